From an optimization exercise on the open Yosys and OpenROAD flow, aimed at small area and a short achievable clock period; shortcuts taken in it are not production practice. RTL that was checked went through simulation tests only; none was proved equivalent to the original. The runs stand in the order in which they began. Some may have run side by side, so a run need not build on the results above it, and the first need not be the original design. Some runs may be left out. An edit can pass the tests and still lose a function that they never use. Function not checked in runs 5 to 10, 16 to 28, 40 and 41: the RTL went through the layout flow alone. Power is estimated from default activity; no workload was simulated.

--- flow/design.v ---
module cla(
		input  [3:0] A, B,
		input  CIN,
		output COUT,
		output [3:0] S
	);
	wire [3:0] P, G; 
	assign P = A ^ B;
	assign G = A & B;
	wire [3:0] CARRY;
	assign CARRY[0] = G[0] | (P[0] & CIN);																															 
	assign CARRY[1] = G[1] | (P[1] & G[0]) | (P[1] & P[0] & CIN);																							 
	assign CARRY[2] = G[2] | (P[2] & G[1]) | (P[2] & P[1] & G[0]) | (P[2] & P[1] & P[0] & CIN);													 
	assign CARRY[3] = G[3] | (P[3] & G[2]) | (P[3] & P[2] & G[1]) | (P[3] & P[2] & P[1] & G[0]) | (P[3] & P[2] & P[1] & P[0] & CIN);  
	assign COUT  = CARRY[3];
	assign S = P ^ {CARRY[2:0], CIN};
endmodule 
module cla_add(
		input  [23:0] A,B,
		input   CIN,
		output [23:0] OUT,
		output  OF
	);
	wire COUT0, COUT1, COUT2, COUT3, COUT4,COUT5;
	cla claalu_0(.A(A[ 3: 0]), .B(B[ 3: 0]^{4{CIN}}), .CIN(CIN),   .COUT(COUT0), .S(OUT[3:0]));
	cla claalu_1(.A(A[ 7: 4]), .B(B[ 7: 4]^{4{CIN}}), .CIN(COUT0), .COUT(COUT1), .S(OUT[7:4]));
	cla claalu_2(.A(A[11: 8]), .B(B[11: 8]^{4{CIN}}), .CIN(COUT1), .COUT(COUT2), .S(OUT[11:8]));
	cla claalu_3(.A(A[15:12]), .B(B[15:12]^{4{CIN}}), .CIN(COUT2), .COUT(COUT3), .S(OUT[15:12]));
	cla claalu_4(.A(A[19:16]),	.B(B[19:16]^{4{CIN}}), .CIN(COUT3), .COUT(COUT4), .S(OUT[19:16]));
	cla claalu_5(.A(A[23:20]),	.B(B[23:20]^{4{CIN}}), .CIN(COUT4), .COUT(COUT5), .S(OUT[23:20]));
	assign OF = COUT5;
endmodule 
module twos_cla(
		input  [3:0] B,
		input  CIN, 
		output COUT,
		output [3:0] S
	);
	wire [3:0] CARRY;
	assign CARRY[0] = (B[0] & CIN);								 
	assign CARRY[1] = (B[1] & B[0] & CIN);						 
	assign CARRY[2] = (B[2] & B[1] & B[0] & CIN);			 
	assign CARRY[3] = (B[3] & B[2] & B[1] & B[0] & CIN);	 
	assign COUT  = CARRY[3];
	assign S = (B ^ {CARRY[2:0], CIN});
endmodule 
module twoscomp(
		input  [23:0] B,
		output [23:0] OUT
	);
	wire COUT0, COUT1, COUT2, COUT3, COUT4;
	twos_cla t0(.B(~B[ 3: 0]), .CIN(1'b1),   .COUT(COUT0), .S(OUT[3:0]));
	twos_cla t1(.B(~B[ 7: 4]), .CIN(COUT0),  .COUT(COUT1), .S(OUT[7:4]));
	twos_cla t2(.B(~B[11: 8]), .CIN(COUT1),  .COUT(COUT2), .S(OUT[11:8]));
	twos_cla t3(.B(~B[15:12]), .CIN(COUT2),  .COUT(COUT3), .S(OUT[15:12]));
	twos_cla t4(.B(~B[19:16]), .CIN(COUT3),  .COUT(COUT4), .S(OUT[19:16]));
	twos_cla t5(.B(~B[23:20]), .CIN(COUT4),  .COUT(),      .S(OUT[23:20]));
endmodule 
module shifter(
		input  [23:0] IN,
		input  [7:0]  BY,
		input  NEG,				 
		output reg [23:0] OUT
	);
	wire COUT_INT;
	wire [7:0] BY_COMPL;
	twos_cla t_shft0(
		.B(~BY[3:0]), 
		.CIN(1'b1),   
		.COUT(COUT_INT), 
		.S(BY_COMPL[3:0])
	);
	twos_cla t_shft1(
		.B(~BY[7:4]), 
		.CIN(COUT_INT),   
		.COUT(), 
		.S(BY_COMPL[7:4])
	);
	always@(*) begin
		if (NEG == 1'b0) begin	 
			OUT = IN >> BY;
		end else begin					 
			OUT = IN >> BY_COMPL;
		end
	end
endmodule 
module normal(
			input  [23:0] IN,
			input  INOF,
			output reg [22:0] OUT,
			output reg [7:0] COUNT,
			output reg ZEROFLAG
	);
	always@(*) begin
		if (INOF == 1'b1) begin
			OUT   <= IN[23:1];	COUNT <= 8'b1;	  ZEROFLAG <= 1'b0;
		end else begin
			casez (IN)			
				24'b1???????????????????????:
					begin
						OUT <= IN[22:0];	COUNT <= 8'd0;  ZEROFLAG <= 1'b0;
					end 
				24'b01??????????????????????:
					begin
						OUT <= {IN[21:0], 1'b0};  COUNT <= -8'd1;  ZEROFLAG <= 1'b0;
					end
				24'b001?????????????????????:
					begin
						OUT <= {IN[20:0], 2'b0};  COUNT <= -8'd2;  ZEROFLAG <= 1'b0;
					end 
				24'b0001????????????????????:
					begin
						OUT <= {IN[19:0], 3'b0};  COUNT <= -8'd3;  ZEROFLAG <= 1'b0;
					end 
				24'b00001???????????????????:
					begin
						OUT <= {IN[18:0], 4'b0};  COUNT <= -8'd4;  ZEROFLAG <= 1'b0;
					end 
				24'b000001??????????????????:
					begin
						OUT <= {IN[17:0], 5'b0};  COUNT <= -8'd5;  ZEROFLAG <= 1'b0;
					end 
				24'b0000001?????????????????:
					begin
						OUT <= {IN[16:0], 6'b0};  COUNT <= -8'd6;  ZEROFLAG <= 1'b0;
					end 
				24'b00000001????????????????:
					begin
						OUT <= {IN[15:0], 7'b0};  COUNT <= -8'd7;  ZEROFLAG <= 1'b0;
					end 
				24'b000000001???????????????:
					begin
						OUT <= {IN[14:0], 8'b0};  COUNT <= -8'd8;  ZEROFLAG <= 1'b0;
					end 
				24'b0000000001??????????????:
					begin
						OUT <= {IN[13:0], 9'b0};  COUNT <= -8'd9;  ZEROFLAG <= 1'b0;
					end 
				24'b00000000001?????????????:
					begin
						OUT <= {IN[12:0], 10'b0};  COUNT <= -8'd10;  ZEROFLAG <= 1'b0;
					end 
				24'b000000000001????????????:
					begin
						OUT <= {IN[11:0], 11'b0};  COUNT <= -8'd11;  ZEROFLAG <= 1'b0;
					end 
				24'b0000000000001???????????:
					begin
						OUT <= {IN[10:0], 12'b0};  COUNT <= -8'd12;  ZEROFLAG <= 1'b0;
					end 
				24'b00000000000001??????????:
					begin
						OUT <= {IN[9:0], 13'b0};  COUNT <= -8'd13;  ZEROFLAG <= 1'b0;
					end 
				24'b000000000000001?????????:
					begin
						OUT <= {IN[8:0], 14'b0};  COUNT <= -8'd14;  ZEROFLAG <= 1'b0;
					end 
				24'b0000000000000001????????:
					begin
						OUT <= {IN[7:0], 15'b0};  COUNT <= -8'd15;  ZEROFLAG <= 1'b0;
					end 
				24'b00000000000000001???????:
					begin
						OUT <= {IN[6:0], 16'b0};  COUNT <= -8'd16;  ZEROFLAG <= 1'b0;
					end 
				24'b000000000000000001??????:
					begin
						OUT <= {IN[5:0], 17'b0};  COUNT <= -8'd17;  ZEROFLAG <= 1'b0;
					end 
				24'b0000000000000000001?????:
					begin
						OUT <= {IN[4:0], 18'b0};  COUNT <= -8'd18;  ZEROFLAG <= 1'b0;
					end 
				24'b00000000000000000001????:
					begin
						OUT <= {IN[3:0], 19'b0};  COUNT <= -8'd19;  ZEROFLAG <= 1'b0;
					end 
				24'b000000000000000000001???:
					begin
						OUT <= {IN[2:0], 20'b0};  COUNT <= -8'd20;  ZEROFLAG <= 1'b0;
					end 
				24'b0000000000000000000001??:
					begin
						OUT <= {IN[1:0], 21'b0};  COUNT <= -8'd21;  ZEROFLAG <= 1'b0;
					end 
				24'b00000000000000000000001?:
					begin
						OUT <= {IN[0], 22'b0};  COUNT <= -8'd22;  ZEROFLAG <= 1'b0;
					end
				24'b000000000000000000000001:
					begin
						OUT <= {23'b0};  COUNT <= -8'd23;  ZEROFLAG <= 1'b0;
					end
				default:
					begin
						OUT <= {23'b0};  COUNT <= -8'd24;  ZEROFLAG <= 1'b1;
					end 
			endcase
		end
	end
endmodule 
module alu(
		input  FPUCLK,
		input  [31:0] A, B,
		input  [2:0]  CTRL,
		output reg [31:0] OUT
	);
	reg [23:0] APP0, APP1, BPP0, BPP1, RESM;	 
	reg [31:0] OUT0;
	reg ASIGN0, ASIGN1, BSIGN0, BSIGN1, SIGN, OF0;
	reg [2:0]  CTRL1, CTRL2, CTRL3;
	reg [7:0] EXPONENT;
	reg  EXPCIN;				 
	wire [7:0] EXPDIF_w;		 
	wire COUT_EX, COUT_EX1;
	reg [7:0]  EXPCARRY0, EXPCARRY1;						 
	reg  EXPZFLAG0, EXPZFLAG1, EXPZFLAG2;
	cla claexp_0(.A(A[26:23]), .B(B[26:23]^{4{EXPCIN}}), .CIN(EXPCIN),  .COUT(COUT_EX), .S(EXPDIF_w[3:0]));	
	cla claexp_1(.A(A[30:27]),	.B(B[30:27]^{4{EXPCIN}}), .CIN(COUT_EX), .COUT(COUT_EX1), .S(EXPDIF_w[7:4]));
	reg [7:0] EXPDIF0;
	reg EXPLT0;					 
	reg [7:0] AEXP0, BEXP0;		 
	reg [23:0] TBSHIFTED;
	wire [23:0] SHIFTOUT_w;
	shifter shift_0(.IN(TBSHIFTED), .BY(EXPDIF0), .NEG(EXPLT0), .OUT(SHIFTOUT_w));
	reg  [23:0] A_ALUIN, B_ALUIN;
	wire [23:0] ALUOUT;
	reg ALUCIN;
	wire OVERFLOW;
	cla_add cla_add0(
		.A(A_ALUIN),
		.B(B_ALUIN),
		.CIN(ALUCIN),
		.OUT(ALUOUT),
		.OF(OVERFLOW)
	);
	wire [23:0] TWOSOUT;
	twoscomp twosconv0(
		.B(ALUOUT),
		.OUT(TWOSOUT)
	);
	wire [22:0] NORMOUT;
	wire NORMFLAG, NORMZERO;
	wire [7:0] NORM_SHIFT;
	normal normalize0(
		.IN(RESM),
		.INOF(OF0),
		.OUT(NORMOUT),
		.COUNT(NORM_SHIFT),
		.ZEROFLAG(NORMZERO)
	);
	wire COUT_SRES;
	wire [7:0] EXPSRES;
	cla clasresexp_0(.A(EXPCARRY1[3:0]),	.B(NORM_SHIFT[3:0]), .CIN(1'b0),      .COUT(COUT_SRES), .S(EXPSRES[3:0]));
	cla clasresexp_1(.A(EXPCARRY1[7:4]),	.B(NORM_SHIFT[7:4]), .CIN(COUT_SRES), .COUT(),          .S(EXPSRES[7:4]));
	parameter ADD = 3'b000, SUB = 3'b001;
	always@(*) begin
		if (CTRL == ADD | CTRL == SUB) begin
			EXPCIN <= 1'b1;
		end else begin
			EXPCIN <= 1'b0;
		end
		if (CTRL1 == ADD | CTRL1 == SUB) begin			
			if (EXPLT0 == 1'b0) begin			 
				TBSHIFTED <= BPP0;
			end else begin								 
				TBSHIFTED <= APP0;		
			end
		end else begin
			TBSHIFTED <= 24'bX;
		end
		if (CTRL2 == ADD) begin		
			if (((ASIGN1 == 1'b0) & (BSIGN1 == 1'b0)) | ((ASIGN1 == 1'b1) & (BSIGN1 == 1'b1))) begin 	 
				A_ALUIN <= APP1;
				B_ALUIN <= BPP1;
				ALUCIN  <= 1'b0;
			end else if ((ASIGN1 == 1'b0) & (BSIGN1 == 1'b1)) begin
				A_ALUIN <= APP1;	 
				B_ALUIN <= BPP1;
				ALUCIN  <= 1'b1;
			end else if ((ASIGN1 == 1'b1) & (BSIGN1 == 1'b0)) begin
				A_ALUIN <= BPP1;	 
				B_ALUIN <= APP1;
				ALUCIN  <= 1'b1;				
			end else begin
				A_ALUIN <= 24'bX;
				B_ALUIN <= 24'bX;
				ALUCIN  <= 1'bX;
			end			
		end else if (CTRL2 == SUB) begin
			if (((ASIGN1 == 1'b0) & (BSIGN1 == 1'b1)) | ((ASIGN1 == 1'b1) & (BSIGN1 == 1'b0))) begin 	 
				A_ALUIN <= APP1;
				B_ALUIN <= BPP1;
				ALUCIN  <= 1'b0;				
			end else if ((ASIGN1 == 1'b0) & (BSIGN1 == 1'b0)) begin
				A_ALUIN <= APP1;	 
				B_ALUIN <= BPP1;
				ALUCIN  <= 1'b1;				
			end else if ((ASIGN1 == 1'b1) & (BSIGN1 == 1'b1)) begin
				A_ALUIN <= BPP1;	 
				B_ALUIN <= APP1;
				ALUCIN  <= 1'b1;
			end else begin
				A_ALUIN <= 24'bX;
				B_ALUIN <= 24'bX;
				ALUCIN  <= 1'bX;
			end	
		end else begin
			A_ALUIN <= 24'bX;
			B_ALUIN <= 24'bX;
			ALUCIN  <= 1'bX;
		end
		if ((CTRL3 == ADD)|(CTRL3 == SUB)) begin
			if ((EXPZFLAG2 == 1'b1) & (NORMZERO == 1'b1)) begin
				EXPONENT <= 8'b0;
			end else begin
				EXPONENT <= EXPSRES;
			end
		end else begin
			EXPONENT <= EXPSRES;			 
		end
	end
	always@(posedge FPUCLK) begin		
		if (CTRL == ADD | CTRL == SUB) begin
			APP0    <= {1'b1,A[22:0]};
			BPP0    <= {1'b1,B[22:0]};
			ASIGN0  <= A[31];
			BSIGN0  <= B[31];
			EXPDIF0 <= EXPDIF_w;
			EXPLT0  <= ~COUT_EX1;
			AEXP0   <= A[30:23];
			BEXP0   <= B[30:23];
			CTRL1	  <= CTRL;
			if (EXPDIF_w == 8'b0) begin
				EXPZFLAG0 <= 1'b1;
			end else begin
				EXPZFLAG0 <= 1'b0;
			end
		end
		if (CTRL1 == ADD | CTRL1 == SUB) begin
			EXPZFLAG1 <= EXPZFLAG0;
			CTRL2  <= CTRL1;					
			ASIGN1 <= ASIGN0;
			BSIGN1 <= BSIGN0;
			if (EXPLT0 == 1'b0) begin			 
				APP1      <= APP0;
				BPP1      <= SHIFTOUT_w;
				EXPCARRY0  <= AEXP0; 
			end else begin									 
				APP1  	 <= SHIFTOUT_w;
				BPP1      <= BPP0;
				EXPCARRY0  <= BEXP0;					
			end
		end
		if (CTRL2 == ADD) begin
			EXPZFLAG2 <= EXPZFLAG1;
			CTRL3 <= CTRL2;
			if (((ASIGN1 == 1'b0) & (BSIGN1 == 1'b0)) | ((ASIGN1 == 1'b1) & (BSIGN1 == 1'b1))) begin 	 
				RESM <= ALUOUT;
				OF0  <= OVERFLOW;
				EXPCARRY1 <= EXPCARRY0;
				SIGN <= ASIGN1;
			end else if ((ASIGN1 == 1'b0) & (BSIGN1 == 1'b1)) begin
				if (OVERFLOW == 1'b0) begin
					RESM <= TWOSOUT;
				end else begin
					RESM <= ALUOUT;
				end
				OF0 <= 1'b0;
				EXPCARRY1 <= EXPCARRY0;
				SIGN <= ~OVERFLOW;
			end else if ((ASIGN1 == 1'b1) & (BSIGN1 == 1'b0)) begin
				if (OVERFLOW == 1'b0) begin
					RESM <= TWOSOUT;
				end else begin
					RESM <= ALUOUT;
				end
				OF0 <= 1'b0;
				EXPCARRY1 <= EXPCARRY0;
				SIGN <= ~OVERFLOW;
			end
		end else if (CTRL2 == SUB) begin
			CTRL3 <= CTRL2;
			EXPZFLAG2 <= EXPZFLAG1;
			if (((ASIGN1 == 1'b0) & (BSIGN1 == 1'b1)) | ((ASIGN1 == 1'b1) & (BSIGN1 == 1'b0))) begin 	 
				RESM <= ALUOUT;
				OF0 <= OVERFLOW;
				EXPCARRY1 <= EXPCARRY0;
				SIGN <= ASIGN1;
			end else if ((ASIGN1 == 1'b0) & (BSIGN1 == 1'b0)) begin
				if (OVERFLOW == 1'b0) begin
					RESM <= TWOSOUT;
				end else begin
					RESM <= ALUOUT;
				end
				OF0 <= 1'b0;
				EXPCARRY1 <= EXPCARRY0;
				SIGN <= ~OVERFLOW;
			end else if ((ASIGN1 == 1'b1) & (BSIGN1 == 1'b1)) begin
				if (OVERFLOW == 1'b0) begin
					RESM <= TWOSOUT;
				end else begin
					RESM <= ALUOUT;
				end
				OF0 <= 1'b0;
				EXPCARRY1 <= EXPCARRY0;
				SIGN <= ~OVERFLOW;
			end
		end
		if ((CTRL3 == ADD)|(CTRL3 == SUB)) begin
			OUT <= {SIGN, EXPONENT, NORMOUT};
		end
	end
endmodule 
--- flow/constraint.sdc ---
create_clock -name core_clock -period 5.5 [get_ports {FPUCLK}]
set_input_delay 1.1000 -clock core_clock [delete_from_list [all_inputs] [get_ports {FPUCLK}]]
set_output_delay 1.1000 -clock core_clock [all_outputs]
set_load 0.01 [all_outputs]
--- flow/config.mk ---
export PLATFORM = sky130hd
export DESIGN_NAME = alu
export DESIGN_NICKNAME = alu
export VERILOG_FILES = /design/flow/design.v
export SDC_FILE = /design/flow/constraint.sdc
export NUM_CORES = 4
export LEC_CHECK = 0
export CAP_MARGIN = 20
export CORE_MARGIN = 2
export CORE_UTILIZATION = 40
export SLEW_MARGIN = 20
--- flow/run.sh ---
#!/bin/bash
# synth_recipe.tcl (not shown) runs the flow's synth.tcl, then flattens the netlist and writes it again
# the make line also repeats each setting of config.mk as NAME=value (left out here)
make -C /OpenROAD-flow-scripts/flow DESIGN_CONFIG=/design/flow/config.mk WORK_HOME=/design/flow/orfs CLKGATE_MAP_FILE= SYNTH_SCRIPT=/design/flow/synth_recipe.tcl finish
==> run summary, run 1 <==
Hold WC Path Type: register to register
Final instance area: 17100 um2
Synth Cell Area: 14500 um2
Max Cap Viol: 0
Register area: 6250 um2
Worst-skew pair later-pin latency: 0.55 ns
Synth async-reset ratio: 0%
H-tree depth: 1
Mapped Avg Cell Area: 9.69 um2
Area of the multi-input gates: 7780 um2
Initial core utilization: 40.7%
GP Congestion: 0.935
Die span in x: 195 um
R2r setup slk: 0.22 ns
Core ar.: 35700 um2
M2 GR Usage: 34.2%
Rel. slew slack: 28.0%
Initial DRC count: 1161
WL/cell: 19.0 um
Syn nets: 1626
Via count: 12200
Layout cells sized above 1: 13.8%
Post-synthesis cell count: 1499
Clock buffer depth: 3
Clk root buf: clkbuf_16
Data arrival, critical path: 5.60 ns
Fin Clk Skew: 0.0203 ns
Met3 Use GR: 3.24%
VDD IR-drop max: 0.252 mV
Rows: 69
Register area share after synthesis: 43.0%
Post-synth EDFFs: 208
Met1 Use GR: 27.2%
CTS Buf Count: 25
Flop and latch count out of synthesis: 208
Placed Instance Area: 16300 um2
Leakage power total: 6.15 nW
Worst Setup Start Kind: register
Detailed Place HPWL: 28.2 mm
Total track usage: 20.6%
Ys flop type: edfxtp_1
Die Y-Extent: 195 um
Detail Route Antenna Nets: 0
Final worst path period need: 5.28 ns
Clk pin slew, worst setup/hold paths: 0.06 ns
CTS tree: yes
GR Overflow Total: 0
Min Hold Slack: 0.416 ns
Remaining DRCs: 0
Final setup viols: 0
Number of antenna violations at the first check in global routing: 0
Total Wirelength: 39.2 mm
PD cells: 413 nW/um2
Area grow syn2layout: 17.9%
Nets: 1710
Vias per inst: 5.91
CTS Hold Bufs: 0
Tightest Pin Transition: 1.08 ns
Critical path class: register to register
Unique masters post-synth: 81
Synth warn: 3
Fmax: 189 MHz
# fillers: 3357
CP Data Required Time: 5.81 ns
Synth area leader: edfxtp_1
IO Pins: 100
Max Slew Vio Count: 0
Synth top area share: 43.0%
Largest net degree at the start of global routing: 79
Gr busiest metal: met2
# diodes: 0
Final period utilization: 96.1%
Clock Sinks: 208
Port-buffer cells: 99
Setup crit end kind: register
Synth top area cells: edfxtp_1, nand2_1, ha_1, nor2_1, a21oi_1
Hold Vio Cnt, Final: 0
Number of global-route vias before repair: 11700
Die area: 37800 um2
Global-route wire length before repair: 63.9 mm
Outcome: no timing/DRC/antenna violations
First-pass DRT Iterations: 6
Worst Path Max Fanout: 7
[through the flow]
step	TNS, ns	power [mW]	worst slack, ns	util (%)	instances
3_3_place_gp	0	5.46	0.277	45.6	2015
4_1_cts	0	7.02	0.100	47.7	2061
5_1_grt	-0.0544	7.55	-0.0451	48.0	2063
2_1_floorplan	0	4.51	0.0495	-	1499
6_report	0	7.08	0.216	48.0	2063
3_5_place_dp	0	5.49	0.109	45.6	2015
[layout by cell type, fill, tap and decap left out, types with 11 or more instances in the layout]
cell type	Yosys	final
a21oi_1	106	103
a221oi_1	51	49
a222oi_1	23	23
a22o_1	23	23
a22oi_1	23	23
and3_1	18	18
buf_4	0	81
clkbuf_16	0	25
clkdlybuf4s50_1	0	99
edfxtp_1	208	208
ha_1	51	48
inv_1	38	38
mux2_2	44	44
mux2i_1	20	19
mux4_2	17	17
nand2_1	177	177
nand2b_1	11	11
nand3_1	33	33
nor2_1	152	148
nor2b_1	14	13
nor3_1	34	34
o21a_1	11	11
o21ai_0	80	79
o31ai_1	16	15
or3_1	12	12
xnor2_1	31	30
xor2_1	23	21
[worst paths after layout]
kind | startpoint | endpoint | cells past startpoint
setup reg to reg | ASIGN1$_DFFE_PP_ | RESM[15]$_DFFE_PP_ | 21
hold reg to reg | EXPCARRY0[0]$_DFFE_PP_ | EXPCARRY1[0]$_DFFE_PP_ | 0
setup / recovery | ASIGN1$_DFFE_PP_ | RESM[15]$_DFFE_PP_ | 21
hold / removal | EXPCARRY0[0]$_DFFE_PP_ | EXPCARRY1[0]$_DFFE_PP_ | 0
[cell type report]
cell class / count / area share, %
clock buffers: 29 / 3.74
flip-flops and latches: 208 / 36.5
clock inverters: 17 / 0.628
well taps: 461 / 3.37
repair buffers: 182 / 9.47
multi-input cells: 1126 / 45.4
inverters: 40 / 0.877
[layer usage]
metal / up-vias / wire length (um)
met2: 515 / 18500
met5: - / 0
met1: 5675 / 16900
met3: 119 / 2390
li1: 5876 / -
met4: 0 / 1420
[synthesized netlist by cell type, drive strengths merged, types with 12 or more instances]
master and number:
nor2 152, a22o 23, xnor2 31, mux4 17, a21oi 106, a221oi 51
buf 14, nand2 177, nand3 33, mux2i 20, ha 51, or3 12
edfxtp 208, a22oi 23, inv 40, o31ai 16, o21ai 81, nor2b 14
and3 18, xor2 23, clkbuf 111, nor3 35, a222oi 23, mux2 44
[cell families (layout without fill, tap and decap cells)]
family | Yosys count | after routing | synth area share (%)
buf+inv | 165 | 268 | 4.32
flops | 208 | 208 | 43.0
xor+xnor | 54 | 54 | 3.26
compound gates | 424 | 424 | 20.2
mux | 81 | 81 | 7.43
simple gates | 508 | 508 | 16.3
fa+ha+maj | 59 | 59 | 5.50
[state kept, by name, summed over array words and instances, names as in the netlist, 2 cells and up]
name,cells
OUT,32
APP1,24
BPP1,24
RESM,24
APP0,23
BPP0,23
AEXP0,8
BEXP0,8
EXPCARRY0,8
EXPCARRY1,8
EXPDIF0,8
CTRL1,3
CTRL2,3
CTRL3,2
[worst max-delay path, cell delays in order (launching register included)]
cell and delay (ns):
edfxtp_1 0.37, inv_1 0.16, ha_2 0.35, or4_1 0.47
nand2_1 0.13, nor2_1 0.05, nor3_1 0.13, a31oi_1 0.07
ha_1 0.34, nand4_1 0.11, nor3_2 0.26, buf_4 0.17
o21ai_0 0.11, a21bo_2 0.27, o21a_1 0.19, fa_1 0.47
xor2_2 0.18, and2_4 0.18, and3_1 0.21, and3_1 0.21
or4b_1 0.46, o2111a_1 0.14
[what timing repair did]
item | CTS | global route
resized for setup | 0 | 22
setup buffers | 0 | 2
endpoints found under the setup margin | 0 | 7
[power by group]
| group | internal (mW) | switching [mW] |
|---|---|---|
| clock network | 0.842 | 0.656 |
| registers | 2.11 | 0.349 |
| logic | 1.39 | 1.73 |
| total | 4.34 | 2.74 |
==> inputs of run 2 (changes only) <==
==> flow/design.v (replaced) <==
module alu(
		input  FPUCLK,
		input  [31:0] A, B,
		input  [2:0]  CTRL,
		output reg [31:0] OUT
	);
	wire        v_in  = (CTRL[2:1] == 2'b00);
	wire        agb_w = (A[30:0] >= B[30:0]);	 
	reg  [30:0] a0, b0;
	reg         sa0, sb0, agb0, v0;
	always @(posedge FPUCLK) begin
		a0   <= A[30:0];
		b0   <= B[30:0];
		sa0  <= A[31];
		sb0  <= B[31] ^ CTRL[0];		 
		agb0 <= agb_w;
		v0   <= v_in;
	end
	wire [30:0] x1 = agb0 ? a0 : b0;	 
	wire [30:0] y1 = agb0 ? b0 : a0;	 
	wire [7:0]  d1 = x1[30:23] - y1[30:23];
	wire [23:0] ys1 = {1'b1, y1[22:0]} >> d1;
	reg  [22:0] xm1;
	reg  [23:0] ym1;
	reg  [7:0]  e1;
	reg         s1, sub1, v1;
	always @(posedge FPUCLK) begin
		xm1  <= x1[22:0];
		ym1  <= ys1;
		e1   <= x1[30:23];
		s1   <= agb0 ? sa0 : sb0;
		sub1 <= sa0 ^ sb0;
		v1   <= v0;
	end
	wire [24:0] sum2 = {1'b0, 1'b1, xm1} + {1'b0, ym1 ^ {24{sub1}}} + {24'b0, sub1};
	wire [24:0] r2   = {sum2[24] & ~sub1, sum2[23:0]};
	wire        z16 = (r2[24:9] == 16'b0);
	wire [24:0] t16 = z16 ? {r2[8:0], 16'b0} : r2;
	wire        z8  = (t16[24:17] == 8'b0);
	wire [24:0] t8  = z8 ? {t16[16:0], 8'b0} : t16;
	reg  [24:0] m2;
	reg  [1:0]  n2;
	reg  [7:0]  e2;
	reg         s2, v2;
	always @(posedge FPUCLK) begin
		m2 <= t8;
		n2 <= {z16, z8};
		e2 <= e1;
		s2 <= s1;
		v2 <= v1;
	end
	wire        z4  = (m2[24:21] == 4'b0);
	wire [24:0] t4  = z4 ? {m2[20:0], 4'b0} : m2;
	wire        z2  = (t4[24:23] == 2'b0);
	wire [24:0] t2  = z2 ? {t4[22:0], 2'b0} : t4;
	wire        z1  = ~t2[24];
	wire [24:0] t1  = z1 ? {t2[23:0], 1'b0} : t2;
	wire [4:0]  n3  = {n2, z4, z2, z1};
	wire [7:0]  e3  = e2 + 8'd1 - {3'b0, n3};
	wire        zero = ~t1[24];				 
	always @(posedge FPUCLK) begin
		if (v2)
			OUT <= zero ? 32'h00000000 : {s2, e3, t1[23:1]};
	end
endmodule
==> run 2 against run 1 <==
Net effect:
- die area down 29%
- critical path type unchanged
- register-to-register slack better by 0.56 ns
- still clean on timing, DRC and antenna
- total power down 11%
- sequential power down about 20%
- utilization up 0.35 points
==> run summary, run 2 <==
Outcome: no timing/DRC/antenna violations (unchanged)
PD cells: 514 nW/um2 (was 413 nW/um2)
Most numerous cell in the Yosys netlist: dfxtp_1 (was edfxtp_1)
Global-route wire length before repair: 38.5 mm (was 63.9 mm)
Final instance area: 12200 um2 (was 17100 um2)
Data arrival, critical path: 5.02 ns (was 5.60 ns)
Worst Path Max Fanout: 14 (was 7)
Synth async-reset ratio: 0% (unchanged)
Pint: 3.74 mW (was 4.34 mW)
Clk network pwr share: 19.7% (was 21.1%)
Sequential Power Share: 31.3% (was 34.7%)
CP Data Required Time: 5.79 ns (was 5.81 ns)
Postcts setup bufs: 0 (unchanged)
Final period utilization: 85.9% (was 96.1%)
H-tree depth: 4 (was 1)
Worst setup path end: m2[9]$_DFF_P_ (was RESM[15]$_DFFE_PP_)
Switching pwr: 2.54 mW (was 2.74 mW)
Number of flip-flops under the largest register name: 32 (unchanged)
Rows: 58 (was 69)
Worst Setup Start Kind: register (unchanged)
Critical-path top delay cell: o31ai_1 (was or4_1)
R2r setup slk: 0.78 ns (was 0.22 ns)
Cts repair resizes: 0 (unchanged)
Vias per inst: 5.23 (was 5.91)
Number of antenna violations at the first check in global routing: 0 (unchanged)
Register area share after synthesis: 40.6% (was 43.0%)
Initial core utilization: 40.8% (was 40.7%)
Clock buffer depth: 2 (was 3)
Number of global-route vias before repair: 7611 (was 11700)
Core ar.: 25300 um2 (was 35700 um2)
Critical path class: register to register (unchanged)
Final worst path period need: 4.72 ns (was 5.28 ns)
Reg2Reg Depth: 12 (was 21)
# diodes: 0 (unchanged)
Most frequent cells in the layout: dfxtp_1, clkdlybuf4s50_1, nor2_1, ha_1, a21oi_1 (was edfxtp_1, nand2_1, nor2_1, a21oi_1, clkdlybuf4s50_1)
GR Overflow Total: 0 (unchanged)
Remaining DRCs: 0 (unchanged)
Clock Sinks: 193 (was 208)
Cell breakdown of the critical path: xor2_1 -> fa_1 -> a211oi_1 -> o31ai_1 -> nand2_1 -> a31oi_1 -> mux2_2 -> a2111oi_2 -> buf_4 -> inv_1 -> a2111oi_0 -> o22ai_1 (was inv_1 -> ha_2 -> or4_1 -> nand2_1 -> nor2_1 -> nor3_1 -> a31oi_1 -> ha_1 -> nand4_1 -> nor3_2 -> buf_4 -> o21ai_0 -> a21bo_2 -> o21a_1 -> fa_1 -> xor2_2 -> and2_4 -> and3_1 -> and3_1 -> or4b_1 -> o2111a_1)
Leakage power total: 5.06 nW (was 6.15 nW)
Max Cap Viol: 0 (unchanged)
Synth Cell Area: 10300 um2 (was 14500 um2)
Setup crit end kind: register (unchanged)
Synth area leader: dfxtp_1 (was edfxtp_1)
Total Wirelength: 23.4 mm (was 39.2 mm)
Hold Vio Cnt, Final: 0 (unchanged)
Hold WC Path Type: register to register (unchanged)
Top reg by flops: OUT (unchanged)
Clk root buf: clkbuf_16 (unchanged)
Synth warn: 1 (was 3)
CTS Hold Bufs: 0 (unchanged)
Via count: 7619 (was 12200)
Worst reg2reg path endpoint: m2[9]$_DFF_P_ (was RESM[15]$_DFFE_PP_)
Detailed Place HPWL: 18.7 mm (was 28.2 mm)
Mapped Avg Cell Area: 9.99 um2 (was 9.69 um2)
Commonest non-fill, non-tap cell in the layout: dfxtp_1 (was edfxtp_1)
Largest net degree at the start of global routing: 47 (was 79)
Detail Route Antenna Nets: 0 (unchanged)
Rel. slew slack: 31.4% (was 28.0%)
Clk pin slew, worst setup/hold paths: 0.08 ns (was 0.06 ns)
Unrepaired setup endpoints after global routing: no
First-pass DRT Iterations: 7 (was 6)
Layout cells sized above 1: 11.2% (was 13.8%)
Placed Instance Area: 11600 um2 (was 16300 um2)
Post-synthesis cell count: 1031 (was 1499)
Die area: 27100 um2 (was 37800 um2)
Final setup viols: 0 (unchanged)
Port-buffer cells: 99 (unchanged)
Initial DRC count: 477 (was 1161)
Largest regs: OUT (32), a0 (31), b0 (31)
Synth top area cells: dfxtp_1, edfxtp_1, ha_1, mux2_2, mux2i_1 (was edfxtp_1, nand2_1, ha_1, nor2_1, a21oi_1)
IO Pins: 100 (unchanged)
Max Slew Vio Count: 0 (unchanged)
Post-synth EDFFs: 32 (was 208)
Unique masters post-synth: 73 (was 81)
VDD IR-drop max: 0.218 mV (was 0.252 mV)
Setup_tns: 0 ns (unchanged)
Ys flop type: dfxtp_1 (was edfxtp_1)
Total power draw: 6.28 mW (was 7.08 mW)
Top cells by count, synth: dfxtp_1, nor2_1, ha_1 (was edfxtp_1, nand2_1, nor2_1)
WL/cell: 16.1 um (was 19.0 um)
Die Y-Extent: 164 um (was 195 um)
Sw Share: 40.5% (was 38.7%)
CTS Buf Count: 17 (was 25)
Kind of cell adding the most delay to the critical path: compound AO/OA/AOI/OAI gates (was simple AND/OR/NAND/NOR gates)
Fin Clk Skew: 0.0120 ns (was 0.0203 ns)
Slowest stage delay, CP: 0.80 ns (was 0.47 ns)
Fmax: 212 MHz (was 189 MHz)
Critical R2R Launch: sub1$_DFF_P_ (was ASIGN1$_DFFE_PP_)
CTS tree: yes (unchanged)
Total track usage: 18.0% (was 20.6%)
Synth top area share: 31.3% (was 43.0%)
CP Launch Point: sub1$_DFF_P_ (was ASIGN1$_DFFE_PP_)
Crit path buf inv count: 2 (unchanged)
Gate power share: 49.1% (was 44.1%)
Tightest Pin Transition: 1.03 ns (was 1.08 ns)
Die span in x: 164 um (was 195 um)
Min Hold Slack: 0.325 ns (was 0.416 ns)
Area grow syn2layout: 18.6% (was 17.9%)
Nets: 1256 (was 1710)
GP Congestion: 0.891 (was 0.935)
Flop and latch count out of synthesis: 193 (was 208)
Worst-skew pair later-pin latency: 0.44 ns (was 0.55 ns)
Syn nets: 1172 (was 1626)
Crit path depth: 12 (was 21)
==> run 2: worst register-to-register path: cells and delay by family, from the launching register on <==
family                   cells  cell delay (ns)
adder cells (fa/ha/maj)      1             0.31
flip-flops                   1             0.63
AO/OA/AOI/OAI                6             2.33
AND/OR/NAND/NOR              1             0.26
multiplexers                 1             0.38
buffers and inverters        2             0.38
XOR/XNOR                     1             0.30
==> run 2: area by class of cell <==
class,instances,area (um2)
inverters,56,210
clock inverters,15,183
flip-flops and latches,193,4190
multi-input cells,738,5730
clock buffers,17,425
repair buffers,109,1070
fillers,2395,13000
well taps,330,413
==> run 2: power by group through the flow <==
stage | registers, mW | clock network (mW) | logic (mW)
floorplan | 1.98 | 0 | 2.21
global placement | 1.99 | 0 | 3.06
detailed placement | 2.00 | 0 | 3.07
CTS | 1.97 | 1.26 | 3.08
global route | 1.99 | 1.33 | 3.44
finish | 1.96 | 1.23 | 3.08
==> run 2: stage by stage <==
| stage | util [%] | setup slack (ns) | std cells |
|---|---|---|---|
| floorplan | - | 0.808 | 1031 |
| global placement | 46.0 | 1.07 | 1426 |
| detailed placement | 46.0 | 0.881 | 1426 |
| CTS | 48.4 | 0.855 | 1458 |
| global route | 48.4 | 0.442 | 1458 |
| finish | 48.4 | 0.778 | 1458 |
==> run 2: metal layers <==
| metal | track usage (%) | vias up | part of all wire, % |
|---|---|---|---|
| met5 | 0 | - | 0 |
| met4 | 5.97 | 0 | 2.1 |
| met3 | 2.84 | 31 | 2.8 |
| met2 | 31.7 | 162 | 49 |
| met1 | 22.6 | 3494 | 46 |
| li1 | - | 3932 | - |
==> run 2: cells by family after synthesis <==
group | count (synthesis) | share of synthesized area [%]
buffers and inverters | 100 | 3.81
AOI/OAI and AO/OA | 247 | 16.1
muxes | 114 | 14.0
and+or+nand+nor | 247 | 11.5
adders and majority gates | 73 | 9.08
xor gates and xnor gates | 57 | 4.85
DFF | 193 | 40.6
==> run 2: how the worst min path moves through the flow <==
stage / startpoint / endpoint / slack (ns) / cells after the start
after floorplan: e1[0]$_DFF_P_ / e2[0]$_DFF_P_ / 0.31 / 0
after global placement: v1$_DFF_P_ / v2$_DFF_P_ / 0.31 / 0
after detailed placement: e1[1]$_DFF_P_ / e2[1]$_DFF_P_ / 0.31 / 0
after CTS: e1[1]$_DFF_P_ / e2[1]$_DFF_P_ / 0.33 / 0
after global routing: e1[1]$_DFF_P_ / e2[1]$_DFF_P_ / 0.33 / 0
final: e1[1]$_DFF_P_ / e2[1]$_DFF_P_ / 0.33 / 0
==> inputs of run 3 (changes only) <==
--- a/flow/config.mk
+++ b/flow/config.mk
@@ -5,7 +5,9 @@
 export SDC_FILE = /design/flow/constraint.sdc
 export NUM_CORES = 4
 export LEC_CHECK = 0
+export ABC_CLOCK_PERIOD_IN_PS = 2500
 export CAP_MARGIN = 20
 export CORE_MARGIN = 2
 export CORE_UTILIZATION = 40
+export SETUP_SLACK_MARGIN = 2.5
 export SLEW_MARGIN = 20
==> run 3 against run 2 <==
Net effect:
- combinational power grew 34%
- sequential cell count unchanged
- global-route usage rose by 1.4 points
- sequential share of layout area decreased by 4.5 points
- total power up 17%
- first-iteration DRC count up 1.3%
- die area is the same
- sequential power about the same
- final cell count is 6.3% higher
- design area increased by 16%
- critical path type unchanged
==> run summary, run 3 <==
Outcome: no timing/DRC/antenna violations (unchanged)
Total Wirelength: 26.3 mm (was 23.4 mm)
Top reg by flops: OUT (unchanged)
Largest net degree at the start of global routing: 47 (unchanged)
Die Y-Extent: 164 um (unchanged)
Worst Path Max Fanout: 5 (was 14)
Synth area leader: dfxtp_1 (unchanged)
Commonest non-fill, non-tap cell in the layout: dfxtp_1 (unchanged)
Top cells by count, synth: dfxtp_1, nor2_1, ha_1 (unchanged)
CTS Buf Count: 17 (unchanged)
Flop and latch count out of synthesis: 193 (unchanged)
Unique masters post-synth: 73 (unchanged)
Final period utilization: 65.7% (was 85.9%)
GR Overflow Total: 0 (unchanged)
Post-synth EDFFs: 32 (unchanged)
Synth top area cells: dfxtp_1, edfxtp_1, ha_1, mux2_2, mux2i_1 (unchanged)
Clock Sinks: 193 (unchanged)
Detail Route Antenna Nets: 0 (unchanged)
Final worst path period need: 3.61 ns (was 4.72 ns)
Rel. slew slack: 39.2% (was 31.4%)
CP Data Required Time: 5.85 ns (was 5.79 ns)
Gate power share: 56.0% (was 49.1%)
Layout cells sized above 1: 30.0% (was 11.2%)
Clk root buf: clkbuf_16 (unchanged)
Setup crit end kind: register (unchanged)
VDD IR-drop max: 0.252 mV (was 0.218 mV)
Unrepaired setup endpoints after global routing: yes (was no)
CTS tree: yes (unchanged)
Fmax: 277 MHz (was 212 MHz)
Number of global-route vias before repair: 8201 (was 7611)
Synth top area share: 31.3% (unchanged)
Sequential Power Share: 26.8% (was 31.3%)
Initial DRC count: 483 (was 477)
Synth warn: 1 (unchanged)
Rows: 58 (unchanged)
Dpl ws: 1.05 ns (was 0.881 ns)
Port-buffer cells: 99 (unchanged)
WL/cell: 17.0 um (was 16.1 um)
CTS Hold Bufs: 0 (unchanged)
Synth async-reset ratio: 0% (unchanged)
Number of flip-flops under the largest register name: 32 (unchanged)
Core ar.: 25300 um2 (unchanged)
H-tree depth: 4 (unchanged)
Leakage power total: 5.80 nW (was 5.06 nW)
Data arrival, critical path: 3.97 ns (was 5.02 ns)
Clk network pwr share: 17.2% (was 19.7%)
Syn nets: 1172 (unchanged)
Pint: 4.34 mW (was 3.74 mW)
Most numerous cell in the Yosys netlist: dfxtp_1 (unchanged)
Nets: 1348 (was 1256)
# diodes: 0 (unchanged)
Via count: 8197 (was 7619)
First-pass DRT Iterations: 5 (was 7)
Most frequent cells in the layout: dfxtp_1, clkdlybuf4s50_1, buf_4, nor2_1, nand2_1 (was dfxtp_1, clkdlybuf4s50_1, nor2_1, ha_1, a21oi_1)
Area grow syn2layout: 37.2% (was 18.6%)
Switching pwr: 3.02 mW (was 2.54 mW)
Initial core utilization: 40.8% (unchanged)
Fin Clk Skew: 0.0126 ns (was 0.0120 ns)
Ys flop type: dfxtp_1 (unchanged)
Worst-skew pair later-pin latency: 0.44 ns (about the same)
Die area: 27100 um2 (unchanged)
Clock buffer depth: 2 (unchanged)
Sw Share: 41.1% (was 40.5%)
Post-synthesis cell count: 1031 (unchanged)
Number of antenna violations at the first check in global routing: 0 (unchanged)
Tightest Pin Transition: 0.909 ns (was 1.03 ns)
Register area share after synthesis: 40.6% (unchanged)
Critical path class: register to register (unchanged)
Remaining DRCs: 0 (unchanged)
IO Pins: 100 (unchanged)
Hold WC Path Type: register to register (unchanged)
Worst setup margin: 1.89 ns (was 0.778 ns)
Final setup viols: 0 (unchanged)
Worst Setup Start Kind: register (unchanged)
Max Cap Viol: 0 (unchanged)
Largest regs: OUT (32), a0 (31), b0 (31) (unchanged)
GP Congestion: 0.908 (was 0.891)
Vias per inst: 5.29 (was 5.23)
Setup_tns: 0 ns (unchanged)
Detailed Place HPWL: 18.7 mm (about the same)
Hold Vio Cnt, Final: 0 (unchanged)
Total track usage: 19.4% (was 18.0%)
Synth Cell Area: 10300 um2 (unchanged)
PD cells: 521 nW/um2 (was 514 nW/um2)
Max Slew Vio Count: 0 (unchanged)
Clk pin slew, worst setup/hold paths: 0.07 ns (was 0.08 ns)
Die span in x: 164 um (unchanged)
Global-route wire length before repair: 41.2 mm (was 38.5 mm)
Mapped Avg Cell Area: 9.99 um2 (unchanged)
-- run 3: cell type report --
cell class	instances	area [um2]
Fill cell	2234	11100
Multi-Input combinational cell	741	6800
Sequential cell	193	4200
Timing Repair Buffer	198	1890
Clock buffer	18	439
Tap cell	330	413
Inverter	56	230
Clock inverter	14	170
-- run 3: final timing paths --
kind            startpoint        endpoint  slack (ns)  cells after the start
max           sub1$_DFF_P_  m2[17]$_DFF_P_        1.89                     12
max reg2reg   sub1$_DFF_P_  m2[17]$_DFF_P_        1.89                     12
min reg2reg  e1[6]$_DFF_P_   e2[6]$_DFF_P_        0.33                      0
min          e1[6]$_DFF_P_   e2[6]$_DFF_P_        0.33                      0
-- run 3: worst max-delay path, cell delays in order, from the launching register on --
cell and delay, ns:
dfxtp_4 0.39, buf_12 0.14, mux2_4 0.28, fa_2 0.39, a211oi_4 0.30, o31ai_4 0.13, a21o_1 0.20, o22a_2 0.27
a31oi_4 0.21, nand4_1 0.14, or3b_4 0.48, or4_4 0.50, o211ai_2 0.09
-- run 3: cells by family after synthesis --
family	count (synthesis)	synth area share (%)
xor gates and xnor gates	57	4.85
buffers and inverters	100	3.81
AOI/OAI and AO/OA	247	16.1
muxes	114	14.0
adders and majority gates	73	9.08
DFF	193	40.6
and+or+nand+nor	247	11.5
-- run 3: timing repair --
| action | in CTS | in global routing |
|---|---|---|
| setup buffers | 72 | 20 |
| pin swaps | 44 | 50 |
| setup endpoints to repair | 76 | 50 |
| gates resized for setup | 112 | 90 |
| cloned | 3 | 2 |
-- run 3: per-stage QoR --
| step | total power [mW] | std cells | hold slack [ns] | util [%] | area, um2 |
|---|---|---|---|---|---|
| finish | 7.36 | 1550 | 0.328 | 56.0 | 14100 |
| global route | 7.82 | 1550 | 0.333 | 56.0 | 14100 |
| CTS | 7.01 | 1528 | 0.330 | 53.6 | 13500 |
| detailed placement | 5.20 | 1421 | 0.313 | 46.9 | 11800 |
| global placement | 5.19 | 1421 | 0.311 | 46.9 | 11800 |
| floorplan | 4.42 | 1031 | 0.310 | - | 10800 |
-- run 3: power by group through the flow --
| stage | Clock, mW | Sequential (mW) | Combinational, mW |
|---|---|---|---|
| 2_1_floorplan | 0 | 1.99 | 2.43 |
| 3_3_place_gp | 0 | 2.01 | 3.18 |
| 3_5_place_dp | 0 | 2.01 | 3.19 |
| 4_1_cts | 1.29 | 1.98 | 3.75 |
| 5_1_grt | 1.35 | 2.01 | 4.47 |
| 6_report | 1.27 | 1.97 | 4.13 |
-- run 3: routing by layer --
metal / global-route usage, % / routed length (um) / vias up
met5: 0 / 0 / -
met4: 9.29 / 1180 / 0
met3: 2.79 / 777 / 68
met2: 34.6 / 13100 / 189
met1: 22.9 / 11300 / 3824
li1: - / - / 4116
==> inputs of run 4 (changes only) <==
--- a/flow/config.mk
+++ b/flow/config.mk
@@ -5,7 +5,6 @@
 export SDC_FILE = /design/flow/constraint.sdc
 export NUM_CORES = 4
 export LEC_CHECK = 0
-export ABC_CLOCK_PERIOD_IN_PS = 2500
 export CAP_MARGIN = 20
 export CORE_MARGIN = 2
 export CORE_UTILIZATION = 40
==> run 4 against run 3 <==
Net effect:
- still clean
- setup slack stayed put
- clock power about the same
- area after synthesis unchanged
- critical endpoint unchanged
- largest power group unchanged
==> run summary, run 4 <==
Outcome: no timing/DRC/antenna violations (unchanged)
Largest net degree at the start of global routing: 47 (unchanged)
Hold path startpoint: e1[6]$_DFF_P_ (unchanged)
Unrepaired setup endpoints after global routing: yes (unchanged)
PD cells: 521 nW/um2 (unchanged)
Synth top area share: 31.3% (unchanged)
Unique masters post-synth: 73 (unchanged)
Total power draw: 7.36 mW (unchanged)
Syn nets: 1172 (unchanged)
Number of flip-flops under the largest register name: 32 (unchanged)
Top cells by count, synth: dfxtp_1, nor2_1, ha_1 (unchanged)
Placed cells: 1421 (unchanged)
Post-Layout Cell Count: 1550 (unchanged)
Post-synthesis cell count: 1031 (unchanged)
Dpl ws: 1.05 ns (unchanged)
Final period utilization: 65.7% (unchanged)
Worst-skew pair later-pin latency: 0.44 ns (about the same)
Critical path class: register to register (unchanged)
CP Data Required Time: 5.85 ns (about the same)
Hold WC Path Type: register to register (unchanged)
Critical R2R Launch: sub1$_DFF_P_ (unchanged)
Number of global-route vias before repair: 8201 (unchanged)
H-tree depth: 4 (unchanged)
Setup crit end kind: register (unchanged)
VDD IR-drop max: 0.252 mV (unchanged)
First-pass DRT Iterations: 5 (unchanged)
Total track usage: 19.4% (unchanged)
Top reg by flops: OUT (unchanged)
Clock Sinks: 193 (unchanged)
Total Wirelength: 26.3 mm (unchanged)
Initial core utilization: 40.8% (unchanged)
GR Overflow Total: 0 (unchanged)
Hold Vio Cnt, Final: 0 (unchanged)
Via count: 8197 (unchanged)
Register area share after synthesis: 40.6% (unchanged)
IO Pins: 100 (unchanged)
Rows: 58 (unchanged)
Die span in x: 164 um (unchanged)
# diodes: 0 (unchanged)
Rel. slew slack: 39.2% (unchanged)
Core ar.: 25300 um2 (unchanged)
Worst setup margin: 1.89 ns (unchanged)
Nets: 1348 (unchanged)
Worst reg2reg path endpoint: m2[17]$_DFF_P_ (unchanged)
Largest regs: OUT (32), a0 (31), b0 (31) (unchanged)
Synth top area cells: dfxtp_1, edfxtp_1, ha_1, mux2_2, mux2i_1 (unchanged)
CTS Buf Count: 17 (unchanged)
Max Cap Viol: 0 (unchanged)
Vias per inst: 5.29 (unchanged)
Area of the multi-input gates: 6800 um2 (unchanged)
Post-synth EDFFs: 32 (unchanged)
R2r setup slk: 1.89 ns (about the same)
Remaining DRCs: 0 (unchanged)
Min-Delay Path Depth: 0 (unchanged)
CTS tree: yes (unchanged)
Detailed Place HPWL: 18.7 mm (unchanged)
Final setup viols: 0 (unchanged)
Tightest Pin Transition: 0.909 ns (unchanged)
GP Congestion: 0.908 (unchanged)
Layout cells sized above 1: 30.0% (unchanged)
# fillers: 2234 (unchanged)
Data arrival, critical path: 3.97 ns (about the same)
WL/cell: 17.0 um (unchanged)
Synth async-reset ratio: 0% (unchanged)
Register area: 4200 um2 (unchanged)
Reg2Reg Depth: 12 (unchanged)
Synth Cell Area: 10300 um2 (unchanged)
Die area: 27100 um2 (unchanged)
Initial DRC count: 483 (unchanged)
Flop and latch count out of synthesis: 193 (unchanged)
Clk root buf: clkbuf_16 (unchanged)
Mapped Avg Cell Area: 9.99 um2 (unchanged)
Synth area leader: dfxtp_1 (unchanged)
Clock buffer depth: 2 (unchanged)
Area grow syn2layout: 37.2% (unchanged)
Worst Path Max Fanout: 5 (unchanged)
Clk pin slew, worst setup/hold paths: 0.07 ns (about the same)
Number of antenna violations at the first check in global routing: 0 (unchanged)
Worst Setup Start Kind: register (unchanged)
Fin Clk Skew: 0.0126 ns (unchanged)
Most frequent cells in the layout: dfxtp_1, clkdlybuf4s50_1, buf_4, nor2_1, nand2_1 (unchanged)
Die Y-Extent: 164 um (unchanged)
Leakage power total: 5.80 nW (unchanged)
Setup_tns: 0 ns (unchanged)
Commonest non-fill, non-tap cell in the layout: dfxtp_1 (unchanged)
Final worst path period need: 3.61 ns (unchanged)
Ys flop type: dfxtp_1 (unchanged)
Detail Route Antenna Nets: 0 (unchanged)
Port-buffer cells: 99 (unchanged)
Most numerous cell in the Yosys netlist: dfxtp_1 (unchanged)
Hold Path End: e2[6]$_DFF_P_ (unchanged)
Max Slew Vio Count: 0 (unchanged)
Synth warn: 1 (unchanged)
Global-route wire length before repair: 41.2 mm (unchanged)
Fmax: 277 MHz (unchanged)
[run 4: cell counts after synthesis]
No cell type changed its count.
[run 4: final cells by class]
type,instances,share of cell area (%)
Multi-Input combinational cell,741,48.1
Sequential cell,193,29.7
Timing Repair Buffer,198,13.4
Clock buffer,18,3.11
Tap cell,330,2.92
Inverter,56,1.63
Clock inverter,14,1.20
[run 4: logic make-up (layout without fill, tap and decap cells)]
family / Yosys count / after routing / share of synthesized area (%)
compound gates: 247 / 247 / 16.1
xor+xnor: 57 / 57 / 4.85
fa+ha+maj: 73 / 73 / 9.08
buf+inv: 100 / 286 / 3.81
flops: 193 / 193 / 40.6
mux: 114 / 114 / 14.0
simple gates: 247 / 250 / 11.5
[run 4: how the worst max path moves through the flow]
stage | start | end | slack, ns
2_1_floorplan | sub1$_DFF_P_ | m2[17]$_DFF_P_ | 1.99
3_3_place_gp | sub1$_DFF_P_ | m2[8]$_DFF_P_ | 1.17
3_5_place_dp | sub1$_DFF_P_ | m2[23]$_DFF_P_ | 1.05
4_1_cts | sub1$_DFF_P_ | m2[17]$_DFF_P_ | 1.85
5_1_grt | sub1$_DFF_P_ | m2[17]$_DFF_P_ | 1.81
6_report | sub1$_DFF_P_ | m2[17]$_DFF_P_ | 1.89
[run 4: power by group]
part | total (mW) | switching [mW] | internal, mW | leakage (nW)
sequential | 1.97 | 0.164 | 1.81 | 1.64
combinational | 4.13 | 2.26 | 1.87 | 3.86
clock | 1.27 | 0.601 | 0.664 | 0.300
total | 7.36 | 3.02 | 4.34 | 5.80
[run 4: per-layer routing]
layer	vias to the layer above	wire length, um	track usage, %
met1	3824	11300	22.9
met4	0	1180	9.29
met2	189	13100	34.6
li1	4116	-	-
met3	68	777	2.79
met5	-	0	0
[run 4: critical path: stages, from the launching register on]
cell and delay [ns]:
dfxtp_4 0.39, buf_12 0.14, mux2_4 0.28, fa_2 0.39, a211oi_4 0.30, o31ai_4 0.13
a21o_1 0.20, o22a_2 0.27, a31oi_4 0.21, nand4_1 0.14, or3b_4 0.48, or4_4 0.50
o211ai_2 0.09
[run 4: what timing repair did]
| action | in CTS | in global routing |
|---|---|---|
| hold buffers | 0 | 0 |
| gates cloned | 3 | 2 |
| setup endpoints to repair | 76 | 50 |
| resized for setup | 112 | 90 |
| buffers inserted | 72 | 20 |
| pin swaps | 44 | 50 |
[run 4: through the flow]
stage                     instance area, um2  hold slack, ns  util, %
final                                  14100           0.328     56.0
after global routing                   14100           0.333     56.0
after CTS                              13500           0.330     53.6
after detailed placement               11800           0.313     46.9
after global placement                 11800           0.311     46.9
after floorplan                        10800           0.310        -
==> inputs of run 5 (changes only) <==
==> flow/design.v (replaced) <==
module alu(
		input  FPUCLK,
		input  [31:0] A, B,
		input  [2:0]  CTRL,
		output reg [31:0] OUT
	);
	wire        v_in = (CTRL[2:1] == 2'b00);
	wire        agb  = (A[30:0] >= B[30:0]);		 
	wire [8:0]  dab  = {1'b0, A[30:23]} - {1'b0, B[30:23]};
	wire [7:0]  dba  = B[30:23] - A[30:23];
	wire        ageb = ~dab[8];						 
	wire [7:0]  d    = ageb ? dab[7:0] : dba;
	wire [4:0]  d5   = (d[7:5] != 3'b000) ? 5'd31 : d[4:0];
	reg  [22:0] ma0, mb0;
	reg  [7:0]  e0;
	reg  [4:0]  d0;
	reg         sa0, sb0, agb0, v0;
	always @(posedge FPUCLK) begin
		ma0  <= A[22:0];
		mb0  <= B[22:0];
		e0   <= ageb ? A[30:23] : B[30:23];
		d0   <= d5;
		sa0  <= A[31];
		sb0  <= B[31] ^ CTRL[0];		 
		agb0 <= agb;
		v0   <= v_in;
	end
	wire [22:0] x1  = agb0 ? ma0 : mb0;	 
	wire [22:0] y1  = agb0 ? mb0 : ma0;	 
	wire        sub = sa0 ^ sb0;
	wire [23:0] ys1 = {1'b1, y1} >> d0;
	reg  [22:0] xm1;
	reg  [23:0] ym1;
	reg  [7:0]  e1;
	reg         s1, sub1, v1;
	always @(posedge FPUCLK) begin
		xm1  <= x1;
		ym1  <= ys1 ^ {24{sub}};
		e1   <= e0;
		s1   <= agb0 ? sa0 : sb0;
		sub1 <= sub;
		v1   <= v0;
	end
	wire [25:0] sum2 = {2'b01, xm1, 1'b1} + {1'b0, ym1, sub1};
	wire [24:0] r2   = {sum2[25] & ~sub1, sum2[24:1]};
	reg  [24:0] r2q;
	reg  [7:0]  e2;
	reg         s2, v2;
	always @(posedge FPUCLK) begin
		r2q <= r2;
		e2  <= e1 + 8'd1;
		s2  <= s1;
		v2  <= v1;
	end
	wire [31:0] lz_in = {r2q, 7'b0};
	wire [15:0] v_1;  wire [15:0] p_1;
	wire [7:0]  v_2;  wire [15:0] p_2;
	wire [3:0]  v_4;  wire [11:0] p_4;
	wire [1:0]  v_8;  wire [7:0]  p_8;
	wire [4:0]  n3;
	genvar gi;
	generate
		for (gi = 0; gi < 16; gi = gi + 1) begin : l1
			assign v_1[gi] = lz_in[2*gi+1] | lz_in[2*gi];
			assign p_1[gi] = ~lz_in[2*gi+1];
		end
		for (gi = 0; gi < 8; gi = gi + 1) begin : l2
			assign v_2[gi] = v_1[2*gi+1] | v_1[2*gi];
			assign p_2[2*gi+1:2*gi] = v_1[2*gi+1] ? {1'b0, p_1[2*gi+1]} : {1'b1, p_1[2*gi]};
		end
		for (gi = 0; gi < 4; gi = gi + 1) begin : l4
			assign v_4[gi] = v_2[2*gi+1] | v_2[2*gi];
			assign p_4[3*gi+2:3*gi] = v_2[2*gi+1] ? {1'b0, p_2[4*gi+3:4*gi+2]} : {1'b1, p_2[4*gi+1:4*gi]};
		end
		for (gi = 0; gi < 2; gi = gi + 1) begin : l8
			assign v_8[gi] = v_4[2*gi+1] | v_4[2*gi];
			assign p_8[4*gi+3:4*gi] = v_4[2*gi+1] ? {1'b0, p_4[6*gi+5:6*gi+3]} : {1'b1, p_4[6*gi+2:6*gi]};
		end
	endgenerate
	assign n3 = v_8[1] ? {1'b0, p_8[7:4]} : {1'b1, p_8[3:0]};
	wire [24:0] t16 = n3[4] ? {r2q[8:0], 16'b0} : r2q;
	wire [24:0] t8  = n3[3] ? {t16[16:0], 8'b0} : t16;
	wire [24:0] t4  = n3[2] ? {t8[20:0], 4'b0}  : t8;
	wire [24:0] t2  = n3[1] ? {t4[22:0], 2'b0}  : t4;
	wire [24:0] t1  = n3[0] ? {t2[23:0], 1'b0}  : t2;
	wire [7:0]  e3  = e2 - {3'b0, n3};
	wire        zero = (r2q == 25'b0);
	always @(posedge FPUCLK) begin
		if (v2)
			OUT <= zero ? 32'h00000000 : {s2, e3, t1[23:1]};
	end
endmodule
--- a/flow/config.mk
+++ b/flow/config.mk
@@ -8,5 +8,5 @@
 export CAP_MARGIN = 20
 export CORE_MARGIN = 2
 export CORE_UTILIZATION = 40
-export SETUP_SLACK_MARGIN = 2.5
+export SETUP_SLACK_MARGIN = 3.0
 export SLEW_MARGIN = 20
==> run 5 against run 4 <==
Net effect:
- setup slack gained 0.45 ns
- final cell count down 3.9%
- non-clock buffer count fell by 23
- clock skew increased by 0.0012 ns
- utilization is 0.21 points lower
- total power shrank 17%
==> run summary, run 5 <==
Min-Delay Path Depth: 0 (unchanged)
Total Wirelength: 23.6 mm (was 26.3 mm)
Flop and latch count out of synthesis: 188 (was 193)
Max Slew Vio Count: 0 (unchanged)
Unique masters post-synth: 72 (was 73)
Commonest non-fill, non-tap cell in the layout: dfxtp_1 (unchanged)
Clk pin slew, worst setup/hold paths: 0.07 ns (about the same)
Leakage power total: 5.42 nW (was 5.80 nW)
GP Congestion: 0.908 (about the same)
Ys flop type: dfxtp_1 (unchanged)
Via count: 7835 (was 8197)
Remaining DRCs: 0 (unchanged)
Number of antenna violations at the first check in global routing: 0 (unchanged)
Most numerous cell in the Yosys netlist: dfxtp_1 (unchanged)
Fin Clk Skew: 0.0137 ns (was 0.0126 ns)
Setup_tns: 0 ns (unchanged)
Clk root buf: clkbuf_16 (unchanged)
Final worst path period need: 3.16 ns (was 3.61 ns)
Top cells by count, synth: dfxtp_1, a21oi_1, ha_1, nor2_1, nand2_1 (was dfxtp_1, nor2_1, ha_1)
Detail Route Antenna Nets: 0 (unchanged)
Top reg by flops: OUT (unchanged)
Layout cells sized above 1: 30.9% (was 30.0%)
Largest net degree at the start of global routing: 33 (was 47)
CP Data Required Time: 5.65 ns (was 5.85 ns)
Rel. slew slack: 34.8% (was 39.2%)
Synth Cell Area: 10000 um2 (was 10300 um2)
Global-route wire length before repair: 37.7 mm (was 41.2 mm)
Die Y-Extent: 162 um (was 164 um)
Mapped Avg Cell Area: 10.1 um2 (was 9.99 um2)
R2r setup slk: 2.34 ns (was 1.89 ns)
Die area: 26400 um2 (was 27100 um2)
Worst reg2reg path endpoint: OUT[1]$_SDFFCE_PN0P_ (was m2[17]$_DFF_P_)
Synth async-reset ratio: 0% (unchanged)
Hold WC Path Type: register to register (unchanged)
Unrepaired setup endpoints after global routing: yes (unchanged)
Most frequent cells in the layout: dfxtp_1, clkdlybuf4s50_1, nor2_1, nand2_1, buf_4 (was dfxtp_1, clkdlybuf4s50_1, buf_4, nor2_1, nand2_1)
Hold Path End: e1[3]$_DFF_P_ (was e2[6]$_DFF_P_)
Die span in x: 162 um (was 164 um)
Max Cap Viol: 0 (unchanged)
First-pass DRT Iterations: 5 (unchanged)
Hold path startpoint: e0[3]$_DFF_P_ (was e1[6]$_DFF_P_)
Largest regs: OUT (32), r2q (25), ym1 (24) (was OUT (32), a0 (31), b0 (31))
Worst-skew pair later-pin latency: 0.43 ns (was 0.44 ns)
# diodes: 0 (unchanged)
CTS tree: yes (unchanged)
Final instance area: 13600 um2 (was 14100 um2)
Number of flip-flops under the largest register name: 32 (unchanged)
Fmax: 316 MHz (was 277 MHz)
WL/cell: 15.8 um (was 17.0 um)
H-tree depth: 4 (unchanged)
Initial DRC count: 380 (was 483)
CTS Buf Count: 17 (unchanged)
GR Overflow Total: 0 (unchanged)
Post-synth EDFFs: 32 (unchanged)
Clock Sinks: 188 (was 193)
Final setup viols: 0 (unchanged)
Syn nets: 1136 (was 1172)
Initial core utilization: 41.1% (was 40.8%)
PD cells: 446 nW/um2 (was 521 nW/um2)
Worst Setup Start Kind: register (unchanged)
Hold Vio Cnt, Final: 0 (unchanged)
Worst Path Max Fanout: 5 (unchanged)
Vias per inst: 5.26 (was 5.29)
Nets: 1291 (was 1348)
# fillers: 2114 (was 2234)
Synth top area cells: dfxtp_1, edfxtp_1, ha_1, mux2i_1, mux2_2 (was dfxtp_1, edfxtp_1, ha_1, mux2_2, mux2i_1)
Tightest Pin Transition: 0.976 ns (was 0.909 ns)
Final period utilization: 57.5% (was 65.7%)
Outcome: no timing/DRC/antenna violations (unchanged)
Data arrival, critical path: 3.31 ns (was 3.97 ns)
VDD IR-drop max: 0.231 mV (was 0.252 mV)
Placed Instance Area: 11500 um2 (was 11800 um2)
Synth area leader: dfxtp_1 (unchanged)
Register area share after synthesis: 40.7% (was 40.6%)
Critical R2R Launch: r2q[16]$_DFF_P_ (was sub1$_DFF_P_)
Rows: 57 (was 58)
Port-buffer cells: 99 (unchanged)
Detailed Place HPWL: 16.4 mm (was 18.7 mm)
Critical path class: register to register (unchanged)
Setup crit end kind: register (unchanged)
Number of global-route vias before repair: 7615 (was 8201)
Reg2Reg Depth: 16 (was 12)
Synth top area share: 31.1% (was 31.3%)
Area grow syn2layout: 35.8% (was 37.2%)
Synth warn: 1 (unchanged)
Post-synthesis cell count: 998 (was 1031)
Core ar.: 24500 um2 (was 25300 um2)
Clock buffer depth: 2 (unchanged)
Total track usage: 17.8% (was 19.4%)
IO Pins: 100 (unchanged)
## run 5: routing by layer
metal  global-route usage, %  share of wire [%]
met2                    29.6                 47
met3                    2.70                3.4
met1                    22.8                 45
met5                       0                  0
met4                    8.69                3.9
## run 5: layout make-up
type                            count  area, um2  share of cell area, %
Inverter                           64        283                   2.07
Clock buffer                       20        478                   3.50
Multi-Input combinational cell    706       6510                   47.7
Clock inverter                     12        116                  0.853
Timing Repair inverter              1       8.76                 0.0642
Timing Repair Buffer              175       1740                   12.7
Tap cell                          324        405                   2.97
Sequential cell                   188       4110                   30.1
## run 5: worst max path at each step
stage	startpoint	to	slack [ns]	cells past startpoint
after detailed placement	A[23]	d0[1]$_SDFF_PP1_	1.21	12
after global routing	r2q[5]$_DFF_P_	OUT[30]$_SDFFCE_PN0P_	2.16	15
after global placement	A[23]	d0[1]$_SDFF_PP1_	1.30	12
final	r2q[16]$_DFF_P_	OUT[1]$_SDFFCE_PN0P_	2.34	16
after CTS	r2q[5]$_DFF_P_	OUT[30]$_SDFFCE_PN0P_	2.34	15
after floorplan	r2q[7]$_DFF_P_	OUT[30]$_SDFFCE_PN0P_	2.14	17
## run 5: cell families (layout without fill, tap and decap cells)
kind of cell	count (synthesis)	after routing	synth area share (%)
adder cells (fa/ha/maj)	70	70	9.02
XOR/XNOR	65	65	5.67
AND/OR/NAND/NOR	217	218	10.4
AO/OA/AOI/OAI	234	236	15.2
flip-flops	188	188	40.7
multiplexers	117	117	14.4
buffers and inverters	107	272	4.61
## run 5: worst max-delay path, stage by stage, from the launching register on
cell and delay (ns):
dfxtp_1 0.40, nor4_4 0.40, nand2_2 0.12, a311oi_2 0.34
o41ai_2 0.11, o311a_4 0.16, buf_4 0.15, buf_6 0.10
buf_6 0.10, buf_6 0.10, buf_6 0.10, buf_6 0.10
buf_6 0.12, bufbuf_16 0.26, and3_4 0.17, a21oi_2 0.10
nor2_1 0.05
## run 5: what timing repair did
| item | in CTS | in global routing |
|---|---|---|
| gates cloned | 7 | 0 |
| hold buffers | 0 | 0 |
| resized for setup | 179 | 99 |
| setup endpoints to repair | 73 | 51 |
| buffers inserted | 50 | 18 |
| pin swaps | 59 | 56 |
## run 5: report_power, final
part,total (mW),switching [mW],internal [mW]
combinational,2.81,1.35,1.45
sequential,2.07,0.289,1.78
clock,1.22,0.565,0.652
total,6.09,2.20,3.88
## run 5: per-stage QoR
stage / worst slack, ns / power, mW / hold WS (ns) / util, % / std cells
finish: 2.34 / 6.09 / 0.329 / 55.8 / 1490
CTS: 2.34 / 5.83 / 0.329 / 53.4 / 1472
global placement: 1.30 / 4.07 / 0.312 / 46.8 / 1383
detailed placement: 1.21 / 4.10 / 0.312 / 46.9 / 1383
floorplan: 2.14 / 3.57 / 0.310 / - / 998
global route: 2.16 / 6.45 / 0.335 / 55.8 / 1490
==> inputs of run 6 (changes only) <==
--- a/flow/config.mk
+++ b/flow/config.mk
@@ -8,5 +8,5 @@
 export CAP_MARGIN = 20
 export CORE_MARGIN = 2
 export CORE_UTILIZATION = 40
-export SETUP_SLACK_MARGIN = 3.0
+export SETUP_SLACK_MARGIN = 2.5
 export SLEW_MARGIN = 20
==> run 6 against run 5 <==
Net effect:
- largest cell class unchanged
- combinational power down 17%
- sequential power about the same
- setup slack better by 0.0090 ns
==> run summary, run 6 <==
Hold Vio Cnt, Final: 0 (unchanged)
Unique masters post-synth: 72 (unchanged)
Dpl ws: 1.28 ns (was 1.21 ns)
GR Overflow Total: 0 (unchanged)
First-pass DRT Iterations: 5 (unchanged)
Critical-path top delay cell: or4_4 (was dfxtp_1)
Worst setup margin: 2.35 ns (was 2.34 ns)
Die area: 26400 um2 (unchanged)
Core ar.: 24500 um2 (unchanged)
# fillers: 2224 (was 2114)
Worst-skew pair later-pin latency: 0.44 ns (was 0.43 ns)
Detail Route Antenna Nets: 0 (unchanged)
Die Y-Extent: 162 um (unchanged)
Largest net degree at the start of global routing: 33 (unchanged)
Synth area leader: dfxtp_1 (unchanged)
Rel. slew slack: 33.9% (was 34.8%)
Via count: 7616 (was 7835)
Syn nets: 1136 (unchanged)
Number of antenna violations at the first check in global routing: 0 (unchanged)
Most numerous cell in the Yosys netlist: dfxtp_1 (unchanged)
Synth Cell Area: 10000 um2 (unchanged)
Data arrival, critical path: 3.33 ns (was 3.31 ns)
Worst Setup Start Kind: register (unchanged)
Synth warn: 1 (unchanged)
Port-buffer cells: 99 (unchanged)
Area grow syn2layout: 26.8% (was 35.8%)
Commonest non-fill, non-tap cell in the layout: dfxtp_1 (unchanged)
Total power draw: 5.58 mW (was 6.09 mW)
Initial DRC count: 397 (was 380)
Crit path buf inv count: 2 (was 8)
Max Slew Vio Count: 0 (unchanged)
Register area: 4100 um2 (was 4110 um2)
Max Cap Viol: 0 (unchanged)
Flop and latch count out of synthesis: 188 (unchanged)
Crit-path most repeated cell: nor2_2 (was buf_6)
Vias per inst: 5.21 (was 5.26)
Register area share after synthesis: 40.7% (unchanged)
# diodes: 0 (unchanged)
Post-synth EDFFs: 32 (unchanged)
Clock Sinks: 188 (unchanged)
Remaining DRCs: 0 (unchanged)
Fmax: 317 MHz (was 316 MHz)
Final period utilization: 57.3% (was 57.5%)
Unrepaired setup endpoints after global routing: yes (unchanged)
Outcome: no timing/DRC/antenna violations (unchanged)
Number of flip-flops under the largest register name: 32 (unchanged)
Ys flop type: dfxtp_1 (unchanged)
Initial core utilization: 41.1% (unchanged)
Largest regs: OUT (32), r2q (25), ym1 (24) (unchanged)
GP Congestion: 0.903 (was 0.908)
Slowest stage delay, CP: 0.55 ns (was 0.40 ns)
CP Data Required Time: 5.68 ns (was 5.65 ns)
Clk pin slew, worst setup/hold paths: 0.07 ns (about the same)
Hold WC Path Type: register to register (unchanged)
Critical path class: register to register (unchanged)
Fin Clk Skew: 0.0128 ns (was 0.0137 ns)
Synth top area share: 31.1% (unchanged)
Area of the multi-input gates: 5960 um2 (was 6510 um2)
Setup crit end kind: register (unchanged)
Detailed Place HPWL: 16.3 mm (was 16.4 mm)
Die span in x: 162 um (unchanged)
Clk root buf: clkbuf_16 (unchanged)
Worst Path Max Fanout: 3 (was 5)
PD cells: 438 nW/um2 (was 446 nW/um2)
Mapped Avg Cell Area: 10.1 um2 (unchanged)
IO Pins: 100 (unchanged)
Total track usage: 17.3% (was 17.8%)
Post-synthesis cell count: 998 (unchanged)
Kind of cell adding the most delay to the critical path: compound AO/OA/AOI/OAI gates (was buffers and inverters)
WL/cell: 15.2 um (was 15.8 um)
Leakage power total: 5.06 nW (was 5.42 nW)
Nets: 1263 (was 1291)
Most frequent cells in the layout: dfxtp_1, clkdlybuf4s50_1, a21oi_1, nor2_1, nand2_1 (was dfxtp_1, clkdlybuf4s50_1, nor2_1, nand2_1, buf_4)
Top reg by flops: OUT (unchanged)
Final setup viols: 0 (unchanged)
Final worst path period need: 3.15 ns (was 3.16 ns)
Layout Utilization: 52.1% (was 55.8%)
CTS tree: yes (unchanged)
Top cells by count, synth: dfxtp_1, a21oi_1, ha_1, nor2_1, nand2_1 (unchanged)
Layout cells sized above 1: 21.4% (was 30.9%)
CTS Buf Count: 17 (unchanged)
Tightest Pin Transition: 0.990 ns (was 0.976 ns)
Total Wirelength: 22.2 mm (was 23.6 mm)
Number of global-route vias before repair: 7493 (was 7615)
Cell breakdown of the critical path: or4_4 -> nor3b_4 -> a311oi_2 -> o41ai_2 -> o311a_4 -> buf_12 -> fa_2 -> inv_2 -> a221oi_4 -> nor2_2 -> a211oi_2 -> xnor2_1 -> nor2_2 (was nor4_4 -> nand2_2 -> a311oi_2 -> o41ai_2 -> o311a_4 -> buf_4 -> buf_6 -> buf_6 -> buf_6 -> buf_6 -> buf_6 -> buf_6 -> bufbuf_16 -> and3_4 -> a21oi_2 -> nor2_1)
Global-route wire length before repair: 36.9 mm (was 37.7 mm)
Rows: 57 (unchanged)
Setup_tns: 0 ns (unchanged)
H-tree depth: 4 (unchanged)
Clock buffer depth: 2 (unchanged)
Synth async-reset ratio: 0% (unchanged)
VDD IR-drop max: 0.194 mV (was 0.231 mV)
Synth top area cells: dfxtp_1, edfxtp_1, ha_1, mux2i_1, mux2_2 (unchanged)
[run 6: cell counts after synthesis]
Identical to the previous run, type by type.
[run 6: final cells by class]
cell class                 count  share of cell area [%]
timing repair buffer         147                    10.9
clock buffer                  17                    3.34
multi-input combinational    706                    46.8
clock inverter                15                    1.32
tap                          324                    3.18
sequential                   188                    32.2
inverter                      64                    2.22
timing repair inverter         1                  0.0688
[run 6: metal layers]
layer | track usage, % | part of all wire [%]
met5 | 0 | 0
met3 | 3.13 | 3.8
met2 | 29.0 | 47
met4 | 7.08 | 2.9
met1 | 22.0 | 46
[run 6: cell families (layout without fill, tap and decap cells)]
group	after synthesis	count (layout)	synth area share (%)
buffers and inverters	107	244	4.61
AOI/OAI and AO/OA	234	236	15.2
DFF	188	188	40.7
muxes	117	117	14.4
adders and majority gates	70	70	9.02
xor gates and xnor gates	65	65	5.67
and+or+nand+nor	217	218	10.4
[run 6: path summary, 6_finish.rpt]
path / start / to / slack [ns] / cells after the start
max: r2q[5]$_DFF_P_ / OUT[29]$_SDFFCE_PN0P_ / 2.35 / 13
min: e0[7]$_DFF_P_ / e1[7]$_DFF_P_ / 0.33 / 0
max reg2reg: r2q[5]$_DFF_P_ / OUT[29]$_SDFFCE_PN0P_ / 2.35 / 13
min reg2reg: e0[7]$_DFF_P_ / e1[7]$_DFF_P_ / 0.33 / 0
[run 6: through the flow]
stage / cells / hold WS [ns] / instance area, um2
detailed placement: 1384 / 0.313 / 11400
global route: 1462 / 0.340 / 12700
finish: 1462 / 0.329 / 12700
global placement: 1384 / 0.311 / 11400
CTS: 1456 / 0.330 / 12600
floorplan: 998 / 0.310 / 10300
[run 6: power by group]
group / internal [mW] / leakage [nW] / switching, mW / total (mW)
Sequential: 1.77 / 1.61 / 0.269 / 2.04
Clock: 0.615 / 0.294 / 0.591 / 1.21
Combinational: 1.17 / 3.15 / 1.16 / 2.33
[run 6: timing repair]
action                                  4_1_cts  5_1_grt
endpoints found under the setup margin       21       15
buffers inserted                             35        6
pin swaps                                    32       16
gates resized for setup                      90       25
cloned                                        5        0
hold buffers                                  0        0
==> inputs of run 7 (changes only) <==
--- a/flow/config.mk
+++ b/flow/config.mk
@@ -8,5 +8,5 @@
 export CAP_MARGIN = 20
 export CORE_MARGIN = 2
 export CORE_UTILIZATION = 40
-export SETUP_SLACK_MARGIN = 2.5
+export SETUP_SLACK_MARGIN = 2.0
 export SLEW_MARGIN = 20
==> run 7 against run 6 <==
Net effect:
- sequential cell count stayed put
- register-to-register slack lost 0.20 ns
- worst hold slack is essentially flat
- non-clock buffer count down 7
- clock power hardly changed
- critical endpoint is now d0[1]$_SDFF_PP1_
- largest cell class unchanged
- highest routed layer unchanged
==> run summary, run 7 <==
Register area share after synthesis: 40.7% (unchanged)
Data arrival, critical path: 3.74 ns (was 3.33 ns)
Reg2Reg Depth: 16 (was 13)
Die span in x: 162 um (unchanged)
CP Data Required Time: 5.79 ns (was 5.68 ns)
Detail Route Antenna Nets: 0 (unchanged)
Rel. slew slack: 34.0% (was 33.9%)
IO Pins: 100 (unchanged)
Min-Delay Path Depth: 0 (unchanged)
Detailed Place HPWL: 16.4 mm (was 16.3 mm)
Mapped Avg Cell Area: 10.1 um2 (unchanged)
Worst reg2reg path endpoint: OUT[30]$_SDFFCE_PN0P_ (was OUT[29]$_SDFFCE_PN0P_)
Register area: 4090 um2 (was 4100 um2)
# fillers: 2210 (was 2224)
R2r setup slk: 2.15 ns (was 2.35 ns)
Clock buffer depth: 2 (unchanged)
# diodes: 0 (unchanged)
Top cells by count, synth: dfxtp_1, a21oi_1, ha_1, nor2_1, nand2_1 (unchanged)
Post-synth EDFFs: 32 (unchanged)
Rows: 57 (unchanged)
Total track usage: 16.8% (was 17.3%)
Core ar.: 24500 um2 (unchanged)
Placed Instance Area: 11300 um2 (was 11400 um2)
Number of flip-flops under the largest register name: 32 (unchanged)
Unique masters post-synth: 72 (unchanged)
CTS Hold Bufs: 0 (unchanged)
Total Wirelength: 21.8 mm (was 22.2 mm)
Number of antenna violations at the first check in global routing: 0 (unchanged)
Largest regs: OUT (32), r2q (25), ym1 (24) (unchanged)
Vias per inst: 5.20 (was 5.21)
Via count: 7563 (was 7616)
Fmax: 289 MHz (was 317 MHz)
Post-synthesis cell count: 998 (unchanged)
Clk pin slew, worst setup/hold paths: 0.07 ns (about the same)
Die Y-Extent: 162 um (unchanged)
Setup_tns: 0 ns (unchanged)
Ys flop type: dfxtp_1 (unchanged)
CTS tree: yes (unchanged)
WL/cell: 15.0 um (was 15.2 um)
Unrepaired setup endpoints after global routing: yes (unchanged)
Tightest Pin Transition: 0.989 ns (was 0.990 ns)
Top reg by flops: OUT (unchanged)
Hold path startpoint: e0[0]$_DFF_P_ (was e0[7]$_DFF_P_)
Clock Sinks: 188 (unchanged)
Synth async-reset ratio: 0% (unchanged)
Worst-skew pair later-pin latency: 0.43 ns (was 0.44 ns)
Max Cap Viol: 0 (unchanged)
Critical path class: input port to register (was register to register)
H-tree depth: 4 (unchanged)
Port-buffer cells: 99 (unchanged)
PD cells: 437 nW/um2 (was 438 nW/um2)
Max Slew Vio Count: 0 (unchanged)
Setup crit end kind: register (unchanged)
Hold WC Path Type: register to register (unchanged)
Most frequent cells in the layout: dfxtp_1, clkdlybuf4s50_1, a21oi_1, nor2_1, nand2_1 (unchanged)
Fin Clk Skew: 0.0146 ns (was 0.0128 ns)
Final worst path period need: 3.46 ns (was 3.15 ns)
Hold Path End: e1[0]$_DFF_P_ (was e1[7]$_DFF_P_)
Syn nets: 1136 (unchanged)
Global-route wire length before repair: 35.9 mm (was 36.9 mm)
Commonest non-fill, non-tap cell in the layout: dfxtp_1 (unchanged)
Clk root buf: clkbuf_16 (unchanged)
GR Overflow Total: 0 (unchanged)
Synth warn: 1 (unchanged)
Number of global-route vias before repair: 7231 (was 7493)
VDD IR-drop max: 0.192 mV (was 0.194 mV)
Outcome: no timing/DRC/antenna violations (unchanged)
Final setup viols: 0 (unchanged)
Worst Setup Start Kind: input port (was register)
Initial DRC count: 318 (was 397)
Synth top area share: 31.1% (unchanged)
Remaining DRCs: 0 (unchanged)
Hold Vio Cnt, Final: 0 (unchanged)
Worst Path Max Fanout: 7 (was 3)
Leakage power total: 5.02 nW (was 5.06 nW)
CTS Buf Count: 17 (unchanged)
Critical R2R Launch: r2q[8]$_DFF_P_ (was r2q[5]$_DFF_P_)
Layout Utilization: 50.9% (was 52.1%)
Synth Cell Area: 10000 um2 (unchanged)
Most numerous cell in the Yosys netlist: dfxtp_1 (unchanged)
GP Congestion: 0.899 (was 0.903)
Synth area leader: dfxtp_1 (unchanged)
Layout cells sized above 1: 17.3% (was 21.4%)
Die area: 26400 um2 (unchanged)
Flop and latch count out of synthesis: 188 (unchanged)
First-pass DRT Iterations: 5 (unchanged)
Initial core utilization: 41.1% (unchanged)
Largest net degree at the start of global routing: 33 (unchanged)
Area grow syn2layout: 24.0% (was 26.8%)
Area of the multi-input gates: 5750 um2 (was 5960 um2)
Synth top area cells: dfxtp_1, edfxtp_1, ha_1, mux2i_1, mux2_2 (unchanged)
Final instance area: 12500 um2 (was 12700 um2)
Final period utilization: 62.8% (was 57.3%)
Nets: 1255 (was 1263)
[run 7: repair_timing]
item / 4_1_cts / 5_1_grt
setup endpoints to repair: 11 / 8
gates cloned: 4 / 0
pin swaps: 16 / 17
resized for setup: 38 / 27
setup buffers: 22 / 10
[run 7: worst max-delay path by stage]
stage | start | endpoint | slack, ns | cells past startpoint
final | A[26] | d0[1]$_SDFF_PP1_ | 2.04 | 12
after global routing | A[26] | d0[1]$_SDFF_PP1_ | 1.94 | 12
after CTS | B[30] | d0[1]$_SDFF_PP1_ | 2.00 | 12
after detailed placement | A[28] | d0[1]$_SDFF_PP1_ | 0.93 | 11
after global placement | A[28] | d0[1]$_SDFF_PP1_ | 1.03 | 11
after floorplan | r2q[21]$_DFF_P_ | OUT[29]$_SDFFCE_PN0P_ | 2.00 | 16
[run 7: power by group]
group / internal, mW / leakage [nW] / switching [mW]
Clock: 0.651 / 0.290 / 0.569
Combinational: 1.09 / 3.12 / 1.09
Sequential: 1.77 / 1.61 / 0.275
[run 7: through the flow]
step | setup WS, ns | power, mW | hold slack (ns) | instances
2_1_floorplan | 2.00 | 3.51 | 0.310 | 998
5_1_grt | 1.94 | 5.81 | 0.335 | 1454
3_5_place_dp | 0.928 | 4.04 | 0.312 | 1386
3_3_place_gp | 1.03 | 4.02 | 0.311 | 1385
4_1_cts | 2.00 | 5.43 | 0.329 | 1444
6_report | 2.04 | 5.44 | 0.328 | 1454
[run 7: area by class of cell]
class / instances / share of cell area, %
Clock inverter: 15 / 1.44
Sequential cell: 188 / 32.9
Timing Repair Buffer: 140 / 10.8
Clock buffer: 17 / 3.42
Multi-Input combinational cell: 706 / 46.2
Tap cell: 324 / 3.25
Inverter: 64 / 2.03
[run 7: cell families after synthesis]
kind of cell	after synthesis	synth area share [%]
fa+ha+maj	70	9.02
buf+inv	107	4.61
mux	117	14.4
compound gates	234	15.2
flops	188	40.7
xor+xnor	65	5.67
simple gates	217	10.4
[run 7: worst max-delay path, stage by stage]
cell and delay (ns):
clkdlybuf4s50_1 0.50, inv_1 0.10, ha_4 0.28, a21oi_4 0.14, nand2_4 0.10, a31oi_4 0.32
mux2i_2 0.29, a21oi_2 0.11, or2_2 0.32, o211ai_1 0.20, buf_4 0.16, o2111ai_1 0.12
[run 7: per-layer routing]
metal	vias up	part of all wire, %	track usage, %	wire, um
met1	3504	47	22.2	10300
li1	3833	-	-	-
met3	37	3.4	2.44	750
met4	0	2.6	5.95	564
met2	189	47	28.3	10200
met5	-	0	0	0
==> inputs of run 8 (changes only) <==
--- a/flow/config.mk
+++ b/flow/config.mk
@@ -5,8 +5,9 @@
 export SDC_FILE = /design/flow/constraint.sdc
 export NUM_CORES = 4
 export LEC_CHECK = 0
+export ABC_AREA = 1
 export CAP_MARGIN = 20
 export CORE_MARGIN = 2
 export CORE_UTILIZATION = 40
-export SETUP_SLACK_MARGIN = 2.0
+export SETUP_SLACK_MARGIN = 2.5
 export SLEW_MARGIN = 20
==> run 8 against run 7 <==
Net effect:
- setup slack improved by 0.59 ns
- critical path depth unchanged
- global-route usage up 2.5 points
- clock skew increased by 0.0012 ns
- first-iteration DRC count increased by 81%
- non-clock buffer count shrank 24
- largest cell class unchanged
- clock-buffer cell count rose by 4
- sequential cell count is the same
- wire length up 24%
- critical path type unchanged
- fmax increased by 21%
- register-to-register slack better by 0.49 ns
- total power grew 4.7%
==> run summary, run 8 <==
Nets: 1655 (was 1255)
Mapped Avg Cell Area: 7.34 um2 (was 10.1 um2)
Hold Vio Cnt, Final: 0 (unchanged)
Synth warn: 1 (unchanged)
Top cells by count, synth: nand2_1, nand3_1, dfxtp_1 (was dfxtp_1, a21oi_1, ha_1, nor2_1, nand2_1)
Unrepaired setup endpoints after global routing: yes (unchanged)
GR Overflow Total: 0 (unchanged)
PD cells: 452 nW/um2 (was 437 nW/um2)
CP Data Required Time: 5.81 ns (was 5.79 ns)
Layout cells sized above 1: 7.19% (was 17.3%)
Die area: 27600 um2 (was 26400 um2)
Syn nets: 1570 (was 1136)
Clock buffer depth: 2 (unchanged)
Placed cells: 1822 (was 1386)
Clk pin slew, worst setup/hold paths: 0.07 ns (about the same)
Global-route wire length before repair: 43.5 mm (was 35.9 mm)
Tightest Pin Transition: 0.766 ns (was 0.989 ns)
Largest regs: OUT (32), r2q (25), ym1 (24) (unchanged)
Max Slew Vio Count: 0 (unchanged)
Rows: 59 (was 57)
Area grow syn2layout: 19.8% (was 24.0%)
Synth top area share: 29.7% (was 31.1%)
Final setup viols: 0 (unchanged)
Dpl ws: 1.67 ns (was 0.928 ns)
Data arrival, critical path: 3.18 ns (was 3.74 ns)
CTS Buf Count: 17 (unchanged)
Die span in x: 166 um (was 162 um)
Setup crit end kind: register (unchanged)
Total Wirelength: 27.0 mm (was 21.8 mm)
CTS tree: yes (unchanged)
R2r setup slk: 2.64 ns (was 2.15 ns)
Leakage power total: 5.87 nW (was 5.02 nW)
Commonest non-fill, non-tap cell in the layout: nand2_1 (was dfxtp_1)
Initial core utilization: 40.6% (was 41.1%)
H-tree depth: 4 (unchanged)
Most frequent cells in the layout: nand2_1, nand3_1, dfxtp_1, inv_1, clkdlybuf4s50_1 (was dfxtp_1, clkdlybuf4s50_1, a21oi_1, nor2_1, nand2_1)
Outcome: no timing/DRC/antenna violations (unchanged)
Register area share after synthesis: 38.9% (was 40.7%)
Total power draw: 5.70 mW (was 5.44 mW)
Rel. slew slack: 48.9% (was 34.0%)
Clk root buf: clkbuf_16 (unchanged)
Synth async-reset ratio: 0% (unchanged)
Flop and latch count out of synthesis: 188 (unchanged)
Setup_tns: 0 ns (unchanged)
VDD IR-drop max: 0.251 mV (was 0.192 mV)
Vias per inst: 4.99 (was 5.20)
Worst-skew pair later-pin latency: 0.43 ns (about the same)
Core ar.: 25900 um2 (was 24500 um2)
Remaining DRCs: 0 (unchanged)
Synth Cell Area: 10500 um2 (was 10000 um2)
Worst Setup Start Kind: input port (unchanged)
Synth top area cells: dfxtp_1, nand2_1, edfxtp_1, nand3_1, ha_1 (was dfxtp_1, edfxtp_1, ha_1, mux2i_1, mux2_2)
Port-buffer cells: 99 (unchanged)
Post-synthesis cell count: 1432 (was 998)
# diodes: 0 (unchanged)
GP Congestion: 0.892 (was 0.899)
Initial DRC count: 576 (was 318)
Worst setup margin: 2.63 ns (was 2.04 ns)
Total track usage: 19.3% (was 16.8%)
Ys flop type: dfxtp_1 (unchanged)
Post-Layout Cell Count: 1865 (was 1454)
Detailed Place HPWL: 21.2 mm (was 16.4 mm)
# fillers: 2613 (was 2210)
WL/cell: 14.5 um (was 15.0 um)
Top reg by flops: OUT (unchanged)
Number of antenna violations at the first check in global routing: 0 (unchanged)
Most numerous cell in the Yosys netlist: nand2_1 (was dfxtp_1)
Largest net degree at the start of global routing: 75 (was 33)
Max Cap Viol: 0 (unchanged)
Detail Route Antenna Nets: 0 (unchanged)
Hold WC Path Type: register to register (unchanged)
Number of flip-flops under the largest register name: 32 (unchanged)
First-pass DRT Iterations: 7 (was 5)
Synth area leader: dfxtp_1 (unchanged)
Clock Sinks: 188 (unchanged)
Number of global-route vias before repair: 8747 (was 7231)
Fin Clk Skew: 0.0157 ns (was 0.0146 ns)
Final instance area: 12600 um2 (was 12500 um2)
Unique masters post-synth: 50 (was 72)
Post-synth EDFFs: 32 (unchanged)
Worst Path Max Fanout: 5 (was 7)
Placed Instance Area: 11800 um2 (was 11300 um2)
Critical path class: input port to register (unchanged)
IO Pins: 100 (unchanged)
Final period utilization: 52.1% (was 62.8%)
Final worst path period need: 2.87 ns (was 3.46 ns)
Fmax: 349 MHz (was 289 MHz)
Via count: 9306 (was 7563)
Die Y-Extent: 166 um (was 162 um)
run 8: path summary, 6_finish.rpt:
| check | to | startpoint | cells after the start |
|---|---|---|---|
| setup / recovery | d0[0]$_SDFF_PP1_ | A[23] | 12 |
| hold / removal | v1$_DFF_P_ | v0$_DFF_P_ | 0 |
| setup reg to reg | OUT[29]$_SDFFCE_PN0P_ | r2q[20]$_DFF_P_ | 17 |
| hold reg to reg | v1$_DFF_P_ | v0$_DFF_P_ | 0 |
run 8: metrics by stage:
step / util, % / hold WS, ns
floorplan: - / 0.310
global placement: 45.3 / 0.311
global route: 48.6 / 0.337
CTS: 48.0 / 0.331
detailed placement: 45.4 / 0.315
finish: 48.6 / 0.327
run 8: routing by layer:
metal | up-vias | part of all wire, % | track usage (%)
met5 | - | 0 | 0
met4 | 0 | 2.1 | 5.67
met3 | 37 | 3.5 | 3.07
met2 | 198 | 48 | 33.1
met1 | 4197 | 46 | 25.1
li1 | 4874 | - | -
run 8: repair_timing:
action	CTS	global route
buffers inserted	4	4
hold buffers	0	0
hold endpoints to repair	0	0
pin swaps	3	8
cloned	1	2
gates resized for setup	11	27
endpoints found under the setup margin	9	18
run 8: cell type report:
| class | instances | area, um2 | area share, % |
|---|---|---|---|
| multi-input combinational | 1058 | 5810 | 46.1 |
| sequential | 188 | 4090 | 32.4 |
| timing repair buffer | 116 | 1150 | 9.12 |
| inverter | 135 | 520 | 4.13 |
| clock buffer | 21 | 482 | 3.82 |
| tap | 335 | 419 | 3.33 |
| clock inverter | 11 | 128 | 1.01 |
| timing repair inverter | 1 | 5.00 | 0.0397 |
run 8: cells by family after synthesis:
family	after synthesis	synth area share (%)
XOR/XNOR	59	4.92
flip-flops	188	38.9
AO/OA/AOI/OAI	187	9.94
AND/OR/NAND/NOR	741	30.6
adder cells (fa/ha/maj)	70	8.62
buffers and inverters	187	7.11
run 8: where the power goes:
| part | total [mW] | switching (mW) | internal [mW] |
|---|---|---|---|
| Sequential | 1.97 | 0.188 | 1.78 |
| Combinational | 2.48 | 1.53 | 0.952 |
| Clock | 1.25 | 0.526 | 0.727 |
| Total | 5.70 | 2.24 | 3.46 |
run 8: worst max-delay path, cell delays in order:
cell	delay, ns
clkdlybuf4s50_1	0.51
inv_1	0.06
ha_2	0.21
fa_2	0.44
o21ai_4	0.17
nand2_2	0.12
nand3_4	0.13
inv_2	0.07
nand2_1	0.06
nand2_1	0.08
nor2_4	0.15
nand3_1	0.09
==> inputs of run 9 (changes only) <==
--- a/flow/config.mk
+++ b/flow/config.mk
@@ -9,5 +9,5 @@
 export CAP_MARGIN = 20
 export CORE_MARGIN = 2
 export CORE_UTILIZATION = 40
-export SETUP_SLACK_MARGIN = 2.5
+export SETUP_SLACK_MARGIN = 3.3
 export SLEW_MARGIN = 20
==> run 9 against run 8 <==
Net effect:
- still clean on timing, DRC and antenna
- non-clock buffer count up 64
- design area up 9.8%
- worst hold slack worse by 0.0027 ns
- register-to-register slack better by 0.39 ns
- sequential share of layout area down 2.7 points
- clock power up 3%
- sequential power up 3%
- fmax up 16%
- wire length up 7.4%
- critical path depth up 4
- clock-buffer cell count down 3
- final cell count up 3.8%
- largest cell class unchanged
==> run summary, run 9 <==
CTS Hold Bufs: 0 (unchanged)
CTS Buf Count: 17 (unchanged)
Die span in x: 166 um (unchanged)
Data arrival, critical path: 2.66 ns (was 3.18 ns)
Via count: 9837 (was 9306)
CTS tree: yes (unchanged)
Area of the multi-input gates: 6520 um2 (was 5810 um2)
Hold Vio Cnt, Final: 0 (unchanged)
Most frequent cells in the layout: nand2_1, nand3_1, dfxtp_1, inv_1, buf_4 (was nand2_1, nand3_1, dfxtp_1, inv_1, clkdlybuf4s50_1)
Reg2Reg Depth: 16 (was 17)
Rows: 59 (unchanged)
Post-Synth Simple-Gate Area: 30.6% (unchanged)
GP Congestion: 0.886 (was 0.892)
Synth top area cells: dfxtp_1, nand2_1, edfxtp_1, nand3_1, ha_1 (unchanged)
Compound-Gate Fraction of Synth Area: 9.94% (unchanged)
Worst reg2reg path endpoint: OUT[29]$_SDFFCE_PN0P_ (unchanged)
WL/cell: 15.0 um (was 14.5 um)
Clock Sinks: 188 (unchanged)
GR Overflow Total: 0 (unchanged)
Fmax: 405 MHz (was 349 MHz)
Commonest non-fill, non-tap cell in the layout: nand2_1 (unchanged)
Setup crit end kind: register (unchanged)
Switching pwr: 2.47 mW (was 2.24 mW)
Ys flop type: dfxtp_1 (unchanged)
Clk network pwr share: 21.2% (was 22.0%)
Critical R2R Launch: r2q[7]$_DFF_P_ (was r2q[20]$_DFF_P_)
Crit path depth: 16 (was 12)
Synth area leader: dfxtp_1 (unchanged)
Detail Route Antenna Nets: 0 (unchanged)
Number of antenna violations at the first check in global routing: 0 (unchanged)
Hold WC Path Type: register to register (unchanged)
Final worst path period need: 2.47 ns (was 2.87 ns)
H-tree depth: 4 (unchanged)
Die area: 27600 um2 (unchanged)
Top cells by count, synth: nand2_1, nand3_1, dfxtp_1 (unchanged)
Initial core utilization: 40.6% (unchanged)
Synth async-reset ratio: 0% (unchanged)
Register area: 4120 um2 (was 4090 um2)
Area grow syn2layout: 31.6% (was 19.8%)
Top reg by flops: OUT (unchanged)
Die Y-Extent: 166 um (unchanged)
Clk root buf: clkbuf_16 (unchanged)
Post-synthesis mux area share: 0% (unchanged)
Synth warn: 1 (unchanged)
Rel. slew slack: 52.0% (was 48.9%)
Synth Cell Area: 10500 um2 (unchanged)
Layout cells sized above 1: 20.0% (was 7.19%)
Fin Clk Skew: 0.0246 ns (was 0.0157 ns)
Vias per inst: 5.08 (was 4.99)
Final setup viols: 0 (unchanged)
Clk pin slew, worst setup/hold paths: 0.07 ns (about the same)
Mapped Avg Cell Area: 7.34 um2 (unchanged)
Setup_tns: 0 ns (unchanged)
CP Launch Point: r2q[7]$_DFF_P_ (was A[23])
Remaining DRCs: 0 (unchanged)
Largest family of logic cells by synthesized area: simple AND/OR/NAND/NOR gates (unchanged)
Sequential Power Share: 33.0% (was 34.5%)
Max Cap Viol: 0 (unchanged)
Unique masters post-synth: 50 (unchanged)
Max Slew Vio Count: 0 (unchanged)
Detailed Place HPWL: 20.4 mm (was 21.2 mm)
VDD IR-drop max: 0.231 mV (was 0.251 mV)
Worst Setup Start Kind: register (was input port)
Most numerous cell in the Yosys netlist: nand2_1 (unchanged)
Post-synth EDFFs: 32 (unchanged)
Crit path buf inv count: 2 (was 3)
Gate power share: 45.8% (was 43.5%)
Core ar.: 25900 um2 (unchanged)
Critical-path top delay cell: fa_2 (was clkdlybuf4s50_1)
Total track usage: 20.0% (was 19.3%)
Tightest Pin Transition: 0.719 ns (was 0.766 ns)
Kind of cell adding the most delay to the critical path: simple AND/OR/NAND/NOR gates (was adder cells)
Cell breakdown of the critical path: nor2_4 -> nand2_4 -> nor2_4 -> nand2_2 -> o211ai_1 -> nand2_4 -> nand2_8 -> inv_6 -> ha_4 -> fa_2 -> inv_2 -> a21oi_2 -> a21oi_2 -> nand2_1 -> a21oi_1 -> nor2_1 (was clkdlybuf4s50_1 -> inv_1 -> ha_2 -> fa_2 -> o21ai_4 -> nand2_2 -> nand3_4 -> inv_2 -> nand2_1 -> nand2_1 -> nor2_4 -> nand3_1)
CP Data Required Time: 5.69 ns (was 5.81 ns)
IO Pins: 100 (unchanged)
Initial DRC count: 646 (was 576)
# fillers: 2429 (was 2613)
Total Wirelength: 28.9 mm (was 27.0 mm)
Dpl ws: 2.04 ns (was 1.67 ns)
Register area share after synthesis: 38.9% (unchanged)
Synth top area share: 29.7% (unchanged)
Total power draw: 6.11 mW (was 5.70 mW)
First-pass DRT Iterations: 6 (was 7)
Nets: 1725 (was 1655)
R2r setup slk: 3.03 ns (was 2.64 ns)
Final period utilization: 44.9% (was 52.1%)
Port-buffer cells: 99 (unchanged)
Post-synthesis cell count: 1432 (unchanged)
Largest regs: OUT (32), r2q (25), ym1 (24) (unchanged)
Flop and latch count out of synthesis: 188 (unchanged)
Critical path class: register to register (was input port to register)
Post-synthesis xor/xnor area fraction: 4.92% (unchanged)
Number of flip-flops under the largest register name: 32 (unchanged)
Pint: 3.64 mW (was 3.46 mW)
Clock buffer depth: 2 (unchanged)
Sw Share: 40.4% (was 39.3%)
Outcome: no timing/DRC/antenna violations (unchanged)
Largest net degree at the start of global routing: 76 (was 75)
Global-route wire length before repair: 44.9 mm (was 43.5 mm)
Placed cells: 1819 (was 1822)
PD cells: 442 nW/um2 (was 452 nW/um2)
Syn nets: 1570 (unchanged)
Synth Area in Adders: 8.62% (unchanged)
Worst setup margin: 3.03 ns (was 2.63 ns)
Post-Layout Cell Count: 1935 (was 1865)
Leakage power total: 6.43 nW (was 5.87 nW)
Unrepaired setup endpoints after global routing: yes (unchanged)
Number of global-route vias before repair: 9197 (was 8747)
Worst setup path end: OUT[29]$_SDFFCE_PN0P_ (was d0[0]$_SDFF_PP1_)
# diodes: 0 (unchanged)
Worst Path Max Fanout: 4 (was 5)
Slowest stage delay, CP: 0.37 ns (was 0.51 ns)
Worst-skew pair later-pin latency: 0.44 ns (was 0.43 ns)
[run 9: cell counts after synthesis]
Identical to the previous run, type by type.
[run 9: final cells by class]
type                            count  share of cell area, %
Inverter                          135                   4.03
Timing Repair Buffer              180                   11.5
Multi-Input combinational cell   1062                   47.1
Sequential cell                   188                   29.8
Clock inverter                     14                   1.31
Clock buffer                       18                   3.10
Timing Repair inverter              3                  0.145
Tap cell                          335                   3.03
[run 9: cell families (layout without fill, tap and decap cells)]
kind of cell | after synthesis | after routing
AOI/OAI and AO/OA | 187 | 187
xor gates and xnor gates | 59 | 59
adders and majority gates | 70 | 70
buffers and inverters | 187 | 350
DFF | 188 | 188
and+or+nand+nor | 741 | 746
[run 9: power by group through the flow]
stage,combinational [mW],clock (mW),sequential [mW]
final,2.80,1.29,2.02
after global routing,3.13,1.37,2.05
after CTS,2.57,1.32,1.99
after detailed placement,2.38,0,2.01
after global placement,2.37,0,2.00
after floorplan,1.76,0,1.97
[run 9: worst min-delay path by stage]
stage	start	end	slack (ns)	cells after the start
6_report	e0[0]$_DFF_P_	e1[0]$_DFF_P_	0.32	0
3_5_place_dp	e0[4]$_DFF_P_	e1[4]$_DFF_P_	0.31	0
3_3_place_gp	e0[3]$_DFF_P_	e1[3]$_DFF_P_	0.31	0
5_1_grt	v1$_DFF_P_	v2$_DFF_P_	0.33	0
4_1_cts	e0[0]$_DFF_P_	e1[0]$_DFF_P_	0.33	0
2_1_floorplan	e0[0]$_DFF_P_	e1[0]$_DFF_P_	0.31	0
[run 9: per-layer routing]
metal,track usage (%),wire length [um]
met1,26.1,13300
met2,34.0,13700
met3,3.24,1240
met4,5.97,724
met5,0,0
[run 9: per-stage QoR]
step / cell area [um2] / utilization, % / hold WS [ns]
finish: 13800 / 53.4 / 0.325
global route: 13800 / 53.4 / 0.330
CTS: 13300 / 51.3 / 0.326
detailed placement: 11900 / 45.9 / 0.312
global placement: 11900 / 45.9 / 0.310
floorplan: 10700 / - / 0.310
[run 9: repair_timing]
item	4_1_cts	5_1_grt
pin swaps	62	53
cloned	5	5
endpoints found under the setup margin	99	83
setup buffers	44	30
resized for setup	253	133
==> inputs of run 10 (changes only) <==
--- a/flow/config.mk
+++ b/flow/config.mk
@@ -9,5 +9,5 @@
 export CAP_MARGIN = 20
 export CORE_MARGIN = 2
 export CORE_UTILIZATION = 40
-export SETUP_SLACK_MARGIN = 3.3
+export SETUP_SLACK_MARGIN = 3.0
 export SLEW_MARGIN = 20
==> run 10 against run 9 <==
Net effect:
- die area is the same
- total power is 1.9% lower
- sequential cell count unchanged
==> run summary, run 10 <==
Placed Instance Area: 11800 um2 (was 11900 um2)
Layout cells sized above 1: 13.4% (was 20.0%)
WL/cell: 14.8 um (was 15.0 um)
Largest net degree at the start of global routing: 76 (unchanged)
Port-buffer cells: 99 (unchanged)
Hold path startpoint: e0[5]$_DFF_P_ (was e0[0]$_DFF_P_)
PD cells: 452 nW/um2 (was 442 nW/um2)
Initial DRC count: 618 (was 646)
Final worst path period need: 2.45 ns (was 2.47 ns)
CP Data Required Time: 5.68 ns (was 5.69 ns)
Mapped Avg Cell Area: 7.34 um2 (unchanged)
Unique masters post-synth: 50 (unchanged)
Via count: 9668 (was 9837)
Outcome: no timing/DRC/antenna violations (unchanged)
GR Overflow Total: 0 (unchanged)
Worst Path Max Fanout: 4 (unchanged)
Synth Cell Area: 10500 um2 (unchanged)
Synth top area share: 29.7% (unchanged)
Rows: 59 (unchanged)
CTS tree: yes (unchanged)
Detailed Place HPWL: 21.1 mm (was 20.4 mm)
Unrepaired setup endpoints after global routing: yes (unchanged)
CP Launch Point: r2q[22]$_DFF_P_ (was r2q[7]$_DFF_P_)
Critical-path top delay cell: dfxtp_1 (was fa_2)
Slowest stage delay, CP: 0.34 ns (was 0.37 ns)
Number of flip-flops under the largest register name: 32 (unchanged)
Synth area leader: dfxtp_1 (unchanged)
VDD IR-drop max: 0.210 mV (was 0.231 mV)
Remaining DRCs: 0 (unchanged)
Post-synth EDFFs: 32 (unchanged)
Worst Setup Start Kind: register (unchanged)
First-pass DRT Iterations: 5 (was 6)
Ys flop type: dfxtp_1 (unchanged)
Initial core utilization: 40.6% (unchanged)
Clk root buf: clkbuf_16 (unchanged)
Largest regs: OUT (32), r2q (25), ym1 (24) (unchanged)
Register area share after synthesis: 38.9% (unchanged)
Synth top area cells: dfxtp_1, nand2_1, edfxtp_1, nand3_1, ha_1 (unchanged)
Syn nets: 1570 (unchanged)
GP Congestion: 0.894 (was 0.886)
Core ar.: 25900 um2 (unchanged)
Rel. slew slack: 47.6% (was 52.0%)
Top cells by count, synth: nand2_1, nand3_1, dfxtp_1 (unchanged)
Hold Vio Cnt, Final: 0 (unchanged)
Commonest non-fill, non-tap cell in the layout: nand2_1 (unchanged)
Most numerous cell in the Yosys netlist: nand2_1 (unchanged)
IO Pins: 100 (unchanged)
Synth warn: 1 (unchanged)
Synth async-reset ratio: 0% (unchanged)
Area grow syn2layout: 26.2% (was 31.6%)
Global-route wire length before repair: 44.8 mm (was 44.9 mm)
Die Y-Extent: 166 um (unchanged)
Post-synthesis cell count: 1432 (unchanged)
Most frequent cells in the layout: nand2_1, nand3_1, dfxtp_1, inv_1, clkdlybuf4s50_1 (was nand2_1, nand3_1, dfxtp_1, inv_1, buf_4)
# diodes: 0 (unchanged)
Fin Clk Skew: 0.0135 ns (was 0.0246 ns)
Setup crit end kind: register (unchanged)
Setup_tns: 0 ns (unchanged)
Die area: 27600 um2 (unchanged)
Tightest Pin Transition: 0.785 ns (was 0.719 ns)
Top reg by flops: OUT (unchanged)
CTS Buf Count: 17 (unchanged)
Hold WC Path Type: register to register (unchanged)
Total Wirelength: 28.3 mm (was 28.9 mm)
Final instance area: 13300 um2 (was 13800 um2)
Final period utilization: 44.6% (was 44.9%)
H-tree depth: 4 (unchanged)
CTS Hold Bufs: 0 (unchanged)
Crit-path most repeated cell: a21oi_2
Nets: 1696 (was 1725)
Clk pin slew, worst setup/hold paths: 0.07 ns (about the same)
Fmax: 408 MHz (was 405 MHz)
Flop and latch count out of synthesis: 188 (unchanged)
Cell breakdown of the critical path: nor2_2 -> nand2_4 -> o21ai_0 -> a21oi_2 -> nand2_4 -> inv_2 -> ha_4 -> fa_2 -> inv_1 -> a21oi_1 -> a21oi_2 -> nand2_1 -> a21oi_2 -> nor2_1 (was nor2_4 -> nand2_4 -> nor2_4 -> nand2_2 -> o211ai_1 -> nand2_4 -> nand2_8 -> inv_6 -> ha_4 -> fa_2 -> inv_2 -> a21oi_2 -> a21oi_2 -> nand2_1 -> a21oi_1 -> nor2_1)
Leakage power total: 6.17 nW (was 6.43 nW)
Detail Route Antenna Nets: 0 (unchanged)
Max Cap Viol: 0 (unchanged)
Max Slew Vio Count: 0 (unchanged)
Clock Sinks: 188 (unchanged)
Total track usage: 20.0% (about the same)
Critical path class: register to register (unchanged)
Critical R2R Launch: r2q[22]$_DFF_P_ (was r2q[7]$_DFF_P_)
Final setup viols: 0 (unchanged)
Die span in x: 166 um (unchanged)
Number of antenna violations at the first check in global routing: 0 (unchanged)
Data arrival, critical path: 2.63 ns (was 2.66 ns)
Vias per inst: 5.07 (was 5.08)
Clock buffer depth: 2 (unchanged)
Worst-skew pair later-pin latency: 0.43 ns (was 0.44 ns)
Number of global-route vias before repair: 8928 (was 9197)
==> run 10: worst max-delay path: cells and delay by family, from the launching register on <==
| kind | cells | cell delay (ns) |
|---|---|---|
| adder cells (fa/ha/maj) | 2 | 0.50 |
| buffers and inverters | 2 | 0.12 |
| flip-flops | 1 | 0.34 |
| AO/OA/AOI/OAI | 5 | 0.78 |
| AND/OR/NAND/NOR | 5 | 0.49 |
==> run 10: routing by layer <==
metal  track usage (%)  routed length [um]
met5                 0                   0
met2              33.0               13400
met3              3.03                1210
met1              26.7               12900
met4              7.41                 782
==> run 10: worst paths after layout <==
check | end | slack, ns | cells past startpoint
hold / removal | e1[5]$_DFF_P_ | 0.33 | 0
setup reg to reg | OUT[29]$_SDFFCE_PN0P_ | 3.05 | 14
hold reg to reg | e1[5]$_DFF_P_ | 0.33 | 0
setup / recovery | OUT[29]$_SDFFCE_PN0P_ | 3.05 | 14
==> run 10: kinds of logic (layout without fill, tap and decap cells) <==
| family | count (synthesis) | in the layout | synth area share, % |
|---|---|---|---|
| AOI/OAI and AO/OA | 187 | 187 | 9.94 |
| and+or+nand+nor | 741 | 746 | 30.6 |
| xor gates and xnor gates | 59 | 59 | 4.92 |
| adders and majority gates | 70 | 70 | 8.62 |
| buffers and inverters | 187 | 321 | 7.11 |
| DFF | 188 | 188 | 38.9 |
==> run 10: report_power, final <==
group | switching (mW) | internal [mW]
Combinational | 1.63 | 1.05
Clock | 0.538 | 0.764
Sequential | 0.223 | 1.80
==> run 10: cell type report <==
cell class | instances | area (um2)
multi-input cells | 1062 | 6150
clock inverters | 11 | 155
clock buffers | 21 | 472
fillers | 2511 | 12600
repair inverters | 1 | 5.00
well taps | 335 | 419
repair buffers | 153 | 1410
inverters | 135 | 533
flip-flops and latches | 188 | 4120
==> run 10: timing repair <==
action / in CTS / in global routing
pin swaps: 28 / 33
setup endpoints to repair: 43 / 59
resized for setup: 78 / 65
cloned: 6 / 0
setup buffers: 30 / 18
==> run 10: stage by stage <==
| step | cells | hold WS [ns] | worst slack, ns | util (%) | total power [mW] |
|---|---|---|---|---|---|
| finish | 1906 | 0.328 | 3.05 | 51.2 | 6.00 |
| global route | 1906 | 0.337 | 2.91 | 51.2 | 6.42 |
| CTS | 1888 | 0.328 | 2.92 | 49.9 | 5.84 |
| detailed placement | 1820 | 0.312 | 2.03 | 45.6 | 4.38 |
| global placement | 1820 | 0.311 | 2.07 | 45.6 | 4.38 |
| floorplan | 1432 | 0.310 | 2.98 | - | 3.68 |
==> inputs of run 11 (changes only) <==
--- a/flow/design.v
+++ b/flow/design.v
@@ -5,10 +5,11 @@
 		output reg [31:0] OUT
 	);
 	wire        v_in = (CTRL[2:1] == 2'b00);
-	wire        agb  = (A[30:0] >= B[30:0]);		 
 	wire [8:0]  dab  = {1'b0, A[30:23]} - {1'b0, B[30:23]};
 	wire [7:0]  dba  = B[30:23] - A[30:23];
 	wire        ageb = ~dab[8];						 
+	wire        mge  = (A[22:0] >= B[22:0]);
+	wire        agb  = ageb & ((dab[7:0] != 8'b0) | mge);	 
 	wire [7:0]  d    = ageb ? dab[7:0] : dba;
 	wire [4:0]  d5   = (d[7:5] != 3'b000) ? 5'd31 : d[4:0];
 	reg  [22:0] ma0, mb0;
@@ -84,9 +85,9 @@
 	wire [24:0] t2  = n3[1] ? {t4[22:0], 2'b0}  : t4;
 	wire [24:0] t1  = n3[0] ? {t2[23:0], 1'b0}  : t2;
 	wire [7:0]  e3  = e2 - {3'b0, n3};
-	wire        zero = (r2q == 25'b0);
+	wire        zero = ~(v_8[1] | v_8[0]);		 
 	always @(posedge FPUCLK) begin
 		if (v2)
-			OUT <= zero ? 32'h00000000 : {s2, e3, t1[23:1]};
+			OUT <= {s2 & ~zero, e3 & {8{~zero}}, t1[23:1]};
 	end
 endmodule
==> run 11 against run 10 <==
Net effect:
- non-clock buffer count is 9 higher
- sequential power barely moved
- setup slack got worse by 0.13 ns
- area after synthesis increased by 1.5%
- die area increased by 1.5%
- largest cell class unchanged
- critical path depth is 1 higher
- sequential cell count is the same
- register-to-register slack worse by 0.13 ns
- via count rose by 3.8%
- total power up 0.69%
- combinational power up 3%
- utilization is 1.0 points higher
==> run summary, run 11 <==
Worst Setup Start Kind: register (unchanged)
Min-Delay Path Depth: 0 (unchanged)
Max Cap Viol: 0 (unchanged)
Worst-skew pair later-pin latency: 0.44 ns (was 0.43 ns)
Worst Path Max Fanout: 5 (was 4)
Detailed Place HPWL: 21.3 mm (was 21.1 mm)
PD cells: 443 nW/um2 (was 452 nW/um2)
Sequential Power Share: 33.9% (was 33.7%)
Layout cells sized above 1: 15.4% (was 13.4%)
H-tree depth: 4 (unchanged)
Critical-path top delay cell: fa_2 (was dfxtp_1)
Most numerous cell in the Yosys netlist: nand2_1 (unchanged)
Hold WC Path Type: register to register (unchanged)
Mapped Avg Cell Area: 7.30 um2 (was 7.34 um2)
Fmax: 388 MHz (was 408 MHz)
Post-synthesis cell count: 1463 (was 1432)
Largest net degree at the start of global routing: 53 (was 76)
Die Y-Extent: 167 um (was 166 um)
Synth async-reset ratio: 0% (unchanged)
Synth top area share: 29.3% (was 29.7%)
Total power draw: 6.04 mW (was 6.00 mW)
Global-route wire length before repair: 46.1 mm (was 44.8 mm)
Flop and latch count out of synthesis: 188 (unchanged)
Largest regs: OUT (32), r2q (25), ym1 (24) (unchanged)
Die area: 28000 um2 (was 27600 um2)
Final period utilization: 46.9% (was 44.6%)
Gate power share: 45.7% (was 44.6%)
Setup crit end kind: register (unchanged)
Number of antenna violations at the first check in global routing: 0 (unchanged)
First-pass DRT Iterations: 19 (was 5)
Die span in x: 167 um (was 166 um)
Final worst path period need: 2.58 ns (was 2.45 ns)
Switching pwr: 2.46 mW (was 2.39 mW)
Min Hold Slack: 0.326 ns (was 0.328 ns)
Register area share after synthesis: 38.3% (was 38.9%)
Reg2Reg Depth: 15 (was 14)
Rows: 59 (unchanged)
Clock buffer depth: 2 (unchanged)
Synth top area cells: dfxtp_1, nand2_1, nand3_1, edfxtp_1, ha_1 (was dfxtp_1, nand2_1, edfxtp_1, nand3_1, ha_1)
Remaining DRCs: 0 (unchanged)
GR Overflow Total: 0 (unchanged)
Pint: 3.58 mW (was 3.61 mW)
CTS Hold Bufs: 0 (unchanged)
VDD IR-drop max: 0.210 mV (about the same)
Core ar.: 26100 um2 (was 25900 um2)
Clk network pwr share: 20.5% (was 21.7%)
Sw Share: 40.8% (was 39.9%)
Unrepaired setup endpoints after global routing: yes (unchanged)
GP Congestion: 0.934 (was 0.894)
Leakage power total: 6.21 nW (was 6.17 nW)
Most frequent cells in the layout: nand2_1, nand3_1, dfxtp_1, inv_1, clkdlybuf4s50_1 (unchanged)
Vias per inst: 5.15 (was 5.07)
Number of global-route vias before repair: 9625 (was 8928)
Initial DRC count: 785 (was 618)
Detail Route Antenna Nets: 0 (unchanged)
Number of flip-flops under the largest register name: 32 (unchanged)
Final instance area: 13600 um2 (was 13300 um2)
CTS Buf Count: 17 (unchanged)
Clk pin slew, worst setup/hold paths: 0.07 ns (about the same)
Total track usage: 20.3% (was 20.0%)
Synth warn: 1 (unchanged)
CP Data Required Time: 5.69 ns (was 5.68 ns)
Rel. slew slack: 50.8% (was 47.6%)
Tightest Pin Transition: 0.737 ns (was 0.785 ns)
Post-synth EDFFs: 32 (unchanged)
Setup_tns: 0 ns (unchanged)
Nets: 1740 (was 1696)
# diodes: 0 (unchanged)
Port-buffer cells: 99 (unchanged)
WL/cell: 14.9 um (was 14.8 um)
Cell breakdown of the critical path: nor2_4 -> nand2_4 -> nor2_8 -> nand2_4 -> inv_4 -> nand2_2 -> nand3_4 -> inv_8 -> ha_4 -> fa_2 -> nor2_4 -> o21ai_2 -> a21oi_2 -> nor2_2 -> o21a_1 (was nor2_2 -> nand2_4 -> o21ai_0 -> a21oi_2 -> nand2_4 -> inv_2 -> ha_4 -> fa_2 -> inv_1 -> a21oi_1 -> a21oi_2 -> nand2_1 -> a21oi_2 -> nor2_1)
CTS tree: yes (unchanged)
Layout Utilization: 52.2% (was 51.2%)
Slowest stage delay, CP: 0.38 ns (was 0.34 ns)
Area grow syn2layout: 27.8% (was 26.2%)
Area of the multi-input gates: 6520 um2 (was 6150 um2)
Total Wirelength: 28.9 mm (was 28.3 mm)
Synth Cell Area: 10700 um2 (was 10500 um2)
Final setup viols: 0 (unchanged)
Ys flop type: dfxtp_1 (unchanged)
Top cells by count, synth: nand2_1, nand3_1, dfxtp_1 (unchanged)
Syn nets: 1603 (was 1570)
Fin Clk Skew: 0.0104 ns (was 0.0135 ns)
IO Pins: 100 (unchanged)
Clk root buf: clkbuf_16 (unchanged)
Outcome: no timing/DRC/antenna violations (unchanged)
Max Slew Vio Count: 0 (unchanged)
# fillers: 2556 (was 2511)
Register area: 4130 um2 (was 4120 um2)
Hold Vio Cnt, Final: 0 (unchanged)
Data arrival, critical path: 2.77 ns (was 2.63 ns)
Placed Instance Area: 12000 um2 (was 11800 um2)
Commonest non-fill, non-tap cell in the layout: nand2_1 (unchanged)
Clock Sinks: 188 (unchanged)
Initial core utilization: 40.8% (was 40.6%)
Critical path class: register to register (unchanged)
Top reg by flops: OUT (unchanged)
Synth area leader: dfxtp_1 (unchanged)
Via count: 10000 (was 9668)
Unique masters post-synth: 46 (was 50)
run 11: repair_timing:
item | 4_1_cts | 5_1_grt
buffers inserted | 36 | 22
gates resized for setup | 127 | 75
pin swaps | 40 | 44
endpoints found under the setup margin | 35 | 25
gates cloned | 5 | 2
run 11: final timing paths:
path | from | endpoint | slack (ns)
max | r2q[24]$_DFF_P_ | OUT[29]$_DFFE_PP_ | 2.92
max reg2reg | r2q[24]$_DFF_P_ | OUT[29]$_DFFE_PP_ | 2.92
min | s1$_DFF_P_ | s2$_DFF_P_ | 0.33
min reg2reg | s1$_DFF_P_ | s2$_DFF_P_ | 0.33
run 11: worst max-delay path: cells and delay by family, from the launching register on:
| kind | cells | cell delay [ns] |
|---|---|---|
| AOI/OAI and AO/OA | 3 | 0.44 |
| adders and majority gates | 2 | 0.54 |
| and+or+nand+nor | 8 | 0.86 |
| DFF | 1 | 0.35 |
| buffers and inverters | 2 | 0.14 |
run 11: layer usage:
layer	global-route usage, %	vias to the layer above	share of wire (%)
met4	8.09	0	3.4
met2	36.7	249	50
met1	24.3	4575	43
li1	-	5144	-
met3	3.10	68	3.3
met5	0	-	0
run 11: power groups by stage:
stage / clock network (mW) / logic (mW) / registers (mW)
after floorplan: 0 / 1.72 / 1.97
after global placement: 0 / 2.31 / 2.03
after detailed placement: 0 / 2.33 / 2.03
after CTS: 1.26 / 2.59 / 2.03
after global routing: 1.32 / 3.07 / 2.07
final: 1.24 / 2.76 / 2.05
run 11: cells by family after synthesis:
logic type	synth area share, %
AOI/OAI and AO/OA	8.37
xor gates and xnor gates	4.51
adders and majority gates	8.72
buffers and inverters	6.62
DFF	38.3
and+or+nand+nor	33.5
run 11: layout make-up:
cell class,count,share of cell area (%)
Multi-Input combinational cell,1108,47.8
Inverter,120,3.55
Timing Repair inverter,3,0.156
Timing Repair Buffer,162,10.8
Clock buffer,21,3.45
Clock inverter,11,0.908
Tap cell,335,3.07
Sequential cell,188,30.3
run 11: per-stage QoR:
stage          cells  setup WS [ns]
2_1_floorplan   1463           2.89
3_3_place_gp    1851           1.85
3_5_place_dp    1851           1.80
4_1_cts         1924           2.95
5_1_grt         1948           2.82
6_report        1948           2.92
==> inputs of run 12 (changes only) <==
==> flow/flow/run.sh (new file) <==
#!/bin/bash
set -euo pipefail
bash standard.sh \
  "BUFFER_PORTS_ARGS=-buffer_cell sky130_fd_sc_hd__buf_2" \
  finish > make_finish.log 2>&1
==> flow/standard.sh (new file) <==
#!/bin/bash
# synth_recipe.tcl (not shown) runs the flow's synth.tcl, then flattens the netlist and writes it again
# the make line also repeats each setting of config.mk as NAME=value (left out here)
make -C /OpenROAD-flow-scripts/flow DESIGN_CONFIG=/design/flow/config.mk WORK_HOME=/design/flow/orfs CLKGATE_MAP_FILE= SYNTH_SCRIPT=/design/flow/synth_recipe.tcl "${@:-finish}"
--- a/flow/config.mk
+++ b/flow/config.mk
@@ -8,6 +8,6 @@
 export ABC_AREA = 1
 export CAP_MARGIN = 20
 export CORE_MARGIN = 2
-export CORE_UTILIZATION = 40
+export CORE_UTILIZATION = 55
 export SETUP_SLACK_MARGIN = 3.0
 export SLEW_MARGIN = 20
removed: flow/run.sh
==> run 12 against run 11 <==
Net effect:
- design area fell by 6.2%
- wire length decreased by 2.1%
- clock skew grew 0.0036 ns
- utilization increased by 16 points
- still clean
- clock-buffer cell count fell by 3
- critical path type unchanged
==> run summary, run 12 <==
Post-synth EDFFs: 32 (unchanged)
Register area share after synthesis: 38.3% (unchanged)
Die area: 20500 um2 (was 28000 um2)
Dpl ws: 2.30 ns (was 1.80 ns)
Sequential Power Share: 33.8% (was 33.9%)
Final period utilization: 47.0% (was 46.9%)
Worst setup margin: 2.92 ns (about the same)
Final setup viols: 0 (unchanged)
Initial DRC count: 725 (was 785)
Synth top area cells: dfxtp_1, nand2_1, nand3_1, edfxtp_1, ha_1 (unchanged)
Port-buffer cells: 99 (unchanged)
Most numerous cell in the Yosys netlist: nand2_1 (unchanged)
Worst Setup Start Kind: register (unchanged)
Largest regs: OUT (32), r2q (25), ym1 (24) (unchanged)
Core ar.: 18900 um2 (was 26100 um2)
Unique masters post-synth: 46 (unchanged)
Commonest non-fill, non-tap cell in the layout: nand2_1 (unchanged)
CP Data Required Time: 5.69 ns (about the same)
Critical path class: register to register (unchanged)
Clock Sinks: 188 (unchanged)
Via count: 10100 (was 10000)
Switching pwr: 2.50 mW (was 2.46 mW)
WL/cell: 15.3 um (was 14.9 um)
# diodes: 0 (unchanged)
Initial core utilization: 56.5% (was 40.8%)
Layout cells sized above 1: 18.6% (was 15.4%)
Largest family of logic cells by synthesized area: simple AND/OR/NAND/NOR gates (unchanged)
Post-Layout Cell Count: 1858 (was 1948)
Outcome: no timing/DRC/antenna violations (unchanged)
Top reg by flops: OUT (unchanged)
Clk pin slew, worst setup/hold paths: 0.07 ns (about the same)
Area grow syn2layout: 19.9% (was 27.8%)
Max Slew Vio Count: 0 (unchanged)
Post-synthesis mux area share: 0% (unchanged)
Layout Utilization: 67.7% (was 52.2%)
Synth warn: 1 (unchanged)
Vias per inst: 5.41 (was 5.15)
Setup crit end kind: register (unchanged)
Fmax: 387 MHz (was 388 MHz)
Post-synthesis xor/xnor area fraction: 4.51% (unchanged)
Worst-skew pair later-pin latency: 0.44 ns (about the same)
Placed cells: 1775 (was 1851)
H-tree depth: 4 (unchanged)
Hold WC Path Type: register to register (unchanged)
Remaining DRCs: 0 (unchanged)
Most frequent cells in the layout: nand2_1, nand3_1, dfxtp_1, inv_1, buf_2 (was nand2_1, nand3_1, dfxtp_1, inv_1, clkdlybuf4s50_1)
Placed Instance Area: 11400 um2 (was 12000 um2)
Clk network pwr share: 21.8% (was 20.5%)
Post-Synth Simple-Gate Area: 33.5% (unchanged)
Synth async-reset ratio: 0% (unchanged)
Global-route wire length before repair: 44.6 mm (was 46.1 mm)
Synth Area in Adders: 8.72% (unchanged)
CTS tree: yes (unchanged)
Rel. slew slack: 53.1% (was 50.8%)
Clk root buf: clkbuf_16 (unchanged)
First-pass DRT Iterations: 5 (was 19)
Number of flip-flops under the largest register name: 32 (unchanged)
Gate power share: 44.4% (was 45.7%)
Register area: 4130 um2 (about the same)
Final instance area: 12800 um2 (was 13600 um2)
Largest net degree at the start of global routing: 53 (unchanged)
Worst Path Max Fanout: 5 (unchanged)
Die Y-Extent: 143 um (was 167 um)
Mapped Avg Cell Area: 7.30 um2 (unchanged)
Detailed Place HPWL: 21.0 mm (was 21.3 mm)
Nets: 1725 (was 1740)
GP Congestion: 0.942 (was 0.934)
Data arrival, critical path: 2.77 ns (about the same)
Ys flop type: dfxtp_1 (unchanged)
Number of global-route vias before repair: 9014 (was 9625)
Tightest Pin Transition: 0.703 ns (was 0.737 ns)
Sw Share: 41.5% (was 40.8%)
Rows: 50 (was 59)
Detail Route Antenna Nets: 0 (unchanged)
Pint: 3.52 mW (was 3.58 mW)
Number of antenna violations at the first check in global routing: 0 (unchanged)
CTS Hold Bufs: 0 (unchanged)
CTS Buf Count: 17 (unchanged)
Post-synthesis cell count: 1463 (unchanged)
IO Pins: 100 (unchanged)
Die span in x: 143 um (was 167 um)
GR Overflow Total: 0 (unchanged)
Flop and latch count out of synthesis: 188 (unchanged)
Clock buffer depth: 2 (unchanged)
Total track usage: 27.5% (was 20.3%)
Synth area leader: dfxtp_1 (unchanged)
Setup_tns: 0 ns (unchanged)
Final worst path period need: 2.58 ns (about the same)
Leakage power total: 6.12 nW (was 6.21 nW)
# fillers: 1666 (was 2556)
Unrepaired setup endpoints after global routing: yes (unchanged)
Synth Cell Area: 10700 um2 (unchanged)
Fin Clk Skew: 0.0140 ns (was 0.0104 ns)
Compound-Gate Fraction of Synth Area: 8.37% (unchanged)
Synth top area share: 29.3% (unchanged)
VDD IR-drop max: 0.214 mV (was 0.210 mV)
PD cells: 471 nW/um2 (was 443 nW/um2)
Hold Vio Cnt, Final: 0 (unchanged)
Syn nets: 1603 (unchanged)
Top cells by count, synth: nand2_1, nand3_1, dfxtp_1 (unchanged)
Total Wirelength: 28.3 mm (was 28.9 mm)
Area of the multi-input gates: 6310 um2 (was 6520 um2)
Max Cap Viol: 0 (unchanged)
[run 12: cell counts after synthesis]
Identical to the previous run, type by type.
[run 12: stage by stage]
stage	hold slack (ns)	power, mW
2_1_floorplan	0.310	3.69
3_3_place_gp	0.310	4.25
3_5_place_dp	0.315	4.27
4_1_cts	0.327	5.79
5_1_grt	0.333	6.40
6_report	0.326	6.02
[run 12: final cells by class]
type                            count  area share (%)
Timing Repair inverter              1          0.0489
Clock inverter                     14            1.46
Timing Repair Buffer              149            7.06
Sequential cell                   188            32.3
Multi-Input combinational cell   1108            49.3
Clock buffer                       18            3.52
Inverter                          120            3.81
Tap cell                          260            2.54
[run 12: repair_timing]
item,4_1_cts,5_1_grt
cloned,5,0
resized for setup,49,68
setup buffers,21,25
endpoints found under the setup margin,20,28
pin swaps,22,38
[run 12: final timing paths]
kind	startpoint	endpoint	slack, ns	cells past startpoint
worst max-delay path	r2q[16]$_DFF_P_	OUT[29]$_DFFE_PP_	2.92	15
worst min-delay path	e0[0]$_DFF_P_	e1[0]$_DFF_P_	0.33	0
worst max register to register	r2q[16]$_DFF_P_	OUT[29]$_DFFE_PP_	2.92	15
worst min register to register	e0[0]$_DFF_P_	e1[0]$_DFF_P_	0.33	0
[run 12: worst max-delay path, stage by stage, from the launching register on]
cell     delay [ns]
dfxtp_4        0.36
nor2_4         0.11
nand2_2        0.09
nor2_4         0.19
nand2_8        0.08
inv_8          0.07
nand2_2        0.07
nand3_4        0.15
inv_8          0.04
ha_4           0.16
fa_2           0.41
nor2_4         0.11
o21ai_2        0.08
a21oi_2        0.18
nor2_2         0.06
o21a_1         0.17
[run 12: layer usage]
layer / global-route usage, % / part of all wire [%] / wire (um) / vias to the layer above
li1: - / - / - / 5109
met1: 37.9 / 46 / 13000 / 4561
met2: 43.9 / 46 / 13100 / 325
met3: 4.17 / 5.3 / 1510 / 55
met4: 9.86 / 2.6 / 731 / 0
met5: 0 / 0 / 0 / -
[run 12: power by group through the flow]
stage / registers (mW) / logic (mW) / clock network (mW)
after floorplan: 1.97 / 1.72 / 0
after global placement: 2.02 / 2.23 / 0
after detailed placement: 2.03 / 2.24 / 0
after CTS: 2.02 / 2.44 / 1.33
after global routing: 2.06 / 2.95 / 1.38
final: 2.04 / 2.67 / 1.32
[run 12: kinds of logic (layout without fill, tap and decap cells)]
kind of cell / count (synthesis) / in the layout
simple gates: 817 / 821
compound gates: 160 / 160
fa+ha+maj: 72 / 72
flops: 188 / 188
buf+inv: 171 / 302
xor+xnor: 55 / 55
==> inputs of run 13 (changes only) <==
--- a/flow/config.mk
+++ b/flow/config.mk
@@ -8,6 +8,7 @@
 export ABC_AREA = 1
 export CAP_MARGIN = 20
 export CORE_MARGIN = 2
-export CORE_UTILIZATION = 55
+export CORE_UTILIZATION = 40
+export CTS_BUF_LIST = sky130_fd_sc_hd__clkbuf_8
 export SETUP_SLACK_MARGIN = 3.0
 export SLEW_MARGIN = 20
==> run 13 against run 12 <==
Net effect:
- sequential cell count stayed put
- critical path depth stayed put
- sequential power is 2% lower
- sequential share of layout area is 0.79 points higher
- worst hold slack worse by 0.0059 ns
- fmax is 1.9% lower
- critical path type unchanged
- design area is 2.7% lower
- total power is 8.0% lower
- largest power group unchanged
- first-iteration DRC count stayed put
==> run summary, run 13 <==
GR Overflow Total: 0 (unchanged)
Min Hold Slack: 0.320 ns (was 0.326 ns)
Largest net degree at the start of global routing: 53 (unchanged)
Post-synth EDFFs: 32 (unchanged)
Worst setup margin: 2.87 ns (was 2.92 ns)
Total track usage: 19.1% (was 27.5%)
Die span in x: 167 um (was 143 um)
Compound-Gate Fraction of Synth Area: 8.37% (unchanged)
Outcome: no timing/DRC/antenna violations (unchanged)
Register area share after synthesis: 38.3% (unchanged)
CTS Buf Count: 17 (unchanged)
Total power draw: 5.54 mW (was 6.02 mW)
Max Slew Vio Count: 0 (unchanged)
Final instance area: 12400 um2 (was 12800 um2)
Area grow syn2layout: 16.6% (was 19.9%)
Ys flop type: dfxtp_1 (unchanged)
Clk root buf: clkbuf_8 (was clkbuf_16)
Worst-skew pair later-pin latency: 0.48 ns (was 0.44 ns)
Largest regs: OUT (32), r2q (25), ym1 (24) (unchanged)
Final period utilization: 47.9% (was 47.0%)
Synth top area share: 29.3% (unchanged)
Clk pin slew, worst setup/hold paths: 0.10 ns (was 0.07 ns)
Die area: 28000 um2 (was 20500 um2)
Largest family of logic cells by synthesized area: simple AND/OR/NAND/NOR gates (unchanged)
Number of flip-flops under the largest register name: 32 (unchanged)
Top reg by flops: OUT (unchanged)
Synth top area cells: dfxtp_1, nand2_1, nand3_1, edfxtp_1, ha_1 (unchanged)
# fillers: 2675 (was 1666)
Initial DRC count: 725 (unchanged)
Data arrival, critical path: 2.86 ns (was 2.77 ns)
Synth warn: 1 (unchanged)
GP Congestion: 0.937 (was 0.942)
Dpl ws: 2.28 ns (was 2.30 ns)
Detail Route Antenna Nets: 0 (unchanged)
Clock Sinks: 188 (unchanged)
Leakage power total: 5.97 nW (was 6.12 nW)
Final worst path period need: 2.63 ns (was 2.58 ns)
Synth area leader: dfxtp_1 (unchanged)
PD cells: 445 nW/um2 (was 471 nW/um2)
Number of antenna violations at the first check in global routing: 0 (unchanged)
Detailed Place HPWL: 20.8 mm (was 21.0 mm)
Post-Layout Cell Count: 1917 (was 1858)
Most frequent cells in the layout: nand2_1, nand3_1, dfxtp_1, inv_1, buf_2 (unchanged)
Fmax: 380 MHz (was 387 MHz)
Setup crit end kind: register (unchanged)
Hold Vio Cnt, Final: 0 (unchanged)
Vias per inst: 5.05 (was 5.41)
Port-buffer cells: 99 (unchanged)
Nets: 1710 (was 1725)
Rows: 59 (was 50)
Worst Setup Start Kind: register (unchanged)
Top cells by count, synth: nand2_1, nand3_1, dfxtp_1 (unchanged)
H-tree depth: 4 (unchanged)
Synth Cell Area: 10700 um2 (unchanged)
Layout cells sized above 1: 16.3% (was 18.6%)
IO Pins: 100 (unchanged)
Post-synthesis mux area share: 0% (unchanged)
Final setup viols: 0 (unchanged)
Rel. slew slack: 52.6% (was 53.1%)
Flop and latch count out of synthesis: 188 (unchanged)
Synth Area in Adders: 8.72% (unchanged)
VDD IR-drop max: 0.171 mV (was 0.214 mV)
Synth async-reset ratio: 0% (unchanged)
Hold WC Path Type: register to register (unchanged)
Clock buffer depth: 2 (unchanged)
Unrepaired setup endpoints after global routing: yes (unchanged)
Remaining DRCs: 0 (unchanged)
Post-synthesis xor/xnor area fraction: 4.51% (unchanged)
Commonest non-fill, non-tap cell in the layout: nand2_1 (unchanged)
Initial core utilization: 40.8% (was 56.5%)
Mapped Avg Cell Area: 7.30 um2 (unchanged)
Worst Path Max Fanout: 5 (unchanged)
Post-Synth Simple-Gate Area: 33.5% (unchanged)
Core ar.: 26100 um2 (was 18900 um2)
Layout Utilization: 47.6% (was 67.7%)
Most numerous cell in the Yosys netlist: nand2_1 (unchanged)
Critical path class: register to register (unchanged)
Placed Instance Area: 11500 um2 (was 11400 um2)
Fin Clk Skew: 0.0183 ns (was 0.0140 ns)
Syn nets: 1603 (unchanged)
Unique masters post-synth: 46 (unchanged)
Post-synthesis cell count: 1463 (unchanged)
Tightest Pin Transition: 0.710 ns (was 0.703 ns)
# diodes: 0 (unchanged)
Placed cells: 1852 (was 1775)
Die Y-Extent: 167 um (was 143 um)
WL/cell: 14.0 um (was 15.3 um)
Total Wirelength: 26.8 mm (was 28.3 mm)
Via count: 9675 (was 10100)
Max Cap Viol: 0 (unchanged)
Global-route wire length before repair: 43.7 mm (was 44.6 mm)
Setup_tns: 0 ns (unchanged)
First-pass DRT Iterations: 16 (was 5)
CP Data Required Time: 5.73 ns (was 5.69 ns)
Number of global-route vias before repair: 9045 (was 9014)
CTS tree: yes (unchanged)
-- run 13: cell counts after synthesis --
Identical to the previous run, type by type.
-- run 13: area by class of cell --
type / instances / area (um2) / area share, %
Multi-Input combinational cell: 1107 / 6190 / 49.7
Sequential cell: 188 / 4120 / 33.1
Timing Repair Buffer: 135 / 779 / 6.26
Inverter: 120 / 485 / 3.90
Tap cell: 335 / 419 / 3.37
Clock buffer: 18 / 248 / 1.99
Clock inverter: 13 / 204 / 1.64
Timing Repair inverter: 1 / 8.76 / 0.0704
-- run 13: final timing paths --
check / start / to / slack [ns] / cells after the start
min: e0[4]$_DFF_P_ / e1[4]$_DFF_P_ / 0.32 / 0
max: r2q[24]$_DFF_P_ / OUT[29]$_DFFE_PP_ / 2.87 / 15
min reg2reg: e0[4]$_DFF_P_ / e1[4]$_DFF_P_ / 0.32 / 0
max reg2reg: r2q[24]$_DFF_P_ / OUT[29]$_DFFE_PP_ / 2.87 / 15
-- run 13: timing repair --
action / 4_1_cts / 5_1_grt
hold buffers: 0 / 0
setup endpoints to repair: 29 / 31
buffers inserted: 13 / 17
cloned: 3 / 1
hold endpoints to repair: 0 / 0
gates resized for setup: 27 / 52
pin swaps: 12 / 21
-- run 13: cells by family (layout without fill, tap and decap cells) --
family	Yosys count	after routing
compound gates	160	160
xor+xnor	55	55
fa+ha+maj	72	72
buf+inv	171	287
flops	188	188
simple gates	817	820
-- run 13: layer usage --
layer	up-vias	GRT usage [%]	share of wire, %
met5	-	0	0
met4	0	8.05	3.0
met1	4342	23.6	45
li1	5069	-	-
met2	205	33.1	49
met3	59	3.14	3.3
-- run 13: power breakdown --
group / internal, mW / switching [mW] / leakage (nW)
clock: 0.518 / 0.502 / 0.231
combinational: 0.925 / 1.61 / 4.13
sequential: 1.78 / 0.204 / 1.61
total: 3.23 / 2.32 / 5.97
-- run 13: critical path: stages, from the launching register on --
cell,delay (ns)
dfxtp_2,0.36
nor2_4,0.15
nand2_4,0.11
nor2_8,0.13
nand2_4,0.08
inv_4,0.08
nand2_2,0.08
nand3_4,0.13
clkinv_8,0.08
ha_4,0.16
fa_2,0.41
nor2_4,0.14
o21ai_2,0.09
a21oi_2,0.17
nor2_1,0.07
o21a_1,0.16
==> inputs of run 14 (changes only) <==
--- a/flow/config.mk
+++ b/flow/config.mk
@@ -9,6 +9,5 @@
 export CAP_MARGIN = 20
 export CORE_MARGIN = 2
 export CORE_UTILIZATION = 40
-export CTS_BUF_LIST = sky130_fd_sc_hd__clkbuf_8
 export SETUP_SLACK_MARGIN = 3.0
 export SLEW_MARGIN = 20
==> run 14 against run 13 <==
Net effect:
- final cell count up 0.21%
- synthesized cell count unchanged
- via count up 1.2%
- wire length up 0.69%
- area after synthesis unchanged
- sequential cell count unchanged
- setup slack better by 0.077 ns
==> run summary, run 14 <==
Port-buffer cells: 99 (unchanged)
Fin Clk Skew: 0.0150 ns (was 0.0183 ns)
Nets: 1714 (was 1710)
Clock Sinks: 188 (unchanged)
Core ar.: 26100 um2 (unchanged)
Rel. slew slack: 53.6% (was 52.6%)
Synth top area share: 29.3% (unchanged)
Initial DRC count: 785 (was 725)
H-tree depth: 4 (unchanged)
Mapped Avg Cell Area: 7.30 um2 (unchanged)
Commonest non-fill, non-tap cell in the layout: nand2_1 (unchanged)
Worst setup margin: 2.94 ns (was 2.87 ns)
Layout cells sized above 1: 16.7% (was 16.3%)
Gr busiest metal: met2 (unchanged)
Pint: 3.46 mW (was 3.23 mW)
Global-route wire length before repair: 44.0 mm (was 43.7 mm)
Post-synthesis cell count: 1463 (unchanged)
Largest regs: OUT (32), r2q (25), ym1 (24) (unchanged)
CTS Buf Count: 17 (unchanged)
Unique masters post-synth: 46 (unchanged)
Met3 Use GR: 3.07% (was 3.14%)
# diodes: 0 (unchanged)
Total power draw: 5.82 mW (was 5.54 mW)
Final period utilization: 46.5% (was 47.9%)
Max Slew Vio Count: 0 (unchanged)
Final worst path period need: 2.56 ns (was 2.63 ns)
Fmax: 391 MHz (was 380 MHz)
Syn nets: 1603 (unchanged)
Rows: 59 (unchanged)
IO Pins: 100 (unchanged)
GR Overflow Total: 0 (unchanged)
Max Cap Viol: 0 (unchanged)
Largest net degree at the start of global routing: 53 (unchanged)
Sequential Power Share: 34.3% (was 35.9%)
Detailed Place HPWL: 20.8 mm (unchanged)
Number of flip-flops under the largest register name: 32 (unchanged)
Worst Setup Start Kind: register (unchanged)
Met1 Use GR: 23.7% (was 23.6%)
Clock buffer depth: 2 (unchanged)
Sw Share: 40.5% (was 41.8%)
Top reg by flops: OUT (unchanged)
Synth async-reset ratio: 0% (unchanged)
Leakage power total: 6.07 nW (was 5.97 nW)
Dpl ws: 2.28 ns (unchanged)
CTS tree: yes (unchanged)
Outcome: no timing/DRC/antenna violations (unchanged)
Register area share after synthesis: 38.3% (unchanged)
Hold Vio Cnt, Final: 0 (unchanged)
Critical-path top delay cell: fa_2 (unchanged)
Post-synth EDFFs: 32 (unchanged)
Final setup viols: 0 (unchanged)
Die span in x: 167 um (unchanged)
Layout Utilization: 48.5% (was 47.6%)
PD cells: 459 nW/um2 (was 445 nW/um2)
Worst-skew pair later-pin latency: 0.44 ns (was 0.48 ns)
Clk root buf: clkbuf_16 (was clkbuf_8)
Hold WC Path Type: register to register (unchanged)
Switching pwr: 2.36 mW (was 2.32 mW)
Cell breakdown of the critical path: nor2_4 -> nand2_4 -> nor2_8 -> nand2_4 -> inv_4 -> nand2_2 -> nand3_4 -> clkinv_8 -> ha_4 -> fa_2 -> nor2_4 -> o21ai_2 -> a21oi_2 -> nor2_1 -> o21a_1 (unchanged)
Vias per inst: 5.10 (was 5.05)
Initial core utilization: 40.8% (unchanged)
Remaining DRCs: 0 (unchanged)
First-pass DRT Iterations: 16 (unchanged)
Setup_tns: 0 ns (unchanged)
Total track usage: 19.3% (was 19.1%)
Number of antenna violations at the first check in global routing: 0 (unchanged)
Synth top area cells: dfxtp_1, nand2_1, nand3_1, edfxtp_1, ha_1 (unchanged)
Data arrival, critical path: 2.74 ns (was 2.86 ns)
CTS Hold Bufs: 0 (unchanged)
Detail Route Antenna Nets: 0 (unchanged)
Clk pin slew, worst setup/hold paths: 0.07 ns (was 0.10 ns)
WL/cell: 14.1 um (was 14.0 um)
Number of global-route vias before repair: 9097 (was 9045)
Kind of cell adding the most delay to the critical path: simple AND/OR/NAND/NOR gates (unchanged)
CP Data Required Time: 5.69 ns (was 5.73 ns)
Via count: 9790 (was 9675)
Ys flop type: dfxtp_1 (unchanged)
Area grow syn2layout: 18.8% (was 16.6%)
M2 GR Usage: 34.0% (was 33.1%)
Critical path class: register to register (unchanged)
Synth warn: 1 (unchanged)
Synth Cell Area: 10700 um2 (unchanged)
Setup crit end kind: register (unchanged)
Slowest stage delay, CP: 0.41 ns (about the same)
Unrepaired setup endpoints after global routing: yes (unchanged)
Total Wirelength: 27.0 mm (was 26.8 mm)
Synth area leader: dfxtp_1 (unchanged)
Gate power share: 43.6% (was 45.7%)
Die Y-Extent: 167 um (unchanged)
Most numerous cell in the Yosys netlist: nand2_1 (unchanged)
Most frequent cells in the layout: nand2_1, nand3_1, dfxtp_1, inv_1, buf_2 (unchanged)
Flop and latch count out of synthesis: 188 (unchanged)
Die area: 28000 um2 (unchanged)
Top cells by count, synth: nand2_1, nand3_1, dfxtp_1 (unchanged)
Worst Path Max Fanout: 5 (unchanged)
GP Congestion: 0.937 (unchanged)
Crit path buf inv count: 2 (unchanged)
Clk network pwr share: 22.1% (was 18.4%)
VDD IR-drop max: 0.170 mV (was 0.171 mV)
Tightest Pin Transition: 0.696 ns (was 0.710 ns)
==> run 14: cell counts after synthesis <==
No cell type changed its count.
==> run 14: cell families after synthesis <==
kind of cell / synth area share [%]
AO/OA/AOI/OAI: 8.37
flip-flops: 38.3
XOR/XNOR: 4.51
AND/OR/NAND/NOR: 33.5
adder cells (fa/ha/maj): 8.72
buffers and inverters: 6.62
==> run 14: cell type report <==
cell class                 count  area (um2)
clock buffer                  21         493
timing repair inverter         1        6.26
timing repair buffer         138         802
sequential                   188        4120
multi-input combinational   1108        6220
inverter                     120         485
fill                        2635       13500
clock inverter                10         140
tap                          335         419
==> run 14: per-stage QoR <==
stage                     area [um2]  instances  hold slack [ns]
after global placement         11500       1852            0.310
final                          12700       1921            0.319
after global routing           12700       1921            0.325
after floorplan                10800       1463            0.310
after CTS                      12400       1903            0.320
after detailed placement       11500       1852            0.313
==> run 14: layer usage <==
layer,vias to the layer above,part of all wire (%)
li1,5085,-
met4,0,2.6
met5,-,0
met3,52,3.6
met2,249,49
met1,4404,44
==> run 14: final timing paths <==
path / from / to / slack, ns / cells after the start
worst max register to register: r2q[23]$_DFF_P_ / OUT[29]$_DFFE_PP_ / 2.94 / 15
worst max-delay path: r2q[23]$_DFF_P_ / OUT[29]$_DFFE_PP_ / 2.94 / 15
worst min-delay path: e0[4]$_DFF_P_ / e1[4]$_DFF_P_ / 0.32 / 0
worst min register to register: e0[4]$_DFF_P_ / e1[4]$_DFF_P_ / 0.32 / 0
==> run 14: power groups by stage <==
| stage | clock network (mW) | logic, mW | registers [mW] |
|---|---|---|---|
| floorplan | 0 | 1.72 | 1.97 |
| global placement | 0 | 2.26 | 1.98 |
| detailed placement | 0 | 2.27 | 1.99 |
| CTS | 1.31 | 2.41 | 1.97 |
| global route | 1.37 | 2.85 | 2.03 |
| finish | 1.29 | 2.54 | 1.99 |
==> run 14: timing repair <==
item / in CTS / in global routing
pin swaps: 17 / 26
resized for setup: 34 / 52
endpoints found under the setup margin: 31 / 28
cloned: 5 / 0
setup buffers: 15 / 18
==> inputs of run 15 (changes only) <==
--- a/flow/config.mk
+++ b/flow/config.mk
@@ -9,5 +9,5 @@
 export CAP_MARGIN = 20
 export CORE_MARGIN = 2
 export CORE_UTILIZATION = 40
-export SETUP_SLACK_MARGIN = 3.0
+export SETUP_SLACK_MARGIN = 3.4
 export SLEW_MARGIN = 20
==> run 15 against run 14 <==
Net effect:
- still clean on timing, DRC and antenna
- utilization is 3.3 points higher
- clock-buffer cell count down 2
- non-clock buffer count up 43
- sequential share of layout area is 1.9 points lower
==> run summary, run 15 <==
Register area share after synthesis: 38.3% (unchanged)
Cell breakdown of the critical path: nor2_2 -> nand2_2 -> nor2_2 -> nand2_1 -> o211ai_1 -> nand2_4 -> nand3_4 -> inv_8 -> ha_4 -> fa_2 -> nor2_4 -> o21ai_2 -> a21oi_2 -> nor2_1 -> o21a_1 (was nor2_4 -> nand2_4 -> nor2_8 -> nand2_4 -> inv_4 -> nand2_2 -> nand3_4 -> clkinv_8 -> ha_4 -> fa_2 -> nor2_4 -> o21ai_2 -> a21oi_2 -> nor2_1 -> o21a_1)
Most numerous cell in the Yosys netlist: nand2_1 (unchanged)
Hold WC Path Type: register to register (unchanged)
Area grow syn2layout: 26.7% (was 18.8%)
Rel. slew slack: 50.1% (was 53.6%)
Data arrival, critical path: 2.66 ns (was 2.74 ns)
Area of the multi-input gates: 6590 um2 (was 6220 um2)
Layout cells sized above 1: 23.4% (was 16.7%)
Initial core utilization: 40.8% (unchanged)
Kind of cell adding the most delay to the critical path: simple AND/OR/NAND/NOR gates (unchanged)
Fin Clk Skew: 0.0168 ns (was 0.0150 ns)
PD cells: 453 nW/um2 (was 459 nW/um2)
Die span in x: 167 um (unchanged)
Post-synth EDFFs: 32 (unchanged)
Port-buffer cells: 99 (unchanged)
Critical path class: register to register (unchanged)
# diodes: 0 (unchanged)
Final setup viols: 0 (unchanged)
Die Y-Extent: 167 um (unchanged)
IO Pins: 100 (unchanged)
Initial DRC count: 697 (was 785)
Vias per inst: 5.10 (about the same)
Remaining DRCs: 0 (unchanged)
Number of flip-flops under the largest register name: 32 (unchanged)
Largest net degree at the start of global routing: 53 (unchanged)
Register area: 4140 um2 (was 4120 um2)
CTS tree: yes (unchanged)
Met3 Use GR: 2.84% (was 3.07%)
Hold path startpoint: s1$_DFF_P_ (was e0[4]$_DFF_P_)
Placed cells: 1850 (was 1852)
Commonest non-fill, non-tap cell in the layout: nand2_1 (unchanged)
Flop and latch count out of synthesis: 188 (unchanged)
Clock buffer depth: 2 (unchanged)
Gr busiest metal: met2 (unchanged)
Synth warn: 1 (unchanged)
Most frequent cells in the layout: nand2_1, nand3_1, dfxtp_1, inv_1, buf_2 (unchanged)
VDD IR-drop max: 0.190 mV (was 0.170 mV)
Outcome: no timing/DRC/antenna violations (unchanged)
GR Overflow Total: 0 (unchanged)
Number of global-route vias before repair: 9495 (was 9097)
Tightest Pin Transition: 0.743 ns (was 0.696 ns)
Post-synthesis cell count: 1463 (unchanged)
Unrepaired setup endpoints after global routing: yes (unchanged)
Detail Route Antenna Nets: 0 (unchanged)
Fmax: 407 MHz (was 391 MHz)
Leakage power total: 6.31 nW (was 6.07 nW)
CTS Buf Count: 17 (unchanged)
Clk root buf: clkbuf_16 (unchanged)
Max Cap Viol: 0 (unchanged)
Synth Cell Area: 10700 um2 (unchanged)
Synth top area cells: dfxtp_1, nand2_1, nand3_1, edfxtp_1, ha_1 (unchanged)
Layout Utilization: 51.8% (was 48.5%)
Ys flop type: dfxtp_1 (unchanged)
Top cells by count, synth: nand2_1, nand3_1, dfxtp_1 (unchanged)
Detailed Place HPWL: 21.4 mm (was 20.8 mm)
Clock Sinks: 188 (unchanged)
Crit path buf inv count: 1 (was 2)
Synth top area share: 29.3% (unchanged)
Worst Path Max Fanout: 5 (unchanged)
M2 GR Usage: 36.5% (was 34.0%)
Slowest stage delay, CP: 0.38 ns (was 0.41 ns)
Total track usage: 20.6% (was 19.3%)
First-pass DRT Iterations: 16 (unchanged)
Setup crit end kind: register (unchanged)
Unique masters post-synth: 46 (unchanged)
Synth area leader: dfxtp_1 (unchanged)
Top reg by flops: OUT (unchanged)
H-tree depth: 4 (unchanged)
Total Wirelength: 29.2 mm (was 27.0 mm)
Nets: 1761 (was 1714)
Met1 Use GR: 24.5% (was 23.7%)
Final worst path period need: 2.46 ns (was 2.56 ns)
Post-Layout Cell Count: 1969 (was 1921)
Worst-skew pair later-pin latency: 0.45 ns (was 0.44 ns)
Syn nets: 1603 (unchanged)
Global-route wire length before repair: 46.5 mm (was 44.0 mm)
Via count: 10000 (was 9790)
Rows: 59 (unchanged)
Number of antenna violations at the first check in global routing: 0 (unchanged)
# fillers: 2518 (was 2635)
Critical R2R Launch: r2q[6]$_DFF_P_ (was r2q[23]$_DFF_P_)
Critical-path top delay cell: fa_2 (unchanged)
Die area: 28000 um2 (unchanged)
Mapped Avg Cell Area: 7.30 um2 (unchanged)
Largest regs: OUT (32), r2q (25), ym1 (24) (unchanged)
Crit-path most repeated cell: nor2_2
GP Congestion: 0.910 (was 0.937)
WL/cell: 14.8 um (was 14.1 um)
Max Slew Vio Count: 0 (unchanged)
CP Launch Point: r2q[6]$_DFF_P_ (was r2q[23]$_DFF_P_)
CP Data Required Time: 5.70 ns (was 5.69 ns)
Worst Setup Start Kind: register (unchanged)
Setup_tns: 0 ns (unchanged)
Clk pin slew, worst setup/hold paths: 0.08 ns (was 0.07 ns)
Hold Vio Cnt, Final: 0 (unchanged)
Core ar.: 26100 um2 (unchanged)
Synth async-reset ratio: 0% (unchanged)
Final period utilization: 44.7% (was 46.5%)
[run 15: through the flow]
step	power, mW	area [um2]	setup WS (ns)	hold slack [ns]
after floorplan	3.71	10900	2.89	0.310
after global placement	4.28	11500	2.38	0.310
after detailed placement	4.29	11500	2.32	0.312
after CTS	5.95	13100	3.03	0.324
after global routing	6.55	13500	2.90	0.336
final	6.12	13500	3.04	0.324
[run 15: layout make-up]
type                    instances  share of cell area [%]
clock buffers                  19                    3.36
clock inverters                13                    1.25
inverters                     120                    3.76
multi-input cells            1108                    48.7
flip-flops and latches        188                    30.6
well taps                     335                    3.10
repair buffers                181                    9.00
repair inverters                5                   0.250
[run 15: layer usage]
layer	routed length (um)	vias to the layer above
li1	-	5191
met3	833	70
met2	14500	239
met5	0	-
met1	12600	4546
met4	1230	0
[run 15: what timing repair did]
action | in CTS | in global routing
hold buffers | 0 | 0
hold endpoints to repair | 0 | 0
pin swaps | 51 | 26
setup endpoints to repair | 75 | 59
resized for setup | 132 | 75
gates cloned | 6 | 5
buffers inserted | 55 | 21
[run 15: worst reg2reg max path, stage by stage, from the launching register on]
cell      delay (ns)
dfxtp_2         0.33
nor2_2          0.11
nand2_2         0.10
nor2_2          0.12
nand2_1         0.08
o211ai_1        0.14
nand2_4         0.10
nand3_4         0.11
inv_8           0.04
ha_4            0.15
fa_2            0.38
nor2_4          0.11
o21ai_2         0.07
a21oi_2         0.15
nor2_1          0.06
o21a_1          0.16
[run 15: cells by family (layout without fill, tap and decap cells)]
logic type                 Yosys count  in the layout  synth area share, %
and+or+nand+nor                    817            821                 33.5
DFF                                188            188                 38.3
buffers and inverters              171            338                 6.62
AOI/OAI and AO/OA                  160            160                 8.37
adders and majority gates           72             72                 8.72
xor gates and xnor gates            55             55                 4.51
[run 15: worst paths after layout]
| check | end | slack [ns] | cells after the start |
|---|---|---|---|
| setup / recovery | OUT[29]$_DFFE_PP_ | 3.04 | 15 |
| hold reg to reg | s2$_DFF_P_ | 0.32 | 0 |
| hold / removal | s2$_DFF_P_ | 0.32 | 0 |
| setup reg to reg | OUT[29]$_DFFE_PP_ | 3.04 | 15 |
[run 15: power breakdown]
group          switching [mW]  internal [mW]  total [mW]
registers               0.215           1.79        2.01
logic                    1.73           1.12        2.85
clock network           0.588          0.682        1.27
==> inputs of run 16 (changes only) <==
--- a/flow/design.v
+++ b/flow/design.v
@@ -15,7 +15,7 @@
 	reg  [22:0] ma0, mb0;
 	reg  [7:0]  e0;
 	reg  [4:0]  d0;
-	reg         sa0, sb0, agb0, v0;
+	reg         sa0, sb0, agb0, nagb0, v0;
 	always @(posedge FPUCLK) begin
 		ma0  <= A[22:0];
 		mb0  <= B[22:0];
@@ -24,10 +24,11 @@
 		sa0  <= A[31];
 		sb0  <= B[31] ^ CTRL[0];		 
 		agb0 <= agb;
+		nagb0 <= ~agb;			 
 		v0   <= v_in;
 	end
 	wire [22:0] x1  = agb0 ? ma0 : mb0;	 
-	wire [22:0] y1  = agb0 ? mb0 : ma0;	 
+	wire [22:0] y1  = nagb0 ? ma0 : mb0;	 
 	wire        sub = sa0 ^ sb0;
 	wire [23:0] ys1 = {1'b1, y1} >> d0;
 	reg  [22:0] xm1;
--- a/flow/config.mk
+++ b/flow/config.mk
@@ -6,8 +6,8 @@
 export NUM_CORES = 4
 export LEC_CHECK = 0
 export ABC_AREA = 1
-export CAP_MARGIN = 20
+export CAP_MARGIN = 0
 export CORE_MARGIN = 2
 export CORE_UTILIZATION = 40
-export SETUP_SLACK_MARGIN = 3.4
-export SLEW_MARGIN = 20
+export SETUP_SLACK_MARGIN = 3.0
+export SLEW_MARGIN = 0
==> run 16 against run 15 <==
Net effect:
- setup slack worse by 0.055 ns
- total power is 4.3% lower
- global-route usage is 1.1 points lower
- sequential cell count is 1 higher
- synthesized cell count is 4.1% lower
- largest power group unchanged
- critical endpoint unchanged
- still clean
==> run summary, run 16 <==
Total Wirelength: 27.9 mm (was 29.2 mm)
Rows: 59 (unchanged)
Dpl ws: 2.05 ns (was 2.32 ns)
Synth area leader: dfxtp_1 (unchanged)
# diodes: 0 (unchanged)
Post-synthesis cell count: 1403 (was 1463)
Final period utilization: 45.7% (was 44.7%)
Flop and latch count out of synthesis: 189 (was 188)
Core ar.: 26100 um2 (unchanged)
Clk root buf: clkbuf_16 (unchanged)
Max Slew Vio Count: 0 (unchanged)
Min Hold Slack: 0.316 ns (was 0.324 ns)
GR Overflow Total: 0 (unchanged)
Nets: 1680 (was 1761)
First-pass DRT Iterations: 17 (was 16)
Final setup viols: 0 (unchanged)
Detail Route Antenna Nets: 0 (unchanged)
Number of global-route vias before repair: 9092 (was 9495)
Clock buffer depth: 2 (unchanged)
Placed Instance Area: 11400 um2 (was 11500 um2)
Port-buffer cells: 99 (unchanged)
Met3 Use GR: 2.95% (was 2.84%)
Hold WC Path Type: register to register (unchanged)
H-tree depth: 4 (unchanged)
Synth Cell Area: 10700 um2 (about the same)
Syn nets: 1543 (was 1603)
Leakage power total: 6.05 nW (was 6.31 nW)
Synth async-reset ratio: 0% (unchanged)
Die Y-Extent: 167 um (about the same)
Setup_tns: 0 ns (unchanged)
Total power draw: 5.86 mW (was 6.12 mW)
Commonest non-fill, non-tap cell in the layout: nand2_1 (unchanged)
Detailed Place HPWL: 20.9 mm (was 21.4 mm)
WL/cell: 14.8 um (about the same)
Remaining DRCs: 0 (unchanged)
Rel. slew slack: 23.0% (was 50.1%)
Synth top area cells: dfxtp_1, nand3_1, nand2_1, edfxtp_1, ha_1 (was dfxtp_1, nand2_1, nand3_1, edfxtp_1, ha_1)
Worst setup margin: 2.99 ns (was 3.04 ns)
Clock Sinks: 189 (was 188)
Layout cells sized above 1: 21.6% (was 23.4%)
Hold Vio Cnt, Final: 0 (unchanged)
Synth warn: 1 (unchanged)
Top cells by count, synth: nand2_1, nand3_1, dfxtp_1 (unchanged)
CTS Buf Count: 17 (unchanged)
Die area: 27900 um2 (was 28000 um2)
Post-Layout Cell Count: 1888 (was 1969)
Max Cap Viol: 0 (unchanged)
Synth top area share: 29.5% (was 29.3%)
Met1 Use GR: 24.3% (was 24.5%)
Vias per inst: 5.13 (was 5.10)
Data arrival, critical path: 2.71 ns (was 2.66 ns)
GP Congestion: 0.916 (was 0.910)
Number of flip-flops under the largest register name: 32 (unchanged)
Worst Setup Start Kind: register (unchanged)
Initial core utilization: 40.8% (about the same)
Ys flop type: dfxtp_1 (unchanged)
Fmax: 398 MHz (was 407 MHz)
Via count: 9692 (was 10000)
Most numerous cell in the Yosys netlist: nand2_1 (unchanged)
Post-synth EDFFs: 32 (unchanged)
VDD IR-drop max: 0.185 mV (was 0.190 mV)
Outcome: no timing/DRC/antenna violations (unchanged)
Setup crit end kind: register (unchanged)
M2 GR Usage: 34.8% (was 36.5%)
Largest net degree at the start of global routing: 33 (was 53)
Fin Clk Skew: 0.0159 ns (was 0.0168 ns)
Area grow syn2layout: 21.7% (was 26.7%)
Final worst path period need: 2.51 ns (was 2.46 ns)
Unrepaired setup endpoints after global routing: yes (unchanged)
Placed cells: 1794 (was 1850)
Critical path class: register to register (unchanged)
CTS tree: yes (unchanged)
Die span in x: 167 um (about the same)
Initial DRC count: 665 (was 697)
CP Data Required Time: 5.70 ns (about the same)
Register area share after synthesis: 38.5% (was 38.3%)
Mapped Avg Cell Area: 7.59 um2 (was 7.30 um2)
Number of antenna violations at the first check in global routing: 0 (unchanged)
Layout Utilization: 49.6% (was 51.8%)
PD cells: 452 nW/um2 (was 453 nW/um2)
Most frequent cells in the layout: nand2_1, nand3_1, dfxtp_1, inv_1, buf_2 (unchanged)
Worst-skew pair later-pin latency: 0.44 ns (was 0.45 ns)
IO Pins: 100 (unchanged)
Worst Path Max Fanout: 5 (unchanged)
Gr busiest metal: met2 (unchanged)
Clk pin slew, worst setup/hold paths: 0.07 ns (was 0.08 ns)
Largest regs: OUT (32), r2q (25), ym1 (24) (unchanged)
Total track usage: 19.5% (was 20.6%)
Global-route wire length before repair: 44.7 mm (was 46.5 mm)
Top reg by flops: OUT (unchanged)
Unique masters post-synth: 48 (was 46)
Tightest Pin Transition: 1.15 ns (was 0.743 ns)
Final instance area: 13000 um2 (was 13500 um2)
[run 16: critical path: stages, from the launching register on]
cell and delay, ns:
dfxtp_2 0.34, nor2_4 0.14, nand2_4 0.09, nor2_8 0.16, nand2_4 0.08, clkinv_4 0.08
nand2_2 0.08, nand3_4 0.12, inv_8 0.05, ha_4 0.15, fa_2 0.41, nor2_4 0.11
o21ai_2 0.07, a21oi_2 0.18, nor2_2 0.06, o21a_1 0.16
[run 16: cell type report]
class / instances / area, um2
fillers: 2660 / 13200
multi-input cells: 1050 / 6320
flip-flops and latches: 189 / 4150
repair buffers: 160 / 982
inverters: 119 / 488
clock buffers: 18 / 439
well taps: 335 / 419
clock inverters: 14 / 150
repair inverters: 3 / 18.8
[run 16: metal layers]
layer	vias to the layer above	wire [um]
li1	4991	-
met1	4419	12300
met2	241	14000
met3	41	1000
met4	0	645
met5	-	0
[run 16: what timing repair did]
item / CTS / global route
buffers inserted: 29 / 26
gates cloned: 4 / 3
pin swaps: 32 / 39
hold buffers: 0 / 0
gates resized for setup: 67 / 64
endpoints found under the setup margin: 38 / 15
[run 16: final timing paths]
check	start	end	slack [ns]	cells past startpoint
worst min register to register	e0[6]$_DFF_P_	e1[6]$_DFF_P_	0.32	0
worst max register to register	r2q[17]$_DFF_P_	OUT[29]$_DFFE_PP_	2.99	15
worst min-delay path	e0[6]$_DFF_P_	e1[6]$_DFF_P_	0.32	0
worst max-delay path	r2q[17]$_DFF_P_	OUT[29]$_DFFE_PP_	2.99	15
[run 16: cells by family (layout without fill, tap and decap cells)]
kind of cell / count (synthesis) / after routing / share of synthesized area, %
mux: 22 / 22 / 2.33
flops: 189 / 189 / 38.5
fa+ha+maj: 72 / 72 / 8.74
xor+xnor: 54 / 54 / 4.51
buf+inv: 168 / 314 / 6.59
compound gates: 161 / 161 / 8.49
simple gates: 737 / 741 / 30.8
[run 16: power breakdown]
part	total, mW	internal [mW]	switching (mW)
clock	1.22	0.657	0.562
sequential	2.02	1.79	0.231
combinational	2.62	1.01	1.61
==> inputs of run 17 (changes only) <==
--- a/flow/config.mk
+++ b/flow/config.mk
@@ -6,8 +6,8 @@
 export NUM_CORES = 4
 export LEC_CHECK = 0
 export ABC_AREA = 1
-export CAP_MARGIN = 0
+export CAP_MARGIN = 20
 export CORE_MARGIN = 2
 export CORE_UTILIZATION = 40
 export SETUP_SLACK_MARGIN = 3.0
-export SLEW_MARGIN = 0
+export SLEW_MARGIN = 20
==> run 17 against run 16 <==
Net effect:
- still clean on timing, DRC and antenna
- sequential cell count unchanged
- sequential power about the same
- worst hold slack hardly changed
- first-iteration DRC count unchanged
- register-to-register slack about the same
- critical path type unchanged
==> run summary, run 17 <==
Outcome: no timing/DRC/antenna violations (unchanged)
Most frequent cells in the layout: nand2_1, nand3_1, dfxtp_1, inv_1, buf_2 (unchanged)
Clk pin slew, worst setup/hold paths: 0.07 ns (about the same)
Crit path buf inv count: 2 (unchanged)
# diodes: 0 (unchanged)
Global-route wire length before repair: 44.7 mm (unchanged)
Switching pwr: 2.40 mW (about the same)
Synth area leader: dfxtp_1 (unchanged)
Hold path startpoint: e0[6]$_DFF_P_ (unchanged)
Top cells by count, synth: nand2_1, nand3_1, dfxtp_1 (unchanged)
Hold WC Path Type: register to register (unchanged)
Via count: 9692 (unchanged)
Post-synth EDFFs: 32 (unchanged)
IO Pins: 100 (unchanged)
Number of global-route vias before repair: 9092 (unchanged)
Data arrival, critical path: 2.71 ns (about the same)
Area grow syn2layout: 21.7% (about the same)
Vias per inst: 5.13 (unchanged)
Die Y-Extent: 167 um (unchanged)
Clk network pwr share: 20.8% (about the same)
Largest family of logic cells by synthesized area: simple AND/OR/NAND/NOR gates (unchanged)
Syn nets: 1543 (unchanged)
M2 GR Usage: 34.8% (unchanged)
Critical R2R Launch: r2q[17]$_DFF_P_ (unchanged)
GR Overflow Total: 0 (unchanged)
Leakage power total: 6.05 nW (about the same)
Post-synthesis cell count: 1403 (unchanged)
Final setup viols: 0 (unchanged)
WL/cell: 14.8 um (about the same)
Synth top area cells: dfxtp_1, nand3_1, nand2_1, edfxtp_1, ha_1 (unchanged)
Total track usage: 19.5% (unchanged)
Number of antenna violations at the first check in global routing: 0 (unchanged)
PD cells: 452 nW/um2 (about the same)
Clock Sinks: 189 (unchanged)
Detailed Place HPWL: 20.9 mm (unchanged)
Most numerous cell in the Yosys netlist: nand2_1 (unchanged)
Clock buffer depth: 2 (unchanged)
Met3 Use GR: 2.95% (unchanged)
CTS Buf Count: 17 (unchanged)
Worst Setup Start Kind: register (unchanged)
Synth async-reset ratio: 0% (unchanged)
Tightest Pin Transition: 0.699 ns (was 1.15 ns)
First-pass DRT Iterations: 16 (was 17)
Final worst path period need: 2.51 ns (about the same)
Post-synthesis mux area share: 2.33% (unchanged)
Nets: 1680 (unchanged)
Rows: 59 (unchanged)
Largest regs: OUT (32), r2q (25), ym1 (24) (unchanged)
Gr busiest metal: met2 (unchanged)
Synth top area share: 29.5% (unchanged)
Met1 Use GR: 24.3% (unchanged)
Detail Route Antenna Nets: 0 (unchanged)
GP Congestion: 0.916 (unchanged)
H-tree depth: 4 (unchanged)
Unrepaired setup endpoints after global routing: yes (unchanged)
Unique masters post-synth: 48 (unchanged)
Sw Share: 41.0% (about the same)
Synth warn: 1 (unchanged)
Synth Cell Area: 10700 um2 (unchanged)
Largest net degree at the start of global routing: 33 (unchanged)
Layout cells sized above 1: 21.6% (about the same)
Ys flop type: dfxtp_1 (unchanged)
Slowest stage delay, CP: 0.41 ns (about the same)
Synth Area in Adders: 8.74% (unchanged)
Worst-skew pair later-pin latency: 0.44 ns (about the same)
Max Slew Vio Count: 0 (unchanged)
Mapped Avg Cell Area: 7.59 um2 (unchanged)
CTS Hold Bufs: 0 (unchanged)
Final period utilization: 45.7% (about the same)
Die area: 27900 um2 (unchanged)
Sequential Power Share: 34.5% (about the same)
Cell breakdown of the critical path: nor2_4 -> nand2_4 -> nor2_8 -> nand2_4 -> clkinv_4 -> nand2_2 -> nand3_4 -> inv_8 -> ha_4 -> fa_2 -> nor2_4 -> o21ai_2 -> a21oi_2 -> nor2_2 -> o21a_1 (unchanged)
Fin Clk Skew: 0.0159 ns (about the same)
VDD IR-drop max: 0.185 mV (about the same)
Setup_tns: 0 ns (unchanged)
Gate power share: 44.7% (about the same)
CP Data Required Time: 5.70 ns (about the same)
Post-Synth Simple-Gate Area: 30.8% (unchanged)
CTS tree: yes (unchanged)
Worst Path Max Fanout: 5 (unchanged)
Initial core utilization: 40.8% (unchanged)
Critical path class: register to register (unchanged)
Kind of cell adding the most delay to the critical path: simple AND/OR/NAND/NOR gates (unchanged)
Rel. slew slack: 53.4% (was 23.0%)
Setup crit end kind: register (unchanged)
Core ar.: 26100 um2 (unchanged)
Compound-Gate Fraction of Synth Area: 8.49% (unchanged)
Clk root buf: clkbuf_16 (unchanged)
Max Cap Viol: 0 (unchanged)
Port-buffer cells: 99 (unchanged)
Total power draw: 5.86 mW (about the same)
CP Launch Point: r2q[17]$_DFF_P_ (unchanged)
Pint: 3.46 mW (about the same)
Top reg by flops: OUT (unchanged)
Critical-path top delay cell: fa_2 (unchanged)
Die span in x: 167 um (unchanged)
Number of flip-flops under the largest register name: 32 (unchanged)
Flop and latch count out of synthesis: 189 (unchanged)
Post-synthesis xor/xnor area fraction: 4.51% (unchanged)
Hold Vio Cnt, Final: 0 (unchanged)
Remaining DRCs: 0 (unchanged)
Fmax: 398 MHz (about the same)
Layout Utilization: 49.6% (about the same)
# fillers: 2659 (was 2660)
Commonest non-fill, non-tap cell in the layout: nand2_1 (unchanged)
Total Wirelength: 27.9 mm (about the same)
Register area share after synthesis: 38.5% (unchanged)
Initial DRC count: 665 (unchanged)
[run 17: layer usage]
layer / part of all wire, % / routed length (um)
met2: 50 / 14000
met5: 0 / 0
met3: 3.6 / 1010
met4: 2.3 / 641
met1: 44 / 12300
[run 17: power by group through the flow]
| stage | clock, mW | combinational, mW | sequential (mW) |
|---|---|---|---|
| floorplan | 0 | 1.70 | 1.95 |
| global placement | 0 | 2.21 | 1.99 |
| detailed placement | 0 | 2.22 | 2.00 |
| CTS | 1.25 | 2.46 | 1.99 |
| global route | 1.31 | 2.92 | 2.05 |
| finish | 1.22 | 2.62 | 2.02 |
[run 17: timing repair]
action,in CTS,in global routing
cloned,4,3
pin swaps,32,39
endpoints found under the setup margin,38,15
hold endpoints to repair,0,0
setup buffers,29,26
gates resized for setup,67,64
[run 17: worst paths after layout]
path                                           to  slack, ns  cells past startpoint
worst max-delay path            OUT[29]$_DFFE_PP_       2.99                     15
worst min-delay path                e1[6]$_DFF_P_       0.32                      0
worst max register to register  OUT[29]$_DFFE_PP_       2.99                     15
worst min register to register      e1[6]$_DFF_P_       0.32                      0
[run 17: through the flow]
step	hold WS (ns)	worst slack, ns	instances	instance area [um2]
after floorplan	0.310	2.86	1403	10700
after global placement	0.311	2.14	1794	11400
after detailed placement	0.313	2.05	1794	11400
after CTS	0.318	2.96	1859	12500
after global routing	0.327	2.88	1888	13000
final	0.316	2.99	1888	13000
[run 17: cell type report]
cell class | count | area [um2] | area share (%)
multi-input cells | 1050 | 6320 | 48.7
flip-flops and latches | 189 | 4150 | 32.0
repair buffers | 160 | 982 | 7.58
inverters | 119 | 488 | 3.76
clock buffers | 18 | 439 | 3.39
well taps | 335 | 419 | 3.23
clock inverters | 14 | 150 | 1.16
repair inverters | 3 | 18.8 | 0.145
[run 17: cells by family after synthesis]
group,after synthesis
AOI/OAI and AO/OA,161
buffers and inverters,168
DFF,189
xor gates and xnor gates,54
muxes,22
and+or+nand+nor,737
adders and majority gates,72
==> inputs of run 18 (changes only) <==
--- a/flow/config.mk
+++ b/flow/config.mk
@@ -5,7 +5,7 @@
 export SDC_FILE = /design/flow/constraint.sdc
 export NUM_CORES = 4
 export LEC_CHECK = 0
-export ABC_AREA = 1
+export ABC_AREA = 0
 export CAP_MARGIN = 20
 export CORE_MARGIN = 2
 export CORE_UTILIZATION = 40
==> run 18 against run 17 <==
Net effect:
- wire length shrank 12%
- clock skew shrank 0.0010 ns
- sequential power grew 4%
- still clean
- sequential cell count is the same
- global-route usage shrank 1.1 points
- worst hold slack gained 0.013 ns
- total power grew 1.8%
- die area shrank 2.6%
- largest cell class unchanged
- register-to-register slack lost 0.47 ns
==> run summary, run 18 <==
# diodes: 0 (unchanged)
Cell breakdown of the critical path: or4_4 -> nor2_8 -> buf_12 -> nor2_4 -> a221oi_4 -> o21a_4 -> ha_4 -> fa_2 -> nor2b_2 -> o21ai_1 -> nand2b_1 -> a211oi_2 -> xnor2_1 -> nor2_1 (was nor2_4 -> nand2_4 -> nor2_8 -> nand2_4 -> clkinv_4 -> nand2_2 -> nand3_4 -> inv_8 -> ha_4 -> fa_2 -> nor2_4 -> o21ai_2 -> a21oi_2 -> nor2_2 -> o21a_1)
Critical path class: register to register (unchanged)
Sw Share: 36.5% (was 41.0%)
Reg2Reg Depth: 14 (was 15)
Final period utilization: 54.2% (was 45.7%)
First-pass DRT Iterations: 5 (was 16)
Worst setup path end: OUT[29]$_DFFE_PP_ (unchanged)
Remaining DRCs: 0 (unchanged)
R2r setup slk: 2.52 ns (was 2.99 ns)
Final setup viols: 0 (unchanged)
Most frequent cells in the layout: dfxtp_1, buf_2, nand2_1, inv_1, a21oi_1 (was nand2_1, nand3_1, dfxtp_1, inv_1, buf_2)
Die span in x: 165 um (was 167 um)
GP Congestion: 0.895 (was 0.916)
Unrepaired setup endpoints after global routing: yes (unchanged)
Critical-path top delay cell: or4_4 (was fa_2)
Largest net degree at the start of global routing: 33 (unchanged)
CP Launch Point: r2q[12]$_DFF_P_ (was r2q[17]$_DFF_P_)
CP Data Required Time: 5.69 ns (was 5.70 ns)
Dpl ws: 1.77 ns (was 2.05 ns)
Layout cells sized above 1: 33.8% (was 21.6%)
Worst Setup Start Kind: register (unchanged)
Number of flip-flops under the largest register name: 32 (unchanged)
Synth async-reset ratio: 0% (unchanged)
Worst-skew pair later-pin latency: 0.44 ns (about the same)
H-tree depth: 4 (unchanged)
Worst setup margin: 2.52 ns (was 2.99 ns)
Switching pwr: 2.18 mW (was 2.40 mW)
Via count: 7926 (was 9692)
Global-route wire length before repair: 39.5 mm (was 44.7 mm)
VDD IR-drop max: 0.343 mV (was 0.185 mV)
Unique masters post-synth: 76 (was 48)
Initial DRC count: 447 (was 665)
Post-synth EDFFs: 32 (unchanged)
Tightest Pin Transition: 0.912 ns (was 0.699 ns)
Vias per inst: 5.15 (was 5.13)
Core ar.: 25300 um2 (was 26100 um2)
Gate power share: 44.7% (about the same)
Area grow syn2layout: 26.5% (was 21.7%)
CTS Buf Count: 17 (unchanged)
Max Cap Viol: 0 (unchanged)
Top cells by count, synth: dfxtp_1, nand2_1, a21oi_1 (was nand2_1, nand3_1, dfxtp_1)
Synth top area share: 30.3% (was 29.5%)
Final worst path period need: 2.98 ns (was 2.51 ns)
CTS Hold Bufs: 0 (unchanged)
Register area share after synthesis: 39.6% (was 38.5%)
Number of global-route vias before repair: 7870 (was 9092)
Max Slew Vio Count: 0 (unchanged)
Slowest stage delay, CP: 0.58 ns (was 0.41 ns)
Die Y-Extent: 165 um (was 167 um)
Clk root buf: clkbuf_16 (unchanged)
Pint: 3.79 mW (was 3.46 mW)
Synth top area cells: dfxtp_1, edfxtp_1, ha_1, mux2_2, mux4_2 (was dfxtp_1, nand3_1, nand2_1, edfxtp_1, ha_1)
Synth Cell Area: 10400 um2 (was 10700 um2)
Setup_tns: 0 ns (unchanged)
Most numerous cell in the Yosys netlist: dfxtp_1 (was nand2_1)
Top reg by flops: OUT (unchanged)
Ys flop type: dfxtp_1 (unchanged)
Critical R2R Launch: r2q[12]$_DFF_P_ (was r2q[17]$_DFF_P_)
Worst Path Max Fanout: 4 (was 5)
Leakage power total: 5.52 nW (was 6.05 nW)
Largest regs: OUT (32), r2q (25), ym1 (24) (unchanged)
Setup crit end kind: register (unchanged)
Clk network pwr share: 19.9% (was 20.8%)
Synth warn: 1 (unchanged)
IO Pins: 100 (unchanged)
Die area: 27200 um2 (was 27900 um2)
Mapped Avg Cell Area: 9.96 um2 (was 7.59 um2)
PD cells: 455 nW/um2 (was 452 nW/um2)
Nets: 1335 (was 1680)
Worst reg2reg path endpoint: OUT[29]$_DFFE_PP_ (unchanged)
Rel. slew slack: 39.1% (was 53.4%)
Clk pin slew, worst setup/hold paths: 0.07 ns (about the same)
Total track usage: 18.4% (was 19.5%)
Number of antenna violations at the first check in global routing: 0 (unchanged)
Post-synthesis cell count: 1041 (was 1403)
Detailed Place HPWL: 17.6 mm (was 20.9 mm)
Outcome: no timing/DRC/antenna violations (unchanged)
Port-buffer cells: 99 (unchanged)
CTS tree: yes (unchanged)
Fin Clk Skew: 0.0148 ns (was 0.0159 ns)
Clock buffer depth: 2 (unchanged)
Flop and latch count out of synthesis: 189 (unchanged)
WL/cell: 15.9 um (was 14.8 um)
GR Overflow Total: 0 (unchanged)
Rows: 58 (was 59)
Hold Vio Cnt, Final: 0 (unchanged)
Initial core utilization: 40.9% (was 40.8%)
Total Wirelength: 24.5 mm (was 27.9 mm)
Min Hold Slack: 0.329 ns (was 0.316 ns)
Detail Route Antenna Nets: 0 (unchanged)
Sequential Power Share: 35.4% (was 34.5%)
Commonest non-fill, non-tap cell in the layout: dfxtp_1 (was nand2_1)
Clock Sinks: 189 (unchanged)
Layout Utilization: 51.8% (was 49.6%)
Hold WC Path Type: register to register (unchanged)
Synth area leader: dfxtp_1 (unchanged)
Data arrival, critical path: 3.17 ns (was 2.71 ns)
Syn nets: 1181 (was 1543)
Fmax: 336 MHz (was 398 MHz)
-- run 18: critical path, delay by kind of cell, from the launching register on --
family	cells	cell delay (ns)
DFF	1	0.35
buffers and inverters	1	0.12
xor gates and xnor gates	1	0.14
and+or+nand+nor	6	0.98
AOI/OAI and AO/OA	4	0.81
adders and majority gates	2	0.33
-- run 18: per-stage QoR --
stage | instances | area (um2) | power (mW)
6_report | 1538 | 13100 | 5.96
5_1_grt | 1538 | 13100 | 6.34
4_1_cts | 1500 | 12500 | 5.66
3_5_place_dp | 1430 | 11300 | 4.11
3_3_place_gp | 1430 | 11300 | 4.11
2_1_floorplan | 1041 | 10600 | 3.65
-- run 18: cell type report --
class,count,area [um2]
sequential,189,4140
multi-input combinational,737,6420
clock inverter,14,146
timing repair buffer,178,1280
clock buffer,18,429
fill,2301,12200
timing repair inverter,1,7.51
inverter,71,292
tap,330,413
-- run 18: kinds of logic after synthesis --
group / share of synthesized area (%)
multiplexers: 15.3
XOR/XNOR: 5.15
AO/OA/AOI/OAI: 15.4
flip-flops: 39.6
AND/OR/NAND/NOR: 10.9
buffers and inverters: 4.74
adder cells (fa/ha/maj): 8.98
-- run 18: timing repair --
| item | in CTS | in global routing |
|---|---|---|
| endpoints found under the setup margin | 70 | 56 |
| setup buffers | 32 | 37 |
| gates cloned | 6 | 1 |
| hold endpoints to repair | 0 | 0 |
| pin swaps | 32 | 49 |
| resized for setup | 75 | 84 |
-- run 18: routing by layer --
metal | up-vias | global-route usage [%] | share of wire [%]
li1 | 4048 | - | -
met1 | 3643 | 23.9 | 46
met2 | 190 | 31.2 | 48
met3 | 45 | 2.54 | 3.6
met4 | 0 | 6.64 | 2.3
met5 | - | 0 | 0
-- run 18: worst min path at each step --
stage	startpoint	slack, ns	to	cells past startpoint
floorplan	e0[0]$_DFF_P_	0.31	e1[0]$_DFF_P_	0
global placement	v0$_DFF_P_	0.31	v1$_DFF_P_	0
detailed placement	s1$_DFF_P_	0.31	s2$_DFF_P_	0
CTS	e0[0]$_DFF_P_	0.33	e1[0]$_DFF_P_	0
global route	s1$_DFF_P_	0.33	s2$_DFF_P_	0
finish	s1$_DFF_P_	0.33	s2$_DFF_P_	0
-- run 18: power groups by stage --
stage / clock network, mW / logic, mW / registers (mW)
finish: 1.19 / 2.67 / 2.11
global route: 1.27 / 2.91 / 2.16
CTS: 1.21 / 2.35 / 2.10
detailed placement: 0 / 2.02 / 2.09
global placement: 0 / 2.03 / 2.08
floorplan: 0 / 1.66 / 1.99
==> inputs of run 19 (changes only) <==
--- a/flow/config.mk
+++ b/flow/config.mk
@@ -9,5 +9,5 @@
 export CAP_MARGIN = 20
 export CORE_MARGIN = 2
 export CORE_UTILIZATION = 40
-export SETUP_SLACK_MARGIN = 3.0
+export SETUP_SLACK_MARGIN = 3.3
 export SLEW_MARGIN = 20
==> run 19 against run 18 <==
Net effect:
- still clean on timing, DRC and antenna
- first-iteration DRC count is 20% higher
- non-clock buffer count is 20 higher
- die area stayed put
- final cell count is 1.3% higher
- area after synthesis stayed put
- total power is 4.8% higher
- design area is 3.7% higher
- critical path type unchanged
- critical endpoint is now OUT[30]$_DFFE_PP_
- largest cell class unchanged
==> run summary, run 19 <==
Outcome: no timing/DRC/antenna violations (unchanged)
Final instance area: 13600 um2 (was 13100 um2)
Number of flip-flops under the largest register name: 32 (unchanged)
Hold Vio Cnt, Final: 0 (unchanged)
CTS Hold Bufs: 0 (unchanged)
Clock Sinks: 189 (unchanged)
IO Pins: 100 (unchanged)
Detail Route Antenna Nets: 0 (unchanged)
Most frequent cells in the layout: dfxtp_1, buf_2, nand2_1, buf_4, inv_1 (was dfxtp_1, buf_2, nand2_1, inv_1, a21oi_1)
WL/cell: 16.5 um (was 15.9 um)
Synth warn: 1 (unchanged)
Die area: 27200 um2 (unchanged)
Fin Clk Skew: 0.0194 ns (was 0.0148 ns)
Register area share after synthesis: 39.6% (unchanged)
Synth async-reset ratio: 0% (unchanged)
Worst Path Max Fanout: 7 (was 4)
Initial core utilization: 40.9% (unchanged)
Port-buffer cells: 99 (unchanged)
# fillers: 2294 (was 2301)
Largest net degree at the start of global routing: 33 (unchanged)
Global-route wire length before repair: 39.5 mm (about the same)
Synth top area share: 30.3% (unchanged)
Initial DRC count: 535 (was 447)
Critical path class: register to register (unchanged)
Detailed Place HPWL: 17.6 mm (about the same)
Placed Instance Area: 11300 um2 (about the same)
CTS tree: yes (unchanged)
Final worst path period need: 3.05 ns (was 2.98 ns)
Setup_tns: 0 ns (unchanged)
Number of antenna violations at the first check in global routing: 0 (unchanged)
PD cells: 459 nW/um2 (was 455 nW/um2)
Final period utilization: 55.5% (was 54.2%)
Nets: 1355 (was 1335)
Clock buffer depth: 2 (unchanged)
Clk pin slew, worst setup/hold paths: 0.07 ns (about the same)
Unrepaired setup endpoints after global routing: yes (unchanged)
Remaining DRCs: 0 (unchanged)
Flop and latch count out of synthesis: 189 (unchanged)
Clk root buf: clkbuf_16 (unchanged)
GR Overflow Total: 0 (unchanged)
Max Cap Viol: 0 (unchanged)
Rel. slew slack: 29.3% (was 39.1%)
GP Congestion: 0.874 (was 0.895)
Fmax: 328 MHz (was 336 MHz)
Met1 Use GR: 23.0% (was 23.9%)
Rows: 58 (unchanged)
Largest regs: OUT (32), r2q (25), ym1 (24) (unchanged)
Total Wirelength: 25.6 mm (was 24.5 mm)
Setup crit end kind: register (unchanged)
Total track usage: 18.4% (about the same)
Top reg by flops: OUT (unchanged)
Most numerous cell in the Yosys netlist: dfxtp_1 (unchanged)
First-pass DRT Iterations: 4 (was 5)
Max Slew Vio Count: 0 (unchanged)
Gr busiest metal: met2 (unchanged)
Die Y-Extent: 165 um (unchanged)
Tightest Pin Transition: 1.06 ns (was 0.912 ns)
Mapped Avg Cell Area: 9.96 um2 (unchanged)
M2 GR Usage: 31.9% (was 31.2%)
Synth top area cells: dfxtp_1, edfxtp_1, ha_1, mux2_2, mux4_2 (unchanged)
VDD IR-drop max: 0.367 mV (was 0.343 mV)
Via count: 8186 (was 7926)
Register area: 4150 um2 (was 4140 um2)
Number of global-route vias before repair: 7884 (was 7870)
Data arrival, critical path: 3.21 ns (was 3.17 ns)
Layout cells sized above 1: 38.0% (was 33.8%)
Top cells by count, synth: dfxtp_1, nand2_1, a21oi_1 (unchanged)
Synth area leader: dfxtp_1 (unchanged)
CTS Buf Count: 17 (unchanged)
Final setup viols: 0 (unchanged)
Met3 Use GR: 3.04% (was 2.54%)
Post-synth EDFFs: 32 (unchanged)
Leakage power total: 5.66 nW (was 5.52 nW)
Worst-skew pair later-pin latency: 0.44 ns (about the same)
H-tree depth: 4 (unchanged)
Area of the multi-input gates: 6660 um2 (was 6420 um2)
Ys flop type: dfxtp_1 (unchanged)
# diodes: 0 (unchanged)
Unique masters post-synth: 76 (unchanged)
CP Data Required Time: 5.66 ns (was 5.69 ns)
Die span in x: 165 um (unchanged)
Core ar.: 25300 um2 (unchanged)
Area grow syn2layout: 31.2% (was 26.5%)
Synth Cell Area: 10400 um2 (unchanged)
Syn nets: 1181 (unchanged)
Post-synthesis cell count: 1041 (unchanged)
Hold WC Path Type: register to register (unchanged)
Worst Setup Start Kind: register (unchanged)
Vias per inst: 5.25 (was 5.15)
Commonest non-fill, non-tap cell in the layout: dfxtp_1 (unchanged)
run 19: repair_timing:
| item | 4_1_cts | 5_1_grt |
|---|---|---|
| buffers inserted | 48 | 39 |
| gates resized for setup | 129 | 107 |
| gates cloned | 8 | 2 |
| pin swaps | 39 | 59 |
| endpoints found under the setup margin | 78 | 67 |
| endpoints found under the hold margin | 0 | 0 |
run 19: worst paths after layout:
path | cells past startpoint | slack, ns | start | to
hold / removal | 0 | 0.33 | e0[1]$_DFF_P_ | e1[1]$_DFF_P_
setup reg to reg | 15 | 2.45 | r2q[11]$_DFF_P_ | OUT[30]$_DFFE_PP_
hold reg to reg | 0 | 0.33 | e0[1]$_DFF_P_ | e1[1]$_DFF_P_
setup / recovery | 15 | 2.45 | r2q[11]$_DFF_P_ | OUT[30]$_DFFE_PP_
run 19: cell families (layout without fill, tap and decap cells):
| kind of cell | Yosys count | after routing | synth area share [%] |
|---|---|---|---|
| buffers and inverters | 119 | 302 | 4.74 |
| multiplexers | 123 | 123 | 15.3 |
| flip-flops | 189 | 189 | 39.6 |
| AO/OA/AOI/OAI | 245 | 246 | 15.4 |
| adder cells (fa/ha/maj) | 72 | 72 | 8.98 |
| XOR/XNOR | 61 | 61 | 5.15 |
| AND/OR/NAND/NOR | 232 | 235 | 10.9 |
run 19: cell type report:
cell class	count	area share [%]
Clock inverter	13	0.975
Inverter	71	2.17
Multi-Input combinational cell	737	49.0
Sequential cell	189	30.5
Clock buffer	19	3.18
Timing Repair inverter	1	0.0552
Timing Repair Buffer	198	11.1
Tap cell	330	3.04
run 19: metrics by stage:
step	total power, mW	utilization (%)	hold WS, ns	std cells	setup WS (ns)
floorplan	3.66	-	0.310	1041	2.41
global placement	4.13	44.5	0.312	1429	1.77
finish	6.25	53.7	0.327	1558	2.45
global route	6.60	53.7	0.332	1558	2.39
CTS	5.83	50.8	0.328	1517	2.50
detailed placement	4.12	44.5	0.312	1429	1.72
run 19: critical path: stages (launching register included):
cell      delay [ns]
dfxtp_2         0.37
or4_4           0.54
nor2_8          0.16
buf_6           0.12
nor2_4          0.04
a221oi_4        0.24
o21a_4          0.22
buf_4           0.13
ha_4            0.12
nor2b_2         0.04
o21ai_2         0.15
a21oi_2         0.09
o21ai_2         0.14
nor4b_4         0.22
xnor2_1         0.14
nor2_1          0.05
run 19: where the power goes:
group | switching (mW) | total (mW) | internal [mW] | leakage (nW)
combinational | 1.40 | 2.96 | 1.56 | 3.77
sequential | 0.323 | 2.12 | 1.80 | 1.62
clock | 0.539 | 1.18 | 0.636 | 0.270
total | 2.26 | 6.25 | 3.99 | 5.66
run 19: per-layer routing:
metal	share of wire, %	vias up
met3	4.2	53
met2	49	230
met4	2.8	0
li1	-	4091
met5	0	-
met1	44	3812
==> inputs of run 20 (changes only) <==
--- a/flow/design.v
+++ b/flow/design.v
@@ -7,30 +7,34 @@
 	wire        v_in = (CTRL[2:1] == 2'b00);
 	wire [8:0]  dab  = {1'b0, A[30:23]} - {1'b0, B[30:23]};
 	wire [7:0]  dba  = B[30:23] - A[30:23];
-	wire        ageb = ~dab[8];						 
-	wire        mge  = (A[22:0] >= B[22:0]);
-	wire        agb  = ageb & ((dab[7:0] != 8'b0) | mge);	 
-	wire [7:0]  d    = ageb ? dab[7:0] : dba;
-	wire [4:0]  d5   = (d[7:5] != 3'b000) ? 5'd31 : d[4:0];
+	wire        agb  = (A[30:0] >= B[30:0]);		 
 	reg  [22:0] ma0, mb0;
-	reg  [7:0]  e0;
-	reg  [4:0]  d0;
+	reg  [7:0]  ea0, eb0;
+	reg  [4:0]  dab0, dba0;		 
+	reg         hab0, hba0;		 
+	reg         ageb0;			 
 	reg         sa0, sb0, agb0, nagb0, v0;
 	always @(posedge FPUCLK) begin
-		ma0  <= A[22:0];
-		mb0  <= B[22:0];
-		e0   <= ageb ? A[30:23] : B[30:23];
-		d0   <= d5;
-		sa0  <= A[31];
-		sb0  <= B[31] ^ CTRL[0];		 
-		agb0 <= agb;
-		nagb0 <= ~agb;			 
-		v0   <= v_in;
+		ma0   <= A[22:0];
+		mb0   <= B[22:0];
+		ea0   <= A[30:23];
+		eb0   <= B[30:23];
+		dab0  <= dab[4:0];
+		dba0  <= dba[4:0];
+		hab0  <= (dab[7:5] != 3'b000);
+		hba0  <= (dba[7:5] != 3'b000);
+		ageb0 <= ~dab[8];
+		sa0   <= A[31];
+		sb0   <= B[31] ^ CTRL[0];		 
+		agb0  <= agb;
+		nagb0 <= ~agb;				 
+		v0    <= v_in;
 	end
 	wire [22:0] x1  = agb0 ? ma0 : mb0;	 
 	wire [22:0] y1  = nagb0 ? ma0 : mb0;	 
 	wire        sub = sa0 ^ sb0;
-	wire [23:0] ys1 = {1'b1, y1} >> d0;
+	wire [4:0]  d1  = (ageb0 ? dab0 : dba0) | {5{ageb0 ? hab0 : hba0}};	 
+	wire [23:0] ys1 = {1'b1, y1} >> d1;
 	reg  [22:0] xm1;
 	reg  [23:0] ym1;
 	reg  [7:0]  e1;
@@ -38,7 +42,7 @@
 	always @(posedge FPUCLK) begin
 		xm1  <= x1;
 		ym1  <= ys1 ^ {24{sub}};
-		e1   <= e0;
+		e1   <= ageb0 ? ea0 : eb0;
 		s1   <= agb0 ? sa0 : sb0;
 		sub1 <= sub;
 		v1   <= v0;
--- a/flow/config.mk
+++ b/flow/config.mk
@@ -5,9 +5,9 @@
 export SDC_FILE = /design/flow/constraint.sdc
 export NUM_CORES = 4
 export LEC_CHECK = 0
-export ABC_AREA = 0
+export ABC_AREA = 1
 export CAP_MARGIN = 20
 export CORE_MARGIN = 2
 export CORE_UTILIZATION = 40
-export SETUP_SLACK_MARGIN = 3.3
+export SETUP_SLACK_MARGIN = 3.2
 export SLEW_MARGIN = 20
==> run 20 against run 19 <==
Net effect:
- critical path type unchanged
- global-route usage increased by 2.1 points
- still clean on timing, DRC and antenna
- clock skew increased by 0.00093 ns
- design area increased by 2.6%
- sequential power about the same
- wire length increased by 23%
- combinational power about the same
- register-to-register slack improved by 0.52 ns
==> run summary, run 20 <==
Final setup viols: 0 (unchanged)
Rel. slew slack: 39.3% (was 29.3%)
WL/cell: 15.3 um (was 16.5 um)
Most frequent cells in the layout: nand2_1, nand3_1, dfxtp_1, inv_1, buf_2 (was dfxtp_1, buf_2, nand2_1, buf_4, inv_1)
Area grow syn2layout: 22.3% (was 31.2%)
Clk pin slew, worst setup/hold paths: 0.06 ns (was 0.07 ns)
Vias per inst: 5.12 (was 5.25)
Number of global-route vias before repair: 10100 (was 7884)
Gate power share: 45.1% (was 47.3%)
Detail Route Antenna Nets: 0 (unchanged)
Critical R2R Launch: r2q[7]$_DFF_P_ (was r2q[11]$_DFF_P_)
Hold Vio Cnt, Final: 0 (unchanged)
Worst Setup Start Kind: register (unchanged)
Clock buffer depth: 3 (was 2)
Synth top area share: 30.2% (was 30.3%)
Die Y-Extent: 173 um (was 165 um)
Top reg by flops: OUT (unchanged)
First-pass DRT Iterations: 5 (was 4)
Fin Clk Skew: 0.0204 ns (was 0.0194 ns)
Setup_tns: 0 ns (unchanged)
Rows: 61 (was 58)
Clock Sinks: 204 (was 189)
Switching pwr: 2.64 mW (was 2.26 mW)
CP Data Required Time: 5.74 ns (was 5.66 ns)
Die area: 29900 um2 (was 27200 um2)
Nets: 1808 (was 1355)
Post-Synth Simple-Gate Area: 32.3% (was 10.9%)
Port-buffer cells: 99 (unchanged)
Clk network pwr share: 22.9% (was 18.8%)
Unique masters post-synth: 46 (was 76)
Max Cap Viol: 0 (unchanged)
# diodes: 0 (unchanged)
Post-synthesis mux area share: 1.68% (was 15.3%)
Total track usage: 20.6% (was 18.4%)
Unrepaired setup endpoints after global routing: yes (unchanged)
Reg2Reg Depth: 16 (was 15)
GP Congestion: 0.903 (was 0.874)
Worst reg2reg path endpoint: OUT[29]$_DFFE_PP_ (was OUT[30]$_DFFE_PP_)
H-tree depth: 1 (was 4)
Register area share after synthesis: 38.6% (was 39.6%)
VDD IR-drop max: 0.180 mV (was 0.367 mV)
Min-Delay Path Depth: 0 (unchanged)
Compound-Gate Fraction of Synth Area: 7.87% (was 15.4%)
Largest family of logic cells by synthesized area: simple AND/OR/NAND/NOR gates (was compound AO/OA/AOI/OAI gates)
Total Wirelength: 31.5 mm (was 25.6 mm)
Sequential Power Share: 32.0% (was 33.9%)
Layout cells sized above 1: 21.3% (was 38.0%)
Initial core utilization: 40.8% (was 40.9%)
Final instance area: 14000 um2 (was 13600 um2)
Synth area leader: dfxtp_1 (unchanged)
Synth warn: 1 (unchanged)
Largest regs: OUT (32), r2q (25), ym1 (24) (unchanged)
PD cells: 471 nW/um2 (was 459 nW/um2)
# fillers: 2782 (was 2294)
Critical path class: register to register (unchanged)
Die span in x: 173 um (was 165 um)
Synth Cell Area: 11400 um2 (was 10400 um2)
Data arrival, critical path: 2.77 ns (was 3.21 ns)
Setup crit end kind: register (unchanged)
Placed Instance Area: 12300 um2 (was 11300 um2)
Clk root buf: clkbuf_16 (unchanged)
Pint: 3.94 mW (was 3.99 mW)
Number of antenna violations at the first check in global routing: 1 (was 0)
Leakage power total: 6.51 nW (was 5.66 nW)
Remaining DRCs: 0 (unchanged)
Ys flop type: dfxtp_1 (unchanged)
Post-synthesis xor/xnor area fraction: 3.92% (was 5.15%)
Final worst path period need: 2.53 ns (was 3.05 ns)
Initial DRC count: 774 (was 535)
Flop and latch count out of synthesis: 204 (was 189)
Top cells by count, synth: nand2_1, nand3_1, dfxtp_1 (was dfxtp_1, nand2_1, a21oi_1)
Synth async-reset ratio: 0% (unchanged)
Core ar.: 27900 um2 (was 25300 um2)
Global-route wire length before repair: 51.0 mm (was 39.5 mm)
Post-synth EDFFs: 32 (unchanged)
Max Slew Vio Count: 0 (unchanged)
CTS Buf Count: 22 (was 17)
Hold path startpoint: v1$_DFF_P_ (was e0[1]$_DFF_P_)
Via count: 10500 (was 8186)
CTS tree: yes (unchanged)
Post-synthesis cell count: 1525 (was 1041)
Sw Share: 40.1% (was 36.1%)
R2r setup slk: 2.97 ns (was 2.45 ns)
Fmax: 395 MHz (was 328 MHz)
Synth Area in Adders: 8.27% (was 8.98%)
Hold Path End: v2$_DFF_P_ (was e1[1]$_DFF_P_)
IO Pins: 100 (unchanged)
Outcome: no timing/DRC/antenna violations (unchanged)
GR Overflow Total: 0 (unchanged)
Syn nets: 1666 (was 1181)
Tightest Pin Transition: 0.903 ns (was 1.06 ns)
Number of flip-flops under the largest register name: 32 (unchanged)
Final period utilization: 46.0% (was 55.5%)
Worst Path Max Fanout: 4 (was 7)
Largest net degree at the start of global routing: 34 (was 33)
Mapped Avg Cell Area: 7.48 um2 (was 9.96 um2)
Detailed Place HPWL: 23.2 mm (was 17.6 mm)
Most numerous cell in the Yosys netlist: nand2_1 (was dfxtp_1)
Commonest non-fill, non-tap cell in the layout: nand2_1 (was dfxtp_1)
Synth top area cells: dfxtp_1, nand2_1, nand3_1, edfxtp_1, ha_1 (was dfxtp_1, edfxtp_1, ha_1, mux2_2, mux4_2)
Worst-skew pair later-pin latency: 0.52 ns (was 0.44 ns)
Hold WC Path Type: register to register (unchanged)
[run 20: cell types whose count changed after synthesis, moves of 13 or more]
cell | previous run | this run
dfxtp_1 | 157 | 172
xor2_1 | 9 | 38
clkbuf_1 | 31 | 13
mux4_2 | 23 | 0
nor2_1 | 59 | 87
xnor2_1 | 52 | 13
nand3_1 | 14 | 266
nor2b_1 | 13 | 0
nand2_1 | 80 | 403
mux2_2 | 52 | 17
inv_1 | 69 | 128
mux2i_1 | 48 | 0
[run 20: cells by family after synthesis]
logic type	after synthesis
xor gates and xnor gates	51
adders and majority gates	73
DFF	204
muxes	17
and+or+nand+nor	827
buffers and inverters	192
AOI/OAI and AO/OA	161
[run 20: area by class of cell]
type	count	area [um2]	area share, %
Sequential cell	204	4440	31.8
Multi-Input combinational cell	1135	6700	48.0
Tap cell	378	473	3.39
Clock inverter	8	133	0.951
Clock buffer	29	609	4.37
Timing Repair inverter	3	18.8	0.135
Inverter	139	581	4.16
Timing Repair Buffer	162	1000	7.18
[run 20: power groups by stage]
stage          clock (mW)  sequential (mW)  combinational, mW
6_report             1.51             2.10               2.96
5_1_grt              1.60             2.14               3.30
4_1_cts              1.54             2.08               2.79
3_5_place_dp            0             2.09               2.51
3_3_place_gp            0             2.08               2.51
2_1_floorplan           0             2.09               1.89
[run 20: worst max path at each step]
stage | start | endpoint | slack, ns | depth (start not counted)
finish | r2q[7]$_DFF_P_ | OUT[29]$_DFFE_PP_ | 2.97 | 16
global route | r2q[7]$_DFF_P_ | OUT[29]$_DFFE_PP_ | 2.81 | 16
CTS | r2q[3]$_DFF_P_ | OUT[29]$_DFFE_PP_ | 3.04 | 16
detailed placement | r2q[20]$_DFF_P_ | OUT[29]$_DFFE_PP_ | 1.97 | 16
global placement | r2q[20]$_DFF_P_ | OUT[29]$_DFFE_PP_ | 2.03 | 16
floorplan | r2q[20]$_DFF_P_ | OUT[29]$_DFFE_PP_ | 2.98 | 17
[run 20: timing repair]
item / in CTS / in global routing
cloned: 8 / 1
pin swaps: 34 / 29
buffers inserted: 39 / 18
endpoints found under the hold margin: 0 / 0
hold buffers: 0 / 0
setup endpoints to repair: 66 / 57
gates resized for setup: 73 / 61
[run 20: layer usage]
| metal | wire (um) | track usage (%) | vias up |
|---|---|---|---|
| li1 | - | - | 5358 |
| met1 | 14200 | 27.7 | 4788 |
| met2 | 14800 | 34.7 | 322 |
| met3 | 1550 | 2.33 | 71 |
| met4 | 965 | 6.32 | 0 |
| met5 | 0 | 0 | - |
[run 20: worst max-delay path, stage by stage (launching register included)]
cell and delay (ns):
dfxtp_2 0.33, nor2_4 0.13, nand2_4 0.08, nor2_4 0.12, nand2_2 0.06, o211ai_1 0.13, nand2_2 0.12, nand3_4 0.12
inv_8 0.05, ha_4 0.15, fa_2 0.40, nor2_2 0.11, o21ai_1 0.09, nand2_1 0.10, nand2_2 0.06, a21oi_2 0.14
nor3_2 0.05
[run 20: metrics by stage]
step	setup slack (ns)	total power, mW	cells	util (%)	hold WS (ns)
2_1_floorplan	2.98	3.97	1525	-	0.310
3_3_place_gp	2.03	4.59	1955	44.0	0.312
3_5_place_dp	1.97	4.60	1955	44.0	0.313
4_1_cts	3.04	6.41	2039	48.7	0.327
5_1_grt	2.81	7.05	2058	49.9	0.332
6_report	2.97	6.58	2058	49.9	0.326
==> inputs of run 21 (changes only) <==
--- a/flow/config.mk
+++ b/flow/config.mk
@@ -9,5 +9,5 @@
 export CAP_MARGIN = 20
 export CORE_MARGIN = 2
 export CORE_UTILIZATION = 40
-export SETUP_SLACK_MARGIN = 3.2
+export SETUP_SLACK_MARGIN = 3.0
 export SLEW_MARGIN = 20
==> run 21 against run 20 <==
Net effect:
- setup slack got worse by 0.020 ns
- fmax down 0.78%
- critical endpoint unchanged
- still clean
- wire length down 2.3%
- synthesized cell count unchanged
- global-route usage down 0.72 points
- via count shrank 1.5%
- worst hold slack improved by 0.00061 ns
==> run summary, run 21 <==
First-pass DRT Iterations: 5 (unchanged)
Clk pin slew, worst setup/hold paths: 0.06 ns (about the same)
Dpl ws: 1.90 ns (was 1.97 ns)
Clk root buf: clkbuf_16 (unchanged)
Die area: 29900 um2 (unchanged)
# diodes: 0 (unchanged)
Tightest Pin Transition: 0.945 ns (was 0.903 ns)
Largest net degree at the start of global routing: 33 (was 34)
Setup_tns: 0 ns (unchanged)
Ys flop type: dfxtp_1 (unchanged)
Clock Sinks: 204 (unchanged)
Register area: 4420 um2 (was 4440 um2)
PD cells: 470 nW/um2 (was 471 nW/um2)
Initial DRC count: 768 (was 774)
Hold Vio Cnt, Final: 0 (unchanged)
Final instance area: 13400 um2 (was 14000 um2)
Post-Layout Cell Count: 2034 (was 2058)
Initial core utilization: 40.8% (unchanged)
Commonest non-fill, non-tap cell in the layout: nand2_1 (unchanged)
Remaining DRCs: 0 (unchanged)
Die span in x: 173 um (unchanged)
Max Cap Viol: 0 (unchanged)
Number of global-route vias before repair: 9682 (was 10100)
Fin Clk Skew: 0.0284 ns (was 0.0204 ns)
Data arrival, critical path: 2.80 ns (was 2.77 ns)
Top reg by flops: OUT (unchanged)
GP Congestion: 0.902 (was 0.903)
Worst Path Max Fanout: 5 (was 4)
Final worst path period need: 2.55 ns (was 2.53 ns)
Worst Setup Start Kind: register (unchanged)
Most frequent cells in the layout: nand2_1, nand3_1, dfxtp_1, inv_1, buf_2 (unchanged)
WL/cell: 15.1 um (was 15.3 um)
Cell breakdown of the critical path: nor2_4 -> nand2_4 -> nor2_4 -> nand2_1 -> o211ai_1 -> nand2_4 -> nand3_4 -> inv_8 -> ha_4 -> fa_2 -> nor2_2 -> o21ai_1 -> nand2_1 -> nand2_2 -> a21oi_2 -> nor3_2 (was nor2_4 -> nand2_4 -> nor2_4 -> nand2_2 -> o211ai_1 -> nand2_2 -> nand3_4 -> inv_8 -> ha_4 -> fa_2 -> nor2_2 -> o21ai_1 -> nand2_1 -> nand2_2 -> a21oi_2 -> nor3_2)
Detailed Place HPWL: 23.1 mm (was 23.2 mm)
Number of antenna violations at the first check in global routing: 3 (was 1)
Rel. slew slack: 36.5% (was 39.3%)
Final period utilization: 46.4% (was 46.0%)
CTS tree: yes (unchanged)
Number of flip-flops under the largest register name: 32 (unchanged)
CP Data Required Time: 5.75 ns (was 5.74 ns)
Area grow syn2layout: 17.8% (was 22.3%)
Fmax: 392 MHz (was 395 MHz)
Layout cells sized above 1: 17.1% (was 21.3%)
Total power draw: 6.31 mW (was 6.58 mW)
Top cells by count, synth: nand2_1, nand3_1, dfxtp_1 (unchanged)
Critical-path top delay cell: fa_2 (unchanged)
Critical path class: register to register (unchanged)
Synth area leader: dfxtp_1 (unchanged)
Synth async-reset ratio: 0% (unchanged)
Core ar.: 27900 um2 (unchanged)
Post-synth EDFFs: 32 (unchanged)
Outcome: no timing/DRC/antenna violations (unchanged)
Rows: 61 (unchanged)
Unrepaired setup endpoints after global routing: yes (unchanged)
VDD IR-drop max: 0.243 mV (was 0.180 mV)
Post-synthesis cell count: 1525 (unchanged)
Synth top area cells: dfxtp_1, nand2_1, nand3_1, edfxtp_1, ha_1 (unchanged)
Port-buffer cells: 99 (unchanged)
Syn nets: 1666 (unchanged)
Largest regs: OUT (32), r2q (25), ym1 (24) (unchanged)
IO Pins: 100 (unchanged)
Max Slew Vio Count: 0 (unchanged)
Global-route wire length before repair: 49.1 mm (was 51.0 mm)
Die Y-Extent: 173 um (unchanged)
Synth warn: 1 (unchanged)
Detail Route Antenna Nets: 0 (unchanged)
Final setup viols: 0 (unchanged)
Most numerous cell in the Yosys netlist: nand2_1 (unchanged)
Flop and latch count out of synthesis: 204 (unchanged)
Placed Instance Area: 12100 um2 (was 12300 um2)
GR Overflow Total: 0 (unchanged)
Leakage power total: 6.35 nW (was 6.51 nW)
Nets: 1782 (was 1808)
Total track usage: 19.9% (was 20.6%)
Register area share after synthesis: 38.6% (unchanged)
Via count: 10400 (was 10500)
H-tree depth: 1 (unchanged)
Setup crit end kind: register (unchanged)
Unique masters post-synth: 46 (unchanged)
CTS Buf Count: 23 (was 22)
Total Wirelength: 30.8 mm (was 31.5 mm)
Synth Cell Area: 11400 um2 (unchanged)
Slowest stage delay, CP: 0.39 ns (was 0.40 ns)
# fillers: 2857 (was 2782)
Vias per inst: 5.10 (was 5.12)
Clock buffer depth: 3 (unchanged)
Worst setup margin: 2.95 ns (was 2.97 ns)
Hold WC Path Type: register to register (unchanged)
Worst-skew pair later-pin latency: 0.53 ns (was 0.52 ns)
Mapped Avg Cell Area: 7.48 um2 (unchanged)
Area of the multi-input gates: 6440 um2 (was 6700 um2)
Placed cells: 1956 (was 1955)
Synth top area share: 30.2% (unchanged)
[run 21: cell type report]
class	count	area share, %
Clock buffer	33	5.01
Clock inverter	7	0.578
Inverter	139	4.05
Multi-Input combinational cell	1134	47.9
Sequential cell	204	32.9
Tap cell	378	3.52
Timing Repair Buffer	136	5.85
Timing Repair inverter	3	0.140
[run 21: timing repair]
item	CTS	global route
gates cloned	6	2
setup endpoints to repair	58	20
hold buffers	0	0
buffers inserted	19	11
pin swaps	14	23
resized for setup	34	40
[run 21: final timing paths]
path                                     endpoint            from  slack, ns  cells past startpoint
worst max-delay path            OUT[29]$_DFFE_PP_  r2q[8]$_DFF_P_       2.95                     16
worst min-delay path                   v1$_DFF_P_      v0$_DFF_P_       0.33                      0
worst max register to register  OUT[29]$_DFFE_PP_  r2q[8]$_DFF_P_       2.95                     16
worst min register to register         v1$_DFF_P_      v0$_DFF_P_       0.33                      0
[run 21: logic make-up after synthesis]
| group | count (synthesis) | share of synthesized area (%) |
|---|---|---|
| simple gates | 827 | 32.3 |
| flops | 204 | 38.6 |
| buf+inv | 192 | 7.37 |
| compound gates | 161 | 7.87 |
| fa+ha+maj | 73 | 8.27 |
| xor+xnor | 51 | 3.92 |
| mux | 17 | 1.68 |
[run 21: report_power, final]
group / internal (mW) / switching [mW] / leakage, nW
combinational: 0.964 / 1.77 / 4.23
sequential: 1.91 / 0.174 / 1.75
clock: 0.898 / 0.600 / 0.371
[run 21: critical path, delay by kind of cell (launching register included)]
family,cells,cell delay (ns)
AO/OA/AOI/OAI,3,0.37
AND/OR/NAND/NOR,10,0.94
adder cells (fa/ha/maj),2,0.54
flip-flops,1,0.36
buffers and inverters,1,0.06
[run 21: metal layers]
layer | global-route usage [%] | routed length (um) | up-vias | share of wire (%)
met5 | 0 | 12 | - | 0.039
met4 | 6.46 | 915 | 2 | 3.0
met3 | 2.84 | 1790 | 63 | 5.8
met2 | 32.8 | 14200 | 341 | 46
met1 | 26.8 | 13800 | 4678 | 45
li1 | - | - | 5299 | -
[run 21: per-stage QoR]
stage	hold slack, ns	utilization [%]
2_1_floorplan	0.310	-
3_3_place_gp	0.311	43.4
3_5_place_dp	0.314	43.4
4_1_cts	0.328	47.2
5_1_grt	0.343	48.1
6_report	0.326	48.1
==> inputs of run 22 (changes only) <==
--- a/flow/design.v
+++ b/flow/design.v
@@ -5,36 +5,56 @@
 		output reg [31:0] OUT
 	);
 	wire        v_in = (CTRL[2:1] == 2'b00);
-	wire [8:0]  dab  = {1'b0, A[30:23]} - {1'b0, B[30:23]};
+	wire [31:0] ca = {A[30:0], 1'b0}, cb = {B[30:0], 1'b0};
+	wire [31:0] cg0 = ca & ~cb, cl0 = ~ca & cb;
+	wire [15:0] cg1, cl1;
+	wire [7:0]  cg2, cl2;
+	wire [3:0]  cg3, cl3;
+	wire [1:0]  cg4, cl4;
+	genvar ci;
+	generate
+		for (ci = 0; ci < 16; ci = ci + 1) begin : c1
+			assign cg1[ci] = cg0[2*ci+1] | (~cl0[2*ci+1] & cg0[2*ci]);
+			assign cl1[ci] = cl0[2*ci+1] | (~cg0[2*ci+1] & cl0[2*ci]);
+		end
+		for (ci = 0; ci < 8; ci = ci + 1) begin : c2
+			assign cg2[ci] = cg1[2*ci+1] | (~cl1[2*ci+1] & cg1[2*ci]);
+			assign cl2[ci] = cl1[2*ci+1] | (~cg1[2*ci+1] & cl1[2*ci]);
+		end
+		for (ci = 0; ci < 4; ci = ci + 1) begin : c3
+			assign cg3[ci] = cg2[2*ci+1] | (~cl2[2*ci+1] & cg2[2*ci]);
+			assign cl3[ci] = cl2[2*ci+1] | (~cg2[2*ci+1] & cl2[2*ci]);
+		end
+		for (ci = 0; ci < 2; ci = ci + 1) begin : c4
+			assign cg4[ci] = cg3[2*ci+1] | (~cl3[2*ci+1] & cg3[2*ci]);
+			assign cl4[ci] = cl3[2*ci+1] | (~cg3[2*ci+1] & cl3[2*ci]);
+		end
+	endgenerate
+	wire        agb  = ~(cl4[1] | (~cg4[1] & cl4[0]));	 
+	wire        ageb = ~cl3[3];					 
+	wire [7:0]  dab  = A[30:23] - B[30:23];
 	wire [7:0]  dba  = B[30:23] - A[30:23];
-	wire        agb  = (A[30:0] >= B[30:0]);		 
+	wire [7:0]  d    = ageb ? dab : dba;
+	wire [4:0]  d5   = (d[7:5] != 3'b000) ? 5'd31 : d[4:0];
 	reg  [22:0] ma0, mb0;
-	reg  [7:0]  ea0, eb0;
-	reg  [4:0]  dab0, dba0;		 
-	reg         hab0, hba0;		 
-	reg         ageb0;			 
+	reg  [7:0]  e0;
+	reg  [4:0]  d0;
 	reg         sa0, sb0, agb0, nagb0, v0;
 	always @(posedge FPUCLK) begin
-		ma0   <= A[22:0];
-		mb0   <= B[22:0];
-		ea0   <= A[30:23];
-		eb0   <= B[30:23];
-		dab0  <= dab[4:0];
-		dba0  <= dba[4:0];
-		hab0  <= (dab[7:5] != 3'b000);
-		hba0  <= (dba[7:5] != 3'b000);
-		ageb0 <= ~dab[8];
-		sa0   <= A[31];
-		sb0   <= B[31] ^ CTRL[0];		 
-		agb0  <= agb;
-		nagb0 <= ~agb;				 
-		v0    <= v_in;
+		ma0  <= A[22:0];
+		mb0  <= B[22:0];
+		e0   <= ageb ? A[30:23] : B[30:23];
+		d0   <= d5;
+		sa0  <= A[31];
+		sb0  <= B[31] ^ CTRL[0];		 
+		agb0 <= agb;
+		nagb0 <= ~agb;			 
+		v0   <= v_in;
 	end
 	wire [22:0] x1  = agb0 ? ma0 : mb0;	 
 	wire [22:0] y1  = nagb0 ? ma0 : mb0;	 
 	wire        sub = sa0 ^ sb0;
-	wire [4:0]  d1  = (ageb0 ? dab0 : dba0) | {5{ageb0 ? hab0 : hba0}};	 
-	wire [23:0] ys1 = {1'b1, y1} >> d1;
+	wire [23:0] ys1 = {1'b1, y1} >> d0;
 	reg  [22:0] xm1;
 	reg  [23:0] ym1;
 	reg  [7:0]  e1;
@@ -42,7 +62,7 @@
 	always @(posedge FPUCLK) begin
 		xm1  <= x1;
 		ym1  <= ys1 ^ {24{sub}};
-		e1   <= ageb0 ? ea0 : eb0;
+		e1   <= e0;
 		s1   <= agb0 ? sa0 : sb0;
 		sub1 <= sub;
 		v1   <= v0;
@@ -54,7 +74,7 @@
 	reg         s2, v2;
 	always @(posedge FPUCLK) begin
 		r2q <= r2;
-		e2  <= e1 + 8'd1;
+		e2  <= e1 + 8'd2;			 
 		s2  <= s1;
 		v2  <= v1;
 	end
@@ -89,7 +109,7 @@
 	wire [24:0] t4  = n3[2] ? {t8[20:0], 4'b0}  : t8;
 	wire [24:0] t2  = n3[1] ? {t4[22:0], 2'b0}  : t4;
 	wire [24:0] t1  = n3[0] ? {t2[23:0], 1'b0}  : t2;
-	wire [7:0]  e3  = e2 - {3'b0, n3};
+	wire [7:0]  e3  = e2 + {3'b111, ~n3};
 	wire        zero = ~(v_8[1] | v_8[0]);		 
 	always @(posedge FPUCLK) begin
 		if (v2)
==> run 22 against run 21 <==
Net effect:
- still clean on timing, DRC and antenna
- design area is 6.6% lower
- fmax hardly changed
- combinational power hardly changed
- sequential cell count is 15 lower
- first-iteration DRC count is 6.0% lower
- non-clock buffer count is 11 lower
- critical path depth is 1 higher
- sequential power is 2% lower
- global-route usage is 0.38 points higher
- largest power group unchanged
==> run summary, run 22 <==
Total track usage: 20.3% (was 19.9%)
Synth warn: 1 (unchanged)
Dpl ws: 2.21 ns (was 1.90 ns)
Tightest Pin Transition: 0.784 ns (was 0.945 ns)
Ys flop type: dfxtp_1 (unchanged)
Fin Clk Skew: 0.0202 ns (was 0.0284 ns)
Unique masters post-synth: 49 (was 46)
Top reg by flops: OUT (unchanged)
Most numerous cell in the Yosys netlist: nand2_1 (unchanged)
Core ar.: 26700 um2 (was 27900 um2)
Setup crit end kind: register (unchanged)
Remaining DRCs: 0 (unchanged)
Layout cells sized above 1: 17.2% (was 17.1%)
Post-synth EDFFs: 32 (unchanged)
Clock buffer depth: 2 (was 3)
IO Pins: 100 (unchanged)
WL/cell: 14.7 um (was 15.1 um)
Vias per inst: 5.10 (about the same)
CP Data Required Time: 5.70 ns (was 5.75 ns)
Synth Cell Area: 10800 um2 (was 11400 um2)
Initial DRC count: 722 (was 768)
Largest regs: OUT (32), r2q (25), ym1 (24) (unchanged)
VDD IR-drop max: 0.194 mV (was 0.243 mV)
Detailed Place HPWL: 21.6 mm (was 23.1 mm)
Die Y-Extent: 168 um (was 173 um)
Synth area leader: dfxtp_1 (unchanged)
Rel. slew slack: 47.7% (was 36.5%)
Post-synthesis cell count: 1475 (was 1525)
R2r setup slk: 2.95 ns (about the same)
Crit path buf inv count: 2 (was 1)
Area grow syn2layout: 16.6% (was 17.8%)
Clk pin slew, worst setup/hold paths: 0.07 ns (was 0.06 ns)
Clock Sinks: 189 (was 204)
Critical R2R Launch: r2q[8]$_DFF_P_ (unchanged)
Hold Vio Cnt, Final: 0 (unchanged)
Worst setup margin: 2.95 ns (about the same)
Register area share after synthesis: 38.2% (was 38.6%)
Via count: 9836 (was 10400)
Data arrival, critical path: 2.75 ns (was 2.80 ns)
Number of global-route vias before repair: 9447 (was 9682)
First-pass DRT Iterations: 6 (was 5)
Outcome: no timing/DRC/antenna violations (unchanged)
Nets: 1692 (was 1782)
Max Slew Vio Count: 0 (unchanged)
Total power draw: 5.95 mW (was 6.31 mW)
Max Cap Viol: 0 (unchanged)
Global-route wire length before repair: 46.2 mm (was 49.1 mm)
Port-buffer cells: 99 (unchanged)
Hold WC Path Type: register to register (unchanged)
Most frequent cells in the layout: nand2_1, nand3_1, dfxtp_1, inv_1, buf_2 (unchanged)
Fmax: 392 MHz (about the same)
Unrepaired setup endpoints after global routing: yes (unchanged)
Worst Setup Start Kind: register (unchanged)
CTS Hold Bufs: 0 (unchanged)
Rows: 60 (was 61)
CTS tree: yes (unchanged)
Top cells by count, synth: nand2_1, nand3_1, dfxtp_1 (unchanged)
Critical path class: register to register (unchanged)
Worst-skew pair later-pin latency: 0.44 ns (was 0.53 ns)
Detail Route Antenna Nets: 0 (unchanged)
Cell breakdown of the critical path: nor2_4 -> nand2_2 -> inv_2 -> nand2_1 -> nand2_1 -> o21ai_0 -> nand2_2 -> a21oi_4 -> ha_4 -> fa_2 -> nand2_2 -> inv_2 -> o21ai_2 -> a21oi_2 -> nor2_2 -> a21oi_1 -> o21a_1 (was nor2_4 -> nand2_4 -> nor2_4 -> nand2_1 -> o211ai_1 -> nand2_4 -> nand3_4 -> inv_8 -> ha_4 -> fa_2 -> nor2_2 -> o21ai_1 -> nand2_1 -> nand2_2 -> a21oi_2 -> nor3_2)
Hold path startpoint: s1$_DFF_P_ (was v0$_DFF_P_)
Slowest stage delay, CP: 0.36 ns (was 0.39 ns)
Die span in x: 168 um (was 173 um)
Initial core utilization: 40.4% (was 40.8%)
H-tree depth: 4 (was 1)
Synth top area share: 29.2% (was 30.2%)
Worst Path Max Fanout: 3 (was 5)
Flop and latch count out of synthesis: 189 (was 204)
Final setup viols: 0 (unchanged)
Critical-path top delay cell: dfxtp_2 (was fa_2)
Synth top area cells: dfxtp_1, nand2_1, nand3_1, edfxtp_1, ha_1 (unchanged)
Number of flip-flops under the largest register name: 32 (unchanged)
Kind of cell adding the most delay to the critical path: simple AND/OR/NAND/NOR gates (unchanged)
Final period utilization: 46.4% (about the same)
Largest net degree at the start of global routing: 33 (unchanged)
Placed Instance Area: 11600 um2 (was 12100 um2)
Crit-path most repeated cell: nand2_2
CTS Buf Count: 17 (was 23)
Clk root buf: clkbuf_16 (unchanged)
GR Overflow Total: 0 (unchanged)
Die area: 28200 um2 (was 29900 um2)
CP Launch Point: r2q[8]$_DFF_P_ (unchanged)
Commonest non-fill, non-tap cell in the layout: nand2_1 (unchanged)
Synth async-reset ratio: 0% (unchanged)
Final worst path period need: 2.55 ns (about the same)
Syn nets: 1594 (was 1666)
Total Wirelength: 28.4 mm (was 30.8 mm)
Mapped Avg Cell Area: 7.29 um2 (was 7.48 um2)
Leakage power total: 5.87 nW (was 6.35 nW)
Setup_tns: 0 ns (unchanged)
Final instance area: 12500 um2 (was 13400 um2)
Number of antenna violations at the first check in global routing: 1 (was 3)
GP Congestion: 0.930 (was 0.902)
PD cells: 474 nW/um2 (was 470 nW/um2)
# diodes: 0 (unchanged)
run 22: cell types whose count changed in the layout (fill, tap and decap cells not counted), sizes merged, moves of 5 or more:
cell,previous run,this run
o21ai,62,51
buf,136,124
xor2,38,49
xnor2,13,8
o21a,2,8
clkbuf,33,19
nand2,417,402
ha,69,47
nand4,16,8
nor2,97,109
mux2,17,22
dfxtp,172,157
o22ai,2,8
run 22: logic make-up (layout without fill, tap and decap cells):
| logic type | after synthesis | after routing | synth area share [%] |
|---|---|---|---|
| compound gates | 164 | 165 | 9.06 |
| xor+xnor | 57 | 57 | 4.64 |
| fa+ha+maj | 51 | 51 | 6.21 |
| buf+inv | 180 | 287 | 6.85 |
| flops | 189 | 189 | 38.2 |
| mux | 22 | 22 | 2.30 |
| simple gates | 812 | 815 | 32.8 |
run 22: final timing paths:
path	cells after the start	to
worst max-delay path	17	OUT[29]$_DFFE_PP_
worst min-delay path	0	s2$_DFF_P_
worst max register to register	17	OUT[29]$_DFFE_PP_
worst min register to register	0	s2$_DFF_P_
run 22: area by class of cell:
type                       instances  area [um2]
inverter                         129         524
clock buffer                      18         429
multi-input combinational       1110        6210
clock inverter                    14         124
timing repair inverter             1        5.00
timing repair buffer             125         697
sequential                       189        4130
fill                            2671       14100
tap                              341         427
run 22: repair_timing:
| action | in CTS | in global routing |
|---|---|---|
| endpoints found under the setup margin | 15 | 54 |
| pin swaps | 13 | 18 |
| resized for setup | 28 | 41 |
| buffers inserted | 13 | 8 |
| cloned | 3 | 2 |
run 22: where the power goes:
group / switching, mW / leakage (nW) / internal [mW] / total, mW
Sequential: 0.238 / 1.62 / 1.80 / 2.04
Clock: 0.580 / 0.277 / 0.597 / 1.18
Combinational: 1.74 / 3.97 / 0.982 / 2.73
run 22: through the flow:
stage               hold slack [ns]  instances  util [%]
finish                        0.320       1927      47.1
global route                  0.338       1927      47.1
CTS                           0.329       1917      46.3
global placement              0.310       1869      43.4
detailed placement            0.312       1869      43.4
floorplan                     0.310       1475         -
run 22: routing by layer:
| metal | vias up | GRT usage, % | wire (um) |
|---|---|---|---|
| li1 | 5094 | - | - |
| met1 | 4429 | 26.8 | 13500 |
| met2 | 252 | 33.5 | 12800 |
| met3 | 61 | 3.13 | 1210 |
| met4 | 0 | 7.45 | 933 |
| met5 | - | 0 | 0 |
==> inputs of run 23 (changes only) <==
--- a/flow/design.v
+++ b/flow/design.v
@@ -5,36 +5,12 @@
 		output reg [31:0] OUT
 	);
 	wire        v_in = (CTRL[2:1] == 2'b00);
-	wire [31:0] ca = {A[30:0], 1'b0}, cb = {B[30:0], 1'b0};
-	wire [31:0] cg0 = ca & ~cb, cl0 = ~ca & cb;
-	wire [15:0] cg1, cl1;
-	wire [7:0]  cg2, cl2;
-	wire [3:0]  cg3, cl3;
-	wire [1:0]  cg4, cl4;
-	genvar ci;
-	generate
-		for (ci = 0; ci < 16; ci = ci + 1) begin : c1
-			assign cg1[ci] = cg0[2*ci+1] | (~cl0[2*ci+1] & cg0[2*ci]);
-			assign cl1[ci] = cl0[2*ci+1] | (~cg0[2*ci+1] & cl0[2*ci]);
-		end
-		for (ci = 0; ci < 8; ci = ci + 1) begin : c2
-			assign cg2[ci] = cg1[2*ci+1] | (~cl1[2*ci+1] & cg1[2*ci]);
-			assign cl2[ci] = cl1[2*ci+1] | (~cg1[2*ci+1] & cl1[2*ci]);
-		end
-		for (ci = 0; ci < 4; ci = ci + 1) begin : c3
-			assign cg3[ci] = cg2[2*ci+1] | (~cl2[2*ci+1] & cg2[2*ci]);
-			assign cl3[ci] = cl2[2*ci+1] | (~cg2[2*ci+1] & cl2[2*ci]);
-		end
-		for (ci = 0; ci < 2; ci = ci + 1) begin : c4
-			assign cg4[ci] = cg3[2*ci+1] | (~cl3[2*ci+1] & cg3[2*ci]);
-			assign cl4[ci] = cl3[2*ci+1] | (~cg3[2*ci+1] & cl3[2*ci]);
-		end
-	endgenerate
-	wire        agb  = ~(cl4[1] | (~cg4[1] & cl4[0]));	 
-	wire        ageb = ~cl3[3];					 
-	wire [7:0]  dab  = A[30:23] - B[30:23];
+	wire [8:0]  dab  = {1'b0, A[30:23]} - {1'b0, B[30:23]};
 	wire [7:0]  dba  = B[30:23] - A[30:23];
-	wire [7:0]  d    = ageb ? dab : dba;
+	wire        ageb = ~dab[8];						 
+	wire        mge  = (A[22:0] >= B[22:0]);
+	wire        agb  = ageb & ((dab[7:0] != 8'b0) | mge);	 
+	wire [7:0]  d    = ageb ? dab[7:0] : dba;
 	wire [4:0]  d5   = (d[7:5] != 3'b000) ? 5'd31 : d[4:0];
 	reg  [22:0] ma0, mb0;
 	reg  [7:0]  e0;
@@ -74,7 +50,7 @@
 	reg         s2, v2;
 	always @(posedge FPUCLK) begin
 		r2q <= r2;
-		e2  <= e1 + 8'd2;			 
+		e2  <= e1 + 8'd1;
 		s2  <= s1;
 		v2  <= v1;
 	end
@@ -109,7 +85,7 @@
 	wire [24:0] t4  = n3[2] ? {t8[20:0], 4'b0}  : t8;
 	wire [24:0] t2  = n3[1] ? {t4[22:0], 2'b0}  : t4;
 	wire [24:0] t1  = n3[0] ? {t2[23:0], 1'b0}  : t2;
-	wire [7:0]  e3  = e2 + {3'b111, ~n3};
+	wire [7:0]  e3  = e2 - {3'b0, n3};
 	wire        zero = ~(v_8[1] | v_8[0]);		 
 	always @(posedge FPUCLK) begin
 		if (v2)
--- a/flow/config.mk
+++ b/flow/config.mk
@@ -9,5 +9,7 @@
 export CAP_MARGIN = 20
 export CORE_MARGIN = 2
 export CORE_UTILIZATION = 40
+export CTS_CLUSTER_DIAMETER = 100
+export CTS_CLUSTER_SIZE = 30
 export SETUP_SLACK_MARGIN = 3.0
 export SLEW_MARGIN = 20
==> run 23 against run 22 <==
Net effect:
- final cell count decreased by 2.0%
- non-clock buffer count increased by 35
- sequential cell count unchanged
- utilization increased by 2.5 points
- design area increased by 3.3%
- critical path depth decreased by 2
- critical endpoint unchanged
- synthesized cell count decreased by 4.9%
- clock skew decreased by 0.0043 ns
==> run summary, run 23 <==
Compound-Gate Fraction of Synth Area: 8.49% (was 9.06%)
Ys flop type: dfxtp_1 (unchanged)
Post-synthesis cell count: 1403 (was 1475)
Detail Route Antenna Nets: 0 (unchanged)
Synth top area cells: dfxtp_1, nand3_1, nand2_1, edfxtp_1, ha_1 (was dfxtp_1, nand2_1, nand3_1, edfxtp_1, ha_1)
Setup crit end kind: register (unchanged)
Layout cells sized above 1: 21.6% (was 17.2%)
Post-synthesis xor/xnor area fraction: 4.51% (was 4.64%)
CP Data Required Time: 5.70 ns (about the same)
Unique masters post-synth: 48 (was 49)
Max Cap Viol: 0 (unchanged)
Total power draw: 5.86 mW (was 5.95 mW)
Post-synthesis mux area share: 2.33% (was 2.30%)
Rows: 59 (was 60)
Largest regs: OUT (32), r2q (25), ym1 (24) (unchanged)
GP Congestion: 0.916 (was 0.930)
Synth area leader: dfxtp_1 (unchanged)
Syn nets: 1543 (was 1594)
Critical-path top delay cell: fa_2 (was dfxtp_2)
Placed cells: 1794 (was 1869)
Die span in x: 167 um (was 168 um)
Worst Path Max Fanout: 5 (was 3)
Clock buffer depth: 2 (unchanged)
# diodes: 0 (unchanged)
Vias per inst: 5.13 (was 5.10)
Slowest stage delay, CP: 0.41 ns (was 0.36 ns)
CTS Buf Count: 17 (unchanged)
Worst-skew pair later-pin latency: 0.44 ns (about the same)
Flop and latch count out of synthesis: 189 (unchanged)
Area grow syn2layout: 21.7% (was 16.6%)
Fmax: 398 MHz (was 392 MHz)
Hold WC Path Type: register to register (unchanged)
Worst Setup Start Kind: register (unchanged)
Post-synth EDFFs: 32 (unchanged)
Register area share after synthesis: 38.5% (was 38.2%)
# fillers: 2659 (was 2671)
Largest net degree at the start of global routing: 33 (unchanged)
PD cells: 452 nW/um2 (was 474 nW/um2)
Port-buffer cells: 99 (unchanged)
Clk pin slew, worst setup/hold paths: 0.07 ns (about the same)
Hold Vio Cnt, Final: 0 (unchanged)
Top cells by count, synth: nand2_1, nand3_1, dfxtp_1 (unchanged)
Crit path buf inv count: 2 (unchanged)
Unrepaired setup endpoints after global routing: yes (unchanged)
Outcome: no timing/DRC/antenna violations (unchanged)
GR Overflow Total: 0 (unchanged)
Number of antenna violations at the first check in global routing: 0 (was 1)
Final period utilization: 45.7% (was 46.4%)
Crit path depth: 15 (was 17)
Total track usage: 19.5% (was 20.3%)
Final setup viols: 0 (unchanged)
Die Y-Extent: 167 um (was 168 um)
VDD IR-drop max: 0.185 mV (was 0.194 mV)
Number of flip-flops under the largest register name: 32 (unchanged)
Most numerous cell in the Yosys netlist: nand2_1 (unchanged)
Largest family of logic cells by synthesized area: simple AND/OR/NAND/NOR gates (unchanged)
First-pass DRT Iterations: 16 (was 6)
Core ar.: 26100 um2 (was 26700 um2)
Clock Sinks: 189 (unchanged)
Setup_tns: 0 ns (unchanged)
Leakage power total: 6.05 nW (was 5.87 nW)
CTS tree: yes (unchanged)
Min-Delay Path Depth: 0 (unchanged)
Global-route wire length before repair: 44.7 mm (was 46.2 mm)
Synth Area in Adders: 8.74% (was 6.21%)
Area of the multi-input gates: 6320 um2 (was 6210 um2)
IO Pins: 100 (unchanged)
Post-Layout Cell Count: 1888 (was 1927)
H-tree depth: 4 (unchanged)
Fin Clk Skew: 0.0159 ns (was 0.0202 ns)
Synth warn: 1 (unchanged)
Placed Instance Area: 11400 um2 (was 11600 um2)
Rel. slew slack: 53.4% (was 47.7%)
Die area: 27900 um2 (was 28200 um2)
Mapped Avg Cell Area: 7.59 um2 (was 7.29 um2)
Data arrival, critical path: 2.71 ns (was 2.75 ns)
Cell breakdown of the critical path: nor2_4 -> nand2_4 -> nor2_8 -> nand2_4 -> clkinv_4 -> nand2_2 -> nand3_4 -> inv_8 -> ha_4 -> fa_2 -> nor2_4 -> o21ai_2 -> a21oi_2 -> nor2_2 -> o21a_1 (was nor2_4 -> nand2_2 -> inv_2 -> nand2_1 -> nand2_1 -> o21ai_0 -> nand2_2 -> a21oi_4 -> ha_4 -> fa_2 -> nand2_2 -> inv_2 -> o21ai_2 -> a21oi_2 -> nor2_2 -> a21oi_1 -> o21a_1)
Tightest Pin Transition: 0.699 ns (was 0.784 ns)
Final worst path period need: 2.51 ns (was 2.55 ns)
Min Hold Slack: 0.316 ns (was 0.320 ns)
Final instance area: 13000 um2 (was 12500 um2)
Initial DRC count: 665 (was 722)
Synth Cell Area: 10700 um2 (was 10800 um2)
Nets: 1680 (was 1692)
Initial core utilization: 40.8% (was 40.4%)
Commonest non-fill, non-tap cell in the layout: nand2_1 (unchanged)
Clk root buf: clkbuf_16 (unchanged)
Max Slew Vio Count: 0 (unchanged)
Top reg by flops: OUT (unchanged)
Remaining DRCs: 0 (unchanged)
Synth top area share: 29.5% (was 29.2%)
Critical path class: register to register (unchanged)
Post-Synth Simple-Gate Area: 30.8% (was 32.8%)
Detailed Place HPWL: 20.9 mm (was 21.6 mm)
Synth async-reset ratio: 0% (unchanged)
Most frequent cells in the layout: nand2_1, nand3_1, dfxtp_1, inv_1, buf_2 (unchanged)
Kind of cell adding the most delay to the critical path: simple AND/OR/NAND/NOR gates (unchanged)
Total Wirelength: 27.9 mm (was 28.4 mm)
Via count: 9692 (was 9836)
WL/cell: 14.8 um (was 14.7 um)
Number of global-route vias before repair: 9092 (was 9447)
Register area: 4150 um2 (was 4130 um2)
Reg2Reg Depth: 15 (was 17)
==> run 23: changes by cell type in the layout (fill, tap and decap cells not counted), moves of 6 or more <==
cell	before	now
nand2_1	385	319
buf_4	25	59
dfxtp_1	142	135
nand4_1	8	14
xor2_1	49	40
ha_1	43	60
nand3_1	263	257
nor2_1	93	75
==> run 23: area by class of cell <==
cell class                      count  area share [%]
Multi-Input combinational cell   1050            48.7
Sequential cell                   189            32.0
Timing Repair Buffer              160            7.58
Inverter                          119            3.76
Clock buffer                       18            3.39
Tap cell                          335            3.23
Clock inverter                     14            1.16
Timing Repair inverter              3           0.145
==> run 23: cells by family (layout without fill, tap and decap cells) <==
kind of cell             after synthesis  count (layout)
AO/OA/AOI/OAI                        161             161
buffers and inverters                168             314
XOR/XNOR                              54              54
flip-flops                           189             189
AND/OR/NAND/NOR                      737             741
multiplexers                          22              22
adder cells (fa/ha/maj)               72              72
==> run 23: power breakdown <==
| group | switching, mW | internal (mW) |
|---|---|---|
| sequential | 0.231 | 1.79 |
| clock | 0.561 | 0.657 |
| combinational | 1.61 | 1.01 |
| total | 2.40 | 3.46 |
==> run 23: final timing paths <==
kind              startpoint                 to  slack (ns)
max reg2reg  r2q[17]$_DFF_P_  OUT[29]$_DFFE_PP_        2.99
max          r2q[17]$_DFF_P_  OUT[29]$_DFFE_PP_        2.99
min            e0[6]$_DFF_P_      e1[6]$_DFF_P_        0.32
min reg2reg    e0[6]$_DFF_P_      e1[6]$_DFF_P_        0.32
==> run 23: per-stage QoR <==
| stage | util [%] | setup slack [ns] |
|---|---|---|
| floorplan | - | 2.86 |
| global placement | 43.7 | 2.14 |
| detailed placement | 43.7 | 2.05 |
| CTS | 47.9 | 2.96 |
| global route | 49.6 | 2.88 |
| finish | 49.6 | 2.99 |
==> run 23: layer usage <==
metal | track usage (%) | wire length, um
met2 | 34.8 | 14000
met5 | 0 | 0
met4 | 6.12 | 641
met1 | 24.3 | 12300
met3 | 2.95 | 1010
==> run 23: what timing repair did <==
item,4_1_cts,5_1_grt
endpoints found under the hold margin,0,0
pin swaps,32,39
resized for setup,67,64
setup buffers,29,26
setup endpoints to repair,38,15
cloned,4,3
hold buffers,0,0
==> inputs of run 24 (changes only) <==
--- a/flow/design.v
+++ b/flow/design.v
@@ -5,12 +5,36 @@
 		output reg [31:0] OUT
 	);
 	wire        v_in = (CTRL[2:1] == 2'b00);
-	wire [8:0]  dab  = {1'b0, A[30:23]} - {1'b0, B[30:23]};
+	wire [31:0] ca = {A[30:0], 1'b0}, cb = {B[30:0], 1'b0};
+	wire [31:0] cg0 = ca & ~cb, cl0 = ~ca & cb;
+	wire [15:0] cg1, cl1;
+	wire [7:0]  cg2, cl2;
+	wire [3:0]  cg3, cl3;
+	wire [1:0]  cg4, cl4;
+	genvar ci;
+	generate
+		for (ci = 0; ci < 16; ci = ci + 1) begin : c1
+			assign cg1[ci] = cg0[2*ci+1] | (~cl0[2*ci+1] & cg0[2*ci]);
+			assign cl1[ci] = cl0[2*ci+1] | (~cg0[2*ci+1] & cl0[2*ci]);
+		end
+		for (ci = 0; ci < 8; ci = ci + 1) begin : c2
+			assign cg2[ci] = cg1[2*ci+1] | (~cl1[2*ci+1] & cg1[2*ci]);
+			assign cl2[ci] = cl1[2*ci+1] | (~cg1[2*ci+1] & cl1[2*ci]);
+		end
+		for (ci = 0; ci < 4; ci = ci + 1) begin : c3
+			assign cg3[ci] = cg2[2*ci+1] | (~cl2[2*ci+1] & cg2[2*ci]);
+			assign cl3[ci] = cl2[2*ci+1] | (~cg2[2*ci+1] & cl2[2*ci]);
+		end
+		for (ci = 0; ci < 2; ci = ci + 1) begin : c4
+			assign cg4[ci] = cg3[2*ci+1] | (~cl3[2*ci+1] & cg3[2*ci]);
+			assign cl4[ci] = cl3[2*ci+1] | (~cg3[2*ci+1] & cl3[2*ci]);
+		end
+	endgenerate
+	wire        agb  = ~(cl4[1] | (~cg4[1] & cl4[0]));	 
+	wire        ageb = ~cl3[3];					 
+	wire [7:0]  dab  = A[30:23] - B[30:23];
 	wire [7:0]  dba  = B[30:23] - A[30:23];
-	wire        ageb = ~dab[8];						 
-	wire        mge  = (A[22:0] >= B[22:0]);
-	wire        agb  = ageb & ((dab[7:0] != 8'b0) | mge);	 
-	wire [7:0]  d    = ageb ? dab[7:0] : dba;
+	wire [7:0]  d    = ageb ? dab : dba;
 	wire [4:0]  d5   = (d[7:5] != 3'b000) ? 5'd31 : d[4:0];
 	reg  [22:0] ma0, mb0;
 	reg  [7:0]  e0;
@@ -50,7 +74,7 @@
 	reg         s2, v2;
 	always @(posedge FPUCLK) begin
 		r2q <= r2;
-		e2  <= e1 + 8'd1;
+		e2  <= e1 + 8'd2;			 
 		s2  <= s1;
 		v2  <= v1;
 	end
@@ -85,7 +109,22 @@
 	wire [24:0] t4  = n3[2] ? {t8[20:0], 4'b0}  : t8;
 	wire [24:0] t2  = n3[1] ? {t4[22:0], 2'b0}  : t4;
 	wire [24:0] t1  = n3[0] ? {t2[23:0], 1'b0}  : t2;
-	wire [7:0]  e3  = e2 - {3'b0, n3};
+	wire [3:0]  elo = {1'b0, e2[2:0]} + {1'b0, ~n3[2:0]};
+	wire [4:0]  u0  = e2[7:3] - 5'd4;
+	wire [4:0]  u1  = e2[7:3] - 5'd3;
+	wire [4:0]  u2  = e2[7:3] - 5'd2;
+	wire [4:0]  u3  = e2[7:3] - 5'd1;
+	wire [4:0]  u4  = e2[7:3];
+	reg  [4:0]  ehi0, ehi1;		 
+	always @(*) begin
+		case (~n3[4:3])
+			2'd0: begin ehi0 = u0; ehi1 = u1; end
+			2'd1: begin ehi0 = u1; ehi1 = u2; end
+			2'd2: begin ehi0 = u2; ehi1 = u3; end
+			default: begin ehi0 = u3; ehi1 = u4; end
+		endcase
+	end
+	wire [7:0]  e3  = {elo[3] ? ehi1 : ehi0, elo[2:0]};
 	wire        zero = ~(v_8[1] | v_8[0]);		 
 	always @(posedge FPUCLK) begin
 		if (v2)
--- a/flow/config.mk
+++ b/flow/config.mk
@@ -9,7 +9,5 @@
 export CAP_MARGIN = 20
 export CORE_MARGIN = 2
 export CORE_UTILIZATION = 40
-export CTS_CLUSTER_DIAMETER = 100
-export CTS_CLUSTER_SIZE = 30
 export SETUP_SLACK_MARGIN = 3.0
 export SLEW_MARGIN = 20
==> run 24 against run 23 <==
Net effect:
- still clean
- clock-buffer cell count is 2 higher
- fmax is 0.59% lower
- highest routed layer unchanged
- first-iteration DRC count is 15% higher
- total power is 1.3% higher
- area after synthesis is 4.3% higher
- synthesized cell count is 10% higher
- register-to-register slack hardly changed
==> run summary, run 24 <==
Synth area leader: dfxtp_1 (unchanged)
Clock Sinks: 189 (unchanged)
Synth Cell Area: 11100 um2 (was 10700 um2)
Ys flop type: dfxtp_1 (unchanged)
CTS Hold Bufs: 0 (unchanged)
Final worst path period need: 2.53 ns (was 2.51 ns)
Flop and latch count out of synthesis: 189 (unchanged)
Port-buffer cells: 99 (unchanged)
Worst Path Max Fanout: 5 (unchanged)
Synth top area share: 28.3% (was 29.5%)
Top reg by flops: OUT (unchanged)
Global-route wire length before repair: 46.1 mm (was 44.7 mm)
Top cells by count, synth: nand2_1, nand3_1, dfxtp_1 (unchanged)
Cell breakdown of the critical path: nor2_2 -> nand2_2 -> buf_4 -> o21ai_1 -> inv_1 -> nand2_4 -> ha_1 -> inv_1 -> o21ai_4 -> xor2_1 -> or2_2 -> a21oi_2 (was nor2_4 -> nand2_4 -> nor2_8 -> nand2_4 -> clkinv_4 -> nand2_2 -> nand3_4 -> inv_8 -> ha_4 -> fa_2 -> nor2_4 -> o21ai_2 -> a21oi_2 -> nor2_2 -> o21a_1)
Data arrival, critical path: 2.82 ns (was 2.71 ns)
Clk network pwr share: 20.0% (was 20.8%)
Die Y-Extent: 171 um (was 167 um)
Leakage power total: 6.05 nW (about the same)
Vias per inst: 5.06 (was 5.13)
Outcome: no timing/DRC/antenna violations (unchanged)
Synth top area cells: dfxtp_1, nand2_1, nand3_1, edfxtp_1, ha_1 (was dfxtp_1, nand3_1, nand2_1, edfxtp_1, ha_1)
Fin Clk Skew: 0.0124 ns (was 0.0159 ns)
Syn nets: 1667 (was 1543)
Sw Share: 42.2% (was 41.0%)
Top Metal Used: met4 (unchanged)
Final period utilization: 46.0% (was 45.7%)
Pint: 3.43 mW (was 3.46 mW)
Placed Instance Area: 11800 um2 (was 11400 um2)
First-pass DRT Iterations: 6 (was 16)
Number of global-route vias before repair: 9575 (was 9092)
Slowest stage delay, CP: 0.37 ns (was 0.41 ns)
Number of flip-flops under the largest register name: 32 (unchanged)
Register area share after synthesis: 36.9% (was 38.5%)
Layout cells sized above 1: 15.7% (was 21.6%)
Post-synthesis cell count: 1544 (was 1403)
Initial DRC count: 766 (was 665)
Gate power share: 45.7% (was 44.7%)
Post-synth EDFFs: 32 (unchanged)
Die span in x: 171 um (was 167 um)
Max Slew Vio Count: 0 (unchanged)
WL met3: 1.05 mm (was 1.01 mm)
Placed cells: 1970 (was 1794)
Unique masters post-synth: 45 (was 48)
Clk root buf: clkbuf_16 (unchanged)
Synth async-reset ratio: 0% (unchanged)
Max Cap Viol: 0 (unchanged)
Detailed Place HPWL: 21.5 mm (was 20.9 mm)
Total track usage: 19.6% (was 19.5%)
Post-Layout Cell Count: 2040 (was 1888)
GR Overflow Total: 0 (unchanged)
Detail Route Antenna Nets: 0 (unchanged)
VDD IR-drop max: 0.235 mV (was 0.185 mV)
Most frequent cells in the layout: nand2_1, nand3_1, dfxtp_1, inv_1, buf_2 (unchanged)
Tightest Pin Transition: 1.08 ns (was 0.699 ns)
Critical path class: register to register (unchanged)
CTS Buf Count: 17 (unchanged)
Largest regs: OUT (32), r2q (25), ym1 (24) (unchanged)
Rel. slew slack: 27.8% (was 53.4%)
M1 WL: 12.8 mm (was 12.3 mm)
PD cells: 463 nW/um2 (was 452 nW/um2)
Critical-path top delay cell: o21ai_1 (was fa_2)
Met2 wire len: 13.6 mm (was 14.0 mm)
GP Congestion: 0.894 (was 0.916)
Core ar.: 27600 um2 (was 26100 um2)
Clk pin slew, worst setup/hold paths: 0.07 ns (about the same)
Die area: 29100 um2 (was 27900 um2)
Synth warn: 1 (unchanged)
Via count: 10300 (was 9692)
Worst Setup Start Kind: register (unchanged)
Fmax: 396 MHz (was 398 MHz)
Worst setup margin: 2.97 ns (was 2.99 ns)
Setup_tns: 0 ns (unchanged)
Clock buffer depth: 2 (unchanged)
Number of antenna violations at the first check in global routing: 0 (unchanged)
Switching pwr: 2.50 mW (was 2.40 mW)
Final instance area: 12800 um2 (was 13000 um2)
Hold Vio Cnt, Final: 0 (unchanged)
Crit-path most repeated cell: inv_1
Largest net degree at the start of global routing: 33 (unchanged)
Remaining DRCs: 0 (unchanged)
Dpl ws: 1.94 ns (was 2.05 ns)
Setup crit end kind: register (unchanged)
Sequential Power Share: 34.2% (was 34.5%)
Mapped Avg Cell Area: 7.19 um2 (was 7.59 um2)
Rows: 61 (was 59)
Final setup viols: 0 (unchanged)
# diodes: 0 (unchanged)
Total Wirelength: 28.5 mm (was 27.9 mm)
IO Pins: 100 (unchanged)
Worst-skew pair later-pin latency: 0.43 ns (was 0.44 ns)
H-tree depth: 4 (unchanged)
Area grow syn2layout: 15.4% (was 21.7%)
Hold WC Path Type: register to register (unchanged)
CTS tree: yes (unchanged)
WL/cell: 14.0 um (was 14.8 um)
Nets: 1772 (was 1680)
Unrepaired setup endpoints after global routing: yes (unchanged)
Commonest non-fill, non-tap cell in the layout: nand2_1 (unchanged)
Initial core utilization: 40.3% (was 40.8%)
CP Data Required Time: 5.79 ns (was 5.70 ns)
Most numerous cell in the Yosys netlist: nand2_1 (unchanged)
==> run 24: changes by cell type after synthesis, moves of 6 or more <==
cell      delta
a21boi_0     +6
a31oi_1     +11
buf_6        +7
ha_1        -17
inv_1       +19
nand2_1     +98
nor2_1       +9
o21ai_0      +7
==> run 24: repair_timing <==
action                     in CTS  in global routing
gates resized for setup        30                 25
hold endpoints to repair        0                  0
setup endpoints to repair      59                 55
gates cloned                    6                  3
pin swaps                      10                 13
buffers inserted               20                  9
==> run 24: layer usage <==
metal / vias to the layer above / global-route usage, %
met2: 288 / 33.9
met1: 4664 / 24.5
met5: - / 0
met4: 0 / 8.10
li1: 5309 / -
met3: 58 / 2.64
==> run 24: critical path, delay by kind of cell, from the launching register on <==
kind / cells / cell delay, ns
AO/OA/AOI/OAI: 3 / 0.58
flip-flops: 1 / 0.33
buffers and inverters: 3 / 0.46
AND/OR/NAND/NOR: 4 / 0.61
XOR/XNOR: 1 / 0.17
adder cells (fa/ha/maj): 1 / 0.24
==> run 24: power by group through the flow <==
stage / clock network (mW) / logic (mW) / registers, mW
finish: 1.19 / 2.71 / 2.03
global route: 1.27 / 3.07 / 2.07
CTS: 1.21 / 2.62 / 2.03
detailed placement: 0 / 2.49 / 2.05
global placement: 0 / 2.48 / 2.05
floorplan: 0 / 1.97 / 2.00
==> run 24: cells by family (layout without fill, tap and decap cells) <==
family,count (synthesis),in the layout,synth area share [%]
xor gates and xnor gates,63,63,4.97
muxes,22,22,2.23
buffers and inverters,193,305,7.59
DFF,189,189,36.9
adders and majority gates,55,55,6.47
AOI/OAI and AO/OA,181,181,9.03
and+or+nand+nor,841,847,32.8
==> run 24: worst paths after layout <==
| kind | start | endpoint | slack (ns) | depth (start not counted) |
|---|---|---|---|---|
| setup reg to reg | r2q[20]$_DFF_P_ | OUT[26]$_DFFE_PP_ | 2.97 | 12 |
| hold reg to reg | v0$_DFF_P_ | v1$_DFF_P_ | 0.33 | 0 |
| setup / recovery | r2q[20]$_DFF_P_ | OUT[26]$_DFFE_PP_ | 2.97 | 12 |
| hold / removal | v0$_DFF_P_ | v1$_DFF_P_ | 0.33 | 0 |
==> run 24: stage by stage <==
step | total power [mW] | utilization [%] | hold slack [ns]
2_1_floorplan | 3.97 | - | 0.310
3_3_place_gp | 4.54 | 42.8 | 0.310
3_5_place_dp | 4.55 | 42.8 | 0.312
4_1_cts | 5.86 | 45.9 | 0.329
5_1_grt | 6.41 | 46.5 | 0.335
6_report | 5.94 | 46.5 | 0.329
==> run 24: layout make-up <==
class / instances / area [um2]
fill: 2761 / 14700
multi-input combinational: 1168 / 6350
sequential: 189 / 4110
timing repair buffer: 131 / 739
inverter: 139 / 548
tap: 378 / 473
clock buffer: 20 / 457
clock inverter: 12 / 121
timing repair inverter: 3 / 18.8
==> inputs of run 25 (changes only) <==
--- a/flow/design.v
+++ b/flow/design.v
@@ -109,22 +109,7 @@
 	wire [24:0] t4  = n3[2] ? {t8[20:0], 4'b0}  : t8;
 	wire [24:0] t2  = n3[1] ? {t4[22:0], 2'b0}  : t4;
 	wire [24:0] t1  = n3[0] ? {t2[23:0], 1'b0}  : t2;
-	wire [3:0]  elo = {1'b0, e2[2:0]} + {1'b0, ~n3[2:0]};
-	wire [4:0]  u0  = e2[7:3] - 5'd4;
-	wire [4:0]  u1  = e2[7:3] - 5'd3;
-	wire [4:0]  u2  = e2[7:3] - 5'd2;
-	wire [4:0]  u3  = e2[7:3] - 5'd1;
-	wire [4:0]  u4  = e2[7:3];
-	reg  [4:0]  ehi0, ehi1;		 
-	always @(*) begin
-		case (~n3[4:3])
-			2'd0: begin ehi0 = u0; ehi1 = u1; end
-			2'd1: begin ehi0 = u1; ehi1 = u2; end
-			2'd2: begin ehi0 = u2; ehi1 = u3; end
-			default: begin ehi0 = u3; ehi1 = u4; end
-		endcase
-	end
-	wire [7:0]  e3  = {elo[3] ? ehi1 : ehi0, elo[2:0]};
+	wire [7:0]  e3  = e2 + {3'b111, ~n3};
 	wire        zero = ~(v_8[1] | v_8[0]);		 
 	always @(posedge FPUCLK) begin
 		if (v2)
--- a/flow/config.mk
+++ b/flow/config.mk
@@ -9,5 +9,5 @@
 export CAP_MARGIN = 20
 export CORE_MARGIN = 2
 export CORE_UTILIZATION = 40
-export SETUP_SLACK_MARGIN = 3.0
+export SETUP_SLACK_MARGIN = 2.9
 export SLEW_MARGIN = 20
==> run 25 against run 24 <==
Net effect:
- highest routed layer is now met5
- sequential share of layout area rose by 0.90 points
- setup slack got worse by 0.13 ns
- total power rose by 0.11%
- die area fell by 3.1%
- non-clock buffer count fell by 5
- clock power rose by 4%
- critical endpoint is now OUT[29]$_DFFE_PP_
- clock-buffer cell count fell by 2
- largest cell class unchanged
- worst hold slack got worse by 0.0062 ns
==> run summary, run 25 <==
Outcome: no timing/DRC/antenna violations (unchanged)
Initial DRC count: 732 (was 766)
Unrepaired setup endpoints after global routing: yes (unchanged)
GR Overflow Total: 0 (unchanged)
Total Wirelength: 27.8 mm (was 28.5 mm)
Nets: 1692 (was 1772)
H-tree depth: 4 (unchanged)
Tightest Pin Transition: 0.953 ns (was 1.08 ns)
R2r setup slk: 2.84 ns (was 2.97 ns)
First-pass DRT Iterations: 9 (was 6)
Mapped Avg Cell Area: 7.29 um2 (was 7.19 um2)
GP Congestion: 0.924 (was 0.894)
Reg2Reg Depth: 15 (was 12)
Worst reg2reg path endpoint: OUT[29]$_DFFE_PP_ (was OUT[26]$_DFFE_PP_)
Synth warn: 1 (unchanged)
Die Y-Extent: 168 um (was 171 um)
# fillers: 2669 (was 2761)
Kind of cell adding the most delay to the critical path: simple AND/OR/NAND/NOR gates (unchanged)
Max Cap Viol: 0 (unchanged)
Top cells by count, synth: nand2_1, nand3_1, dfxtp_1 (unchanged)
Commonest non-fill, non-tap cell in the layout: nand2_1 (unchanged)
CTS Hold Bufs: 0 (unchanged)
Crit path buf inv count: 1 (was 3)
Dpl ws: 2.20 ns (was 1.94 ns)
Synth top area cells: dfxtp_1, nand2_1, nand3_1, edfxtp_1, ha_1 (unchanged)
Post-synth EDFFs: 32 (unchanged)
PD cells: 476 nW/um2 (was 463 nW/um2)
Synth area leader: dfxtp_1 (unchanged)
Worst Setup Start Kind: register (unchanged)
Fin Clk Skew: 0.0158 ns (was 0.0124 ns)
Setup crit end kind: register (unchanged)
Worst Path Max Fanout: 11 (was 5)
Clock buffer depth: 2 (unchanged)
Clk root buf: clkbuf_16 (unchanged)
Number of antenna violations at the first check in global routing: 1 (was 0)
Hold WC Path Type: register to register (unchanged)
CP Data Required Time: 5.69 ns (was 5.79 ns)
Vias per inst: 5.14 (was 5.06)
Critical path class: register to register (unchanged)
CTS tree: yes (unchanged)
WL/cell: 14.4 um (was 14.0 um)
Worst setup margin: 2.84 ns (was 2.97 ns)
Crit path depth: 15 (was 12)
Setup_tns: 0 ns (unchanged)
Final setup viols: 0 (unchanged)
Hold Vio Cnt, Final: 0 (unchanged)
Top reg by flops: OUT (unchanged)
Rows: 60 (was 61)
Hold Path End: v2$_DFF_P_ (was v1$_DFF_P_)
Synth top area share: 29.2% (was 28.3%)
Post-synthesis cell count: 1475 (was 1544)
Register area share after synthesis: 38.2% (was 36.9%)
Port-buffer cells: 99 (unchanged)
Area grow syn2layout: 16.1% (was 15.4%)
Detailed Place HPWL: 21.5 mm (about the same)
Data arrival, critical path: 2.85 ns (was 2.82 ns)
Die span in x: 168 um (was 171 um)
Most numerous cell in the Yosys netlist: nand2_1 (unchanged)
Min-Delay Path Depth: 0 (unchanged)
Total track usage: 20.1% (was 19.6%)
Clk pin slew, worst setup/hold paths: 0.08 ns (was 0.07 ns)
Final period utilization: 48.3% (was 46.0%)
Detail Route Antenna Nets: 0 (unchanged)
Critical R2R Launch: r2q[24]$_DFF_P_ (was r2q[20]$_DFF_P_)
Global-route wire length before repair: 45.7 mm (was 46.1 mm)
Number of flip-flops under the largest register name: 32 (unchanged)
Synth Cell Area: 10800 um2 (was 11100 um2)
Final worst path period need: 2.66 ns (was 2.53 ns)
Worst-skew pair later-pin latency: 0.44 ns (was 0.43 ns)
Flop and latch count out of synthesis: 189 (unchanged)
Fmax: 376 MHz (was 396 MHz)
Die area: 28200 um2 (was 29100 um2)
Syn nets: 1594 (was 1667)
Critical-path top delay cell: dfxtp_2 (was o21ai_1)
Leakage power total: 5.92 nW (was 6.05 nW)
Number of global-route vias before repair: 9390 (was 9575)
Cell breakdown of the critical path: nor2_4 -> nand2_4 -> nor2_8 -> nand2_8 -> o21ai_4 -> a21oi_4 -> ha_2 -> fa_2 -> nand2_1 -> inv_1 -> o21ai_2 -> a21oi_2 -> nor2_1 -> a21oi_1 -> o21a_1 (was nor2_2 -> nand2_2 -> buf_4 -> o21ai_1 -> inv_1 -> nand2_4 -> ha_1 -> inv_1 -> o21ai_4 -> xor2_1 -> or2_2 -> a21oi_2)
Min Hold Slack: 0.322 ns (was 0.329 ns)
Synth async-reset ratio: 0% (unchanged)
Slowest stage delay, CP: 0.34 ns (was 0.37 ns)
# diodes: 0 (unchanged)
Rel. slew slack: 36.5% (was 27.8%)
Clock Sinks: 189 (unchanged)
Ys flop type: dfxtp_1 (unchanged)
Largest net degree at the start of global routing: 33 (unchanged)
Final instance area: 12500 um2 (was 12800 um2)
Remaining DRCs: 0 (unchanged)
Via count: 9904 (was 10300)
Placed Instance Area: 11500 um2 (was 11800 um2)
Initial core utilization: 40.4% (was 40.3%)
Unique masters post-synth: 49 (was 45)
Largest regs: OUT (32), r2q (25), ym1 (24) (unchanged)
Layout cells sized above 1: 15.4% (was 15.7%)
Hold path startpoint: v1$_DFF_P_ (was v0$_DFF_P_)
Core ar.: 26700 um2 (was 27600 um2)
Max Slew Vio Count: 0 (unchanged)
CTS Buf Count: 17 (unchanged)
Most frequent cells in the layout: nand2_1, nand3_1, dfxtp_1, inv_1, buf_2 (unchanged)
IO Pins: 100 (unchanged)
VDD IR-drop max: 0.190 mV (was 0.235 mV)
run 25: stage by stage:
step	utilization, %	cells	total power, mW
2_1_floorplan	-	1475	3.86
3_3_place_gp	43.0	1869	4.51
3_5_place_dp	43.0	1869	4.50
4_1_cts	45.8	1910	5.81
5_1_grt	46.9	1927	6.42
6_report	46.9	1927	5.94
run 25: how the worst max path moves through the flow:
| stage | endpoint | from | slack [ns] |
|---|---|---|---|
| floorplan | OUT[29]$_DFFE_PP_ | r2q[23]$_DFF_P_ | 2.86 |
| global placement | OUT[29]$_DFFE_PP_ | r2q[19]$_DFF_P_ | 2.30 |
| detailed placement | OUT[29]$_DFFE_PP_ | r2q[19]$_DFF_P_ | 2.20 |
| CTS | OUT[29]$_DFFE_PP_ | r2q[4]$_DFF_P_ | 2.77 |
| global route | OUT[29]$_DFFE_PP_ | r2q[7]$_DFF_P_ | 2.69 |
| finish | OUT[29]$_DFFE_PP_ | r2q[24]$_DFF_P_ | 2.84 |
run 25: report_power, final:
group / total [mW] / internal [mW] / switching (mW)
sequential: 2.02 / 1.80 / 0.226
clock: 1.24 / 0.628 / 0.611
combinational: 2.68 / 0.983 / 1.70
total: 5.94 / 3.41 / 2.54
run 25: cell type report:
class                   count  area [um2]  area share, %
clock buffers              18         439           3.52
clock inverters            14         169           1.35
inverters                 129         492           3.94
multi-input cells        1110        6110           48.9
flip-flops and latches    189        4120           32.9
well taps                 341         427           3.42
repair buffers            126         736           5.89
run 25: logic make-up (layout without fill, tap and decap cells):
group	after synthesis	after routing	synth area share, %
simple gates	812	815	32.8
flops	189	189	38.2
buf+inv	180	287	6.85
compound gates	164	165	9.06
xor+xnor	57	57	4.64
fa+ha+maj	51	51	6.21
mux	22	22	2.30
run 25: routing by layer:
metal | GRT usage, % | up-vias | routed length, um
li1 | - | 5092 | -
met1 | 25.6 | 4513 | 12700
met2 | 34.8 | 243 | 13200
met3 | 2.84 | 54 | 1050
met4 | 6.88 | 2 | 780
met5 | 0 | - | 13
run 25: timing repair:
| action | in CTS | in global routing |
|---|---|---|
| endpoints found under the hold margin | 0 | 0 |
| gates resized for setup | 14 | 40 |
| pin swaps | 5 | 16 |
| setup endpoints to repair | 13 | 44 |
| cloned | 3 | 2 |
| buffers inserted | 6 | 15 |
==> inputs of run 26 (changes only) <==
--- a/flow/config.mk
+++ b/flow/config.mk
@@ -9,5 +9,5 @@
 export CAP_MARGIN = 20
 export CORE_MARGIN = 2
 export CORE_UTILIZATION = 40
-export SETUP_SLACK_MARGIN = 2.9
+export SETUP_SLACK_MARGIN = 3.1
 export SLEW_MARGIN = 20
==> run 26 against run 25 <==
Net effect:
- largest power group unchanged
- still clean on timing, DRC and antenna
- critical path depth is the same
- design area grew 0.94%
- combinational power grew 2%
- worst hold slack gained 0.0017 ns
- non-clock buffer count grew 4
- register-to-register slack gained 0.13 ns
- via count shrank 0.10%
- global-route usage grew 0.25 points
- total power grew 0.28%
- sequential cell count is the same
- final cell count grew 0.31%
- first-iteration DRC count shrank 7.4%
==> run summary, run 26 <==
Outcome: no timing/DRC/antenna violations (unchanged)
CP Data Required Time: 5.69 ns (about the same)
Worst-skew pair later-pin latency: 0.44 ns (about the same)
First-pass DRT Iterations: 5 (was 9)
Data arrival, critical path: 2.71 ns (was 2.85 ns)
Initial core utilization: 40.4% (unchanged)
Leakage power total: 5.89 nW (was 5.92 nW)
Clock Sinks: 189 (unchanged)
VDD IR-drop max: 0.193 mV (was 0.190 mV)
Setup_tns: 0 ns (unchanged)
Placed Instance Area: 11600 um2 (was 11500 um2)
CTS tree: yes (unchanged)
Gate power share: 45.9% (was 45.1%)
Top reg by flops: OUT (unchanged)
Clock buffer depth: 2 (unchanged)
Area grow syn2layout: 17.2% (was 16.1%)
Ys flop type: dfxtp_1 (unchanged)
Unrepaired setup endpoints after global routing: yes (unchanged)
Rel. slew slack: 47.8% (was 36.5%)
Synth warn: 1 (unchanged)
Fin Clk Skew: 0.0184 ns (was 0.0158 ns)
Detail Route Antenna Nets: 0 (unchanged)
Flop and latch count out of synthesis: 189 (unchanged)
Total Wirelength: 28.5 mm (was 27.8 mm)
GP Congestion: 0.930 (was 0.924)
Die span in x: 168 um (unchanged)
Tightest Pin Transition: 0.783 ns (was 0.953 ns)
Clk pin slew, worst setup/hold paths: 0.07 ns (was 0.08 ns)
Rows: 60 (unchanged)
Mapped Avg Cell Area: 7.29 um2 (unchanged)
Post-synthesis cell count: 1475 (unchanged)
Pint: 3.40 mW (was 3.41 mW)
Top cells by count, synth: nand2_1, nand3_1, dfxtp_1 (unchanged)
Max Slew Vio Count: 0 (unchanged)
IO Pins: 100 (unchanged)
Clk root buf: clkbuf_16 (unchanged)
Core ar.: 26700 um2 (unchanged)
Total power draw: 5.96 mW (was 5.94 mW)
Synth Area in Adders: 6.21% (unchanged)
Final worst path period need: 2.52 ns (was 2.66 ns)
Initial DRC count: 678 (was 732)
Sw Share: 43.0% (was 42.7%)
CTS Buf Count: 17 (unchanged)
# fillers: 2655 (was 2669)
Via count: 9894 (was 9904)
Nets: 1698 (was 1692)
Worst Path Max Fanout: 5 (was 11)
Die area: 28200 um2 (unchanged)
Syn nets: 1594 (unchanged)
Compound-Gate Fraction of Synth Area: 9.06% (unchanged)
Unique masters post-synth: 49 (unchanged)
Synth Cell Area: 10800 um2 (unchanged)
Fmax: 396 MHz (was 376 MHz)
H-tree depth: 4 (unchanged)
Most frequent cells in the layout: nand2_1, nand3_1, dfxtp_1, inv_1, buf_2 (unchanged)
# diodes: 0 (unchanged)
Number of antenna violations at the first check in global routing: 1 (unchanged)
Synth top area cells: dfxtp_1, nand2_1, nand3_1, edfxtp_1, ha_1 (unchanged)
Hold Vio Cnt, Final: 0 (unchanged)
Global-route wire length before repair: 46.4 mm (was 45.7 mm)
Sequential Power Share: 34.3% (was 34.0%)
Hold WC Path Type: register to register (unchanged)
PD cells: 473 nW/um2 (was 476 nW/um2)
Critical path class: register to register (unchanged)
Post-synthesis xor/xnor area fraction: 4.64% (unchanged)
Largest regs: OUT (32), r2q (25), ym1 (24) (unchanged)
Layout cells sized above 1: 18.2% (was 15.4%)
Clk network pwr share: 19.7% (was 20.8%)
Final setup viols: 0 (unchanged)
Setup crit end kind: register (unchanged)
Remaining DRCs: 0 (unchanged)
Post-synth EDFFs: 32 (unchanged)
Vias per inst: 5.12 (was 5.14)
Worst Setup Start Kind: register (unchanged)
WL/cell: 14.8 um (was 14.4 um)
Port-buffer cells: 99 (unchanged)
Largest net degree at the start of global routing: 33 (unchanged)
Synth async-reset ratio: 0% (unchanged)
Die Y-Extent: 168 um (unchanged)
Commonest non-fill, non-tap cell in the layout: nand2_1 (unchanged)
Synth top area share: 29.2% (unchanged)
GR Overflow Total: 0 (unchanged)
Register area share after synthesis: 38.2% (unchanged)
Final period utilization: 45.9% (was 48.3%)
Largest family of logic cells by synthesized area: simple AND/OR/NAND/NOR gates (unchanged)
Max Cap Viol: 0 (unchanged)
Synth area leader: dfxtp_1 (unchanged)
Number of global-route vias before repair: 9487 (was 9390)
Final instance area: 12600 um2 (was 12500 um2)
Layout Utilization: 47.3% (was 46.9%)
Min Hold Slack: 0.324 ns (was 0.322 ns)
Switching pwr: 2.56 mW (was 2.54 mW)
CTS Hold Bufs: 0 (unchanged)
Detailed Place HPWL: 21.6 mm (was 21.5 mm)
Most numerous cell in the Yosys netlist: nand2_1 (unchanged)
Post-Synth Simple-Gate Area: 32.8% (unchanged)
Number of flip-flops under the largest register name: 32 (unchanged)
Total track usage: 20.3% (was 20.1%)
Post-synthesis mux area share: 2.30% (unchanged)
## run 26: worst paths after layout
check	depth (start not counted)	from	end	slack, ns
worst min-delay path	0	s1$_DFF_P_	s2$_DFF_P_	0.32
worst max register to register	15	r2q[19]$_DFF_P_	OUT[29]$_DFFE_PP_	2.98
worst min register to register	0	s1$_DFF_P_	s2$_DFF_P_	0.32
worst max-delay path	15	r2q[19]$_DFF_P_	OUT[29]$_DFFE_PP_	2.98
## run 26: through the flow
stage / std cells / setup slack [ns]
2_1_floorplan: 1475 / 2.98
3_3_place_gp: 1869 / 2.29
3_5_place_dp: 1869 / 2.21
4_1_cts: 1919 / 3.02
5_1_grt: 1933 / 2.87
6_report: 1933 / 2.98
## run 26: worst max-delay path, cell delays in order, from the launching register on
cell     delay, ns
dfxtp_2       0.34
nor2_4        0.13
nand2_4       0.08
nor2_8        0.23
nand2_8       0.08
o21ai_4       0.16
a21oi_4       0.06
ha_4          0.16
fa_2          0.34
nand2_2       0.07
inv_2         0.04
o21ai_2       0.17
a21oi_2       0.10
nor2_2        0.11
a21oi_1       0.07
o21a_1        0.12
## run 26: per-layer routing
layer / vias up / routed length, um / GRT usage, %
met1: 4468 / 13300 / 26.8
met5: - / 0 / 0
met4: 0 / 933 / 7.52
met2: 268 / 12900 / 33.7
li1: 5101 / - / -
met3: 57 / 1400 / 3.17
## run 26: power by group through the flow
stage,Clock [mW],Combinational [mW],Sequential [mW]
floorplan,0,1.89,1.98
global placement,0,2.51,2.03
detailed placement,0,2.50,2.03
CTS,1.20,2.65,2.03
global route,1.26,3.08,2.08
finish,1.18,2.74,2.04
## run 26: final cells by class
| type | instances | area [um2] | area share (%) |
|---|---|---|---|
| multi-input combinational | 1110 | 6240 | 49.4 |
| sequential | 189 | 4130 | 32.7 |
| timing repair buffer | 130 | 734 | 5.82 |
| inverter | 129 | 519 | 4.12 |
| clock buffer | 18 | 429 | 3.40 |
| tap | 341 | 427 | 3.38 |
| clock inverter | 14 | 124 | 0.982 |
| timing repair inverter | 2 | 15.0 | 0.119 |
## run 26: cell families after synthesis
logic type,count (synthesis)
AO/OA/AOI/OAI,164
XOR/XNOR,57
adder cells (fa/ha/maj),51
buffers and inverters,180
flip-flops,189
multiplexers,22
AND/OR/NAND/NOR,812
## run 26: repair_timing
| item | in CTS | in global routing |
|---|---|---|
| endpoints found under the setup margin | 26 | 33 |
| buffers inserted | 15 | 11 |
| pin swaps | 16 | 20 |
| cloned | 3 | 3 |
| gates resized for setup | 45 | 39 |
==> inputs of run 27 (changes only) <==
--- a/flow/config.mk
+++ b/flow/config.mk
@@ -9,5 +9,5 @@
 export CAP_MARGIN = 20
 export CORE_MARGIN = 2
 export CORE_UTILIZATION = 40
-export SETUP_SLACK_MARGIN = 3.1
+export SETUP_SLACK_MARGIN = 3.2
 export SLEW_MARGIN = 20
==> run 27 against run 26 <==
Net effect:
- setup slack better by 0.020 ns
- final cell count up 0.67%
- sequential cell count stayed put
- critical path depth up 1
- die area unchanged
- wire length rose by 1.7%
- largest power group unchanged
- highest routed layer unchanged
- largest cell class unchanged
- synthesized cell count unchanged
==> run summary, run 27 <==
Global-route wire length before repair: 46.9 mm (was 46.4 mm)
Layout Utilization: 48.5% (was 47.3%)
Detail Route Antenna Nets: 0 (unchanged)
Initial DRC count: 644 (was 678)
Nets: 1711 (was 1698)
Worst setup margin: 3.00 ns (was 2.98 ns)
H-tree depth: 4 (unchanged)
First-pass DRT Iterations: 5 (unchanged)
Number of antenna violations at the first check in global routing: 0 (was 1)
Min-Delay Path Depth: 0 (unchanged)
CP Data Required Time: 5.69 ns (about the same)
Largest net degree at the start of global routing: 33 (unchanged)
Worst-skew pair later-pin latency: 0.43 ns (was 0.44 ns)
Fmax: 399 MHz (was 396 MHz)
Synth async-reset ratio: 0% (unchanged)
Sequential Power Share: 32.9% (was 34.3%)
Top reg by flops: OUT (unchanged)
Synth area leader: dfxtp_1 (unchanged)
Hold Vio Cnt, Final: 0 (unchanged)
Synth top area cells: dfxtp_1, nand2_1, nand3_1, edfxtp_1, ha_1 (unchanged)
Detailed Place HPWL: 21.7 mm (was 21.6 mm)
Top cells by count, synth: nand2_1, nand3_1, dfxtp_1 (unchanged)
Remaining DRCs: 0 (unchanged)
Rows: 60 (unchanged)
CTS Buf Count: 17 (unchanged)
Commonest non-fill, non-tap cell in the layout: nand2_1 (unchanged)
Worst Path Max Fanout: 4 (was 5)
Post-synth EDFFs: 32 (unchanged)
Pint: 3.64 mW (was 3.40 mW)
Synth top area share: 29.2% (unchanged)
Syn nets: 1594 (unchanged)
Crit path buf inv count: 3 (was 1)
Clk network pwr share: 21.8% (was 19.7%)
Mapped Avg Cell Area: 7.29 um2 (unchanged)
Data arrival, critical path: 2.70 ns (was 2.71 ns)
Slowest stage delay, CP: 0.35 ns (was 0.34 ns)
WL/cell: 14.9 um (was 14.8 um)
IO Pins: 100 (unchanged)
Leakage power total: 6.02 nW (was 5.89 nW)
Layout cells sized above 1: 18.8% (was 18.2%)
CTS Hold Bufs: 0 (unchanged)
Fin Clk Skew: 0.00880 ns (was 0.0184 ns)
Critical-path top delay cell: dfxtp_1 (was dfxtp_2)
Initial core utilization: 40.4% (unchanged)
Unrepaired setup endpoints after global routing: yes (unchanged)
GP Congestion: 0.945 (was 0.930)
Final setup viols: 0 (unchanged)
Die span in x: 168 um (unchanged)
Final period utilization: 45.5% (was 45.9%)
Clk pin slew, worst setup/hold paths: 0.07 ns (about the same)
Number of flip-flops under the largest register name: 32 (unchanged)
Post-synthesis cell count: 1475 (unchanged)
Die area: 28200 um2 (unchanged)
Via count: 9999 (was 9894)
Clock Sinks: 189 (unchanged)
Sw Share: 41.3% (was 43.0%)
CTS tree: yes (unchanged)
Rel. slew slack: 47.5% (was 47.8%)
Most numerous cell in the Yosys netlist: nand2_1 (unchanged)
Worst reg2reg path endpoint: OUT[29]$_DFFE_PP_ (unchanged)
Clock buffer depth: 2 (unchanged)
GR Overflow Total: 0 (unchanged)
Clk root buf: clkbuf_16 (unchanged)
Setup crit end kind: register (unchanged)
Kind of cell adding the most delay to the critical path: simple AND/OR/NAND/NOR gates (unchanged)
Switching pwr: 2.56 mW (about the same)
Critical path class: register to register (unchanged)
Ys flop type: dfxtp_1 (unchanged)
Area grow syn2layout: 20.1% (was 17.2%)
Synth warn: 1 (unchanged)
Unique masters post-synth: 49 (unchanged)
Final worst path period need: 2.50 ns (was 2.52 ns)
# diodes: 0 (unchanged)
Max Cap Viol: 0 (unchanged)
Core ar.: 26700 um2 (unchanged)
Register area share after synthesis: 38.2% (unchanged)
Flop and latch count out of synthesis: 189 (unchanged)
Hold path startpoint: e0[3]$_DFF_P_ (was s1$_DFF_P_)
Vias per inst: 5.14 (was 5.12)
R2r setup slk: 3.00 ns (was 2.98 ns)
# fillers: 2631 (was 2655)
Cell breakdown of the critical path: nor2_4 -> nand2_4 -> nor2_8 -> buf_12 -> nand2_8 -> inv_8 -> a21oi_4 -> ha_4 -> fa_2 -> nand2_2 -> inv_2 -> o21ai_2 -> a21oi_2 -> nor2_2 -> a21oi_1 -> o21a_1 (was nor2_4 -> nand2_4 -> nor2_8 -> nand2_8 -> o21ai_4 -> a21oi_4 -> ha_4 -> fa_2 -> nand2_2 -> inv_2 -> o21ai_2 -> a21oi_2 -> nor2_2 -> a21oi_1 -> o21a_1)
Gate power share: 45.3% (was 45.9%)
Port-buffer cells: 99 (unchanged)
Critical R2R Launch: r2q[19]$_DFF_P_ (unchanged)
Setup_tns: 0 ns (unchanged)
Total track usage: 20.5% (was 20.3%)
Hold Path End: e1[3]$_DFF_P_ (was s2$_DFF_P_)
Worst Setup Start Kind: register (unchanged)
Largest regs: OUT (32), r2q (25), ym1 (24) (unchanged)
Tightest Pin Transition: 0.786 ns (was 0.783 ns)
Hold WC Path Type: register to register (unchanged)
Reg2Reg Depth: 16 (was 15)
Max Slew Vio Count: 0 (unchanged)
Dpl ws: 2.21 ns (about the same)
VDD IR-drop max: 0.204 mV (was 0.193 mV)
Total Wirelength: 29.0 mm (was 28.5 mm)
Outcome: no timing/DRC/antenna violations (unchanged)
Die Y-Extent: 168 um (unchanged)
Synth Cell Area: 10800 um2 (unchanged)
Most frequent cells in the layout: nand2_1, nand3_1, dfxtp_1, inv_1, buf_2 (unchanged)
Number of global-route vias before repair: 9581 (was 9487)
PD cells: 480 nW/um2 (was 473 nW/um2)
==> run 27: cell counts after synthesis <==
No cell type changed its count.
==> run 27: cell families (layout without fill, tap and decap cells) <==
kind of cell,after synthesis,after routing,synth area share [%]
AOI/OAI and AO/OA,164,166,9.06
xor gates and xnor gates,57,57,4.64
adders and majority gates,51,51,6.21
buffers and inverters,180,305,6.85
DFF,189,189,38.2
muxes,22,22,2.30
and+or+nand+nor,812,815,32.8
==> run 27: how the worst max path moves through the flow <==
| stage | start | endpoint | cells past startpoint |
|---|---|---|---|
| floorplan | B[23] | d0[2]$_SDFF_PP1_ | 13 |
| finish | r2q[19]$_DFF_P_ | OUT[29]$_DFFE_PP_ | 16 |
| detailed placement | A[26] | d0[4]$_SDFF_PP1_ | 14 |
| global route | r2q[19]$_DFF_P_ | OUT[29]$_DFFE_PP_ | 16 |
| CTS | r2q[24]$_DFF_P_ | OUT[29]$_DFFE_PP_ | 16 |
| global placement | r2q[20]$_DFF_P_ | OUT[29]$_DFFE_PP_ | 15 |
==> run 27: per-stage QoR <==
| stage | instance area [um2] | cells | total power, mW | hold slack (ns) |
|---|---|---|---|---|
| after global routing | 12900 | 1946 | 6.63 | 0.332 |
| after global placement | 11600 | 1870 | 4.53 | 0.310 |
| after floorplan | 10900 | 1475 | 3.88 | 0.310 |
| final | 12900 | 1946 | 6.19 | 0.327 |
| after detailed placement | 11600 | 1870 | 4.53 | 0.312 |
| after CTS | 12600 | 1927 | 6.05 | 0.327 |
==> run 27: per-layer routing <==
metal | vias to the layer above | part of all wire, % | GRT usage (%)
met2 | 267 | 46 | 34.1
li1 | 5141 | - | -
met5 | - | 0 | 0
met4 | 0 | 2.8 | 7.60
met1 | 4537 | 47 | 27.2
met3 | 54 | 4.3 | 2.89
==> run 27: power groups by stage <==
stage / Sequential (mW) / Clock [mW] / Combinational, mW
after floorplan: 1.98 / 0 / 1.89
after global placement: 2.02 / 0 / 2.51
after detailed placement: 2.03 / 0 / 2.50
after CTS: 2.01 / 1.37 / 2.67
after global routing: 2.07 / 1.43 / 3.13
final: 2.04 / 1.35 / 2.81
==> run 27: worst reg2reg max path: cells and delay by family, from the launching register on <==
kind                     cells  cell delay, ns
buffers and inverters        3            0.27
adder cells (fa/ha/maj)      2            0.51
flip-flops                   1            0.35
AO/OA/AOI/OAI                5            0.47
AND/OR/NAND/NOR              6            0.66
==> run 27: what timing repair did <==
| item | 4_1_cts | 5_1_grt |
|---|---|---|
| setup buffers | 21 | 16 |
| pin swaps | 22 | 27 |
| gates cloned | 4 | 3 |
| gates resized for setup | 47 | 52 |
| endpoints found under the setup margin | 42 | 57 |
==> run 27: area by class of cell <==
cell class | count | area [um2] | area share, %
clock buffers | 22 | 475 | 3.68
clock inverters | 10 | 173 | 1.34
inverters | 129 | 519 | 4.02
multi-input cells | 1111 | 6320 | 48.9
flip-flops and latches | 189 | 4130 | 31.9
well taps | 341 | 427 | 3.30
repair buffers | 142 | 867 | 6.71
repair inverters | 2 | 15.0 | 0.116
==> inputs of run 28 (changes only) <==
--- a/flow/config.mk
+++ b/flow/config.mk
@@ -9,5 +9,5 @@
 export CAP_MARGIN = 20
 export CORE_MARGIN = 2
 export CORE_UTILIZATION = 40
-export SETUP_SLACK_MARGIN = 3.2
+export SETUP_SLACK_MARGIN = 3.3
 export SLEW_MARGIN = 20
==> run 28 against run 27 <==
Net effect:
- sequential share of layout area down 0.050 points
- synthesized cell count is the same
- clock skew rose by 0.0064 ns
- still clean
- wire length is 0.92% higher
- worst hold slack lost 0.0028 ns
- area after synthesis stayed put
- die area did not move
==> run summary, run 28 <==
Outcome: no timing/DRC/antenna violations (unchanged)
# diodes: 0 (unchanged)
Die Y-Extent: 168 um (unchanged)
Worst setup path end: OUT[29]$_DFFE_PP_ (unchanged)
Synth Cell Area: 10800 um2 (unchanged)
Die area: 28200 um2 (unchanged)
Most frequent cells in the layout: nand2_1, nand3_1, dfxtp_1, inv_1, buf_2 (unchanged)
Synth top area cells: dfxtp_1, nand2_1, nand3_1, edfxtp_1, ha_1 (unchanged)
Unique masters post-synth: 49 (unchanged)
Synth area leader: dfxtp_1 (unchanged)
Flop and latch count out of synthesis: 189 (unchanged)
Fin Clk Skew: 0.0152 ns (was 0.00880 ns)
Final setup viols: 0 (unchanged)
Hold WC Path Type: register to register (unchanged)
Detailed Place HPWL: 21.6 mm (was 21.7 mm)
Number of global-route vias before repair: 9677 (was 9581)
Post-Synth Simple-Gate Area: 32.8% (unchanged)
Most numerous cell in the Yosys netlist: nand2_1 (unchanged)
Rel. slew slack: 54.5% (was 47.5%)
Top cells by count, synth: nand2_1, nand3_1, dfxtp_1 (unchanged)
Post-synthesis mux area share: 2.30% (unchanged)
Remaining DRCs: 0 (unchanged)
Die span in x: 168 um (unchanged)
Port-buffer cells: 99 (unchanged)
Crit path depth: 16 (unchanged)
Clk pin slew, worst setup/hold paths: 0.07 ns (about the same)
Layout cells sized above 1: 20.3% (was 18.8%)
Clock buffer depth: 2 (unchanged)
Clock Sinks: 189 (unchanged)
CP Data Required Time: 5.69 ns (about the same)
Hold Vio Cnt, Final: 0 (unchanged)
Slowest stage delay, CP: 0.35 ns (about the same)
Clk root buf: clkbuf_16 (unchanged)
Syn nets: 1594 (unchanged)
Placed Instance Area: 11600 um2 (about the same)
CTS Buf Count: 17 (unchanged)
VDD IR-drop max: 0.171 mV (was 0.204 mV)
Cell breakdown of the critical path: nor2_4 -> nand2_4 -> nor2_8 -> buf_12 -> nand2_8 -> inv_8 -> a21oi_4 -> ha_4 -> fa_2 -> nand2_2 -> inv_2 -> o21ai_2 -> a21oi_2 -> nor2_2 -> a21oi_1 -> o21a_1 (unchanged)
Nets: 1721 (was 1711)
Critical R2R Launch: r2q[23]$_DFF_P_ (was r2q[19]$_DFF_P_)
R2r setup slk: 3.00 ns (about the same)
GP Congestion: 0.934 (was 0.945)
CP Launch Point: r2q[23]$_DFF_P_ (was r2q[19]$_DFF_P_)
Initial core utilization: 40.4% (unchanged)
Kind of cell adding the most delay to the critical path: simple AND/OR/NAND/NOR gates (unchanged)
Worst Path Max Fanout: 4 (unchanged)
Largest family of logic cells by synthesized area: simple AND/OR/NAND/NOR gates (unchanged)
Worst reg2reg path endpoint: OUT[29]$_DFFE_PP_ (unchanged)
Layout Utilization: 48.6% (was 48.5%)
First-pass DRT Iterations: 5 (unchanged)
Setup crit end kind: register (unchanged)
Final instance area: 13000 um2 (was 12900 um2)
Initial DRC count: 814 (was 644)
Setup_tns: 0 ns (unchanged)
Core ar.: 26700 um2 (unchanged)
WL/cell: 15.0 um (was 14.9 um)
Worst-skew pair later-pin latency: 0.44 ns (was 0.43 ns)
PD cells: 471 nW/um2 (was 480 nW/um2)
Largest net degree at the start of global routing: 33 (unchanged)
Number of flip-flops under the largest register name: 32 (unchanged)
Post-synth EDFFs: 32 (unchanged)
Data arrival, critical path: 2.69 ns (was 2.70 ns)
Max Slew Vio Count: 0 (unchanged)
Rows: 60 (unchanged)
Post-synthesis cell count: 1475 (unchanged)
Max Cap Viol: 0 (unchanged)
Total track usage: 20.9% (was 20.5%)
Via count: 10100 (was 9999)
Final period utilization: 45.4% (was 45.5%)
Number of antenna violations at the first check in global routing: 1 (was 0)
GR Overflow Total: 0 (unchanged)
Post-synthesis xor/xnor area fraction: 4.64% (unchanged)
Tightest Pin Transition: 0.682 ns (was 0.786 ns)
Commonest non-fill, non-tap cell in the layout: nand2_1 (unchanged)
Vias per inst: 5.18 (was 5.14)
Synth Area in Adders: 6.21% (unchanged)
Synth top area share: 29.2% (unchanged)
Total Wirelength: 29.3 mm (was 29.0 mm)
Ys flop type: dfxtp_1 (unchanged)
Largest regs: OUT (32), r2q (25), ym1 (24) (unchanged)
Compound-Gate Fraction of Synth Area: 9.06% (unchanged)
Leakage power total: 6.02 nW (about the same)
Synth warn: 1 (unchanged)
Worst Setup Start Kind: register (unchanged)
Area grow syn2layout: 20.5% (was 20.1%)
Register area share after synthesis: 38.2% (unchanged)
Detail Route Antenna Nets: 0 (unchanged)
IO Pins: 100 (unchanged)
Critical-path top delay cell: dfxtp_2 (was dfxtp_1)
# fillers: 2680 (was 2631)
CTS tree: yes (unchanged)
Mapped Avg Cell Area: 7.29 um2 (unchanged)
Critical path class: register to register (unchanged)
Synth async-reset ratio: 0% (unchanged)
Reg2Reg Depth: 16 (unchanged)
H-tree depth: 4 (unchanged)
Top reg by flops: OUT (unchanged)
Unrepaired setup endpoints after global routing: yes (unchanged)
Fmax: 400 MHz (was 399 MHz)
Global-route wire length before repair: 47.6 mm (was 46.9 mm)
Crit path buf inv count: 3 (unchanged)
Final worst path period need: 2.50 ns (about the same)
## run 28: cell count changes in the layout (fill, tap and decap cells not counted), moves of 4 or more
cell       change
inv_2          +5
buf_4          +7
o21ai_0        -4
bufinv_16      -4
inv_1          -5
dfxtp_1        -4
inv_8          +4
## run 28: cell families after synthesis
logic type / after synthesis
simple gates: 812
flops: 189
buf+inv: 180
compound gates: 164
xor+xnor: 57
fa+ha+maj: 51
mux: 22
## run 28: final cells by class
type | instances | area [um2] | area share, %
clock buffer | 18 | 439 | 3.39
clock inverter | 14 | 120 | 0.927
inverter | 129 | 526 | 4.05
multi-input combinational | 1112 | 6350 | 49.0
sequential | 189 | 4130 | 31.9
tap | 341 | 427 | 3.29
timing repair buffer | 151 | 956 | 7.37
timing repair inverter | 2 | 15.0 | 0.116
## run 28: worst min-delay path by stage
| stage | start | endpoint | slack, ns | cells past startpoint |
|---|---|---|---|---|
| 3_5_place_dp | e0[7]$_DFF_P_ | e1[7]$_DFF_P_ | 0.31 | 0 |
| 2_1_floorplan | e0[0]$_DFF_P_ | e1[0]$_DFF_P_ | 0.31 | 0 |
| 4_1_cts | e0[7]$_DFF_P_ | e1[7]$_DFF_P_ | 0.33 | 0 |
| 6_report | e0[1]$_DFF_P_ | e1[1]$_DFF_P_ | 0.32 | 0 |
| 5_1_grt | e0[1]$_DFF_P_ | e1[1]$_DFF_P_ | 0.33 | 0 |
| 3_3_place_gp | v0$_DFF_P_ | v1$_DFF_P_ | 0.31 | 0 |
## run 28: what timing repair did
item / CTS / global route
hold buffers: 0 / 0
cloned: 7 / 1
pin swaps: 38 / 15
setup endpoints to repair: 57 / 67
buffers inserted: 35 / 12
gates resized for setup: 75 / 42
## run 28: per-stage QoR
| step | cells | setup WS (ns) | power, mW | hold WS, ns |
|---|---|---|---|---|
| after global placement | 1869 | 2.29 | 4.53 | 0.311 |
| final | 1956 | 3.00 | 6.11 | 0.324 |
| after global routing | 1956 | 2.88 | 6.57 | 0.331 |
| after detailed placement | 1869 | 2.20 | 4.52 | 0.312 |
| after CTS | 1943 | 3.02 | 5.97 | 0.329 |
| after floorplan | 1475 | 2.98 | 3.88 | 0.310 |
## run 28: where the power goes
part | total (mW) | internal, mW | switching (mW) | leakage, nW
clock network | 1.19 | 0.609 | 0.579 | 0.276
logic | 2.88 | 1.06 | 1.82 | 4.12
registers | 2.04 | 1.81 | 0.232 | 1.62
## run 28: metal layers
layer  vias up  part of all wire, %  GRT usage, %
li1       5150                    -             -
met1      4599                   45          27.2
met2       332                   47          35.3
met3        60                  5.3          3.17
met4         0                  2.7          7.75
met5         -                    0             0
==> inputs of run 29 (changes only) <==
--- a/flow/design.v
+++ b/flow/design.v
@@ -2,7 +2,7 @@
 		input  FPUCLK,
 		input  [31:0] A, B,
 		input  [2:0]  CTRL,
-		output reg [31:0] OUT
+		output [31:0] OUT
 	);
 	wire        v_in = (CTRL[2:1] == 2'b00);
 	wire [31:0] ca = {A[30:0], 1'b0}, cb = {B[30:0], 1'b0};
@@ -111,8 +111,13 @@
 	wire [24:0] t1  = n3[0] ? {t2[23:0], 1'b0}  : t2;
 	wire [7:0]  e3  = e2 + {3'b111, ~n3};
 	wire        zero = ~(v_8[1] | v_8[0]);		 
+	reg  [31:0] res3;
+	reg         z3;
 	always @(posedge FPUCLK) begin
-		if (v2)
-			OUT <= {s2 & ~zero, e3 & {8{~zero}}, t1[23:1]};
+		if (v2) begin
+			res3 <= {s2, e3, t1[23:1]};
+			z3   <= zero;
+		end
 	end
+	assign OUT = {res3[31:23] & {9{~z3}}, res3[22:0]};
 endmodule
--- a/flow/config.mk
+++ b/flow/config.mk
@@ -9,5 +9,5 @@
 export CAP_MARGIN = 20
 export CORE_MARGIN = 2
 export CORE_UTILIZATION = 40
-export SETUP_SLACK_MARGIN = 3.3
+export SETUP_SLACK_MARGIN = 3.0
 export SLEW_MARGIN = 20
==> run 29 against run 28 <==
Net effect:
- still clean on timing, DRC and antenna
- die area up 0.61%
- wire length down 9.6%
- synthesized cell count up 2.6%
- register-to-register slack improved by 0.09 ns
- clock skew increased by 0.0019 ns
- global-route usage shrank 2.0 points
- sequential power about the same
- largest cell class unchanged
- highest routed layer unchanged
==> run summary, run 29 <==
Top cells by count, synth: nand2_1, nand3_1, inv_1 (was nand2_1, nand3_1, dfxtp_1)
Most frequent cells in the layout: nand2_1, nand3_1, inv_1, dfxtp_1, o21ai_0 (was nand2_1, nand3_1, dfxtp_1, inv_1, buf_2)
Register area share after synthesis: 38.2% (about the same)
Global-route wire length before repair: 43.8 mm (was 47.6 mm)
Synth area leader: dfxtp_1 (unchanged)
Synth top area cells: dfxtp_1, nand2_1, edfxtp_1, nand3_1, inv_1 (was dfxtp_1, nand2_1, nand3_1, edfxtp_1, ha_1)
Flop and latch count out of synthesis: 190 (was 189)
Layout cells sized above 1: 13.8% (was 20.3%)
Register area: 4140 um2 (was 4130 um2)
Worst Setup Start Kind: register (unchanged)
# fillers: 2711 (was 2680)
Worst Path Max Fanout: 24 (was 4)
First-pass DRT Iterations: 5 (unchanged)
Reg2Reg Depth: 9 (was 16)
Clk pin slew, worst setup/hold paths: 0.07 ns (about the same)
Leakage power total: 5.92 nW (was 6.02 nW)
Detailed Place HPWL: 20.4 mm (was 21.6 mm)
# diodes: 0 (unchanged)
Total track usage: 18.9% (was 20.9%)
Outcome: no timing/DRC/antenna violations (unchanged)
Rel. slew slack: 50.3% (was 54.5%)
Ys flop type: dfxtp_1 (unchanged)
Port-buffer cells: 99 (unchanged)
Setup_tns: 0 ns (unchanged)
Die span in x: 169 um (was 168 um)
Largest net degree at the start of global routing: 47 (was 33)
Setup crit end kind: register (unchanged)
Detail Route Antenna Nets: 0 (unchanged)
Syn nets: 1630 (was 1594)
WL/cell: 13.7 um (was 15.0 um)
Placed Instance Area: 11300 um2 (was 11600 um2)
Worst-skew pair later-pin latency: 0.44 ns (about the same)
Top reg by flops: res3 (was OUT)
Largest regs: res3 (32), r2q (25), ym1 (24) (was OUT (32), r2q (25), ym1 (24))
Clock buffer depth: 2 (unchanged)
Layout Utilization: 45.8% (was 48.6%)
Initial DRC count: 680 (was 814)
Number of global-route vias before repair: 9092 (was 9677)
Hold Vio Cnt, Final: 0 (unchanged)
Total Wirelength: 26.5 mm (was 29.3 mm)
Initial core utilization: 40.5% (was 40.4%)
Commonest non-fill, non-tap cell in the layout: nand2_1 (unchanged)
GR Overflow Total: 0 (unchanged)
Post-Layout Cell Count: 1931 (was 1956)
Hold WC Path Type: register to register (unchanged)
Synth top area share: 29.0% (was 29.2%)
Remaining DRCs: 0 (unchanged)
Number of antenna violations at the first check in global routing: 0 (was 1)
Vias per inst: 5.01 (was 5.18)
Worst reg2reg path endpoint: ym1[3]$_DFF_P_ (was OUT[29]$_DFFE_PP_)
PD cells: 471 nW/um2 (about the same)
Fin Clk Skew: 0.0171 ns (was 0.0152 ns)
Nets: 1694 (was 1721)
GP Congestion: 0.924 (was 0.934)
Synth warn: 1 (unchanged)
IO Pins: 100 (unchanged)
Die Y-Extent: 169 um (was 168 um)
VDD IR-drop max: 0.230 mV (was 0.171 mV)
Worst setup margin: 3.09 ns (was 3.00 ns)
Hold Path End: e1[3]$_DFF_P_ (was e1[1]$_DFF_P_)
Critical R2R Launch: d0[1]$_SDFF_PP1_ (was r2q[23]$_DFF_P_)
Final instance area: 12300 um2 (was 13000 um2)
Synth async-reset ratio: 0% (unchanged)
Clock Sinks: 190 (was 189)
Unrepaired setup endpoints after global routing: yes (unchanged)
Top Metal Used: met4 (unchanged)
Final period utilization: 43.8% (was 45.4%)
Core ar.: 26700 um2 (about the same)
Max Slew Vio Count: 0 (unchanged)
WL met3: 879 um (was 1.56 mm)
Post-synth EDFFs: 33 (was 32)
Tightest Pin Transition: 0.745 ns (was 0.682 ns)
Synth Cell Area: 10800 um2 (about the same)
CP Data Required Time: 5.81 ns (was 5.69 ns)
Clk root buf: clkbuf_16 (unchanged)
Final worst path period need: 2.41 ns (was 2.50 ns)
Unique masters post-synth: 51 (was 49)
Via count: 9680 (was 10100)
Max Cap Viol: 0 (unchanged)
Most numerous cell in the Yosys netlist: nand2_1 (unchanged)
Met2 wire len: 12.6 mm (was 13.7 mm)
Mapped Avg Cell Area: 7.15 um2 (was 7.29 um2)
Area of the multi-input gates: 5770 um2 (was 6350 um2)
Min-Delay Path Depth: 0 (unchanged)
Min Hold Slack: 0.327 ns (was 0.324 ns)
Placed cells: 1880 (was 1869)
Final setup viols: 0 (unchanged)
Rows: 60 (unchanged)
CTS Buf Count: 17 (unchanged)
Dpl ws: 2.13 ns (was 2.20 ns)
Hold path startpoint: e0[3]$_DFF_P_ (was e0[1]$_DFF_P_)
Die area: 28400 um2 (was 28200 um2)
Total power draw: 5.77 mW (was 6.11 mW)
R2r setup slk: 3.09 ns (was 3.00 ns)
Data arrival, critical path: 2.72 ns (was 2.69 ns)
CTS tree: yes (unchanged)
M1 WL: 12.2 mm (was 13.3 mm)
Post-synthesis cell count: 1514 (was 1475)
Area grow syn2layout: 13.2% (was 20.5%)
Fmax: 415 MHz (was 400 MHz)
H-tree depth: 4 (unchanged)
Number of flip-flops under the largest register name: 32 (unchanged)
Critical path class: register to register (unchanged)
[run 29: area by class of cell]
class	instances	share of cell area, %
repair inverters	2	0.102
inverters	172	5.44
multi-input cells	1078	47.1
well taps	341	3.48
flip-flops and latches	190	33.8
clock inverters	11	1.30
clock buffers	20	3.56
repair buffers	117	5.18
[run 29: per-layer routing]
metal / up-vias / GRT usage, %
met4: 0 / 7.61
met1: 4357 / 23.9
met3: 58 / 2.67
met5: - / 0
met2: 235 / 32.5
li1: 5030 / -
[run 29: worst max-delay path, cell delays in order (launching register included)]
cell        delay, ns
dfxtp_2          0.65
clkinvlp_2       0.65
nand3_1          0.29
nand3_1          0.11
nand3_1          0.13
o21ai_0          0.11
nand2_1          0.13
nand2_1          0.07
nand2_1          0.06
nand2_1          0.09
[run 29: worst max-delay path by stage]
stage	start	to	cells after the start
3_5_place_dp	B[28]	d0[1]$_SDFF_PP1_	14
5_1_grt	B[28]	d0[1]$_SDFF_PP1_	14
4_1_cts	r2q[13]$_DFF_P_	res3[29]$_DFFE_PP_	18
3_3_place_gp	A[26]	d0[4]$_SDFF_PP1_	15
6_report	d0[1]$_SDFF_PP1_	ym1[3]$_DFF_P_	9
2_1_floorplan	A[23]	d0[0]$_SDFF_PP1_	11
[run 29: kinds of logic (layout without fill, tap and decap cells)]
group	count (synthesis)	in the layout	synth area share, %
AO/OA/AOI/OAI	234	234	12.3
XOR/XNOR	57	57	4.61
adder cells (fa/ha/maj)	48	48	5.76
buffers and inverters	249	322	9.92
flip-flops	190	190	38.2
multiplexers	3	3	0.301
AND/OR/NAND/NOR	733	736	28.9
[run 29: what timing repair did]
action | 4_1_cts | 5_1_grt
buffers inserted | 2 | 13
pin swaps | 2 | 11
setup endpoints to repair | 52 | 38
resized for setup | 12 | 46
hold buffers | 0 | 0
gates cloned | 1 | 4
[run 29: power breakdown]
group	leakage (nW)	internal (mW)	total (mW)	switching [mW]
clock network	0.281	0.721	1.25	0.527
logic	4.01	0.876	2.50	1.62
registers	1.63	1.82	2.02	0.209
total	5.92	3.41	5.77	2.36
==> inputs of run 30 (changes only) <==
--- a/flow/config.mk
+++ b/flow/config.mk
@@ -9,5 +9,5 @@
 export CAP_MARGIN = 20
 export CORE_MARGIN = 2
 export CORE_UTILIZATION = 40
-export SETUP_SLACK_MARGIN = 3.0
+export SETUP_SLACK_MARGIN = 3.1
 export SLEW_MARGIN = 20
==> run 30 against run 29 <==
Net effect:
- still clean
- sequential power about the same
- register-to-register slack improved by 0.08 ns
- total power grew 0.97%
- die area unchanged
- critical endpoint is now OUT[28]
- largest cell class unchanged
- highest routed layer unchanged
==> run summary, run 30 <==
Dpl ws: 2.44 ns (was 2.13 ns)
Fmax: 427 MHz (was 415 MHz)
Vias per inst: 4.98 (was 5.01)
Synth async-reset ratio: 0% (unchanged)
Detailed Place HPWL: 20.6 mm (was 20.4 mm)
Largest net degree at the start of global routing: 47 (unchanged)
Area grow syn2layout: 14.3% (was 13.2%)
Largest regs: res3 (32), r2q (25), ym1 (24) (unchanged)
Total Wirelength: 26.3 mm (was 26.5 mm)
Number of flip-flops under the largest register name: 32 (unchanged)
Worst-skew pair later-pin latency: 0.44 ns (about the same)
Initial DRC count: 592 (was 680)
CTS Hold Bufs: 0 (unchanged)
Reg2Reg Depth: 15 (was 9)
Rows: 60 (unchanged)
Layout cells sized above 1: 15.3% (was 13.8%)
Final setup viols: 0 (unchanged)
Tightest Pin Transition: 0.743 ns (was 0.745 ns)
Worst Setup Start Kind: register (unchanged)
Rel. slew slack: 50.4% (was 50.3%)
Port-buffer cells: 99 (unchanged)
R2r setup slk: 3.17 ns (was 3.09 ns)
Hold Vio Cnt, Final: 0 (unchanged)
Final period utilization: 42.6% (was 43.8%)
Global-route wire length before repair: 43.0 mm (was 43.8 mm)
Data arrival, critical path: 1.24 ns (was 2.72 ns)
Worst setup margin: 3.16 ns (was 3.09 ns)
Gr busiest metal: met2 (unchanged)
Met3 Use GR: 2.83% (was 2.67%)
Max Slew Vio Count: 0 (unchanged)
Synth Cell Area: 10800 um2 (unchanged)
Synth top area cells: dfxtp_1, nand2_1, edfxtp_1, nand3_1, inv_1 (unchanged)
Post-synthesis cell count: 1514 (unchanged)
Clock buffer depth: 2 (unchanged)
Cell breakdown of the critical path: buf_4 -> nor2_1 -> buf_2 (was clkinvlp_2 -> nand3_1 -> nand3_1 -> nand3_1 -> o21ai_0 -> nand2_1 -> nand2_1 -> nand2_1 -> nand2_1)
Placed cells: 1880 (unchanged)
Top reg by flops: res3 (unchanged)
Synth area leader: dfxtp_1 (unchanged)
Remaining DRCs: 0 (unchanged)
Clk root buf: clkbuf_16 (unchanged)
Core ar.: 26700 um2 (unchanged)
Post-synth EDFFs: 33 (unchanged)
Ys flop type: dfxtp_1 (unchanged)
Worst Path Max Fanout: 2 (was 24)
H-tree depth: 4 (unchanged)
PD cells: 471 nW/um2 (about the same)
WL/cell: 13.6 um (was 13.7 um)
Final instance area: 12400 um2 (was 12300 um2)
Mapped Avg Cell Area: 7.15 um2 (unchanged)
CTS tree: yes (unchanged)
Number of antenna violations at the first check in global routing: 0 (unchanged)
Register area share after synthesis: 38.2% (unchanged)
M2 GR Usage: 32.6% (was 32.5%)
Critical-path top delay cell: edfxtp_1 (was dfxtp_2)
Synth top area share: 29.0% (unchanged)
Die area: 28400 um2 (unchanged)
Clk pin slew, worst setup/hold paths: 0.07 ns (about the same)
Leakage power total: 5.92 nW (about the same)
Clock Sinks: 190 (unchanged)
Met1 Use GR: 23.3% (was 23.9%)
CTS Buf Count: 17 (unchanged)
Top cells by count, synth: nand2_1, nand3_1, inv_1 (unchanged)
Nets: 1697 (was 1694)
Via count: 9637 (was 9680)
Hold Path End: v1$_DFF_P_ (was e1[3]$_DFF_P_)
IO Pins: 100 (unchanged)
Hold WC Path Type: register to register (unchanged)
First-pass DRT Iterations: 5 (unchanged)
Outcome: no timing/DRC/antenna violations (unchanged)
Total track usage: 18.6% (was 18.9%)
Total power draw: 5.83 mW (was 5.77 mW)
Hold path startpoint: v0$_DFF_P_ (was e0[3]$_DFF_P_)
Placed Instance Area: 11400 um2 (was 11300 um2)
Initial core utilization: 40.5% (unchanged)
Fin Clk Skew: 0.0140 ns (was 0.0171 ns)
Unique masters post-synth: 51 (unchanged)
# diodes: 0 (unchanged)
Die span in x: 169 um (unchanged)
CP Data Required Time: 4.40 ns (was 5.81 ns)
Critical R2R Launch: r2q[6]$_DFF_P_ (was d0[1]$_SDFF_PP1_)
Worst reg2reg path endpoint: res3[29]$_DFFE_PP_ (was ym1[3]$_DFF_P_)
Final worst path period need: 2.34 ns (was 2.41 ns)
Setup_tns: 0 ns (unchanged)
GP Congestion: 0.896 (was 0.924)
Number of global-route vias before repair: 8842 (was 9092)
Critical path class: register to primary output (was register to register)
Slowest stage delay, CP: 0.40 ns (was 0.65 ns)
Detail Route Antenna Nets: 0 (unchanged)
Commonest non-fill, non-tap cell in the layout: nand2_1 (unchanged)
VDD IR-drop max: 0.200 mV (was 0.230 mV)
GR Overflow Total: 0 (unchanged)
Synth warn: 1 (unchanged)
Max Cap Viol: 0 (unchanged)
Post-Layout Cell Count: 1934 (was 1931)
Flop and latch count out of synthesis: 190 (unchanged)
Unrepaired setup endpoints after global routing: yes (unchanged)
Setup crit end kind: primary output (was register)
Most frequent cells in the layout: nand2_1, nand3_1, inv_1, dfxtp_1, buf_2 (was nand2_1, nand3_1, inv_1, dfxtp_1, o21ai_0)
Min-Delay Path Depth: 0 (unchanged)
Syn nets: 1630 (unchanged)
Die Y-Extent: 169 um (unchanged)
Most numerous cell in the Yosys netlist: nand2_1 (unchanged)
==> run 30: cell counts after synthesis <==
Identical to the previous run, type by type.
==> run 30: critical path, delay by kind of cell, from the launching register on <==
family / cells / cell delay, ns
buf+inv: 2 / 0.30
simple gates: 1 / 0.11
flops: 1 / 0.40
==> run 30: cells by family after synthesis <==
logic type      count (synthesis)  synth area share (%)
simple gates                  733                  28.9
buf+inv                       249                  9.92
compound gates                234                  12.3
flops                         190                  38.2
xor+xnor                       57                  4.61
fa+ha+maj                      48                  5.76
mux                             3                 0.301
==> run 30: report_power, final <==
group,switching (mW),internal [mW]
clock network,0.531,0.730
registers,0.217,1.82
logic,1.62,0.907
total,2.37,3.45
==> run 30: metal layers <==
layer / vias up / wire length [um]
met1: 4300 / 12000
met4: 0 / 826
met3: 55 / 1010
li1: 5046 / -
met2: 236 / 12500
met5: - / 0
==> run 30: worst max path at each step <==
stage                     cells after the start            start  slack [ns]                 end
after floorplan                              11            B[23]        3.10    d0[0]$_SDFF_PP1_
after global placement                       18  r2q[21]$_DFF_P_        2.47  res3[29]$_DFFE_PP_
after detailed placement                     18  r2q[21]$_DFF_P_        2.44  res3[29]$_DFFE_PP_
after CTS                                    16  r2q[17]$_DFF_P_        3.08  res3[29]$_DFFE_PP_
after global routing                         13  r2q[13]$_DFF_P_        3.02  res3[29]$_DFFE_PP_
final                                         3     z3$_DFFE_PP_        3.16             OUT[28]
==> run 30: area by class of cell <==
class,instances,area [um2]
fillers,2725,14400
multi-input cells,1079,5860
flip-flops and latches,190,4150
inverters,172,673
repair buffers,119,649
clock buffers,19,443
well taps,341,427
clock inverters,12,161
repair inverters,2,15.0
==> run 30: repair_timing <==
item / 4_1_cts / 5_1_grt
gates cloned: 3 / 3
buffers inserted: 7 / 10
pin swaps: 8 / 10
setup endpoints to repair: 56 / 44
gates resized for setup: 14 / 48
==> run 30: metrics by stage <==
stage / util [%] / hold WS (ns)
2_1_floorplan: - / 0.310
3_3_place_gp: 42.8 / 0.313
3_5_place_dp: 42.8 / 0.312
4_1_cts: 45.5 / 0.326
5_1_grt: 46.3 / 0.341
6_report: 46.3 / 0.327
==> inputs of run 31 (changes only) <==
--- a/flow/config.mk
+++ b/flow/config.mk
@@ -9,5 +9,5 @@
 export CAP_MARGIN = 20
 export CORE_MARGIN = 2
 export CORE_UTILIZATION = 40
-export SETUP_SLACK_MARGIN = 3.1
+export SETUP_SLACK_MARGIN = 3.3
 export SLEW_MARGIN = 20
==> run 31 against run 30 <==
Net effect:
- non-clock buffer count grew 15
- sequential power is essentially flat
- clock skew shrank 0.0022 ns
- combinational power grew 5%
- total power grew 1.7%
- clock-buffer cell count grew 2
- fmax grew 0.39%
==> run summary, run 31 <==
Initial DRC count: 610 (was 592)
Critical R2R Launch: r2q[16]$_DFF_P_ (was r2q[6]$_DFF_P_)
Worst setup margin: 3.17 ns (was 3.16 ns)
Total track usage: 18.9% (was 18.6%)
Unrepaired setup endpoints after global routing: yes (unchanged)
# fillers: 2745 (was 2725)
Final worst path period need: 2.33 ns (was 2.34 ns)
Worst reg2reg path endpoint: res3[29]$_DFFE_PP_ (unchanged)
Synth Cell Area: 10800 um2 (unchanged)
H-tree depth: 4 (unchanged)
Synth top area share: 29.0% (unchanged)
Worst Setup Start Kind: register (unchanged)
Die Y-Extent: 169 um (unchanged)
Data arrival, critical path: 1.23 ns (was 1.24 ns)
Top cells by count, synth: nand2_1, nand3_1, inv_1 (unchanged)
Worst Path Max Fanout: 7 (was 2)
Total power draw: 5.93 mW (was 5.83 mW)
Commonest non-fill, non-tap cell in the layout: nand2_1 (unchanged)
Rows: 60 (unchanged)
Leakage power total: 6.10 nW (was 5.92 nW)
Remaining DRCs: 0 (unchanged)
Largest net degree at the start of global routing: 47 (unchanged)
Setup crit end kind: primary output (unchanged)
Nets: 1712 (was 1697)
CTS tree: yes (unchanged)
Clock Sinks: 190 (unchanged)
Clk pin slew, worst setup/hold paths: 0.07 ns (about the same)
Dpl ws: 2.52 ns (was 2.44 ns)
Rel. slew slack: 49.8% (was 50.4%)
Hold WC Path Type: register to register (unchanged)
Post-synth EDFFs: 33 (unchanged)
Core ar.: 26700 um2 (unchanged)
Reg2Reg Depth: 18 (was 15)
Post-synthesis cell count: 1514 (unchanged)
Layout cells sized above 1: 20.1% (was 15.3%)
Port-buffer cells: 99 (unchanged)
Setup_tns: 0 ns (unchanged)
Syn nets: 1630 (unchanged)
Hold path startpoint: e0[3]$_DFF_P_ (was v0$_DFF_P_)
GP Congestion: 0.951 (was 0.896)
Fin Clk Skew: 0.0118 ns (was 0.0140 ns)
Ys flop type: dfxtp_1 (unchanged)
Unique masters post-synth: 51 (unchanged)
Vias per inst: 4.99 (was 4.98)
GR Overflow Total: 0 (unchanged)
Final instance area: 12900 um2 (was 12400 um2)
R2r setup slk: 3.34 ns (was 3.17 ns)
Synth warn: 1 (unchanged)
Outcome: no timing/DRC/antenna violations (unchanged)
Placed Instance Area: 11500 um2 (was 11400 um2)
Mapped Avg Cell Area: 7.15 um2 (unchanged)
Number of global-route vias before repair: 9232 (was 8842)
Max Slew Vio Count: 0 (unchanged)
CTS Hold Bufs: 0 (unchanged)
Clk root buf: clkbuf_16 (unchanged)
Initial core utilization: 40.5% (unchanged)
Synth top area cells: dfxtp_1, nand2_1, edfxtp_1, nand3_1, inv_1 (unchanged)
Final period utilization: 42.4% (was 42.6%)
Die area: 28400 um2 (unchanged)
# diodes: 0 (unchanged)
Min-Delay Path Depth: 0 (unchanged)
Synth area leader: dfxtp_1 (unchanged)
Tightest Pin Transition: 0.752 ns (was 0.743 ns)
Layout Utilization: 48.4% (was 46.3%)
Clock buffer depth: 2 (unchanged)
Hold Path End: e1[3]$_DFF_P_ (was v1$_DFF_P_)
Synth async-reset ratio: 0% (unchanged)
Fmax: 429 MHz (was 427 MHz)
WL/cell: 13.7 um (was 13.6 um)
Hold Vio Cnt, Final: 0 (unchanged)
Detail Route Antenna Nets: 0 (unchanged)
CTS Buf Count: 17 (unchanged)
Worst-skew pair later-pin latency: 0.44 ns (about the same)
First-pass DRT Iterations: 6 (was 5)
Final setup viols: 0 (unchanged)
Area grow syn2layout: 19.5% (was 14.3%)
Critical path class: register to primary output (unchanged)
Via count: 9730 (was 9637)
Number of flip-flops under the largest register name: 32 (unchanged)
Global-route wire length before repair: 43.7 mm (was 43.0 mm)
CP Data Required Time: 4.40 ns (about the same)
Number of antenna violations at the first check in global routing: 1 (was 0)
Register area share after synthesis: 38.2% (unchanged)
Most numerous cell in the Yosys netlist: nand2_1 (unchanged)
Most frequent cells in the layout: nand2_1, nand3_1, inv_1, dfxtp_1, o21ai_0 (was nand2_1, nand3_1, inv_1, dfxtp_1, buf_2)
Die span in x: 169 um (unchanged)
Top reg by flops: res3 (unchanged)
IO Pins: 100 (unchanged)
PD cells: 458 nW/um2 (was 471 nW/um2)
Max Cap Viol: 0 (unchanged)
Total Wirelength: 26.8 mm (was 26.3 mm)
Flop and latch count out of synthesis: 190 (unchanged)
VDD IR-drop max: 0.196 mV (was 0.200 mV)
Detailed Place HPWL: 20.5 mm (was 20.6 mm)
Largest regs: res3 (32), r2q (25), ym1 (24) (unchanged)
run 31: cell counts after synthesis:
No cell type changed its count.
run 31: area by class of cell:
cell class / count / area, um2 / area share, %
flip-flops and latches: 190 / 4160 / 32.1
clock buffers: 21 / 480 / 3.71
multi-input cells: 1078 / 6190 / 47.9
well taps: 341 / 427 / 3.30
repair inverters: 3 / 23.8 / 0.184
repair buffers: 134 / 830 / 6.41
inverters: 172 / 706 / 5.45
clock inverters: 11 / 121 / 0.938
run 31: how the worst max path moves through the flow:
stage	start	endpoint	slack, ns	cells past startpoint
6_report	z3$_DFFE_PP_	OUT[29]	3.17	3
3_5_place_dp	B[27]	d0[3]$_SDFF_PP1_	2.52	14
4_1_cts	z3$_DFFE_PP_	OUT[30]	3.15	3
3_3_place_gp	B[27]	d0[4]$_SDFF_PP1_	2.59	14
2_1_floorplan	A[23]	d0[0]$_SDFF_PP1_	3.11	11
5_1_grt	z3$_DFFE_PP_	OUT[24]	3.13	3
run 31: worst max-delay path, cell delays in order (launching register included):
cell      delay (ns)
edfxtp_1        0.42
buf_6           0.17
nor2_1          0.09
buf_2           0.13
run 31: where the power goes:
part           switching [mW]  internal [mW]  total [mW]
clock                   0.542          0.687        1.23
combinational            1.68          0.968        2.65
sequential              0.227           1.82        2.05
total                    2.45           3.48        5.93
run 31: kinds of logic after synthesis:
group,Yosys count,synth area share (%)
AND/OR/NAND/NOR,733,28.9
buffers and inverters,249,9.92
AO/OA/AOI/OAI,234,12.3
flip-flops,190,38.2
XOR/XNOR,57,4.61
adder cells (fa/ha/maj),48,5.76
multiplexers,3,0.301
run 31: what timing repair did:
action | CTS | global route
resized for setup | 52 | 111
endpoints found under the hold margin | 0 | 0
pin swaps | 22 | 42
setup endpoints to repair | 71 | 75
setup buffers | 17 | 15
gates cloned | 5 | 1
run 31: per-layer routing:
layer / vias up / share of wire [%] / wire length, um / global-route usage [%]
met5: - / 0.037 / 10 / 0
met2: 215 / 48 / 12900 / 32.8
met4: 2 / 3.2 / 870 / 8.13
li1: 5086 / - / - / -
met3: 58 / 3.7 / 984 / 3.04
met1: 4369 / 45 / 12100 / 23.2
run 31: per-stage QoR:
step / instances / hold WS (ns)
after floorplan: 1514 / 0.310
after global placement: 1880 / 0.313
after detailed placement: 1880 / 0.312
after CTS: 1934 / 0.330
after global routing: 1950 / 0.336
final: 1950 / 0.330
==> inputs of run 32 (changes only) <==
--- a/flow/config.mk
+++ b/flow/config.mk
@@ -9,5 +9,5 @@
 export CAP_MARGIN = 20
 export CORE_MARGIN = 2
 export CORE_UTILIZATION = 40
-export SETUP_SLACK_MARGIN = 3.3
+export SETUP_SLACK_MARGIN = 3.2
 export SLEW_MARGIN = 20
==> run 32 against run 31 <==
Net effect:
- still clean on timing, DRC and antenna
- clock-buffer cell count fell by 2
- global-route usage barely moved
- wire length fell by 0.28%
- total power shrank 1.3%
- clock skew grew 0.00096 ns
- clock power about the same
- via count shrank 0.68%
- non-clock buffer count shrank 9
- critical path depth is the same
- design area decreased by 2.6%
- area after synthesis unchanged
- sequential cell count did not move
- largest power group unchanged
==> run summary, run 32 <==
Synth area leader: dfxtp_1 (unchanged)
Flop and latch count out of synthesis: 190 (unchanged)
Setup crit end kind: primary output (unchanged)
Nets: 1703 (was 1712)
Max Cap Viol: 0 (unchanged)
Worst Path Max Fanout: 7 (unchanged)
Critical-path top delay cell: edfxtp_1 (unchanged)
Synth top area share: 29.0% (unchanged)
Unique masters post-synth: 51 (unchanged)
Pint: 3.43 mW (was 3.48 mW)
Via count: 9664 (was 9730)
Post-synthesis mux area share: 0.301% (unchanged)
Area grow syn2layout: 16.4% (was 19.5%)
Synth async-reset ratio: 0% (unchanged)
Port-buffer cells: 99 (unchanged)
Synth top area cells: dfxtp_1, nand2_1, edfxtp_1, nand3_1, inv_1 (unchanged)
Sequential Power Share: 34.9% (was 34.6%)
Layout cells sized above 1: 17.4% (was 20.1%)
Hold Vio Cnt, Final: 0 (unchanged)
First-pass DRT Iterations: 5 (was 6)
Detailed Place HPWL: 20.6 mm (was 20.5 mm)
Most numerous cell in the Yosys netlist: nand2_1 (unchanged)
Die area: 28400 um2 (unchanged)
Compound-Gate Fraction of Synth Area: 12.3% (unchanged)
VDD IR-drop max: 0.252 mV (was 0.196 mV)
Post-synthesis xor/xnor area fraction: 4.61% (unchanged)
Data arrival, critical path: 1.23 ns (about the same)
Most frequent cells in the layout: nand2_1, nand3_1, inv_1, dfxtp_1, buf_2 (was nand2_1, nand3_1, inv_1, dfxtp_1, o21ai_0)
Total track usage: 18.8% (was 18.9%)
Commonest non-fill, non-tap cell in the layout: nand2_1 (unchanged)
Largest net degree at the start of global routing: 47 (unchanged)
Largest regs: res3 (32), r2q (25), ym1 (24) (unchanged)
Final period utilization: 42.3% (was 42.4%)
Reg2Reg Depth: 18 (unchanged)
Ys flop type: dfxtp_1 (unchanged)
Outcome: no timing/DRC/antenna violations (unchanged)
Global-route wire length before repair: 43.7 mm (unchanged)
Hold path startpoint: e0[6]$_DFF_P_ (was e0[3]$_DFF_P_)
Post-synthesis cell count: 1514 (unchanged)
Mapped Avg Cell Area: 7.15 um2 (unchanged)
Worst reg2reg path endpoint: res3[29]$_DFFE_PP_ (unchanged)
Total Wirelength: 26.7 mm (was 26.8 mm)
Total power draw: 5.85 mW (was 5.93 mW)
Syn nets: 1630 (unchanged)
Max Slew Vio Count: 0 (unchanged)
CTS Hold Bufs: 0 (unchanged)
Clk network pwr share: 20.5% (was 20.7%)
CP Launch Point: z3$_DFFE_PP_ (unchanged)
Cell breakdown of the critical path: buf_6 -> nor2_1 -> buf_2 (unchanged)
Post-Synth Simple-Gate Area: 28.9% (unchanged)
Top reg by flops: res3 (unchanged)
H-tree depth: 4 (unchanged)
Remaining DRCs: 0 (unchanged)
Switching pwr: 2.42 mW (was 2.45 mW)
R2r setup slk: 3.29 ns (was 3.34 ns)
Worst-skew pair later-pin latency: 0.43 ns (was 0.44 ns)
Slowest stage delay, CP: 0.41 ns (was 0.42 ns)
Vias per inst: 4.98 (was 4.99)
Number of flip-flops under the largest register name: 32 (unchanged)
Initial core utilization: 40.5% (unchanged)
Die span in x: 169 um (unchanged)
Synth Cell Area: 10800 um2 (unchanged)
Largest family of logic cells by synthesized area: simple AND/OR/NAND/NOR gates (unchanged)
Final worst path period need: 2.33 ns (about the same)
GR Overflow Total: 0 (unchanged)
Rows: 60 (unchanged)
CTS Buf Count: 17 (unchanged)
Gate power share: 44.6% (was 44.7%)
Worst Setup Start Kind: register (unchanged)
Critical path class: register to primary output (unchanged)
Leakage power total: 5.94 nW (was 6.10 nW)
GP Congestion: 0.938 (was 0.951)
Fmax: 429 MHz (about the same)
CTS tree: yes (unchanged)
Tightest Pin Transition: 0.744 ns (was 0.752 ns)
Register area share after synthesis: 38.2% (unchanged)
CP Data Required Time: 4.40 ns (about the same)
Core ar.: 26700 um2 (unchanged)
Min-Delay Path Depth: 0 (unchanged)
Clock buffer depth: 2 (unchanged)
Post-synth EDFFs: 33 (unchanged)
Synth Area in Adders: 5.76% (unchanged)
Die Y-Extent: 169 um (unchanged)
Final setup viols: 0 (unchanged)
Rel. slew slack: 50.3% (was 49.8%)
Fin Clk Skew: 0.0128 ns (was 0.0118 ns)
Critical R2R Launch: r2q[14]$_DFF_P_ (was r2q[16]$_DFF_P_)
Top cells by count, synth: nand2_1, nand3_1, inv_1 (unchanged)
PD cells: 464 nW/um2 (was 458 nW/um2)
IO Pins: 100 (unchanged)
Clk pin slew, worst setup/hold paths: 0.06 ns (was 0.07 ns)
# fillers: 2727 (was 2745)
Sw Share: 41.3% (about the same)
Synth warn: 1 (unchanged)
# diodes: 0 (unchanged)
Clock Sinks: 190 (unchanged)
Unrepaired setup endpoints after global routing: yes (unchanged)
Setup_tns: 0 ns (unchanged)
WL/cell: 13.8 um (was 13.7 um)
Hold WC Path Type: register to register (unchanged)
Worst setup path end: OUT[29] (unchanged)
Number of antenna violations at the first check in global routing: 0 (was 1)
Detail Route Antenna Nets: 0 (unchanged)
Clk root buf: clkbuf_16 (unchanged)
Initial DRC count: 665 (was 610)
Number of global-route vias before repair: 9164 (was 9232)
run 32: cell counts after synthesis:
Identical to the previous run, type by type.
run 32: layout make-up:
type / instances / area (um2) / area share, %
timing repair inverter: 3 / 23.8 / 0.189
tap: 341 / 427 / 3.39
clock inverter: 11 / 135 / 1.07
clock buffer: 19 / 433 / 3.44
timing repair buffer: 125 / 716 / 5.68
sequential: 190 / 4150 / 33.0
inverter: 172 / 696 / 5.52
multi-input combinational: 1078 / 6020 / 47.8
run 32: kinds of logic (layout without fill, tap and decap cells):
logic type | after synthesis | in the layout
AO/OA/AOI/OAI | 234 | 234
flip-flops | 190 | 190
AND/OR/NAND/NOR | 733 | 736
XOR/XNOR | 57 | 57
multiplexers | 3 | 3
buffers and inverters | 249 | 330
adder cells (fa/ha/maj) | 48 | 48
run 32: metrics by stage:
step | hold slack [ns] | util, % | std cells | cell area (um2) | setup WS, ns
after detailed placement | 0.312 | 43.0 | 1880 | 11500 | 2.48
after global placement | 0.312 | 43.0 | 1880 | 11500 | 2.54
final | 0.325 | 47.2 | 1939 | 12600 | 3.17
after global routing | 0.327 | 47.2 | 1939 | 12600 | 3.09
after CTS | 0.324 | 45.7 | 1924 | 12200 | 3.16
after floorplan | 0.310 | - | 1514 | 11000 | 3.11
run 32: timing repair:
action / in CTS / in global routing
setup endpoints to repair: 70 / 62
pin swaps: 11 / 27
gates cloned: 3 / 3
buffers inserted: 11 / 12
endpoints found under the hold margin: 0 / 0
resized for setup: 28 / 83
run 32: how the worst min path moves through the flow:
| stage | to | slack [ns] |
|---|---|---|
| after global placement | e1[6]$_DFF_P_ | 0.31 |
| after floorplan | e1[0]$_DFF_P_ | 0.31 |
| after detailed placement | e1[6]$_DFF_P_ | 0.31 |
| after CTS | e1[6]$_DFF_P_ | 0.32 |
| after global routing | e1[6]$_DFF_P_ | 0.33 |
| final | e1[6]$_DFF_P_ | 0.33 |
run 32: routing by layer:
layer | part of all wire, % | routed length (um) | GRT usage, %
met5 | 0 | 0 | 0
met4 | 1.7 | 459 | 5.40
met3 | 3.4 | 912 | 2.97
met2 | 49 | 13200 | 34.1
met1 | 46 | 12200 | 23.1
run 32: power by group through the flow:
| stage | registers (mW) | clock network, mW | logic (mW) |
|---|---|---|---|
| floorplan | 1.95 | 0 | 1.96 |
| global placement | 2.03 | 0 | 2.40 |
| detailed placement | 2.04 | 0 | 2.39 |
| CTS | 2.02 | 1.23 | 2.48 |
| global route | 2.08 | 1.28 | 2.95 |
| finish | 2.04 | 1.20 | 2.61 |
run 32: worst max-delay path: cells and delay by family, from the launching register on:
kind	cells	cell delay, ns
and+or+nand+nor	1	0.10
buffers and inverters	2	0.29
DFF	1	0.41
==> inputs of run 33 (changes only) <==
==> flow/flow/run.sh (replaced) <==
#!/bin/bash
set -euo pipefail
bash standard.sh \
  "BUFFER_PORTS_ARGS=-buffer_cell sky130_fd_sc_hd__buf_1" \
  finish > make_finish.log 2>&1
--- a/flow/config.mk
+++ b/flow/config.mk
@@ -9,5 +9,5 @@
 export CAP_MARGIN = 20
 export CORE_MARGIN = 2
 export CORE_UTILIZATION = 40
-export SETUP_SLACK_MARGIN = 3.2
+export SETUP_SLACK_MARGIN = 3.1
 export SLEW_MARGIN = 20
==> run 33 against run 32 <==
Net effect:
- still clean
- clock power hardly changed
- first-iteration DRC count fell by 16%
- design area is 2.1% lower
- sequential power is essentially flat
- global-route usage shrank 0.33 points
- non-clock buffer count did not move
==> run summary, run 33 <==
Mapped Avg Cell Area: 7.15 um2 (unchanged)
Dpl ws: 2.42 ns (was 2.48 ns)
Flop and latch count out of synthesis: 190 (unchanged)
Port-buffer cells: 99 (unchanged)
Number of global-route vias before repair: 8833 (was 9164)
CP Data Required Time: 4.40 ns (about the same)
WL/cell: 13.7 um (was 13.8 um)
CP Launch Point: z3$_DFFE_PP_ (unchanged)
Max Slew Vio Count: 0 (unchanged)
Switching pwr: 2.45 mW (was 2.42 mW)
Data arrival, critical path: 1.23 ns (about the same)
Setup_tns: 0 ns (unchanged)
Vias per inst: 4.98 (about the same)
Ys flop type: dfxtp_1 (unchanged)
Nets: 1704 (was 1703)
GR Overflow Total: 0 (unchanged)
Fmax: 430 MHz (was 429 MHz)
Remaining DRCs: 0 (unchanged)
Placed Instance Area: 11300 um2 (was 11500 um2)
Synth top area share: 29.0% (unchanged)
Die span in x: 169 um (unchanged)
Sequential Power Share: 35.2% (was 34.9%)
Post-synth EDFFs: 33 (unchanged)
H-tree depth: 4 (unchanged)
IO Pins: 100 (unchanged)
CTS Buf Count: 17 (unchanged)
Most numerous cell in the Yosys netlist: nand2_1 (unchanged)
GP Congestion: 0.929 (was 0.938)
Most frequent cells in the layout: nand2_1, nand3_1, inv_1, dfxtp_1, o21ai_0 (was nand2_1, nand3_1, inv_1, dfxtp_1, buf_2)
Synth top area cells: dfxtp_1, nand2_1, edfxtp_1, nand3_1, inv_1 (unchanged)
Syn nets: 1630 (unchanged)
Outcome: no timing/DRC/antenna violations (unchanged)
Die Y-Extent: 169 um (unchanged)
Leakage power total: 5.73 nW (was 5.94 nW)
Met1 Use GR: 23.6% (was 23.1%)
R2r setup slk: 3.21 ns (was 3.29 ns)
Min-Delay Path Depth: 0 (unchanged)
Register area share after synthesis: 38.2% (unchanged)
Critical path class: register to primary output (unchanged)
Unique masters post-synth: 51 (unchanged)
Worst Setup Start Kind: register (unchanged)
Total track usage: 18.5% (was 18.8%)
Initial core utilization: 40.5% (unchanged)
Detailed Place HPWL: 20.4 mm (was 20.6 mm)
Layout cells sized above 1: 10.4% (was 17.4%)
Rel. slew slack: 50.7% (was 50.3%)
Synth area leader: dfxtp_1 (unchanged)
Commonest non-fill, non-tap cell in the layout: nand2_1 (unchanged)
Total Wirelength: 26.7 mm (about the same)
First-pass DRT Iterations: 5 (unchanged)
Detail Route Antenna Nets: 0 (unchanged)
Pint: 3.36 mW (was 3.43 mW)
Area of the multi-input gates: 5910 um2 (was 6020 um2)
Worst Path Max Fanout: 9 (was 7)
Clk pin slew, worst setup/hold paths: 0.07 ns (was 0.06 ns)
Setup crit end kind: primary output (unchanged)
Critical R2R Launch: r2q[14]$_DFF_P_ (unchanged)
# fillers: 2797 (was 2727)
Max Cap Viol: 0 (unchanged)
Gate power share: 44.2% (was 44.6%)
Via count: 9663 (was 9664)
Rows: 60 (unchanged)
Largest net degree at the start of global routing: 47 (unchanged)
Hold path startpoint: v0$_DFF_P_ (was e0[6]$_DFF_P_)
Register area: 4150 um2 (unchanged)
Worst setup margin: 3.17 ns (about the same)
Area grow syn2layout: 14.0% (was 16.4%)
Number of flip-flops under the largest register name: 32 (unchanged)
Sw Share: 42.2% (was 41.3%)
Clock buffer depth: 2 (unchanged)
Final worst path period need: 2.33 ns (about the same)
# diodes: 0 (unchanged)
Final period utilization: 42.3% (about the same)
VDD IR-drop max: 0.191 mV (was 0.252 mV)
Top cells by count, synth: nand2_1, nand3_1, inv_1 (unchanged)
Unrepaired setup endpoints after global routing: yes (unchanged)
Tightest Pin Transition: 0.739 ns (was 0.744 ns)
Layout Utilization: 46.2% (was 47.2%)
Final instance area: 12300 um2 (was 12600 um2)
Clk network pwr share: 20.7% (was 20.5%)
Worst-skew pair later-pin latency: 0.44 ns (was 0.43 ns)
Number of antenna violations at the first check in global routing: 0 (unchanged)
Global-route wire length before repair: 42.6 mm (was 43.7 mm)
Hold Path End: v1$_DFF_P_ (was e1[6]$_DFF_P_)
Clock Sinks: 190 (unchanged)
CTS Hold Bufs: 0 (unchanged)
Reg2Reg Depth: 15 (was 18)
Hold Vio Cnt, Final: 0 (unchanged)
Total power draw: 5.81 mW (was 5.85 mW)
Top reg by flops: res3 (unchanged)
Post-synthesis cell count: 1514 (unchanged)
CTS tree: yes (unchanged)
Initial DRC count: 559 (was 665)
Hold WC Path Type: register to register (unchanged)
M2 GR Usage: 32.2% (was 34.1%)
Synth async-reset ratio: 0% (unchanged)
Clk root buf: clkbuf_16 (unchanged)
PD cells: 471 nW/um2 (was 464 nW/um2)
Worst reg2reg path endpoint: res3[25]$_DFFE_PP_ (was res3[29]$_DFFE_PP_)
Gr busiest metal: met2 (unchanged)
Fin Clk Skew: 0.0176 ns (was 0.0128 ns)
Met3 Use GR: 3.06% (was 2.97%)
Core ar.: 26700 um2 (unchanged)
Final setup viols: 0 (unchanged)
Synth warn: 1 (unchanged)
Largest regs: res3 (32), r2q (25), ym1 (24) (unchanged)
Synth Cell Area: 10800 um2 (unchanged)
Die area: 28400 um2 (unchanged)
==> run 33: cell counts after synthesis <==
No cell type changed its count.
==> run 33: how the worst max path moves through the flow <==
stage,end,slack [ns],cells past startpoint
2_1_floorplan,d0[0]$_SDFF_PP1_,3.10,11
6_report,OUT[23],3.17,3
3_5_place_dp,res3[29]$_DFFE_PP_,2.42,18
3_3_place_gp,res3[29]$_DFFE_PP_,2.49,18
4_1_cts,res3[29]$_DFFE_PP_,3.06,17
5_1_grt,res3[29]$_DFFE_PP_,3.04,17
==> run 33: power by group through the flow <==
stage / Sequential [mW] / Clock, mW / Combinational (mW)
final: 2.04 / 1.20 / 2.57
after floorplan: 1.95 / 0 / 1.95
after global placement: 2.03 / 0 / 2.36
after detailed placement: 2.04 / 0 / 2.36
after global routing: 2.08 / 1.29 / 2.88
after CTS: 2.01 / 1.23 / 2.42
==> run 33: critical path, cell delays in order, from the launching register on <==
cell,delay (ns)
edfxtp_1,0.36
buf_4,0.17
nor2_1,0.11
buf_1,0.15
==> run 33: logic make-up (layout without fill, tap and decap cells) <==
| logic type | after synthesis | in the layout | synth area share [%] |
|---|---|---|---|
| compound gates | 234 | 234 | 12.3 |
| buf+inv | 249 | 331 | 9.92 |
| mux | 3 | 3 | 0.301 |
| fa+ha+maj | 48 | 48 | 5.76 |
| flops | 190 | 190 | 38.2 |
| xor+xnor | 57 | 57 | 4.61 |
| simple gates | 733 | 737 | 28.9 |
==> run 33: routing by layer <==
metal  vias up  part of all wire, %
li1       5062                    -
met2       218                   49
met5         -                    0
met1      4348                   46
met3        35                  3.2
met4         0                  2.0
==> run 33: repair_timing <==
| action | in CTS | in global routing |
|---|---|---|
| setup buffers | 7 | 16 |
| cloned | 2 | 5 |
| resized for setup | 14 | 65 |
| pin swaps | 7 | 22 |
| setup endpoints to repair | 64 | 47 |
==> run 33: cell type report <==
cell class	instances	area share (%)
repair inverters	3	0.193
multi-input cells	1079	47.9
flip-flops and latches	190	33.7
inverters	172	5.46
clock buffers	19	3.76
clock inverters	12	0.903
well taps	341	3.46
repair buffers	125	4.68
==> run 33: through the flow <==
stage,std cells,hold WS (ns)
6_report,1941,0.329
3_5_place_dp,1880,0.312
2_1_floorplan,1514,0.310
5_1_grt,1941,0.340
3_3_place_gp,1880,0.314
4_1_cts,1920,0.328
==> inputs of run 34 (changes only) <==
==> flow/flow/run.sh (replaced) <==
#!/bin/bash
set -euo pipefail
bash standard.sh \
  "BUFFER_PORTS_ARGS=-buffer_cell sky130_fd_sc_hd__buf_2" \
  finish > make_finish.log 2>&1
--- a/flow/config.mk
+++ b/flow/config.mk
@@ -8,6 +8,6 @@
 export ABC_AREA = 1
 export CAP_MARGIN = 20
 export CORE_MARGIN = 2
-export CORE_UTILIZATION = 40
+export CORE_UTILIZATION = 50
 export SETUP_SLACK_MARGIN = 3.1
 export SLEW_MARGIN = 20
==> run 34 against run 33 <==
Net effect:
- area after synthesis unchanged
- critical path depth stayed put
- fmax fell by 0.36%
- clock power hardly changed
- sequential cell count unchanged
- global-route usage up 5.7 points
- combinational power rose by 4%
- final cell count shrank 2.7%
- critical endpoint is now OUT[27]
==> run summary, run 34 <==
Detail Route Antenna Nets: 0 (unchanged)
Flop and latch count out of synthesis: 190 (unchanged)
Hold Vio Cnt, Final: 0 (unchanged)
Min Hold Slack: 0.328 ns (was 0.329 ns)
Synth top area cells: dfxtp_1, nand2_1, edfxtp_1, nand3_1, inv_1 (unchanged)
Synth area leader: dfxtp_1 (unchanged)
PD cells: 475 nW/um2 (was 471 nW/um2)
Min-Delay Path Depth: 0 (unchanged)
Compound-Gate Fraction of Synth Area: 12.3% (unchanged)
Setup_tns: 0 ns (unchanged)
Top reg by flops: res3 (unchanged)
Final setup viols: 0 (unchanged)
Fin Clk Skew: 0.0125 ns (was 0.0176 ns)
Gr busiest metal: met2 (unchanged)
Die Y-Extent: 151 um (was 169 um)
Hold Path End: v1$_DFF_P_ (unchanged)
Switching pwr: 2.50 mW (was 2.45 mW)
Register area share after synthesis: 38.2% (unchanged)
Nets: 1716 (was 1704)
Sw Share: 42.2% (about the same)
Leakage power total: 6.03 nW (was 5.73 nW)
GP Congestion: 0.902 (was 0.929)
Post-synthesis xor/xnor area fraction: 4.61% (unchanged)
Cell breakdown of the critical path: buf_6 -> nor2_1 -> buf_2 (was buf_4 -> nor2_1 -> buf_1)
CP Data Required Time: 4.40 ns (about the same)
Number of flip-flops under the largest register name: 32 (unchanged)
Met3 Use GR: 4.67% (was 3.06%)
Mapped Avg Cell Area: 7.15 um2 (unchanged)
Gate power share: 45.4% (was 44.2%)
Rows: 53 (was 60)
Most numerous cell in the Yosys netlist: nand2_1 (unchanged)
Worst reg2reg path endpoint: res3[29]$_DFFE_PP_ (was res3[25]$_DFFE_PP_)
Largest family of logic cells by synthesized area: simple AND/OR/NAND/NOR gates (unchanged)
Clock Sinks: 190 (unchanged)
Vias per inst: 5.21 (was 4.98)
Unrepaired setup endpoints after global routing: yes (unchanged)
Syn nets: 1630 (unchanged)
Largest net degree at the start of global routing: 47 (unchanged)
Clk network pwr share: 20.4% (was 20.7%)
Detailed Place HPWL: 21.0 mm (was 20.4 mm)
CTS Buf Count: 17 (unchanged)
Sequential Power Share: 34.3% (was 35.2%)
Number of antenna violations at the first check in global routing: 2 (was 0)
Pint: 3.42 mW (was 3.36 mW)
Synth Cell Area: 10800 um2 (unchanged)
Tightest Pin Transition: 0.750 ns (was 0.739 ns)
Remaining DRCs: 0 (unchanged)
Unique masters post-synth: 51 (unchanged)
Final worst path period need: 2.33 ns (about the same)
Initial core utilization: 51.2% (was 40.5%)
Die area: 22800 um2 (was 28400 um2)
Die span in x: 151 um (was 169 um)
Met1 Use GR: 33.6% (was 23.6%)
Data arrival, critical path: 1.23 ns (about the same)
Number of global-route vias before repair: 8779 (was 8833)
Total track usage: 24.2% (was 18.5%)
Total power draw: 5.91 mW (was 5.81 mW)
Rel. slew slack: 49.9% (was 50.7%)
WL/cell: 14.6 um (was 13.7 um)
Hold WC Path Type: register to register (unchanged)
Worst-skew pair later-pin latency: 0.44 ns (about the same)
Commonest non-fill, non-tap cell in the layout: nand2_1 (unchanged)
Synth warn: 1 (unchanged)
Core ar.: 21200 um2 (was 26700 um2)
Post-synthesis mux area share: 0.301% (unchanged)
Synth Area in Adders: 5.76% (unchanged)
Initial DRC count: 648 (was 559)
Crit path buf inv count: 2 (unchanged)
CTS tree: yes (unchanged)
Area grow syn2layout: 14.9% (was 14.0%)
Top cells by count, synth: nand2_1, nand3_1, inv_1 (unchanged)
Reg2Reg Depth: 17 (was 15)
Ys flop type: dfxtp_1 (unchanged)
H-tree depth: 4 (unchanged)
Most frequent cells in the layout: nand2_1, nand3_1, inv_1, dfxtp_1, buf_2 (was nand2_1, nand3_1, inv_1, dfxtp_1, o21ai_0)
M2 GR Usage: 38.5% (was 32.2%)
# fillers: 2028 (was 2797)
First-pass DRT Iterations: 6 (was 5)
Clk pin slew, worst setup/hold paths: 0.07 ns (about the same)
Clock buffer depth: 2 (unchanged)
Post-synth EDFFs: 33 (unchanged)
Critical path class: register to primary output (unchanged)
Critical-path top delay cell: edfxtp_1 (unchanged)
Area of the multi-input gates: 5880 um2 (was 5910 um2)
Final period utilization: 42.4% (was 42.3%)
Layout cells sized above 1: 16.7% (was 10.4%)
Outcome: no timing/DRC/antenna violations (unchanged)
VDD IR-drop max: 0.223 mV (was 0.191 mV)
Global-route wire length before repair: 43.1 mm (was 42.6 mm)
Fmax: 428 MHz (was 430 MHz)
Largest regs: res3 (32), r2q (25), ym1 (24) (unchanged)
Critical R2R Launch: r2q[19]$_DFF_P_ (was r2q[14]$_DFF_P_)
Hold path startpoint: v0$_DFF_P_ (unchanged)
Synth top area share: 29.0% (unchanged)
Slowest stage delay, CP: 0.38 ns (was 0.36 ns)
Post-synthesis cell count: 1514 (unchanged)
Worst Path Max Fanout: 9 (unchanged)
Setup crit end kind: primary output (unchanged)
Via count: 9839 (was 9663)
R2r setup slk: 3.18 ns (was 3.21 ns)
Max Slew Vio Count: 0 (unchanged)
GR Overflow Total: 0 (unchanged)
IO Pins: 100 (unchanged)
Port-buffer cells: 99 (unchanged)
Synth async-reset ratio: 0% (unchanged)
Clk root buf: clkbuf_16 (unchanged)
Post-Synth Simple-Gate Area: 28.9% (unchanged)
Worst Setup Start Kind: register (unchanged)
Max Cap Viol: 0 (unchanged)
Register area: 4150 um2 (about the same)
Kind of cell adding the most delay to the critical path: flip-flops (unchanged)
Total Wirelength: 27.6 mm (was 26.7 mm)
## run 34: worst reg2reg max path: cells and delay by family, from the launching register on
| kind | cells | cell delay (ns) |
|---|---|---|
| adder cells (fa/ha/maj) | 1 | 0.14 |
| buffers and inverters | 4 | 0.37 |
| flip-flops | 1 | 0.32 |
| AND/OR/NAND/NOR | 12 | 1.24 |
## run 34: timing repair
item | CTS | global route
buffers inserted | 10 | 24
cloned | 3 | 3
hold buffers | 0 | 0
setup endpoints to repair | 55 | 52
pin swaps | 11 | 19
resized for setup | 17 | 50
## run 34: cell families after synthesis
kind of cell               Yosys count
and+or+nand+nor                    733
buffers and inverters              249
AOI/OAI and AO/OA                  234
DFF                                190
xor gates and xnor gates            57
adders and majority gates           48
muxes                                3
## run 34: layer usage
metal	up-vias	part of all wire, %
li1	5086	-
met1	4404	47
met2	302	45
met3	45	5.6
met4	2	1.9
met5	-	0.065
## run 34: per-stage QoR
| step | utilization (%) | setup slack (ns) | cell area [um2] | cells |
|---|---|---|---|---|
| final | 58.8 | 3.17 | 12400 | 1889 |
| after global routing | 58.8 | 3.06 | 12400 | 1888 |
| after CTS | 57.1 | 3.03 | 12100 | 1861 |
| after detailed placement | 53.8 | 2.39 | 11400 | 1816 |
| after global placement | 53.8 | 2.46 | 11400 | 1816 |
| after floorplan | - | 3.10 | 11000 | 1514 |
## run 34: worst max path at each step
stage                               start  slack, ns            endpoint  cells past startpoint
after detailed placement  r2q[21]$_DFF_P_       2.39  res3[29]$_DFFE_PP_                     18
after global placement    r2q[21]$_DFF_P_       2.46  res3[29]$_DFFE_PP_                     18
after floorplan                     B[23]       3.10    d0[0]$_SDFF_PP1_                     11
after CTS                 r2q[23]$_DFF_P_       3.03  res3[29]$_DFFE_PP_                     17
after global routing      r2q[14]$_DFF_P_       3.06  res3[29]$_DFFE_PP_                     15
final                        z3$_DFFE_PP_       3.17             OUT[27]                      3
## run 34: final cells by class
| class | count | area share [%] |
|---|---|---|
| Timing Repair inverter | 2 | 0.131 |
| Multi-Input combinational cell | 1079 | 47.3 |
| Clock buffer | 19 | 3.65 |
| Clock inverter | 13 | 0.976 |
| Antenna cell | 1 | 0.0201 |
| Inverter | 172 | 5.43 |
| Timing Repair Buffer | 138 | 6.40 |
| Sequential cell | 190 | 33.4 |
| Tap cell | 275 | 2.77 |
## run 34: power by group through the flow
stage | Combinational (mW) | Sequential (mW) | Clock [mW]
2_1_floorplan | 1.95 | 1.95 | 0
3_3_place_gp | 2.43 | 2.02 | 0
3_5_place_dp | 2.43 | 2.03 | 0
4_1_cts | 2.51 | 2.01 | 1.23
5_1_grt | 3.00 | 2.06 | 1.28
6_report | 2.68 | 2.03 | 1.20
==> inputs of run 35 (changes only) <==
==> flow/flow/run.sh (replaced) <==
#!/bin/bash
set -euo pipefail
bash standard.sh \
  "BUFFER_PORTS_ARGS=-buffer_cell sky130_fd_sc_hd__buf_1" \
  finish > make_finish.log 2>&1
--- a/flow/config.mk
+++ b/flow/config.mk
@@ -6,8 +6,9 @@
 export NUM_CORES = 4
 export LEC_CHECK = 0
 export ABC_AREA = 1
+export ABC_CLOCK_PERIOD_IN_PS = 2000
 export CAP_MARGIN = 20
 export CORE_MARGIN = 2
-export CORE_UTILIZATION = 50
+export CORE_UTILIZATION = 40
 export SETUP_SLACK_MARGIN = 3.1
 export SLEW_MARGIN = 20
==> run 35 against run 34 <==
Net effect:
- fmax up 0.36%
- largest cell class unchanged
- register-to-register slack better by 0.03 ns
- sequential power about the same
- combinational power down 4%
- clock power about the same
- setup slack better by 0.0084 ns
- sequential share of layout area up 0.31 points
==> run summary, run 35 <==
VDD IR-drop max: 0.191 mV (was 0.223 mV)
Synth top area cells: dfxtp_1, nand2_1, edfxtp_1, nand3_1, inv_1 (unchanged)
Outcome: no timing/DRC/antenna violations (unchanged)
Largest regs: res3 (32), r2q (25), ym1 (24) (unchanged)
Dpl ws: 2.42 ns (was 2.39 ns)
IO Pins: 100 (unchanged)
WL/cell: 13.7 um (was 14.6 um)
Rel. slew slack: 50.7% (was 49.9%)
Flop and latch count out of synthesis: 190 (unchanged)
Die area: 28400 um2 (was 22800 um2)
Setup crit end kind: primary output (unchanged)
CTS tree: yes (unchanged)
Detail Route Antenna Nets: 0 (unchanged)
GR Overflow Total: 0 (unchanged)
Ys flop type: dfxtp_1 (unchanged)
Layout cells sized above 1: 10.4% (was 16.7%)
CTS Buf Count: 17 (unchanged)
Max Slew Vio Count: 0 (unchanged)
Synth top area share: 29.0% (unchanged)
Commonest non-fill, non-tap cell in the layout: nand2_1 (unchanged)
Syn nets: 1630 (unchanged)
Clk root buf: clkbuf_16 (unchanged)
Number of antenna violations at the first check in global routing: 0 (was 2)
Post-synthesis cell count: 1514 (unchanged)
Via count: 9663 (was 9839)
Initial DRC count: 559 (was 648)
Synth Cell Area: 10800 um2 (unchanged)
Min Hold Slack: 0.329 ns (was 0.328 ns)
Top reg by flops: res3 (unchanged)
Worst Setup Start Kind: register (unchanged)
GP Congestion: 0.929 (was 0.902)
# diodes: 0 (was 1)
Synth area leader: dfxtp_1 (unchanged)
Register area: 4150 um2 (about the same)
Area of the multi-input gates: 5910 um2 (was 5880 um2)
Register area share after synthesis: 38.2% (unchanged)
Max Cap Viol: 0 (unchanged)
Top cells by count, synth: nand2_1, nand3_1, inv_1 (unchanged)
Remaining DRCs: 0 (unchanged)
Worst setup margin: 3.17 ns (about the same)
Vias per inst: 4.98 (was 5.21)
Data arrival, critical path: 1.23 ns (about the same)
Final period utilization: 42.3% (was 42.4%)
Synth async-reset ratio: 0% (unchanged)
Die Y-Extent: 169 um (was 151 um)
Leakage power total: 5.73 nW (was 6.03 nW)
Post-synth EDFFs: 33 (unchanged)
Unrepaired setup endpoints after global routing: yes (unchanged)
CTS Hold Bufs: 0 (unchanged)
Worst Path Max Fanout: 9 (unchanged)
Most frequent cells in the layout: nand2_1, nand3_1, inv_1, dfxtp_1, o21ai_0 (was nand2_1, nand3_1, inv_1, dfxtp_1, buf_2)
Largest net degree at the start of global routing: 47 (unchanged)
Number of flip-flops under the largest register name: 32 (unchanged)
Number of global-route vias before repair: 8833 (was 8779)
Hold Vio Cnt, Final: 0 (unchanged)
PD cells: 471 nW/um2 (was 475 nW/um2)
Mapped Avg Cell Area: 7.15 um2 (unchanged)
Total track usage: 18.5% (was 24.2%)
Final worst path period need: 2.33 ns (about the same)
Unique masters post-synth: 51 (unchanged)
Area grow syn2layout: 14.0% (was 14.9%)
Die span in x: 169 um (was 151 um)
First-pass DRT Iterations: 5 (was 6)
H-tree depth: 4 (unchanged)
Fmax: 430 MHz (was 428 MHz)
Clock Sinks: 190 (unchanged)
Core ar.: 26700 um2 (was 21200 um2)
Clock buffer depth: 2 (unchanged)
Port-buffer cells: 99 (unchanged)
Tightest Pin Transition: 0.739 ns (was 0.750 ns)
Total Wirelength: 26.7 mm (was 27.6 mm)
Placed Instance Area: 11300 um2 (was 11400 um2)
Most numerous cell in the Yosys netlist: nand2_1 (unchanged)
Hold WC Path Type: register to register (unchanged)
Nets: 1704 (was 1716)
CP Data Required Time: 4.40 ns (about the same)
Final instance area: 12300 um2 (was 12400 um2)
Final setup viols: 0 (unchanged)
Global-route wire length before repair: 42.6 mm (was 43.1 mm)
Worst-skew pair later-pin latency: 0.44 ns (about the same)
# fillers: 2797 (was 2028)
Rows: 60 (was 53)
Setup_tns: 0 ns (unchanged)
Fin Clk Skew: 0.0176 ns (was 0.0125 ns)
Total power draw: 5.81 mW (was 5.91 mW)
Synth warn: 1 (unchanged)
Detailed Place HPWL: 20.4 mm (was 21.0 mm)
Clk pin slew, worst setup/hold paths: 0.07 ns (about the same)
Initial core utilization: 40.5% (was 51.2%)
Critical path class: register to primary output (unchanged)
## run 35: cell counts after synthesis
Identical to the previous run, type by type.
## run 35: power breakdown
group	leakage, nW	switching, mW	internal, mW
Sequential	1.63	0.223	1.82
Clock	0.288	0.564	0.637
Combinational	3.82	1.66	0.902
Total	5.73	2.45	3.36
## run 35: cell families after synthesis
family / synth area share, %
adders and majority gates: 5.76
AOI/OAI and AO/OA: 12.3
buffers and inverters: 9.92
DFF: 38.2
xor gates and xnor gates: 4.61
and+or+nand+nor: 28.9
muxes: 0.301
## run 35: layout make-up
cell class                      count  share of cell area (%)
Timing Repair inverter              3                   0.193
Sequential cell                   190                    33.7
Clock buffer                       19                    3.76
Inverter                          172                    5.46
Clock inverter                     12                   0.903
Multi-Input combinational cell   1079                    47.9
Timing Repair Buffer              125                    4.68
Tap cell                          341                    3.46
## run 35: what timing repair did
item	4_1_cts	5_1_grt
resized for setup	14	65
buffers inserted	7	16
gates cloned	2	5
setup endpoints to repair	64	47
pin swaps	7	22
## run 35: routing by layer
metal  vias up  routed length (um)  GRT usage, %
met1      4348               12300          23.6
met2       218               13000          32.2
met3        35                 850          3.06
met4         0                 532          5.55
li1       5062                   -             -
met5         -                   0             0
## run 35: critical path, cell delays in order (launching register included)
cell and delay, ns:
edfxtp_1 0.36, buf_4 0.17, nor2_1 0.11, buf_1 0.15
## run 35: path summary, 6_finish.rpt
kind	slack, ns	to	cells after the start	startpoint
max	3.17	OUT[23]	3	z3$_DFFE_PP_
min	0.33	v1$_DFF_P_	0	v0$_DFF_P_
max reg2reg	3.21	res3[25]$_DFFE_PP_	15	r2q[14]$_DFF_P_
min reg2reg	0.33	v1$_DFF_P_	0	v0$_DFF_P_
## run 35: metrics by stage
step,utilization (%),instances
after floorplan,-,1514
after global routing,46.2,1941
after global placement,42.3,1880
after detailed placement,42.3,1880
after CTS,44.9,1920
final,46.2,1941
==> inputs of run 36 (changes only) <==
--- a/flow/config.mk
+++ b/flow/config.mk
@@ -6,7 +6,7 @@
 export NUM_CORES = 4
 export LEC_CHECK = 0
 export ABC_AREA = 1
-export ABC_CLOCK_PERIOD_IN_PS = 2000
+export ABC_CLOCK_PERIOD_IN_PS = 1600
 export CAP_MARGIN = 20
 export CORE_MARGIN = 2
 export CORE_UTILIZATION = 40
==> run 36 against run 35 <==
Net effect:
- worst hold slack did not move
- clock skew did not move
- clock power hardly changed
- setup slack did not move
- non-clock buffer count unchanged
- still clean on timing, DRC and antenna
- via count unchanged
- global-route usage unchanged
- sequential cell count is the same
- critical endpoint unchanged
==> run summary, run 36 <==
CP Launch Point: z3$_DFFE_PP_ (unchanged)
Worst-skew pair later-pin latency: 0.44 ns (about the same)
# diodes: 0 (unchanged)
Synth async-reset ratio: 0% (unchanged)
CTS tree: yes (unchanged)
Synth area leader: dfxtp_1 (unchanged)
Unrepaired setup endpoints after global routing: yes (unchanged)
Via count: 9663 (unchanged)
Synth Cell Area: 10800 um2 (unchanged)
Most frequent cells in the layout: nand2_1, nand3_1, inv_1, dfxtp_1, o21ai_0 (unchanged)
Total Wirelength: 26.7 mm (unchanged)
Worst reg2reg path endpoint: res3[25]$_DFFE_PP_ (unchanged)
Synth warn: 1 (unchanged)
Critical R2R Launch: r2q[14]$_DFF_P_ (unchanged)
Flop and latch count out of synthesis: 190 (unchanged)
Number of flip-flops under the largest register name: 32 (unchanged)
Largest regs: res3 (32), r2q (25), ym1 (24) (unchanged)
Syn nets: 1630 (unchanged)
Area grow syn2layout: 14.0% (unchanged)
Mapped Avg Cell Area: 7.15 um2 (unchanged)
Register area share after synthesis: 38.2% (unchanged)
Remaining DRCs: 0 (unchanged)
Post-synthesis cell count: 1514 (unchanged)
Top reg by flops: res3 (unchanged)
Leakage power total: 5.73 nW (unchanged)
Sequential Power Share: 35.2% (about the same)
Detailed Place HPWL: 20.4 mm (unchanged)
Hold WC Path Type: register to register (unchanged)
Post-synth EDFFs: 33 (unchanged)
Commonest non-fill, non-tap cell in the layout: nand2_1 (unchanged)
R2r setup slk: 3.21 ns (about the same)
Final period utilization: 42.3% (unchanged)
# fillers: 2797 (unchanged)
Worst Path Max Fanout: 9 (unchanged)
Initial core utilization: 40.5% (unchanged)
Rel. slew slack: 50.7% (unchanged)
Ys flop type: dfxtp_1 (unchanged)
CP Data Required Time: 4.40 ns (about the same)
GP Congestion: 0.929 (unchanged)
Port-buffer cells: 99 (unchanged)
Reg2Reg Depth: 15 (unchanged)
Synth top area share: 29.0% (unchanged)
Gate power share: 44.2% (about the same)
Rows: 60 (unchanged)
Vias per inst: 4.98 (unchanged)
Pint: 3.36 mW (unchanged)
Largest net degree at the start of global routing: 47 (unchanged)
Tightest Pin Transition: 0.739 ns (unchanged)
Dpl ws: 2.42 ns (unchanged)
Total track usage: 18.5% (unchanged)
Die span in x: 169 um (unchanged)
Nets: 1704 (unchanged)
Sw Share: 42.2% (unchanged)
Clock buffer depth: 2 (unchanged)
CTS Hold Bufs: 0 (unchanged)
Critical path class: register to primary output (unchanged)
Die area: 28400 um2 (unchanged)
Fmax: 430 MHz (unchanged)
Number of global-route vias before repair: 8833 (unchanged)
Max Cap Viol: 0 (unchanged)
Most numerous cell in the Yosys netlist: nand2_1 (unchanged)
WL/cell: 13.7 um (unchanged)
Global-route wire length before repair: 42.6 mm (unchanged)
Clk network pwr share: 20.7% (about the same)
Worst setup margin: 3.17 ns (unchanged)
Data arrival, critical path: 1.23 ns (about the same)
Layout Utilization: 46.2% (unchanged)
Clk root buf: clkbuf_16 (unchanged)
Final worst path period need: 2.33 ns (unchanged)
Max Slew Vio Count: 0 (unchanged)
Setup_tns: 0 ns (unchanged)
GR Overflow Total: 0 (unchanged)
IO Pins: 100 (unchanged)
Worst Setup Start Kind: register (unchanged)
Worst setup path end: OUT[23] (unchanged)
Hold Vio Cnt, Final: 0 (unchanged)
Number of antenna violations at the first check in global routing: 0 (unchanged)
Die Y-Extent: 169 um (unchanged)
Top cells by count, synth: nand2_1, nand3_1, inv_1 (unchanged)
First-pass DRT Iterations: 5 (unchanged)
PD cells: 471 nW/um2 (unchanged)
VDD IR-drop max: 0.191 mV (unchanged)
CTS Buf Count: 17 (unchanged)
Initial DRC count: 559 (unchanged)
Detail Route Antenna Nets: 0 (unchanged)
Setup crit end kind: primary output (unchanged)
Fin Clk Skew: 0.0176 ns (unchanged)
Layout cells sized above 1: 10.4% (unchanged)
H-tree depth: 4 (unchanged)
Outcome: no timing/DRC/antenna violations (unchanged)
Unique masters post-synth: 51 (unchanged)
Core ar.: 26700 um2 (unchanged)
Final instance area: 12300 um2 (unchanged)
Synth top area cells: dfxtp_1, nand2_1, edfxtp_1, nand3_1, inv_1 (unchanged)
Final setup viols: 0 (unchanged)
Clk pin slew, worst setup/hold paths: 0.07 ns (about the same)
Clock Sinks: 190 (unchanged)
Switching pwr: 2.45 mW (unchanged)
Placed Instance Area: 11300 um2 (unchanged)
-- run 36: how the worst min path moves through the flow --
stage,start,end,slack (ns),cells past startpoint
floorplan,e0[0]$_DFF_P_,e1[0]$_DFF_P_,0.31,0
global placement,e0[6]$_DFF_P_,e1[6]$_DFF_P_,0.31,0
detailed placement,v0$_DFF_P_,v1$_DFF_P_,0.31,0
CTS,v0$_DFF_P_,v1$_DFF_P_,0.33,0
global route,e1[0]$_DFF_P_,e2[0]$_DFF_P_,0.34,0
finish,v0$_DFF_P_,v1$_DFF_P_,0.33,0
-- run 36: power groups by stage --
stage / clock (mW) / sequential [mW] / combinational (mW)
2_1_floorplan: 0 / 1.95 / 1.95
3_3_place_gp: 0 / 2.03 / 2.36
3_5_place_dp: 0 / 2.04 / 2.36
4_1_cts: 1.23 / 2.01 / 2.42
5_1_grt: 1.29 / 2.08 / 2.88
6_report: 1.20 / 2.04 / 2.57
-- run 36: cell families after synthesis --
| group | count (synthesis) | share of synthesized area, % |
|---|---|---|
| xor gates and xnor gates | 57 | 4.61 |
| DFF | 190 | 38.2 |
| AOI/OAI and AO/OA | 234 | 12.3 |
| buffers and inverters | 249 | 9.92 |
| muxes | 3 | 0.301 |
| adders and majority gates | 48 | 5.76 |
| and+or+nand+nor | 733 | 28.9 |
-- run 36: final cells by class --
| cell class | instances | area (um2) | area share [%] |
|---|---|---|---|
| repair inverters | 3 | 23.8 | 0.193 |
| multi-input cells | 1079 | 5910 | 47.9 |
| clock buffers | 19 | 464 | 3.76 |
| repair buffers | 125 | 577 | 4.68 |
| clock inverters | 12 | 111 | 0.903 |
| well taps | 341 | 427 | 3.46 |
| inverters | 172 | 673 | 5.46 |
| flip-flops and latches | 190 | 4150 | 33.7 |
-- run 36: critical path: stages (launching register included) --
cell      delay [ns]
edfxtp_1        0.36
buf_4           0.17
nor2_1          0.11
buf_1           0.15
-- run 36: routing by layer --
layer | up-vias | global-route usage (%) | part of all wire (%)
met5 | - | 0 | 0
met1 | 4348 | 23.6 | 46
met2 | 218 | 32.2 | 49
met4 | 0 | 5.55 | 2.0
li1 | 5062 | - | -
met3 | 35 | 3.06 | 3.2
-- run 36: timing repair --
action,in CTS,in global routing
resized for setup,14,65
cloned,2,5
endpoints found under the setup margin,64,47
buffers inserted,7,16
pin swaps,7,22
-- run 36: per-stage QoR --
stage | total power [mW] | std cells | hold WS (ns)
floorplan | 3.90 | 1514 | 0.310
global placement | 4.39 | 1880 | 0.314
detailed placement | 4.40 | 1880 | 0.312
CTS | 5.66 | 1920 | 0.328
global route | 6.25 | 1941 | 0.340
finish | 5.81 | 1941 | 0.329
==> inputs of run 37 (changes only) <==
--- a/flow/design.v
+++ b/flow/design.v
@@ -67,7 +67,52 @@
 		sub1 <= sub;
 		v1   <= v0;
 	end
-	wire [25:0] sum2 = {2'b01, xm1, 1'b1} + {1'b0, ym1, sub1};
+	wire [25:0] aa2 = {2'b01, xm1, 1'b1};
+	wire [25:0] bb2 = {1'b0, ym1, sub1};
+	wire [25:0] pp2 = aa2 ^ bb2;
+	wire [25:0] sg0 = aa2 & bb2, sp0 = pp2;
+	wire [25:0] sg1, sp1, sg2, sp2, sg3, sp3, sg4, sp4, sg5, sp5;
+	genvar ai;
+	generate
+		for (ai = 0; ai < 26; ai = ai + 1) begin : sk
+			if (ai & 1) begin : m1
+				assign sg1[ai] = sg0[ai] | (sp0[ai] & sg0[ai - 1]);
+				assign sp1[ai] = sp0[ai] & sp0[ai - 1];
+			end else begin : p1
+				assign sg1[ai] = sg0[ai];
+				assign sp1[ai] = sp0[ai];
+			end
+			if (ai & 2) begin : m2
+				assign sg2[ai] = sg1[ai] | (sp1[ai] & sg1[(ai & ~1) - 1]);
+				assign sp2[ai] = sp1[ai] & sp1[(ai & ~1) - 1];
+			end else begin : p2
+				assign sg2[ai] = sg1[ai];
+				assign sp2[ai] = sp1[ai];
+			end
+			if (ai & 4) begin : m3
+				assign sg3[ai] = sg2[ai] | (sp2[ai] & sg2[(ai & ~3) - 1]);
+				assign sp3[ai] = sp2[ai] & sp2[(ai & ~3) - 1];
+			end else begin : p3
+				assign sg3[ai] = sg2[ai];
+				assign sp3[ai] = sp2[ai];
+			end
+			if (ai & 8) begin : m4
+				assign sg4[ai] = sg3[ai] | (sp3[ai] & sg3[(ai & ~7) - 1]);
+				assign sp4[ai] = sp3[ai] & sp3[(ai & ~7) - 1];
+			end else begin : p4
+				assign sg4[ai] = sg3[ai];
+				assign sp4[ai] = sp3[ai];
+			end
+			if (ai & 16) begin : m5
+				assign sg5[ai] = sg4[ai] | (sp4[ai] & sg4[(ai & ~15) - 1]);
+				assign sp5[ai] = sp4[ai] & sp4[(ai & ~15) - 1];
+			end else begin : p5
+				assign sg5[ai] = sg4[ai];
+				assign sp5[ai] = sp4[ai];
+			end
+		end
+	endgenerate
+	wire [25:0] sum2 = pp2 ^ {sg5[24:0], 1'b0};
 	wire [24:0] r2   = {sum2[25] & ~sub1, sum2[24:1]};
 	reg  [24:0] r2q;
 	reg  [7:0]  e2;
--- a/flow/config.mk
+++ b/flow/config.mk
@@ -6,9 +6,8 @@
 export NUM_CORES = 4
 export LEC_CHECK = 0
 export ABC_AREA = 1
-export ABC_CLOCK_PERIOD_IN_PS = 1600
 export CAP_MARGIN = 20
 export CORE_MARGIN = 2
 export CORE_UTILIZATION = 40
-export SETUP_SLACK_MARGIN = 3.1
+export SETUP_SLACK_MARGIN = 3.0
 export SLEW_MARGIN = 20
==> run 37 against run 36 <==
Net effect:
- area after synthesis hardly changed
- global-route usage shrank 0.56 points
- largest cell class unchanged
- design area shrank 0.54%
- sequential power is 2% lower
- still clean on timing, DRC and antenna
- critical path type is now register to register
- fmax shrank 4.6%
- sequential cell count unchanged
- critical path depth rose by 13
- die area barely moved
==> run summary, run 37 <==
Outcome: no timing/DRC/antenna violations (unchanged)
Number of global-route vias before repair: 8629 (was 8833)
Critical path class: register to register (was register to primary output)
Final period utilization: 44.3% (was 42.3%)
IO Pins: 100 (unchanged)
Largest family of logic cells by synthesized area: simple AND/OR/NAND/NOR gates (unchanged)
GP Congestion: 0.916 (was 0.929)
Worst reg2reg path endpoint: res3[29]$_DFFE_PP_ (was res3[25]$_DFFE_PP_)
Hold path startpoint: e0[7]$_DFF_P_ (was v0$_DFF_P_)
First-pass DRT Iterations: 6 (was 5)
Min Hold Slack: 0.324 ns (was 0.329 ns)
Post-synthesis xor/xnor area fraction: 3.56% (was 4.61%)
Largest regs: res3 (32), r2q (25), ym1 (24) (unchanged)
Core ar.: 26800 um2 (was 26700 um2)
Commonest non-fill, non-tap cell in the layout: nand2_1 (unchanged)
GR Overflow Total: 0 (unchanged)
Post-synthesis mux area share: 0.520% (was 0.301%)
Total power draw: 5.69 mW (was 5.81 mW)
Synth async-reset ratio: 0% (unchanged)
Number of flip-flops under the largest register name: 32 (unchanged)
Max Slew Vio Count: 0 (unchanged)
Global-route wire length before repair: 41.6 mm (was 42.6 mm)
Rel. slew slack: 36.6% (was 50.7%)
H-tree depth: 4 (unchanged)
Nets: 1701 (was 1704)
Detail Route Antenna Nets: 0 (unchanged)
Unique masters post-synth: 52 (was 51)
Worst Setup Start Kind: register (unchanged)
Cell breakdown of the critical path: nor2_2 -> nand2_2 -> nor2_4 -> inv_4 -> nand2_1 -> o21ai_2 -> nand2_4 -> nand2_8 -> clkinv_8 -> ha_2 -> inv_1 -> fa_2 -> inv_1 -> nand3_1 -> nand3_1 -> nand2_1 (was buf_4 -> nor2_1 -> buf_1)
Die area: 28400 um2 (about the same)
Port-buffer cells: 99 (unchanged)
Setup crit end kind: register (was primary output)
Clk pin slew, worst setup/hold paths: 0.07 ns (about the same)
Max Cap Viol: 0 (unchanged)
Hold Path End: e1[7]$_DFF_P_ (was v1$_DFF_P_)
Largest net degree at the start of global routing: 49 (was 47)
Area grow syn2layout: 13.3% (was 14.0%)
Slowest stage delay, CP: 0.36 ns (about the same)
Setup_tns: 0 ns (unchanged)
Number of antenna violations at the first check in global routing: 0 (unchanged)
Total Wirelength: 25.4 mm (was 26.7 mm)
Hold WC Path Type: register to register (unchanged)
Flop and latch count out of synthesis: 190 (unchanged)
Worst-skew pair later-pin latency: 0.43 ns (was 0.44 ns)
Critical R2R Launch: r2q[19]$_DFF_P_ (was r2q[14]$_DFF_P_)
Synth Area in Adders: 6.49% (was 5.76%)
Synth warn: 1 (unchanged)
Min-Delay Path Depth: 0 (unchanged)
Compound-Gate Fraction of Synth Area: 10.2% (was 12.3%)
Hold Vio Cnt, Final: 0 (unchanged)
Initial core utilization: 40.4% (was 40.5%)
Rows: 60 (unchanged)
Critical-path top delay cell: fa_2 (was edfxtp_1)
Top reg by flops: res3 (unchanged)
Remaining DRCs: 0 (unchanged)
Fmax: 410 MHz (was 430 MHz)
Initial DRC count: 689 (was 559)
Kind of cell adding the most delay to the critical path: simple AND/OR/NAND/NOR gates (was flip-flops)
Worst Path Max Fanout: 11 (was 9)
PD cells: 464 nW/um2 (was 471 nW/um2)
Final instance area: 12300 um2 (about the same)
Post-synth EDFFs: 33 (unchanged)
Area of the multi-input gates: 5770 um2 (was 5910 um2)
Fin Clk Skew: 0.0127 ns (was 0.0176 ns)
Layout cells sized above 1: 9.47% (was 10.4%)
Crit path buf inv count: 4 (was 2)
Ys flop type: dfxtp_1 (unchanged)
Synth Cell Area: 10800 um2 (about the same)
Register area: 4140 um2 (was 4150 um2)
# diodes: 0 (unchanged)
CP Data Required Time: 5.69 ns (was 4.40 ns)
Total track usage: 18.0% (was 18.5%)
CTS tree: yes (unchanged)
Synth top area share: 29.0% (about the same)
Top cells by count, synth: nand2_1, nand3_1, dfxtp_1, inv_1, nor2_1 (was nand2_1, nand3_1, inv_1)
Clock buffer depth: 2 (unchanged)
Syn nets: 1619 (was 1630)
Most numerous cell in the Yosys netlist: nand2_1 (unchanged)
Dpl ws: 2.09 ns (was 2.42 ns)
Unrepaired setup endpoints after global routing: yes (unchanged)
Via count: 9472 (was 9663)
Clock Sinks: 190 (unchanged)
Worst setup margin: 3.06 ns (was 3.17 ns)
Die span in x: 169 um (about the same)
Tightest Pin Transition: 0.950 ns (was 0.739 ns)
WL/cell: 13.1 um (was 13.7 um)
Data arrival, critical path: 2.63 ns (was 1.23 ns)
R2r setup slk: 3.06 ns (was 3.21 ns)
Clk root buf: clkbuf_16 (unchanged)
Synth area leader: dfxtp_1 (unchanged)
# fillers: 2740 (was 2797)
Mapped Avg Cell Area: 7.23 um2 (was 7.15 um2)
VDD IR-drop max: 0.168 mV (was 0.191 mV)
Detailed Place HPWL: 19.3 mm (was 20.4 mm)
Post-synthesis cell count: 1499 (was 1514)
Most frequent cells in the layout: nand2_1, nand3_1, inv_1, dfxtp_1, buf_1 (was nand2_1, nand3_1, inv_1, dfxtp_1, o21ai_0)
Die Y-Extent: 169 um (about the same)
Final setup viols: 0 (unchanged)
CTS Buf Count: 17 (unchanged)
Synth top area cells: dfxtp_1, nand2_1, nand3_1, edfxtp_1, inv_1 (was dfxtp_1, nand2_1, edfxtp_1, nand3_1, inv_1)
Register area share after synthesis: 38.2% (about the same)
Reg2Reg Depth: 16 (was 15)
Placed Instance Area: 11200 um2 (was 11300 um2)
Final worst path period need: 2.44 ns (was 2.33 ns)
Leakage power total: 5.73 nW (about the same)
Post-Synth Simple-Gate Area: 30.9% (was 28.9%)
Vias per inst: 4.90 (was 4.98)
[run 37: cell count changes after synthesis, moves of 8 or more]
cell | before | now
o211ai_1 | 16 | 32
o21ai_0 | 104 | 69
inv_1 | 166 | 157
nand2_1 | 405 | 420
nor2_1 | 94 | 86
a21oi_1 | 62 | 50
nand3_1 | 191 | 231
[run 37: logic make-up after synthesis]
family          Yosys count
compound gates          188
xor+xnor                 44
fa+ha+maj                52
buf+inv                 247
flops                   190
mux                       5
simple gates            773
[run 37: how the worst max path moves through the flow]
stage                     from                 end  slack, ns  cells past startpoint
2_1_floorplan            B[23]    d0[1]$_SDFF_PP1_       3.00                     11
3_3_place_gp             B[24]    d0[2]$_SDFF_PP1_       2.16                     17
3_5_place_dp             B[24]    d0[0]$_SDFF_PP1_       2.09                     17
4_1_cts         r2q[5]$_DFF_P_  res3[29]$_DFFE_PP_       2.95                     16
5_1_grt        r2q[20]$_DFF_P_  res3[28]$_DFFE_PP_       2.90                     15
6_report       r2q[19]$_DFF_P_  res3[29]$_DFFE_PP_       3.06                     16
[run 37: layout make-up]
class | count | area share (%)
timing repair buffer | 137 | 5.50
sequential | 190 | 33.7
clock buffer | 18 | 3.67
inverter | 168 | 5.39
multi-input combinational | 1066 | 47.1
timing repair inverter | 1 | 0.0510
tap | 341 | 3.48
clock inverter | 14 | 1.10
[run 37: worst reg2reg max path, cell delays in order, from the launching register on]
cell	delay, ns
dfxtp_1	0.33
nor2_2	0.14
nand2_2	0.12
nor2_4	0.19
inv_4	0.09
nand2_1	0.10
o21ai_2	0.09
nand2_4	0.11
nand2_8	0.08
clkinv_8	0.08
ha_2	0.17
inv_1	0.05
fa_2	0.36
inv_1	0.08
nand3_1	0.09
nand3_1	0.09
nand2_1	0.05
[run 37: per-layer routing]
metal / wire (um) / part of all wire (%) / global-route usage, %
met5: 0 / 0 / 0
met3: 949 / 3.7 / 3.04
met1: 12000 / 47 / 23.5
met2: 12100 / 48 / 30.7
met4: 433 / 1.7 / 4.76
[run 37: stage by stage]
stage	util, %	instances
after floorplan	-	1499
after global placement	41.9	1867
after detailed placement	41.9	1867
after CTS	44.7	1911
after global routing	45.8	1935
final	45.8	1935
[run 37: power breakdown]
group          switching (mW)  leakage (nW)  internal, mW
logic                    1.58          3.82         0.898
clock network           0.583         0.288         0.631
registers               0.189          1.63          1.81
total                    2.36          5.73          3.34
[run 37: timing repair]
action / CTS / global route
pin swaps: 5 / 12
hold buffers: 0 / 0
setup buffers: 8 / 23
cloned: 4 / 1
resized for setup: 22 / 38
endpoints found under the setup margin: 44 / 36
==> inputs of run 38 (changes only) <==
--- a/flow/config.mk
+++ b/flow/config.mk
@@ -9,5 +9,5 @@
 export CAP_MARGIN = 20
 export CORE_MARGIN = 2
 export CORE_UTILIZATION = 40
-export SETUP_SLACK_MARGIN = 3.0
+export SETUP_SLACK_MARGIN = 3.1
 export SLEW_MARGIN = 20
==> run 38 against run 37 <==
Net effect:
- sequential cell count stayed put
- utilization is 0.67 points higher
- die area stayed put
- critical path depth is 13 lower
- non-clock buffer count is 6 lower
- area after synthesis stayed put
- total power is 1.6% higher
- still clean on timing, DRC and antenna
- via count hardly changed
- combinational power hardly changed
==> run summary, run 38 <==
Total track usage: 18.3% (was 18.0%)
Register area share after synthesis: 38.2% (unchanged)
Via count: 9468 (was 9472)
Dpl ws: 2.25 ns (was 2.09 ns)
PD cells: 464 nW/um2 (about the same)
CTS tree: yes (unchanged)
Largest regs: res3 (32), r2q (25), ym1 (24) (unchanged)
Synth Cell Area: 10800 um2 (unchanged)
Final instance area: 12400 um2 (was 12300 um2)
CTS Buf Count: 17 (unchanged)
Port-buffer cells: 99 (unchanged)
Fmax: 430 MHz (was 410 MHz)
Min-Delay Path Depth: 0 (unchanged)
H-tree depth: 4 (unchanged)
Fin Clk Skew: 0.0138 ns (was 0.0127 ns)
Most frequent cells in the layout: nand2_1, nand3_1, dfxtp_1, inv_1, buf_1 (was nand2_1, nand3_1, inv_1, dfxtp_1, buf_1)
Critical-path top delay cell: edfxtp_1 (was fa_2)
GP Congestion: 0.900 (was 0.916)
Worst-skew pair later-pin latency: 0.44 ns (was 0.43 ns)
Commonest non-fill, non-tap cell in the layout: nand2_1 (unchanged)
Most numerous cell in the Yosys netlist: nand2_1 (unchanged)
First-pass DRT Iterations: 5 (was 6)
Reg2Reg Depth: 14 (was 16)
Detail Route Antenna Nets: 0 (unchanged)
Area grow syn2layout: 14.9% (was 13.3%)
Top Metal Used: met4 (unchanged)
Core ar.: 26800 um2 (unchanged)
Top reg by flops: res3 (unchanged)
Final worst path period need: 2.33 ns (was 2.44 ns)
Worst setup margin: 3.17 ns (was 3.06 ns)
GR Overflow Total: 0 (unchanged)
Max Slew Vio Count: 0 (unchanged)
Synth warn: 1 (unchanged)
Total Wirelength: 25.6 mm (was 25.4 mm)
Die area: 28400 um2 (unchanged)
Rel. slew slack: 39.2% (was 36.6%)
IO Pins: 100 (unchanged)
Remaining DRCs: 0 (unchanged)
VDD IR-drop max: 0.214 mV (was 0.168 mV)
Nets: 1696 (was 1701)
Placed Instance Area: 11400 um2 (was 11200 um2)
M1 WL: 12.2 mm (was 12.0 mm)
Kind of cell adding the most delay to the critical path: flip-flops (was simple AND/OR/NAND/NOR gates)
Crit path depth: 3 (was 16)
Clk root buf: clkbuf_16 (unchanged)
Layout cells sized above 1: 12.3% (was 9.47%)
WL/cell: 13.2 um (was 13.1 um)
Synth area leader: dfxtp_1 (unchanged)
Hold Vio Cnt, Final: 0 (unchanged)
Crit path buf inv count: 2 (was 4)
Largest net degree at the start of global routing: 49 (unchanged)
Min Hold Slack: 0.321 ns (was 0.324 ns)
# diodes: 0 (unchanged)
# fillers: 2732 (was 2740)
Post-synthesis cell count: 1499 (unchanged)
Clock buffer depth: 2 (unchanged)
Ys flop type: dfxtp_1 (unchanged)
Worst Setup Start Kind: register (unchanged)
Initial core utilization: 40.4% (unchanged)
Max Cap Viol: 0 (unchanged)
Die Y-Extent: 169 um (unchanged)
Synth async-reset ratio: 0% (unchanged)
Post-synth EDFFs: 33 (unchanged)
WL met3: 868 um (was 949 um)
Data arrival, critical path: 1.23 ns (was 2.63 ns)
Leakage power total: 5.79 nW (was 5.73 nW)
Final period utilization: 42.3% (was 44.3%)
Unrepaired setup endpoints after global routing: yes (unchanged)
Clock Sinks: 190 (unchanged)
Number of global-route vias before repair: 8520 (was 8629)
Synth top area share: 29.0% (unchanged)
Clk pin slew, worst setup/hold paths: 0.07 ns (about the same)
Initial DRC count: 632 (was 689)
Flop and latch count out of synthesis: 190 (unchanged)
Setup_tns: 0 ns (unchanged)
Setup crit end kind: primary output (was register)
Cell breakdown of the critical path: buf_4 -> nor2_1 -> buf_2 (was nor2_2 -> nand2_2 -> nor2_4 -> inv_4 -> nand2_1 -> o21ai_2 -> nand2_4 -> nand2_8 -> clkinv_8 -> ha_2 -> inv_1 -> fa_2 -> inv_1 -> nand3_1 -> nand3_1 -> nand2_1)
Hold WC Path Type: register to register (unchanged)
Critical path class: register to primary output (was register to register)
CP Data Required Time: 4.40 ns (was 5.69 ns)
Vias per inst: 4.91 (was 4.90)
Rows: 60 (unchanged)
Top cells by count, synth: nand2_1, nand3_1, dfxtp_1, inv_1, nor2_1 (unchanged)
Tightest Pin Transition: 0.911 ns (was 0.950 ns)
Slowest stage delay, CP: 0.38 ns (was 0.36 ns)
Global-route wire length before repair: 42.0 mm (was 41.6 mm)
Syn nets: 1619 (unchanged)
Number of flip-flops under the largest register name: 32 (unchanged)
Final setup viols: 0 (unchanged)
Met2 wire len: 12.0 mm (was 12.1 mm)
Outcome: no timing/DRC/antenna violations (unchanged)
Die span in x: 169 um (unchanged)
CTS Hold Bufs: 0 (unchanged)
Unique masters post-synth: 52 (unchanged)
Mapped Avg Cell Area: 7.23 um2 (unchanged)
Worst Path Max Fanout: 5 (was 11)
Detailed Place HPWL: 19.6 mm (was 19.3 mm)
Synth top area cells: dfxtp_1, nand2_1, nand3_1, edfxtp_1, inv_1 (unchanged)
Number of antenna violations at the first check in global routing: 0 (unchanged)
## run 38: changes by cell type in the layout (fill, tap and decap cells not counted), moves of 6 or more
cell      previous run  this run
buf_1               96        83
inv_1              152       141
a21oi_2              1         9
a21oi_1             49        42
clkbuf_2             2         9
inv_2                6        13
buf_2                2         8
buf_4               35        29
## run 38: kinds of logic after synthesis
group                    Yosys count  share of synthesized area (%)
AO/OA/AOI/OAI                    188                           10.2
XOR/XNOR                          44                           3.56
adder cells (fa/ha/maj)           52                           6.49
buffers and inverters            247                           10.2
flip-flops                       190                           38.2
multiplexers                       5                          0.520
AND/OR/NAND/NOR                  773                           30.9
## run 38: report_power, final
part           leakage [nW]  switching (mW)  internal, mW  total (mW)
sequential             1.63           0.194          1.81        2.00
clock                 0.309           0.586         0.714        1.30
combinational          3.86            1.58         0.893        2.48
total                  5.79            2.36          3.42        5.78
## run 38: timing repair
action	CTS	global route
gates cloned	5	1
endpoints found under the setup margin	66	63
setup buffers	11	14
hold endpoints to repair	0	0
pin swaps	5	16
gates resized for setup	28	63
## run 38: worst paths after layout
path | end | slack [ns] | start
max | OUT[23] | 3.17 | z3$_DFFE_PP_
min | e1[6]$_DFF_P_ | 0.32 | e0[6]$_DFF_P_
min reg2reg | e1[6]$_DFF_P_ | 0.32 | e0[6]$_DFF_P_
max reg2reg | res3[29]$_DFFE_PP_ | 3.19 | r2q[15]$_DFF_P_
## run 38: final cells by class
| cell class | count | area [um2] | share of cell area, % |
|---|---|---|---|
| well taps | 341 | 427 | 3.43 |
| clock inverters | 13 | 191 | 1.54 |
| clock buffers | 19 | 443 | 3.56 |
| inverters | 168 | 679 | 5.46 |
| multi-input cells | 1066 | 5900 | 47.4 |
| repair inverters | 2 | 13.8 | 0.111 |
| repair buffers | 131 | 649 | 5.22 |
| flip-flops and latches | 190 | 4150 | 33.3 |
## run 38: worst register-to-register path, delay by kind of cell (launching register included)
| kind | cells | cell delay [ns] |
|---|---|---|
| simple gates | 7 | 0.68 |
| fa+ha+maj | 2 | 0.50 |
| compound gates | 2 | 0.39 |
| flops | 1 | 0.35 |
| buf+inv | 3 | 0.17 |
## run 38: stage by stage
step | std cells | power [mW] | util, %
floorplan | 1499 | 3.85 | -
global placement | 1867 | 4.26 | 42.4
detailed placement | 1867 | 4.28 | 42.4
CTS | 1915 | 5.71 | 45.5
global route | 1930 | 6.27 | 46.4
finish | 1930 | 5.78 | 46.4
## run 38: metal layers
| metal | vias up | global-route usage [%] |
|---|---|---|
| li1 | 5024 | - |
| met1 | 4206 | 24.2 |
| met2 | 204 | 30.6 |
| met3 | 34 | 3.09 |
| met4 | 0 | 5.92 |
| met5 | - | 0 |
==> inputs of run 39 (changes only) <==
--- a/flow/config.mk
+++ b/flow/config.mk
@@ -9,5 +9,5 @@
 export CAP_MARGIN = 20
 export CORE_MARGIN = 2
 export CORE_UTILIZATION = 40
-export SETUP_SLACK_MARGIN = 3.1
+export SETUP_SLACK_MARGIN = 3.2
 export SLEW_MARGIN = 20
==> run 39 against run 38 <==
Net effect:
- fmax down 1.3%
- area after synthesis did not move
- critical endpoint unchanged
- combinational power up 2%
- largest cell class unchanged
- largest power group unchanged
- design area rose by 1.3%
- sequential cell count unchanged
- sequential share of layout area fell by 0.43 points
- worst hold slack better by 0.0036 ns
- clock power shrank 4%
- clock skew rose by 0.0057 ns
- utilization rose by 0.62 points
- clock-buffer cell count up 1
- wire length increased by 2.9%
==> run summary, run 39 <==
CP Launch Point: z3$_DFFE_PP_ (unchanged)
Synth async-reset ratio: 0% (unchanged)
Mapped Avg Cell Area: 7.23 um2 (unchanged)
Layout cells sized above 1: 14.1% (was 12.3%)
CTS Hold Bufs: 0 (unchanged)
Sequential Power Share: 34.7% (about the same)
Most numerous cell in the Yosys netlist: nand2_1 (unchanged)
Pint: 3.42 mW (about the same)
Total power draw: 5.79 mW (was 5.78 mW)
Max Cap Viol: 0 (unchanged)
Register area: 4150 um2 (about the same)
Initial core utilization: 40.4% (unchanged)
Die Y-Extent: 169 um (unchanged)
Final period utilization: 42.9% (was 42.3%)
Setup crit end kind: primary output (unchanged)
Total Wirelength: 26.3 mm (was 25.6 mm)
Fin Clk Skew: 0.0195 ns (was 0.0138 ns)
Number of flip-flops under the largest register name: 32 (unchanged)
Slowest stage delay, CP: 0.43 ns (was 0.38 ns)
Synth top area share: 29.0% (unchanged)
Worst Path Max Fanout: 8 (was 5)
Port-buffer cells: 99 (unchanged)
Critical-path top delay cell: edfxtp_1 (unchanged)
Unrepaired setup endpoints after global routing: yes (unchanged)
Rel. slew slack: 53.3% (was 39.2%)
Syn nets: 1619 (unchanged)
Data arrival, critical path: 1.26 ns (was 1.23 ns)
PD cells: 459 nW/um2 (was 464 nW/um2)
Number of global-route vias before repair: 8788 (was 8520)
Post-synthesis cell count: 1499 (unchanged)
Layout Utilization: 47.1% (was 46.4%)
Gate power share: 43.8% (was 42.8%)
Area of the multi-input gates: 5990 um2 (was 5900 um2)
R2r setup slk: 3.18 ns (was 3.19 ns)
H-tree depth: 4 (unchanged)
Rows: 60 (unchanged)
Cell breakdown of the critical path: buf_6 -> nor2_2 -> buf_2 (was buf_4 -> nor2_1 -> buf_2)
Hold Vio Cnt, Final: 0 (unchanged)
Number of antenna violations at the first check in global routing: 1 (was 0)
Unique masters post-synth: 52 (unchanged)
Worst setup path end: OUT[23] (unchanged)
Outcome: no timing/DRC/antenna violations (unchanged)
GP Congestion: 0.914 (was 0.900)
Top cells by count, synth: nand2_1, nand3_1, dfxtp_1, inv_1, nor2_1 (unchanged)
Max Slew Vio Count: 0 (unchanged)
Synth top area cells: dfxtp_1, nand2_1, nand3_1, edfxtp_1, inv_1 (unchanged)
GR Overflow Total: 0 (unchanged)
Hold path startpoint: e0[0]$_DFF_P_ (was e0[6]$_DFF_P_)
Leakage power total: 5.84 nW (was 5.79 nW)
Most frequent cells in the layout: nand2_1, nand3_1, dfxtp_1, inv_1, buf_1 (unchanged)
Clk root buf: clkbuf_16 (unchanged)
# fillers: 2696 (was 2732)
Synth Cell Area: 10800 um2 (unchanged)
WL/cell: 13.5 um (was 13.2 um)
Final worst path period need: 2.36 ns (was 2.33 ns)
Final setup viols: 0 (unchanged)
Reg2Reg Depth: 17 (was 14)
Clock buffer depth: 2 (unchanged)
Clock Sinks: 190 (unchanged)
Largest regs: res3 (32), r2q (25), ym1 (24) (unchanged)
Post-synth EDFFs: 33 (unchanged)
Critical R2R Launch: r2q[7]$_DFF_P_ (was r2q[15]$_DFF_P_)
Flop and latch count out of synthesis: 190 (unchanged)
CTS Buf Count: 17 (unchanged)
Via count: 9609 (was 9468)
Synth warn: 1 (unchanged)
Global-route wire length before repair: 42.8 mm (was 42.0 mm)
IO Pins: 100 (unchanged)
Ys flop type: dfxtp_1 (unchanged)
Switching pwr: 2.36 mW (about the same)
Setup_tns: 0 ns (unchanged)
Worst reg2reg path endpoint: res3[29]$_DFFE_PP_ (unchanged)
Largest net degree at the start of global routing: 49 (unchanged)
Clk network pwr share: 21.5% (was 22.5%)
Fmax: 424 MHz (was 430 MHz)
CP Data Required Time: 4.40 ns (about the same)
Area grow syn2layout: 16.5% (was 14.9%)
Worst-skew pair later-pin latency: 0.44 ns (about the same)
Critical path class: register to primary output (unchanged)
Tightest Pin Transition: 0.700 ns (was 0.911 ns)
Worst Setup Start Kind: register (unchanged)
First-pass DRT Iterations: 6 (was 5)
Vias per inst: 4.95 (was 4.91)
Top reg by flops: res3 (unchanged)
Clk pin slew, worst setup/hold paths: 0.07 ns (about the same)
Register area share after synthesis: 38.2% (unchanged)
VDD IR-drop max: 0.185 mV (was 0.214 mV)
CTS tree: yes (unchanged)
Hold WC Path Type: register to register (unchanged)
Initial DRC count: 649 (was 632)
# diodes: 0 (unchanged)
Die area: 28400 um2 (unchanged)
Total track usage: 18.6% (was 18.3%)
Commonest non-fill, non-tap cell in the layout: nand2_1 (unchanged)
Nets: 1708 (was 1696)
Synth area leader: dfxtp_1 (unchanged)
Core ar.: 26800 um2 (unchanged)
Detailed Place HPWL: 19.7 mm (was 19.6 mm)
Die span in x: 169 um (unchanged)
Remaining DRCs: 0 (unchanged)
Detail Route Antenna Nets: 0 (unchanged)
Sw Share: 40.9% (about the same)
-- run 39: worst min-delay path by stage --
stage               cells past startpoint  slack, ns       endpoint
finish                                  0       0.32  e1[0]$_DFF_P_
global route                            0       0.33  e1[0]$_DFF_P_
CTS                                     0       0.33  e1[5]$_DFF_P_
detailed placement                      0       0.31     v2$_DFF_P_
global placement                        0       0.31     v2$_DFF_P_
floorplan                               0       0.31  e1[0]$_DFF_P_
-- run 39: power by group through the flow --
stage / combinational [mW] / clock (mW) / sequential (mW)
2_1_floorplan: 1.91 / 0 / 1.94
3_3_place_gp: 2.24 / 0 / 2.02
3_5_place_dp: 2.25 / 0 / 2.02
4_1_cts: 2.42 / 1.27 / 2.00
5_1_grt: 2.88 / 1.33 / 2.04
6_report: 2.53 / 1.25 / 2.01
-- run 39: cells by family after synthesis --
family                     share of synthesized area, %
buffers and inverters                              10.2
DFF                                                38.2
xor gates and xnor gates                           3.56
muxes                                             0.520
adders and majority gates                          6.49
and+or+nand+nor                                    30.9
AOI/OAI and AO/OA                                  10.2
-- run 39: layer usage --
layer	GRT usage, %	wire, um
met1	24.3	12300
met2	31.9	12500
met3	3.04	948
met4	5.32	491
met5	0	0
-- run 39: per-stage QoR --
step / hold slack, ns / instance area [um2] / setup WS [ns] / cells
floorplan: 0.310 / 11000 / 3.08 / 1499
global placement: 0.311 / 11400 / 2.31 / 1867
detailed placement: 0.312 / 11400 / 2.25 / 1867
CTS: 0.327 / 12300 / 3.15 / 1923
global route: 0.329 / 12600 / 3.04 / 1942
finish: 0.324 / 12600 / 3.14 / 1942
-- run 39: final cells by class --
cell class              count  share of cell area, %
clock buffers              20                   3.46
clock inverters            12                   1.19
inverters                 168                   5.45
multi-input cells        1066                   47.5
flip-flops and latches    190                   32.9
well taps                 341                   3.38
repair buffers            142                   6.02
repair inverters            3                  0.149
-- run 39: timing repair --
item	in CTS	in global routing
pin swaps	18	23
setup endpoints to repair	80	76
gates cloned	5	2
resized for setup	64	56
endpoints found under the hold margin	0	0
setup buffers	19	17
-- run 39: critical path, delay by kind of cell, from the launching register on --
kind	cells	cell delay, ns
AND/OR/NAND/NOR	1	0.09
buffers and inverters	2	0.30
flip-flops	1	0.43
==> inputs of run 40 (changes only) <==
--- a/flow/design.v
+++ b/flow/design.v
@@ -35,16 +35,17 @@
 	wire [7:0]  dab  = A[30:23] - B[30:23];
 	wire [7:0]  dba  = B[30:23] - A[30:23];
 	wire [7:0]  d    = ageb ? dab : dba;
-	wire [4:0]  d5   = (d[7:5] != 3'b000) ? 5'd31 : d[4:0];
 	reg  [22:0] ma0, mb0;
 	reg  [7:0]  e0;
 	reg  [4:0]  d0;
+	reg         big0;			 
 	reg         sa0, sb0, agb0, nagb0, v0;
 	always @(posedge FPUCLK) begin
 		ma0  <= A[22:0];
 		mb0  <= B[22:0];
 		e0   <= ageb ? A[30:23] : B[30:23];
-		d0   <= d5;
+		d0   <= d[4:0];
+		big0 <= (d[7:5] != 3'b000);
 		sa0  <= A[31];
 		sb0  <= B[31] ^ CTRL[0];		 
 		agb0 <= agb;
@@ -58,17 +59,19 @@
 	reg  [22:0] xm1;
 	reg  [23:0] ym1;
 	reg  [7:0]  e1;
-	reg         s1, sub1, v1;
+	reg         s1, sub1, big1, v1;
 	always @(posedge FPUCLK) begin
 		xm1  <= x1;
 		ym1  <= ys1 ^ {24{sub}};
 		e1   <= e0;
 		s1   <= agb0 ? sa0 : sb0;
 		sub1 <= sub;
+		big1 <= big0;
 		v1   <= v0;
 	end
 	wire [25:0] aa2 = {2'b01, xm1, 1'b1};
-	wire [25:0] bb2 = {1'b0, ym1, sub1};
+	wire [23:0] yb2 = big1 ? {24{sub1}} : ym1;	 
+	wire [25:0] bb2 = {1'b0, yb2, sub1};
 	wire [25:0] pp2 = aa2 ^ bb2;
 	wire [25:0] sg0 = aa2 & bb2, sp0 = pp2;
 	wire [25:0] sg1, sp1, sg2, sp2, sg3, sp3, sg4, sp4, sg5, sp5;
@@ -154,15 +157,31 @@
 	wire [24:0] t4  = n3[2] ? {t8[20:0], 4'b0}  : t8;
 	wire [24:0] t2  = n3[1] ? {t4[22:0], 2'b0}  : t4;
 	wire [24:0] t1  = n3[0] ? {t2[23:0], 1'b0}  : t2;
-	wire [7:0]  e3  = e2 + {3'b111, ~n3};
+	wire [3:0]  elo = {1'b0, e2[2:0]} + {1'b0, ~n3[2:0]};
+	wire [4:0]  u0  = e2[7:3] - 5'd4;
+	wire [4:0]  u1  = e2[7:3] - 5'd3;
+	wire [4:0]  u2  = e2[7:3] - 5'd2;
+	wire [4:0]  u3  = e2[7:3] - 5'd1;
+	wire [4:0]  u4  = e2[7:3];
+	reg  [4:0]  ehi0, ehi1;		 
+	always @(*) begin
+		case (~n3[4:3])
+			2'd0: begin ehi0 = u0; ehi1 = u1; end
+			2'd1: begin ehi0 = u1; ehi1 = u2; end
+			2'd2: begin ehi0 = u2; ehi1 = u3; end
+			default: begin ehi0 = u3; ehi1 = u4; end
+		endcase
+	end
+	wire [7:0]  e3  = {elo[3] ? ehi1 : ehi0, elo[2:0]};
 	wire        zero = ~(v_8[1] | v_8[0]);		 
 	reg  [31:0] res3;
-	reg         z3;
+	reg         z3, nz3;		 
 	always @(posedge FPUCLK) begin
 		if (v2) begin
 			res3 <= {s2, e3, t1[23:1]};
 			z3   <= zero;
+			nz3  <= ~zero;
 		end
 	end
-	assign OUT = {res3[31:23] & {9{~z3}}, res3[22:0]};
+	assign OUT = {res3[31:27] & {5{~z3}}, res3[26:23] & {4{nz3}}, res3[22:0]};
 endmodule
--- a/flow/config.mk
+++ b/flow/config.mk
@@ -9,5 +9,5 @@
 export CAP_MARGIN = 20
 export CORE_MARGIN = 2
 export CORE_UTILIZATION = 40
-export SETUP_SLACK_MARGIN = 3.2
+export SETUP_SLACK_MARGIN = 3.1
 export SLEW_MARGIN = 20
==> run 40 against run 39 <==
Net effect:
- sequential cell count grew 3
- largest power group unchanged
- final cell count rose by 5.5%
- clock-buffer cell count down 2
- total power up 12%
- design area rose by 4.2%
- combinational power grew 23%
- utilization up 0.23 points
- area after synthesis is 4.0% higher
- clock skew is 0.0036 ns lower
- die area rose by 3.9%
==> run summary, run 40 <==
Post-synthesis cell count: 1562 (was 1499)
Critical path class: register to register (was register to primary output)
Synth area leader: dfxtp_1 (unchanged)
Sw Share: 43.0% (was 40.9%)
PD cells: 495 nW/um2 (was 459 nW/um2)
Clk root buf: clkbuf_16 (unchanged)
CTS Buf Count: 17 (unchanged)
Clk pin slew, worst setup/hold paths: 0.07 ns (about the same)
Rows: 61 (was 60)
Unique masters post-synth: 50 (was 52)
Number of antenna violations at the first check in global routing: 0 (was 1)
Port-buffer cells: 99 (unchanged)
Largest family of logic cells by synthesized area: simple AND/OR/NAND/NOR gates (unchanged)
CTS tree: yes (unchanged)
Synth warn: 1 (unchanged)
WL/cell: 13.5 um (about the same)
Largest regs: res3 (32), r2q (25), ym1 (24) (unchanged)
Layout Utilization: 47.3% (was 47.1%)
Outcome: no timing/DRC/antenna violations (unchanged)
Post-synthesis mux area share: 2.10% (was 0.520%)
CP Data Required Time: 5.69 ns (was 4.40 ns)
Total track usage: 18.8% (was 18.6%)
Min-Delay Path Depth: 0 (unchanged)
Clock buffer depth: 2 (unchanged)
Clock Sinks: 193 (was 190)
Die area: 29500 um2 (was 28400 um2)
Register area share after synthesis: 37.3% (was 38.2%)
Post-synthesis xor/xnor area fraction: 3.73% (was 3.56%)
Synth top area share: 28.3% (was 29.0%)
First-pass DRT Iterations: 5 (was 6)
Final worst path period need: 2.32 ns (was 2.36 ns)
Largest net degree at the start of global routing: 35 (was 49)
Setup crit end kind: register (was primary output)
Vias per inst: 4.91 (was 4.95)
Area grow syn2layout: 16.7% (was 16.5%)
Synth top area cells: dfxtp_1, nand2_1, nand3_1, edfxtp_1, ha_1 (was dfxtp_1, nand2_1, nand3_1, edfxtp_1, inv_1)
H-tree depth: 4 (unchanged)
Rel. slew slack: 50.9% (was 53.3%)
Most frequent cells in the layout: nand2_1, nand3_1, dfxtp_1, inv_1, buf_1 (unchanged)
Commonest non-fill, non-tap cell in the layout: nand2_1 (unchanged)
Synth Area in Adders: 6.80% (was 6.49%)
Die span in x: 172 um (was 169 um)
Synth async-reset ratio: 0% (unchanged)
Critical-path top delay cell: dfxtp_4 (was edfxtp_1)
Placed Instance Area: 11700 um2 (was 11400 um2)
Pint: 3.71 mW (was 3.42 mW)
Max Slew Vio Count: 0 (unchanged)
Most numerous cell in the Yosys netlist: nand2_1 (unchanged)
Nets: 1783 (was 1708)
Cell breakdown of the critical path: nor2_4 -> nand2_4 -> nor2_8 -> buf_12 -> nand2_8 -> o21ai_2 -> inv_2 -> nand2_8 -> inv_12 -> ha_4 -> a31o_4 -> xor2_1 -> xor2_1 (was buf_6 -> nor2_2 -> buf_2)
Final instance area: 13100 um2 (was 12600 um2)
Number of flip-flops under the largest register name: 32 (unchanged)
Initial core utilization: 40.5% (was 40.4%)
Compound-Gate Fraction of Synth Area: 8.37% (was 10.2%)
Core ar.: 27800 um2 (was 26800 um2)
Reg2Reg Depth: 13 (was 17)
CTS Hold Bufs: 0 (unchanged)
GR Overflow Total: 0 (unchanged)
Worst Setup Start Kind: register (unchanged)
Gate power share: 47.7% (was 43.8%)
Top reg by flops: res3 (unchanged)
Worst Path Max Fanout: 24 (was 8)
Fin Clk Skew: 0.0159 ns (was 0.0195 ns)
Final setup viols: 0 (unchanged)
Tightest Pin Transition: 0.735 ns (was 0.700 ns)
Flop and latch count out of synthesis: 193 (was 190)
Sequential Power Share: 33.3% (was 34.7%)
Switching pwr: 2.80 mW (was 2.36 mW)
Mapped Avg Cell Area: 7.21 um2 (was 7.23 um2)
VDD IR-drop max: 0.269 mV (was 0.185 mV)
Data arrival, critical path: 2.50 ns (was 1.26 ns)
Syn nets: 1687 (was 1619)
Clk network pwr share: 19.0% (was 21.5%)
Number of global-route vias before repair: 9235 (was 8788)
Post-Layout Cell Count: 2049 (was 1942)
Top cells by count, synth: nand2_1, nand3_1, dfxtp_1 (was nand2_1, nand3_1, dfxtp_1, inv_1, nor2_1)
Max Cap Viol: 0 (unchanged)
Detailed Place HPWL: 20.3 mm (was 19.7 mm)
Detail Route Antenna Nets: 0 (unchanged)
Total Wirelength: 27.6 mm (was 26.3 mm)
Fmax: 432 MHz (was 424 MHz)
Via count: 10100 (was 9609)
Synth Cell Area: 11300 um2 (was 10800 um2)
Post-Synth Simple-Gate Area: 32.2% (was 30.9%)
Hold Vio Cnt, Final: 0 (unchanged)
Ys flop type: dfxtp_1 (unchanged)
IO Pins: 100 (unchanged)
Final period utilization: 42.1% (was 42.9%)
Setup_tns: 0 ns (unchanged)
Unrepaired setup endpoints after global routing: yes (unchanged)
Initial DRC count: 682 (was 649)
Leakage power total: 6.25 nW (was 5.84 nW)
Slowest stage delay, CP: 0.36 ns (was 0.43 ns)
Global-route wire length before repair: 44.6 mm (was 42.8 mm)
Die Y-Extent: 172 um (was 169 um)
Post-synth EDFFs: 34 (was 33)
Worst-skew pair later-pin latency: 0.44 ns (about the same)
Remaining DRCs: 0 (unchanged)
# diodes: 0 (unchanged)
Hold WC Path Type: register to register (unchanged)
Layout cells sized above 1: 11.8% (was 14.1%)
GP Congestion: 0.914 (about the same)
Placed cells: 1966 (was 1867)
## run 40: cell families (layout without fill, tap and decap cells)
kind of cell	after synthesis	in the layout
AO/OA/AOI/OAI	160	161
AND/OR/NAND/NOR	849	855
XOR/XNOR	48	48
buffers and inverters	234	336
flip-flops	193	193
multiplexers	21	21
adder cells (fa/ha/maj)	57	57
## run 40: repair_timing
action	CTS	global route
pin swaps	13	19
setup buffers	21	19
resized for setup	43	70
setup endpoints to repair	83	65
cloned	6	5
## run 40: area by class of cell
type                            count  area (um2)
Clock buffer                       18         429
Clock inverter                     14         170
Fill cell                        2853       14600
Inverter                          157         637
Multi-Input combinational cell   1142        6410
Sequential cell                   193        4230
Tap cell                          378         473
Timing Repair Buffer              144         769
Timing Repair inverter              3        22.5
## run 40: metrics by stage
step                setup WS, ns  hold slack (ns)  power [mW]
floorplan                   3.10            0.310        4.35
global placement            2.35            0.310        4.82
detailed placement          2.26            0.312        4.83
CTS                         3.06            0.329        6.29
global route                3.04            0.329        7.07
finish                      3.18            0.328        6.51
## run 40: critical path: cells and delay by family (launching register included)
kind | cells | cell delay, ns
simple gates | 5 | 0.57
flops | 1 | 0.36
compound gates | 2 | 0.38
xor+xnor | 2 | 0.30
buf+inv | 3 | 0.29
fa+ha+maj | 1 | 0.16
## run 40: final timing paths
kind / startpoint / end / slack (ns)
setup / recovery: r2q[23]$_DFF_P_ / res3[26]$_DFFE_PP_ / 3.18
hold / removal: big0$_DFF_P_ / big1$_DFF_P_ / 0.33
setup reg to reg: r2q[23]$_DFF_P_ / res3[26]$_DFFE_PP_ / 3.18
hold reg to reg: big0$_DFF_P_ / big1$_DFF_P_ / 0.33
## run 40: layer usage
layer,track usage [%],up-vias,part of all wire [%]
met4,7.01,0,2.8
met5,0,-,0
li1,-,5260,-
met1,23.9,4507,46
met3,2.62,53,3.5
met2,32.2,232,48
## run 40: power groups by stage
stage | logic, mW | registers (mW) | clock network [mW]
2_1_floorplan | 2.29 | 2.05 | 0
6_report | 3.11 | 2.17 | 1.23
4_1_cts | 2.88 | 2.15 | 1.26
3_3_place_gp | 2.66 | 2.16 | 0
5_1_grt | 3.53 | 2.22 | 1.32
3_5_place_dp | 2.67 | 2.17 | 0
==> inputs of run 41 (changes only) <==
--- a/flow/config.mk
+++ b/flow/config.mk
@@ -9,5 +9,5 @@
 export CAP_MARGIN = 20
 export CORE_MARGIN = 2
 export CORE_UTILIZATION = 40
-export SETUP_SLACK_MARGIN = 3.1
+export SETUP_SLACK_MARGIN = 3.2
 export SLEW_MARGIN = 20
==> run 41 against run 40 <==
Net effect:
- sequential power is essentially flat
- largest power group unchanged
- die area stayed put
- combinational power is 2% higher
- clock-buffer cell count is 1 lower
- final cell count up 0.39%
- critical path type unchanged
- fmax fell by 0.79%
- clock skew is 0.0013 ns lower
- sequential share of layout area fell by 0.44 points
- via count grew 1.6%
- synthesized cell count did not move
==> run summary, run 41 <==
Clk pin slew, worst setup/hold paths: 0.07 ns (about the same)
Final worst path period need: 2.34 ns (was 2.32 ns)
Initial core utilization: 40.5% (unchanged)
Hold path startpoint: big0$_DFF_P_ (unchanged)
R2r setup slk: 3.16 ns (was 3.18 ns)
Register area: 4230 um2 (unchanged)
Number of antenna violations at the first check in global routing: 0 (unchanged)
Die area: 29500 um2 (unchanged)
Worst-skew pair later-pin latency: 0.44 ns (about the same)
Largest regs: res3 (32), r2q (25), ym1 (24) (unchanged)
Synth top area cells: dfxtp_1, nand2_1, nand3_1, edfxtp_1, ha_1 (unchanged)
Rows: 61 (unchanged)
Register area share after synthesis: 37.3% (unchanged)
# diodes: 0 (unchanged)
# fillers: 2800 (was 2853)
Nets: 1791 (was 1783)
Top reg by flops: res3 (unchanged)
Synth area leader: dfxtp_1 (unchanged)
Max Cap Viol: 0 (unchanged)
Die span in x: 172 um (unchanged)
Max Slew Vio Count: 0 (unchanged)
Detailed Place HPWL: 20.3 mm (about the same)
GR Overflow Total: 0 (unchanged)
IO Pins: 100 (unchanged)
Post-synthesis cell count: 1562 (unchanged)
Hold Vio Cnt, Final: 0 (unchanged)
Tightest Pin Transition: 0.732 ns (was 0.735 ns)
Data arrival, critical path: 2.65 ns (was 2.50 ns)
VDD IR-drop max: 0.212 mV (was 0.269 mV)
Detail Route Antenna Nets: 0 (unchanged)
Final period utilization: 42.5% (was 42.1%)
Worst Path Max Fanout: 5 (was 24)
Die Y-Extent: 172 um (unchanged)
Most numerous cell in the Yosys netlist: nand2_1 (unchanged)
Total power draw: 6.65 mW (was 6.51 mW)
Clock buffer depth: 2 (unchanged)
Layout Utilization: 47.9% (was 47.3%)
Setup_tns: 0 ns (unchanged)
Placed cells: 1965 (was 1966)
Flop and latch count out of synthesis: 193 (unchanged)
Hold WC Path Type: register to register (unchanged)
CTS tree: yes (unchanged)
Post-synth EDFFs: 34 (unchanged)
Synth warn: 1 (unchanged)
Setup crit end kind: register (unchanged)
Final setup viols: 0 (unchanged)
Largest net degree at the start of global routing: 35 (unchanged)
Clk root buf: clkbuf_16 (unchanged)
Layout cells sized above 1: 14.8% (was 11.8%)
Initial DRC count: 574 (was 682)
Remaining DRCs: 0 (unchanged)
Worst Setup Start Kind: register (unchanged)
Vias per inst: 4.96 (was 4.91)
Post-Layout Cell Count: 2057 (was 2049)
Port-buffer cells: 99 (unchanged)
PD cells: 499 nW/um2 (was 495 nW/um2)
Min-Delay Path Depth: 0 (unchanged)
Number of flip-flops under the largest register name: 32 (unchanged)
Number of global-route vias before repair: 9444 (was 9235)
CTS Buf Count: 17 (unchanged)
Worst reg2reg path endpoint: r2q[8]$_DFF_P_ (was res3[26]$_DFFE_PP_)
Most frequent cells in the layout: nand2_1, nand3_1, dfxtp_1, inv_1, buf_1 (unchanged)
Synth async-reset ratio: 0% (unchanged)
Synth top area share: 28.3% (unchanged)
Commonest non-fill, non-tap cell in the layout: nand2_1 (unchanged)
CP Data Required Time: 5.82 ns (was 5.69 ns)
Unrepaired setup endpoints after global routing: yes (unchanged)
Syn nets: 1687 (unchanged)
WL/cell: 13.4 um (was 13.5 um)
Leakage power total: 6.33 nW (was 6.25 nW)
Clock Sinks: 193 (unchanged)
Fmax: 428 MHz (was 432 MHz)
Fin Clk Skew: 0.0146 ns (was 0.0159 ns)
Via count: 10200 (was 10100)
Critical path class: register to register (unchanged)
Global-route wire length before repair: 44.6 mm (about the same)
Area grow syn2layout: 18.3% (was 16.7%)
H-tree depth: 4 (unchanged)
Reg2Reg Depth: 11 (was 13)
Synth Cell Area: 11300 um2 (unchanged)
Top cells by count, synth: nand2_1, nand3_1, dfxtp_1 (unchanged)
GP Congestion: 0.925 (was 0.914)
Total Wirelength: 27.5 mm (was 27.6 mm)
Area of the multi-input gates: 6510 um2 (was 6410 um2)
Core ar.: 27800 um2 (unchanged)
Unique masters post-synth: 50 (unchanged)
Ys flop type: dfxtp_1 (unchanged)
First-pass DRT Iterations: 7 (was 5)
Outcome: no timing/DRC/antenna violations (unchanged)
Critical R2R Launch: big1$_DFF_P_ (was r2q[23]$_DFF_P_)
Rel. slew slack: 51.2% (was 50.9%)
Mapped Avg Cell Area: 7.21 um2 (unchanged)
Total track usage: 18.7% (was 18.8%)
Hold Path End: big1$_DFF_P_ (unchanged)
[run 41: cell counts after synthesis]
No cell type changed its count.
[run 41: cell families after synthesis]
logic type	Yosys count	synth area share, %
and+or+nand+nor	849	32.2
adders and majority gates	57	6.80
DFF	193	37.3
xor gates and xnor gates	48	3.73
AOI/OAI and AO/OA	160	8.37
buffers and inverters	234	9.42
muxes	21	2.10
[run 41: routing by layer]
| layer | GRT usage [%] | wire length [um] |
|---|---|---|
| met1 | 23.5 | 12400 |
| met2 | 32.2 | 13200 |
| met3 | 3.93 | 1360 |
| met4 | 5.30 | 507 |
| met5 | 0 | 0 |
[run 41: critical path, stage by stage, from the launching register on]
cell and delay [ns]:
dfxtp_4 0.41, clkinvlp_4 0.15, buf_6 0.15, buf_4 0.14, nand2_1 0.05, nand2_1 0.06, ha_2 0.32, a21oi_4 0.17
nand3_4 0.13, buf_6 0.14, fa_2 0.33, xor2_1 0.16
[run 41: layout make-up]
cell class                      count  area share [%]
Timing Repair inverter              4           0.235
Timing Repair Buffer              151            6.03
Inverter                          157            4.79
Multi-Input combinational cell   1142            48.9
Sequential cell                   193            31.7
Clock buffer                       17            3.19
Clock inverter                     15            1.58
Tap cell                          378            3.55
[run 41: where the power goes]
part / internal, mW / total, mW / leakage [nW] / switching [mW]
combinational: 1.21 / 3.17 / 4.37 / 1.96
sequential: 1.90 / 2.19 / 1.66 / 0.280
clock: 0.704 / 1.30 / 0.307 / 0.596
[run 41: worst max-delay path by stage]
stage            startpoint              end
5_1_grt        big1$_DFF_P_  r2q[15]$_DFF_P_
6_report       big1$_DFF_P_   r2q[8]$_DFF_P_
2_1_floorplan         A[25]     big0$_DFF_P_
3_3_place_gp          B[24]     big0$_DFF_P_
3_5_place_dp          B[24]    d0[3]$_DFF_P_
4_1_cts               B[24]    d0[3]$_DFF_P_
[run 41: repair_timing]
action / CTS / global route
hold buffers: 0 / 0
setup endpoints to repair: 90 / 72
cloned: 7 / 4
gates resized for setup: 58 / 82
setup buffers: 28 / 21
pin swaps: 15 / 22
[run 41: metrics by stage]
| stage | setup WS (ns) | hold WS [ns] | cell area, um2 |
|---|---|---|---|
| after floorplan | 3.18 | 0.310 | 11400 |
| after global placement | 2.32 | 0.312 | 11700 |
| after detailed placement | 2.28 | 0.312 | 11700 |
| after CTS | 3.16 | 0.327 | 12800 |
| after global routing | 3.04 | 0.333 | 13300 |
| final | 3.16 | 0.327 | 13300 |
==> inputs of run 42 (changes only) <==
--- a/flow/design.v
+++ b/flow/design.v
@@ -35,17 +35,16 @@
 	wire [7:0]  dab  = A[30:23] - B[30:23];
 	wire [7:0]  dba  = B[30:23] - A[30:23];
 	wire [7:0]  d    = ageb ? dab : dba;
+	wire [4:0]  d5   = (d[7:5] != 3'b000) ? 5'd31 : d[4:0];
 	reg  [22:0] ma0, mb0;
 	reg  [7:0]  e0;
 	reg  [4:0]  d0;
-	reg         big0;			 
 	reg         sa0, sb0, agb0, nagb0, v0;
 	always @(posedge FPUCLK) begin
 		ma0  <= A[22:0];
 		mb0  <= B[22:0];
 		e0   <= ageb ? A[30:23] : B[30:23];
-		d0   <= d[4:0];
-		big0 <= (d[7:5] != 3'b000);
+		d0   <= d5;
 		sa0  <= A[31];
 		sb0  <= B[31] ^ CTRL[0];		 
 		agb0 <= agb;
@@ -59,19 +58,17 @@
 	reg  [22:0] xm1;
 	reg  [23:0] ym1;
 	reg  [7:0]  e1;
-	reg         s1, sub1, big1, v1;
+	reg         s1, sub1, v1;
 	always @(posedge FPUCLK) begin
 		xm1  <= x1;
 		ym1  <= ys1 ^ {24{sub}};
 		e1   <= e0;
 		s1   <= agb0 ? sa0 : sb0;
 		sub1 <= sub;
-		big1 <= big0;
 		v1   <= v0;
 	end
 	wire [25:0] aa2 = {2'b01, xm1, 1'b1};
-	wire [23:0] yb2 = big1 ? {24{sub1}} : ym1;	 
-	wire [25:0] bb2 = {1'b0, yb2, sub1};
+	wire [25:0] bb2 = {1'b0, ym1, sub1};
 	wire [25:0] pp2 = aa2 ^ bb2;
 	wire [25:0] sg0 = aa2 & bb2, sp0 = pp2;
 	wire [25:0] sg1, sp1, sg2, sp2, sg3, sp3, sg4, sp4, sg5, sp5;
@@ -157,31 +154,15 @@
 	wire [24:0] t4  = n3[2] ? {t8[20:0], 4'b0}  : t8;
 	wire [24:0] t2  = n3[1] ? {t4[22:0], 2'b0}  : t4;
 	wire [24:0] t1  = n3[0] ? {t2[23:0], 1'b0}  : t2;
-	wire [3:0]  elo = {1'b0, e2[2:0]} + {1'b0, ~n3[2:0]};
-	wire [4:0]  u0  = e2[7:3] - 5'd4;
-	wire [4:0]  u1  = e2[7:3] - 5'd3;
-	wire [4:0]  u2  = e2[7:3] - 5'd2;
-	wire [4:0]  u3  = e2[7:3] - 5'd1;
-	wire [4:0]  u4  = e2[7:3];
-	reg  [4:0]  ehi0, ehi1;		 
-	always @(*) begin
-		case (~n3[4:3])
-			2'd0: begin ehi0 = u0; ehi1 = u1; end
-			2'd1: begin ehi0 = u1; ehi1 = u2; end
-			2'd2: begin ehi0 = u2; ehi1 = u3; end
-			default: begin ehi0 = u3; ehi1 = u4; end
-		endcase
-	end
-	wire [7:0]  e3  = {elo[3] ? ehi1 : ehi0, elo[2:0]};
+	wire [7:0]  e3  = e2 + {3'b111, ~n3};
 	wire        zero = ~(v_8[1] | v_8[0]);		 
 	reg  [31:0] res3;
-	reg         z3, nz3;		 
+	reg         z3;
 	always @(posedge FPUCLK) begin
 		if (v2) begin
 			res3 <= {s2, e3, t1[23:1]};
 			z3   <= zero;
-			nz3  <= ~zero;
 		end
 	end
-	assign OUT = {res3[31:27] & {5{~z3}}, res3[26:23] & {4{nz3}}, res3[22:0]};
+	assign OUT = {res3[31:23] & {9{~z3}}, res3[22:0]};
 endmodule
--- a/flow/config.mk
+++ b/flow/config.mk
@@ -9,5 +9,6 @@
 export CAP_MARGIN = 20
 export CORE_MARGIN = 2
 export CORE_UTILIZATION = 40
-export SETUP_SLACK_MARGIN = 3.2
+export PLACE_DENSITY = 0.75
+export SETUP_SLACK_MARGIN = 3.1
 export SLEW_MARGIN = 20
==> run 42 against run 41 <==
Net effect:
- fmax fell by 0.95%
- register-to-register slack barely moved
- synthesized cell count fell by 4.0%
- design area fell by 6.9%
- global-route usage fell by 0.51 points
- clock-buffer cell count rose by 1
- total power fell by 15%
- largest power group unchanged
- still clean on timing, DRC and antenna
- largest cell class unchanged
- wire length fell by 7.8%
==> run summary, run 42 <==
Outcome: no timing/DRC/antenna violations (unchanged)
H-tree depth: 4 (unchanged)
Remaining DRCs: 0 (unchanged)
Synth top area share: 29.0% (was 28.3%)
Die Y-Extent: 169 um (was 172 um)
Leakage power total: 5.79 nW (was 6.33 nW)
WL/cell: 13.1 um (was 13.4 um)
Hold Vio Cnt, Final: 0 (unchanged)
Number of antenna violations at the first check in global routing: 0 (unchanged)
Most frequent cells in the layout: nand2_1, nand3_1, dfxtp_1, inv_1, buf_1 (unchanged)
Clk network pwr share: 20.3% (was 19.5%)
Largest net degree at the start of global routing: 49 (was 35)
Die span in x: 169 um (was 172 um)
Post-synth EDFFs: 33 (was 34)
Synth warn: 1 (unchanged)
Crit path buf inv count: 2 (was 4)
# fillers: 2644 (was 2800)
Switching pwr: 2.36 mW (was 2.84 mW)
Synth top area cells: dfxtp_1, nand2_1, nand3_1, edfxtp_1, inv_1 (was dfxtp_1, nand2_1, nand3_1, edfxtp_1, ha_1)
Worst-skew pair later-pin latency: 0.44 ns (about the same)
Commonest non-fill, non-tap cell in the layout: nand2_1 (unchanged)
Worst Path Max Fanout: 9 (was 5)
Tightest Pin Transition: 0.911 ns (was 0.732 ns)
Vias per inst: 4.98 (was 4.96)
Final period utilization: 42.9% (was 42.5%)
Flop and latch count out of synthesis: 190 (was 193)
Area grow syn2layout: 14.5% (was 18.3%)
Critical path class: register to primary output (was register to register)
Kind of cell adding the most delay to the critical path: flip-flops (was adder cells)
Sequential Power Share: 35.5% (was 32.9%)
VDD IR-drop max: 0.283 mV (was 0.212 mV)
Number of flip-flops under the largest register name: 32 (unchanged)
Worst Setup Start Kind: register (unchanged)
CTS Buf Count: 17 (unchanged)
IO Pins: 100 (unchanged)
Crit path depth: 3 (was 11)
Rows: 60 (was 61)
Total Wirelength: 25.3 mm (was 27.5 mm)
Worst reg2reg path endpoint: res3[29]$_DFFE_PP_ (was r2q[8]$_DFF_P_)
Port-buffer cells: 99 (unchanged)
First-pass DRT Iterations: 5 (was 7)
Max Slew Vio Count: 0 (unchanged)
Most numerous cell in the Yosys netlist: nand2_1 (unchanged)
GR Overflow Total: 0 (unchanged)
Cell breakdown of the critical path: buf_6 -> nor2_1 -> buf_2 (was clkinvlp_4 -> buf_6 -> buf_4 -> nand2_1 -> nand2_1 -> ha_2 -> a21oi_4 -> nand3_4 -> buf_6 -> fa_2 -> xor2_1)
Synth area leader: dfxtp_1 (unchanged)
Setup crit end kind: primary output (was register)
Clock Sinks: 190 (was 193)
CP Data Required Time: 4.40 ns (was 5.82 ns)
Layout cells sized above 1: 13.0% (was 14.8%)
Data arrival, critical path: 1.26 ns (was 2.65 ns)
Core ar.: 26800 um2 (was 27800 um2)
Gr busiest metal: met2 (unchanged)
Sw Share: 41.6% (was 42.6%)
Number of global-route vias before repair: 8902 (was 9444)
M2 GR Usage: 30.6% (was 32.2%)
Die area: 28400 um2 (was 29500 um2)
Critical-path top delay cell: edfxtp_1 (was dfxtp_4)
Gate power share: 44.2% (was 47.6%)
PD cells: 458 nW/um2 (was 499 nW/um2)
Max Cap Viol: 0 (unchanged)
Fmax: 424 MHz (was 428 MHz)
Slowest stage delay, CP: 0.38 ns (was 0.41 ns)
Reg2Reg Depth: 16 (was 11)
Post-synthesis cell count: 1499 (was 1562)
Synth async-reset ratio: 0% (unchanged)
Largest regs: res3 (32), r2q (25), ym1 (24) (unchanged)
Hold WC Path Type: register to register (unchanged)
Final worst path period need: 2.36 ns (was 2.34 ns)
CTS tree: yes (unchanged)
Mapped Avg Cell Area: 7.23 um2 (was 7.21 um2)
Global-route wire length before repair: 42.5 mm (was 44.6 mm)
Initial core utilization: 40.4% (was 40.5%)
GP Congestion: 0.924 (was 0.925)
Clk root buf: clkbuf_16 (unchanged)
Top cells by count, synth: nand2_1, nand3_1, dfxtp_1, inv_1, nor2_1 (was nand2_1, nand3_1, dfxtp_1)
Detailed Place HPWL: 19.3 mm (was 20.3 mm)
Pint: 3.32 mW (was 3.82 mW)
Detail Route Antenna Nets: 0 (unchanged)
Min-Delay Path Depth: 0 (unchanged)
Total track usage: 18.2% (was 18.7%)
Register area share after synthesis: 38.2% (was 37.3%)
# diodes: 0 (unchanged)
Nets: 1697 (was 1791)
R2r setup slk: 3.16 ns (about the same)
Via count: 9625 (was 10200)
Fin Clk Skew: 0.0236 ns (was 0.0146 ns)
Hold Path End: e1[7]$_DFF_P_ (was big1$_DFF_P_)
Final setup viols: 0 (unchanged)
Setup_tns: 0 ns (unchanged)
Min Hold Slack: 0.328 ns (was 0.327 ns)
Unrepaired setup endpoints after global routing: yes (unchanged)
Clock buffer depth: 2 (unchanged)
Top reg by flops: res3 (unchanged)
Critical R2R Launch: r2q[6]$_DFF_P_ (was big1$_DFF_P_)
Syn nets: 1619 (was 1687)
Ys flop type: dfxtp_1 (unchanged)
Hold path startpoint: e0[7]$_DFF_P_ (was big0$_DFF_P_)
Met1 Use GR: 23.5% (about the same)
Initial DRC count: 742 (was 574)
Met3 Use GR: 3.37% (was 3.93%)
Unique masters post-synth: 52 (was 50)
Synth Cell Area: 10800 um2 (was 11300 um2)
Rel. slew slack: 39.2% (was 51.2%)
Clk pin slew, worst setup/hold paths: 0.07 ns (about the same)
==> run 42: changes by cell type in the layout (fill, tap and decap cells not counted), sizes merged, moves of 5 or more <==
cell      change
nand2        -69
nand4         -6
o211ai       +23
clkinvlp      -7
mux2         -16
a21oi        -12
nor2          +7
nand3        -14
buf          -21
clkinv        +5
inv          +11
ha            -5
o21ai        +27
==> run 42: routing by layer <==
layer	wire length, um	vias up	share of wire, %
li1	-	5008	-
met1	11600	4334	46
met2	12000	233	48
met3	1040	50	4.1
met4	656	0	2.6
met5	0	-	0
==> run 42: logic make-up (layout without fill, tap and decap cells) <==
family	count (synthesis)	count (layout)	synth area share [%]
simple gates	773	777	30.9
buf+inv	247	334	10.2
flops	190	190	38.2
compound gates	188	188	10.2
fa+ha+maj	52	52	6.49
xor+xnor	44	44	3.56
mux	5	5	0.520
==> run 42: layout make-up <==
class	instances	area (um2)	share of cell area, %
clock buffer	18	429	3.46
clock inverter	14	125	1.01
inverter	168	669	5.40
multi-input combinational	1066	5940	47.9
sequential	190	4150	33.5
tap	341	427	3.44
timing repair buffer	133	656	5.29
timing repair inverter	1	6.26	0.0504
==> run 42: worst max path at each step <==
stage / startpoint / to / slack [ns]
global route: r2q[6]$_DFF_P_ / res3[29]$_DFFE_PP_ / 3.07
floorplan: r2q[20]$_DFF_P_ / res3[29]$_DFFE_PP_ / 3.08
CTS: r2q[24]$_DFF_P_ / res3[29]$_DFFE_PP_ / 3.08
finish: z3$_DFFE_PP_ / OUT[25] / 3.14
global placement: r2q[20]$_DFF_P_ / res3[29]$_DFFE_PP_ / 2.35
detailed placement: r2q[20]$_DFF_P_ / res3[29]$_DFFE_PP_ / 2.26
==> run 42: what timing repair did <==
action,in CTS,in global routing
setup endpoints to repair,74,67
resized for setup,32,68
pin swaps,8,18
gates cloned,5,0
hold buffers,0,0
buffers inserted,13,15
==> run 42: metrics by stage <==
step | utilization (%) | worst slack, ns | power, mW | instances | instance area, um2
2_1_floorplan | - | 3.08 | 3.85 | 1499 | 11000
3_3_place_gp | 42.3 | 2.35 | 4.21 | 1866 | 11300
3_5_place_dp | 42.3 | 2.26 | 4.27 | 1866 | 11300
4_1_cts | 45.3 | 3.08 | 5.57 | 1916 | 12100
5_1_grt | 46.3 | 3.07 | 6.14 | 1931 | 12400
6_report | 46.3 | 3.14 | 5.68 | 1931 | 12400
==> run 42: power groups by stage <==
stage                     registers, mW  clock network [mW]  logic [mW]
after CTS                          1.99                1.18        2.40
final                              2.01                1.15        2.51
after global routing               2.05                1.23        2.86
after detailed placement           2.02                   0        2.25
after global placement             2.02                   0        2.19
after floorplan                    1.94                   0        1.91
==> inputs of run 43 (changes only) <==
--- a/flow/config.mk
+++ b/flow/config.mk
@@ -9,6 +9,6 @@
 export CAP_MARGIN = 20
 export CORE_MARGIN = 2
 export CORE_UTILIZATION = 40
-export PLACE_DENSITY = 0.75
+export GPL_ROUTABILITY_DRIVEN = 0
 export SETUP_SLACK_MARGIN = 3.1
 export SLEW_MARGIN = 20
==> run 43 against run 42 <==
Net effect:
- clock skew fell by 0.015 ns
- utilization grew 0.38 points
- global-route usage decreased by 0.17 points
- combinational power barely moved
- total power increased by 1.1%
- highest routed layer unchanged
- first-iteration DRC count fell by 3.9%
- design area grew 0.82%
- sequential cell count did not move
- setup slack lost 0.015 ns
- register-to-register slack about the same
- largest cell class unchanged
==> run summary, run 43 <==
Synth top area cells: dfxtp_1, nand2_1, nand3_1, edfxtp_1, inv_1 (unchanged)
Cell breakdown of the critical path: buf_6 -> nor2_2 -> buf_2 (was buf_6 -> nor2_1 -> buf_2)
Worst-skew pair later-pin latency: 0.43 ns (was 0.44 ns)
Number of global-route vias before repair: 8659 (was 8902)
CTS Hold Bufs: 0 (unchanged)
Detailed Place HPWL: 19.4 mm (was 19.3 mm)
Clk root buf: clkbuf_16 (unchanged)
R2r setup slk: 3.17 ns (was 3.16 ns)
Hold Vio Cnt, Final: 0 (unchanged)
Unique masters post-synth: 52 (unchanged)
Switching pwr: 2.37 mW (was 2.36 mW)
Rel. slew slack: 39.7% (was 39.2%)
Area grow syn2layout: 15.4% (was 14.5%)
# diodes: 0 (unchanged)
Die area: 28400 um2 (unchanged)
Mapped Avg Cell Area: 7.23 um2 (unchanged)
Rows: 60 (unchanged)
Hold WC Path Type: register to register (unchanged)
Fmax: 421 MHz (was 424 MHz)
IO Pins: 100 (unchanged)
Global-route wire length before repair: 41.9 mm (was 42.5 mm)
Number of flip-flops under the largest register name: 32 (unchanged)
Remaining DRCs: 0 (unchanged)
Syn nets: 1619 (unchanged)
H-tree depth: 4 (unchanged)
PD cells: 459 nW/um2 (was 458 nW/um2)
Tightest Pin Transition: 0.904 ns (was 0.911 ns)
# fillers: 2677 (was 2644)
Top reg by flops: res3 (unchanged)
VDD IR-drop max: 0.180 mV (was 0.283 mV)
Setup crit end kind: primary output (unchanged)
Synth area leader: dfxtp_1 (unchanged)
Unrepaired setup endpoints after global routing: yes (unchanged)
First-pass DRT Iterations: 5 (unchanged)
Sequential Power Share: 34.9% (was 35.5%)
Core ar.: 26800 um2 (unchanged)
Worst Path Max Fanout: 8 (was 9)
Clock buffer depth: 2 (unchanged)
Die Y-Extent: 169 um (unchanged)
Die span in x: 169 um (unchanged)
Most numerous cell in the Yosys netlist: nand2_1 (unchanged)
Min-Delay Path Depth: 0 (unchanged)
Critical-path top delay cell: edfxtp_1 (unchanged)
Post-synth EDFFs: 33 (unchanged)
Reg2Reg Depth: 16 (unchanged)
Final setup viols: 0 (unchanged)
Leakage power total: 5.82 nW (was 5.79 nW)
Setup_tns: 0 ns (unchanged)
GR Overflow Total: 0 (unchanged)
Hold Path End: e1[1]$_DFF_P_ (was e1[7]$_DFF_P_)
Gate power share: 44.1% (was 44.2%)
Via count: 9663 (was 9625)
Vias per inst: 4.98 (about the same)
Layout cells sized above 1: 13.4% (was 13.0%)
Worst reg2reg path endpoint: res3[29]$_DFFE_PP_ (unchanged)
CTS Buf Count: 17 (unchanged)
Data arrival, critical path: 1.27 ns (was 1.26 ns)
Clock Sinks: 190 (unchanged)
Clk network pwr share: 21.0% (was 20.3%)
Final period utilization: 43.1% (was 42.9%)
Nets: 1706 (was 1697)
Initial DRC count: 713 (was 742)
Synth async-reset ratio: 0% (unchanged)
Number of antenna violations at the first check in global routing: 0 (unchanged)
Max Cap Viol: 0 (unchanged)
Detail Route Antenna Nets: 0 (unchanged)
Total track usage: 18.0% (was 18.2%)
Critical path class: register to primary output (unchanged)
Clk pin slew, worst setup/hold paths: 0.07 ns (about the same)
Largest regs: res3 (32), r2q (25), ym1 (24) (unchanged)
Port-buffer cells: 99 (unchanged)
Fin Clk Skew: 0.00866 ns (was 0.0236 ns)
Register area share after synthesis: 38.2% (unchanged)
Ys flop type: dfxtp_1 (unchanged)
Top cells by count, synth: nand2_1, nand3_1, dfxtp_1, inv_1, nor2_1 (unchanged)
CTS tree: yes (unchanged)
Sw Share: 41.2% (was 41.6%)
Synth Cell Area: 10800 um2 (unchanged)
Pint: 3.37 mW (was 3.32 mW)
Largest net degree at the start of global routing: 49 (unchanged)
Synth top area share: 29.0% (unchanged)
Slowest stage delay, CP: 0.43 ns (was 0.38 ns)
Total Wirelength: 25.6 mm (was 25.3 mm)
Commonest non-fill, non-tap cell in the layout: nand2_1 (unchanged)
Hold path startpoint: e0[1]$_DFF_P_ (was e0[7]$_DFF_P_)
Most frequent cells in the layout: nand2_1, nand3_1, dfxtp_1, inv_1, buf_1 (unchanged)
Worst Setup Start Kind: register (unchanged)
Max Slew Vio Count: 0 (unchanged)
Initial core utilization: 40.4% (unchanged)
Flop and latch count out of synthesis: 190 (unchanged)
Critical R2R Launch: r2q[19]$_DFF_P_ (was r2q[6]$_DFF_P_)
Post-synthesis cell count: 1499 (unchanged)
CP Data Required Time: 4.40 ns (about the same)
Min Hold Slack: 0.326 ns (was 0.328 ns)
Outcome: no timing/DRC/antenna violations (unchanged)
WL/cell: 13.2 um (was 13.1 um)
Final worst path period need: 2.37 ns (was 2.36 ns)
Synth warn: 1 (unchanged)
-- run 43: cell counts after synthesis --
Identical to the previous run, type by type.
-- run 43: final cells by class --
cell class / instances / area, um2 / share of cell area, %
clock buffers: 18 / 429 / 3.43
clock inverters: 14 / 148 / 1.18
inverters: 168 / 674 / 5.39
multi-input cells: 1067 / 5950 / 47.6
flip-flops and latches: 190 / 4140 / 33.1
well taps: 341 / 427 / 3.41
repair buffers: 141 / 721 / 5.76
repair inverters: 1 / 6.26 / 0.0500
-- run 43: timing repair --
item | CTS | global route
gates resized for setup | 37 | 66
pin swaps | 6 | 24
endpoints found under the setup margin | 62 | 66
buffers inserted | 14 | 21
cloned | 5 | 1
-- run 43: how the worst max path moves through the flow --
stage	start	end	slack, ns	cells after the start
6_report	z3$_DFFE_PP_	OUT[23]	3.13	3
2_1_floorplan	r2q[20]$_DFF_P_	res3[29]$_DFFE_PP_	3.08	18
4_1_cts	r2q[9]$_DFF_P_	res3[29]$_DFFE_PP_	3.06	15
5_1_grt	r2q[19]$_DFF_P_	res3[29]$_DFFE_PP_	3.04	16
3_5_place_dp	r2q[20]$_DFF_P_	res3[29]$_DFFE_PP_	2.30	16
3_3_place_gp	r2q[20]$_DFF_P_	res3[29]$_DFFE_PP_	2.37	14
-- run 43: through the flow --
stage | utilization [%] | instance area [um2] | power, mW | setup slack [ns] | cells
after global placement | 42.4 | 11400 | 4.23 | 2.37 | 1867
after detailed placement | 42.4 | 11400 | 4.26 | 2.30 | 1867
after global routing | 46.7 | 12500 | 6.20 | 3.04 | 1940
after CTS | 45.4 | 12200 | 5.61 | 3.06 | 1918
final | 46.7 | 12500 | 5.74 | 3.13 | 1940
after floorplan | - | 11000 | 3.85 | 3.08 | 1499
-- run 43: power by group through the flow --
stage	clock network, mW	registers [mW]	logic [mW]
finish	1.21	2.00	2.53
global route	1.29	2.03	2.87
CTS	1.24	1.99	2.38
detailed placement	0	2.02	2.24
global placement	0	2.01	2.22
floorplan	0	1.94	1.91
-- run 43: critical path, delay by kind of cell, from the launching register on --
family / cells / cell delay (ns)
buffers and inverters: 2 / 0.31
flip-flops: 1 / 0.43
AND/OR/NAND/NOR: 1 / 0.09
-- run 43: cell families after synthesis --
family                   after synthesis  share of synthesized area, %
AO/OA/AOI/OAI                        188                          10.2
XOR/XNOR                              44                          3.56
adder cells (fa/ha/maj)               52                          6.49
buffers and inverters                247                          10.2
flip-flops                           190                          38.2
multiplexers                           5                         0.520
AND/OR/NAND/NOR                      773                          30.9
-- run 43: routing by layer --
metal  part of all wire, %  GRT usage, %  wire length, um  up-vias
met4                   1.9          5.40              490        0
li1                      -             -                -     5032
met5                     0             0                0        -
met2                    48          31.2            12400      220
met3                   3.5          2.71              899       34
met1                    46          23.3            11800     4377
==> inputs of run 44 (changes only) <==
--- a/flow/config.mk
+++ b/flow/config.mk
@@ -9,6 +9,5 @@
 export CAP_MARGIN = 20
 export CORE_MARGIN = 2
 export CORE_UTILIZATION = 40
-export GPL_ROUTABILITY_DRIVEN = 0
-export SETUP_SLACK_MARGIN = 3.1
+export SETUP_SLACK_MARGIN = 3.05
 export SLEW_MARGIN = 20
==> run 44 against run 43 <==
Net effect:
- setup slack got worse by 0.012 ns
- clock skew up 0.0066 ns
- non-clock buffer count shrank 6
- synthesized cell count is the same
- final cell count down 0.31%
- clock-buffer cell count increased by 1
- still clean
- combinational power is 2% lower
- critical path depth unchanged
- fmax shrank 0.49%
- worst hold slack got worse by 0.0039 ns
==> run summary, run 44 <==
Outcome: no timing/DRC/antenna violations (unchanged)
Clk root buf: clkbuf_16 (unchanged)
Placed cells: 1867 (unchanged)
Leakage power total: 5.74 nW (was 5.82 nW)
CTS tree: yes (unchanged)
Flop and latch count out of synthesis: 190 (unchanged)
Number of global-route vias before repair: 8761 (was 8659)
Total Wirelength: 25.9 mm (was 25.6 mm)
Max Cap Viol: 0 (unchanged)
CTS Hold Bufs: 0 (unchanged)
Worst-skew pair later-pin latency: 0.44 ns (was 0.43 ns)
Core ar.: 26800 um2 (unchanged)
PD cells: 463 nW/um2 (was 459 nW/um2)
Unique masters post-synth: 52 (unchanged)
Initial DRC count: 649 (was 713)
WL/cell: 13.4 um (was 13.2 um)
Post-synthesis cell count: 1499 (unchanged)
GR Overflow Total: 0 (unchanged)
Post-synthesis xor/xnor area fraction: 3.56% (unchanged)
Final worst path period need: 2.38 ns (was 2.37 ns)
Most numerous cell in the Yosys netlist: nand2_1 (unchanged)
Critical R2R Launch: r2q[19]$_DFF_P_ (unchanged)
Total power draw: 5.72 mW (was 5.74 mW)
Post-synthesis mux area share: 0.520% (unchanged)
Worst Path Max Fanout: 8 (unchanged)
Die span in x: 169 um (unchanged)
Nets: 1700 (was 1706)
Post-Synth Simple-Gate Area: 30.9% (unchanged)
Largest net degree at the start of global routing: 49 (unchanged)
Rel. slew slack: 36.6% (was 39.7%)
First-pass DRT Iterations: 5 (unchanged)
Clock Sinks: 190 (unchanged)
Unrepaired setup endpoints after global routing: no (was yes)
Min Hold Slack: 0.322 ns (was 0.326 ns)
Clk pin slew, worst setup/hold paths: 0.07 ns (about the same)
Synth Area in Adders: 6.49% (unchanged)
Detail Route Antenna Nets: 0 (unchanged)
Area grow syn2layout: 14.1% (was 15.4%)
Die area: 28400 um2 (unchanged)
Compound-Gate Fraction of Synth Area: 10.2% (unchanged)
Most frequent cells in the layout: nand2_1, nand3_1, inv_1, dfxtp_1, buf_1 (was nand2_1, nand3_1, dfxtp_1, inv_1, buf_1)
Largest regs: res3 (32), r2q (25), ym1 (24) (unchanged)
Number of flip-flops under the largest register name: 32 (unchanged)
GP Congestion: 0.912
# fillers: 2748 (was 2677)
Dpl ws: 2.20 ns (was 2.30 ns)
R2r setup slk: 3.16 ns (was 3.17 ns)
CP Data Required Time: 4.40 ns (about the same)
Via count: 9537 (was 9663)
Worst setup path end: OUT[29] (was OUT[23])
Vias per inst: 4.93 (was 4.98)
Hold WC Path Type: register to register (unchanged)
Top cells by count, synth: nand2_1, nand3_1, dfxtp_1, inv_1, nor2_1 (unchanged)
Final period utilization: 43.4% (was 43.1%)
CTS Buf Count: 17 (unchanged)
Synth warn: 1 (unchanged)
Clock buffer depth: 2 (unchanged)
Ys flop type: dfxtp_1 (unchanged)
Post-Layout Cell Count: 1934 (was 1940)
Synth Cell Area: 10800 um2 (unchanged)
Syn nets: 1619 (unchanged)
VDD IR-drop max: 0.195 mV (was 0.180 mV)
Max Slew Vio Count: 0 (unchanged)
CP Launch Point: z3$_DFFE_PP_ (unchanged)
Die Y-Extent: 169 um (unchanged)
Global-route wire length before repair: 42.7 mm (was 41.9 mm)
Fin Clk Skew: 0.0153 ns (was 0.00866 ns)
Critical path class: register to primary output (unchanged)
Worst Setup Start Kind: register (unchanged)
Fmax: 419 MHz (was 421 MHz)
Data arrival, critical path: 1.28 ns (was 1.27 ns)
Rows: 60 (unchanged)
H-tree depth: 4 (unchanged)
Synth area leader: dfxtp_1 (unchanged)
Total track usage: 18.5% (was 18.0%)
Register area share after synthesis: 38.2% (unchanged)
Min-Delay Path Depth: 0 (unchanged)
Port-buffer cells: 99 (unchanged)
Commonest non-fill, non-tap cell in the layout: nand2_1 (unchanged)
IO Pins: 100 (unchanged)
Mapped Avg Cell Area: 7.23 um2 (unchanged)
Synth top area cells: dfxtp_1, nand2_1, nand3_1, edfxtp_1, inv_1 (unchanged)
Layout cells sized above 1: 11.6% (was 13.4%)
Tightest Pin Transition: 0.950 ns (was 0.904 ns)
Detailed Place HPWL: 19.5 mm (was 19.4 mm)
Synth top area share: 29.0% (unchanged)
Number of antenna violations at the first check in global routing: 0 (unchanged)
Remaining DRCs: 0 (unchanged)
Synth async-reset ratio: 0% (unchanged)
Initial core utilization: 40.4% (unchanged)
Reg2Reg Depth: 12 (was 16)
# diodes: 0 (unchanged)
Top reg by flops: res3 (unchanged)
Hold Vio Cnt, Final: 0 (unchanged)
Worst setup margin: 3.12 ns (was 3.13 ns)
Setup_tns: 0 ns (unchanged)
Worst reg2reg path endpoint: res3[29]$_DFFE_PP_ (unchanged)
Final setup viols: 0 (unchanged)
Setup crit end kind: primary output (unchanged)
Largest family of logic cells by synthesized area: simple AND/OR/NAND/NOR gates (unchanged)
Post-synth EDFFs: 33 (unchanged)
-- run 44: per-stage QoR --
step	cell area, um2	utilization, %
detailed placement	11300	42.0
CTS	12100	45.0
global placement	11300	42.0
finish	12400	46.1
floorplan	10900	-
global route	12400	46.1
-- run 44: kinds of logic (layout without fill, tap and decap cells) --
kind of cell | count (synthesis) | after routing
adders and majority gates | 52 | 52
DFF | 190 | 190
and+or+nand+nor | 773 | 777
muxes | 5 | 5
buffers and inverters | 247 | 337
AOI/OAI and AO/OA | 188 | 188
xor gates and xnor gates | 44 | 44
-- run 44: worst max-delay path: stages, from the launching register on --
cell and delay (ns):
edfxtp_1 0.40, buf_4 0.18, nor2_1 0.11, buf_1 0.16
-- run 44: cell type report --
type                            count  area [um2]  area share [%]
Inverter                          168         662            5.36
Sequential cell                   190        4150            33.6
Multi-Input combinational cell   1066        5860            47.4
Tap cell                          341         427            3.45
Timing Repair Buffer              135         657            5.32
Clock inverter                     13         154            1.25
Timing Repair inverter              2        11.3          0.0911
Clock buffer                       19         433            3.50
-- run 44: worst min-delay path by stage --
| stage | from | endpoint | slack (ns) |
|---|---|---|---|
| detailed placement | e0[6]$_DFF_P_ | e1[6]$_DFF_P_ | 0.31 |
| finish | e0[6]$_DFF_P_ | e1[6]$_DFF_P_ | 0.32 |
| global placement | e0[1]$_DFF_P_ | e1[1]$_DFF_P_ | 0.31 |
| floorplan | e0[0]$_DFF_P_ | e1[0]$_DFF_P_ | 0.31 |
| CTS | e0[6]$_DFF_P_ | e1[6]$_DFF_P_ | 0.32 |
| global route | e0[6]$_DFF_P_ | e1[6]$_DFF_P_ | 0.33 |
-- run 44: where the power goes --
part	switching (mW)	internal (mW)
registers	0.199	1.81
logic	1.59	0.892
clock network	0.583	0.646
total	2.37	3.35
-- run 44: what timing repair did --
action / 4_1_cts / 5_1_grt
gates cloned: 5 / 1
pin swaps: 8 / 15
resized for setup: 29 / 59
endpoints found under the setup margin: 49 / 49
setup buffers: 9 / 20
-- run 44: layer usage --
metal  vias to the layer above  global-route usage, %  routed length [um]
li1                       5013                      -                   -
met1                      4291                   24.3               12200
met2                       201                   31.6               12400
met3                        32                   3.04                 938
met4                         0                   5.25                 440
met5                         -                      0                   0
==> inputs of run 45 (changes only) <==
--- a/flow/config.mk
+++ b/flow/config.mk
@@ -9,5 +9,5 @@
 export CAP_MARGIN = 20
 export CORE_MARGIN = 2
 export CORE_UTILIZATION = 40
-export SETUP_SLACK_MARGIN = 3.05
+export SETUP_SLACK_MARGIN = 3.15
 export SLEW_MARGIN = 20
==> run 45 against run 44 <==
Net effect:
- still clean
- total power is 2.0% higher
- via count about the same
- worst hold slack improved by 0.0076 ns
- critical path type unchanged
- critical endpoint is now OUT[24]
- largest cell class unchanged
==> run summary, run 45 <==
Data arrival, critical path: 1.26 ns (was 1.28 ns)
Synth async-reset ratio: 0% (unchanged)
CTS Buf Count: 17 (unchanged)
Die Y-Extent: 169 um (unchanged)
Final period utilization: 42.8% (was 43.4%)
Total Wirelength: 26.2 mm (was 25.9 mm)
H-tree depth: 4 (unchanged)
CTS tree: yes (unchanged)
Hold WC Path Type: register to register (unchanged)
Worst Path Max Fanout: 2 (was 8)
Clk root buf: clkbuf_16 (unchanged)
Register area: 4150 um2 (about the same)
Commonest non-fill, non-tap cell in the layout: nand2_1 (unchanged)
Vias per inst: 4.90 (was 4.93)
Largest net degree at the start of global routing: 49 (unchanged)
Rel. slew slack: 53.1% (was 36.6%)
Number of flip-flops under the largest register name: 32 (unchanged)
VDD IR-drop max: 0.189 mV (was 0.195 mV)
Post-synth EDFFs: 33 (unchanged)
Most numerous cell in the Yosys netlist: nand2_1 (unchanged)
Most frequent cells in the layout: nand2_1, nand3_1, dfxtp_1, inv_1, buf_1 (was nand2_1, nand3_1, inv_1, dfxtp_1, buf_1)
Unrepaired setup endpoints after global routing: yes (was no)
Largest regs: res3 (32), r2q (25), ym1 (24) (unchanged)
Clock Sinks: 190 (unchanged)
Detailed Place HPWL: 19.8 mm (was 19.5 mm)
Synth top area cells: dfxtp_1, nand2_1, nand3_1, edfxtp_1, inv_1 (unchanged)
Critical-path top delay cell: edfxtp_1 (unchanged)
Synth Cell Area: 10800 um2 (unchanged)
WL/cell: 13.5 um (was 13.4 um)
Fin Clk Skew: 0.0225 ns (was 0.0153 ns)
Final worst path period need: 2.36 ns (was 2.38 ns)
Synth warn: 1 (unchanged)
Cell breakdown of the critical path: buf_4 -> nor2_2 -> buf_2 (was buf_4 -> nor2_1 -> buf_1)
Register area share after synthesis: 38.2% (unchanged)
Top cells by count, synth: nand2_1, nand3_1, dfxtp_1, inv_1, nor2_1 (unchanged)
Initial core utilization: 40.4% (unchanged)
Final setup viols: 0 (unchanged)
CTS Hold Bufs: 0 (unchanged)
Synth area leader: dfxtp_1 (unchanged)
Area of the multi-input gates: 5970 um2 (was 5860 um2)
Max Slew Vio Count: 0 (unchanged)
CP Data Required Time: 4.40 ns (about the same)
IO Pins: 100 (unchanged)
Via count: 9530 (was 9537)
Area grow syn2layout: 17.0% (was 14.1%)
GR Overflow Total: 0 (unchanged)
# fillers: 2693 (was 2748)
Die area: 28400 um2 (unchanged)
Remaining DRCs: 0 (unchanged)
Tightest Pin Transition: 0.702 ns (was 0.950 ns)
Nets: 1710 (was 1700)
First-pass DRT Iterations: 5 (unchanged)
Detail Route Antenna Nets: 0 (unchanged)
Worst Setup Start Kind: register (unchanged)
Setup_tns: 0 ns (unchanged)
Number of antenna violations at the first check in global routing: 0 (unchanged)
Setup crit end kind: primary output (unchanged)
Synth top area share: 29.0% (unchanged)
# diodes: 0 (unchanged)
Unique masters post-synth: 52 (unchanged)
Hold Vio Cnt, Final: 0 (unchanged)
Reg2Reg Depth: 17 (was 12)
PD cells: 460 nW/um2 (was 463 nW/um2)
Die span in x: 169 um (unchanged)
Placed Instance Area: 11400 um2 (was 11300 um2)
Core ar.: 26800 um2 (unchanged)
Post-synthesis cell count: 1499 (unchanged)
Clk pin slew, worst setup/hold paths: 0.08 ns (was 0.07 ns)
Layout cells sized above 1: 14.8% (was 11.6%)
Initial DRC count: 712 (was 649)
Syn nets: 1619 (unchanged)
Worst-skew pair later-pin latency: 0.44 ns (about the same)
Mapped Avg Cell Area: 7.23 um2 (unchanged)
Clock buffer depth: 2 (unchanged)
Top reg by flops: res3 (unchanged)
Total track usage: 18.5% (about the same)
Flop and latch count out of synthesis: 190 (unchanged)
Leakage power total: 5.87 nW (was 5.74 nW)
Port-buffer cells: 99 (unchanged)
Slowest stage delay, CP: 0.42 ns (was 0.40 ns)
Number of global-route vias before repair: 8647 (was 8761)
Outcome: no timing/DRC/antenna violations (unchanged)
Rows: 60 (unchanged)
Max Cap Viol: 0 (unchanged)
Min-Delay Path Depth: 0 (unchanged)
Fmax: 424 MHz (was 419 MHz)
GP Congestion: 0.900 (was 0.912)
Critical path class: register to primary output (unchanged)
Global-route wire length before repair: 42.7 mm (about the same)
Ys flop type: dfxtp_1 (unchanged)
Final instance area: 12700 um2 (was 12400 um2)
-- run 45: cell counts after synthesis --
No cell type changed its count.
-- run 45: per-stage QoR --
step	util [%]	power [mW]	hold slack (ns)	cells	worst slack (ns)
2_1_floorplan	-	3.85	0.310	1499	3.08
3_3_place_gp	42.4	4.25	0.311	1867	2.29
3_5_place_dp	42.4	4.27	0.313	1867	2.26
4_1_cts	45.8	5.70	0.332	1921	3.12
5_1_grt	47.3	6.30	0.338	1944	3.06
6_report	47.3	5.83	0.330	1944	3.14
-- run 45: kinds of logic (layout without fill, tap and decap cells) --
kind of cell | after synthesis | in the layout | share of synthesized area [%]
AND/OR/NAND/NOR | 773 | 777 | 30.9
buffers and inverters | 247 | 347 | 10.2
flip-flops | 190 | 190 | 38.2
AO/OA/AOI/OAI | 188 | 188 | 10.2
adder cells (fa/ha/maj) | 52 | 52 | 6.49
XOR/XNOR | 44 | 44 | 3.56
multiplexers | 5 | 5 | 0.520
-- run 45: metal layers --
layer	GRT usage, %	vias up	share of wire [%]
li1	-	5047	-
met1	24.7	4250	48
met2	31.3	198	47
met3	2.45	35	3.0
met4	6.03	0	2.1
met5	0	-	0
-- run 45: critical path, delay by kind of cell (launching register included) --
kind | cells | cell delay (ns)
buffers and inverters | 2 | 0.31
and+or+nand+nor | 1 | 0.11
DFF | 1 | 0.42
-- run 45: area by class of cell --
class                           instances  area share [%]
Timing Repair inverter                  2           0.109
Tap cell                              341            3.37
Clock inverter                         14            1.41
Inverter                              168            5.41
Clock buffer                           18            3.55
Sequential cell                       190            32.8
Multi-Input combinational cell       1066            47.1
Timing Repair Buffer                  145            6.26
-- run 45: path summary, 6_finish.rpt --
check,startpoint,end,slack [ns]
worst max register to register,r2q[18]$_DFF_P_,res3[29]$_DFFE_PP_,3.17
worst min-delay path,v0$_DFF_P_,v1$_DFF_P_,0.33
worst min register to register,v0$_DFF_P_,v1$_DFF_P_,0.33
worst max-delay path,z3$_DFFE_PP_,OUT[24],3.14
-- run 45: timing repair --
action,in CTS,in global routing
gates resized for setup,54,74
endpoints found under the setup margin,75,72
pin swaps,9,26
gates cloned,5,1
setup buffers,17,22
-- run 45: power breakdown --
| part | internal [mW] | total, mW | switching, mW |
|---|---|---|---|
| Sequential | 1.81 | 2.01 | 0.198 |
| Combinational | 0.936 | 2.55 | 1.62 |
| Clock | 0.649 | 1.27 | 0.621 |
| Total | 3.40 | 5.83 | 2.43 |

static timing again, ports no longer ideal:
No port has a modelled driver above. Below, the same layouts with a new extraction and two added sets of constraints. Step 1 assumes that a clkbuf_16 drives the clock port and a buf_2 every other input. Step 2, shift: input delay + t, output delay - t, t = (earliest + latest rising clock arrival at the registers) / 2. This alone moves slack from input paths to output paths. a / b / c = ideal ports / drivers / drivers and shift; a / b = the first two.
run	shift t [ns]	setup slack, ns	latest minus earliest clock arrival (ns)
run 1	0.593	0.216 / 0.216 / 0.216	0.021 / 0.021
run 2	0.475	0.778 / 0.778 / 0.778	0.013 / 0.013
run 3	0.477	1.888 / 1.888 / 1.888	0.013 / 0.013
run 4	0.477	1.888 / 1.888 / 1.888	0.013 / 0.013
run 5	0.472	2.338 / 2.338 / 1.981	0.014 / 0.014
run 6	0.484	2.347 / 2.347 / 2.018	0.015 / 0.015
run 7	0.472	2.045 / 2.062 / 1.591	0.015 / 0.015
run 8	0.470	2.633 / 2.639 / 2.179	0.016 / 0.016
run 9	0.476	3.032 / 3.032 / 2.721	0.024 / 0.024
run 10	0.470	3.050 / 3.050 / 2.632	0.014 / 0.015
run 11	0.487	2.921 / 2.921 / 2.517	0.012 / 0.012
run 12	0.477	2.917 / 2.917 / 2.552	0.014 / 0.014
run 13	0.514	2.866 / 2.866 / 2.569	0.024 / 0.024
run 14	0.481	2.943 / 2.943 / 2.589	0.020 / 0.020
run 15	0.491	3.042 / 3.042 / 2.580	0.021 / 0.020
run 16	0.478	2.987 / 2.983 / 2.505	0.018 / 0.018
run 17	0.477	2.987 / 2.984 / 2.507	0.017 / 0.018
run 18	0.478	2.521 / 2.521 / 2.230	0.015 / 0.015
run 19	0.478	2.449 / 2.449 / 2.279	0.023 / 0.022
run 20	0.555	2.971 / 2.971 / 2.779	0.020 / 0.021
run 21	0.560	2.950 / 2.950 / 2.627	0.029 / 0.028
run 22	0.478	2.950 / 2.950 / 2.654	0.020 / 0.020
run 23	0.477	2.987 / 2.984 / 2.507	0.017 / 0.018
run 24	0.473	2.972 / 2.972 / 2.655	0.016 / 0.016
run 25	0.475	2.844 / 2.844 / 2.605	0.016 / 0.016
run 26	0.478	2.976 / 2.976 / 2.743	0.019 / 0.019
run 27	0.475	2.996 / 2.996 / 2.654	0.009 / 0.009
run 28	0.474	3.003 / 3.003 / 2.759	0.015 / 0.015
run 29	0.476	3.089 / 3.089 / 2.652	0.020 / 0.021
run 30	0.476	3.158 / 3.112 / 2.752	0.014 / 0.014
run 31	0.483	3.167 / 3.116 / 2.798	0.013 / 0.014
run 32	0.471	3.171 / 3.125 / 2.819	0.016 / 0.016
run 33	0.482	3.174 / 3.126 / 2.718	0.019 / 0.019
run 34	0.487	3.165 / 3.116 / 2.743	0.017 / 0.017
run 35	0.482	3.174 / 3.126 / 2.718	0.019 / 0.019
run 36	0.482	3.174 / 3.126 / 2.718	0.019 / 0.019
run 37	0.473	3.061 / 3.038 / 2.708	0.014 / 0.014
run 38	0.473	3.173 / 3.129 / 2.766	0.014 / 0.014
run 39	0.481	3.142 / 3.095 / 2.828	0.022 / 0.022
run 40	0.482	3.183 / 3.177 / 2.724	0.019 / 0.018
run 41	0.479	3.165 / 3.165 / 2.793	0.015 / 0.014
run 42	0.478	3.142 / 3.092 / 2.757	0.031 / 0.031
run 43	0.477	3.127 / 3.079 / 2.738	0.008 / 0.009
run 44	0.480	3.115 / 3.066 / 2.694	0.016 / 0.016
run 45	0.476	3.144 / 3.099 / 2.802	0.024 / 0.024
After both steps setup and hold are still met in every run listed. For run 16, which loses most, drivers alone change the setup slack by -0.004 ns; drivers and shift together by -0.482 ns.
